Context: an optimization exercise on an open-source flow, tuned for small area and a short achievable clock period. The choices shown serve that exercise and are no tape-out recipe.
Where RTL was checked, it was by simulation tests only, not by an equivalence proof against the original.
The runs stand in the order in which they began. Some may have run side by side, so a run need not build on the results above it, and the first need not be the original design.
Not every run is shown, and edits may drop behaviour that the tests do not exercise.
No functional check of the RTL was part of runs 10 to 20, 30, 32 to 34, 36 to 39, 41, 42, 51, 67 and 70.
The clock cells of runs 17 to 46 and 49 to 70 come from the design's own scripts or RTL, not from TritonCTS.
The clock port is modelled as an ideal driver, which makes a skipped or thinned clock tree look cheaper than it is; a real chip needs a root buffer or a tree.
Power figures rest on the tool's default switching activity, not on a simulated workload.

===== flow/run.sh =====
#!/bin/bash
# synth_recipe.tcl (not shown) runs the flow's synth.tcl, then flattens the netlist and writes it again
# the make line also repeats each setting of config.mk as NAME=value (left out here)
make -C /OpenROAD-flow-scripts/flow DESIGN_CONFIG=/design/flow/config.mk WORK_HOME=/design/flow/orfs CLKGATE_MAP_FILE= SYNTH_SCRIPT=/design/flow/synth_recipe.tcl finish

===== flow/config.mk =====
export PLATFORM = sky130hd
export DESIGN_NAME = Benes_8p
export DESIGN_NICKNAME = Benes_8p
export VERILOG_FILES = /design/flow/design.v
export SDC_FILE = /design/flow/constraint.sdc
export NUM_CORES = 4
export LEC_CHECK = 0
export CAP_MARGIN = 20
export CORE_MARGIN = 2
export CORE_UTILIZATION = 40
export SLEW_MARGIN = 20

===== flow/constraint.sdc =====
create_clock -name core_clock -period 2.5 [get_ports {clk}]
set_input_delay 0.5000 -clock core_clock [delete_from_list [all_inputs] [get_ports {clk}]]
set_output_delay 0.5000 -clock core_clock [all_outputs]
set_load 0.01 [all_outputs]

===== flow/design.v =====
module MN_Serials (
    input wire [2:0] mp0, mp1, mp2, mp3, mp4, mp5, mp6, mp7,
    output wire [2:0]  mn0, mn1, mn2, mn3, mn4, mn5, mn6, mn7
);
    wire [2:0] mp [0:7];
    reg [2:0] mn [0:7];
    assign mp[0] = mp0;
    assign mp[1] = mp1;
    assign mp[2] = mp2;
    assign mp[3] = mp3;
    assign mp[4] = mp4;
    assign mp[5] = mp5;
    assign mp[6] = mp6;
    assign mp[7] = mp7;
    assign mn0 = mn[0];
    assign mn1 = mn[1];
    assign mn2 = mn[2];
    assign mn3 = mn[3];
    assign mn4 = mn[4];
    assign mn5 = mn[5];
    assign mn6 = mn[6];
    assign mn7 = mn[7];
    integer i;
    always @(*) begin
        for (i=0; i<8; i=i+1) begin
            mn[i] = 3'd0;
        end
        for (i=0; i<8; i=i+1) begin
            mn[mp[i]] = i;
        end
    end
endmodule
module NB_Series (
    input wire [2:0] mp0, mp1, mp2, mp3, mp4, mp5, mp6, mp7,mn0, mn1, mn2, mn3, mn4, mn5, mn6, mn7,
    output wire [2:0]  nb0, nb1, nb2, nb3, nb4, nb5, nb6, nb7
);
    wire [2:0] mp [0:7];
    reg [2:0] nb [0:7];
    wire [2:0] mt [0:7];
    wire [2:0] mn [0:7];
    assign mp[0] = mp0;
    assign mp[1] = mp1;
    assign mp[2] = mp2;
    assign mp[3] = mp3;
    assign mp[4] = mp4;
    assign mp[5] = mp5;
    assign mp[6] = mp6;
    assign mp[7] = mp7;
    assign mn[0] = mn0;
    assign mn[1] = mn1;
    assign mn[2] = mn2;
    assign mn[3] = mn3;
    assign mn[4] = mn4;
    assign mn[5] = mn5;
    assign mn[6] = mn6;
    assign mn[7] = mn7;
    assign nb0 = nb[0];
    assign nb1 = nb[1];
    assign nb2 = nb[2];
    assign nb3 = nb[3];
    assign nb4 = nb[4];
    assign nb5 = nb[5];
    assign nb6 = nb[6];
    assign nb7 = nb[7];
    assign mt[0] = 3'd1;
    assign mt[1] = 3'd0;
    assign mt[2] = 3'd3;
    assign mt[3] = 3'd2;
    assign mt[4] = 3'd5;
    assign mt[5] = 3'd4;
    assign mt[6] = 3'd7;
    assign mt[7] = 3'd6;
    integer i;
    always @(*) begin
        for (i=0; i<8; i=i+1) begin
            nb[i] = mn[mt[mp[i]]];
        end
    end
endmodule
`timescale 1ns / 1ps
module Priority_4_Encoder(input wire [3:0] in1, output wire [1:0] value);
    wire [1:0] data_2;
    assign value[1] = &(in1[1:0]);
    assign value[0] = data_2[0];
    assign data_2 = value[1] ? in1[3:2] : in1[1:0];
endmodule
module decoder2to4 (
    input [1:0] in,      
    output reg [3:0] out  
);
always @(*) begin
    out = 4'b0000;  
    case (in)
        2'b00: out[0] = 1;
        2'b01: out[1] = 1;
        2'b10: out[2] = 1;
        2'b11: out[3] = 1;
        default: out = 4'b0000;  
    endcase
end
endmodule
module benes_4(
    input [1:0] in0,
    input [1:0] in1,
    input [1:0] in2,
    input [1:0] in3,
    output reg state_0_0,
    output reg state_0_1,
    output reg state_0_2,
    output reg state_1_0,
    output reg state_1_1,
    output reg state_1_2
);
always @(*) begin
    case({in0, in1, in2, in3})
        {2'd0, 2'd1, 2'd2, 2'd3}: begin
            state_0_0 = 1'b1;
            state_0_1 = 1'b1;
            state_0_2 = 1'b1;
            state_1_0 = 1'b1;
            state_1_1 = 1'b1;
            state_1_2 = 1'b1;
        end
        {2'd0, 2'd1, 2'd3, 2'd2}: begin
            state_0_0 = 1'b1;
            state_0_1 = 1'b1;
            state_0_2 = 1'b1;
            state_1_0 = 1'b1;
            state_1_1 = 1'b1;
            state_1_2 = 1'b0;
        end
        {2'd0, 2'd2, 2'd1, 2'd3}: begin
            state_0_0 = 1'b1;
            state_0_1 = 1'b1;
            state_0_2 = 1'b1;
            state_1_0 = 1'b0;
            state_1_1 = 1'b0;
            state_1_2 = 1'b0;
        end
        {2'd0, 2'd2, 2'd3, 2'd1}: begin
            state_0_0 = 1'b1;
            state_0_1 = 1'b1;
            state_0_2 = 1'b1;
            state_1_0 = 1'b1;
            state_1_1 = 1'b0;
            state_1_2 = 1'b0;
        end
        {2'd0, 2'd3, 2'd1, 2'd2}: begin
            state_0_0 = 1'b1;
            state_0_1 = 1'b1;
            state_0_2 = 1'b1;
            state_1_0 = 1'b0;
            state_1_1 = 1'b0;
            state_1_2 = 1'b1;
        end
        {2'd0, 2'd3, 2'd2, 2'd1}: begin
            state_0_0 = 1'b1;
            state_0_1 = 1'b1;
            state_0_2 = 1'b1;
            state_1_0 = 1'b1;
            state_1_1 = 1'b0;
            state_1_2 = 1'b1;
        end
        {2'd1, 2'd0, 2'd2, 2'd3}: begin
            state_0_0 = 1'b1;
            state_0_1 = 1'b1;
            state_0_2 = 1'b0;
            state_1_0 = 1'b1;
            state_1_1 = 1'b1;
            state_1_2 = 1'b1;
        end
        {2'd1, 2'd0, 2'd3, 2'd2}: begin
            state_0_0 = 1'b1;
            state_0_1 = 1'b1;
            state_0_2 = 1'b0;
            state_1_0 = 1'b1;
            state_1_1 = 1'b1;
            state_1_2 = 1'b0;
        end
        {2'd1, 2'd2, 2'd0, 2'd3}: begin
            state_0_0 = 1'b1;
            state_0_1 = 1'b1;
            state_0_2 = 1'b0;
            state_1_0 = 1'b0;
            state_1_1 = 1'b0;
            state_1_2 = 1'b0;
        end
        {2'd1, 2'd2, 2'd3, 2'd0}: begin
            state_0_0 = 1'b1;
            state_0_1 = 1'b1;
            state_0_2 = 1'b0;
            state_1_0 = 1'b1;
            state_1_1 = 1'b0;
            state_1_2 = 1'b0;
        end
        {2'd1, 2'd3, 2'd0, 2'd2}: begin
            state_0_0 = 1'b1;
            state_0_1 = 1'b1;
            state_0_2 = 1'b0;
            state_1_0 = 1'b0;
            state_1_1 = 1'b0;
            state_1_2 = 1'b1;
        end
        {2'd1, 2'd3, 2'd2, 2'd0}: begin
            state_0_0 = 1'b1;
            state_0_1 = 1'b1;
            state_0_2 = 1'b0;
            state_1_0 = 1'b1;
            state_1_1 = 1'b0;
            state_1_2 = 1'b1;
        end
        {2'd2, 2'd0, 2'd1, 2'd3}: begin
            state_0_0 = 1'b1;
            state_0_1 = 1'b0;
            state_0_2 = 1'b0;
            state_1_0 = 1'b1;
            state_1_1 = 1'b1;
            state_1_2 = 1'b1;
        end
        {2'd2, 2'd0, 2'd3, 2'd1}: begin
            state_0_0 = 1'b1;
            state_0_1 = 1'b0;
            state_0_2 = 1'b0;
            state_1_0 = 1'b0;
            state_1_1 = 1'b1;
            state_1_2 = 1'b1;
        end
        {2'd2, 2'd1, 2'd0, 2'd3}: begin
            state_0_0 = 1'b1;
            state_0_1 = 1'b0;
            state_0_2 = 1'b1;
            state_1_0 = 1'b1;
            state_1_1 = 1'b1;
            state_1_2 = 1'b1;
        end
        {2'd2, 2'd1, 2'd3, 2'd0}: begin
            state_0_0 = 1'b1;
            state_0_1 = 1'b0;
            state_0_2 = 1'b1;
            state_1_0 = 1'b0;
            state_1_1 = 1'b1;
            state_1_2 = 1'b1;
        end
        {2'd2, 2'd3, 2'd0, 2'd1}: begin
            state_0_0 = 1'b1;
            state_0_1 = 1'b0;
            state_0_2 = 1'b1;
            state_1_0 = 1'b1;
            state_1_1 = 1'b0;
            state_1_2 = 1'b1;
        end
        {2'd2, 2'd3, 2'd1, 2'd0}: begin
            state_0_0 = 1'b1;
            state_0_1 = 1'b0;
            state_0_2 = 1'b0;
            state_1_0 = 1'b1;
            state_1_1 = 1'b0;
            state_1_2 = 1'b1;
        end
        {2'd3, 2'd0, 2'd1, 2'd2}: begin
            state_0_0 = 1'b1;
            state_0_1 = 1'b0;
            state_0_2 = 1'b0;
            state_1_0 = 1'b1;
            state_1_1 = 1'b1;
            state_1_2 = 1'b0;
        end
        {2'd3, 2'd0, 2'd2, 2'd1}: begin
            state_0_0 = 1'b1;
            state_0_1 = 1'b0;
            state_0_2 = 1'b0;
            state_1_0 = 1'b0;
            state_1_1 = 1'b1;
            state_1_2 = 1'b0;
        end
        {2'd3, 2'd1, 2'd0, 2'd2}: begin
            state_0_0 = 1'b1;
            state_0_1 = 1'b0;
            state_0_2 = 1'b1;
            state_1_0 = 1'b1;
            state_1_1 = 1'b1;
            state_1_2 = 1'b0;
        end
        {2'd3, 2'd1, 2'd2, 2'd0}: begin
            state_0_0 = 1'b1;
            state_0_1 = 1'b0;
            state_0_2 = 1'b1;
            state_1_0 = 1'b0;
            state_1_1 = 1'b1;
            state_1_2 = 1'b0;
        end
        {2'd3, 2'd2, 2'd0, 2'd1}: begin
            state_0_0 = 1'b1;
            state_0_1 = 1'b0;
            state_0_2 = 1'b1;
            state_1_0 = 1'b1;
            state_1_1 = 1'b0;
            state_1_2 = 1'b0;
        end
        {2'd3, 2'd2, 2'd1, 2'd0}: begin
            state_0_0 = 1'b1;
            state_0_1 = 1'b0;
            state_0_2 = 1'b0;
            state_1_0 = 1'b1;
            state_1_1 = 1'b0;
            state_1_2 = 1'b0;
        end
        default: begin
            state_0_0 = 1'b0;
            state_0_1 = 1'b0;
            state_0_2 = 1'b0;
            state_1_0 = 1'b0;
            state_1_1 = 1'b0;
            state_1_2 = 1'b0;
        end
    endcase
end
endmodule
module Benes_8p (input wire [2:0] mp0, mp1, mp2, mp3, mp4, mp5, mp6, mp7,
    input clk,
    output reg [19:0] state
);
    wire [2:0] nb0, nb1, nb2, nb3, nb4, nb5, nb6, nb7;
    wire [2:0]  mn0, mn1, mn2, mn3, mn4, mn5, mn6, mn7;
    MN_Serials m1(.mp0(mp0),
    .mp1(mp1),
    .mp2(mp2),
    .mp3(mp3),
    .mp4(mp4),
    .mp5(mp5),
    .mp6(mp6),
    .mp7(mp7),
    .mn0(mn0),
    .mn1(mn1),
    .mn2(mn2),
    .mn3(mn3),
    .mn4(mn4),
    .mn5(mn5),
    .mn6(mn6),
    .mn7(mn7)
    );
    NB_Series m2(.mp0(MP_1[0]),
    .mp1(MP_1[1]),
    .mp2(MP_1[2]),
    .mp3(MP_1[3]),
    .mp4(MP_1[4]),
    .mp5(MP_1[5]),
    .mp6(MP_1[6]),
    .mp7(MP_1[7]),
    .mn0(MN_1[0]),
    .mn1(MN_1[1]),
    .mn2(MN_1[2]),
    .mn3(MN_1[3]),
    .mn4(MN_1[4]),
    .mn5(MN_1[5]),
    .mn6(MN_1[6]),
    .mn7(MN_1[7]),
    .nb0(nb0),
    .nb1(nb1),
    .nb2(nb2),
    .nb3(nb3),
    .nb4(nb4),
    .nb5(nb5),
    .nb6(nb6),
    .nb7(nb7)
    );
    wire [2:0] mp [0:7];
    integer i, j, m;
    reg [2:0] MP_1 [0:7];
    reg [2:0] MN_1 [0:7];
    reg [2:0] MP_2 [0:7];
    reg [2:0] NB_2 [0:7];
    reg [3:0] CI_2;
    reg [2:0] MP_3 [0:7];
    reg [2:0] NB_3 [0:7];
    reg [3:0] CI_3;
    wire [2:0] P_NEXT_3_W;
    reg [2:0] P_NEXT_3;
    reg [3:0] COVER_TBL_3;
    assign P_NEXT_3_W = (NB_2[1] == 3'b000) ? 3'b010 : NB_2[1];
    wire [3:0] MASK_3_2, MASK_3;
    wire [1:0] MIN_PORT_3_W; 
    assign MASK_3_2 = 4'b0001;
    decoder2to4 d3(.in(P_NEXT_3_W[2:1]),
    .out(MASK_3)
    );
    Priority_4_Encoder p3(.in1(COVER_TBL_3),
    .value(MIN_PORT_3_W)
    );
    reg [2:0] MP_4 [0:7];
    reg [2:0] NB_4 [0:7];
    reg [3:0] CI_4;
    wire [2:0] P_NEXT_4_W, P_NEXT_4_W1;
    reg [2:0] P_NEXT_4;
    reg [3:0] COVER_TBL_4;
    assign P_NEXT_4_W = NB_3[{P_NEXT_3[2:1], ~P_NEXT_3[0]}];
    assign P_NEXT_4_W1 = (COVER_TBL_3[P_NEXT_4_W[2:1]] == 0) ? P_NEXT_4_W: {MIN_PORT_3_W,1'b0} ;
    wire [3:0] MASK_4;
    wire [1:0] MIN_PORT_4_W;
    decoder2to4 d4(.in(P_NEXT_4_W1[2:1]),
    .out(MASK_4)
    );
    Priority_4_Encoder p4(.in1(COVER_TBL_4),
    .value(MIN_PORT_4_W)
    );
    reg [2:0] P_NEXT_5;
    reg [3:0] CI_5;
    reg [2:0] MP_5 [0:7];
    wire [2:0] P_NEXT_5_W, P_NEXT_5_W1;
    assign P_NEXT_5_W = NB_4[{P_NEXT_4[2:1], ~P_NEXT_4[0]}];
    assign P_NEXT_5_W1 = (COVER_TBL_4[P_NEXT_5_W[2:1]] == 0) ? P_NEXT_5_W: {MIN_PORT_4_W,1'b0} ;
    wire [3:0] MASK_5;
    decoder2to4 d5(.in(P_NEXT_5_W1[2:1]),
    .out(MASK_5)
    );
    reg [7:0] CO;
    reg [3:0] CI_6;
    reg [1:0] ump [0:3];
    reg [1:0] dmp [0:3];
    wire state_0_0, state_0_1, state_0_2, state_1_0, state_1_1, state_1_2;
    wire state_0_0d, state_0_1d, state_0_2d, state_1_0d, state_1_1d, state_1_2d;
    benes_4 B6_U(.in0(ump[0]),
        .in1(ump[1]),
        .in2(ump[2]),
        .in3(ump[3]),
        .state_0_0(state_0_0),
        .state_0_1(state_0_1),
        .state_0_2(state_0_2),
        .state_1_0(state_1_0),
        .state_1_1(state_1_1),
        .state_1_2(state_1_2)
    );
    benes_4 B6_D(.in0(dmp[0]),
        .in1(dmp[1]),
        .in2(dmp[2]),
        .in3(dmp[3]),
        .state_0_0(state_0_0d),
        .state_0_1(state_0_1d),
        .state_0_2(state_0_2d),
        .state_1_0(state_1_0d),
        .state_1_1(state_1_1d),
        .state_1_2(state_1_2d)
    );
    always@(posedge clk)begin
        MN_1[0] <= mn0;
        MN_1[1] <= mn1;
        MN_1[2] <= mn2;
        MN_1[3] <= mn3;
        MN_1[4] <= mn4;
        MN_1[5] <= mn5;
        MN_1[6] <= mn6;
        MN_1[7] <= mn7;
        MP_1[0] <= mp0;
        MP_1[1] <= mp1;
        MP_1[2] <= mp2;
        MP_1[3] <= mp3;
        MP_1[4] <= mp4;
        MP_1[5] <= mp5;
        MP_1[6] <= mp6;
        MP_1[7] <= mp7;
        NB_2[0] <= nb0;
        NB_2[1] <= nb1;
        NB_2[2] <= nb2;
        NB_2[3] <= nb3;
        NB_2[4] <= nb4;
        NB_2[5] <= nb5;
        NB_2[6] <= nb6;
        NB_2[7] <= nb7;
        MP_2[0] <= MP_1[0];
        MP_2[1] <= MP_1[1];
        MP_2[2] <= MP_1[2];
        MP_2[3] <= MP_1[3];
        MP_2[4] <= MP_1[4];
        MP_2[5] <= MP_1[5];
        MP_2[6] <= MP_1[6];
        MP_2[7] <= MP_1[7];
        CI_2[0] <= 1'b1;
        CI_2[1] <= 1'b0;
        CI_2[2] <= 1'b0;
        CI_2[3] <= 1'b0;
        P_NEXT_3 <= P_NEXT_3_W; 
        CI_3 <= CI_2 | (MASK_3 & {4{~P_NEXT_3_W[0]}});
        MP_3[0] <= MP_2[0];
        MP_3[1] <= MP_2[1];
        MP_3[2] <= MP_2[2];
        MP_3[3] <= MP_2[3];
        MP_3[4] <= MP_2[4];
        MP_3[5] <= MP_2[5];
        MP_3[6] <= MP_2[6];
        MP_3[7] <= MP_2[7];
        NB_3[0] <= NB_2[0];
        NB_3[1] <= NB_2[1];
        NB_3[2] <= NB_2[2];
        NB_3[3] <= NB_2[3];
        NB_3[4] <= NB_2[4];
        NB_3[5] <= NB_2[5];
        NB_3[6] <= NB_2[6];
        NB_3[7] <= NB_2[7];
        COVER_TBL_3 <= MASK_3 | MASK_3_2;
        P_NEXT_4 <= P_NEXT_4_W1; 
        CI_4 <= CI_3 | (MASK_4 & {4{~P_NEXT_4_W1[0]}});
        MP_4[0] <= MP_3[0];
        MP_4[1] <= MP_3[1];
        MP_4[2] <= MP_3[2];
        MP_4[3] <= MP_3[3];
        MP_4[4] <= MP_3[4];
        MP_4[5] <= MP_3[5];
        MP_4[6] <= MP_3[6];
        MP_4[7] <= MP_3[7];
        NB_4[0] <= NB_3[0];
        NB_4[1] <= NB_3[1];
        NB_4[2] <= NB_3[2];
        NB_4[3] <= NB_3[3];
        NB_4[4] <= NB_3[4];
        NB_4[5] <= NB_3[5];
        NB_4[6] <= NB_3[6];
        NB_4[7] <= NB_3[7];
        COVER_TBL_4 <= MASK_4 | COVER_TBL_3;
        MP_5[0] <= MP_4[0];
        MP_5[1] <= MP_4[1];
        MP_5[2] <= MP_4[2];
        MP_5[3] <= MP_4[3];
        MP_5[4] <= MP_4[4];
        MP_5[5] <= MP_4[5];
        MP_5[6] <= MP_4[6];
        MP_5[7] <= MP_4[7];
        P_NEXT_5 <= P_NEXT_5_W1; 
        CI_5 <= CI_4 | (MASK_5 & {4{~P_NEXT_5_W1[0]}});
        for (i=0; i<8; i=i+1) begin
            CO[MP_5[i]] <= CI_5[i[2:1]] ^ i[0] ;
        end
        for (j=0; j<4; j=j+1) begin
            ump[j] <= (CI_5[j]== 1'b1) ? MP_5[2*j][2:1] : MP_5[2*j+1][2:1];
            dmp[j] <= (CI_5[j]== 1'b1) ? MP_5[2*j+1][2:1] : MP_5[2*j][2:1];
        end
        CI_6 <= CI_5;
        for (m=0; m<4; m=m+1) begin
            state[5*m] <= CI_6[m];
            state[5*m+4] <= CO[2*m];
        end
        state[1] <= state_0_0;
        state[2] <= state_0_1;
        state[3] <= state_0_2;
        state[6] <= state_1_0;
        state[7] <= state_1_1;
        state[8] <= state_1_2;
        state[11] <= state_0_0d;
        state[12] <= state_0_1d;
        state[13] <= state_0_2d;
        state[16] <= state_1_0d;
        state[17] <= state_1_1d;
        state[18] <= state_1_2d;
    end
endmodule

==> summary.md, run 1 <==
| Metric | Value |
|---|---|
| Status | `complete, no violations` |
| Seq/Total Area, Yosys | `50.6%` |
| TritonCTS clock tree | `yes` |
| CP startpoint kind | `flip-flop` |
| Crit path kind | `flip-flop to flip-flop` |
| H-tree Lvls | `1` |
| Final nets | `1181` |
| Clock Sink Count | `279` |
| Worst slew pin tran | `0.662 ns` |
| Post-synth top area share | `50.6%` |
| Worst-path clk slew | `0.06 ns` |
| Leading cell types in the layout, fill and taps excluded | `dfxtp_1 (279), nand2_1 (80), nor2_1 (63), a21oi_1 (61), o21ai_0 (61)` |
| Skew final | `0.0143 ns` |
| Tot Pwr | `12.4 mW` |
| PortBufs | `43` |
| Fmax | `0.439 GHz` |
| Die Wd | `170 µm` |
| Pins Over Slew Limit | `0` |
| Ys flop type | `dfxtp_1` |
| Top routing layer in use | `met4` |
| Initial antenna violation count | `0` |
| Per-cell routed wire length | `16.9 µm` |
| Skew-Pair Late Insertion Delay | `0.54 ns` |
| Post-Syn Instances | `1127` |
| Remaining DRCs | `0` |
| Final Critical Period | `2.28 ns` |
| Fin crit share | `91.2%` |
| Synth cell types | `73` |
| Largest net degree at the start of global routing | `18` |
| CP max-delay cell | `dfxtp_1` |
| CTS max path bufs | `3` |
| # resized after CTS | `0` |
| I/O pin total | `45` |
| Critical Path Sink Type | `flip-flop` |
| FFs w/ async S/R, synth | `0%` |
| Detailed Place HPWL | `18300 µm` |
| Syn Area/Cell | `9.79 µm²` |
| Area Overhead vs Synth | `14.3%` |
| Ordered list of cells on the worst path | `inv_1 > ha_1 > nor4_1 > nand2_1 > and3_1 > a211o_1 > a221oi_1 > o221ai_1` |
| DR vias | `8334` |
| Global-route wire length before repair | `40900 µm` |
| First-pass iteration count of the detailed router | `5` |
| RePlAce Congestion | `0.876` |
| Vias in the first global route | `7802` |
| RSZ-0062 raised after global routing | `false` |
| Leading cell type in the layout, fill and taps excluded | `dfxtp_1` |
| Core footprint | `27000 µm²` |
| YS warnings | `29` |
| Fillcell total | `2550` |
| Synth Register Bits | `279` |
| Crit-path leading delay family | `simple AND/OR/NAND/NOR gates` |
| Post-Syn Area | `11000 µm²` |
| Pwr Density | `983 nW/µm²` |
| Hold buffers post-CTS | `0` |
| Post-DR vias/cell | `5.53` |
| CP required | `2.90 ns` |
| Routed Antenna Nets | `0` |
| Sequential cell area | `5590 µm²` |
| Top post-synthesis cells by area | `dfxtp_1 (51%), mux4_2 (4.7%), a21oi_1 (2.8%)` |
| Slew headroom | `55.8%` |
| First DRT Iteration DRCs | `668` |
| CTS Buf Count | `29` |
| Share of cells above drive strength 1 | `9.86%` |
| Final Hold Fails | `0` |
| Total track usage | `17.6%` |
| Met3 WL | `1330 µm` |
| Setup violators final | `0` |
| Routed wire length | `25400 µm` |
| CP bufs+invs | `1` |
| Post-synth top area cell | `dfxtp_1` |
| Setup Buffers After CTS | `0` |
| Met1 WL | `11400 µm` |
| Critical Path Fanout Max | `5` |
| Multi-input logic area | `5000 µm²` |
| WP data arrival | `2.68 ns` |
| Worst VDD drop | `0.512 mV` |
| EDFF count, synth | `0` |
| Die Span Y | `170 µm` |
| Antenna diode instance count | `0` |
| Met2 wire length | `12100 µm` |
| Setup TNS | `0 ns` |
| CP peak stage delay | `0.39 ns` |
| Initial Util | `40.8%` |
| Worst hold path type | `flip-flop to flip-flop` |
| FP Rows | `60` |
| Pleak | `4.93 nW` |
| Remaining global-route overflow | `0` |
| Max-cap violations | `0` |
| Root buffer cell | `clkbuf_16` |
| Die ar. | `28900 µm²` |
-- cell families (layout without fill, tap and decap cells) --
logic type                 after synthesis  count (layout)  synth area share [%]
and+or+nand+nor                        382             382                  18.8
other                                    1               1                0.0340
muxes                                   64              64                  8.65
adders and majority gates               11              11                  1.25
xor gates and xnor gates                11              11                 0.874
DFF                                    279             279                  50.6
buffers and inverters                  114             153                  4.05
AOI/OAI and AO/OA                      265             265                  15.7
-- through the flow --
step           hold slack (ns)  utilization, %  worst slack [ns]  cells  cell area [µm²]
5_1_grt                  0.328            46.6            0.0848   1507            12600
4_1_cts                  0.324            46.6             0.278   1507            12600
2_1_floorplan            0.310               -             0.511   1127            11000
6_report                 0.323            46.6             0.221   1507            12600
3_5_place_dp             0.312            43.2             0.297   1455            11700
3_3_place_gp             0.310            43.2             0.355   1455            11700
-- cell usage after synthesis (all sizes together) (15+ instances only) --
master  number
a31oi       17
clkbuf      58
o22ai       15
mux2        20
nor2        63
nor3        29
nand2b      37
nor2b       28
nor3b       23
nand3b      17
nand3       36
mux4        23
dfxtp      279
o21ai       62
inv         50
a21oi       61
nand2       81
mux2i       21
-- final timing paths --
check | start | end | slack [ns] | depth (start not counted)
max | MP_5[3][1]$_DFF_P_ | CO[0]$_DFF_P_ | 0.22 | 8
min | NB_2[6][1]$_DFF_P_ | NB_3[6][1]$_DFF_P_ | 0.32 | 0
max reg2reg | MP_5[3][1]$_DFF_P_ | CO[0]$_DFF_P_ | 0.22 | 8
min reg2reg | NB_2[6][1]$_DFF_P_ | NB_3[6][1]$_DFF_P_ | 0.32 | 0
-- layer usage --
layer	global-route usage, %	up-vias
met2	30.2	273
li1	-	4103
met4	5.43	0
met1	23.0	3917
met3	2.56	41
met5	0	-
-- worst register-to-register path, delay by kind of cell, from the launching register on --
family / cells / cell delay [ns]
adder cells (fa/ha/maj): 1 / 0.30
AO/OA/AOI/OAI: 3 / 0.68
AND/OR/NAND/NOR: 3 / 0.71
buffers and inverters: 1 / 0.07
flip-flops: 1 / 0.39
-- flip-flops by register name, indices dropped and copies added (netlist names), 19 cells and up --
name	flops
MP_3	24
NB_2	24
NB_4	24
state	19
MP_2	24
MN_1	24
MP_1	24
NB_3	24
MP_5	24
MP_4	24
-- layout make-up --
type                            instances  area share (%)
Sequential cell                       279            44.3
Multi-Input combinational cell        734            39.6
Clock buffer                           40            6.56
Timing Repair Buffer                   51            3.89
Tap cell                              341            3.39
Inverter                               50            1.49
Clock inverter                         12           0.695
-- power by group --
part           leakage (nW)  internal, mW  switching (mW)
registers              2.35          5.15           0.858
logic                  2.15          1.20            1.17
clock network         0.437          2.32            1.68
total                  4.93          8.67            3.72
==> inputs of run 2 (changes only) <==
==> flow/design.v (replaced) <==
module Col0_Route (
    input  [23:0] p,
    output [2:0]  s0       
);
    wire [1:0] d [0:7];
    genvar k;
    generate for (k = 0; k < 8; k = k + 1) begin : g_d
        assign d[k] = p[3*k+1 +: 2];
    end endgenerate
    wire bs01 = (d[0] == d[3]) | (d[1] == d[2]);
    wire bd01 = (d[0] == d[2]) | (d[1] == d[3]);
    wire bs02 = (d[0] == d[5]) | (d[1] == d[4]);
    wire bd02 = (d[0] == d[4]) | (d[1] == d[5]);
    wire bs03 = (d[0] == d[7]) | (d[1] == d[6]);
    wire bd03 = (d[0] == d[6]) | (d[1] == d[7]);
    wire bs12 = (d[2] == d[5]) | (d[3] == d[4]);
    wire bd12 = (d[2] == d[4]) | (d[3] == d[5]);
    wire bs13 = (d[2] == d[7]) | (d[3] == d[6]);
    wire bd13 = (d[2] == d[6]) | (d[3] == d[7]);
    wire bs23 = (d[4] == d[7]) | (d[5] == d[6]);
    wire bd23 = (d[4] == d[6]) | (d[5] == d[7]);
    wire a1 = bs01 | bd01, a2 = bs02 | bd02, a3 = bs03 | bd03;
    wire v1 = bs01, v2 = bs02, v3 = bs03;
    wire h1_2 = a2 & (bs12 | bd12);
    wire h1_3 = a3 & (bs13 | bd13);
    wire w1   = h1_2 ? (v2 ^ bd12) : h1_3 ? (v3 ^ bd13) : 1'b1;
    wire s1   = a1 ? v1 : w1;
    wire h2_1 = a1 & (bs12 | bd12);
    wire h2_3 = a3 & (bs23 | bd23);
    wire w2   = h2_1 ? (v1 ^ bd12) : h2_3 ? (v3 ^ bd23) :
                (bs12 | bd12) ? (s1 ^ bd12) : 1'b1;
    wire s2   = a2 ? v2 : w2;
    wire h3_1 = a1 & (bs13 | bd13);
    wire h3_2 = a2 & (bs23 | bd23);
    wire w3   = h3_1 ? (v1 ^ bd13) : h3_2 ? (v2 ^ bd23) :
                (bs13 | bd13) ? (s1 ^ bd13) : (bs23 | bd23) ? (s2 ^ bd23) : 1'b1;
    wire s3   = a3 ? v3 : w3;
    assign s0 = {s3, s2, s1};
endmodule
module Sub_Route (
    input [1:0] g0,
    input       g1h,
    input [1:0] g2,
    input       g3l,
    output [4:0] s     
);
    wire c11 = g2[1] ^ g0[1];
    wire a   = ~g0[0];
    wire b   = c11 ? ~g2[0] : ~g3l;
    assign s[0] = c11;
    assign s[1] = ~g0[1];
    assign s[2] = ~g1h;
    assign s[3] = g0[1] ? b : a;
    assign s[4] = g0[1] ? a : b;
endmodule
module Benes_8p (input wire [2:0] mp0, mp1, mp2, mp3, mp4, mp5, mp6, mp7,
    input clk,
    output wire [19:0] state
);
    reg [23:0] p1;
    always @(posedge clk) p1 <= {mp7, mp6, mp5, mp4, mp3, mp2, mp1, mp0};
    wire [2:0] s0_w;
    Col0_Route c0(.p(p1), .s0(s0_w));
    reg [2:0] s0_2;
    reg [7:0] su_2;      
    reg [3:0] lu_2;      
    reg [5:0] sl_2;      
    wire [3:0] s0x = {s0_w, 1'b1};
    integer r;
    always @(posedge clk) begin
        s0_2 <= s0_w;
        for (r = 0; r < 4; r = r + 1) begin
            su_2[2*r +: 2] <= s0x[r] ? p1[6*r+1 +: 2] : p1[6*r+4 +: 2];
            lu_2[r]        <= s0x[r] ? p1[6*r]        : p1[6*r+3];
        end
        sl_2[1:0] <= p1[5:4];                         
        sl_2[2]   <= s0x[1] ? p1[11]    : p1[8];      
        sl_2[4:3] <= s0x[2] ? p1[17:16] : p1[14:13];  
        sl_2[5]   <= s0x[3] ? p1[22]    : p1[19];     
    end
    wire [3:0] t_w;
    wire [4:0] bu_w, bl_w;
    assign t_w[0] = |{su_2[1:0] == 2'd0 & ~lu_2[0], su_2[3:2] == 2'd0 & ~lu_2[1],
                      su_2[5:4] == 2'd0 & ~lu_2[2], su_2[7:6] == 2'd0 & ~lu_2[3]};
    assign t_w[1] = |{su_2[1:0] == 2'd1 & ~lu_2[0], su_2[3:2] == 2'd1 & ~lu_2[1],
                      su_2[5:4] == 2'd1 & ~lu_2[2], su_2[7:6] == 2'd1 & ~lu_2[3]};
    assign t_w[2] = |{su_2[1:0] == 2'd2 & ~lu_2[0], su_2[3:2] == 2'd2 & ~lu_2[1],
                      su_2[5:4] == 2'd2 & ~lu_2[2], su_2[7:6] == 2'd2 & ~lu_2[3]};
    assign t_w[3] = |{su_2[1:0] == 2'd3 & ~lu_2[0], su_2[3:2] == 2'd3 & ~lu_2[1],
                      su_2[5:4] == 2'd3 & ~lu_2[2], su_2[7:6] == 2'd3 & ~lu_2[3]};
    Sub_Route bu(.g0(su_2[1:0]), .g1h(su_2[3]), .g2(su_2[5:4]), .g3l(su_2[6]), .s(bu_w));
    Sub_Route bl(.g0(sl_2[1:0]), .g1h(sl_2[2]), .g2(sl_2[4:3]), .g3l(sl_2[5]), .s(bl_w));
    reg [16:0] q3, q4, q5, q6, q7;
    always @(posedge clk) begin
        q3 <= {t_w, s0_2, bl_w, bu_w};
        q4 <= q3;
        q5 <= q4;
        q6 <= q5;
        q7 <= q6;
    end
    assign state[0]  = 1'b1;
    assign state[1]  = 1'b1;
    assign state[2]  = q7[1];
    assign state[3]  = q7[3];
    assign state[4]  = q7[13];
    assign state[5]  = q7[10];
    assign state[6]  = q7[0];
    assign state[7]  = q7[2];
    assign state[8]  = q7[4];
    assign state[9]  = q7[14];
    assign state[10] = q7[11];
    assign state[11] = 1'b1;
    assign state[12] = q7[6];
    assign state[13] = q7[8];
    assign state[14] = q7[15];
    assign state[15] = q7[12];
    assign state[16] = q7[5];
    assign state[17] = q7[7];
    assign state[18] = q7[9];
    assign state[19] = q7[16];
endmodule
==> run 2 against run 1 <==
Net effect:
- now fails the layout checks on negative setup slack
- power shrank 55%
- cell area fell by 57%
- cell count fell by 65%
- combinational power decreased by 66%
- worst setup slack got worse by 0.55 ns
- count of clock-buffer cells in the layout fell by 21
- utilization increased by 8.5 points
- via count is 72% lower
- synthesized area fell by 64%
- synthesized cell count shrank 73%
- clock power shrank 47%
- largest power group unchanged
==> summary.md, run 2 <==
| Metric | Value |
|---|---|
| Status | `failed layout checks` |
| SO Viols | `negative setup slack` |
| DP Area | `4720 µm² (-60%)` |
| Setup Buffers After CTS | `5 (+5)` |
| Post-DR vias/cell | `4.50 (-19%)` |
| Per-cell routed wire length | `12.7 µm (-25%)` |
| Area Overhead vs Synth | `34.5%` |
| Ys flop type | `dfxtp_1` |
| Final nets | `403 (-66%)` |
| Setup ws final | `-0.326 ns (-0.548 ns)` |
| Core footprint | `9730 µm² (-64%)` |
| Largest Register | `p1` |
| Detailed Place HPWL | `4510 µm (-75%)` |
| Switching share of total power | `24.9% (-5.1 points)` |
| Top routing layer in use | `met4` |
| CTS max path bufs | `2 (-1)` |
| Routed wire length | `6680 µm (-74%)` |
| Pins Over Slew Limit | `0 (unchanged)` |
| Setup violators final | `10 (+10)` |
| Final Util | `55.2% (+8.5 points)` |
| Setup crit start | `p1[5]$_DFF_P_` |
| TritonCTS clock tree | `yes` |
| Global-route wire length before repair | `11000 µm (-73%)` |
| Remaining global-route overflow | `0 (unchanged)` |
| Multi-input comb cells | `153 (-79%)` |
| CLK BUF | `19 (-53%)` |
| Multi-input logic area | `1380 µm² (-72%)` |
| FFs w/ async S/R, synth | `0% (unchanged)` |
| Worst-path clk slew | `0.06 ns (about the same)` |
| Inverters | `8 (-84%)` |
| Seq/Total Area, Yosys | `64.7% (+14 points)` |
| Combinational share of power | `14.8% (-4.4 points)` |
| YS warnings | `2 (-93%)` |
| Synth cell types | `44 (-40%)` |
| NetSw | `1.38 mW (-63%)` |
| Clock Power | `2.12 mW (-47%)` |
| Largest register FFs | `23` |
| Post-synth top area share | `64.7% (+14 points)` |
| Leading cell type in the layout, fill and taps excluded | `dfxtp_1` |
| RSZ-0062 raised after global routing | `true` |
| Hold buffers post-CTS | `0 (unchanged)` |
| Clock share of power | `38.3% (+6.0 points)` |
| Synth Register Bits | `129 (-54%)` |
| Root buffer cell | `clkbuf_8` |
| Pre-CTS setup slack | `-0.485 ns (-0.782 ns)` |
| Sequential cell area | `2640 µm² (-53%)` |
| PortBufs | `40 (-7.0%)` |
| Vias in the first global route | `2338 (-70%)` |
| Tap cell count | `133 (-61%)` |
==> run 2: cell count changes in the layout (fill, tap and decap cells not counted), sizes merged, moves of 22 or more <==
cell,previous run,this run
mux4,23,0
xor2,7,50
dfxtp,279,129
nor3b,23,1
a21oi,61,10
o21ai,62,2
nand2b,37,4
nor3,29,3
nand2,81,5
inv,53,14
nor2,63,10
nand3,36,0
nor2b,28,2
==> run 2: per-layer routing <==
layer  vias up  global-route usage [%]
met4         0                    8.30
met1      1100                    14.6
met3        19                    4.20
met2        62                    22.2
met5         -                       0
li1       1179                       -
==> run 2: kinds of logic (layout without fill, tap and decap cells) <==
| logic type | Yosys count | count (layout) | synth area share (%) |
|---|---|---|---|
| buffers and inverters | 28 | 109 | 4.23 |
| xor gates and xnor gates | 50 | 50 | 11.2 |
| other | 1 | 3 | 0.0940 |
| DFF | 129 | 129 | 64.7 |
| and+or+nand+nor | 32 | 32 | 4.42 |
| AOI/OAI and AO/OA | 51 | 51 | 10.3 |
| muxes | 17 | 17 | 5.05 |
==> run 2: worst max-delay path, stage by stage, from the launching register on <==
cell and delay (ns):
dfxtp_4 0.39, xor2_2 0.19, o22a_1 0.26, nand4_1 0.13, a21oi_1 0.07, o32a_1 0.32
or4_4 0.55, o311ai_4 0.24, a31o_4 0.25, mux2_4 0.31
==> run 2: path summary, 6_finish.rpt <==
path / endpoint / slack [ns] / depth (start not counted)
worst max-delay path: su_2[6]$_DFF_P_ / -0.33 / 9
worst min-delay path: q4[0]$_DFF_P_ / 0.31 / 0
worst max register to register: su_2[6]$_DFF_P_ / -0.33 / 9
worst min register to register: q4[0]$_DFF_P_ / 0.31 / 0
==> inputs of run 3 (changes only) <==
--- a/flow/design.v
+++ b/flow/design.v
@@ -58,6 +58,5 @@
     output wire [19:0] state
 );
-    reg [23:0] p1;
-    always @(posedge clk) p1 <= {mp7, mp6, mp5, mp4, mp3, mp2, mp1, mp0};
+    wire [23:0] p1 = {mp7, mp6, mp5, mp4, mp3, mp2, mp1, mp0};
     wire [2:0] s0_w;
     Col0_Route c0(.p(p1), .s0(s0_w));
@@ -91,7 +90,8 @@
     Sub_Route bu(.g0(su_2[1:0]), .g1h(su_2[3]), .g2(su_2[5:4]), .g3l(su_2[6]), .s(bu_w));
     Sub_Route bl(.g0(sl_2[1:0]), .g1h(sl_2[2]), .g2(sl_2[4:3]), .g3l(sl_2[5]), .s(bl_w));
-    reg [16:0] q3, q4, q5, q6, q7;
+    reg [16:0] q2, q3, q4, q5, q6, q7;
     always @(posedge clk) begin
-        q3 <= {t_w, s0_2, bl_w, bu_w};
+        q2 <= {t_w, s0_2, bl_w, bu_w};
+        q3 <= q2;
         q4 <= q3;
         q5 <= q4;
==> run 3 against run 2 <==
Net effect:
- still fails the layout checks on negative setup slack
- non-clock buffer count up 36
- clock power up 16%
- critical path depth up 2
- cell count up 4.8%
- worst hold slack worse by 0.12 ns
- clock skew down 0.0075 ns
- global-route usage up 2.1 points
- routed wire length up 12%
- sequential power down 3%
- via count up 4.5%
- worst setup slack better by 0.23 ns
- synthesized area down 3.0%
==> summary.md, run 3 <==
| Metric | Value |
|---|---|
| Worst hold path stage count | `1 (+1)` |
| R2R depth | `3 (-6)` |
| RePlAce Congestion | `0.805` |
| Die Wd | `102 µm` |
| Ordered list of cells on the worst path | `buf_2 > buf_12 > xor2_1 > o22a_1 > nand4_1 > a21oi_1 > o32a_1 > or4_4 > o311ai_4 > a31o_4 > mux2_4` |
| Synth cell types | `44 (unchanged)` |
| Post-DR vias/cell | `4.49 (-0.23%)` |
| Post-synth top area share | `63.6% (-1.1 points)` |
| CP max-delay cell | `or4_4` |
| Worst-path clk slew | `0.05 ns (about the same)` |
| Hold buffers post-CTS | `0 (unchanged)` |
| Met3 usage | `5.13% (+0.93 points)` |
| Ys flop type | `dfxtp_1` |
| Mux cell area share after synthesis | `5.21% (+0.16 points)` |
| Met1 usage | `16.0% (+1.5 points)` |
| CP peak stage delay | `0.54 ns (about the same)` |
| FFs w/ async S/R, synth | `0% (unchanged)` |
| SO Viols | `negative setup slack` |
| Clock Sink Count | `123` |
| GRT Max-Usage Layer | `met2` |
| Seq/Total Area, Yosys | `63.6% (-1.1 points)` |
| PortBufs | `40 (unchanged)` |
| Global-route wire length before repair | `11900 µm (+8.2%)` |
| RSZ-0062 raised after global routing | `true` |
| Area Overhead vs Synth | `51.2%` |
| XOR/XNOR share of the synthesized area | `11.5% (+0.35 points)` |
| Root buffer cell | `clkbuf_8` |
| Post-synth top area cell | `dfxtp_1` |
| Status | `failed layout checks` |
| Skew final | `0.00485 ns` |
| Per-cell routed wire length | `13.6 µm (+6.8%)` |
| TritonCTS clock tree | `yes` |
| Final nets | `433 (+7.4%)` |
| Setup ws final | `-0.0954 ns (+0.231 ns)` |
| Pre-CTS setup slack | `-1.10 ns (-0.613 ns)` |
| Crit-path leading delay family | `compound AO/OA/AOI/OAI gates` |
| Pins Over Slew Limit | `0 (unchanged)` |
| Setup violators final | `4 (-6)` |
| YS warnings | `2 (unchanged)` |
| Leading cell type in the layout, fill and taps excluded | `dfxtp_1` |
| Routed wire length | `7470 µm (+12%)` |
| Compound-gate portion of the synthesized area | `10.6% (+0.32 points)` |
| Final Util | `62.7% (+7.5 points)` |
| Routing usage on met2 | `27.4% (+5.2 points)` |
| Remaining global-route overflow | `0 (unchanged)` |
| CTS max path bufs | `2 (unchanged)` |
| R2R Path End | `q2[16]$_DFF_P_` |
| R2R Setup Slk | `1.38 ns (+1.71 ns)` |
| Synth Area in Simple Gates | `4.56% (+0.14 points)` |
run 3: cell count changes after synthesis:
cell	delta
dfxtp_1	-6
run 3: where the power goes:
| part | internal, mW | switching, mW |
|---|---|---|
| registers | 2.39 | 0.125 |
| logic | 0.581 | 0.444 |
| clock network | 1.62 | 0.831 |
run 3: stage by stage:
step	setup TNS [ns]	area, µm²	instances
4_1_cts	-0.390	5780	554
2_1_floorplan	-2.36	3970	304
3_3_place_gp	-12.70	4700	497
5_1_grt	-0.600	5850	549
3_5_place_dp	-12.31	4700	497
6_report	-0.373	5850	549
run 3: worst max path at each step:
stage | startpoint | to | cells past startpoint
2_1_floorplan | mp5[2] | lu_2[3]$_DFF_P_ | 10
3_3_place_gp | mp1[2] | su_2[7]$_DFF_P_ | 10
3_5_place_dp | mp1[2] | sl_2[5]$_DFF_P_ | 10
4_1_cts | mp2[2] | sl_2[5]$_DFF_P_ | 11
5_1_grt | mp5[2] | lu_2[3]$_DFF_P_ | 11
6_report | mp4[2] | su_2[7]$_DFF_P_ | 11
run 3: layout make-up:
class | instances | area [µm²]
fillers | 753 | 3480
flip-flops and latches | 123 | 2460
multi-input cells | 153 | 1640
repair buffers | 105 | 947
clock buffers | 18 | 418
clock inverters | 13 | 193
well taps | 129 | 161
inverters | 8 | 30.0
run 3: metal layers:
layer | up-vias | routed length [µm]
met5 | - | 0
met2 | 54 | 4080
met3 | 15 | 177
met1 | 1187 | 3030
li1 | 1211 | -
met4 | 0 | 180
run 3: timing repair:
item / CTS / global route
endpoints found under the hold margin: 0 / 0
pin swaps: 22 / 7
buffers inserted: 26 / 3
gates resized for setup: 114 / 28
setup endpoints to repair: 11 / 10
==> inputs of run 4 (changes only) <==
--- a/flow/design.v
+++ b/flow/design.v
@@ -20,20 +20,12 @@
     wire bs23 = (d[4] == d[7]) | (d[5] == d[6]);
     wire bd23 = (d[4] == d[6]) | (d[5] == d[7]);
-    wire a1 = bs01 | bd01, a2 = bs02 | bd02, a3 = bs03 | bd03;
-    wire v1 = bs01, v2 = bs02, v3 = bs03;
-    wire h1_2 = a2 & (bs12 | bd12);
-    wire h1_3 = a3 & (bs13 | bd13);
-    wire w1   = h1_2 ? (v2 ^ bd12) : h1_3 ? (v3 ^ bd13) : 1'b1;
-    wire s1   = a1 ? v1 : w1;
-    wire h2_1 = a1 & (bs12 | bd12);
-    wire h2_3 = a3 & (bs23 | bd23);
-    wire w2   = h2_1 ? (v1 ^ bd12) : h2_3 ? (v3 ^ bd23) :
-                (bs12 | bd12) ? (s1 ^ bd12) : 1'b1;
-    wire s2   = a2 ? v2 : w2;
-    wire h3_1 = a1 & (bs13 | bd13);
-    wire h3_2 = a2 & (bs23 | bd23);
-    wire w3   = h3_1 ? (v1 ^ bd13) : h3_2 ? (v2 ^ bd23) :
-                (bs13 | bd13) ? (s1 ^ bd13) : (bs23 | bd23) ? (s2 ^ bd23) : 1'b1;
-    wire s3   = a3 ? v3 : w3;
+    wire f0_1 = bd01 | (bs02 & bd12) | (bd02 & bs12) | (bs03 & bd13) | (bd03 & bs13);
+    wire f1_2 = bs02 | (bs01 & bs12) | (bd01 & bd12) | (bs03 & bs23) | (bd03 & bd23);
+    wire f0_2 = bd02 | (bs01 & bd12) | (bd01 & bs12) | (bs03 & bd23) | (bd03 & bs23);
+    wire f1_3 = bs03 | (bs01 & bs13) | (bd01 & bd13) | (bs02 & bs23) | (bd02 & bd23);
+    wire f0_3 = bd03 | (bs01 & bd13) | (bd01 & bs13) | (bs02 & bd23) | (bd02 & bs23);
+    wire s1 = ~f0_1;
+    wire s2 = f1_2 | ~(f0_2 | bd12);
+    wire s3 = f1_3 | ~(f0_3 | bd13 | (bd23 & ~bs13));
     assign s0 = {s3, s2, s1};
 endmodule
@@ -58,5 +50,6 @@
     output wire [19:0] state
 );
-    wire [23:0] p1 = {mp7, mp6, mp5, mp4, mp3, mp2, mp1, mp0};
+    reg [23:0] p1;
+    always @(posedge clk) p1 <= {mp7, mp6, mp5, mp4, mp3, mp2, mp1, mp0};
     wire [2:0] s0_w;
     Col0_Route c0(.p(p1), .s0(s0_w));
@@ -90,8 +83,7 @@
     Sub_Route bu(.g0(su_2[1:0]), .g1h(su_2[3]), .g2(su_2[5:4]), .g3l(su_2[6]), .s(bu_w));
     Sub_Route bl(.g0(sl_2[1:0]), .g1h(sl_2[2]), .g2(sl_2[4:3]), .g3l(sl_2[5]), .s(bl_w));
-    reg [16:0] q2, q3, q4, q5, q6, q7;
+    reg [16:0] q3, q4, q5, q6, q7;
     always @(posedge clk) begin
-        q2 <= {t_w, s0_2, bl_w, bu_w};
-        q3 <= q2;
+        q3 <= {t_w, s0_2, bl_w, bu_w};
         q4 <= q3;
         q5 <= q4;
==> run 4 against run 3 <==
Net effect:
- now clean on timing, DRC and antenna
- non-clock buffer count is 62 lower
- sequential share of layout area rose by 11 points
- die area decreased by 0.25%
- register-to-register slack got worse by 1.1 ns
- flip-flop and latch count grew 6
- clock power shrank 4%
- synthesized area down 0.26%
- count of clock-buffer cells in the layout is 2 higher
- sequential power barely moved
- routed wire length down 24%
- cell area is 17% lower
- global-route usage down 3.1 points
==> summary.md, run 4 <==
| Metric | Value |
|---|---|
| Routed wire length | `5680 µm (-24%)` |
| RePlAce Congestion | `0.896 (+11%)` |
| Global-route wire length before repair | `9150 µm (-23%)` |
| PortBufs | `40 (unchanged)` |
| Cell area after layout | `4870 µm² (-17%)` |
| Critical Path Fanout Max | `8` |
| Pwr Density | `1110 nW/µm²` |
| CP peak stage delay | `0.61 ns (+0.07 ns)` |
| Root buffer cell | `clkbuf_8` |
| Hold buffers post-CTS | `0 (unchanged)` |
| Stages on the worst setup path | `7 (-4)` |
| Setup crit start | `p1[14]$_DFF_P_` |
| Setup TNS | `0 ns (+0.373 ns)` |
| Pins Over Slew Limit | `0 (unchanged)` |
| CP endpoint | `su_2[6]$_DFF_P_` |
| CTS max path bufs | `2 (unchanged)` |
| R2R depth | `7 (+4)` |
| Pre-CTS setup slack | `0.281 ns (+1.38 ns)` |
| Remaining global-route overflow | `0 (unchanged)` |
| Die Wd | `102 µm (-0.13%)` |
| DP Area | `4290 µm² (-8.8%)` |
| # resized after CTS | `0 (-100%)` |
| TritonCTS clock tree | `yes` |
| Post-DR vias/cell | `4.23 (-5.9%)` |
| Setup violators final | `0 (-4)` |
| Fillcell total | `810 (+7.6%)` |
| Die Span Y | `102 µm` |
| YS warnings | `2 (unchanged)` |
| Ordered list of cells on the worst path | `xnor2_1 > a22oi_4 > nand2_1 > a2111oi_2 > a211oi_2 > buf_4 > mux2_2` |
| CP max-delay cell | `dfxtp_1` |
| Worst-path clk slew | `0.06 ns (about the same)` |
| RSZ-0062 raised after global routing | `false` |
| Leading cell type in the layout, fill and taps excluded | `dfxtp_1` |
| Synth cell types | `41 (-6.8%)` |
| R2R Path End | `su_2[6]$_DFF_P_` |
| Final nets | `356 (-18%)` |
| Area Overhead vs Synth | `26.2%` |
| Per-cell routed wire length | `12.0 µm (-12%)` |
| Ys flop type | `dfxtp_1` |
| Status | `complete, no violations` |
| Final Util | `52.4% (-10 points)` |
| Post-synth top area share | `66.9% (+3.3 points)` |
| Setup Buffers After CTS | `0 (-100%)` |
| R2R Setup Slk | `0.25 ns (-1.13 ns)` |
| Crit-path leading delay family | `compound AO/OA/AOI/OAI gates` |
| Seq/Total Area, Yosys | `66.9% (+3.3 points)` |
| Placed instance count | `441 (-11%)` |
| Min-delay src | `q6[14]$_DFF_P_` |
| FFs w/ async S/R, synth | `0% (unchanged)` |
## run 4: cell count changes in the layout (fill, tap and decap cells not counted), sizes merged, moves of 4 or more
cell           delta
a21oi             -4
a22oi             +5
o22a              -6
dfxtp             +6
clkdlybuf4s50    +16
xor2             -12
o22ai             -5
buf              -74
nand3             +4
xnor2            +12
## run 4: cell families (layout without fill, tap and decap cells)
logic type,Yosys count,count (layout),synth area share [%]
AOI/OAI and AO/OA,31,31,7.17
xor gates and xnor gates,50,50,11.5
buffers and inverters,27,82,4.93
DFF,129,129,66.9
muxes,17,17,4.83
other,1,3,0.0972
and+or+nand+nor,32,32,4.51
## run 4: layout make-up
type / count / area [µm²] / area share, %
Multi-Input combinational cell: 133 / 1090 / 22.5
Clock buffer: 20 / 435 / 8.94
Timing Repair Buffer: 43 / 423 / 8.69
Inverter: 7 / 26.3 / 0.540
Tap cell: 129 / 161 / 3.32
Clock inverter: 12 / 146 / 3.01
Sequential cell: 129 / 2580 / 53.0
## run 4: worst register-to-register path, delay by kind of cell, from the launching register on
family	cells	cell delay, ns
DFF	1	0.61
buffers and inverters	1	0.18
xor gates and xnor gates	1	0.19
AOI/OAI and AO/OA	3	0.79
and+or+nand+nor	1	0.09
muxes	1	0.27
## run 4: per-layer routing
layer	share of wire [%]	track usage, %
met5	0	0
met4	3.1	7.38
met2	45	19.4
met1	46	13.6
met3	5.5	5.47
## run 4: power by group
group,internal [mW],switching [mW],leakage (nW)
Combinational,0.297,0.207,0.637
Clock,1.47,0.895,0.282
Sequential,2.40,0.140,1.09
==> inputs of run 5 (changes only) <==
--- a/flow/design.v
+++ b/flow/design.v
@@ -50,6 +50,5 @@
     output wire [19:0] state
 );
-    reg [23:0] p1;
-    always @(posedge clk) p1 <= {mp7, mp6, mp5, mp4, mp3, mp2, mp1, mp0};
+    wire [23:0] p1 = {mp7, mp6, mp5, mp4, mp3, mp2, mp1, mp0};
     wire [2:0] s0_w;
     Col0_Route c0(.p(p1), .s0(s0_w));
@@ -83,7 +82,8 @@
     Sub_Route bu(.g0(su_2[1:0]), .g1h(su_2[3]), .g2(su_2[5:4]), .g3l(su_2[6]), .s(bu_w));
     Sub_Route bl(.g0(sl_2[1:0]), .g1h(sl_2[2]), .g2(sl_2[4:3]), .g3l(sl_2[5]), .s(bl_w));
-    reg [16:0] q3, q4, q5, q6, q7;
+    reg [16:0] q2, q3, q4, q5, q6, q7;
     always @(posedge clk) begin
-        q3 <= {t_w, s0_2, bl_w, bu_w};
+        q2 <= {t_w, s0_2, bl_w, bu_w};
+        q3 <= q2;
         q4 <= q3;
         q5 <= q4;
==> run 5 against run 4 <==
Net effect:
- utilization rose by 2.0 points
- worst setup slack worse by 0.12 ns
- still clean on timing, DRC and antenna
- largest cell class unchanged
- flip-flop and latch count down 6
- fmax is 5.0% lower
- critical endpoint is now sl_2[3]$_DFF_P_
==> summary.md, run 5 <==
| Metric | Value |
|---|---|
| Pins Over Slew Limit | `0 (unchanged)` |
| Seq/Total Area, Yosys | `65.9% (-1.1 points)` |
| Die Span Y | `101 µm (-1.5%)` |
| Synth cell types | `41 (unchanged)` |
| Mux cell area share after synthesis | `4.99% (+0.16 points)` |
| RSZ-0062 raised after global routing | `false` |
| Clock share of power | `42.2% (-1.5 points)` |
| # resized after CTS | `0 (unchanged)` |
| Pwr Density | `1070 nW/µm² (-3.9%)` |
| Leading cell type in the layout, fill and taps excluded | `dfxtp_1` |
| Setup violators final | `0 (unchanged)` |
| Setup Buffers After CTS | `0 (unchanged)` |
| Adder-Cell Fraction of Synth Area | `0% (unchanged)` |
| Fillcell total | `741 (-8.5%)` |
| Worst-path clk slew | `0.06 ns (about the same)` |
| NetSw | `1.27 mW (+2.3%)` |
| Global-route wire length before repair | `9830 µm (+7.5%)` |
| Root buffer cell | `clkbuf_8` |
| CTS max path bufs | `2 (unchanged)` |
| Pre-CTS setup slack | `-0.374 ns (-0.655 ns)` |
| Final Util | `54.4% (+2.0 points)` |
| Combinational share of power | `11.8% (+2.5 points)` |
| Sequential share of power | `46.0% (-1.0 points)` |
| Post-DR vias/cell | `4.29 (+1.3%)` |
| Int Power | `4.05 mW (-2.8%)` |
| Compound-gate portion of the synthesized area | `7.40% (+0.23 points)` |
| Clock Power | `2.25 mW (-5%)` |
| Routed wire length | `5900 µm (+3.8%)` |
| Area Overhead vs Synth | `33.3%` |
| Status | `complete, no violations` |
| Switching share of total power | `23.9% (+0.91 points)` |
| XOR/XNOR share of the synthesized area | `11.9% (+0.37 points)` |
| Remaining global-route overflow | `0 (unchanged)` |
| Final nets | `385 (+8.1%)` |
| Ys flop type | `dfxtp_1` |
| Synth Area in Simple Gates | `4.65% (+0.14 points)` |
| Per-cell routed wire length | `12.2 µm (+1.5%)` |
| YS warnings | `2 (unchanged)` |
| PortBufs | `40 (unchanged)` |
| Seq group | `2.45 mW (-4%)` |
| FFs w/ async S/R, synth | `0% (unchanged)` |
| Die Wd | `101 µm (-1.5%)` |
| Post-synth top area share | `65.9% (-1.1 points)` |
| Largest family of logic cells by synthesized area | `XOR/XNOR gates` |
| Cell area after layout | `4980 µm² (+2.4%)` |
| Comb power | `626 µW (+24%)` |
| Critical Path Fanout Max | `6 (-2)` |
| DP Area | `4410 µm² (+2.8%)` |
| Placed instance count | `452 (+2.5%)` |
## run 5: layout make-up
class	count	area [µm²]	share of cell area (%)
Sequential cell	123	2460	49.4
Tap cell	111	139	2.79
Timing Repair Buffer	78	686	13.8
Clock inverter	15	155	3.11
Inverter	7	26.3	0.527
Clock buffer	17	414	8.31
Multi-Input combinational cell	133	1100	22.1
## run 5: path summary, 6_finish.rpt
check,start,end,slack (ns)
setup / recovery,mp4[2],sl_2[3]$_DFF_P_,0.13
hold / removal,q2[2]$_DFF_P_,q3[2]$_DFF_P_,0.32
setup reg to reg,su_2[5]$_DFF_P_,q2[13]$_DFF_P_,1.43
hold reg to reg,q2[2]$_DFF_P_,q3[2]$_DFF_P_,0.32
## run 5: stage by stage
| stage | TNS (ns) | hold WS (ns) | power, mW |
|---|---|---|---|
| 2_1_floorplan | 0 | 0.310 | 2.83 |
| 3_3_place_gp | -5.57 | 0.310 | 3.10 |
| 3_5_place_dp | -4.64 | 0.312 | 3.12 |
| 4_1_cts | 0 | 0.320 | 5.39 |
| 5_1_grt | 0 | 0.323 | 5.58 |
| 6_report | 0 | 0.320 | 5.32 |
## run 5: critical path, stage by stage
cell and delay [ns]:
clkdlybuf4s50_1 0.65, buf_4 0.21, xnor2_1 0.10, a22oi_2 0.25
nor2b_1 0.13, a2111oi_4 0.35, nand3_2 0.23, mux2_2 0.33
## run 5: routing by layer
metal  routed length (µm)  vias to the layer above  track usage, %
li1                     -                     1080               -
met2                 2950                       45            21.4
met5                    0                        -               0
met4                  125                        0            7.48
met1                 2630                      939            14.6
met3                  190                       10            4.99
==> inputs of run 6 (changes only) <==
--- a/flow/design.v
+++ b/flow/design.v
@@ -50,5 +50,6 @@
     output wire [19:0] state
 );
-    wire [23:0] p1 = {mp7, mp6, mp5, mp4, mp3, mp2, mp1, mp0};
+    reg [23:0] p1;
+    always @(posedge clk) p1 <= {mp7, mp6, mp5, mp4, mp3, mp2, mp1, mp0};
     wire [2:0] s0_w;
     Col0_Route c0(.p(p1), .s0(s0_w));
@@ -82,8 +83,7 @@
     Sub_Route bu(.g0(su_2[1:0]), .g1h(su_2[3]), .g2(su_2[5:4]), .g3l(su_2[6]), .s(bu_w));
     Sub_Route bl(.g0(sl_2[1:0]), .g1h(sl_2[2]), .g2(sl_2[4:3]), .g3l(sl_2[5]), .s(bl_w));
-    reg [16:0] q2, q3, q4, q5, q6, q7;
+    reg [16:0] q3, q4, q5, q6, q7;
     always @(posedge clk) begin
-        q2 <= {t_w, s0_2, bl_w, bu_w};
-        q3 <= q2;
+        q3 <= {t_w, s0_2, bl_w, bu_w};
         q4 <= q3;
         q5 <= q4;
--- a/flow/config.mk
+++ b/flow/config.mk
@@ -9,3 +9,4 @@
 export CORE_MARGIN = 2
 export CORE_UTILIZATION = 40
+export SETUP_SLACK_MARGIN = 1.1
 export SLEW_MARGIN = 20
==> run 6 against run 5 <==
Net effect:
- still clean
- via count decreased by 1.7%
- worst setup slack improved by 0.42 ns
- register-to-register slack got worse by 0.88 ns
- power increased by 5.7%
- clock power increased by 12%
- synthesized area increased by 3.2%
- utilization increased by 1.2 points
- non-clock buffer count decreased by 24
- cell area increased by 3.7%
- fmax increased by 21%
- critical endpoint is now su_2[7]$_DFF_P_
==> summary.md, run 6 <==
| Metric | Value |
|---|---|
| Setup violators final | `0 (unchanged)` |
| Remaining global-route overflow | `0 (unchanged)` |
| Met2 wire length | `2890 µm (-2.0%)` |
| Global-route wire length before repair | `9600 µm (-2.3%)` |
| Post-DR vias/cell | `4.21 (-1.7%)` |
| PortBufs | `40 (unchanged)` |
| Top routing layer in use | `met4` |
| CP endpoint | `su_2[7]$_DFF_P_` |
| YS warnings | `2 (unchanged)` |
| Pwr Density | `1090 nW/µm² (+1.9%)` |
| Leading cell type in the layout, fill and taps excluded | `dfxtp_1` |
| Seq_cells | `129 (+4.9%)` |
| Post-synth top area share | `66.9% (+1.1 points)` |
| Stages on the worst setup path | `7 (-1)` |
| Met1 WL | `2560 µm (-2.8%)` |
| Biggest Area Class | `registers` |
| Synth cell types | `41 (unchanged)` |
| ClkCell Share | `12.0% (+0.58 points)` |
| Combinational share of power | `9.8% (-2.0 points)` |
| Status | `complete, no violations` |
| RSZ-0062 raised after global routing | `true` |
| Worst hold endpoint | `q5[10]$_DFF_P_` |
| Met3 WL | `310 µm (+63%)` |
| Area Overhead vs Synth | `34.0%` |
| Crit-path leading delay family | `compound AO/OA/AOI/OAI gates` |
| DP Area | `4290 µm² (-2.7%)` |
| Pins Over Slew Limit | `0 (unchanged)` |
| Setup crit start | `p1[22]$_DFF_P_` |
| Multi-input comb cells | `133 (unchanged)` |
| Comb power | `554 µW (-12%)` |
| Worst r2r src | `p1[22]$_DFF_P_` |
| Tap cell count | `129 (+16%)` |
| Non-clock buffer share | `8.40% (-5.4 points)` |
| NetSw | `1.28 mW (+0.71%)` |
| Inverters | `7 (unchanged)` |
| R2R Path End | `su_2[7]$_DFF_P_` |
| Die Wd | `102 µm (+1.5%)` |
| Die Span Y | `102 µm (+1.5%)` |
| Clock Power | `2.53 mW (+12%)` |
| Seq/Total Area, Yosys | `66.9% (+1.1 points)` |
| Seq/total area | `51.1% (+1.7 points)` |
| Setup TNS | `0 ns (unchanged)` |
| Cell area after layout | `5170 µm² (+3.7%)` |
| Root buffer cell | `clkbuf_8` |
| Sequential share of power | `45.2% (-0.8 points)` |
| CTS max path bufs | `2 (unchanged)` |
| Multi-input combinational area share | `24.8% (+2.7 points)` |
| Routed wire length | `5850 µm (-0.83%)` |
| FFs w/ async S/R, synth | `0% (unchanged)` |
==> run 6: cell types whose count changed after synthesis <==
cell     change
dfxtp_1      +6
==> run 6: worst reg2reg max path, cell delays in order (launching register included) <==
cell and delay, ns:
dfxtp_4 0.40, xor2_2 0.19, o22ai_2 0.23, nand2_2 0.11, a2111oi_4 0.34, a211oi_2 0.11
buf_4 0.17, mux2_4 0.29
==> run 6: kinds of logic after synthesis <==
family          after synthesis  synth area share, %
compound gates               31                 7.17
xor+xnor                     50                 11.5
buf+inv                      27                 4.93
flops                       129                 66.9
mux                          17                 4.83
other cells                   1               0.0972
simple gates                 32                 4.51
==> run 6: per-layer routing <==
metal	vias to the layer above	GRT usage, %
li1	1040	-
met1	937	14.5
met2	52	19.4
met3	9	6.91
met4	0	7.08
met5	-	0
==> run 6: timing repair <==
| item | 4_1_cts | 5_1_grt |
|---|---|---|
| pin swaps | 6 | 6 |
| setup endpoints to repair | 33 | 33 |
| resized for setup | 112 | 21 |
| hold buffers | 0 | 0 |
| buffers inserted | 8 | 4 |
==> run 6: stage by stage <==
step,utilization [%],hold slack (ns),worst slack (ns),cells,power [mW]
final,55.7,0.315,0.551,484,5.63
after global routing,55.7,0.325,0.452,484,5.89
after CTS,53.9,0.320,0.573,480,5.65
after detailed placement,46.2,0.312,0.290,440,3.09
after global placement,46.2,0.310,0.292,440,3.08
after floorplan,-,0.310,0.641,289,2.89
==> inputs of run 7 (changes only) <==
--- a/flow/design.v
+++ b/flow/design.v
@@ -50,6 +50,5 @@
     output wire [19:0] state
 );
-    reg [23:0] p1;
-    always @(posedge clk) p1 <= {mp7, mp6, mp5, mp4, mp3, mp2, mp1, mp0};
+    wire [23:0] p1 = {mp7, mp6, mp5, mp4, mp3, mp2, mp1, mp0};
     wire [2:0] s0_w;
     Col0_Route c0(.p(p1), .s0(s0_w));
@@ -83,7 +82,8 @@
     Sub_Route bu(.g0(su_2[1:0]), .g1h(su_2[3]), .g2(su_2[5:4]), .g3l(su_2[6]), .s(bu_w));
     Sub_Route bl(.g0(sl_2[1:0]), .g1h(sl_2[2]), .g2(sl_2[4:3]), .g3l(sl_2[5]), .s(bl_w));
-    reg [16:0] q3, q4, q5, q6, q7;
+    reg [16:0] q2, q3, q4, q5, q6, q7;
     always @(posedge clk) begin
-        q3 <= {t_w, s0_2, bl_w, bu_w};
+        q2 <= {t_w, s0_2, bl_w, bu_w};
+        q3 <= q2;
         q4 <= q3;
         q5 <= q4;
==> run 7 against run 6 <==
Net effect:
- register-to-register slack better by 0.92 ns
- sequential share of layout area down 7.5 points
- combinational power up 49%
- synthesized area down 3.1%
- clock power down 17%
- flip-flop and latch count down 6
- synthesized cell count down 2.1%
- first-iteration DRC count up 83%
- non-clock buffer count up 53
- critical path type is now input port to flip-flop
- highest routed layer unchanged
==> summary.md, run 7 <==
| Metric | Value |
|---|---|
| Status | `complete, no violations` |
| Core footprint | `9150 µm²` |
| FFs w/ async S/R, synth | `0% (unchanged)` |
| NetSw | `1.34 mW (+4.5%)` |
| Sequential share of power | `45.5% (+0.3 points)` |
| Tot Pwr | `5.37 mW (-4.5%)` |
| # resized after CTS | `187 (+67%)` |
| Placed instance count | `454 (+3.2%)` |
| Hold buffers post-CTS | `0 (unchanged)` |
| FP Rows | `35` |
| Seq group | `2.45 mW` |
| Setup violators final | `0 (unchanged)` |
| Global-route wire length before repair | `10500 µm (+9.1%)` |
| Seq/Total Area, Yosys | `65.9% (-1.1 points)` |
| Post-DR vias/cell | `4.39 (+4.2%)` |
| Crit-path most repeated cell | `buf_6` |
| DP Area | `4460 µm² (+4.1%)` |
| Comb power | `826 µW (+49%)` |
| Die Span Y | `101 µm (-1.5%)` |
| Leading cell type in the layout, fill and taps excluded | `dfxtp_1` |
| Pins Over Slew Limit | `0 (unchanged)` |
| Pre-CTS setup slack | `-0.371 ns (-0.661 ns)` |
| Critical Path Sink Type | `flip-flop` |
| Pwr top | `registers` |
| Pwr Density | `951 nW/µm² (-13%)` |
| Routed Antenna Nets | `0` |
| Root buffer cell | `clkbuf_8` |
| Remaining global-route overflow | `0 (unchanged)` |
| Post-synth top area share | `65.9% (-1.1 points)` |
| PortBufs | `40 (unchanged)` |
| Setup ws final | `0.665 ns (+0.114 ns)` |
| Clock Power | `2.10 mW (-17%)` |
| Post-synth top area cell | `dfxtp_1` |
| CTS Buf Count | `17` |
| Combinational share of power | `15.4% (+5.6 points)` |
| Die Wd | `101 µm (-1.5%)` |
| Crit-path leading delay family | `compound AO/OA/AOI/OAI gates` |
| Synth cell types | `41 (unchanged)` |
| YS warnings | `2 (unchanged)` |
| I/O pin total | `45` |
| CP peak stage delay | `0.39 ns` |
| CTS max path bufs | `2 (unchanged)` |
| Final Non-Filler Cells | `513 (+6.0%)` |
| Area Overhead vs Synth | `51.1%` |
| Cell area after layout | `5650 µm² (+9.2%)` |
| Routed wire length | `6810 µm (+16%)` |
| Post-synth top cells | `dfxtp_1 (123), xor2_1 (38), buf_4 (15)` |
| Setup Buffers After CTS | `17 (+9)` |
| RSZ-0062 raised after global routing | `true` |
==> run 7: cells by family after synthesis <==
logic type                synth area share, %
buffers and inverters                    5.09
xor gates and xnor gates                 11.9
AOI/OAI and AO/OA                        7.40
other                                   0.100
and+or+nand+nor                          4.65
DFF                                      65.9
muxes                                    4.99
==> run 7: worst paths after layout <==
check	from	to	slack [ns]	cells past startpoint
worst max-delay path	mp6[1]	su_2[4]$_DFF_P_	0.66	9
worst min-delay path	mp1[2]	sl_2[1]$_DFF_P_	0.24	2
worst max register to register	su_2[5]$_DFF_P_	q2[13]$_DFF_P_	1.47	3
worst min register to register	q2[14]$_DFF_P_	q3[14]$_DFF_P_	0.32	0
==> run 7: per-stage QoR <==
stage | hold slack (ns) | TNS, ns | utilization (%)
5_1_grt | 0.216 | 0 | 61.7
3_3_place_gp | 0.310 | -3.78 | 48.8
6_report | 0.240 | 0 | 61.7
3_5_place_dp | 0.312 | -3.92 | 48.8
4_1_cts | 0.196 | 0 | 57.6
2_1_floorplan | 0.310 | 0 | -
==> run 7: final cells by class <==
| cell class | instances | area share [%] |
|---|---|---|
| Sequential cell | 123 | 43.6 |
| Clock buffer | 17 | 7.33 |
| Clock inverter | 15 | 2.06 |
| Inverter | 7 | 0.465 |
| Timing Repair Buffer | 107 | 17.4 |
| Multi-Input combinational cell | 133 | 26.7 |
| Tap cell | 111 | 2.46 |
==> run 7: layer usage <==
layer	share of wire (%)	up-vias	global-route usage (%)
li1	-	1127	-
met1	41	1060	15.4
met2	52	52	22.8
met3	3.9	12	5.41
met4	3.4	0	8.11
met5	0	-	0
==> inputs of run 8 (changes only) <==
--- a/flow/design.v
+++ b/flow/design.v
@@ -50,5 +50,6 @@
     output wire [19:0] state
 );
-    wire [23:0] p1 = {mp7, mp6, mp5, mp4, mp3, mp2, mp1, mp0};
+    reg [23:0] p1;
+    always @(posedge clk) p1 <= {mp7, mp6, mp5, mp4, mp3, mp2, mp1, mp0};
     wire [2:0] s0_w;
     Col0_Route c0(.p(p1), .s0(s0_w));
@@ -82,8 +83,7 @@
     Sub_Route bu(.g0(su_2[1:0]), .g1h(su_2[3]), .g2(su_2[5:4]), .g3l(su_2[6]), .s(bu_w));
     Sub_Route bl(.g0(sl_2[1:0]), .g1h(sl_2[2]), .g2(sl_2[4:3]), .g3l(sl_2[5]), .s(bl_w));
-    reg [16:0] q2, q3, q4, q5, q6, q7;
+    reg [16:0] q3, q4, q5, q6, q7;
     always @(posedge clk) begin
-        q2 <= {t_w, s0_2, bl_w, bu_w};
-        q3 <= q2;
+        q3 <= {t_w, s0_2, bl_w, bu_w};
         q4 <= q3;
         q5 <= q4;
--- a/flow/config.mk
+++ b/flow/config.mk
@@ -9,4 +9,6 @@
 export CORE_MARGIN = 2
 export CORE_UTILIZATION = 40
+export CTS_CLUSTER_DIAMETER = 150
+export CTS_CLUSTER_SIZE = 50
 export SETUP_SLACK_MARGIN = 1.1
 export SLEW_MARGIN = 20
==> run 8 against run 7 <==
Net effect:
- count of clock-buffer cells in the layout increased by 1
- via count decreased by 9.5%
- first-iteration DRC count decreased by 45%
- worst hold slack improved by 0.075 ns
- critical endpoint is now su_2[7]$_DFF_P_
==> summary.md, run 8 <==
| Metric | Value |
|---|---|
| Worst r2r src | `p1[22]$_DFF_P_` |
| Setup crit start | `p1[22]$_DFF_P_` |
| Placed instance count | `440 (-3.1%)` |
| R2R Setup Slk | `0.55 ns (-0.92 ns)` |
| Die Wd | `102 µm (+1.5%)` |
| CTS Buf Count | `17 (unchanged)` |
| Synth cell types | `41 (unchanged)` |
| Synth Area in Simple Gates | `4.51% (-0.14 points)` |
| Seq/Total Area, Yosys | `66.9% (+1.1 points)` |
| Mux cell area share after synthesis | `4.83% (-0.16 points)` |
| R2R Path End | `su_2[7]$_DFF_P_` |
| Sequential share of power | `45.2% (-0.3 points)` |
| Root buffer cell | `clkbuf_8` |
| Largest family of logic cells by synthesized area | `XOR/XNOR gates` |
| Routed Antenna Nets | `0 (unchanged)` |
| Met1 usage | `14.5% (-0.89 points)` |
| Compound-gate portion of the synthesized area | `7.17% (-0.23 points)` |
| FP Rows | `35 (unchanged)` |
| Post-synth top area share | `66.9% (+1.1 points)` |
| R2R depth | `7 (+4)` |
| Core footprint | `9280 µm² (+1.4%)` |
| Area Overhead vs Synth | `34.0%` |
| Pins Over Slew Limit | `0 (unchanged)` |
| GRT Max-Usage Layer | `met2` |
| Final Non-Filler Cells | `484 (-5.7%)` |
| Met2 wire length | `2890 µm (-18%)` |
| FFs w/ async S/R, synth | `0% (unchanged)` |
| Routing usage on met2 | `19.4% (-3.3 points)` |
| Routed wire length | `5850 µm (-14%)` |
| CTS max path bufs | `2 (unchanged)` |
| RSZ-0062 raised after global routing | `true` |
| I/O pin total | `45 (unchanged)` |
| Global-route wire length before repair | `9600 µm (-8.4%)` |
| Setup TNS | `0 ns (unchanged)` |
| Met3 WL | `310 µm (+18%)` |
| YS warnings | `2 (unchanged)` |
| Met1 WL | `2560 µm (-7.5%)` |
| Post-DR vias/cell | `4.21 (-4.0%)` |
| Adder-Cell Fraction of Synth Area | `0% (unchanged)` |
| Leading cell type in the layout, fill and taps excluded | `dfxtp_1` |
| Pwr Density | `1090 nW/µm² (+14%)` |
| Min-delay src | `q4[10]$_DFF_P_` |
| Status | `complete, no violations` |
| Top routing layer in use | `met4` |
| Met3 usage | `6.91% (+1.5 points)` |
| NetSw | `1.28 mW (-4.3%)` |
| Critical Path Sink Type | `flip-flop` |
| PortBufs | `40 (unchanged)` |
| Remaining global-route overflow | `0 (unchanged)` |
run 8: layout make-up:
cell class,instances,area [µm²]
clock buffers,18,418
clock inverters,14,203
fillers,783,4110
well taps,129,161
flip-flops and latches,129,2640
multi-input cells,133,1280
repair buffers,54,434
inverters,7,26.3
run 8: stage by stage:
step           power, mW  area [µm²]  util [%]  hold slack (ns)
2_1_floorplan       2.89        3870         -            0.310
3_3_place_gp        3.08        4290      46.2            0.310
3_5_place_dp        3.09        4290      46.2            0.312
4_1_cts             5.65        5010      53.9            0.320
5_1_grt             5.89        5170      55.7            0.325
6_report            5.63        5170      55.7            0.315
run 8: power groups by stage:
stage	registers (mW)	clock network, mW	logic, mW
final	2.55	2.53	0.554
after floorplan	2.55	0	0.343
after global routing	2.59	2.70	0.603
after detailed placement	2.59	0	0.500
after CTS	2.54	2.60	0.506
after global placement	2.58	0	0.496
run 8: repair_timing:
| action | in CTS | in global routing |
|---|---|---|
| pin swaps | 6 | 6 |
| setup buffers | 8 | 4 |
| resized for setup | 112 | 21 |
| setup endpoints to repair | 33 | 33 |
| hold buffers | 0 | 0 |
run 8: worst max-delay path, cell delays in order (launching register included):
cell	delay, ns
dfxtp_4	0.40
xor2_2	0.19
o22ai_2	0.22
nand2_2	0.11
a2111oi_4	0.34
a211oi_2	0.11
buf_4	0.17
mux2_4	0.29
run 8: cells by family after synthesis:
family                    count (synthesis)
and+or+nand+nor                          32
xor gates and xnor gates                 50
DFF                                     129
muxes                                    17
AOI/OAI and AO/OA                        31
buffers and inverters                    27
other                                     1
==> inputs of run 9 (changes only) <==
--- a/flow/config.mk
+++ b/flow/config.mk
@@ -9,6 +9,6 @@
 export CORE_MARGIN = 2
 export CORE_UTILIZATION = 40
-export CTS_CLUSTER_DIAMETER = 150
-export CTS_CLUSTER_SIZE = 50
+export CTS_CLUSTER_DIAMETER = 100
+export CTS_CLUSTER_SIZE = 30
 export SETUP_SLACK_MARGIN = 1.1
 export SLEW_MARGIN = 20
==> run 9 against run 8 <==
Net effect:
- via count stayed put
- synthesized area unchanged
- sequential power is essentially flat
- critical path type unchanged
- cell count did not move
- critical endpoint unchanged
- worst setup slack unchanged
- largest cell class unchanged
==> summary.md, run 9 <==
| Metric | Value |
|---|---|
| Placed instance count | `440 (unchanged)` |
| Post-DR vias/cell | `4.21 (unchanged)` |
| I/O pin total | `45 (unchanged)` |
| Leading cell type in the layout, fill and taps excluded | `dfxtp_1` |
| PortBufs | `40 (unchanged)` |
| Synth Area in Simple Gates | `4.51% (unchanged)` |
| Root buffer cell | `clkbuf_8` |
| Tot Pwr | `5.63 mW (unchanged)` |
| RSZ-0062 raised after global routing | `true` |
| Sequential share of power | `45.2% (about the same)` |
| Routed Antenna Nets | `0 (unchanged)` |
| DP Area | `4290 µm² (unchanged)` |
| Final nets | `367` |
| Remaining global-route overflow | `0 (unchanged)` |
| Pins Over Slew Limit | `0 (unchanged)` |
| FFs w/ async S/R, synth | `0% (unchanged)` |
| Largest family of logic cells by synthesized area | `XOR/XNOR gates` |
| CTS max path bufs | `2 (unchanged)` |
| Area Overhead vs Synth | `34.0% (unchanged)` |
| Final Util | `55.7% (unchanged)` |
| CTS Buf Count | `17 (unchanged)` |
| Final Non-Filler Cells | `484 (unchanged)` |
| Post-synth top area cell | `dfxtp_1` |
| Setup TNS | `0 ns (unchanged)` |
| Hold buffers post-CTS | `0 (unchanged)` |
| Adder-Cell Fraction of Synth Area | `0% (unchanged)` |
| Synth cell types | `41 (unchanged)` |
| Switching share of total power | `22.7%` |
| Worst hold margin | `0.315 ns (unchanged)` |
| Compound-gate portion of the synthesized area | `7.17% (unchanged)` |
| Cell area after layout | `5170 µm² (unchanged)` |
| Post-synth top area share | `66.9% (unchanged)` |
| RePlAce Congestion | `0.916` |
| H-tree Lvls | `4` |
| Seq/Total Area, Yosys | `66.9% (unchanged)` |
| Mux cell area share after synthesis | `4.83% (unchanged)` |
| Pwr Density | `1090 nW/µm² (unchanged)` |
| Status | `complete, no violations` |
| Critical Path Sink Type | `flip-flop` |
| Routed wire length | `5850 µm (unchanged)` |
| Die Wd | `102 µm (unchanged)` |
| Global-route wire length before repair | `9600 µm (unchanged)` |
| FP Rows | `35 (unchanged)` |
| NetSw | `1.28 mW (unchanged)` |
| R2R Setup Slk | `0.55 ns (about the same)` |
| Core footprint | `9280 µm² (unchanged)` |
| YS warnings | `2 (unchanged)` |
| Largest Register | `p1` |
| Antenna diode instance count | `0` |
==> run 9: cell counts in the layout (fill, tap and decap cells not counted) <==
No cell type changed its count.
==> run 9: routing by layer <==
layer	vias up	routed length, µm	global-route usage, %
met3	9	310	6.91
met2	52	2890	19.4
li1	1040	-	-
met4	0	89	7.08
met1	937	2560	14.5
met5	-	0	0
==> run 9: worst paths after layout <==
kind | from | end | cells past startpoint
worst max-delay path | p1[22]$_DFF_P_ | su_2[7]$_DFF_P_ | 7
worst min-delay path | q4[10]$_DFF_P_ | q5[10]$_DFF_P_ | 0
worst max register to register | p1[22]$_DFF_P_ | su_2[7]$_DFF_P_ | 7
worst min register to register | q4[10]$_DFF_P_ | q5[10]$_DFF_P_ | 0
==> run 9: repair_timing <==
item | in CTS | in global routing
buffers inserted | 8 | 4
setup endpoints to repair | 33 | 33
resized for setup | 112 | 21
pin swaps | 6 | 6
==> run 9: area by class of cell <==
class	count	area (µm²)
Tap cell	129	161
Clock inverter	14	203
Multi-Input combinational cell	133	1280
Timing Repair Buffer	54	434
Fill cell	783	4110
Sequential cell	129	2640
Inverter	7	26.3
Clock buffer	18	418
==> run 9: worst max-delay path, cell delays in order (launching register included) <==
cell and delay (ns):
dfxtp_4 0.40, xor2_2 0.19, o22ai_2 0.22, nand2_2 0.11, a2111oi_4 0.34, a211oi_2 0.11, buf_4 0.17, mux2_4 0.29
==> run 9: power groups by stage <==
stage	Clock [mW]	Sequential, mW	Combinational [mW]
after floorplan	0	2.55	0.343
after global placement	0	2.58	0.496
after detailed placement	0	2.59	0.500
after CTS	2.60	2.54	0.506
after global routing	2.70	2.59	0.603
final	2.53	2.55	0.554
==> inputs of run 10 (changes only) <==
--- a/flow/design.v
+++ b/flow/design.v
@@ -46,4 +46,33 @@
     assign s[4] = g0[1] ? a : b;
 endmodule
+module Rest_Route (
+    input  [23:0] p,
+    input  [2:0]  s0,
+    output [16:0] q     
+);
+    wire [3:0] s0x = {s0, 1'b1};
+    wire [7:0] su;      
+    wire [3:0] lu;      
+    wire [5:0] sl;      
+    genvar r;
+    generate for (r = 0; r < 4; r = r + 1) begin : g_u
+        assign su[2*r +: 2] = s0x[r] ? p[6*r+1 +: 2] : p[6*r+4 +: 2];
+        assign lu[r]        = s0x[r] ? p[6*r]        : p[6*r+3];
+    end endgenerate
+    assign sl[1:0] = p[5:4];                         
+    assign sl[2]   = s0x[1] ? p[11]    : p[8];       
+    assign sl[4:3] = s0x[2] ? p[17:16] : p[14:13];   
+    assign sl[5]   = s0x[3] ? p[22]    : p[19];      
+    wire [3:0] t;
+    genvar j;
+    generate for (j = 0; j < 4; j = j + 1) begin : g_t
+        assign t[j] = (su[1:0] == j & ~lu[0]) | (su[3:2] == j & ~lu[1]) |
+                      (su[5:4] == j & ~lu[2]) | (su[7:6] == j & ~lu[3]);
+    end endgenerate
+    wire [4:0] bu, bl;
+    Sub_Route u(.g0(su[1:0]), .g1h(su[3]), .g2(su[5:4]), .g3l(su[6]), .s(bu));
+    Sub_Route l(.g0(sl[1:0]), .g1h(sl[2]), .g2(sl[4:3]), .g3l(sl[5]), .s(bl));
+    assign q = {t, s0, bl, bu};
+endmodule
 module Benes_8p (input wire [2:0] mp0, mp1, mp2, mp3, mp4, mp5, mp6, mp7,
     input clk,
@@ -54,36 +83,15 @@
     wire [2:0] s0_w;
     Col0_Route c0(.p(p1), .s0(s0_w));
-    reg [2:0] s0_2;
-    reg [7:0] su_2;      
-    reg [3:0] lu_2;      
-    reg [5:0] sl_2;      
-    wire [3:0] s0x = {s0_w, 1'b1};
-    integer r;
+    reg [23:0] p2;
+    reg [2:0]  s0_2;
     always @(posedge clk) begin
+        p2   <= p1;
         s0_2 <= s0_w;
-        for (r = 0; r < 4; r = r + 1) begin
-            su_2[2*r +: 2] <= s0x[r] ? p1[6*r+1 +: 2] : p1[6*r+4 +: 2];
-            lu_2[r]        <= s0x[r] ? p1[6*r]        : p1[6*r+3];
-        end
-        sl_2[1:0] <= p1[5:4];                         
-        sl_2[2]   <= s0x[1] ? p1[11]    : p1[8];      
-        sl_2[4:3] <= s0x[2] ? p1[17:16] : p1[14:13];  
-        sl_2[5]   <= s0x[3] ? p1[22]    : p1[19];     
     end
-    wire [3:0] t_w;
-    wire [4:0] bu_w, bl_w;
-    assign t_w[0] = |{su_2[1:0] == 2'd0 & ~lu_2[0], su_2[3:2] == 2'd0 & ~lu_2[1],
-                      su_2[5:4] == 2'd0 & ~lu_2[2], su_2[7:6] == 2'd0 & ~lu_2[3]};
-    assign t_w[1] = |{su_2[1:0] == 2'd1 & ~lu_2[0], su_2[3:2] == 2'd1 & ~lu_2[1],
-                      su_2[5:4] == 2'd1 & ~lu_2[2], su_2[7:6] == 2'd1 & ~lu_2[3]};
-    assign t_w[2] = |{su_2[1:0] == 2'd2 & ~lu_2[0], su_2[3:2] == 2'd2 & ~lu_2[1],
-                      su_2[5:4] == 2'd2 & ~lu_2[2], su_2[7:6] == 2'd2 & ~lu_2[3]};
-    assign t_w[3] = |{su_2[1:0] == 2'd3 & ~lu_2[0], su_2[3:2] == 2'd3 & ~lu_2[1],
-                      su_2[5:4] == 2'd3 & ~lu_2[2], su_2[7:6] == 2'd3 & ~lu_2[3]};
-    Sub_Route bu(.g0(su_2[1:0]), .g1h(su_2[3]), .g2(su_2[5:4]), .g3l(su_2[6]), .s(bu_w));
-    Sub_Route bl(.g0(sl_2[1:0]), .g1h(sl_2[2]), .g2(sl_2[4:3]), .g3l(sl_2[5]), .s(bl_w));
+    wire [16:0] q_w;
+    Rest_Route rr(.p(p2), .s0(s0_2), .q(q_w));
     reg [16:0] q3, q4, q5, q6, q7;
     always @(posedge clk) begin
-        q3 <= {t_w, s0_2, bl_w, bu_w};
+        q3 <= q_w;
         q4 <= q3;
         q5 <= q4;
--- a/flow/config.mk
+++ b/flow/config.mk
@@ -9,6 +9,4 @@
 export CORE_MARGIN = 2
 export CORE_UTILIZATION = 40
-export CTS_CLUSTER_DIAMETER = 100
-export CTS_CLUSTER_SIZE = 30
 export SETUP_SLACK_MARGIN = 1.1
 export SLEW_MARGIN = 20
==> run 10 against run 9 <==
Net effect:
- utilization grew 0.30 points
- worst setup slack improved by 0.48 ns
- sequential share of layout area increased by 1.6 points
- sequential power is 3% higher
- first-iteration DRC count decreased by 61%
- count of clock-buffer cells in the layout stayed put
- non-clock buffer count decreased by 10
- critical path type unchanged
- highest routed layer unchanged
==> summary.md, run 10 <==
| Metric | Value |
|---|---|
| NetSw | `1.32 mW (+3.1%)` |
| Root buffer cell | `clkbuf_8` |
| FFs w/ async S/R, synth | `0% (unchanged)` |
| Global-route wire length before repair | `9630 µm (+0.29%)` |
| Synth cell types | `36 (-12%)` |
| Seq group | `2.63 mW (+3%)` |
| CP max-delay cell | `dfxtp_4` |
| Met1 WL | `2710 µm (+5.8%)` |
| Comb power | `511 µW (-7.8%)` |
| Area Overhead vs Synth | `34.8%` |
| YS warnings | `2 (unchanged)` |
| Met3 usage | `5.95% (-0.96 points)` |
| R2R Setup Slk | `1.03 ns (+0.48 ns)` |
| Post-DR vias/cell | `4.33 (+2.7%)` |
| Switching share of total power | `22.9% (+0.16 points)` |
| Antenna diode instance count | `0 (unchanged)` |
| Ordered list of cells on the worst path | `xor2_1 > o22a_1 > o22ai_1 > a221oi_2 > o211ai_1` |
| CTS max path bufs | `2 (unchanged)` |
| PortBufs | `40 (unchanged)` |
| Setup TNS | `0 ns (unchanged)` |
| CP peak stage delay | `0.44 ns (+0.04 ns)` |
| Tot Pwr | `5.76 mW (+2.3%)` |
| Met1 usage | `15.0% (+0.50 points)` |
| RSZ-0062 raised after global routing | `true` |
| Routed wire length | `6030 µm (+3.0%)` |
| Met3 WL | `264 µm (-15%)` |
| Pwr top | `registers` |
| Post-synth top area share | `69.2% (+2.3 points)` |
| H-tree Lvls | `4 (unchanged)` |
| Final Util | `56.0% (+0.30 points)` |
| Leading cell type in the layout, fill and taps excluded | `dfxtp_1` |
| Fillcell total | `752 (-4.0%)` |
| Ys flop type | `dfxtp_1` |
| CTS Buf Count | `17 (unchanged)` |
| Final nets | `353 (-3.8%)` |
| Top routing layer in use | `met4` |
| Status | `complete, no violations` |
| Core footprint | `9330 µm² (+0.47%)` |
| Routed Antenna Nets | `0 (unchanged)` |
| Sequential share of power | `45.7% (+0.5 points)` |
| I/O pin total | `45 (unchanged)` |
| FP Rows | `35 (unchanged)` |
| Pwr Density | `1100 nW/µm² (+1.3%)` |
| RePlAce Congestion | `0.768 (-16%)` |
| Fin crit share | `58.8%` |
| Routing usage on met2 | `19.8% (+0.38 points)` |
| Die Wd | `102 µm (+0.21%)` |
| Post-synth top area cell | `dfxtp_1` |
| Pins Over Slew Limit | `0 (unchanged)` |
-- run 10: final timing paths --
kind	start	end	cells after the start
max reg2reg	p1[4]$_DFF_P_	s0_2[2]$_DFF_P_	5
min reg2reg	q6[2]$_DFF_P_	q7[2]$_DFF_P_	0
max	p1[4]$_DFF_P_	s0_2[2]$_DFF_P_	5
min	q6[2]$_DFF_P_	q7[2]$_DFF_P_	0
-- run 10: cell families (layout without fill, tap and decap cells) --
logic type,Yosys count,after routing,synth area share (%)
compound gates,40,40,8.72
other cells,1,3,0.0968
flops,134,134,69.2
buf+inv,27,81,4.62
mux,15,15,3.97
xor+xnor,50,50,11.3
simple gates,18,18,2.07
-- run 10: area by class of cell --
class	instances	area (µm²)	share of cell area [%]
Multi-Input combinational cell	126	1290	24.7
Clock buffer	18	428	8.19
Sequential cell	134	2750	52.7
Timing Repair Buffer	44	358	6.85
Clock inverter	14	211	4.05
Tap cell	129	161	3.09
Inverter	5	18.8	0.359
-- run 10: repair_timing --
action | in CTS | in global routing
gates resized for setup | 118 | 27
pin swaps | 7 | 7
hold buffers | 0 | 0
endpoints found under the setup margin | 26 | 25
setup buffers | 2 | 2
-- run 10: metrics by stage --
step / cell area [µm²] / hold WS, ns / instances
final: 5220 / 0.321 / 470
after global routing: 5220 / 0.330 / 470
after CTS: 5050 / 0.324 / 468
after detailed placement: 4320 / 0.312 / 434
after global placement: 4320 / 0.310 / 434
after floorplan: 3920 / 0.310 / 287
-- run 10: critical path, delay by kind of cell (launching register included) --
family | cells | cell delay [ns]
compound gates | 4 | 0.66
flops | 1 | 0.44
xor+xnor | 1 | 0.22
==> inputs of run 11 (changes only) <==
--- a/flow/design.v
+++ b/flow/design.v
@@ -79,19 +79,19 @@
     output wire [19:0] state
 );
+    wire [23:0] p0 = {mp7, mp6, mp5, mp4, mp3, mp2, mp1, mp0};
+    wire [2:0] s0_w;
+    Col0_Route c0(.p(p0), .s0(s0_w));
     reg [23:0] p1;
-    always @(posedge clk) p1 <= {mp7, mp6, mp5, mp4, mp3, mp2, mp1, mp0};
-    wire [2:0] s0_w;
-    Col0_Route c0(.p(p1), .s0(s0_w));
-    reg [23:0] p2;
-    reg [2:0]  s0_2;
+    reg [2:0]  s0_1;
     always @(posedge clk) begin
-        p2   <= p1;
-        s0_2 <= s0_w;
+        p1   <= p0;
+        s0_1 <= s0_w;
     end
     wire [16:0] q_w;
-    Rest_Route rr(.p(p2), .s0(s0_2), .q(q_w));
-    reg [16:0] q3, q4, q5, q6, q7;
+    Rest_Route rr(.p(p1), .s0(s0_1), .q(q_w));
+    reg [16:0] q2, q3, q4, q5, q6, q7;
     always @(posedge clk) begin
-        q3 <= q_w;
+        q2 <= q_w;
+        q3 <= q2;
         q4 <= q3;
         q5 <= q4;
==> run 11 against run 10 <==
Net effect:
- worst hold slack lost 0.073 ns
- critical path depth fell by 4
- worst setup slack better by 0.047 ns
- die area decreased by 3.0%
- non-clock buffer count is 18 higher
- routed wire length decreased by 1.7%
- synthesized cell count is 2.1% lower
- still clean on timing, DRC and antenna
- cell area shrank 3.4%
- global-route usage increased by 0.14 points
- synthesized area shrank 3.1%
- fmax grew 3.3%
- largest power group unchanged
- sequential power is 4% lower
- critical endpoint is now state[15]
- largest cell class unchanged
==> summary.md, run 11 <==
| Metric | Value |
|---|---|
| Post-synth top area cell | `dfxtp_1` |
| H-tree Lvls | `4 (unchanged)` |
| Setup TNS | `0 ns (unchanged)` |
| Crit-path leading delay family | `flip-flops` |
| Ys flop type | `dfxtp_1` |
| Post-DR vias/cell | `4.54 (+4.9%)` |
| Final Util | `55.1% (-0.86 points)` |
| Setup violators final | `0` |
| RSZ-0062 raised after global routing | `true` |
| Final nets | `365 (+3.4%)` |
| DP Area | `4330 µm² (+0.26%)` |
| Leading cell type in the layout, fill and taps excluded | `dfxtp_1` |
| CP peak stage delay | `0.31 ns (-0.13 ns)` |
| Die Span Y | `101 µm` |
| CTS max path bufs | `2 (unchanged)` |
| Hold buffers post-CTS | `0 (unchanged)` |
| Worst r2r src | `s0_1[0]$_DFF_P_` |
| Antenna diode instance count | `0 (unchanged)` |
| Pwr Density | `1060 nW/µm² (-4.1%)` |
| Cell area after layout | `5050 µm² (-3.4%)` |
| FFs w/ async S/R, synth | `0% (unchanged)` |
| Final Non-Filler Cells | `464 (-1.3%)` |
| Global-route wire length before repair | `9520 µm (-1.2%)` |
| Crit path kind | `flip-flop to output pin` |
| Worst hold endpoint | `p1[11]$_DFF_P_` |
| Status | `complete, no violations` |
| R2R Setup Slk | `1.16 ns (+0.13 ns)` |
| CTS Buf Count | `17 (unchanged)` |
| Setup crit start | `q7[12]$_DFF_P_` |
| R2R depth | `4 (-1)` |
| Min-delay src | `mp3[2]` |
| Worst hold margin | `0.248 ns (-0.0733 ns)` |
| R2R Path End | `q2[16]$_DFF_P_` |
| Stages on the worst setup path | `1 (-4)` |
| YS warnings | `2 (unchanged)` |
| CP bufs+invs | `1 (+1)` |
| RePlAce Congestion | `0.812 (+5.7%)` |
| Pins Over Slew Limit | `0 (unchanged)` |
| Fin crit share | `56.9% (-1.9 points)` |
| Post-synth top area share | `68.2% (-0.98 points)` |
| Routed wire length | `5920 µm (-1.7%)` |
| Worst hold path stage count | `1 (+1)` |
| CP endpoint | `state[15]` |
| Die Wd | `101 µm (-1.5%)` |
| PortBufs | `40 (unchanged)` |
| Placed instance count | `418 (-3.7%)` |
| Clock Sink Count | `128` |
| CP max-delay cell | `dfxtp_2` |
| Routed Antenna Nets | `0 (unchanged)` |
-- run 11: cell type report --
class	count	area [µm²]	share of cell area (%)
Clock buffer	18	428	8.48
Tap cell	111	139	2.75
Clock inverter	14	133	2.63
Multi-Input combinational cell	126	1270	25.1
Sequential cell	128	2570	51.0
Timing Repair Buffer	62	487	9.65
Inverter	5	18.8	0.372
-- run 11: power breakdown --
part | internal [mW] | switching (mW)
clock network | 1.35 | 0.868
registers | 2.42 | 0.107
logic | 0.305 | 0.283
total | 4.08 | 1.26
-- run 11: worst reg2reg max path, delay by kind of cell, from the launching register on --
kind	cells	cell delay [ns]
AND/OR/NAND/NOR	2	0.24
AO/OA/AOI/OAI	1	0.30
flip-flops	1	0.40
multiplexers	1	0.28
-- run 11: cell families (layout without fill, tap and decap cells) --
logic type	count (synthesis)	in the layout	share of synthesized area (%)
flip-flops	128	128	68.2
buffers and inverters	27	99	4.77
other	1	3	0.0999
AND/OR/NAND/NOR	18	18	2.13
multiplexers	15	15	4.10
AO/OA/AOI/OAI	40	40	9.00
XOR/XNOR	50	50	11.7
-- run 11: routing by layer --
layer	wire length (µm)	vias to the layer above	track usage [%]	part of all wire [%]
met5	0	-	0	0
met4	202	0	7.59	3.4
met3	326	18	5.62	5.5
met2	2990	78	21.4	51
met1	2400	956	13.1	41
li1	-	1054	-	-
-- run 11: repair_timing --
action / in CTS / in global routing
setup buffers: 9 / 5
resized for setup: 130 / 29
endpoints found under the setup margin: 26 / 24
pin swaps: 16 / 9
==> inputs of run 12 (changes only) <==
--- a/flow/config.mk
+++ b/flow/config.mk
@@ -9,4 +9,5 @@
 export CORE_MARGIN = 2
 export CORE_UTILIZATION = 40
-export SETUP_SLACK_MARGIN = 1.1
+export CTS_BUF_LIST = sky130_fd_sc_hd__clkbuf_16
+export SETUP_SLACK_MARGIN = 1.2
 export SLEW_MARGIN = 20
==> run 12 against run 11 <==
Net effect:
- still clean on timing, DRC and antenna
- clock skew up 0.0036 ns
- combinational power is 13% higher
- fmax rose by 1.6%
- via count decreased by 1.0%
- worst setup slack better by 0.023 ns
- routed wire length rose by 3.4%
- critical path depth up 6
- power is 2.3% higher
- register-to-register slack better by 0.04 ns
- sequential power barely moved
- cell area rose by 4.4%
- highest routed layer unchanged
==> summary.md, run 12 <==
| Metric | Value |
|---|---|
| Top routing layer in use | `met4` |
| Pins Over Slew Limit | `0 (unchanged)` |
| Final Non-Filler Cells | `466 (+0.43%)` |
| Fin crit share | `56.0% (-0.91 points)` |
| Max-cap violations | `0` |
| Post-synth top area cell | `dfxtp_1` |
| Routing usage on met2 | `22.3% (+0.82 points)` |
| Leading cell type in the layout, fill and taps excluded | `dfxtp_1` |
| CTS max path bufs | `2 (unchanged)` |
| Setup violators final | `0 (unchanged)` |
| Post-DR vias/cell | `4.47 (-1.4%)` |
| Worst hold endpoint | `p1[23]$_DFF_P_` |
| H-tree Lvls | `4 (unchanged)` |
| Crit path kind | `input port to flip-flop` |
| First-pass iteration count of the detailed router | `5` |
| Placed instance count | `419 (+0.24%)` |
| Detailed Place HPWL | `3930 µm` |
| GRT Max-Usage Layer | `met2` |
| RePlAce Congestion | `0.849 (+4.6%)` |
| YS warnings | `2 (unchanged)` |
| R2R Setup Slk | `1.20 ns (+0.04 ns)` |
| R2R Path End | `q2[3]$_DFF_P_` |
| Die Wd | `101 µm (unchanged)` |
| Routed Antenna Nets | `0 (unchanged)` |
| Antenna diode instance count | `0 (unchanged)` |
| Final nets | `367 (+0.55%)` |
| Met3 WL | `287 µm (-12%)` |
| Routed wire length | `6120 µm (+3.4%)` |
| Ys flop type | `dfxtp_1` |
| TritonCTS clock tree | `yes` |
| Global-route wire length before repair | `9560 µm (+0.43%)` |
| Met1 usage | `13.7% (+0.57 points)` |
| Met1 WL | `2500 µm (+4.3%)` |
| Met2 wire length | `3250 µm (+8.6%)` |
| FFs w/ async S/R, synth | `0% (unchanged)` |
| Clock Sink Count | `128 (unchanged)` |
| Setup crit start | `mp1[2]` |
| Die Span Y | `101 µm (unchanged)` |
| Setup TNS | `0 ns (unchanged)` |
| R2R depth | `5 (+1)` |
| Per-cell routed wire length | `13.1 µm` |
| Pwr Density | `1040 nW/µm² (-2.0%)` |
| Post-synth top area share | `68.2% (unchanged)` |
| Worst hold path stage count | `1 (unchanged)` |
| RSZ-0062 raised after global routing | `true` |
| Met3 usage | `5.62% (unchanged)` |
| Worst r2r src | `s0_1[1]$_DFF_P_` |
| Status | `complete, no violations` |
| Min-delay src | `mp7[2]` |
==> run 12: cell counts after synthesis <==
Identical to the previous run, type by type.
==> run 12: what timing repair did <==
| action | CTS | global route |
|---|---|---|
| pin swaps | 19 | 14 |
| buffers inserted | 10 | 5 |
| resized for setup | 172 | 38 |
| endpoints found under the hold margin | 0 | 0 |
| setup endpoints to repair | 26 | 27 |
==> run 12: stage by stage <==
stage	instance area [µm²]	hold slack, ns
3_3_place_gp	4360	0.309
5_1_grt	5270	0.200
3_5_place_dp	4360	0.312
2_1_floorplan	3950	0.310
4_1_cts	5040	0.206
6_report	5270	0.224
==> run 12: worst max-delay path: stages <==
cell	delay, ns
buf_6	0.10
buf_12	0.14
buf_8	0.13
xnor2_4	0.14
a22oi_4	0.22
o21ai_2	0.10
a2111o_1	0.35
==> run 12: cell type report <==
cell class	count	area [µm²]	area share [%]
Inverter	5	18.8	0.356
Sequential cell	128	2570	48.9
Multi-Input combinational cell	126	1370	25.9
Timing Repair Buffer	64	596	11.3
Clock inverter	15	146	2.78
Clock buffer	17	425	8.08
Tap cell	111	139	2.64
==> run 12: kinds of logic after synthesis <==
logic type / synth area share (%)
mux: 4.10
flops: 68.2
xor+xnor: 11.7
buf+inv: 4.77
compound gates: 9.00
simple gates: 2.13
other cells: 0.0999
==> run 12: power breakdown <==
group          leakage, nW  switching [mW]  internal, mW  total [mW]
combinational        0.883           0.309         0.355       0.664
sequential            1.08           0.110          2.42        2.53
clock                0.276           0.944          1.32        2.26
total                 2.24            1.36          4.10        5.46
==> inputs of run 13 (changes only) <==
--- a/flow/config.mk
+++ b/flow/config.mk
@@ -10,4 +10,4 @@
 export CORE_UTILIZATION = 40
 export CTS_BUF_LIST = sky130_fd_sc_hd__clkbuf_16
-export SETUP_SLACK_MARGIN = 1.2
+export SETUP_SLACK_MARGIN = 1.3
 export SLEW_MARGIN = 20
==> run 13 against run 12 <==
Net effect:
- still clean on timing, DRC and antenna
- sequential share of layout area rose by 0.64 points
- cell area is 1.2% lower
- synthesized area unchanged
- cell count fell by 0.86%
- fmax is 0.89% higher
- via count increased by 0.29%
- routed wire length down 3.7%
- synthesized cell count did not move
- die area did not move
- non-clock buffer count decreased by 4
- power is 3.6% higher
- largest cell class unchanged
- highest routed layer unchanged
==> summary.md, run 13 <==
| Metric | Value |
|---|---|
| Comb power | `629 µW (-5.3%)` |
| Clock Power | `2.48 mW (+9.7%)` |
| Ys flop type | `dfxtp_1` |
| Post-synth top area share | `68.2% (unchanged)` |
| Sequential share of power | `45.0% (-1.4 points)` |
| Ordered list of cells on the worst path | `buf_6 > buf_8 > buf_4 > xor2_1 > o22ai_2 > a2111oi_2 > a2111o_1` |
| Crit-path leading delay family | `compound AO/OA/AOI/OAI gates` |
| CP bufs+invs | `3 (unchanged)` |
| H-tree Lvls | `4 (unchanged)` |
| Post-synth top area cell | `dfxtp_1` |
| FFs w/ async S/R, synth | `0% (unchanged)` |
| Pwr Density | `1090 nW/µm² (+4.9%)` |
| Leading cell type in the layout, fill and taps excluded | `dfxtp_1` |
| Seq group | `2.55 mW (about the same)` |
| Setup crit start | `mp5[2]` |
| Status | `complete, no violations` |
| Post-DR vias/cell | `4.53 (+1.2%)` |
| Setup violators final | `0 (unchanged)` |
| CTS max path bufs | `2 (unchanged)` |
| Worst r2r src | `s0_1[0]$_DFF_P_` |
| Met3 usage | `4.99% (-0.62 points)` |
| Global-route wire length before repair | `9650 µm (+1.0%)` |
| Routed Antenna Nets | `0 (unchanged)` |
| NetSw | `1.23 mW (-9.6%)` |
| Final nets | `363 (-1.1%)` |
| Clock share of power | `43.9% (+2.4 points)` |
| GRT Max-Usage Layer | `met2` |
| Setup TNS | `0 ns (unchanged)` |
| RSZ-0062 raised after global routing | `true` |
| Routing usage on met2 | `20.5% (-1.8 points)` |
| Max-cap violations | `0 (unchanged)` |
| TritonCTS clock tree | `yes` |
| First-pass iteration count of the detailed router | `4 (-1)` |
| Fin crit share | `55.5% (-0.49 points)` |
| RePlAce Congestion | `0.864 (+1.8%)` |
| Worst hold path stage count | `0 (-1)` |
| Switching share of total power | `21.8% (-3.2 points)` |
| Worst hold endpoint | `q4[12]$_DFF_P_` |
| R2R Path End | `q2[16]$_DFF_P_` |
| Crit path kind | `input port to flip-flop` |
| Int Power | `4.43 mW (+8.0%)` |
| Clock Sink Count | `128 (unchanged)` |
| Detailed Place HPWL | `3850 µm (-2.1%)` |
| Stages on the worst setup path | `7 (unchanged)` |
| Pins Over Slew Limit | `0 (unchanged)` |
| Combinational share of power | `11.1% (-1.1 points)` |
| Antenna diode instance count | `0 (unchanged)` |
| Per-cell routed wire length | `12.8 µm (-2.9%)` |
| CP peak stage delay | `0.31 ns (-0.04 ns)` |
-- run 13: cell counts after synthesis --
Identical to the previous run, type by type.
-- run 13: cell families (layout without fill, tap and decap cells) --
logic type / count (synthesis) / count (layout) / synth area share, %
buffers and inverters: 27 / 97 / 4.77
DFF: 128 / 128 / 68.2
AOI/OAI and AO/OA: 40 / 40 / 9.00
xor gates and xnor gates: 50 / 50 / 11.7
muxes: 15 / 15 / 4.10
other: 1 / 3 / 0.0999
and+or+nand+nor: 18 / 18 / 2.13
-- run 13: area by class of cell --
class	instances	share of cell area (%)
Sequential cell	128	49.5
Timing Repair Buffer	60	10.2
Clock inverter	15	3.73
Inverter	5	0.361
Multi-Input combinational cell	126	25.4
Tap cell	111	2.67
Clock buffer	17	8.18
-- run 13: stage by stage --
stage	std cells	setup WS [ns]	hold WS (ns)	area (µm²)	utilization, %
after CTS	460	1.12	0.319	5020	54.9
after floorplan	281	0.938	0.310	3990	-
after global placement	421	0.121	0.310	4400	48.1
after global routing	462	1.06	0.327	5200	56.8
final	462	1.11	0.318	5200	56.8
after detailed placement	421	0.0613	0.312	4400	48.1
-- run 13: what timing repair did --
| item | in CTS | in global routing |
|---|---|---|
| setup buffers | 7 | 2 |
| resized for setup | 162 | 34 |
| endpoints found under the setup margin | 29 | 28 |
| pin swaps | 18 | 14 |
-- run 13: per-layer routing --
metal	vias to the layer above	part of all wire, %
met2	62	50
met4	0	1.8
met1	972	43
met3	10	4.7
li1	1047	-
met5	-	0
==> inputs of run 14 (changes only) <==
--- a/flow/config.mk
+++ b/flow/config.mk
@@ -6,4 +6,5 @@
 export NUM_CORES = 4
 export LEC_CHECK = 0
+export ABC_CLOCK_PERIOD_IN_PS = 1200
 export CAP_MARGIN = 20
 export CORE_MARGIN = 2
==> run 14 against run 13 <==
Net effect:
- still clean
- via count unchanged
- global-route usage unchanged
- combinational power is essentially flat
- count of clock-buffer cells in the layout unchanged
- worst hold slack is the same
- utilization stayed put
- cell area is the same
- cell count unchanged
- routed wire length stayed put
- clock power barely moved
- die area is the same
- critical path type unchanged
==> summary.md, run 14 <==
| Metric | Value |
|---|---|
| Routed Antenna Nets | `0 (unchanged)` |
| CP peak stage delay | `0.31 ns (about the same)` |
| Die ar. | `10200 µm²` |
| H-tree Lvls | `4 (unchanged)` |
| RePlAce Congestion | `0.864 (unchanged)` |
| Placed instance count | `421 (unchanged)` |
| Global-route wire length before repair | `9650 µm (unchanged)` |
| Worst hold path stage count | `0 (unchanged)` |
| Leading cell type in the layout, fill and taps excluded | `dfxtp_1` |
| Per-cell routed wire length | `12.8 µm (unchanged)` |
| Max-cap violations | `0 (unchanged)` |
| First-pass iteration count of the detailed router | `4 (unchanged)` |
| CTS max path bufs | `2 (unchanged)` |
| WP data arrival | `1.66 ns` |
| Post-synth top area share | `68.2% (unchanged)` |
| Worst hold endpoint | `q4[12]$_DFF_P_` |
| Setup crit start | `mp5[2]` |
| Stages on the worst setup path | `7 (unchanged)` |
| Crit path kind | `input port to flip-flop` |
| Met3 WL | `275 µm (unchanged)` |
| Remaining DRCs | `0` |
| R2R Setup Slk | `1.13 ns` |
| Ys flop type | `dfxtp_1` |
| TritonCTS clock tree | `yes` |
| RSZ-0062 raised after global routing | `true` |
| Post-Syn Instances | `279` |
| CP bufs+invs | `3 (unchanged)` |
| Post-DR vias/cell | `4.53 (unchanged)` |
| Vias in the first global route | `2031` |
| Worst r2r src | `s0_1[0]$_DFF_P_` |
| FFs w/ async S/R, synth | `0% (unchanged)` |
| Status | `complete, no violations` |
| Clock Sink Count | `128 (unchanged)` |
| Met2 wire length | `2960 µm (unchanged)` |
| Met1 WL | `2560 µm (unchanged)` |
| Crit-path leading delay family | `compound AO/OA/AOI/OAI gates` |
| Post-synth top area cell | `dfxtp_1` |
| Final Non-Filler Cells | `462 (unchanged)` |
| Pins Over Slew Limit | `0 (unchanged)` |
| Antenna diode instance count | `0 (unchanged)` |
| Final nets | `363 (unchanged)` |
| Ordered list of cells on the worst path | `buf_6 > buf_8 > buf_4 > xor2_1 > o22ai_2 > a2111oi_2 > a2111o_1` |
| Setup TNS | `0 ns (unchanged)` |
| Setup violators final | `0 (unchanged)` |
| Pwr Density | `1090 nW/µm² (unchanged)` |
| Fin crit share | `55.5% (unchanged)` |
| R2R Path End | `q2[16]$_DFF_P_` |
| Detailed Place HPWL | `3850 µm (unchanged)` |
| Top routing layer in use | `met4` |
## run 14: cell counts after synthesis
No cell type changed its count.
## run 14: per-stage QoR
stage          utilization (%)  instance area [µm²]  setup WS (ns)  hold slack [ns]
5_1_grt                   56.8                 5200           1.06            0.327
3_3_place_gp              48.1                 4400          0.121            0.310
6_report                  56.8                 5200           1.11            0.318
4_1_cts                   54.9                 5020           1.12            0.319
2_1_floorplan                -                 3990          0.938            0.310
3_5_place_dp              48.1                 4400         0.0613            0.312
## run 14: logic make-up after synthesis
| group | count (synthesis) | share of synthesized area (%) |
|---|---|---|
| buffers and inverters | 27 | 4.77 |
| XOR/XNOR | 50 | 11.7 |
| flip-flops | 128 | 68.2 |
| AND/OR/NAND/NOR | 18 | 2.13 |
| multiplexers | 15 | 4.10 |
| other | 1 | 0.0999 |
| AO/OA/AOI/OAI | 40 | 9.00 |
## run 14: per-layer routing
metal	track usage (%)	vias to the layer above
li1	-	1047
met1	14.4	972
met2	20.5	62
met3	4.99	10
met4	7.38	0
met5	0	-
## run 14: where the power goes
part	total, mW	switching, mW	internal, mW
clock	2.48	0.824	1.66
sequential	2.55	0.120	2.43
combinational	0.629	0.287	0.342
total	5.66	1.23	4.43
## run 14: what timing repair did
action	4_1_cts	5_1_grt
gates cloned	0	0
endpoints found under the setup margin	29	28
pin swaps	18	14
resized for setup	162	34
buffers inserted	7	2
## run 14: area by class of cell
type | instances | area, µm²
fillers | 707 | 3950
flip-flops and latches | 128 | 2580
multi-input cells | 126 | 1320
repair buffers | 60 | 529
clock buffers | 17 | 425
clock inverters | 15 | 194
well taps | 111 | 139
inverters | 5 | 18.8
==> inputs of run 15 (changes only) <==
--- a/flow/config.mk
+++ b/flow/config.mk
@@ -6,5 +6,5 @@
 export NUM_CORES = 4
 export LEC_CHECK = 0
-export ABC_CLOCK_PERIOD_IN_PS = 1200
+export ABC_CLOCK_PERIOD_IN_PS = 600
 export CAP_MARGIN = 20
 export CORE_MARGIN = 2
==> run 15 against run 14 <==
Net effect:
- register-to-register slack barely moved
- largest cell class unchanged
- routed wire length did not move
- sequential power barely moved
- cell area did not move
- global-route usage did not move
- synthesized area did not move
- worst setup slack did not move
- worst hold slack did not move
- utilization did not move
==> summary.md, run 15 <==
| Metric | Value |
|---|---|
| Met3 WL | `275 µm (unchanged)` |
| DP Area | `4400 µm² (unchanged)` |
| Compound-gate portion of the synthesized area | `9.00% (unchanged)` |
| Per-cell routed wire length | `12.8 µm (unchanged)` |
| Fillcell total | `707 (unchanged)` |
| R2R Path End | `q2[16]$_DFF_P_` |
| Setup TNS | `0 ns (unchanged)` |
| Routing usage on met2 | `20.5% (unchanged)` |
| Met1 WL | `2560 µm (unchanged)` |
| Mux cell area share after synthesis | `4.10% (unchanged)` |
| Routed Antenna Nets | `0 (unchanged)` |
| Setup violators final | `0 (unchanged)` |
| Final Non-Filler Cells | `462 (unchanged)` |
| Clock Power | `2.48 mW (about the same)` |
| Int Power | `4.43 mW (unchanged)` |
| Remaining DRCs | `0 (unchanged)` |
| Worst hold path stage count | `0 (unchanged)` |
| RePlAce Congestion | `0.864 (unchanged)` |
| Sequential share of power | `45.0% (about the same)` |
| Synth Area in Simple Gates | `2.13% (unchanged)` |
| TritonCTS clock tree | `yes` |
| Largest family of logic cells by synthesized area | `XOR/XNOR gates` |
| XOR/XNOR share of the synthesized area | `11.7% (unchanged)` |
| Global-route wire length before repair | `9650 µm (unchanged)` |
| Pwr Density | `1090 nW/µm² (unchanged)` |
| Comb power | `629 µW (about the same)` |
| Final nets | `363 (unchanged)` |
| NetSw | `1.23 mW (unchanged)` |
| Antenna diode instance count | `0 (unchanged)` |
| Combinational share of power | `11.1% (about the same)` |
| Switching share of total power | `21.8% (unchanged)` |
| Worst hold endpoint | `q4[12]$_DFF_P_` |
| Pre-CTS setup slack | `0.0613 ns (unchanged)` |
| Detailed Place HPWL | `3850 µm (unchanged)` |
| Die ar. | `10200 µm² (unchanged)` |
| First-pass iteration count of the detailed router | `4 (unchanged)` |
| Status | `complete, no violations` |
| Leading cell type in the layout, fill and taps excluded | `dfxtp_1` |
| Clock share of power | `43.9% (about the same)` |
| Fin crit share | `55.5% (unchanged)` |
| Max-cap violations | `0 (unchanged)` |
| CTS max path bufs | `2 (unchanged)` |
| Post-synth top area share | `68.2% (unchanged)` |
| WP data arrival | `1.66 ns (about the same)` |
| Ys flop type | `dfxtp_1` |
| Worst hold margin | `0.318 ns (unchanged)` |
| Clock Sink Count | `128 (unchanged)` |
| Met1 usage | `14.4% (unchanged)` |
| Met2 wire length | `2960 µm (unchanged)` |
-- run 15: cell counts in the layout (fill, tap and decap cells not counted) --
Identical to the previous run, type by type.
-- run 15: worst max-delay path, stage by stage --
cell and delay (ns):
buf_6 0.09, buf_8 0.14, buf_4 0.13, xor2_1 0.15
o22ai_2 0.23, a2111oi_2 0.10, a2111o_1 0.31
-- run 15: layout make-up --
type | instances | area [µm²] | share of cell area [%]
multi-input cells | 126 | 1320 | 25.4
inverters | 5 | 18.8 | 0.361
clock buffers | 17 | 425 | 8.18
repair buffers | 60 | 529 | 10.2
clock inverters | 15 | 194 | 3.73
flip-flops and latches | 128 | 2580 | 49.5
well taps | 111 | 139 | 2.67
-- run 15: timing repair --
action / CTS / global route
setup buffers: 7 / 2
setup endpoints to repair: 29 / 28
pin swaps: 18 / 14
resized for setup: 162 / 34
-- run 15: cell families after synthesis --
family	Yosys count
AOI/OAI and AO/OA	40
buffers and inverters	27
and+or+nand+nor	18
DFF	128
xor gates and xnor gates	50
muxes	15
other	1
-- run 15: worst max path at each step --
stage | startpoint | endpoint | slack [ns]
3_5_place_dp | mp5[1] | s0_1[1]$_DFF_P_ | 0.06
3_3_place_gp | mp5[1] | s0_1[1]$_DFF_P_ | 0.12
5_1_grt | mp7[2] | s0_1[2]$_DFF_P_ | 1.06
2_1_floorplan | mp1[1] | s0_1[1]$_DFF_P_ | 0.94
6_report | mp5[2] | s0_1[1]$_DFF_P_ | 1.11
4_1_cts | mp7[1] | s0_1[2]$_DFF_P_ | 1.12
==> inputs of run 16 (changes only) <==
--- a/flow/design.v
+++ b/flow/design.v
@@ -30,48 +30,55 @@
     assign s0 = {s3, s2, s1};
 endmodule
-module Sub_Route (
-    input [1:0] g0,
-    input       g1h,
-    input [1:0] g2,
-    input       g3l,
-    output [4:0] s     
+module Rest_Route (
+    input  [23:0] p,       
+    input  [2:0]  s,       
+    input  [2:0]  sn,      
+    output [16:0] q        
 );
-    wire c11 = g2[1] ^ g0[1];
-    wire a   = ~g0[0];
-    wire b   = c11 ? ~g2[0] : ~g3l;
-    assign s[0] = c11;
-    assign s[1] = ~g0[1];
-    assign s[2] = ~g1h;
-    assign s[3] = g0[1] ? b : a;
-    assign s[4] = g0[1] ? a : b;
-endmodule
-module Rest_Route (
-    input  [23:0] p,
-    input  [2:0]  s0,
-    output [16:0] q     
-);
-    wire [3:0] s0x = {s0, 1'b1};
-    wire [7:0] su;      
-    wire [3:0] lu;      
-    wire [5:0] sl;      
-    genvar r;
-    generate for (r = 0; r < 4; r = r + 1) begin : g_u
-        assign su[2*r +: 2] = s0x[r] ? p[6*r+1 +: 2] : p[6*r+4 +: 2];
-        assign lu[r]        = s0x[r] ? p[6*r]        : p[6*r+3];
+    wire [2:0] m [0:7];
+    genvar k;
+    generate for (k = 0; k < 8; k = k + 1) begin : g_m
+        assign m[k] = p[3*k +: 3];
     end endgenerate
-    assign sl[1:0] = p[5:4];                         
-    assign sl[2]   = s0x[1] ? p[11]    : p[8];       
-    assign sl[4:3] = s0x[2] ? p[17:16] : p[14:13];   
-    assign sl[5]   = s0x[3] ? p[22]    : p[19];      
     wire [3:0] t;
     genvar j;
     generate for (j = 0; j < 4; j = j + 1) begin : g_t
-        assign t[j] = (su[1:0] == j & ~lu[0]) | (su[3:2] == j & ~lu[1]) |
-                      (su[5:4] == j & ~lu[2]) | (su[7:6] == j & ~lu[3]);
+        assign t[j] = (m[0] == 2*j) |
+                      (s[0] & (m[2] == 2*j)) | (sn[0] & (m[3] == 2*j)) |
+                      (s[1] & (m[4] == 2*j)) | (sn[1] & (m[5] == 2*j)) |
+                      (s[2] & (m[6] == 2*j)) | (sn[2] & (m[7] == 2*j));
     end endgenerate
     wire [4:0] bu, bl;
-    Sub_Route u(.g0(su[1:0]), .g1h(su[3]), .g2(su[5:4]), .g3l(su[6]), .s(bu));
-    Sub_Route l(.g0(sl[1:0]), .g1h(sl[2]), .g2(sl[4:3]), .g3l(sl[5]), .s(bl));
-    assign q = {t, s0, bl, bu};
+    wire cu4 = m[4][2] ^ m[0][2], cu5 = m[5][2] ^ m[0][2];
+    wire bu46 = cu4 ? ~m[4][1] : ~m[6][1];
+    wire bu47 = cu4 ? ~m[4][1] : ~m[7][1];
+    wire bu56 = cu5 ? ~m[5][1] : ~m[6][1];
+    wire bu57 = cu5 ? ~m[5][1] : ~m[7][1];
+    wire au   = ~m[0][1];
+    wire [3:0] b3u = m[0][2] ? {bu57, bu56, bu47, bu46} : {4{au}};
+    wire [3:0] b4u = m[0][2] ? {4{au}} : {bu57, bu56, bu47, bu46};
+    assign bu[0] = (s[1] & cu4) | (sn[1] & cu5);
+    assign bu[1] = ~m[0][2];
+    assign bu[2] = ~((s[0] & m[2][2]) | (sn[0] & m[3][2]));
+    assign bu[3] = (s[1] & s[2] & b3u[0]) | (s[1] & sn[2] & b3u[1]) |
+                   (sn[1] & s[2] & b3u[2]) | (sn[1] & sn[2] & b3u[3]);
+    assign bu[4] = (s[1] & s[2] & b4u[0]) | (s[1] & sn[2] & b4u[1]) |
+                   (sn[1] & s[2] & b4u[2]) | (sn[1] & sn[2] & b4u[3]);
+    wire cl5 = m[5][2] ^ m[1][2], cl4 = m[4][2] ^ m[1][2];
+    wire bl57 = cl5 ? ~m[5][1] : ~m[7][1];
+    wire bl56 = cl5 ? ~m[5][1] : ~m[6][1];
+    wire bl47 = cl4 ? ~m[4][1] : ~m[7][1];
+    wire bl46 = cl4 ? ~m[4][1] : ~m[6][1];
+    wire al   = ~m[1][1];
+    wire [3:0] b3l = m[1][2] ? {bl46, bl47, bl56, bl57} : {4{al}};
+    wire [3:0] b4l = m[1][2] ? {4{al}} : {bl46, bl47, bl56, bl57};
+    assign bl[0] = (s[1] & cl5) | (sn[1] & cl4);
+    assign bl[1] = ~m[1][2];
+    assign bl[2] = ~((s[0] & m[3][2]) | (sn[0] & m[2][2]));
+    assign bl[3] = (s[1] & s[2] & b3l[0]) | (s[1] & sn[2] & b3l[1]) |
+                   (sn[1] & s[2] & b3l[2]) | (sn[1] & sn[2] & b3l[3]);
+    assign bl[4] = (s[1] & s[2] & b4l[0]) | (s[1] & sn[2] & b4l[1]) |
+                   (sn[1] & s[2] & b4l[2]) | (sn[1] & sn[2] & b4l[3]);
+    assign q = {t, s, bl, bu};
 endmodule
 module Benes_8p (input wire [2:0] mp0, mp1, mp2, mp3, mp4, mp5, mp6, mp7,
@@ -83,11 +90,12 @@
     Col0_Route c0(.p(p0), .s0(s0_w));
     reg [23:0] p1;
-    reg [2:0]  s0_1;
+    reg [2:0]  s0_1, s0n_1;    
     always @(posedge clk) begin
-        p1   <= p0;
-        s0_1 <= s0_w;
+        p1    <= p0;
+        s0_1  <= s0_w;
+        s0n_1 <= ~s0_w;
     end
     wire [16:0] q_w;
-    Rest_Route rr(.p(p1), .s0(s0_1), .q(q_w));
+    Rest_Route rr(.p(p1), .s(s0_1), .sn(s0n_1), .q(q_w));
     reg [16:0] q2, q3, q4, q5, q6, q7;
     always @(posedge clk) begin
--- a/flow/config.mk
+++ b/flow/config.mk
@@ -6,5 +6,4 @@
 export NUM_CORES = 4
 export LEC_CHECK = 0
-export ABC_CLOCK_PERIOD_IN_PS = 600
 export CAP_MARGIN = 20
 export CORE_MARGIN = 2
==> run 16 against run 15 <==
Net effect:
- first-iteration DRC count grew 75%
- routed wire length grew 29%
- sequential share of layout area shrank 3.3 points
- worst hold slack lost 0.0057 ns
- critical path depth is the same
- via count grew 24%
- fmax shrank 15%
- clock power is essentially flat
- synthesized cell count grew 19%
- worst setup slack lost 0.25 ns
- clock skew grew 0.0063 ns
- global-route usage grew 2.2 points
- largest cell class unchanged
- highest routed layer unchanged
==> summary.md, run 16 <==
| Metric | Value |
|---|---|
| Status | `complete, no violations` |
| WP data arrival | `1.92 ns (+0.26 ns)` |
| Met1 usage | `16.8% (+2.3 points)` |
| Setup TNS | `0 ns (unchanged)` |
| Combinational share of power | `12.7% (+1.6 points)` |
| Final nets | `444 (+22%)` |
| Crit path kind | `input port to flip-flop` |
| Clock Power | `2.46 mW (about the same)` |
| TritonCTS clock tree | `yes` |
| Met2 wire length | `3760 µm (+27%)` |
| Setup crit start | `mp7[1]` |
| Worst hold endpoint | `q6[16]$_DFF_P_` |
| Clock share of power | `42.1% (-1.8 points)` |
| CP startpoint kind | `input port` |
| Die ar. | `10800 µm² (+6.2%)` |
| Pwr Density | `1020 nW/µm² (-5.9%)` |
| CP endpoint | `s0_1[2]$_DFF_P_` |
| RSZ-0062 raised after global routing | `true` |
| Remaining DRCs | `0 (unchanged)` |
| Routing usage on met2 | `24.8% (+4.4 points)` |
| Met3 WL | `375 µm (+36%)` |
| DP Area | `4650 µm² (+5.7%)` |
| Global-route wire length before repair | `12500 µm (+30%)` |
| Max-cap violations | `0 (unchanged)` |
| Comb power | `744 µW (+18%)` |
| CP max-delay cell | `or4_4` |
| Worst hold margin | `0.312 ns (-0.00570 ns)` |
| Switching share of total power | `23.6% (+1.8 points)` |
| CP peak stage delay | `0.47 ns (+0.16 ns)` |
| Detailed Place HPWL | `4810 µm (+25%)` |
| Ordered list of cells on the worst path | `buf_6 > buf_6 > xor2_2 > o22a_1 > o211a_1 > and3_4 > or4_4` |
| First DRT Iteration DRCs | `135` |
| Pwr top | `registers` |
| R2R Path End | `q2[8]$_DFF_P_` |
| Fin crit share | `65.6% (+10 points)` |
| Antenna diode instance count | `0 (unchanged)` |
| Worst hold path stage count | `0 (unchanged)` |
| Int Power | `4.47 mW (+0.93%)` |
| Post-synth top cells | `dfxtp_1 (131), xor2_1 (43), nand2_1 (21)` |
| Per-cell routed wire length | `13.5 µm (+5.8%)` |
| First-pass iteration count of the detailed router | `4 (unchanged)` |
| Crit-path most repeated cell | `buf_6` |
| Met1 WL | `3330 µm (+30%)` |
| Leading cell type in the layout, fill and taps excluded | `dfxtp_1` |
| Setup violators final | `0 (unchanged)` |
| Routed Antenna Nets | `0 (unchanged)` |
| Sequential share of power | `45.2% (+0.2 points)` |
| Ys flop type | `dfxtp_1` |
| RePlAce Congestion | `0.831 (-3.8%)` |
[run 16: changes by cell type after synthesis, moves of 4 or more]
cell	before	now
nand2_1	6	21
a22oi_1	1	10
xnor2_1	22	9
buf_4	11	3
mux2i_1	12	0
xor2_1	28	43
a31oi_1	1	5
[run 16: stage by stage]
stage | power [mW] | util [%] | std cells | setup WS, ns
2_1_floorplan | 3.03 | - | 333 | 0.570
3_3_place_gp | 3.29 | 47.8 | 508 | 0.0265
3_5_place_dp | 3.32 | 47.8 | 508 | 0.0184
4_1_cts | 5.80 | 56.0 | 560 | 0.824
5_1_grt | 6.12 | 58.7 | 565 | 0.803
6_report | 5.85 | 58.7 | 565 | 0.859
[run 16: what timing repair did]
| item | 4_1_cts | 5_1_grt |
|---|---|---|
| setup buffers | 20 | 5 |
| gates resized for setup | 162 | 58 |
| gates cloned | 0 | 0 |
| pin swaps | 17 | 17 |
| setup endpoints to repair | 30 | 30 |
[run 16: logic make-up after synthesis]
family                    Yosys count  synth area share [%]
AOI/OAI and AO/OA                  57                  10.1
and+or+nand+nor                    58                  7.51
xor gates and xnor gates           52                  11.4
buffers and inverters              32                  5.23
other                               1                0.0938
DFF                               131                  65.6
[run 16: final cells by class]
type	instances	area, µm²
Clock buffer	17	425
Clock inverter	15	181
Fill cell	811	4020
Inverter	8	30.0
Multi-Input combinational cell	170	1530
Sequential cell	131	2640
Tap cell	133	166
Timing Repair Buffer	91	742
[run 16: critical path, delay by kind of cell]
kind | cells | cell delay (ns)
xor+xnor | 1 | 0.15
buf+inv | 2 | 0.22
compound gates | 2 | 0.43
simple gates | 2 | 0.62
==> inputs of run 17 (changes only) <==
==> flow/design.v: back to that of run 11 <==
==> flow/flow/run.sh (new file) <==
#!/bin/bash
# The standard layout, with the clock tree built by flow/clock_tree.tcl (a
# two-stage tree with up to FLOW_CTS_LEAF registers per leaf buffer) in
# place of TritonCTS's.
set -euo pipefail
here=$(pwd)
export FLOW_CTS_LEAF=${FLOW_CTS_LEAF:-32}
export FLOW_CLOCK_PORT=clk
bash standard.sh "PRE_CTS_TCL=$here/flow/clock_tree.tcl" finish > "$here/make_finish.log" 2>&1
test -f out/final.def
==> flow/flow/clock_tree.tcl (new file) <==
# Clock tree for a small design, run as ORFS's PRE_CTS_TCL hook: the clock
# port drives one root buffer, which drives one leaf buffer per group of at
# most FLOW_CTS_LEAF registers. The groups come from splitting the
# registers at the median of their longer spread, recursively, and each
# leaf buffer sits at its group's centre and the root at the centre of the
# leaves. Every register sees the same two buffer stages. TritonCTS is then
# skipped; the rest of cts.tcl (legalisation, timing repair) runs as usual.
set ::ct_leaf [expr {[info exists ::env(FLOW_CTS_LEAF)] ? $::env(FLOW_CTS_LEAF) : 32}]
set ::ct_cell sky130_fd_sc_hd__clkbuf_16
set ::ct_block [ord::get_db_block]
set ::ct_master [[ord::get_db] findMaster $::ct_cell]

proc ct_center {iterms} {
  set sx 0.0; set sy 0.0
  foreach it $iterms {
    set b [[$it getInst] getBBox]
    set sx [expr {$sx + ([$b xMin] + [$b xMax]) / 2.0}]
    set sy [expr {$sy + ([$b yMin] + [$b yMax]) / 2.0}]
  }
  set n [llength $iterms]
  return [list [expr {$sx / $n}] [expr {$sy / $n}]]
}

proc ct_split {iterms leaf} {
  if {[llength $iterms] <= $leaf} { return [list $iterms] }
  set pts {}
  set xs {}; set ys {}
  foreach it $iterms {
    set b [[$it getInst] getBBox]
    set x [expr {([$b xMin] + [$b xMax]) / 2}]
    set y [expr {([$b yMin] + [$b yMax]) / 2}]
    lappend pts [list $it $x $y]
    lappend xs $x; lappend ys $y
  }
  set xs [lsort -integer $xs]; set ys [lsort -integer $ys]
  set k [expr {([lindex $xs end] - [lindex $xs 0]) >= ([lindex $ys end] - [lindex $ys 0]) ? 1 : 2}]
  set pts [lsort -integer -index $k $pts]
  set h [expr {[llength $pts] / 2}]
  set a {}; set b {}
  foreach p [lrange $pts 0 [expr {$h - 1}]] { lappend a [lindex $p 0] }
  foreach p [lrange $pts $h end] { lappend b [lindex $p 0] }
  return [concat [ct_split $a $leaf] [ct_split $b $leaf]]
}

proc ct_buffer {name x y in_net out_net} {
  set ct_block $::ct_block; set ct_master $::ct_master
  set inst [odb::dbInst_create $ct_block $ct_master $name]
  $inst setLocation [expr {int($x)}] [expr {int($y)}]
  $inst setPlacementStatus PLACED
  [$inst findITerm A] connect $in_net
  [$inst findITerm X] connect $out_net
  return $inst
}

proc ct_build {} {
  set ct_port [$::ct_block findBTerm $::env(FLOW_CLOCK_PORT)]
  set ct_clk [$ct_port getNet]
  set ct_sinks [$ct_clk getITerms]
  set ct_groups [ct_split $ct_sinks $::ct_leaf]
  puts "clock_tree: [llength $ct_sinks] sinks in [llength $ct_groups] groups of at most $::ct_leaf"

  set ct_root_net [odb::dbNet_create $::ct_block clknet_root]
  $ct_root_net setSigType CLOCK
  set ct_i 0
  set ct_leaves {}
  foreach g $ct_groups {
    set net [odb::dbNet_create $::ct_block clknet_leaf_$ct_i]
    $net setSigType CLOCK
    foreach it $g {
      $it disconnect
      $it connect $net
    }
    lassign [ct_center $g] x y
    set inst [ct_buffer clkbuf_leaf_$ct_i $x $y $ct_root_net $net]
    lappend ct_leaves [$inst findITerm A]
    incr ct_i
  }
  lassign [ct_center $ct_leaves] x y
  ct_buffer clkbuf_root $x $y $ct_clk $ct_root_net
  $ct_clk setSigType CLOCK
}
ct_build

set_propagated_clock [all_clocks]
proc clock_tree_synthesis {args} {
  puts "clock_tree: TritonCTS skipped, the tree is built"
}
==> flow/standard.sh (new file) <==
#!/bin/bash
# synth_recipe.tcl (not shown) runs the flow's synth.tcl, then flattens the netlist and writes it again
# the make line also repeats each setting of config.mk as NAME=value (left out here)
make -C /OpenROAD-flow-scripts/flow DESIGN_CONFIG=/design/flow/config.mk WORK_HOME=/design/flow/orfs CLKGATE_MAP_FILE= SYNTH_SCRIPT=/design/flow/synth_recipe.tcl "${@:-finish}"
--- a/flow/config.mk
+++ b/flow/config.mk
@@ -9,5 +9,4 @@
 export CORE_MARGIN = 2
 export CORE_UTILIZATION = 40
-export CTS_BUF_LIST = sky130_fd_sc_hd__clkbuf_16
 export SETUP_SLACK_MARGIN = 1.3
 export SLEW_MARGIN = 20
removed: flow/run.sh
==> run 17 against run 16 <==
Net effect:
- first-iteration DRC count shrank 65%
- worst setup slack improved by 0.19 ns
- fmax grew 13%
- critical path depth did not move
==> summary.md, run 17 <==
| Metric | Value |
|---|---|
| Final nets | `351 (-21%)` |
| Fillcell total | `769 (-5.2%)` |
| Detailed Place HPWL | `3850 µm (-20%)` |
| DP Area | `4400 µm² (-5.4%)` |
| Int Power | `3.11 mW (-30%)` |
| Ordered list of cells on the worst path | `buf_2 > buf_8 > xnor2_1 > a22oi_2 > o22ai_1 > a221oi_1 > o211ai_1` |
| Remaining DRCs | `0 (unchanged)` |
| First-pass iteration count of the detailed router | `4 (unchanged)` |
| Post-synth top cells | `dfxtp_1 (128), xor2_1 (28), xnor2_1 (22)` |
| First DRT Iteration DRCs | `47 (-65%)` |
| WP data arrival | `1.65 ns (-0.27 ns)` |
| Combinational share of power | `15.1% (+2.4 points)` |
| R2R Path End | `q2[16]$_DFF_P_` |
| Largest net degree at the start of global routing | `33` |
| Switching share of total power | `22.7% (-0.89 points)` |
| CP bufs+invs | `2 (unchanged)` |
| CP peak stage delay | `0.26 ns (-0.21 ns)` |
| Die ar. | `10200 µm² (-5.8%)` |
| Pre-CTS setup slack | `0.0613 ns (+0.0429 ns)` |
| Pwr Density | `861 nW/µm² (-16%)` |
| Global-route wire length before repair | `8830 µm (-30%)` |
| Routed Antenna Nets | `0 (unchanged)` |
| Setup TNS | `0 ns (unchanged)` |
| Met3 WL | `242 µm (-35%)` |
| Crit path kind | `input port to flip-flop` |
| RSZ-0062 raised after global routing | `true` |
| CP startpoint kind | `input port` |
| Final Util | `51.1% (-7.6 points)` |
| CP endpoint | `s0_1[2]$_DFF_P_` |
| Max-cap violations | `0 (unchanged)` |
| Fin crit share | `58.1% (-7.5 points)` |
| CP max-delay cell | `a22oi_2` |
| Tot Pwr | `4.03 mW (-31%)` |
| Syn Area/Cell | `13.5 µm²` |
| Worst hold margin | `0.332 ns (+0.0199 ns)` |
| Sequential share of power | `62.9% (+18 points)` |
| Antenna diode instance count | `0 (unchanged)` |
| Routing usage on met2 | `19.0% (-5.8 points)` |
| Stages on the worst setup path | `7 (unchanged)` |
| Setup violators final | `0 (unchanged)` |
| RePlAce Congestion | `0.864 (+4.0%)` |
| Clock share of power | `22.0% (-20 points)` |
| Per-cell routed wire length | `12.8 µm (-5.4%)` |
| YS warnings | `2` |
| Placed instance count | `421 (-17%)` |
| Ys flop type | `dfxtp_1` |
| Setup crit start | `mp4[1]` |
| Status | `complete, no violations` |
| Crit-path leading delay family | `compound AO/OA/AOI/OAI gates` |
run 17: what timing repair did:
action | CTS | global route
resized for setup | 159 | 33
pin swaps | 18 | 12
setup endpoints to repair | 32 | 28
hold buffers | 0 | 0
buffers inserted | 4 | 5
run 17: power by group through the flow:
| stage | registers (mW) | clock network [mW] | logic, mW |
|---|---|---|---|
| after floorplan | 2.56 | 0 | 0.396 |
| after global placement | 2.56 | 0 | 0.568 |
| after detailed placement | 2.58 | 0 | 0.574 |
| after CTS | 2.54 | 0.926 | 0.545 |
| after global routing | 2.57 | 0.992 | 0.656 |
| final | 2.53 | 0.887 | 0.608 |
run 17: kinds of logic after synthesis:
group / count (synthesis) / share of synthesized area, %
AOI/OAI and AO/OA: 40 / 9.00
muxes: 15 / 4.10
xor gates and xnor gates: 50 / 11.7
buffers and inverters: 27 / 4.77
other: 1 / 0.0999
and+or+nand+nor: 18 / 2.13
DFF: 128 / 68.2
run 17: worst min-delay path by stage:
stage	slack (ns)	to	cells past startpoint
6_report	0.33	q7[16]$_DFF_P_	0
5_1_grt	0.34	q5[5]$_DFF_P_	0
4_1_cts	0.33	q7[11]$_DFF_P_	0
3_5_place_dp	0.31	q4[0]$_DFF_P_	0
3_3_place_gp	0.31	q4[7]$_DFF_P_	0
2_1_floorplan	0.31	q3[0]$_DFF_P_	0
run 17: cell type report:
cell class	count	area, µm²	share of cell area (%)
buffer	5	125	2.68
inverter	5	18.8	0.401
multi-input combinational	126	1290	27.5
sequential	128	2580	55.1
tap	111	139	2.97
timing repair buffer	60	531	11.3
==> inputs of run 18 (changes only) <==
--- a/flow/flow/run.sh
+++ b/flow/flow/run.sh
@@ -7,4 +7,4 @@
 export FLOW_CTS_LEAF=${FLOW_CTS_LEAF:-32}
 export FLOW_CLOCK_PORT=clk
-bash standard.sh "PRE_CTS_TCL=$here/flow/clock_tree.tcl" finish > "$here/make_finish.log" 2>&1
+bash standard.sh "PRE_CTS_TCL=$here/flow/clock_tree.tcl" "BUFFER_PORTS_ARGS=-buffer_cell sky130_fd_sc_hd__buf_4" finish > "$here/make_finish.log" 2>&1
 test -f out/final.def
==> run 18 against run 17 <==
Net effect:
- global-route usage grew 0.30 points
- power is 1.8% higher
- synthesized cell count stayed put
- sequential power barely moved
- cell area increased by 1.2%
- critical endpoint is now s0_1[1]$_DFF_P_
- fmax is 5.9% higher
- clock power down 1%
- worst hold slack worse by 0.063 ns
- worst setup slack improved by 0.081 ns
- critical path depth unchanged
- register-to-register slack improved by 0.05 ns
==> summary.md, run 18 <==
| Metric | Value |
|---|---|
| Global-route wire length before repair | `9000 µm (+2.0%)` |
| Setup TNS | `0 ns (unchanged)` |
| Status | `complete, no violations` |
| Placed instance count | `410 (-2.6%)` |
| Fmax | `0.729 GHz` |
| Hold buffers post-CTS | `0 (unchanged)` |
| DP Area | `4200 µm² (-4.4%)` |
| Fin crit share | `54.9% (-3.2 points)` |
| RePlAce Congestion | `0.849 (-1.7%)` |
| Switching share of total power | `22.7% (about the same)` |
| Tot Pwr | `4.10 mW (+1.8%)` |
| Sequential share of power | `62.2% (-0.7 points)` |
| RSZ-0062 raised after global routing | `true` |
| CP startpoint kind | `input port` |
| Initial antenna violation count | `0` |
| Total track usage | `10.8%` |
| Pre-CTS setup slack | `0.683 ns (+0.621 ns)` |
| Routed Antenna Nets | `0 (unchanged)` |
| Remaining global-route overflow | `0` |
| Post-synth top cells | `dfxtp_1 (128), xor2_1 (28), xnor2_1 (22)` |
| Int Power | `3.17 mW (+1.8%)` |
| I/O pin total | `45` |
| YS warnings | `2 (unchanged)` |
| Die ar. | `10200 µm² (unchanged)` |
| Ys flop type | `dfxtp_1` |
| Combinational share of power | `16.4% (+1.3 points)` |
| Setup Buffers After CTS | `8 (+4)` |
| Worst hold margin | `0.269 ns (-0.0630 ns)` |
| Post-synth top area cell | `dfxtp_1` |
| Max-cap violations | `0 (unchanged)` |
| Antenna diode instance count | `0 (unchanged)` |
| Detailed Place HPWL | `3820 µm (-0.80%)` |
| # resized after CTS | `52 (-67%)` |
| Pwr Density | `867 nW/µm² (+0.67%)` |
| Largest net degree at the start of global routing | `33 (unchanged)` |
| PortBufs | `40` |
| Seq/Total Area, Yosys | `68.2%` |
| First DRT Iteration DRCs | `65 (+38%)` |
| Setup violators final | `0 (unchanged)` |
| First-pass iteration count of the detailed router | `4 (unchanged)` |
| Met3 WL | `176 µm (-27%)` |
| Per-cell routed wire length | `13.4 µm (+4.6%)` |
| WP data arrival | `1.59 ns (-0.06 ns)` |
| Syn Area/Cell | `13.5 µm² (unchanged)` |
| Final nets | `340 (-3.1%)` |
| Remaining DRCs | `0 (unchanged)` |
| Crit path kind | `input port to flip-flop` |
| Final Util | `51.7% (+0.59 points)` |
| Clock share of power | `21.4% (-0.6 points)` |
-- run 18: final timing paths --
kind | slack, ns | cells after the start | end | from
worst max-delay path | 1.13 | 7 | s0_1[1]$_DFF_P_ | mp7[1]
worst max register to register | 1.20 | 5 | q2[4]$_DFF_P_ | s0_1[1]$_DFF_P_
worst min-delay path | 0.27 | 1 | p1[21]$_DFF_P_ | mp7[0]
worst min register to register | 0.33 | 0 | q7[8]$_DFF_P_ | q6[8]$_DFF_P_
-- run 18: logic make-up after synthesis --
family                    share of synthesized area (%)
AOI/OAI and AO/OA                                  9.00
xor gates and xnor gates                           11.7
buffers and inverters                              4.77
DFF                                                68.2
muxes                                              4.10
other                                            0.0999
and+or+nand+nor                                    2.13
-- run 18: worst max-delay path, stage by stage --
cell       delay, ns
buf_12          0.12
buf_12          0.13
xnor2_2         0.16
a22oi_4         0.09
o22ai_2         0.16
a2111oi_2       0.06
a2111o_1        0.37
-- run 18: layer usage --
layer / vias up / GRT usage (%)
met5: - / 0
met4: 0 / 2.21
met3: 9 / 0.902
met2: 43 / 20.4
met1: 923 / 13.5
li1: 984 / -
-- run 18: cell type report --
type	count	area, µm²
plain buffers	5	125
fillers	788	4420
inverters	5	18.8
multi-input cells	126	1330
flip-flops and latches	128	2590
well taps	111	139
repair buffers	49	528
-- run 18: power groups by stage --
stage / registers [mW] / logic, mW / clock network, mW
floorplan: 2.56 / 0.396 / 0
global placement: 2.56 / 0.522 / 0
detailed placement: 2.58 / 0.529 / 0
CTS: 2.55 / 0.639 / 0.920
global route: 2.59 / 0.726 / 0.984
finish: 2.55 / 0.674 / 0.876
==> inputs of run 19 (changes only) <==
==> flow/flow/run.sh (replaced) <==
#!/bin/bash
# The standard layout, with the clock tree built by flow/clock_tree.tcl (a
# two-stage tree with up to FLOW_CTS_LEAF registers per leaf buffer) in
# place of TritonCTS's.
set -euo pipefail
here=$(pwd)
export FLOW_CTS_LEAF=${FLOW_CTS_LEAF:-26}
export FLOW_CLOCK_PORT=clk
bash standard.sh "PRE_CTS_TCL=$here/flow/clock_tree.tcl" finish > "$here/make_finish.log" 2>&1
test -f out/final.def
==> run 19 against run 18 <==
Net effect:
- still clean
- worst setup slack worse by 0.073 ns
- combinational power decreased by 8.3%
- sequential power is essentially flat
- worst hold slack gained 0.057 ns
- die area is the same
- routed wire length fell by 1.7%
- register-to-register slack hardly changed
- clock skew is 0.0012 ns higher
- critical endpoint unchanged
==> summary.md, run 19 <==
| Metric | Value |
|---|---|
| Switching share of total power | `22.2% (-0.48 points)` |
| Setup TNS | `0 ns (unchanged)` |
| CP bufs+invs | `3 (+1)` |
| Crit path kind | `input port to flip-flop` |
| Worst hold path stage count | `0 (-1)` |
| Detailed Place HPWL | `3850 µm (+0.81%)` |
| RSZ-0062 raised after global routing | `true` |
| Post-synth top area cell | `dfxtp_1` |
| Pre-CTS setup slack | `0.0613 ns (-0.621 ns)` |
| Tot Pwr | `4.36 mW (+6.4%)` |
| First DRT Iteration DRCs | `30 (-54%)` |
| Initial antenna violation count | `0 (unchanged)` |
| Post-synth top cells | `dfxtp_1 (128), xor2_1 (28), xnor2_1 (22)` |
| Worst hold endpoint | `q4[9]$_DFF_P_` |
| PortBufs | `40 (unchanged)` |
| Fmax | `0.692 GHz (-5.1%)` |
| R2R depth | `5 (unchanged)` |
| Setup crit start | `mp5[2]` |
| Crit-path leading delay family | `compound AO/OA/AOI/OAI gates` |
| I/O pin total | `45 (unchanged)` |
| DP Area | `4400 µm² (+4.6%)` |
| Hold buffers post-CTS | `0 (unchanged)` |
| Largest net degree at the start of global routing | `17 (-48%)` |
| R2R Path End | `q2[4]$_DFF_P_` |
| CP peak stage delay | `0.30 ns (-0.07 ns)` |
| Remaining DRCs | `0 (unchanged)` |
| Ordered list of cells on the worst path | `buf_6 > buf_8 > buf_4 > xor2_1 > o22ai_2 > a2111oi_2 > a2111o_1` |
| Status | `complete, no violations` |
| Int Power | `3.39 mW (+7.1%)` |
| Clock Power | `1.21 mW (+38%)` |
| Min-delay src | `q3[9]$_DFF_P_` |
| Total track usage | `10.7% (-0.14 points)` |
| CP startpoint kind | `input port` |
| Antenna diode instance count | `0 (unchanged)` |
| Final nets | `354 (+4.1%)` |
| Seq group | `2.54 mW (about the same)` |
| Pwr top | `registers` |
| Global-route wire length before repair | `8960 µm (-0.46%)` |
| Worst hold margin | `0.326 ns (+0.0565 ns)` |
| Ys flop type | `dfxtp_1` |
| Placed instance count | `421 (+2.7%)` |
| Remaining global-route overflow | `0 (unchanged)` |
| Combinational share of power | `14.2% (-2.2 points)` |
| Per-cell routed wire length | `12.7 µm (-4.9%)` |
| Final Util | `52.4% (+0.72 points)` |
| CP max-delay cell | `a2111o_1` |
| Worst r2r src | `s0_1[1]$_DFF_P_` |
| Pwr Density | `909 nW/µm² (+4.9%)` |
| Clock share of power | `27.6% (+6.2 points)` |
-- run 19: timing repair --
| item | in CTS | in global routing |
|---|---|---|
| pin swaps | 18 | 15 |
| resized for setup | 163 | 32 |
| endpoints found under the setup margin | 31 | 28 |
| buffers inserted | 5 | 3 |
-- run 19: routing by layer --
layer / GRT usage (%) / vias up / share of wire [%]
met1: 13.9 / 902 / 45
li1: - / 1010 / -
met3: 1.25 / 9 / 4.0
met4: 2.21 / 0 / 1.9
met2: 19.2 / 44 / 49
met5: 0 / - / 0
-- run 19: logic make-up after synthesis --
kind of cell / Yosys count / share of synthesized area, %
compound gates: 40 / 9.00
xor+xnor: 50 / 11.7
buf+inv: 27 / 4.77
flops: 128 / 68.2
mux: 15 / 4.10
other cells: 1 / 0.0999
simple gates: 18 / 2.13
-- run 19: worst max path at each step --
stage,end,slack (ns),depth (start not counted)
after CTS,s0_1[2]$_DFF_P_,1.07,7
after global routing,s0_1[2]$_DFF_P_,1.01,7
final,s0_1[1]$_DFF_P_,1.05,7
after detailed placement,s0_1[1]$_DFF_P_,0.06,5
after global placement,s0_1[1]$_DFF_P_,0.12,5
after floorplan,s0_1[1]$_DFF_P_,0.94,5
-- run 19: layout make-up --
cell class	instances	area, µm²
Buffer	9	225
Fill cell	760	4360
Inverter	5	18.8
Multi-Input combinational cell	126	1320
Sequential cell	128	2580
Tap cell	111	139
Timing Repair Buffer	59	519
-- run 19: worst reg2reg max path, stage by stage, from the launching register on --
cell and delay, ns:
dfxtp_4 0.39, mux2i_4 0.29, xnor2_2 0.16, nor2_1 0.06, a31oi_1 0.19, mux2i_1 0.11
==> inputs of run 20 (changes only) <==
==> flow/design.v (replaced) <==
module Col0_Links (
    input  [23:0] p,
    output [11:0] l     
);
    wire [1:0] d [0:7];
    genvar k;
    generate for (k = 0; k < 8; k = k + 1) begin : g_d
        assign d[k] = p[3*k+1 +: 2];
    end endgenerate
    assign l[0]  = (d[0] == d[3]) | (d[1] == d[2]);
    assign l[1]  = (d[0] == d[2]) | (d[1] == d[3]);
    assign l[2]  = (d[0] == d[5]) | (d[1] == d[4]);
    assign l[3]  = (d[0] == d[4]) | (d[1] == d[5]);
    assign l[4]  = (d[0] == d[7]) | (d[1] == d[6]);
    assign l[5]  = (d[0] == d[6]) | (d[1] == d[7]);
    assign l[6]  = (d[2] == d[5]) | (d[3] == d[4]);
    assign l[7]  = (d[2] == d[4]) | (d[3] == d[5]);
    assign l[8]  = (d[2] == d[7]) | (d[3] == d[6]);
    assign l[9]  = (d[2] == d[6]) | (d[3] == d[7]);
    assign l[10] = (d[4] == d[7]) | (d[5] == d[6]);
    assign l[11] = (d[4] == d[6]) | (d[5] == d[7]);
endmodule
module Col0_Settings (
    input  [11:0] l,
    output [2:0]  s0       
);
    wire bs01 = l[0],  bd01 = l[1],  bs02 = l[2],  bd02 = l[3];
    wire bs03 = l[4],  bd03 = l[5],  bs12 = l[6],  bd12 = l[7];
    wire bs13 = l[8],  bd13 = l[9],  bs23 = l[10], bd23 = l[11];
    wire f0_1 = bd01 | (bs02 & bd12) | (bd02 & bs12) | (bs03 & bd13) | (bd03 & bs13);
    wire f1_2 = bs02 | (bs01 & bs12) | (bd01 & bd12) | (bs03 & bs23) | (bd03 & bd23);
    wire f0_2 = bd02 | (bs01 & bd12) | (bd01 & bs12) | (bs03 & bd23) | (bd03 & bs23);
    wire f1_3 = bs03 | (bs01 & bs13) | (bd01 & bd13) | (bs02 & bs23) | (bd02 & bd23);
    wire f0_3 = bd03 | (bs01 & bd13) | (bd01 & bs13) | (bs02 & bd23) | (bd02 & bs23);
    wire s1 = ~f0_1;
    wire s2 = f1_2 | ~(f0_2 | bd12);
    wire s3 = f1_3 | ~(f0_3 | bd13 | (bd23 & ~bs13));
    assign s0 = {s3, s2, s1};
endmodule
module Sub_Route (
    input [1:0] g0,
    input       g1h,
    input [1:0] g2,
    input       g3l,
    output [4:0] s     
);
    wire c11 = g2[1] ^ g0[1];
    wire a   = ~g0[0];
    wire b   = c11 ? ~g2[0] : ~g3l;
    assign s[0] = c11;
    assign s[1] = ~g0[1];
    assign s[2] = ~g1h;
    assign s[3] = g0[1] ? b : a;
    assign s[4] = g0[1] ? a : b;
endmodule
module Benes_8p (input wire [2:0] mp0, mp1, mp2, mp3, mp4, mp5, mp6, mp7,
    input clk,
    output wire [19:0] state
);
    wire [23:0] p0 = {mp7, mp6, mp5, mp4, mp3, mp2, mp1, mp0};
    wire [11:0] l_w;
    Col0_Links c0l(.p(p0), .l(l_w));
    reg [23:0] p1;
    reg [11:0] l1;
    always @(posedge clk) begin
        p1 <= p0;
        l1 <= l_w;
    end
    wire [2:0] s0_w;
    Col0_Settings c0s(.l(l1), .s0(s0_w));
    reg [2:0] s0_2;
    reg [7:0] su_2;      
    reg [3:0] lu_2;      
    reg [5:0] sl_2;      
    wire [3:0] s0x = {s0_w, 1'b1};
    integer r;
    always @(posedge clk) begin
        s0_2 <= s0_w;
        for (r = 0; r < 4; r = r + 1) begin
            su_2[2*r +: 2] <= s0x[r] ? p1[6*r+1 +: 2] : p1[6*r+4 +: 2];
            lu_2[r]        <= s0x[r] ? p1[6*r]        : p1[6*r+3];
        end
        sl_2[1:0] <= p1[5:4];                         
        sl_2[2]   <= s0x[1] ? p1[11]    : p1[8];      
        sl_2[4:3] <= s0x[2] ? p1[17:16] : p1[14:13];  
        sl_2[5]   <= s0x[3] ? p1[22]    : p1[19];     
    end
    wire [3:0] t_w;
    wire [4:0] bu_w, bl_w;
    genvar j;
    generate for (j = 0; j < 4; j = j + 1) begin : g_t
        assign t_w[j] = (su_2[1:0] == j & ~lu_2[0]) | (su_2[3:2] == j & ~lu_2[1]) |
                        (su_2[5:4] == j & ~lu_2[2]) | (su_2[7:6] == j & ~lu_2[3]);
    end endgenerate
    Sub_Route bu(.g0(su_2[1:0]), .g1h(su_2[3]), .g2(su_2[5:4]), .g3l(su_2[6]), .s(bu_w));
    Sub_Route bl(.g0(sl_2[1:0]), .g1h(sl_2[2]), .g2(sl_2[4:3]), .g3l(sl_2[5]), .s(bl_w));
    reg [16:0] q3, q4, q5, q6, q7;
    always @(posedge clk) begin
        q3 <= {t_w, s0_2, bl_w, bu_w};
        q4 <= q3;
        q5 <= q4;
        q6 <= q5;
        q7 <= q6;
    end
    assign state[0]  = 1'b1;
    assign state[1]  = 1'b1;
    assign state[2]  = q7[1];
    assign state[3]  = q7[3];
    assign state[4]  = q7[13];
    assign state[5]  = q7[10];
    assign state[6]  = q7[0];
    assign state[7]  = q7[2];
    assign state[8]  = q7[4];
    assign state[9]  = q7[14];
    assign state[10] = q7[11];
    assign state[11] = 1'b1;
    assign state[12] = q7[6];
    assign state[13] = q7[8];
    assign state[14] = q7[15];
    assign state[15] = q7[12];
    assign state[16] = q7[5];
    assign state[17] = q7[7];
    assign state[18] = q7[9];
    assign state[19] = q7[16];
endmodule
--- a/flow/flow/run.sh
+++ b/flow/flow/run.sh
@@ -5,5 +5,5 @@
 set -euo pipefail
 here=$(pwd)
-export FLOW_CTS_LEAF=${FLOW_CTS_LEAF:-26}
+export FLOW_CTS_LEAF=${FLOW_CTS_LEAF:-32}
 export FLOW_CLOCK_PORT=clk
 bash standard.sh "PRE_CTS_TCL=$here/flow/clock_tree.tcl" finish > "$here/make_finish.log" 2>&1
==> run 20 against run 19 <==
Net effect:
- still clean on timing, DRC and antenna
- combinational power decreased by 22%
- cell area fell by 3.4%
- clock skew down 0.0035 ns
- via count increased by 3.6%
==> summary.md, run 20 <==
| Metric | Value |
|---|---|
| Per-cell routed wire length | `12.1 µm (-4.6%)` |
| Met3 WL | `302 µm (+34%)` |
| CP bufs+invs | `1 (-2)` |
| Crit-path leading delay family | `compound AO/OA/AOI/OAI gates` |
| Clock share of power | `28.1% (+0.5 points)` |
| Routed Antenna Nets | `0` |
| Antenna diode instance count | `0 (unchanged)` |
| WP data arrival | `1.76 ns` |
| Met2 wire length | `2760 µm (+0.80%)` |
| Synth Area in Simple Gates | `3.38% (+1.2 points)` |
| Largest Register | `p1` |
| Compound-gate portion of the synthesized area | `5.77% (-3.2 points)` |
| I/O pin total | `45 (unchanged)` |
| Final nets | `358 (+1.1%)` |
| Adder-Cell Fraction of Synth Area | `0% (unchanged)` |
| Multi-input logic area | `1020 µm² (-23%)` |
| Pwr Density | `972 nW/µm² (+6.9%)` |
| Seq group | `2.76 mW (+8.7%)` |
| Fmax | `0.651 GHz (-5.8%)` |
| XOR/XNOR share of the synthesized area | `11.2% (-0.51 points)` |
| Int Power | `3.52 mW (+3.8%)` |
| First DRT Iteration DRCs | `55 (+83%)` |
| CP startpoint kind | `flip-flop` |
| Status | `complete, no violations` |
| Met1 WL | `2500 µm (about the same)` |
| GRT Max-Usage Layer | `met2` |
| CP peak stage delay | `0.34 ns (+0.04 ns)` |
| Largest family of logic cells by synthesized area | `XOR/XNOR gates` |
| Mux cell area share after synthesis | `4.75% (+0.65 points)` |
| Met3 usage | `1.15% (-0.096 points)` |
| Remaining global-route overflow | `0 (unchanged)` |
| Initial antenna violation count | `0 (unchanged)` |
| Combinational share of power | `10.6% (-3.6 points)` |
| Detailed Place HPWL | `3700 µm (-4.0%)` |
| RSZ-0062 raised after global routing | `true` |
| CP max-delay cell | `a222oi_1` |
| Sequential cell area | `2830 µm² (+9.8%)` |
| Remaining DRCs | `0 (unchanged)` |
| Switching share of total power | `21.7% (-0.46 points)` |
| Ordered list of cells on the worst path | `a222oi_1 > nand2_1 > a31oi_4 > buf_12 > mux2_4` |
| Total track usage | `10.4% (-0.31 points)` |
| Routing usage on met2 | `19.4% (+0.25 points)` |
| Fin crit share | `61.4%` |
| Met1 usage | `13.3% (-0.63 points)` |
| Pwr top | `registers` |
| Post-synth top cells | `dfxtp_1 (141), xor2_1 (50), clkbuf_1 (14)` |
| Tot Pwr | `4.50 mW (+3.2%)` |
| Fillcell total | `918 (+21%)` |
| Largest net degree at the start of global routing | `19 (+2)` |
==> run 20: cell count changes in the layout (fill, tap and decap cells not counted), sizes merged, moves of 8 or more <==
cell / previous run / this run
buf: 50 / 23
dfxtp: 128 / 141
dlygate4sd2: 0 / 16
mux2: 3 / 13
mux2i: 12 / 4
xnor2: 22 / 0
xor2: 28 / 50
==> run 20: worst paths after layout <==
kind                     endpoint           from  cells past startpoint  slack (ns)
hold reg to reg     q6[1]$_DFF_P_  q5[1]$_DFF_P_                      0        0.33
setup / recovery  sl_2[5]$_DFF_P_  l1[0]$_DFF_P_                      5        0.96
setup reg to reg  sl_2[5]$_DFF_P_  l1[0]$_DFF_P_                      5        0.96
hold / removal      q6[1]$_DFF_P_  q5[1]$_DFF_P_                      0        0.33
==> run 20: through the flow <==
step                      instance area, µm²  utilization [%]  setup WS (ns)  std cells  hold WS (ns)
final                                   4630             48.1          0.965        464         0.326
after CTS                               4590             47.6          0.946        462         0.328
after global placement                  4410             45.8          0.813        449         0.310
after floorplan                         3930                -           1.12        297         0.310
after global routing                    4630             48.1          0.914        464         0.332
after detailed placement                4410             45.8          0.813        449         0.312
==> run 20: repair_timing <==
action / in CTS / in global routing
hold buffers: 0 / 0
setup endpoints to repair: 43 / 34
pin swaps: 3 / 4
gates resized for setup: 89 / 13
setup buffers: 4 / 2
==> run 20: area by class of cell <==
type / instances / share of cell area, %
sequential: 141 / 61.1
multi-input combinational: 128 / 21.9
timing repair buffer: 46 / 7.99
buffer: 9 / 4.86
tap: 133 / 3.59
inverter: 7 / 0.567
==> inputs of run 21 (changes only) <==
--- a/flow/design.v
+++ b/flow/design.v
@@ -54,4 +54,35 @@
     assign s[4] = g0[1] ? a : b;
 endmodule
+module Rest_Route (
+    input  [23:0] p,
+    input  [2:0]  s,
+    input  [2:0]  sn,
+    output [16:0] q     
+);
+    wire [3:0] sx  = {s, 1'b1};
+    wire [3:0] sxn = {sn, 1'b0};
+    wire [7:0] su;      
+    wire [3:0] lu;      
+    wire [5:0] sl;      
+    genvar r;
+    generate for (r = 0; r < 4; r = r + 1) begin : g_u
+        assign su[2*r +: 2] = ({2{sx[r]}} & p[6*r+1 +: 2]) | ({2{sxn[r]}} & p[6*r+4 +: 2]);
+        assign lu[r]        = (sx[r] & p[6*r])             | (sxn[r] & p[6*r+3]);
+    end endgenerate
+    assign sl[1:0] = p[5:4];                                           
+    assign sl[2]   = (sx[1] & p[11])            | (sxn[1] & p[8]);           
+    assign sl[4:3] = ({2{sx[2]}} & p[17:16])    | ({2{sxn[2]}} & p[14:13]);  
+    assign sl[5]   = (sx[3] & p[22])            | (sxn[3] & p[19]);          
+    wire [3:0] t;
+    genvar j;
+    generate for (j = 0; j < 4; j = j + 1) begin : g_t
+        assign t[j] = (su[1:0] == j & ~lu[0]) | (su[3:2] == j & ~lu[1]) |
+                      (su[5:4] == j & ~lu[2]) | (su[7:6] == j & ~lu[3]);
+    end endgenerate
+    wire [4:0] bu, bl;
+    Sub_Route u(.g0(su[1:0]), .g1h(su[3]), .g2(su[5:4]), .g3l(su[6]), .s(bu));
+    Sub_Route l(.g0(sl[1:0]), .g1h(sl[2]), .g2(sl[4:3]), .g3l(sl[5]), .s(bl));
+    assign q = {t, s, bl, bu};
+endmodule
 module Benes_8p (input wire [2:0] mp0, mp1, mp2, mp3, mp4, mp5, mp6, mp7,
     input clk,
@@ -69,33 +100,16 @@
     wire [2:0] s0_w;
     Col0_Settings c0s(.l(l1), .s0(s0_w));
-    reg [2:0] s0_2;
-    reg [7:0] su_2;      
-    reg [3:0] lu_2;      
-    reg [5:0] sl_2;      
-    wire [3:0] s0x = {s0_w, 1'b1};
-    integer r;
+    reg [23:0] p2;
+    reg [2:0]  s0_2, s0n_2;
     always @(posedge clk) begin
-        s0_2 <= s0_w;
-        for (r = 0; r < 4; r = r + 1) begin
-            su_2[2*r +: 2] <= s0x[r] ? p1[6*r+1 +: 2] : p1[6*r+4 +: 2];
-            lu_2[r]        <= s0x[r] ? p1[6*r]        : p1[6*r+3];
-        end
-        sl_2[1:0] <= p1[5:4];                         
-        sl_2[2]   <= s0x[1] ? p1[11]    : p1[8];      
-        sl_2[4:3] <= s0x[2] ? p1[17:16] : p1[14:13];  
-        sl_2[5]   <= s0x[3] ? p1[22]    : p1[19];     
+        p2     <= p1;
+        s0_2   <= s0_w;
+        s0n_2  <= ~s0_w;
     end
-    wire [3:0] t_w;
-    wire [4:0] bu_w, bl_w;
-    genvar j;
-    generate for (j = 0; j < 4; j = j + 1) begin : g_t
-        assign t_w[j] = (su_2[1:0] == j & ~lu_2[0]) | (su_2[3:2] == j & ~lu_2[1]) |
-                        (su_2[5:4] == j & ~lu_2[2]) | (su_2[7:6] == j & ~lu_2[3]);
-    end endgenerate
-    Sub_Route bu(.g0(su_2[1:0]), .g1h(su_2[3]), .g2(su_2[5:4]), .g3l(su_2[6]), .s(bu_w));
-    Sub_Route bl(.g0(sl_2[1:0]), .g1h(sl_2[2]), .g2(sl_2[4:3]), .g3l(sl_2[5]), .s(bl_w));
+    wire [16:0] q_w;
+    Rest_Route rr(.p(p2), .s(s0_2), .sn(s0n_2), .q(q_w));
     reg [16:0] q3, q4, q5, q6, q7;
     always @(posedge clk) begin
-        q3 <= {t_w, s0_2, bl_w, bu_w};
+        q3 <= q_w;
         q4 <= q3;
         q5 <= q4;
--- a/flow/flow/run.sh
+++ b/flow/flow/run.sh
@@ -7,4 +7,4 @@
 export FLOW_CTS_LEAF=${FLOW_CTS_LEAF:-32}
 export FLOW_CLOCK_PORT=clk
-bash standard.sh "PRE_CTS_TCL=$here/flow/clock_tree.tcl" finish > "$here/make_finish.log" 2>&1
+bash standard.sh "PRE_CTS_TCL=$here/flow/clock_tree.tcl" "BUFFER_PORTS_ARGS=-buffer_cell sky130_fd_sc_hd__buf_4" finish > "$here/make_finish.log" 2>&1
 test -f out/final.def
==> run 21 against run 20 <==
Net effect:
- flip-flop and latch count increased by 8
- register-to-register slack improved by 0.32 ns
- clock skew increased by 0.0061 ns
- sequential power increased by 8.0%
- highest routed layer unchanged
- clock power about the same
- global-route usage decreased by 0.28 points
- critical path type is now flip-flop to output pin
==> summary.md, run 21 <==
| Metric | Value |
|---|---|
| Status | `complete, no violations` |
| Antenna diode instance count | `0 (unchanged)` |
| Per-cell routed wire length | `12.1 µm (+0.22%)` |
| DP Area | `4480 µm² (+1.5%)` |
| Met1 WL | `2620 µm (+5.0%)` |
| Setup ws final | `1.23 ns (+0.265 ns)` |
| Hold buffers post-CTS | `0 (unchanged)` |
| Clock share of power | `26.8% (-1.3 points)` |
| CP peak stage delay | `0.32 ns (-0.02 ns)` |
| Met2 wire length | `2850 µm (+3.6%)` |
| FFs w/ async S/R, synth | `0%` |
| Remaining global-route overflow | `0 (unchanged)` |
| I/O pin total | `45 (unchanged)` |
| CP max-delay cell | `dfxtp_2` |
| Initial antenna violation count | `0 (unchanged)` |
| Routed Antenna Nets | `0 (unchanged)` |
| Largest net degree at the start of global routing | `20 (+1)` |
| Cell area after layout | `4860 µm² (+5.0%)` |
| Crit-path leading delay family | `flip-flops` |
| Global-route wire length before repair | `9380 µm` |
| Ordered list of cells on the worst path | `buf_6` |
| Final Non-Filler Cells | `482 (+3.9%)` |
| Detailed Place HPWL | `3970 µm (+7.6%)` |
| Pleak | `2.05 nW` |
| First DRT Iteration DRCs | `62 (+13%)` |
| CP startpoint kind | `flip-flop` |
| Worst hold margin | `0.251 ns (-0.0759 ns)` |
| Final Util | `49.3% (+1.2 points)` |
| Post-synth top cells | `dfxtp_1 (149), xor2_1 (48), nand2_1 (16)` |
| Final nets | `376 (+5.0%)` |
| Post-DR vias/cell | `4.53` |
| Remaining DRCs | `0 (unchanged)` |
| First-pass iteration count of the detailed router | `4` |
| Fmax | `0.787 GHz (+21%)` |
| Met3 WL | `215 µm (-29%)` |
| Pwr top | `registers` |
| Fin crit share | `50.8% (-11 points)` |
| Combinational share of power | `11.6% (+1.0 points)` |
| Total track usage | `10.1% (-0.28 points)` |
| Fillcell total | `816 (-11%)` |
| Pwr Density | `994 nW/µm² (+2.3%)` |
| Pre-CTS setup slack | `1.19 ns (+0.381 ns)` |
| Pins Over Slew Limit | `0` |
| WP data arrival | `0.77 ns (-0.99 ns)` |
| Seq group | `2.98 mW (+8.0%)` |
| CP bufs+invs | `1 (unchanged)` |
| Die ar. | `11000 µm²` |
| Int Power | `3.77 mW (+7.1%)` |
| Switching share of total power | `22.0% (+0.23 points)` |
[run 21: cell families after synthesis]
| group | synth area share, % |
|---|---|
| flip-flops | 73.0 |
| XOR/XNOR | 10.9 |
| AO/OA/AOI/OAI | 8.55 |
| AND/OR/NAND/NOR | 3.77 |
| buffers and inverters | 2.66 |
| multiplexers | 1.01 |
| other | 0.0918 |
[run 21: timing repair]
item / CTS / global route
setup buffers: 2 / 3
pin swaps: 1 / 6
resized for setup: 26 / 22
setup endpoints to repair: 21 / 23
hold endpoints to repair: 0 / 0
[run 21: path summary, 6_finish.rpt]
kind	startpoint	endpoint	slack, ns	cells past startpoint
setup / recovery	q7[11]$_DFF_P_	state[10]	1.23	1
hold / removal	mp5[0]	p1[15]$_DFF_P_	0.25	1
setup reg to reg	s0_2[2]$_DFF_P_	q3[14]$_DFF_P_	1.28	3
hold reg to reg	p1[19]$_DFF_P_	p2[19]$_DFF_P_	0.32	0
[run 21: layout make-up]
| cell class | count | area, µm² | area share (%) |
|---|---|---|---|
| buffer | 9 | 225 | 4.63 |
| inverter | 7 | 26.3 | 0.540 |
| multi-input combinational | 139 | 1030 | 21.2 |
| sequential | 149 | 3020 | 62.0 |
| tap | 133 | 166 | 3.42 |
| timing repair buffer | 45 | 402 | 8.26 |
[run 21: metal layers]
metal | track usage [%] | vias to the layer above
met4 | 3.14 | 0
met3 | 1.31 | 14
met5 | 0 | -
met1 | 12.7 | 1020
met2 | 18.0 | 55
li1 | - | 1094
==> inputs of run 22 (changes only) <==
==> flow/flow/run.sh (replaced) <==
#!/bin/bash
# The standard layout, with the clock tree built by flow/clock_tree.tcl (a
# two-stage tree with up to FLOW_CTS_LEAF registers per leaf buffer) in
# place of TritonCTS's.
set -euo pipefail
here=$(pwd)
export FLOW_CTS_LEAF=${FLOW_CTS_LEAF:-32}
export FLOW_CLOCK_PORT=clk
bash standard.sh "PRE_CTS_TCL=$here/flow/clock_tree.tcl" finish > "$here/make_finish.log" 2>&1
test -f out/final.def
==> run 22 against run 21 <==
Net effect:
- synthesized area unchanged
- clock power about the same
- utilization fell by 0.57 points
- combinational power down 9.8%
- register-to-register slack gained 0.02 ns
- synthesized cell count stayed put
- still clean on timing, DRC and antenna
- via count down 0.37%
==> summary.md, run 22 <==
| Metric | Value |
|---|---|
| Clock share of power | `27.2% (+0.4 points)` |
| CP peak stage delay | `0.32 ns (about the same)` |
| Die Wd | `105 µm` |
| EDFF count, synth | `0` |
| Pre-CTS setup slack | `0.806 ns (-0.387 ns)` |
| Worst VDD drop | `0.410 mV` |
| Fmax | `0.787 GHz (about the same)` |
| First-pass iteration count of the detailed router | `5 (+1)` |
| Remaining global-route overflow | `0 (unchanged)` |
| WP data arrival | `0.77 ns (about the same)` |
| Post-DR vias/cell | `4.51 (-0.37%)` |
| Status | `complete, no violations` |
| Fillcell total | `879 (+7.7%)` |
| Hold buffers post-CTS | `0 (unchanged)` |
| Routed Antenna Nets | `0 (unchanged)` |
| Die ar. | `11000 µm² (unchanged)` |
| Crit-path leading delay family | `flip-flops` |
| Mux cell area share after synthesis | `1.01% (unchanged)` |
| Largest family of logic cells by synthesized area | `XOR/XNOR gates` |
| CP max-delay cell | `dfxtp_2` |
| Detailed Place HPWL | `3900 µm (-1.8%)` |
| CP bufs+invs | `1 (unchanged)` |
| Final nets | `376 (unchanged)` |
| Pleak | `2.02 nW (-1.2%)` |
| Switching share of total power | `22.0% (+0.077 points)` |
| Synth Area in Simple Gates | `3.77% (unchanged)` |
| Total track usage | `10.2% (+0.093 points)` |
| Compound-gate portion of the synthesized area | `8.55% (unchanged)` |
| Pins Over Slew Limit | `0 (unchanged)` |
| Ordered list of cells on the worst path | `buf_6` |
| Per-cell routed wire length | `12.1 µm (-0.72%)` |
| Largest net degree at the start of global routing | `20 (unchanged)` |
| Post-synth top cells | `dfxtp_1 (149), xor2_1 (48), nand2_1 (16)` |
| Worst r2r src | `s0n_2[1]$_DFF_P_` |
| Seq group | `2.96 mW (about the same)` |
| FFs w/ async S/R, synth | `0% (unchanged)` |
| Antenna diode instance count | `0 (unchanged)` |
| CP startpoint kind | `flip-flop` |
| Pwr Density | `991 nW/µm² (-0.32%)` |
| Setup ws final | `1.23 ns (+0.0000300 ns)` |
| Final Util | `48.7% (-0.57 points)` |
| First DRT Iteration DRCs | `77 (+24%)` |
| Final Non-Filler Cells | `482 (unchanged)` |
| XOR/XNOR share of the synthesized area | `10.9% (unchanged)` |
| Int Power | `3.72 mW (-1.6%)` |
| Initial antenna violation count | `0 (unchanged)` |
| Seq/Total Area, Yosys | `73.0%` |
| Adder-Cell Fraction of Synth Area | `0% (unchanged)` |
| Pwr top | `registers` |
run 22: cell counts after synthesis:
Identical to the previous run, type by type.
run 22: worst paths after layout:
kind | end | slack (ns) | cells after the start
worst min register to register | p2[1]$_DFF_P_ | 0.32 | 0
worst min-delay path | p2[1]$_DFF_P_ | 0.32 | 0
worst max register to register | q3[9]$_DFF_P_ | 1.30 | 4
worst max-delay path | state[10] | 1.23 | 1
run 22: cell type report:
type	instances	area, µm²	area share (%)
buffer	9	225	4.68
sequential	149	3000	62.4
multi-input combinational	139	1020	21.3
inverter	7	26.3	0.546
tap	133	166	3.46
timing repair buffer	45	364	7.57
run 22: repair_timing:
action                     in CTS  in global routing
resized for setup              94                 16
buffers inserted                3                  2
setup endpoints to repair      34                 22
pin swaps                       3                  6
run 22: logic make-up after synthesis:
group                  after synthesis
buffers and inverters               26
flip-flops                         149
AND/OR/NAND/NOR                     33
XOR/XNOR                            50
other                                1
AO/OA/AOI/OAI                       49
multiplexers                         4
run 22: per-layer routing:
| metal | global-route usage (%) | vias to the layer above | wire length (µm) |
|---|---|---|---|
| li1 | - | 1100 | - |
| met1 | 12.1 | 999 | 2510 |
| met2 | 19.3 | 62 | 2870 |
| met3 | 1.19 | 14 | 289 |
| met4 | 2.67 | 0 | 136 |
| met5 | 0 | - | 0 |
run 22: stage by stage:
stage	total power, mW	hold slack [ns]	area (µm²)
6_report	4.77	0.324	4810
5_1_grt	4.99	0.325	4810
4_1_cts	4.77	0.328	4740
3_5_place_dp	3.52	0.312	4580
3_3_place_gp	3.50	0.310	4580
2_1_floorplan	3.27	0.310	4090
==> inputs of run 23 (changes only) <==
==> flow/flow/run.sh (replaced) <==
#!/bin/bash
# The standard layout, with the clock tree built by flow/clock_tree.tcl (a
# tree with up to FLOW_CTS_LEAF registers per leaf buffer) in
# place of TritonCTS's.
set -euo pipefail
here=$(pwd)
export FLOW_CTS_LEAF=${FLOW_CTS_LEAF:-38}
export FLOW_CLOCK_PORT=clk
bash standard.sh "PRE_CTS_TCL=$here/flow/clock_tree.tcl" finish > "$here/make_finish.log" 2>&1
test -f out/final.def
==> flow/flow/clock_tree.tcl (replaced) <==
set ::ct_leaf [expr {[info exists ::env(FLOW_CTS_LEAF)] ? $::env(FLOW_CTS_LEAF) : 32}]
set ::ct_cell sky130_fd_sc_hd__clkbuf_16
set ::ct_port_max 4
set ::ct_block [ord::get_db_block]
set ::ct_master [[ord::get_db] findMaster $::ct_cell]

proc ct_center {iterms} {
  set sx 0.0; set sy 0.0
  foreach it $iterms {
    set b [[$it getInst] getBBox]
    set sx [expr {$sx + ([$b xMin] + [$b xMax]) / 2.0}]
    set sy [expr {$sy + ([$b yMin] + [$b yMax]) / 2.0}]
  }
  set n [llength $iterms]
  return [list [expr {$sx / $n}] [expr {$sy / $n}]]
}

proc ct_split {iterms k} {
  if {$k <= 1} { return [list $iterms] }
  set pts {}
  set xs {}; set ys {}
  foreach it $iterms {
    set b [[$it getInst] getBBox]
    set x [expr {([$b xMin] + [$b xMax]) / 2}]
    set y [expr {([$b yMin] + [$b yMax]) / 2}]
    lappend pts [list $it $x $y]
    lappend xs $x; lappend ys $y
  }
  set xs [lsort -integer $xs]; set ys [lsort -integer $ys]
  set axis [expr {([lindex $xs end] - [lindex $xs 0]) >= ([lindex $ys end] - [lindex $ys 0]) ? 1 : 2}]
  set pts [lsort -integer -index $axis $pts]
  set k1 [expr {$k / 2}]
  set h [expr {([llength $pts] * $k1 + $k / 2) / $k}]
  set a {}; set b {}
  foreach p [lrange $pts 0 [expr {$h - 1}]] { lappend a [lindex $p 0] }
  foreach p [lrange $pts $h end] { lappend b [lindex $p 0] }
  return [concat [ct_split $a $k1] [ct_split $b [expr {$k - $k1}]]]
}

proc ct_buffer {name x y in_net out_net} {
  set ct_block $::ct_block; set ct_master $::ct_master
  set inst [odb::dbInst_create $ct_block $ct_master $name]
  $inst setLocation [expr {int($x)}] [expr {int($y)}]
  $inst setPlacementStatus PLACED
  [$inst findITerm A] connect $in_net
  [$inst findITerm X] connect $out_net
  return $inst
}

proc ct_build {} {
  set port [$::ct_block findBTerm $::env(FLOW_CLOCK_PORT)]
  set clk [$port getNet]
  set sinks [$clk getITerms]
  set k [expr {([llength $sinks] + $::ct_leaf - 1) / $::ct_leaf}]
  set groups [ct_split $sinks $k]
  # the clock port drives the leaf buffers itself when there are at most
  # ct_port_max of them, else through one root buffer
  if {$k <= $::ct_port_max} {
    set feed $clk
  } else {
    set feed [odb::dbNet_create $::ct_block clknet_root]
    $feed setSigType CLOCK
  }
  puts "clock_tree: [llength $sinks] sinks in $k groups, root buffer: [expr {$k > $::ct_port_max}]"
  set i 0
  set leaves {}
  foreach g $groups {
    set net [odb::dbNet_create $::ct_block clknet_leaf_$i]
    $net setSigType CLOCK
    foreach it $g {
      $it disconnect
      $it connect $net
    }
    lassign [ct_center $g] x y
    set inst [ct_buffer clkbuf_leaf_$i $x $y $feed $net]
    lappend leaves [$inst findITerm A]
    incr i
  }
  if {$k > $::ct_port_max} {
    lassign [ct_center $leaves] x y
    ct_buffer clkbuf_root $x $y $clk $feed
  }
  $clk setSigType CLOCK
}
ct_build

set_propagated_clock [all_clocks]
proc clock_tree_synthesis {args} {
  puts "clock_tree: TritonCTS skipped, the tree is built"
}
==> run 23 against run 22 <==
Net effect:
- still clean
- worst setup slack gained 0.055 ns
- utilization shrank 2.0 points
- die area is the same
- register-to-register slack lost 0.02 ns
- via count shrank 1.7%
- routed wire length shrank 2.3%
- critical path type is now flip-flop to flip-flop
==> summary.md, run 23 <==
| Metric | Value |
|---|---|
| R2R Setup Slk | `1.28 ns (-0.02 ns)` |
| Fmax | `0.823 GHz (+4.5%)` |
| WP data arrival | `1.29 ns (+0.52 ns)` |
| Max-cap violations | `0` |
| First DRT Iteration DRCs | `134 (+74%)` |
| Total track usage | `9.85% (-0.36 points)` |
| Met2 wire length | `2750 µm (-4.3%)` |
| Seq/Total Area, Yosys | `73.0% (unchanged)` |
| Die Wd | `105 µm (unchanged)` |
| Largest net degree at the start of global routing | `39 (+95%)` |
| Final nets | `370 (-1.6%)` |
| Setup Buffers After CTS | `1 (-2)` |
| DP Area | `4580 µm² (unchanged)` |
| Pre-CTS setup slack | `0.806 ns (unchanged)` |
| Remaining global-route overflow | `0 (unchanged)` |
| Skew final | `0.0111 ns` |
| Top routing layer in use | `met4` |
| Share of cells above drive strength 1 | `15.2%` |
| Met1 WL | `2590 µm (+2.8%)` |
| Detailed Place HPWL | `3900 µm (unchanged)` |
| Hold buffers post-CTS | `0 (unchanged)` |
| R2R depth | `4 (unchanged)` |
| Pwr Density | `923 nW/µm² (-6.9%)` |
| CP startpoint kind | `flip-flop` |
| First-pass iteration count of the detailed router | `5 (unchanged)` |
| Per-cell routed wire length | `11.9 µm (-1.1%)` |
| R2R Path End | `q3[4]$_DFF_P_` |
| Final Non-Filler Cells | `476 (-1.2%)` |
| Antenna diode instance count | `0 (unchanged)` |
| Final Hold Fails | `0` |
| Pins Over Slew Limit | `0 (unchanged)` |
| Routing usage on met2 | `18.6% (-0.65 points)` |
| Fillcell total | `885 (+0.68%)` |
| Die ar. | `11000 µm² (unchanged)` |
| Worst hold path stage count | `0 (unchanged)` |
| Crit path kind | `flip-flop to flip-flop` |
| GRT Max-Usage Layer | `met2` |
| Worst VDD drop | `0.553 mV (+35%)` |
| CP endpoint | `q3[4]$_DFF_P_` |
| Worst hold endpoint | `q6[2]$_DFF_P_` |
| Initial antenna violation count | `0 (unchanged)` |
| # resized after CTS | `91 (-3.2%)` |
| Post-DR vias/cell | `4.49 (-0.42%)` |
| Routed Antenna Nets | `0 (unchanged)` |
| Cell area after layout | `4610 µm² (-4.1%)` |
| Status | `complete, no violations` |
| Worst r2r src | `s0_2[1]$_DFF_P_` |
| Post-synth top cells | `dfxtp_1 (149), xor2_1 (48), nand2_1 (16)` |
| Tot Pwr | `4.26 mW (-11%)` |
==> run 23: changes by cell type in the layout (fill, tap and decap cells not counted), sizes merged <==
cell	previous run	this run
buf	22	20
dlygate4sd2	16	5
clkbuf	9	14
clkdlybuf4s15	0	2
==> run 23: final cells by class <==
cell class                 instances  area (µm²)  share of cell area [%]
buffer                             4         100                    2.17
inverter                           7        26.3                   0.570
multi-input combinational        139        1020                    22.2
sequential                       149        3000                    65.0
tap                              133         166                    3.61
timing repair buffer              44         295                    6.40
==> run 23: metrics by stage <==
step                util (%)  hold slack (ns)
detailed placement      46.4            0.312
global route            46.8            0.339
finish                  46.8            0.336
global placement        46.4            0.310
CTS                     46.7            0.336
floorplan                  -            0.310
==> run 23: logic make-up (layout without fill, tap and decap cells) <==
logic type / Yosys count / in the layout / synth area share (%)
xor gates and xnor gates: 50 / 50 / 10.9
other: 1 / 3 / 0.0918
buffers and inverters: 26 / 55 / 2.66
muxes: 4 / 4 / 1.01
and+or+nand+nor: 33 / 33 / 3.77
AOI/OAI and AO/OA: 49 / 49 / 8.55
DFF: 149 / 149 / 73.0
==> run 23: where the power goes <==
part | leakage, nW | total, mW | switching, mW | internal [mW]
clock | 0.0493 | 0.829 | 0.529 | 0.300
combinational | 0.628 | 0.476 | 0.240 | 0.236
sequential | 1.26 | 2.95 | 0.148 | 2.80
==> run 23: critical path: stages, from the launching register on <==
cell     delay, ns
dfxtp_4       0.39
a22oi_2       0.27
mux2_4        0.33
nand2_2       0.06
o21ai_1       0.05
==> inputs of run 24 (changes only) <==
--- a/flow/config.mk
+++ b/flow/config.mk
@@ -9,4 +9,4 @@
 export CORE_MARGIN = 2
 export CORE_UTILIZATION = 40
-export SETUP_SLACK_MARGIN = 1.3
+export SETUP_SLACK_MARGIN = 1.4
 export SLEW_MARGIN = 20
==> run 24 against run 23 <==
Net effect:
- clock skew increased by 0.00052 ns
- first-iteration DRC count is 37% lower
- die area is the same
- fmax fell by 1.8%
- synthesized cell count did not move
- cell count grew 2.3%
- worst hold slack worse by 0.0017 ns
- utilization up 2.6 points
- highest routed layer unchanged
- flip-flop and latch count stayed put
==> summary.md, run 24 <==
| Metric | Value |
|---|---|
| Final nets | `381 (+3.0%)` |
| Adder-Cell Fraction of Synth Area | `0% (unchanged)` |
| CP startpoint kind | `flip-flop` |
| Per-cell routed wire length | `12.2 µm (+2.0%)` |
| Top post-synthesis cells by area | `dfxtp_1 (73%), xor2_1 (10%), o22ai_1 (2.1%)` |
| Worst VDD drop | `0.390 mV (-30%)` |
| Compound-gate portion of the synthesized area | `8.55% (unchanged)` |
| Int Power | `3.44 mW (+2.9%)` |
| Crit path kind | `flip-flop to flip-flop` |
| Post-DR vias/cell | `4.43 (-1.5%)` |
| Post-synth top cells | `dfxtp_1 (149), xor2_1 (48), nand2_1 (16)` |
| Detailed Place HPWL | `4020 µm (+3.0%)` |
| Die Wd | `105 µm (unchanged)` |
| Clock share of power | `18.8% (-0.7 points)` |
| Leading cell types in the layout, fill and taps excluded | `dfxtp_1 (131), xor2_1 (48), clkdlybuf4s15_2 (16), nand2_1 (15)` |
| Antenna diode instance count | `0 (unchanged)` |
| RePlAce Congestion | `0.832` |
| DP Area | `4590 µm² (+0.27%)` |
| Largest net degree at the start of global routing | `39 (unchanged)` |
| Final Non-Filler Cells | `487 (+2.3%)` |
| R2R depth | `4 (unchanged)` |
| Cell area after layout | `4870 µm² (+5.6%)` |
| Largest family of logic cells by synthesized area | `XOR/XNOR gates` |
| Share of cells above drive strength 1 | `24.0% (+8.9 points)` |
| Worst hold path stage count | `0 (unchanged)` |
| Initial antenna violation count | `0 (unchanged)` |
| Pre-CTS setup slack | `0.803 ns (-0.00297 ns)` |
| Final Hold Fails | `0 (unchanged)` |
| Worst hold path type | `flip-flop to flip-flop` |
| Die ar. | `11000 µm² (unchanged)` |
| Max-cap violations | `0 (unchanged)` |
| Pwr Density | `899 nW/µm² (-2.5%)` |
| Seq/Total Area, Yosys | `73.0% (unchanged)` |
| Status | `complete, no violations` |
| Worst hold margin | `0.334 ns (-0.00172 ns)` |
| Mux cell area share after synthesis | `1.01% (unchanged)` |
| WP data arrival | `1.31 ns (+0.02 ns)` |
| XOR/XNOR share of the synthesized area | `10.9% (unchanged)` |
| Combinational share of power | `13.7% (+2.5 points)` |
| Fmax | `0.808 GHz (-1.8%)` |
| NetSw | `945 µW (+3.1%)` |
| Remaining global-route overflow | `0 (unchanged)` |
| Sequential share of power | `67.5% (-1.9 points)` |
| Skew final | `0.0116 ns (+0.000523 ns)` |
| Switching share of total power | `21.6% (+0.032 points)` |
| Total track usage | `10.6% (+0.71 points)` |
| First DRT Iteration DRCs | `84 (-37%)` |
| Synth Area in Simple Gates | `3.77% (unchanged)` |
| Final Util | `49.4% (+2.6 points)` |
==> run 24: final timing paths <==
kind	start	endpoint	slack [ns]
max	p2[14]$_DFF_P_	q3[9]$_DFF_P_	1.26
max reg2reg	p2[14]$_DFF_P_	q3[9]$_DFF_P_	1.26
min reg2reg	q6[15]$_DFF_P_	q7[15]$_DFF_P_	0.33
min	q6[15]$_DFF_P_	q7[15]$_DFF_P_	0.33
==> run 24: power groups by stage <==
stage | Clock [mW] | Sequential [mW] | Combinational, mW
floorplan | 0 | 3.00 | 0.285
global placement | 0 | 2.99 | 0.518
detailed placement | 0 | 3.01 | 0.530
CTS | 0.861 | 2.95 | 0.545
global route | 0.959 | 3.01 | 0.656
finish | 0.824 | 2.96 | 0.602
==> run 24: area by class of cell <==
type                       count  area [µm²]
timing repair buffer          55         514
sequential                   149        3020
fill                         868        4990
tap                          133         166
buffer                         4         100
multi-input combinational    139        1050
inverter                       7        26.3
==> run 24: what timing repair did <==
item                       CTS  global route
buffers inserted            12             3
cloned                       0             0
setup endpoints to repair   55            28
resized for setup          128            31
pin swaps                    9            11
hold buffers                 0             0
==> run 24: worst max-delay path, stage by stage, from the launching register on <==
cell and delay, ns:
dfxtp_4 0.37, a22oi_2 0.24, xnor2_2 0.15, mux2i_1 0.26, mux2i_1 0.10
==> run 24: per-layer routing <==
metal / global-route usage, % / up-vias / part of all wire (%)
met2: 19.2 / 47 / 49
met4: 3.05 / 0 / 3.2
met1: 13.3 / 984 / 44
li1: - / 1112 / -
met3: 0.811 / 13 / 3.7
met5: 0 / - / 0
==> inputs of run 25 (changes only) <==
--- a/flow/config.mk
+++ b/flow/config.mk
@@ -8,5 +8,5 @@
 export CAP_MARGIN = 20
 export CORE_MARGIN = 2
-export CORE_UTILIZATION = 40
-export SETUP_SLACK_MARGIN = 1.4
+export CORE_UTILIZATION = 60
+export SETUP_SLACK_MARGIN = 1.3
 export SLEW_MARGIN = 20
==> run 25 against run 24 <==
Net effect:
- still clean on timing, DRC and antenna
- first-iteration DRC count grew 31%
- cell count shrank 12%
- synthesized area did not move
- synthesized cell count is the same
- worst hold slack better by 0.00074 ns
- fmax rose by 2.5%
- worst setup slack gained 0.030 ns
- critical path depth unchanged
- global-route usage rose by 4.6 points
- sequential power about the same
- cell area fell by 5.6%
==> summary.md, run 25 <==
| Metric | Value |
|---|---|
| Clock share of power | `19.2% (+0.4 points)` |
| Switching share of total power | `21.7% (+0.091 points)` |
| # resized after CTS | `97 (-24%)` |
| Met3 WL | `244 µm (+10%)` |
| Share of cells above drive strength 1 | `16.7% (-7.3 points)` |
| Die ar. | `7480 µm² (-32%)` |
| Max-cap violations | `0 (unchanged)` |
| Fmax | `0.829 GHz (+2.5%)` |
| Setup Buffers After CTS | `6 (-6)` |
| NetSw | `930 µW (-1.6%)` |
| Worst r2r src | `s0n_2[1]$_DFF_P_` |
| Cell area after layout | `4600 µm² (-5.6%)` |
| Detailed Place HPWL | `3890 µm (-3.3%)` |
| Fillcell total | `512 (-41%)` |
| Hold buffers post-CTS | `0 (unchanged)` |
| Seq group | `2.96 mW (about the same)` |
| CP max-delay cell | `dfxtp_4` |
| Worst VDD drop | `0.534 mV (+37%)` |
| Status | `complete, no violations` |
| R2R Setup Slk | `1.29 ns (+0.03 ns)` |
| Post-synth top cells | `dfxtp_1 (149), xor2_1 (48), nand2_1 (16)` |
| CP peak stage delay | `0.39 ns (+0.02 ns)` |
| Per-cell routed wire length | `13.6 µm (+12%)` |
| Final nets | `375 (-1.6%)` |
| Largest net degree at the start of global routing | `39 (unchanged)` |
| Final Util | `68.9% (+19 points)` |
| Final Hold Fails | `0 (unchanged)` |
| Worst hold path type | `flip-flop to flip-flop` |
| Final Non-Filler Cells | `428 (-12%)` |
| R2R Path End | `q3[8]$_DFF_P_` |
| Worst hold margin | `0.335 ns (+0.000736 ns)` |
| Pwr top | `registers` |
| Leading cell types in the layout, fill and taps excluded | `dfxtp_1 (136), xor2_1 (48), nand2_1 (16), buf_2 (16), o22ai_1 (14)` |
| Sequential share of power | `68.9% (+1.4 points)` |
| Ordered list of cells on the worst path | `a22oi_2 > xnor2_2 > mux2i_1 > mux2i_1` |
| Int Power | `3.36 mW (-2.2%)` |
| Routing usage on met2 | `28.3% (+9.1 points)` |
| CP endpoint | `q3[8]$_DFF_P_` |
| Met1 usage | `19.8% (+6.5 points)` |
| Met2 wire length | `2830 µm (-2.0%)` |
| Remaining global-route overflow | `0 (unchanged)` |
| Die Wd | `86.5 µm (-18%)` |
| Combinational share of power | `11.9% (-1.8 points)` |
| GRT Max-Usage Layer | `met2` |
| Top post-synthesis cells by area | `dfxtp_1 (73%), xor2_1 (10%), o22ai_1 (2.1%)` |
| WP data arrival | `1.29 ns (-0.02 ns)` |
| Seq/Total Area, Yosys | `73.0% (unchanged)` |
| Comb power | `510 µW (-15%)` |
| First DRT Iteration DRCs | `110 (+31%)` |
run 25: cells by family (layout without fill, tap and decap cells):
| family | count (synthesis) | after routing | share of synthesized area, % |
|---|---|---|---|
| xor+xnor | 50 | 50 | 10.9 |
| flops | 149 | 149 | 73.0 |
| compound gates | 49 | 49 | 8.55 |
| buf+inv | 26 | 60 | 2.66 |
| simple gates | 33 | 33 | 3.77 |
| mux | 4 | 4 | 1.01 |
| other cells | 1 | 3 | 0.0918 |
run 25: area by class of cell:
| type | count | area, µm² | share of cell area [%] |
|---|---|---|---|
| buffer | 4 | 100 | 2.18 |
| inverter | 7 | 26.3 | 0.571 |
| tap | 80 | 100 | 2.18 |
| sequential | 149 | 3010 | 65.4 |
| multi-input combinational | 139 | 1020 | 22.2 |
| timing repair buffer | 49 | 343 | 7.45 |
run 25: worst min-delay path by stage:
stage,startpoint,end,slack [ns],cells after the start
2_1_floorplan,p1[0]$_DFF_P_,p2[0]$_DFF_P_,0.31,0
3_5_place_dp,p1[9]$_DFF_P_,p2[9]$_DFF_P_,0.31,0
6_report,q6[9]$_DFF_P_,q7[9]$_DFF_P_,0.33,0
4_1_cts,q6[9]$_DFF_P_,q7[9]$_DFF_P_,0.33,0
5_1_grt,p1[14]$_DFF_P_,p2[14]$_DFF_P_,0.34,0
3_3_place_gp,q3[8]$_DFF_P_,q4[8]$_DFF_P_,0.31,0
run 25: critical path: cells and delay by family (launching register included):
family | cells | cell delay, ns
compound gates | 1 | 0.21
mux | 2 | 0.35
xor+xnor | 1 | 0.15
flops | 1 | 0.39
==> inputs of run 26 (changes only) <==
--- a/flow/config.mk
+++ b/flow/config.mk
@@ -8,5 +8,5 @@
 export CAP_MARGIN = 20
 export CORE_MARGIN = 2
-export CORE_UTILIZATION = 60
+export CORE_UTILIZATION = 75
 export SETUP_SLACK_MARGIN = 1.3
 export SLEW_MARGIN = 20
==> run 26 against run 25 <==
Net effect:
- still clean
- via count up 19%
- worst hold slack gained 0.0038 ns
- routed wire length increased by 64%
- critical path type unchanged
- cell count decreased by 1.2%
- cell area up 1.9%
==> summary.md, run 26 <==
| Metric | Value |
|---|---|
| Per-cell routed wire length | `22.6 µm (+66%)` |
| Final Hold Fails | `0 (unchanged)` |
| Worst hold path stage count | `0 (unchanged)` |
| Switching share of total power | `25.0% (+3.3 points)` |
| Remaining global-route overflow | `0 (unchanged)` |
| Worst hold path type | `flip-flop to flip-flop` |
| NetSw | `1.14 mW (+22%)` |
| # resized after CTS | `106 (+9.3%)` |
| Combinational share of power | `14.8% (+2.9 points)` |
| Mux cell area share after synthesis | `1.01% (unchanged)` |
| Largest net degree at the start of global routing | `39 (unchanged)` |
| Seq/Total Area, Yosys | `73.0% (unchanged)` |
| Hold buffers post-CTS | `0 (unchanged)` |
| Synth Area in Simple Gates | `3.77% (unchanged)` |
| Largest family of logic cells by synthesized area | `XOR/XNOR gates` |
| Leading cell type in the layout, fill and taps excluded | `dfxtp_1` |
| Setup Buffers After CTS | `10 (+4)` |
| First-pass iteration count of the detailed router | `7` |
| Clock share of power | `19.0% (-0.2 points)` |
| Die Wd | `77.8 µm (-10%)` |
| Top post-synthesis cells by area | `dfxtp_1 (73%), xor2_1 (10%), o22ai_1 (2.1%)` |
| Compound-gate portion of the synthesized area | `8.55% (unchanged)` |
| Worst r2r src | `s0_2[1]$_DFF_P_` |
| R2R Path End | `q3[14]$_DFF_P_` |
| Global-route wire length before repair | `12800 µm` |
| XOR/XNOR share of the synthesized area | `10.9% (unchanged)` |
| Sequential cell area | `3010 µm² (unchanged)` |
| Max-cap violations | `0 (unchanged)` |
| Int Power | `3.42 mW (+1.6%)` |
| Fmax | `0.650 GHz (-22%)` |
| Final nets | `380 (+1.3%)` |
| FFs w/ async S/R, synth | `0%` |
| First DRT Iteration DRCs | `187 (+70%)` |
| Adder-Cell Fraction of Synth Area | `0% (unchanged)` |
| Multi-input logic area | `1080 µm² (+6.0%)` |
| Leading cell types in the layout, fill and taps excluded | `dfxtp_1 (136), xor2_1 (48), buf_2 (16), nand2_1 (15)` |
| Sequential share of power | `66.2% (-2.7 points)` |
| R2R Setup Slk | `0.96 ns (-0.33 ns)` |
| WP data arrival | `1.61 ns (+0.32 ns)` |
| Worst hold endpoint | `p2[14]$_DFF_P_` |
| Worst VDD drop | `0.723 mV (+35%)` |
| CP endpoint | `q3[14]$_DFF_P_` |
| Fillcell total | `184 (-64%)` |
| Share of cells above drive strength 1 | `22.4% (+5.7 points)` |
| Die ar. | `6050 µm² (-19%)` |
| Detailed Place HPWL | `4500 µm (+16%)` |
| Status | `complete, no violations` |
| Min-delay src | `p1[14]$_DFF_P_` |
| Post-synth top cells | `dfxtp_1 (149), xor2_1 (48), nand2_1 (16)` |
## run 26: cell counts after synthesis
No cell type changed its count.
## run 26: worst max-delay path, cell delays in order, from the launching register on
cell     delay [ns]
dfxtp_4        0.41
buf_4          0.13
buf_6          0.11
o21ai_0        0.20
nand2_1        0.21
nor2_1         0.07
a311o_1        0.31
## run 26: cell families after synthesis
| family | Yosys count |
|---|---|
| flops | 149 |
| other cells | 1 |
| xor+xnor | 50 |
| compound gates | 49 |
| mux | 4 |
| buf+inv | 26 |
| simple gates | 33 |
## run 26: layout make-up
type | count | share of cell area, %
tap | 70 | 1.87
timing repair buffer | 54 | 8.16
sequential | 149 | 64.2
inverter | 7 | 0.560
buffer | 4 | 2.13
multi-input combinational | 139 | 23.1
## run 26: metal layers
layer / global-route usage, % / share of wire, % / vias to the layer above
met5: 0 / 0 / -
met4: 11.8 / 5.3 / 0
met3: 3.37 / 6.9 / 52
met2: 51.5 / 51 / 169
met1: 31.3 / 37 / 1228
li1: - / - / 1107
## run 26: stage by stage
stage                     cell area [µm²]  utilization [%]  std cells  hold slack (ns)
after floorplan                      4090                -        314            0.310
after global placement               4500             87.0        405            0.310
after detailed placement             4500             87.0        405            0.312
after CTS                            4630             89.6        419            0.337
after global routing                 4690             90.7        423            0.339
final                                4690             90.7        423            0.338
## run 26: power groups by stage
stage,clock network [mW],registers (mW),logic (mW)
global placement,0,2.98,0.500
floorplan,0,3.00,0.275
finish,0.866,3.01,0.675
global route,0.917,3.04,0.708
CTS,0.846,2.98,0.563
detailed placement,0,3.02,0.526
==> inputs of run 27 (changes only) <==
--- a/flow/config.mk
+++ b/flow/config.mk
@@ -8,5 +8,5 @@
 export CAP_MARGIN = 20
 export CORE_MARGIN = 2
-export CORE_UTILIZATION = 75
-export SETUP_SLACK_MARGIN = 1.3
+export CORE_UTILIZATION = 60
+export SETUP_SLACK_MARGIN = 1.2
 export SLEW_MARGIN = 20
==> run 27 against run 26 <==
Net effect:
- power fell by 6.2%
- critical path depth fell by 5
- register-to-register slack improved by 0.29 ns
- sequential share of layout area rose by 0.47 points
- synthesized cell count did not move
- utilization fell by 22 points
- die area rose by 24%
- synthesized area did not move
- largest power group unchanged
==> summary.md, run 27 <==
| Metric | Value |
|---|---|
| Status | `complete, no violations` |
| Share of cells above drive strength 1 | `5.26% (-17 points)` |
| Per-cell routed wire length | `13.3 µm (-41%)` |
| Detailed Place HPWL | `3890 µm (-14%)` |
| WP data arrival | `0.76 ns (-0.85 ns)` |
| Die ar. | `7480 µm² (+24%)` |
| Worst hold path type | `flip-flop to flip-flop` |
| R2R depth | `4` |
| Initial Util | `61.1%` |
| Setup violators final | `0` |
| Post-synth top cells | `dfxtp_1 (149), xor2_1 (48), nand2_1 (16)` |
| R2R Path End | `q3[4]$_DFF_P_` |
| Seq/Total Area, Yosys | `73.0% (unchanged)` |
| Max-cap violations | `0 (unchanged)` |
| Die Wd | `86.5 µm (+11%)` |
| R2R Setup Slk | `1.25 ns (+0.29 ns)` |
| Ordered list of cells on the worst path | `dlygate4sd2_1` |
| Worst-path clk slew | `0.12 ns` |
| Worst r2r src | `s0_2[1]$_DFF_P_` |
| DP Area | `4510 µm² (+0.28%)` |
| Worst hold margin | `0.338 ns (+0.000115 ns)` |
| Final Hold Fails | `0 (unchanged)` |
| CP bufs+invs | `1 (-1)` |
| Skew-Pair Late Insertion Delay | `0.18 ns` |
| Leading cell type in the layout, fill and taps excluded | `dfxtp_1` |
| Stages on the worst setup path | `1 (-5)` |
| Leading cell types in the layout, fill and taps excluded | `dfxtp_1 (146), xor2_1 (48), dlygate4sd2_1 (27), nand2_1 (16), o22ai_1 (14)` |
| Final Util | `69.2% (-22 points)` |
| Largest net degree at the start of global routing | `39 (unchanged)` |
| Critical Path Sink Type | `output pin` |
| CP peak stage delay | `0.32 ns (-0.09 ns)` |
| Fmax | `0.792 GHz (+22%)` |
| Tot Pwr | `4.27 mW` |
| Crit-path leading delay family | `flip-flops` |
| First DRT Iteration DRCs | `83 (-56%)` |
| CP endpoint | `state[4]` |
| CP max-delay cell | `dfxtp_1` |
| Cell area after layout | `4620 µm² (-1.5%)` |
| Worst VDD drop | `0.534 mV (-26%)` |
| Remaining global-route overflow | `0 (unchanged)` |
| Final nets | `369 (-2.9%)` |
| Top post-synthesis cells by area | `dfxtp_1 (73%), xor2_1 (10%), o22ai_1 (2.1%)` |
| First-pass iteration count of the detailed router | `4 (-3)` |
| Min-delay src | `p1[22]$_DFF_P_` |
| Worst hold path stage count | `0 (unchanged)` |
| FFs w/ async S/R, synth | `0% (unchanged)` |
| Leading registers by flop count | `p1 x23, p2 x23` |
| Global-route wire length before repair | `9160 µm (-29%)` |
| Worst hold endpoint | `p2[22]$_DFF_P_` |
-- run 27: cell counts after synthesis --
No cell type changed its count.
-- run 27: power breakdown --
| group | leakage (nW) | switching [mW] | total [mW] | internal (mW) |
|---|---|---|---|---|
| sequential | 1.25 | 0.153 | 2.95 | 2.80 |
| clock | 0.0493 | 0.528 | 0.828 | 0.300 |
| combinational | 0.647 | 0.240 | 0.492 | 0.251 |
-- run 27: layer usage --
| layer | vias up | GRT usage [%] | wire length (µm) |
|---|---|---|---|
| met1 | 975 | 19.0 | 2560 |
| met3 | 4 | 1.43 | 202 |
| met2 | 44 | 28.3 | 2800 |
| met5 | - | 0 | 0 |
| li1 | 1081 | - | - |
| met4 | 0 | 1.56 | 68 |
-- run 27: cells by family after synthesis --
kind of cell | Yosys count | share of synthesized area, %
compound gates | 49 | 8.55
xor+xnor | 50 | 10.9
buf+inv | 26 | 2.66
flops | 149 | 73.0
mux | 4 | 1.01
other cells | 1 | 0.0918
simple gates | 33 | 3.77
-- run 27: area by class of cell --
cell class | count | area, µm²
Multi-Input combinational cell | 139 | 1020
Tap cell | 80 | 100
Sequential cell | 149 | 2990
Buffer | 4 | 100
Fill cell | 516 | 2060
Inverter | 7 | 26.3
Timing Repair Buffer | 43 | 389
-- run 27: repair_timing --
item	in CTS	in global routing
pin swaps	1	2
hold buffers	0	0
resized for setup	36	9
endpoints found under the setup margin	31	11
setup buffers	2	1
-- run 27: per-stage QoR --
step,setup slack [ns],instances
5_1_grt,1.19,422
6_report,1.24,422
4_1_cts,1.20,421
3_3_place_gp,0.835,415
2_1_floorplan,1.32,314
3_5_place_dp,0.805,415
==> inputs of run 28 (changes only) <==
--- a/flow/config.mk
+++ b/flow/config.mk
@@ -9,4 +9,4 @@
 export CORE_MARGIN = 2
 export CORE_UTILIZATION = 60
-export SETUP_SLACK_MARGIN = 1.2
+export SETUP_SLACK_MARGIN = 1.35
 export SLEW_MARGIN = 20
==> run 28 against run 27 <==
Net effect:
- still clean on timing, DRC and antenna
- clock skew is 0.0026 ns lower
- clock power is 1% lower
- worst setup slack better by 0.043 ns
- global-route usage hardly changed
- critical path depth is 3 higher
- flip-flop and latch count stayed put
- combinational power is 3% higher
- register-to-register slack better by 0.03 ns
- worst hold slack worse by 0.0046 ns
- via count is 2.9% higher
- cell count is 0.95% higher
- largest cell class unchanged
- largest power group unchanged
- highest routed layer unchanged
==> summary.md, run 28 <==
| Metric | Value |
|---|---|
| Status | `complete, no violations` |
| Leading registers by flop count | `p1 x23, p2 x23` |
| CP peak stage delay | `0.40 ns (+0.08 ns)` |
| Adder-Cell Fraction of Synth Area | `0% (unchanged)` |
| XOR/XNOR share of the synthesized area | `10.9% (unchanged)` |
| Post-synth top cells | `dfxtp_1 (149), xor2_1 (48), nand2_1 (16)` |
| R2R Path End | `q3[4]$_DFF_P_` |
| Fmax | `0.820 GHz (+3.5%)` |
| Seq group | `2.96 mW (about the same)` |
| Critical Path Sink Type | `flip-flop` |
| Setup violators final | `0 (unchanged)` |
| Compound-gate portion of the synthesized area | `8.55% (unchanged)` |
| Mux cell area share after synthesis | `1.01% (unchanged)` |
| Initial Util | `61.1% (unchanged)` |
| CP bufs+invs | `0 (-1)` |
| Met2 wire length | `2910 µm (+4.1%)` |
| Final Hold Fails | `0 (unchanged)` |
| CP max-delay cell | `dfxtp_4` |
| Met3 WL | `285 µm (+41%)` |
| Fillcell total | `515 (-0.19%)` |
| Worst hold path type | `flip-flop to flip-flop` |
| Detailed Place HPWL | `3980 µm (+2.4%)` |
| Largest family of logic cells by synthesized area | `XOR/XNOR gates` |
| R2R Setup Slk | `1.28 ns (+0.03 ns)` |
| Clock share of power | `19.1% (-0.3 points)` |
| Synth Area in Simple Gates | `3.77% (unchanged)` |
| Leading cell types in the layout, fill and taps excluded | `dfxtp_1 (139), xor2_1 (48), nand2_1 (16), buf_2 (16), o22ai_1 (14)` |
| Met1 WL | `2490 µm (-2.6%)` |
| Per-cell routed wire length | `13.6 µm (+2.0%)` |
| NetSw | `925 µW (+0.38%)` |
| Worst VDD drop | `0.525 mV (-1.7%)` |
| Leading cell type in the layout, fill and taps excluded | `dfxtp_1` |
| Seq/Total Area, Yosys | `73.0% (unchanged)` |
| Met3 usage | `1.43% (unchanged)` |
| Max-cap violations | `0 (unchanged)` |
| Worst hold endpoint | `q6[13]$_DFF_P_` |
| Met1 usage | `18.8% (-0.28 points)` |
| Comb power | `508 µW (+3%)` |
| Min-delay src | `q5[13]$_DFF_P_` |
| First-pass iteration count of the detailed router | `4 (unchanged)` |
| Pwr top | `registers` |
| Largest net degree at the start of global routing | `39 (unchanged)` |
| FFs w/ async S/R, synth | `0% (unchanged)` |
| Combinational share of power | `11.8% (+0.3 points)` |
| First DRT Iteration DRCs | `78 (-6.0%)` |
| Global-route wire length before repair | `9090 µm (-0.83%)` |
| Routing usage on met2 | `28.3% (unchanged)` |
| Worst r2r src | `s0_2[1]$_DFF_P_` |
| Ordered list of cells on the worst path | `a22oi_2 > mux2_4 > nand2_1 > o21ai_1` |
[run 28: cell count changes in the layout (fill, tap and decap cells not counted), moves of 3 or more]
cell             delta
dlygate4sd2_1      -27
buf_2              +16
clkdlybuf4s15_2    +10
dfxtp_1             -7
clkbuf_2            +6
clkdlybuf4s15_1     -6
buf_4               +4
dfxtp_4             +4
dfxtp_2             +3
[run 28: logic make-up (layout without fill, tap and decap cells)]
group / after synthesis / after routing
buf+inv: 26 / 58
simple gates: 33 / 33
flops: 149 / 149
mux: 4 / 4
other cells: 1 / 3
compound gates: 49 / 49
xor+xnor: 50 / 50
[run 28: layout make-up]
cell class / instances / area, µm² / share of cell area [%]
sequential: 149 / 3010 / 65.1
multi-input combinational: 139 / 1030 / 22.3
timing repair buffer: 47 / 357 / 7.73
buffer: 4 / 100 / 2.17
tap: 80 / 100 / 2.17
inverter: 7 / 26.3 / 0.569
[run 28: stage by stage]
| stage | instance area (µm²) | setup WS [ns] | hold slack [ns] | util, % | instances |
|---|---|---|---|---|---|
| after floorplan | 4100 | 1.35 | 0.310 | - | 314 |
| after global placement | 4520 | 0.845 | 0.309 | 67.6 | 415 |
| after detailed placement | 4520 | 0.828 | 0.312 | 67.6 | 415 |
| after CTS | 4600 | 1.28 | 0.333 | 68.8 | 424 |
| after global routing | 4620 | 1.24 | 0.343 | 69.1 | 426 |
| final | 4620 | 1.28 | 0.334 | 69.1 | 426 |
[run 28: what timing repair did]
item / CTS / global route
resized for setup: 112 / 21
pin swaps: 6 / 7
setup buffers: 5 / 2
hold buffers: 0 / 0
setup endpoints to repair: 48 / 26
==> inputs of run 29 (changes only) <==
--- a/flow/config.mk
+++ b/flow/config.mk
@@ -9,4 +9,4 @@
 export CORE_MARGIN = 2
 export CORE_UTILIZATION = 60
-export SETUP_SLACK_MARGIN = 1.35
+export SETUP_SLACK_MARGIN = 1.25
 export SLEW_MARGIN = 20
==> run 29 against run 28 <==
Net effect:
- die area unchanged
- synthesized area stayed put
- critical path depth shrank 3
- combinational power shrank 1%
- routed wire length down 1.0%
- critical path type is now flip-flop to output pin
- sequential share of layout area did not move
- first-iteration DRC count increased by 15%
- cell count decreased by 0.23%
- via count decreased by 2.0%
- worst hold slack improved by 0.0037 ns
- global-route usage rose by 0.089 points
- worst setup slack worse by 0.018 ns
==> summary.md, run 29 <==
| Metric | Value |
|---|---|
| Worst r2r src | `s0n_2[1]$_DFF_P_` |
| Routed wire length | `5730 µm` |
| GRT Max-Usage Layer | `met2` |
| Placed instance count | `415 (unchanged)` |
| Remaining global-route overflow | `0` |
| Met1 usage | `19.4% (+0.64 points)` |
| Worst hold path type | `flip-flop to flip-flop` |
| Critical Path Sink Type | `output pin` |
| Switching share of total power | `21.6%` |
| NetSw | `927 µW (+0.19%)` |
| Routing usage on met2 | `28.2% (-0.14 points)` |
| Seq/Total Area, Yosys | `73.0% (unchanged)` |
| Met1 WL | `2630 µm (+5.7%)` |
| Post-synth top cells | `dfxtp_1 (149), xor2_1 (48), nand2_1 (16)` |
| First DRT Iteration DRCs | `90 (+15%)` |
| Setup crit start | `q7[11]$_DFF_P_` |
| Met2 wire length | `2810 µm (-3.3%)` |
| Detailed Place HPWL | `3890 µm (-2.3%)` |
| Met3 usage | `1.43% (unchanged)` |
| Clock share of power | `19.3% (+0.2 points)` |
| CP peak stage delay | `0.33 ns (-0.07 ns)` |
| Final Critical Period | `1.24 ns` |
| Setup violators final | `0 (unchanged)` |
| Share of cells above drive strength 1 | `13.3%` |
| Worst VDD drop | `0.535 mV (+2.0%)` |
| CP max-delay cell | `dfxtp_1` |
| Worst hold margin | `0.338 ns (+0.00371 ns)` |
| Leading registers by flop count | `p1 x23, p2 x23` |
| Per-cell routed wire length | `13.5 µm (-0.77%)` |
| Ordered list of cells on the worst path | `clkdlybuf4s15_1` |
| Seq group | `2.96 mW (about the same)` |
| Final Non-Filler Cells | `425 (-0.23%)` |
| Pwr top | `registers` |
| FFs w/ async S/R, synth | `0% (unchanged)` |
| CP bufs+invs | `1 (+1)` |
| Met3 WL | `216 µm (-24%)` |
| Leading cell type in the layout, fill and taps excluded | `dfxtp_1` |
| Skew final | `0.0130 ns` |
| Initial Util | `61.1% (unchanged)` |
| Fmax | `0.808 GHz (-1.4%)` |
| Routed Antenna Nets | `0` |
| Leading cell types in the layout, fill and taps excluded | `dfxtp_1 (137), xor2_1 (48), nand2_1 (16), o22ai_1 (14)` |
| Global-route wire length before repair | `9220 µm (+1.4%)` |
| Min-delay src | `p1[22]$_DFF_P_` |
| Comb power | `502 µW (-1%)` |
| First-pass iteration count of the detailed router | `4 (unchanged)` |
| Combinational share of power | `11.7% (about the same)` |
| Max-cap violations | `0 (unchanged)` |
| Status | `complete, no violations` |
[run 29: per-stage QoR]
step	instance area, µm²	total power [mW]	worst slack (ns)
2_1_floorplan	4090	3.27	1.32
5_1_grt	4620	4.49	1.20
4_1_cts	4630	4.31	1.22
3_5_place_dp	4510	3.53	0.805
3_3_place_gp	4510	3.49	0.835
6_report	4620	4.29	1.26
[run 29: path summary, 6_finish.rpt]
| kind | endpoint | slack (ns) | depth (start not counted) |
|---|---|---|---|
| worst max register to register | q3[8]$_DFF_P_ | 1.30 | 4 |
| worst min-delay path | p2[22]$_DFF_P_ | 0.34 | 0 |
| worst max-delay path | state[10] | 1.26 | 1 |
| worst min register to register | p2[22]$_DFF_P_ | 0.34 | 0 |
[run 29: final cells by class]
cell class / instances / area, µm²
well taps: 80 / 100
flip-flops and latches: 149 / 3010
multi-input cells: 139 / 1020
fillers: 514 / 2070
plain buffers: 4 / 100
inverters: 7 / 26.3
repair buffers: 46 / 362
[run 29: logic make-up after synthesis]
kind of cell,share of synthesized area [%]
flip-flops,73.0
XOR/XNOR,10.9
AO/OA/AOI/OAI,8.55
AND/OR/NAND/NOR,3.77
buffers and inverters,2.66
multiplexers,1.01
other,0.0918
[run 29: what timing repair did]
action	4_1_cts	5_1_grt
setup endpoints to repair	34	22
hold buffers	0	0
pin swaps	2	6
resized for setup	58	32
setup buffers	3	3
hold endpoints to repair	0	0
[run 29: worst register-to-register path, cell delays in order (launching register included)]
cell and delay (ns):
dfxtp_4 0.39, a22oi_2 0.21, xnor2_2 0.15, mux2i_1 0.25, mux2i_1 0.10
==> inputs of run 30 (changes only) <==
--- a/flow/design.v
+++ b/flow/design.v
@@ -55,33 +55,26 @@
 endmodule
 module Rest_Route (
-    input  [23:0] p,
-    input  [2:0]  s,
-    input  [2:0]  sn,
-    output [16:0] q     
+    input  [2:0]  m0,
+    input  [2:1]  m1,
+    input  [2:0]  u1,
+    input         l1h,
+    input  [5:0]  m45,     
+    input  [5:0]  m67,     
+    input  [1:0]  s,       
+    input  [1:0]  sn,
+    output [3:0]  t,
+    output [4:0]  bu,
+    output [4:0]  bl
 );
-    wire [3:0] sx  = {s, 1'b1};
-    wire [3:0] sxn = {sn, 1'b0};
-    wire [7:0] su;      
-    wire [3:0] lu;      
-    wire [5:0] sl;      
-    genvar r;
-    generate for (r = 0; r < 4; r = r + 1) begin : g_u
-        assign su[2*r +: 2] = ({2{sx[r]}} & p[6*r+1 +: 2]) | ({2{sxn[r]}} & p[6*r+4 +: 2]);
-        assign lu[r]        = (sx[r] & p[6*r])             | (sxn[r] & p[6*r+3]);
-    end endgenerate
-    assign sl[1:0] = p[5:4];                                           
-    assign sl[2]   = (sx[1] & p[11])            | (sxn[1] & p[8]);           
-    assign sl[4:3] = ({2{sx[2]}} & p[17:16])    | ({2{sxn[2]}} & p[14:13]);  
-    assign sl[5]   = (sx[3] & p[22])            | (sxn[3] & p[19]);          
-    wire [3:0] t;
+    wire [2:0] u2 = ({3{s[0]}} & m45[2:0]) | ({3{sn[0]}} & m45[5:3]);
+    wire [2:0] u3 = ({3{s[1]}} & m67[2:0]) | ({3{sn[1]}} & m67[5:3]);
+    wire [1:0] l2 = ({2{s[0]}} & m45[5:4]) | ({2{sn[0]}} & m45[2:1]);
+    wire       l3 = (s[1] & m67[4])        | (sn[1] & m67[1]);
     genvar j;
     generate for (j = 0; j < 4; j = j + 1) begin : g_t
-        assign t[j] = (su[1:0] == j & ~lu[0]) | (su[3:2] == j & ~lu[1]) |
-                      (su[5:4] == j & ~lu[2]) | (su[7:6] == j & ~lu[3]);
+        assign t[j] = (m0 == 2*j) | (u1 == 2*j) | (u2 == 2*j) | (u3 == 2*j);
     end endgenerate
-    wire [4:0] bu, bl;
-    Sub_Route u(.g0(su[1:0]), .g1h(su[3]), .g2(su[5:4]), .g3l(su[6]), .s(bu));
-    Sub_Route l(.g0(sl[1:0]), .g1h(sl[2]), .g2(sl[4:3]), .g3l(sl[5]), .s(bl));
-    assign q = {t, s, bl, bu};
+    Sub_Route u(.g0(m0[2:1]), .g1h(u1[2]), .g2(u2[2:1]), .g3l(u3[1]), .s(bu));
+    Sub_Route l(.g0(m1[2:1]), .g1h(l1h),   .g2(l2),      .g3l(l3),    .s(bl));
 endmodule
 module Benes_8p (input wire [2:0] mp0, mp1, mp2, mp3, mp4, mp5, mp6, mp7,
@@ -100,13 +93,26 @@
     wire [2:0] s0_w;
     Col0_Settings c0s(.l(l1), .s0(s0_w));
-    reg [23:0] p2;
-    reg [2:0]  s0_2, s0n_2;
+    reg [2:0]  s0_2;
+    reg [1:0]  s0n_2;
+    reg [2:0]  m0_2;
+    reg [2:1]  m1_2;
+    reg [2:0]  u1_2;
+    reg        l1h_2;
+    reg [11:0] m47_2;
     always @(posedge clk) begin
-        p2     <= p1;
-        s0_2   <= s0_w;
-        s0n_2  <= ~s0_w;
+        s0_2  <= s0_w;
+        s0n_2 <= ~s0_w[2:1];
+        m0_2  <= p1[2:0];
+        m1_2  <= p1[5:4];
+        u1_2  <= s0_w[0] ? p1[8:6] : p1[11:9];
+        l1h_2 <= s0_w[0] ? p1[11]  : p1[8];
+        m47_2 <= p1[23:12];
     end
-    wire [16:0] q_w;
-    Rest_Route rr(.p(p2), .s(s0_2), .sn(s0n_2), .q(q_w));
+    wire [3:0] t_w;
+    wire [4:0] bu_w, bl_w;
+    Rest_Route rr(.m0(m0_2), .m1(m1_2), .u1(u1_2), .l1h(l1h_2),
+                  .m45(m47_2[5:0]), .m67(m47_2[11:6]),
+                  .s(s0_2[2:1]), .sn(s0n_2), .t(t_w), .bu(bu_w), .bl(bl_w));
+    wire [16:0] q_w = {t_w, s0_2, bl_w, bu_w};
     reg [16:0] q3, q4, q5, q6, q7;
     always @(posedge clk) begin
--- a/flow/config.mk
+++ b/flow/config.mk
@@ -9,4 +9,4 @@
 export CORE_MARGIN = 2
 export CORE_UTILIZATION = 60
-export SETUP_SLACK_MARGIN = 1.25
+export SETUP_SLACK_MARGIN = 1.3
 export SLEW_MARGIN = 20
==> run 30 against run 29 <==
Net effect:
- still clean
- die area shrank 1.2%
- clock skew shrank 0.0029 ns
- worst hold slack lost 0.0013 ns
- power shrank 2.6%
- first-iteration DRC count grew 2.2%
- critical path type is now flip-flop to flip-flop
==> summary.md, run 30 <==
| Metric | Value |
|---|---|
| Status | `complete, no violations` |
| Switching share of total power | `21.7% (+0.073 points)` |
| Post-synth top cells | `dfxtp_1 (146), xor2_1 (48), clkbuf_1 (14)` |
| Worst hold path type | `flip-flop to flip-flop` |
| Critical Path Sink Type | `flip-flop` |
| DP Area | `4450 µm² (-1.3%)` |
| R2R Setup Slk | `1.20 ns (-0.10 ns)` |
| Pre-CTS setup slack | `0.837 ns (+0.0325 ns)` |
| First-pass iteration count of the detailed router | `4 (unchanged)` |
| Multi-input comb cells | `134 (-3.6%)` |
| Seq/Total Area, Yosys | `72.5% (-0.56 points)` |
| CP bufs+invs | `0 (-1)` |
| Combinational share of power | `11.3% (-0.4 points)` |
| Inverters | `11 (+4)` |
| Min-delay src | `p1[17]$_DFF_P_` |
| Setup violators final | `0 (unchanged)` |
| Ordered list of cells on the worst path | `a222oi_1 > nand2_2 > mux2_2` |
| Stages on the worst setup path | `3 (+2)` |
| CP max-delay cell | `a222oi_1` |
| Max-cap violations | `0 (unchanged)` |
| Seq/total area | `65.5% (+0.42 points)` |
| Seq_cells | `146 (-2.0%)` |
| Remaining global-route overflow | `0 (unchanged)` |
| Multi-input combinational area share | `22.8% (+0.67 points)` |
| Final Critical Period | `1.30 ns (+0.0588 ns)` |
| Initial Util | `62.8% (+1.7 points)` |
| Comb power | `472 µW (-6.0%)` |
| Seq group | `2.89 mW (-2%)` |
| Worst hold margin | `0.336 ns (-0.00129 ns)` |
| R2R depth | `3 (-1)` |
| Worst hold path stage count | `0 (unchanged)` |
| Pwr top | `registers` |
| Clock share of power | `19.4% (about the same)` |
| FFs w/ async S/R, synth | `0% (unchanged)` |
| Share of cells above drive strength 1 | `15.1% (+1.8 points)` |
| Multi-input logic area | `1020 µm² (unchanged)` |
| Hold buffers post-CTS | `0 (unchanged)` |
| Cell area after layout | `4480 µm² (-3.0%)` |
| Biggest Area Class | `registers` |
| Fillcell total | `480 (-6.6%)` |
| Sequential cell area | `2940 µm² (-2.3%)` |
| NetSw | `905 µW (-2.3%)` |
| Global-route wire length before repair | `8670 µm (-5.9%)` |
| First DRT Iteration DRCs | `92 (+2.2%)` |
| Worst hold endpoint | `m47_2[5]$_DFF_P_` |
| Per-cell routed wire length | `13.4 µm (-0.74%)` |
| Detailed Place HPWL | `3790 µm (-2.4%)` |
| Leading cell types in the layout, fill and taps excluded | `dfxtp_1 (140), xor2_1 (48), buf_2 (16), o22ai_1 (12)` |
| Skew final | `0.0101 ns (-0.00288 ns)` |
[run 30: how the worst max path moves through the flow]
stage                     startpoint               to  slack (ns)
floorplan            s0_2[1]$_DFF_P_    q3[8]$_DFF_P_        1.31
global placement              mp1[2]    l1[2]$_DFF_P_        0.84
detailed placement            mp5[2]    l1[7]$_DFF_P_        0.84
CTS                    l1[2]$_DFF_P_  u1_2[1]$_DFF_P_        1.18
global route        s0n_2[0]$_DFF_P_    q3[8]$_DFF_P_        1.16
finish                 l1[2]$_DFF_P_  u1_2[1]$_DFF_P_        1.20
[run 30: timing repair]
| item | 4_1_cts | 5_1_grt |
|---|---|---|
| endpoints found under the setup margin | 38 | 20 |
| buffers inserted | 1 | 2 |
| pin swaps | 3 | 2 |
| gates resized for setup | 87 | 27 |
[run 30: stage by stage]
stage	std cells	power, mW
floorplan	312	3.20
global placement	408	3.42
detailed placement	408	3.45
CTS	413	4.17
global route	415	4.36
finish	415	4.17
[run 30: cells by family (layout without fill, tap and decap cells)]
| kind of cell | Yosys count | count (layout) | share of synthesized area (%) |
|---|---|---|---|
| mux | 8 | 8 | 2.11 |
| compound gates | 50 | 50 | 8.50 |
| xor+xnor | 50 | 50 | 11.0 |
| buf+inv | 32 | 58 | 3.29 |
| flops | 146 | 146 | 72.5 |
| simple gates | 23 | 23 | 2.51 |
| other cells | 1 | 3 | 0.0930 |
[run 30: metal layers]
metal	share of wire, %	routed length (µm)	GRT usage (%)	up-vias
li1	-	-	-	1062
met1	44	2420	18.1	980
met2	51	2830	27.3	41
met3	4.3	240	1.35	6
met4	1.1	63	1.44	0
met5	0	0	0	-
==> inputs of run 31 (changes only) <==
==> flow/design.v: back to that of run 21 <==
--- a/flow/flow/run.sh
+++ b/flow/flow/run.sh
@@ -7,4 +7,4 @@
 export FLOW_CTS_LEAF=${FLOW_CTS_LEAF:-38}
 export FLOW_CLOCK_PORT=clk
-bash standard.sh "PRE_CTS_TCL=$here/flow/clock_tree.tcl" finish > "$here/make_finish.log" 2>&1
+bash standard.sh "PRE_CTS_TCL=$here/flow/clock_tree.tcl" "BUFFER_PORTS_ARGS=-buffer_cell sky130_fd_sc_hd__buf_4" finish > "$here/make_finish.log" 2>&1
 test -f out/final.def
==> run 31 against run 30 <==
Net effect:
- still clean
- fmax rose by 6.3%
- critical endpoint is now q3[14]$_DFF_P_
- global-route usage is 0.56 points higher
- sequential power increased by 2%
- cell count is 2.9% higher
- register-to-register slack improved by 0.08 ns
==> summary.md, run 31 <==
| Metric | Value |
|---|---|
| CP max-delay cell | `dfxtp_4` |
| FP Rows | `30` |
| Worst hold endpoint | `p2[14]$_DFF_P_` |
| Stages on the worst setup path | `3 (unchanged)` |
| Ordered list of cells on the worst path | `a22oi_2 > nor2_1 > a311o_1` |
| Post-synth top cells | `dfxtp_1 (149), xor2_1 (48), nand2_1 (16)` |
| Routing usage on met2 | `26.7% (-0.56 points)` |
| Leading cell types in the layout, fill and taps excluded | `dfxtp_1 (140), xor2_1 (48), buf_4 (48), nand2_1 (16), o22ai_1 (14)` |
| Combinational share of power | `12.5% (+1.2 points)` |
| Skew final | `0.0131 ns (+0.00299 ns)` |
| Final Critical Period | `1.22 ns (-0.0770 ns)` |
| Worst hold margin | `0.337 ns (+0.00100 ns)` |
| Clock share of power | `19.0% (-0.4 points)` |
| Min-delay src | `p1[14]$_DFF_P_` |
| Initial Util | `61.1% (-1.7 points)` |
| Fillcell total | `488 (+1.7%)` |
| Remaining global-route overflow | `0 (unchanged)` |
| Pre-CTS setup slack | `1.20 ns (+0.362 ns)` |
| Share of cells above drive strength 1 | `20.2% (+5.1 points)` |
| Met1 usage | `20.3% (+2.2 points)` |
| Synth Area in Simple Gates | `3.77% (+1.3 points)` |
| DP Area | `4410 µm² (-0.93%)` |
| Hold buffers post-CTS | `0 (unchanged)` |
| Seq/Total Area, Yosys | `73.0% (+0.56 points)` |
| Status | `complete, no violations` |
| Setup violators final | `0 (unchanged)` |
| Critical Path Sink Type | `flip-flop` |
| Detailed Place HPWL | `3710 µm (-2.3%)` |
| Largest family of logic cells by synthesized area | `XOR/XNOR gates` |
| Top routing layer in use | `met4` |
| First DRT Iteration DRCs | `116 (+26%)` |
| Compound-gate portion of the synthesized area | `8.55% (+0.046 points)` |
| Max-cap violations | `0 (unchanged)` |
| Per-cell routed wire length | `13.0 µm (-3.1%)` |
| Cell area after layout | `4620 µm² (+3.0%)` |
| CP endpoint | `q3[14]$_DFF_P_` |
| R2R depth | `3 (unchanged)` |
| Global-route wire length before repair | `9050 µm (+4.3%)` |
| XOR/XNOR share of the synthesized area | `10.9% (-0.14 points)` |
| Met2 wire length | `2710 µm (-4.2%)` |
| Worst hold path type | `flip-flop to flip-flop` |
| Met1 WL | `2540 µm (+4.9%)` |
| Worst hold path stage count | `0 (unchanged)` |
| First-pass iteration count of the detailed router | `5 (+1)` |
| NetSw | `924 µW (+2.1%)` |
| Mux cell area share after synthesis | `1.01% (-1.1 points)` |
| R2R Setup Slk | `1.28 ns (+0.08 ns)` |
| GRT Max-Usage Layer | `met2` |
| FFs w/ async S/R, synth | `0% (unchanged)` |
[run 31: changes by cell type in the layout (fill, tap and decap cells not counted), sizes merged, moves of 3 or more]
cell / before / now
clkdlybuf4s50: 7 / 0
o221ai: 3 / 0
dlygate4sd2: 7 / 0
clkbuf: 14 / 4
dfxtp: 146 / 149
nand3: 1 / 6
mux2: 4 / 1
buf: 19 / 48
inv: 11 / 7
nand2: 12 / 16
a21oi: 7 / 4
[run 31: cell families after synthesis]
family / count (synthesis)
DFF: 149
xor gates and xnor gates: 50
AOI/OAI and AO/OA: 49
and+or+nand+nor: 33
buffers and inverters: 26
muxes: 4
other: 1
[run 31: power by group through the flow]
stage / clock (mW) / combinational [mW] / sequential [mW]
CTS: 0.845 / 0.516 / 2.96
global placement: 0 / 0.472 / 2.99
finish: 0.822 / 0.540 / 2.96
floorplan: 0 / 0.275 / 3.00
global route: 0.930 / 0.591 / 3.01
detailed placement: 0 / 0.480 / 3.01
[run 31: cell type report]
type | instances | area (µm²) | area share, %
flip-flops and latches | 149 | 3000 | 65.0
multi-input cells | 139 | 1030 | 22.3
repair buffers | 48 | 360 | 7.81
plain buffers | 4 | 100 | 2.17
well taps | 80 | 100 | 2.17
inverters | 7 | 26.3 | 0.569
[run 31: repair_timing]
action | 4_1_cts | 5_1_grt
buffers inserted | 5 | 3
pin swaps | 5 | 7
setup endpoints to repair | 5 | 8
gates resized for setup | 9 | 10
[run 31: through the flow]
step	util, %	power, mW	std cells
final	69.1	4.32	427
after global placement	66.0	3.46	415
after floorplan	-	3.27	314
after global routing	69.1	4.53	427
after detailed placement	66.0	3.49	415
after CTS	68.4	4.32	424
==> inputs of run 32 (changes only) <==
==> flow/design.v (replaced) <==
module Col0_Links (
    input  [23:0] p,
    output [10:0] l     
);
    wire [1:0] d [0:7];
    genvar k;
    generate for (k = 0; k < 8; k = k + 1) begin : g_d
        assign d[k] = p[3*k+1 +: 2];
    end endgenerate
    wire bs02 = (d[0] == d[5]) | (d[1] == d[4]);
    wire bd02 = (d[0] == d[4]) | (d[1] == d[5]);
    wire bs03 = (d[0] == d[7]) | (d[1] == d[6]);
    wire bd03 = (d[0] == d[6]) | (d[1] == d[7]);
    wire bs12 = (d[2] == d[5]) | (d[3] == d[4]);
    wire bd12 = (d[2] == d[4]) | (d[3] == d[5]);
    wire bs13 = (d[2] == d[7]) | (d[3] == d[6]);
    wire bd13 = (d[2] == d[6]) | (d[3] == d[7]);
    wire bs23 = (d[4] == d[7]) | (d[5] == d[6]);
    wire bd23 = (d[4] == d[6]) | (d[5] == d[7]);
    assign l[0]  = (d[0] == d[2]) | (d[1] == d[3]);      
    assign l[1]  = ~((bs02 & bd12) | (bd02 & bs12));     
    assign l[2]  = ~((bs03 & bd13) | (bd03 & bs13));     
    assign l[3]  = bd02;
    assign l[4]  = bs12;
    assign l[5]  = bd12;
    assign l[6]  = bs13;
    assign l[7]  = bd13;
    assign l[8]  = bs23;
    assign l[9]  = bd23;
    assign l[10] = bd03;
endmodule
module Col0_Settings (
    input  [10:0] l,
    output [2:0]  s0       
);
    wire bd01 = l[0], h2 = l[1], h3 = l[2], bd02 = l[3];
    wire bs12 = l[4], bd12 = l[5], bs13 = l[6], bd13 = l[7];
    wire bs23 = l[8], bd23 = l[9], bd03 = l[10];
    wire s1 = ~bd01 & h2 & h3;
    wire s2 = (bs12 | bd12) ? (s1 ^ bd12) : ~bd02;
    wire s3 = (bs13 | bd13) ? (s1 ^ bd13) : (bs23 | bd23) ? (s2 ^ bd23) : ~bd03;
    assign s0 = {s3, s2, s1};
endmodule
module Sub_Route (
    input [1:0] g0,
    input       g1h,
    input [1:0] g2,
    input       g3l,
    output [4:0] s     
);
    wire c11 = g2[1] ^ g0[1];
    wire a   = ~g0[0];
    wire b   = c11 ? ~g2[0] : ~g3l;
    assign s[0] = c11;
    assign s[1] = ~g0[1];
    assign s[2] = ~g1h;
    assign s[3] = g0[1] ? b : a;
    assign s[4] = g0[1] ? a : b;
endmodule
module Benes_8p (input wire [2:0] mp0, mp1, mp2, mp3, mp4, mp5, mp6, mp7,
    input clk,
    output wire [19:0] state
);
    wire [23:0] p0 = {mp7, mp6, mp5, mp4, mp3, mp2, mp1, mp0};
    wire [10:0] l_w;
    Col0_Links c0l(.p(p0), .l(l_w));
    reg [23:0] p1;
    reg [10:0] l1;
    always @(posedge clk) begin
        p1 <= p0;
        l1 <= l_w;
    end
    wire [2:0] s0_w;
    Col0_Settings c0s(.l(l1), .s0(s0_w));
    reg [2:0] s0_2;
    reg [7:0] su_2;      
    reg [3:0] lu_2;      
    reg [5:0] sl_2;      
    wire [3:0] s0x = {s0_w, 1'b1};
    integer r;
    always @(posedge clk) begin
        s0_2 <= s0_w;
        for (r = 0; r < 4; r = r + 1) begin
            su_2[2*r +: 2] <= s0x[r] ? p1[6*r+1 +: 2] : p1[6*r+4 +: 2];
            lu_2[r]        <= s0x[r] ? p1[6*r]        : p1[6*r+3];
        end
        sl_2[1:0] <= p1[5:4];                         
        sl_2[2]   <= s0x[1] ? p1[11]    : p1[8];      
        sl_2[4:3] <= s0x[2] ? p1[17:16] : p1[14:13];  
        sl_2[5]   <= s0x[3] ? p1[22]    : p1[19];     
    end
    wire [3:0] t_w;
    wire [4:0] bu_w, bl_w;
    genvar j;
    generate for (j = 0; j < 4; j = j + 1) begin : g_t
        assign t_w[j] = (su_2[1:0] == j & ~lu_2[0]) | (su_2[3:2] == j & ~lu_2[1]) |
                        (su_2[5:4] == j & ~lu_2[2]) | (su_2[7:6] == j & ~lu_2[3]);
    end endgenerate
    Sub_Route bu(.g0(su_2[1:0]), .g1h(su_2[3]), .g2(su_2[5:4]), .g3l(su_2[6]), .s(bu_w));
    Sub_Route bl(.g0(sl_2[1:0]), .g1h(sl_2[2]), .g2(sl_2[4:3]), .g3l(sl_2[5]), .s(bl_w));
    reg [16:0] q3, q4, q5, q6, q7;
    always @(posedge clk) begin
        q3 <= {t_w, s0_2, bl_w, bu_w};
        q4 <= q3;
        q5 <= q4;
        q6 <= q5;
        q7 <= q6;
    end
    assign state[0]  = 1'b1;
    assign state[1]  = 1'b1;
    assign state[2]  = q7[1];
    assign state[3]  = q7[3];
    assign state[4]  = q7[13];
    assign state[5]  = q7[10];
    assign state[6]  = q7[0];
    assign state[7]  = q7[2];
    assign state[8]  = q7[4];
    assign state[9]  = q7[14];
    assign state[10] = q7[11];
    assign state[11] = 1'b1;
    assign state[12] = q7[6];
    assign state[13] = q7[8];
    assign state[14] = q7[15];
    assign state[15] = q7[12];
    assign state[16] = q7[5];
    assign state[17] = q7[7];
    assign state[18] = q7[9];
    assign state[19] = q7[16];
endmodule
==> flow/flow/run.sh (replaced) <==
#!/bin/bash
# The standard layout, with the clock tree built by flow/clock_tree.tcl (a
# tree with up to FLOW_CTS_LEAF registers per leaf buffer) in
# place of TritonCTS's.
set -euo pipefail
here=$(pwd)
export FLOW_CTS_LEAF=${FLOW_CTS_LEAF:-38}
export FLOW_CLOCK_PORT=clk
bash standard.sh "PRE_CTS_TCL=$here/flow/clock_tree.tcl" "BUFFER_PORTS_ARGS=-buffer_cell sky130_fd_sc_hd__buf_2" finish > "$here/make_finish.log" 2>&1
test -f out/final.def
==> run 32 against run 31 <==
Net effect:
- clock skew shrank 0.0062 ns
- worst setup slack got worse by 0.18 ns
- sequential share of layout area down 2.5 points
- flip-flop and latch count decreased by 9
- critical path type unchanged
- cell area down 2.8%
- global-route usage is 0.079 points lower
- still clean
- first-iteration DRC count down 43%
- routed wire length shrank 0.90%
- cell count rose by 1.6%
- largest power group unchanged
- utilization increased by 0.80 points
- combinational power is 22% higher
==> summary.md, run 32 <==
| Metric | Value |
|---|---|
| Routing usage on met2 | `28.3% (+1.6 points)` |
| Multi-input logic area | `1160 µm² (+13%)` |
| Post-synth top cells | `dfxtp_1 (140), xor2_1 (46), nand2_1 (19)` |
| Biggest Area Class | `registers` |
| FP Rows | `29 (-3.3%)` |
| Setup violators final | `0 (unchanged)` |
| Worst hold margin | `0.337 ns (-0.0000110 ns)` |
| Pre-CTS setup slack | `1.05 ns (-0.145 ns)` |
| Core footprint | `6420 µm²` |
| Sequential cell area | `2810 µm² (-6.5%)` |
| Pins Over Slew Limit | `0` |
| EDFF count, synth | `0` |
| First-pass iteration count of the detailed router | `5 (unchanged)` |
| CP startpoint kind | `flip-flop` |
| Met1 WL | `2390 µm (-6.0%)` |
| Tap cell count | `77 (-3.8%)` |
| Critical Path Sink Type | `flip-flop` |
| Fin crit share | `55.8%` |
| Initial Util | `62.9% (+1.8 points)` |
| Final Non-Filler Cells | `434 (+1.6%)` |
| Per-cell routed wire length | `12.6 µm (-2.5%)` |
| Worst hold path type | `flip-flop to flip-flop` |
| Share of cells above drive strength 1 | `19.6% (-0.57 points)` |
| Seq_cells | `140 (-6.0%)` |
| Hold buffers post-CTS | `0 (unchanged)` |
| DP Area | `4240 µm² (-3.8%)` |
| FFs w/ async S/R, synth | `0% (unchanged)` |
| Met1 usage | `18.5% (-1.8 points)` |
| Skew final | `0.00686 ns (-0.00624 ns)` |
| Status | `complete, no violations` |
| Remaining global-route overflow | `0 (unchanged)` |
| Multi-input combinational area share | `25.9% (+3.6 points)` |
| Worst-path clk slew | `0.11 ns` |
| First DRT Iteration DRCs | `66 (-43%)` |
| Global-route wire length before repair | `9230 µm (+2.1%)` |
| Tot Pwr | `4.32 mW (+0.12%)` |
| Final Util | `69.9% (+0.80 points)` |
| Met2 wire length | `2820 µm (+3.7%)` |
| Cell area after layout | `4490 µm² (-2.8%)` |
| Post-DR vias/cell | `5.09` |
| Fillcell total | `464 (-4.9%)` |
| Inverters | `10 (+3)` |
| Cell with the most instances after synthesis | `dfxtp_1` |
| Detailed Place HPWL | `3760 µm (+1.4%)` |
| Fmax | `0.717 GHz` |
| GRT Max-Usage Layer | `met2` |
| Multi-input comb cells | `155 (+12%)` |
| Top routing layer in use | `met4` |
| Leading cell types in the layout, fill and taps excluded | `dfxtp_1 (137), xor2_1 (46), buf_2 (38), nand2_1 (19), o22ai_1 (11)` |
run 32: cell count changes in the layout (fill, tap and decap cells not counted), sizes merged, moves of 3 or more:
| cell | delta |
|---|---|
| nor2 | +8 |
| mux2 | +4 |
| o2111ai | +4 |
| o21ai | -7 |
| a21oi | +5 |
| a211oi | -4 |
| o211ai | +6 |
| a22oi | -5 |
| a222oi | -3 |
| dfxtp | -9 |
| nand2 | +3 |
run 32: critical path: stages (launching register included):
cell      delay [ns]
dfxtp_2         0.34
nand4b_1        0.30
buf_4           0.23
o211ai_4        0.12
o21a_4          0.20
o211ai_1        0.09
run 32: logic make-up after synthesis:
group	after synthesis	synth area share (%)
buf+inv	33	3.74
simple gates	50	6.13
mux	8	2.14
compound gates	48	8.60
flops	140	69.3
other cells	1	0.0928
xor+xnor	46	9.97
run 32: power breakdown:
group          internal (mW)  total, mW  switching (mW)  leakage [nW]
sequential              2.72       2.89           0.165          1.18
combinational          0.329      0.657           0.328         0.714
clock                  0.298      0.781           0.483        0.0493
total                   3.35       4.32           0.975          1.94
run 32: path summary, 6_finish.rpt:
kind	start	end	slack [ns]	cells after the start
worst min-delay path	q4[2]$_DFF_P_	q5[2]$_DFF_P_	0.34	0
worst max-delay path	l1[0]$_DFF_P_	lu_2[3]$_DFF_P_	1.10	5
worst min register to register	q4[2]$_DFF_P_	q5[2]$_DFF_P_	0.34	0
worst max register to register	l1[0]$_DFF_P_	lu_2[3]$_DFF_P_	1.10	5
run 32: what timing repair did:
action                                  in CTS  in global routing
buffers inserted                             5                  2
pin swaps                                    0                 10
gates resized for setup                      4                 15
endpoints found under the setup margin      13                 13
==> inputs of run 33 (changes only) <==
--- a/flow/design.v
+++ b/flow/design.v
@@ -1,5 +1,5 @@
 module Col0_Links (
     input  [23:0] p,
-    output [10:0] l     
+    output [8:0] l     
 );
     wire [1:0] d [0:7];
@@ -18,24 +18,22 @@
     wire bs23 = (d[4] == d[7]) | (d[5] == d[6]);
     wire bd23 = (d[4] == d[6]) | (d[5] == d[7]);
-    assign l[0]  = (d[0] == d[2]) | (d[1] == d[3]);      
-    assign l[1]  = ~((bs02 & bd12) | (bd02 & bs12));     
-    assign l[2]  = ~((bs03 & bd13) | (bd03 & bs13));     
-    assign l[3]  = bd02;
-    assign l[4]  = bs12;
-    assign l[5]  = bd12;
-    assign l[6]  = bs13;
-    assign l[7]  = bd13;
-    assign l[8]  = bs23;
-    assign l[9]  = bd23;
-    assign l[10] = bd03;
+    wire bd01 = (d[0] == d[2]) | (d[1] == d[3]);
+    assign l[0] = ~(bd01 | (bs02 & bd12) | (bd02 & bs12) | (bs03 & bd13) | (bd03 & bs13));
+    assign l[1] = bd02;
+    assign l[2] = bs12;
+    assign l[3] = bd12;
+    assign l[4] = bs13;
+    assign l[5] = bd13;
+    assign l[6] = bs23;
+    assign l[7] = bd23;
+    assign l[8] = bd03;
 endmodule
 module Col0_Settings (
-    input  [10:0] l,
+    input  [8:0]  l,
     output [2:0]  s0       
 );
-    wire bd01 = l[0], h2 = l[1], h3 = l[2], bd02 = l[3];
-    wire bs12 = l[4], bd12 = l[5], bs13 = l[6], bd13 = l[7];
-    wire bs23 = l[8], bd23 = l[9], bd03 = l[10];
-    wire s1 = ~bd01 & h2 & h3;
+    wire s1   = l[0], bd02 = l[1];
+    wire bs12 = l[2], bd12 = l[3], bs13 = l[4], bd13 = l[5];
+    wire bs23 = l[6], bd23 = l[7], bd03 = l[8];
     wire s2 = (bs12 | bd12) ? (s1 ^ bd12) : ~bd02;
     wire s3 = (bs13 | bd13) ? (s1 ^ bd13) : (bs23 | bd23) ? (s2 ^ bd23) : ~bd03;
@@ -63,8 +61,8 @@
 );
     wire [23:0] p0 = {mp7, mp6, mp5, mp4, mp3, mp2, mp1, mp0};
-    wire [10:0] l_w;
+    wire [8:0] l_w;
     Col0_Links c0l(.p(p0), .l(l_w));
     reg [23:0] p1;
-    reg [10:0] l1;
+    reg [8:0] l1;
     always @(posedge clk) begin
         p1 <= p0;
==> run 33 against run 32 <==
Net effect:
- still clean
- sequential share of layout area is 1.0 points higher
- global-route usage shrank 1.3 points
- synthesized cell count shrank 12%
- sequential power shrank 3%
- flip-flop and latch count down 2
- synthesized area down 4.8%
- first-iteration DRC count up 32%
- cell count is 9.4% lower
- worst setup slack worse by 0.048 ns
- routed wire length down 10%
- register-to-register slack worse by 0.05 ns
- critical endpoint is now sl_2[5]$_DFF_P_
==> summary.md, run 33 <==
| Metric | Value |
|---|---|
| Inverters | `9 (-1)` |
| GRT Max-Usage Layer | `met2` |
| First-pass iteration count of the detailed router | `4 (-1)` |
| Worst-path clk slew | `0.12 ns (about the same)` |
| Met1 WL | `2130 µm (-11%)` |
| Core footprint | `6280 µm² (-2.3%)` |
| Pins Over Slew Limit | `0 (unchanged)` |
| XOR/XNOR share of the synthesized area | `10.5% (+0.50 points)` |
| Fillcell total | `478 (+3.0%)` |
| Sequential cell area | `2780 µm² (-1.1%)` |
| Routing usage on met2 | `26.2% (-2.1 points)` |
| Remaining global-route overflow | `0 (unchanged)` |
| Critical Path Sink Type | `flip-flop` |
| Met1 usage | `16.2% (-2.3 points)` |
| FFs w/ async S/R, synth | `0% (unchanged)` |
| Skew final | `0.00912 ns (+0.00226 ns)` |
| Final Non-Filler Cells | `393 (-9.4%)` |
| CP required | `2.58 ns` |
| Seq_cells | `138 (-1.4%)` |
| Crit-path leading delay family | `flip-flops` |
| Multi-input logic area | `1000 µm² (-14%)` |
| Top routing layer in use | `met4` |
| CP max-delay cell | `dfxtp_4` |
| Cell with the most instances after synthesis | `dfxtp_1` |
| First DRT Iteration DRCs | `87 (+32%)` |
| Initial Util | `61.3% (-1.6 points)` |
| Setup violators final | `0 (unchanged)` |
| Per-cell routed wire length | `12.5 µm (-0.94%)` |
| Multi-input combinational area share | `23.0% (-2.9 points)` |
| Tot Pwr | `4.12 mW (-4.8%)` |
| Met2 wire length | `2560 µm (-9.2%)` |
| Ordered list of cells on the worst path | `nor2_1 > nor4b_2 > a221oi_2 > nand2_4 > mux2_4` |
| Detailed Place HPWL | `3460 µm (-7.8%)` |
| Fin crit share | `57.7% (+1.9 points)` |
| CP startpoint kind | `flip-flop` |
| Post-DR vias/cell | `4.82 (-5.3%)` |
| EDFF count, synth | `0 (unchanged)` |
| Mux cell area share after synthesis | `4.78% (+2.6 points)` |
| FP Rows | `29 (unchanged)` |
| Final Util | `69.6% (-0.30 points)` |
| Adder-Cell Fraction of Synth Area | `0% (unchanged)` |
| CP peak stage delay | `0.39 ns (+0.05 ns)` |
| Cell area after layout | `4370 µm² (-2.7%)` |
| Biggest Area Class | `registers` |
| Tap cell count | `77 (unchanged)` |
| Multi-input comb cells | `122 (-21%)` |
| Post-synth top cells | `dfxtp_1 (138), xor2_1 (42), buf_2 (15)` |
| DP Area | `4060 µm² (-4.4%)` |
| Status | `complete, no violations` |
==> run 33: cell count changes after synthesis, sizes merged, moves of 4 or more <==
cell,delta
o211ai,-6
o2111ai,-4
xor2,-4
mux2,+8
nand2,-16
clkbuf,-4
nor3,+5
nand3,-8
xnor2,+4
==> run 33: timing repair <==
| item | CTS | global route |
|---|---|---|
| gates resized for setup | 46 | 10 |
| endpoints found under the setup margin | 12 | 12 |
| buffers inserted | 3 | 0 |
| pin swaps | 19 | 5 |
==> run 33: path summary, 6_finish.rpt <==
| check | cells after the start | to | slack, ns | start |
|---|---|---|---|---|
| worst max-delay path | 5 | sl_2[5]$_DFF_P_ | 1.06 | l1[5]$_DFF_P_ |
| worst max register to register | 5 | sl_2[5]$_DFF_P_ | 1.06 | l1[5]$_DFF_P_ |
| worst min-delay path | 0 | q6[12]$_DFF_P_ | 0.34 | q5[12]$_DFF_P_ |
| worst min register to register | 0 | q6[12]$_DFF_P_ | 0.34 | q5[12]$_DFF_P_ |
==> run 33: power by group <==
part	leakage, nW	switching (mW)	internal, mW
Combinational	0.669	0.234	0.287
Clock	0.0493	0.491	0.298
Sequential	1.16	0.155	2.65
==> run 33: worst reg2reg max path, cell delays in order, from the launching register on <==
cell and delay, ns:
dfxtp_4 0.39, nor2_1 0.05, nor4b_2 0.16, a221oi_2 0.32, nand2_4 0.13, mux2_4 0.30
==> run 33: stage by stage <==
step | setup WS, ns | hold WS [ns]
6_report | 1.06 | 0.337
5_1_grt | 1.03 | 0.342
4_1_cts | 1.04 | 0.338
3_5_place_dp | 0.791 | 0.312
3_3_place_gp | 0.818 | 0.310
2_1_floorplan | 1.10 | 0.310
==> inputs of run 34 (changes only) <==
==> flow/design.v (replaced) <==
module Col0_Links (
    input  [23:0] p,
    output [9:0]  c
);
    wire [1:0] d [0:7];
    genvar k;
    generate for (k = 0; k < 8; k = k + 1) begin : g_d
        assign d[k] = p[3*k+1 +: 2];
    end endgenerate
    wire bd01 = (d[0] == d[2]) | (d[1] == d[3]);
    wire bs02 = (d[0] == d[5]) | (d[1] == d[4]);
    wire bd02 = (d[0] == d[4]) | (d[1] == d[5]);
    wire bs03 = (d[0] == d[7]) | (d[1] == d[6]);
    wire bd03 = (d[0] == d[6]) | (d[1] == d[7]);
    wire bs12 = (d[2] == d[5]) | (d[3] == d[4]);
    wire bd12 = (d[2] == d[4]) | (d[3] == d[5]);
    wire bs13 = (d[2] == d[7]) | (d[3] == d[6]);
    wire bd13 = (d[2] == d[6]) | (d[3] == d[7]);
    wire bs23 = (d[4] == d[7]) | (d[5] == d[6]);
    wire bd23 = (d[4] == d[6]) | (d[5] == d[7]);
    wire n13  = ~(bs13 | bd13);
    assign c[0] = bd01;
    assign c[1] = ~((bs02 & bd12) | (bd02 & bs12));
    assign c[2] = ~((bs03 & bd13) | (bd03 & bs13));
    assign c[3] = bs12 | (~bd12 & ~bd02);
    assign c[4] = bd12 | (~bs12 & ~bd02);
    assign c[5] = bs13;
    assign c[6] = bd13;
    assign c[7] = n13 & bs23;
    assign c[8] = n13 & bd23;
    assign c[9] = n13 & ~(bs23 | bd23 | bd03);
endmodule
module Col0_Settings (
    input  [9:0] c,
    output [2:0] s0
);
    wire s1 = ~c[0] & c[1] & c[2];
    wire x1 = c[5] | (c[7] & c[3]) | (c[8] & ~c[3]) | c[9];
    wire x0 = c[6] | (c[7] & c[4]) | (c[8] & ~c[4]) | c[9];
    assign s0[0] = s1;
    assign s0[1] = s1 ? c[3] : c[4];
    assign s0[2] = s1 ? x1 : x0;
endmodule
module Sub_Route (
    input [1:0] g0,
    input       g1h,
    input [1:0] g2,
    input       g3l,
    output [4:0] s     
);
    wire c11 = g2[1] ^ g0[1];
    wire a   = ~g0[0];
    wire b   = c11 ? ~g2[0] : ~g3l;
    assign s[0] = c11;
    assign s[1] = ~g0[1];
    assign s[2] = ~g1h;
    assign s[3] = g0[1] ? b : a;
    assign s[4] = g0[1] ? a : b;
endmodule
module Rest_Route (
    input  [2:0] m0,
    input  [2:1] m1,
    input  [2:0] u1,
    input        l1h,
    input  [2:0] u2,
    input  [2:1] l2,
    input  [2:0] m6,
    input  [2:0] m7,
    input        s3,
    input        s3n,
    output [3:0] t,
    output [4:0] bu,
    output [4:0] bl
);
    wire [2:0] u3 = ({3{s3}} & m6) | ({3{s3n}} & m7);
    wire       l3 = (s3 & m7[1]) | (s3n & m6[1]);
    genvar j;
    generate for (j = 0; j < 4; j = j + 1) begin : g_t
        assign t[j] = (m0 == 2*j) | (u1 == 2*j) | (u2 == 2*j) | (u3 == 2*j);
    end endgenerate
    Sub_Route u(.g0(m0[2:1]), .g1h(u1[2]), .g2(u2[2:1]), .g3l(u3[1]), .s(bu));
    Sub_Route l(.g0(m1[2:1]), .g1h(l1h),   .g2(l2),      .g3l(l3),    .s(bl));
endmodule
module Benes_8p (input wire [2:0] mp0, mp1, mp2, mp3, mp4, mp5, mp6, mp7,
    input clk,
    output wire [19:0] state
);
    wire [23:0] p0 = {mp7, mp6, mp5, mp4, mp3, mp2, mp1, mp0};
    wire [9:0] c_w;
    Col0_Links c0l(.p(p0), .c(c_w));
    reg [23:0] p1;
    reg [9:0]  c1;
    always @(posedge clk) begin
        p1 <= p0;
        c1 <= c_w;
    end
    wire [2:0] s0_w;
    Col0_Settings c0s(.c(c1), .s0(s0_w));
    reg [2:0] s0_2;
    reg       s3n_2;
    reg [2:0] m0_2, u1_2, u2_2, m6_2, m7_2;
    reg [2:1] m1_2, l2_2;
    reg       l1h_2;
    always @(posedge clk) begin
        s0_2  <= s0_w;
        s3n_2 <= ~s0_w[2];
        m0_2  <= p1[2:0];
        m1_2  <= p1[5:4];
        u1_2  <= s0_w[0] ? p1[8:6]   : p1[11:9];
        l1h_2 <= s0_w[0] ? p1[11]    : p1[8];
        u2_2  <= s0_w[1] ? p1[14:12] : p1[17:15];
        l2_2  <= s0_w[1] ? p1[17:16] : p1[14:13];
        m6_2  <= p1[20:18];
        m7_2  <= p1[23:21];
    end
    wire [3:0] t_w;
    wire [4:0] bu_w, bl_w;
    Rest_Route rr(.m0(m0_2), .m1(m1_2), .u1(u1_2), .l1h(l1h_2), .u2(u2_2), .l2(l2_2),
                  .m6(m6_2), .m7(m7_2), .s3(s0_2[2]), .s3n(s3n_2),
                  .t(t_w), .bu(bu_w), .bl(bl_w));
    reg [16:0] q3, q4, q5, q6, q7;
    always @(posedge clk) begin
        q3 <= {t_w, s0_2, bl_w, bu_w};
        q4 <= q3;
        q5 <= q4;
        q6 <= q5;
        q7 <= q6;
    end
    assign state[0]  = 1'b1;
    assign state[1]  = 1'b1;
    assign state[2]  = q7[1];
    assign state[3]  = q7[3];
    assign state[4]  = q7[13];
    assign state[5]  = q7[10];
    assign state[6]  = q7[0];
    assign state[7]  = q7[2];
    assign state[8]  = q7[4];
    assign state[9]  = q7[14];
    assign state[10] = q7[11];
    assign state[11] = 1'b1;
    assign state[12] = q7[6];
    assign state[13] = q7[8];
    assign state[14] = q7[15];
    assign state[15] = q7[12];
    assign state[16] = q7[5];
    assign state[17] = q7[7];
    assign state[18] = q7[9];
    assign state[19] = q7[16];
endmodule
==> run 34 against run 33 <==
Net effect:
- worst hold slack hardly changed
- routed wire length is 1.0% lower
- synthesized area is 2.6% higher
- combinational power is 8.1% higher
- sequential share of layout area is 0.57 points higher
- still clean
- critical endpoint is now s3n_2$_DFF_P_
- critical path type unchanged
- die area is 2.4% higher
- first-iteration DRC count is 34% higher
- largest cell class unchanged
- critical path depth stayed put
- register-to-register slack better by 0.15 ns
- clock power hardly changed
==> summary.md, run 34 <==
| Metric | Value |
|---|---|
| Cell area after layout | `4430 µm² (+1.5%)` |
| Switching share of total power | `21.4% (+0.095 points)` |
| Remaining DRCs | `0` |
| Fmax | `0.771 GHz` |
| First-pass iteration count of the detailed router | `4 (unchanged)` |
| R2R Setup Slk | `1.20 ns (+0.15 ns)` |
| Setup ws final | `1.20 ns (+0.147 ns)` |
| Worst hold endpoint | `q6[15]$_DFF_P_` |
| Comb power | `562 µW (+8.1%)` |
| DP Area | `4130 µm² (+1.9%)` |
| CP startpoint kind | `flip-flop` |
| FP Rows | `29 (unchanged)` |
| CP max-delay cell | `dfxtp_1` |
| Combinational share of power | `13.3% (+0.7 points)` |
| Final Util | `69.8% (+0.25 points)` |
| CP peak stage delay | `0.33 ns (-0.06 ns)` |
| Per-cell routed wire length | `11.9 µm (-4.6%)` |
| Worst r2r src | `c1[0]$_DFF_P_` |
| Critical Path Sink Type | `flip-flop` |
| Tot Pwr | `4.23 mW (+2.7%)` |
| Post-DR vias/cell | `4.79 (-0.58%)` |
| Post-synth top area share | `72.0%` |
| Worst hold path stage count | `0 (unchanged)` |
| Worst-path clk slew | `0.12 ns (about the same)` |
| Int Power | `3.32 mW (+2.6%)` |
| Worst VDD drop | `1.07 mV` |
| Core footprint | `6350 µm² (+1.2%)` |
| Cell with the most instances after synthesis | `dfxtp_1` |
| Skew final | `0.00793 ns (-0.00119 ns)` |
| FFs w/ async S/R, synth | `0% (unchanged)` |
| Initial Util | `62.2% (+0.86 points)` |
| R2R depth | `5 (unchanged)` |
| Detailed Place HPWL | `3400 µm (-2.0%)` |
| Pwr top | `registers` |
| R2R Path End | `s3n_2$_DFF_P_` |
| Ordered list of cells on the worst path | `nand3b_4 > mux2i_4 > buf_12 > mux2i_2 > and3b_1` |
| Clock Power | `790 µW (about the same)` |
| Final Non-Filler Cells | `408 (+3.8%)` |
| Pins Over Slew Limit | `0 (unchanged)` |
| Fin crit share | `51.9% (-5.9 points)` |
| NetSw | `907 µW (+3.2%)` |
| Sequential share of power | `68.0% (-0.2 points)` |
| Status | `complete, no violations` |
| Crit-path leading delay family | `multiplexers` |
| CP required | `2.63 ns (+0.05 ns)` |
| Min-delay src | `q5[15]$_DFF_P_` |
| Pre-CTS setup slack | `1.01 ns (+0.214 ns)` |
| EDFF count, synth | `0 (unchanged)` |
| First DRT Iteration DRCs | `117 (+34%)` |
[run 34: worst max-delay path by stage]
stage                        startpoint            end  slack [ns]  cells past startpoint
after floorplan                  mp6[1]  c1[7]$_DFF_P_        1.22                      5
after global placement           mp6[2]  c1[7]$_DFF_P_        1.03                      5
after detailed placement         mp7[2]  c1[9]$_DFF_P_        1.01                      5
after CTS                 c1[0]$_DFF_P_  s3n_2$_DFF_P_        1.20                      5
after global routing      c1[0]$_DFF_P_  s3n_2$_DFF_P_        1.14                      5
final                     c1[0]$_DFF_P_  s3n_2$_DFF_P_        1.20                      5
[run 34: per-layer routing]
metal / global-route usage, % / share of wire [%]
met2: 24.9 / 49
met4: 3.32 / 2.9
met5: 0 / 0
met3: 1.56 / 4.1
met1: 16.2 / 43
[run 34: layout make-up]
| type | count | area (µm²) | share of cell area [%] |
|---|---|---|---|
| Timing Repair Buffer | 45 | 303 | 6.83 |
| Sequential cell | 142 | 2840 | 64.1 |
| Tap cell | 77 | 96.3 | 2.17 |
| Buffer | 4 | 100 | 2.26 |
| Multi-Input combinational cell | 134 | 1070 | 24.1 |
| Inverter | 6 | 22.5 | 0.508 |
[run 34: what timing repair did]
action,CTS,global route
buffers inserted,3,2
cloned,0,0
pin swaps,5,9
gates resized for setup,17,18
setup endpoints to repair,10,14
[run 34: kinds of logic after synthesis]
| group | Yosys count | share of synthesized area, % |
|---|---|---|
| DFF | 142 | 72.0 |
| buffers and inverters | 26 | 3.77 |
| muxes | 11 | 3.26 |
| xor gates and xnor gates | 46 | 10.2 |
| AOI/OAI and AO/OA | 33 | 5.39 |
| other | 1 | 0.0950 |
| and+or+nand+nor | 41 | 5.26 |
==> inputs of run 35 (changes only) <==
==> flow/design.v: back to that of run 21 <==
==> run 35 against run 34 <==
Net effect:
- still clean
- power grew 0.92%
- register-to-register slack better by 0.09 ns
- fmax increased by 7.7%
- cell area up 1.6%
==> summary.md, run 35 <==
| Metric | Value |
|---|---|
| Worst-path clk slew | `0.12 ns (about the same)` |
| EDFF count, synth | `0 (unchanged)` |
| CP startpoint kind | `flip-flop` |
| R2R Path End | `q3[14]$_DFF_P_` |
| Synth Area in Simple Gates | `3.77% (-1.5 points)` |
| Mux cell area share after synthesis | `1.01% (-2.3 points)` |
| Detailed Place HPWL | `3800 µm (+12%)` |
| Post-synth top area share | `73.0% (+1.0 points)` |
| First-pass iteration count of the detailed router | `5 (+1)` |
| Fmax | `0.831 GHz (+7.7%)` |
| Initial Util | `61.1% (-1.0 points)` |
| Clock Power | `826 µW (+4.6%)` |
| Adder-Cell Fraction of Synth Area | `0% (unchanged)` |
| Per-cell routed wire length | `13.1 µm (+9.5%)` |
| Setup crit start | `s0_2[1]$_DFF_P_` |
| XOR/XNOR share of the synthesized area | `10.9% (+0.70 points)` |
| Worst r2r src | `s0_2[1]$_DFF_P_` |
| Final Util | `67.4% (-2.4 points)` |
| Pre-CTS setup slack | `1.17 ns (+0.167 ns)` |
| Largest family of logic cells by synthesized area | `XOR/XNOR gates` |
| Setup ws final | `1.30 ns (+0.0929 ns)` |
| Final Non-Filler Cells | `425 (+4.2%)` |
| Ordered list of cells on the worst path | `a22oi_2 > nor2_1 > a311o_1` |
| Remaining DRCs | `0 (unchanged)` |
| Worst VDD drop | `0.463 mV (-57%)` |
| Status | `complete, no violations` |
| Critical Path Sink Type | `flip-flop` |
| Met1 usage | `19.2% (+3.0 points)` |
| Sequential share of power | `69.3% (+1.3 points)` |
| Top routing layer in use | `met4` |
| # resized after CTS | `9 (-8)` |
| Crit-path leading delay family | `compound AO/OA/AOI/OAI gates` |
| CP endpoint | `q3[14]$_DFF_P_` |
| Routing usage on met2 | `27.7% (+2.8 points)` |
| Stages on the worst setup path | `3 (-2)` |
| Skew final | `0.00982 ns (+0.00190 ns)` |
| R2R Setup Slk | `1.30 ns (+0.09 ns)` |
| FP Rows | `30 (+3.4%)` |
| Post-DR vias/cell | `5.00 (+4.2%)` |
| Met2 wire length | `2780 µm (+15%)` |
| Setup Buffers After CTS | `3 (unchanged)` |
| GRT Max-Usage Layer | `met2` |
| Pins Over Slew Limit | `0 (unchanged)` |
| Int Power | `3.34 mW (+0.65%)` |
| NetSw | `924 µW (+1.9%)` |
| Cell with the most instances after synthesis | `dfxtp_1` |
| R2R depth | `3 (-2)` |
| Fin crit share | `48.1% (-3.7 points)` |
| Comb power | `484 µW (-14%)` |
run 35: changes by cell type after synthesis, moves of 4 or more:
cell      previous run  this run
buf_1                0         7
xor2_1              38        48
clkbuf_1             5         9
nand3_1              0         6
dfxtp_1            142       149
buf_2                5         0
nor3_1               5         0
o22ai_1              9        14
mux2_2               5         1
nor2_1               8         3
xnor2_1              8         1
buf_4                8         3
run 35: worst register-to-register path, cell delays in order, from the launching register on:
cell and delay (ns):
dfxtp_4 0.39, a22oi_2 0.32, nor2_1 0.09, a311o_1 0.29
run 35: layout make-up:
cell class / count / area (µm²) / area share [%]
sequential: 149 / 3000 / 66.7
multi-input combinational: 139 / 1030 / 22.9
timing repair buffer: 46 / 245 / 5.44
buffer: 4 / 100 / 2.22
tap: 80 / 100 / 2.22
inverter: 7 / 26.3 / 0.583
run 35: through the flow:
step / area [µm²] / hold WS, ns
6_report: 4510 / 0.339
2_1_floorplan: 4090 / 0.310
5_1_grt: 4510 / 0.343
3_3_place_gp: 4310 / 0.310
3_5_place_dp: 4310 / 0.312
4_1_cts: 4460 / 0.340
run 35: worst min path at each step:
stage                     slack [ns]  depth (start not counted)              to           start
after floorplan                 0.31                          0   p2[0]$_DFF_P_   p1[0]$_DFF_P_
after global placement          0.31                          0   q7[2]$_DFF_P_   q6[2]$_DFF_P_
after detailed placement        0.31                          0  p2[10]$_DFF_P_  p1[10]$_DFF_P_
after CTS                       0.34                          0  q7[12]$_DFF_P_  q6[12]$_DFF_P_
after global routing            0.34                          0   q6[6]$_DFF_P_   q5[6]$_DFF_P_
final                           0.34                          0  q7[16]$_DFF_P_  q6[16]$_DFF_P_
==> inputs of run 36 (changes only) <==
==> flow/design.v (replaced) <==
module Col0_Links (
    input  [23:0] p,
    output [9:0]  c
);
    wire [1:0] d [0:7];
    genvar k;
    generate for (k = 0; k < 8; k = k + 1) begin : g_d
        assign d[k] = p[3*k+1 +: 2];
    end endgenerate
    wire bd01 = (d[0] == d[2]) | (d[1] == d[3]);
    wire bs02 = (d[0] == d[5]) | (d[1] == d[4]);
    wire bd02 = (d[0] == d[4]) | (d[1] == d[5]);
    wire bs03 = (d[0] == d[7]) | (d[1] == d[6]);
    wire bd03 = (d[0] == d[6]) | (d[1] == d[7]);
    wire bs12 = (d[2] == d[5]) | (d[3] == d[4]);
    wire bd12 = (d[2] == d[4]) | (d[3] == d[5]);
    wire bs13 = (d[2] == d[7]) | (d[3] == d[6]);
    wire bd13 = (d[2] == d[6]) | (d[3] == d[7]);
    wire bs23 = (d[4] == d[7]) | (d[5] == d[6]);
    wire bd23 = (d[4] == d[6]) | (d[5] == d[7]);
    wire n13  = ~(bs13 | bd13);
    assign c[0] = bd01;
    assign c[1] = ~((bs02 & bd12) | (bd02 & bs12));
    assign c[2] = ~((bs03 & bd13) | (bd03 & bs13));
    assign c[3] = bs12 | (~bd12 & ~bd02);
    assign c[4] = bd12 | (~bs12 & ~bd02);
    assign c[5] = bs13;
    assign c[6] = bd13;
    assign c[7] = n13 & bs23;
    assign c[8] = n13 & bd23;
    assign c[9] = n13 & ~(bs23 | bd23 | bd03);
endmodule
module Col0_Settings (
    input  [9:0] c,
    output [2:0] s0
);
    wire s1 = ~c[0] & c[1] & c[2];
    wire x1 = c[5] | (c[7] & c[3]) | (c[8] & ~c[3]) | c[9];
    wire x0 = c[6] | (c[7] & c[4]) | (c[8] & ~c[4]) | c[9];
    assign s0[0] = s1;
    assign s0[1] = s1 ? c[3] : c[4];
    assign s0[2] = s1 ? x1 : x0;
endmodule
module Sub_Route (
    input [1:0] g0,
    input       g1h,
    input [1:0] g2,
    input       g3l,
    output [4:0] s     
);
    wire c11 = g2[1] ^ g0[1];
    wire a   = ~g0[0];
    wire b   = c11 ? ~g2[0] : ~g3l;
    assign s[0] = c11;
    assign s[1] = ~g0[1];
    assign s[2] = ~g1h;
    assign s[3] = g0[1] ? b : a;
    assign s[4] = g0[1] ? a : b;
endmodule
module Rest_Route (
    input  [2:0]  m0,
    input  [2:1]  m1,
    input  [2:0]  u1,
    input         l1h,
    input  [5:0]  m45,     
    input  [5:0]  m67,     
    input  [1:0]  s,       
    input  [1:0]  sn,
    output [3:0]  t,
    output [4:0]  bu,
    output [4:0]  bl
);
    wire [2:0] u2 = ({3{s[0]}} & m45[2:0]) | ({3{sn[0]}} & m45[5:3]);
    wire [2:0] u3 = ({3{s[1]}} & m67[2:0]) | ({3{sn[1]}} & m67[5:3]);
    wire [1:0] l2 = ({2{s[0]}} & m45[5:4]) | ({2{sn[0]}} & m45[2:1]);
    wire       l3 = (s[1] & m67[4])        | (sn[1] & m67[1]);
    genvar j;
    generate for (j = 0; j < 4; j = j + 1) begin : g_t
        assign t[j] = (m0 == 2*j) | (u1 == 2*j) | (u2 == 2*j) | (u3 == 2*j);
    end endgenerate
    Sub_Route u(.g0(m0[2:1]), .g1h(u1[2]), .g2(u2[2:1]), .g3l(u3[1]), .s(bu));
    Sub_Route l(.g0(m1[2:1]), .g1h(l1h),   .g2(l2),      .g3l(l3),    .s(bl));
endmodule
module Benes_8p (input wire [2:0] mp0, mp1, mp2, mp3, mp4, mp5, mp6, mp7,
    input clk,
    output wire [19:0] state
);
    wire [23:0] p0 = {mp7, mp6, mp5, mp4, mp3, mp2, mp1, mp0};
    wire [9:0] c_w;
    Col0_Links c0l(.p(p0), .c(c_w));
    reg [23:0] p1;
    reg [9:0]  c1;
    always @(posedge clk) begin
        p1 <= p0;
        c1 <= c_w;
    end
    wire [2:0] s0_w;
    Col0_Settings c0s(.c(c1), .s0(s0_w));
    reg [2:0]  s0_2;
    reg [1:0]  s0n_2;
    reg [2:0]  m0_2;
    reg [2:1]  m1_2;
    reg [2:0]  u1_2;
    reg        l1h_2;
    reg [11:0] m47_2;
    always @(posedge clk) begin
        s0_2  <= s0_w;
        s0n_2 <= ~s0_w[2:1];
        m0_2  <= p1[2:0];
        m1_2  <= p1[5:4];
        u1_2  <= s0_w[0] ? p1[8:6] : p1[11:9];
        l1h_2 <= s0_w[0] ? p1[11]  : p1[8];
        m47_2 <= p1[23:12];
    end
    wire [3:0] t_w;
    wire [4:0] bu_w, bl_w;
    Rest_Route rr(.m0(m0_2), .m1(m1_2), .u1(u1_2), .l1h(l1h_2),
                  .m45(m47_2[5:0]), .m67(m47_2[11:6]),
                  .s(s0_2[2:1]), .sn(s0n_2), .t(t_w), .bu(bu_w), .bl(bl_w));
    reg [16:0] q3, q4, q5, q6, q7;
    always @(posedge clk) begin
        q3 <= {t_w, s0_2, bl_w, bu_w};
        q4 <= q3;
        q5 <= q4;
        q6 <= q5;
        q7 <= q6;
    end
    assign state[0]  = 1'b1;
    assign state[1]  = 1'b1;
    assign state[2]  = q7[1];
    assign state[3]  = q7[3];
    assign state[4]  = q7[13];
    assign state[5]  = q7[10];
    assign state[6]  = q7[0];
    assign state[7]  = q7[2];
    assign state[8]  = q7[4];
    assign state[9]  = q7[14];
    assign state[10] = q7[11];
    assign state[11] = 1'b1;
    assign state[12] = q7[6];
    assign state[13] = q7[8];
    assign state[14] = q7[15];
    assign state[15] = q7[12];
    assign state[16] = q7[5];
    assign state[17] = q7[7];
    assign state[18] = q7[9];
    assign state[19] = q7[16];
endmodule
==> run 36 against run 35 <==
Net effect:
- power up 1.5%
- largest cell class unchanged
- sequential share of layout area down 1.4 points
- highest routed layer unchanged
- worst setup slack worse by 0.0091 ns
- clock skew down 0.0025 ns
- fmax down 0.75%
- combinational power up 19%
==> summary.md, run 36 <==
| Metric | Value |
|---|---|
| Status | `complete, no violations` |
| Sequential cell area | `2890 µm² (-3.7%)` |
| Setup TNS | `0 ns` |
| Top routing layer in use | `met4` |
| Pins Over Slew Limit | `0 (unchanged)` |
| Fmax | `0.825 GHz (-0.75%)` |
| Worst VDD drop | `1.01 mV (+120%)` |
| Met3 usage | `1.15%` |
| Min-delay src | `q6[13]$_DFF_P_` |
| Setup ws final | `1.29 ns (-0.00908 ns)` |
| Multi-input comb cells | `128 (-7.9%)` |
| Final Util | `69.4% (+2.0 points)` |
| Worst r2r src | `s0n_2[0]$_DFF_P_` |
| DR vias | `1938` |
| Met2 wire length | `2700 µm (-2.9%)` |
| CP required | `2.56 ns` |
| Worst-path clk slew | `0.12 ns (about the same)` |
| Critical Path Sink Type | `flip-flop` |
| First-pass iteration count of the detailed router | `4 (-1)` |
| Post-DR vias/cell | `4.80 (-4.0%)` |
| Worst hold path stage count | `0 (unchanged)` |
| CP startpoint kind | `flip-flop` |
| Ordered list of cells on the worst path | `a22oi_2 > xnor2_2 > mux2i_1 > mux2i_1` |
| Skew final | `0.00732 ns (-0.00250 ns)` |
| Tap cell count | `77 (-3.8%)` |
| Inverters | `6 (-1)` |
| FP Rows | `29 (-3.3%)` |
| EDFF count, synth | `0 (unchanged)` |
| Cell area after layout | `4430 µm² (-1.6%)` |
| # resized after CTS | `11 (+2)` |
| R2R Setup Slk | `1.29 ns (about the same)` |
| FFs w/ async S/R, synth | `0%` |
| Per-cell routed wire length | `13.0 µm (-0.86%)` |
| Detailed Place HPWL | `3580 µm (-5.7%)` |
| Remaining DRCs | `0 (unchanged)` |
| Cell with the most instances after synthesis | `dfxtp_1` |
| Multi-input logic area | `1040 µm² (+1.5%)` |
| R2R Path End | `q3[8]$_DFF_P_` |
| Worst hold endpoint | `q7[13]$_DFF_P_` |
| Worst hold margin | `0.334 ns (-0.00436 ns)` |
| Post-synth top area share | `72.2% (-0.81 points)` |
| DP Area | `4180 µm² (-3.1%)` |
| Crit-path leading delay family | `flip-flops` |
| R2R depth | `4 (+1)` |
| Fin crit share | `48.5% (+0.36 points)` |
| Met1 usage | `16.1% (-3.1 points)` |
| Seq/total area | `65.3% (-1.4 points)` |
| Seq_cells | `144 (-3.4%)` |
| Biggest Area Class | `registers` |
## run 36: cells by family (layout without fill, tap and decap cells)
logic type | Yosys count | after routing | share of synthesized area [%]
other | 1 | 3 | 0.0939
xor gates and xnor gates | 46 | 46 | 10.7
and+or+nand+nor | 33 | 33 | 4.20
AOI/OAI and AO/OA | 40 | 40 | 7.40
muxes | 6 | 6 | 1.82
buffers and inverters | 25 | 55 | 3.63
DFF | 144 | 144 | 72.2
## run 36: worst max path at each step
stage / to / slack, ns / cells after the start / start
floorplan: c1[7]$_DFF_P_ / 1.22 / 5 / mp3[2]
global placement: c1[9]$_DFF_P_ / 1.05 / 5 / mp6[2]
detailed placement: c1[9]$_DFF_P_ / 1.03 / 5 / mp6[2]
CTS: q3[8]$_DFF_P_ / 1.30 / 4 / s0_2[1]$_DFF_P_
global route: q3[4]$_DFF_P_ / 1.20 / 5 / s0_2[1]$_DFF_P_
finish: q3[8]$_DFF_P_ / 1.29 / 4 / s0n_2[0]$_DFF_P_
## run 36: worst register-to-register path: cells and delay by family (launching register included)
| kind | cells | cell delay (ns) |
|---|---|---|
| compound gates | 1 | 0.20 |
| mux | 2 | 0.37 |
| xor+xnor | 1 | 0.15 |
| flops | 1 | 0.39 |
## run 36: power by group
| group | total (mW) | internal, mW | leakage (nW) | switching, mW |
|---|---|---|---|---|
| Sequential | 2.95 | 2.80 | 1.21 | 0.150 |
| Clock | 0.806 | 0.299 | 0.0493 | 0.507 |
| Combinational | 0.576 | 0.280 | 0.646 | 0.296 |
| Total | 4.33 | 3.38 | 1.91 | 0.953 |
==> inputs of run 37 (changes only) <==
--- a/flow/config.mk
+++ b/flow/config.mk
@@ -6,4 +6,5 @@
 export NUM_CORES = 4
 export LEC_CHECK = 0
+export ABC_AREA = 1
 export CAP_MARGIN = 20
 export CORE_MARGIN = 2
==> run 37 against run 36 <==
Net effect:
- first-iteration DRC count grew 64%
- cell count increased by 34%
- critical path depth is 5 higher
- flip-flop and latch count stayed put
- cell area is 2.4% higher
- routed wire length up 15%
- register-to-register slack better by 0.11 ns
- sequential power is 2% lower
- global-route usage grew 1.5 points
- synthesized cell count rose by 42%
- synthesized area rose by 6.9%
- fmax is 3.1% higher
- largest cell class unchanged
==> summary.md, run 37 <==
| Metric | Value |
|---|---|
| Detailed Place HPWL | `4320 µm (+21%)` |
| Final Util | `66.4% (-3.0 points)` |
| Clock share of power | `19.2% (+0.6 points)` |
| Seq/Total Area, Yosys | `67.6%` |
| Final Hold Fails | `0` |
| R2R depth | `7 (+3)` |
| First-pass iteration count of the detailed router | `4 (unchanged)` |
| FFs w/ async S/R, synth | `0% (unchanged)` |
| Met1 usage | `17.6% (+1.5 points)` |
| Sequential share of power | `67.8% (-0.3 points)` |
| Critical Path Sink Type | `flip-flop` |
| Pins Over Slew Limit | `0 (unchanged)` |
| Status | `complete, no violations` |
| Setup TNS | `0 ns (unchanged)` |
| Crit-path leading delay family | `simple AND/OR/NAND/NOR gates` |
| Post-DR vias/cell | `4.53 (-5.6%)` |
| Worst-path clk slew | `0.12 ns (about the same)` |
| EDFF count, synth | `0 (unchanged)` |
| CP peak stage delay | `0.20 ns` |
| DR vias | `2459 (+27%)` |
| Stages on the worst setup path | `9 (+5)` |
| Fin crit share | `47.1% (-1.4 points)` |
| Skew final | `0.00733 ns (+0.00000391 ns)` |
| Core footprint | `6830 µm²` |
| Seq group | `2.88 mW (-2%)` |
| Met3 WL | `179 µm` |
| Int Power | `3.27 mW (-3.3%)` |
| Combinational share of power | `13.0% (-0.3 points)` |
| CP startpoint kind | `input port` |
| Pwr top | `registers` |
| CP required | `2.63 ns (+0.07 ns)` |
| Met3 usage | `0.933% (-0.22 points)` |
| Skew-Pair Late Insertion Delay | `0.18 ns` |
| NetSw | `980 µW (+2.8%)` |
| Comb power | `552 µW (-4.2%)` |
| Worst VDD drop | `0.431 mV (-57%)` |
| CP max-delay cell | `buf_2` |
| Top routing layer in use | `met4` |
| Worst hold path stage count | `0 (unchanged)` |
| Setup ws final | `1.32 ns (+0.0359 ns)` |
| Cell with the most instances after synthesis | `dfxtp_1` |
| Initial Util | `62.5%` |
| Clock Power | `815 µW (+1%)` |
| Final Non-Filler Cells | `543` |
| Remaining DRCs | `0 (unchanged)` |
| Per-cell routed wire length | `11.1 µm (-15%)` |
| Switching share of total power | `23.1% (+1.1 points)` |
| Post-synth top area share | `67.6% (-4.6 points)` |
| Met2 wire length | `3170 µm (+17%)` |
run 37: changes by cell type after synthesis, moves of 5 or more:
cell,before,now
buf_2,5,0
inv_2,0,8
buf_6,2,8
xnor2_1,9,23
o22ai_1,8,1
nand2_1,18,132
nand3_1,0,13
inv_1,6,36
xor2_1,34,4
mux2i_1,5,0
a22oi_1,11,0
nand4_1,0,6
run 37: repair_timing:
item                                    CTS  global route
resized for setup                         0             8
buffers inserted                          0             0
endpoints found under the setup margin    0             8
run 37: stage by stage:
stage,total power [mW],hold slack [ns],area (µm²)
6_report,4.25,0.338,4540
4_1_cts,4.27,0.340,4520
5_1_grt,4.47,0.344,4540
3_3_place_gp,3.45,0.310,4420
3_5_place_dp,3.48,0.312,4420
2_1_floorplan,3.31,0.310,4270
run 37: final cells by class:
class                           count  area [µm²]
Fill cell                         578        2290
Inverter                           45         171
Sequential cell                   144        2890
Tap cell                           96         120
Multi-Input combinational cell    214        1050
Buffer                              4         100
Timing Repair Buffer               40         213
run 37: final timing paths:
check                                      from        endpoint  slack (ns)
worst max-delay path                     mp6[1]   c1[9]$_DFF_P_        1.32
worst min-delay path             q5[16]$_DFF_P_  q6[16]$_DFF_P_        0.34
worst max register to register  s0_2[1]$_DFF_P_   q3[4]$_DFF_P_        1.40
worst min register to register   q5[16]$_DFF_P_  q6[16]$_DFF_P_        0.34
run 37: cells by family after synthesis:
kind of cell    count (synthesis)  synth area share [%]
simple gates                  169                  16.5
flops                         144                  67.6
buf+inv                        64                  8.06
xor+xnor                       27                  5.54
compound gates                 15                  2.29
other cells                     1                0.0879
==> inputs of run 38 (changes only) <==
--- a/flow/config.mk
+++ b/flow/config.mk
@@ -10,4 +10,4 @@
 export CORE_MARGIN = 2
 export CORE_UTILIZATION = 60
-export SETUP_SLACK_MARGIN = 1.3
+export SETUP_SLACK_MARGIN = 1.4
 export SLEW_MARGIN = 20
==> run 38 against run 37 <==
Net effect:
- synthesized cell count did not move
- synthesized area is the same
- sequential share of layout area shrank 4.0 points
- largest power group unchanged
- clock skew grew 0.0017 ns
- die area stayed put
- worst setup slack improved by 0.057 ns
- still clean
- cell area is 7.3% higher
- critical path depth fell by 8
- combinational power rose by 21%
- cell count rose by 0.55%
- first-iteration DRC count decreased by 17%
- flip-flop and latch count did not move
- critical endpoint is now state[14]
==> summary.md, run 38 <==
| Metric | Value |
|---|---|
| Status | `complete, no violations` |
| WP data arrival | `0.62 ns` |
| Seq/Total Area, Yosys | `67.6% (unchanged)` |
| CP required | `2.00 ns (-0.63 ns)` |
| Worst hold margin | `0.334 ns (-0.00345 ns)` |
| Global-route wire length before repair | `9920 µm` |
| First-pass iteration count of the detailed router | `4 (unchanged)` |
| Remaining DRCs | `0 (unchanged)` |
| Tot Pwr | `4.37 mW (+2.9%)` |
| Setup violators final | `0` |
| Setup ws final | `1.38 ns (+0.0566 ns)` |
| Skew-Pair Late Insertion Delay | `0.18 ns (about the same)` |
| DR vias | `2505 (+1.9%)` |
| Crit path kind | `flip-flop to output pin` |
| CP peak stage delay | `0.34 ns (+0.14 ns)` |
| Max-cap violations | `0` |
| Setup TNS | `0 ns (unchanged)` |
| FFs w/ async S/R, synth | `0% (unchanged)` |
| Final Non-Filler Cells | `546 (+0.55%)` |
| Post-synth top area share | `67.6% (unchanged)` |
| Initial Util | `62.5% (unchanged)` |
| CP max-delay cell | `dfxtp_2` |
| Per-cell routed wire length | `11.4 µm (+2.6%)` |
| Skew final | `0.00907 ns (+0.00174 ns)` |
| Worst VDD drop | `0.477 mV (+11%)` |
| EDFF count, synth | `0 (unchanged)` |
| Pins Over Slew Limit | `0 (unchanged)` |
| Critical Path Sink Type | `output pin` |
| Crit-path leading delay family | `flip-flops` |
| Fin crit share | `44.8% (-2.3 points)` |
| Cell with the most instances after synthesis | `dfxtp_1` |
| Routed Antenna Nets | `0` |
| Worst-path clk slew | `0.11 ns (about the same)` |
| DP Area | `4500 µm² (+1.8%)` |
| Core footprint | `6830 µm² (unchanged)` |
| Detailed Place HPWL | `4470 µm (+3.5%)` |
| CP startpoint kind | `flip-flop` |
| PortBufs | `40` |
| Post-DR vias/cell | `4.59 (+1.3%)` |
| Critical Path Fanout Max | `1` |
| Antenna diode instance count | `0` |
| Routed wire length | `6210 µm` |
| Cell area after layout | `4870 µm² (+7.3%)` |
| Largest net degree at the start of global routing | `37` |
| RePlAce Congestion | `0.857` |
| Placed instance count | `539` |
| Final Util | `71.2% (+4.8 points)` |
| Final Hold Fails | `0 (unchanged)` |
| Ordered list of cells on the worst path | `buf_6` |
run 38: cell counts after synthesis:
Identical to the previous run, type by type.
run 38: path summary, 6_finish.rpt:
kind	start	to	slack [ns]	depth (start not counted)
worst max register to register	m47_2[5]$_DFF_P_	q3[4]$_DFF_P_	1.48	7
worst min-delay path	q6[2]$_DFF_P_	q7[2]$_DFF_P_	0.33	0
worst min register to register	q6[2]$_DFF_P_	q7[2]$_DFF_P_	0.33	0
worst max-delay path	q7[15]$_DFF_P_	state[14]	1.38	1
run 38: cell families (layout without fill, tap and decap cells):
logic type,count (synthesis),in the layout,synth area share (%)
compound gates,15,15,2.29
xor+xnor,27,27,5.54
buf+inv,64,92,8.06
flops,144,144,67.6
other cells,1,3,0.0879
simple gates,169,169,16.5
run 38: cell type report:
type	count	area (µm²)
multi-input cells	214	1190
flip-flops and latches	144	2900
well taps	96	120
inverters	45	179
repair buffers	43	383
fillers	509	1960
plain buffers	4	100
run 38: where the power goes:
part           internal (mW)  total, mW  switching (mW)
registers               2.76       2.89           0.130
logic                  0.302      0.667           0.364
clock network          0.299      0.810           0.511
total                   3.37       4.37            1.01
run 38: what timing repair did:
item	in CTS	in global routing
pin swaps	0	6
hold endpoints to repair	0	0
setup endpoints to repair	27	31
gates resized for setup	15	59
buffers inserted	0	3
run 38: per-layer routing:
layer | global-route usage, % | vias to the layer above | share of wire [%]
met5 | 0 | - | 0
met1 | 18.2 | 1127 | 41
met3 | 1.59 | 10 | 3.7
met4 | 3.72 | 0 | 2.7
li1 | - | 1315 | -
met2 | 31.2 | 53 | 52
==> inputs of run 39 (changes only) <==
==> flow/design.v (replaced) <==
module Col0_Links (
    input  [23:0] p,
    output [11:0] l     
);
    wire [1:0] d [0:7];
    genvar k;
    generate for (k = 0; k < 8; k = k + 1) begin : g_d
        assign d[k] = p[3*k+1 +: 2];
    end endgenerate
    assign l[0]  = (d[0] == d[3]) | (d[1] == d[2]);
    assign l[1]  = (d[0] == d[2]) | (d[1] == d[3]);
    assign l[2]  = (d[0] == d[5]) | (d[1] == d[4]);
    assign l[3]  = (d[0] == d[4]) | (d[1] == d[5]);
    assign l[4]  = (d[0] == d[7]) | (d[1] == d[6]);
    assign l[5]  = (d[0] == d[6]) | (d[1] == d[7]);
    assign l[6]  = (d[2] == d[5]) | (d[3] == d[4]);
    assign l[7]  = (d[2] == d[4]) | (d[3] == d[5]);
    assign l[8]  = (d[2] == d[7]) | (d[3] == d[6]);
    assign l[9]  = (d[2] == d[6]) | (d[3] == d[7]);
    assign l[10] = (d[4] == d[7]) | (d[5] == d[6]);
    assign l[11] = (d[4] == d[6]) | (d[5] == d[7]);
endmodule
module Col0_Settings (
    input  [11:0] l,
    output [2:0]  s0       
);
    wire bs01 = l[0],  bd01 = l[1],  bs02 = l[2],  bd02 = l[3];
    wire bs03 = l[4],  bd03 = l[5],  bs12 = l[6],  bd12 = l[7];
    wire bs13 = l[8],  bd13 = l[9],  bs23 = l[10], bd23 = l[11];
    wire f0_1 = bd01 | (bs02 & bd12) | (bd02 & bs12) | (bs03 & bd13) | (bd03 & bs13);
    wire f1_2 = bs02 | (bs01 & bs12) | (bd01 & bd12) | (bs03 & bs23) | (bd03 & bd23);
    wire f0_2 = bd02 | (bs01 & bd12) | (bd01 & bs12) | (bs03 & bd23) | (bd03 & bs23);
    wire f1_3 = bs03 | (bs01 & bs13) | (bd01 & bd13) | (bs02 & bs23) | (bd02 & bd23);
    wire f0_3 = bd03 | (bs01 & bd13) | (bd01 & bs13) | (bs02 & bd23) | (bd02 & bs23);
    wire s1 = ~f0_1;
    wire s2 = f1_2 | ~(f0_2 | bd12);
    wire s3 = f1_3 | ~(f0_3 | bd13 | (bd23 & ~bs13));
    assign s0 = {s3, s2, s1};
endmodule
module Sub_Route (
    input [1:0] g0,
    input       g1h,
    input [1:0] g2,
    input       g3l,
    output [4:0] s     
);
    wire c11 = g2[1] ^ g0[1];
    wire a   = ~g0[0];
    wire b   = c11 ? ~g2[0] : ~g3l;
    assign s[0] = c11;
    assign s[1] = ~g0[1];
    assign s[2] = ~g1h;
    assign s[3] = g0[1] ? b : a;
    assign s[4] = g0[1] ? a : b;
endmodule
module Rest_Route (
    input  [23:0] p,
    input  [2:0]  s,
    input  [2:0]  sn,
    output [16:0] q     
);
    wire [3:0] sx  = {s, 1'b1};
    wire [3:0] sxn = {sn, 1'b0};
    wire [7:0] su;      
    wire [3:0] lu;      
    wire [5:0] sl;      
    genvar r;
    generate for (r = 0; r < 4; r = r + 1) begin : g_u
        assign su[2*r +: 2] = ({2{sx[r]}} & p[6*r+1 +: 2]) | ({2{sxn[r]}} & p[6*r+4 +: 2]);
        assign lu[r]        = (sx[r] & p[6*r])             | (sxn[r] & p[6*r+3]);
    end endgenerate
    assign sl[1:0] = p[5:4];                                           
    assign sl[2]   = (sx[1] & p[11])            | (sxn[1] & p[8]);           
    assign sl[4:3] = ({2{sx[2]}} & p[17:16])    | ({2{sxn[2]}} & p[14:13]);  
    assign sl[5]   = (sx[3] & p[22])            | (sxn[3] & p[19]);          
    wire [3:0] t;
    genvar j;
    generate for (j = 0; j < 4; j = j + 1) begin : g_t
        assign t[j] = (su[1:0] == j & ~lu[0]) | (su[3:2] == j & ~lu[1]) |
                      (su[5:4] == j & ~lu[2]) | (su[7:6] == j & ~lu[3]);
    end endgenerate
    wire [4:0] bu, bl;
    Sub_Route u(.g0(su[1:0]), .g1h(su[3]), .g2(su[5:4]), .g3l(su[6]), .s(bu));
    Sub_Route l(.g0(sl[1:0]), .g1h(sl[2]), .g2(sl[4:3]), .g3l(sl[5]), .s(bl));
    assign q = {t, s, bl, bu};
endmodule
module Benes_8p (input wire [2:0] mp0, mp1, mp2, mp3, mp4, mp5, mp6, mp7,
    input clk,
    output wire [19:0] state
);
    wire [23:0] p0 = {mp7, mp6, mp5, mp4, mp3, mp2, mp1, mp0};
    wire [11:0] l_w;
    Col0_Links c0l(.p(p0), .l(l_w));
    reg [23:0] p1;
    reg [11:0] l1;
    always @(posedge clk) begin
        p1 <= p0;
        l1 <= l_w;
    end
    wire [2:0] s0_w;
    Col0_Settings c0s(.l(l1), .s0(s0_w));
    reg [23:0] p2;
    reg [2:0]  s0_2;
    always @(posedge clk) begin
        p2     <= p1;
        s0_2   <= s0_w;
    end
    wire [16:0] q_w;
    Rest_Route rr(.p(p2), .s(s0_2), .sn(~s0_2), .q(q_w));
    reg [16:0] q3, q4, q5, q6, q7;
    always @(posedge clk) begin
        q3 <= q_w;
        q4 <= q3;
        q5 <= q4;
        q6 <= q5;
        q7 <= q6;
    end
    assign state[0]  = 1'b1;
    assign state[1]  = 1'b1;
    assign state[2]  = q7[1];
    assign state[3]  = q7[3];
    assign state[4]  = q7[13];
    assign state[5]  = q7[10];
    assign state[6]  = q7[0];
    assign state[7]  = q7[2];
    assign state[8]  = q7[4];
    assign state[9]  = q7[14];
    assign state[10] = q7[11];
    assign state[11] = 1'b1;
    assign state[12] = q7[6];
    assign state[13] = q7[8];
    assign state[14] = q7[15];
    assign state[15] = q7[12];
    assign state[16] = q7[5];
    assign state[17] = q7[7];
    assign state[18] = q7[9];
    assign state[19] = q7[16];
endmodule
--- a/flow/config.mk
+++ b/flow/config.mk
@@ -10,4 +10,4 @@
 export CORE_MARGIN = 2
 export CORE_UTILIZATION = 60
-export SETUP_SLACK_MARGIN = 1.4
+export SETUP_SLACK_MARGIN = 1.3
 export SLEW_MARGIN = 20
==> run 39 against run 38 <==
Net effect:
- routed wire length down 8.7%
- worst setup slack worse by 0.0050 ns
- worst hold slack worse by 0.0047 ns
- critical path depth unchanged
- die area down 0.64%
- fmax down 0.44%
- global-route usage down 0.74 points
- combinational power down 29%
- critical endpoint is now state[15]
- highest routed layer unchanged
==> summary.md, run 39 <==
| Metric | Value |
|---|---|
| Max-cap violations | `0 (unchanged)` |
| Post-DR vias/cell | `4.59 (about the same)` |
| Skew-Pair Late Insertion Delay | `0.18 ns (about the same)` |
| Clock Power | `819 µW (+1%)` |
| Per-cell routed wire length | `11.5 µm (+1.1%)` |
| CP peak stage delay | `0.33 ns (about the same)` |
| Skew final | `0.0148 ns (+0.00576 ns)` |
| EDFF count, synth | `0 (unchanged)` |
| Cell area after layout | `4540 µm² (-6.7%)` |
| Tot Pwr | `4.15 mW (-5.0%)` |
| Comb power | `476 µW (-29%)` |
| Crit path kind | `flip-flop to output pin` |
| Crit-path leading delay family | `flip-flops` |
| Seq group | `2.86 mW (about the same)` |
| Cell with the most instances after synthesis | `dfxtp_1` |
| DP Area | `4430 µm² (-1.6%)` |
| Combinational share of power | `11.5% (-3.8 points)` |
| PortBufs | `40 (unchanged)` |
| Worst-path clk slew | `0.12 ns (about the same)` |
| Largest net degree at the start of global routing | `38 (+2.7%)` |
| Initial Util | `62.0% (-0.42 points)` |
| Global-route wire length before repair | `9490 µm (-4.2%)` |
| FFs w/ async S/R, synth | `0% (unchanged)` |
| Min-delay src | `p1[17]$_DFF_P_` |
| Pins Over Slew Limit | `0 (unchanged)` |
| Worst r2r src | `s0_2[1]$_DFF_P_` |
| Fillcell total | `545 (+7.1%)` |
| Routed wire length | `5660 µm (-8.7%)` |
| Critical Path Fanout Max | `1 (unchanged)` |
| Final Non-Filler Cells | `493 (-9.7%)` |
| DR vias | `2264 (-9.6%)` |
| CP max-delay cell | `dfxtp_1` |
| Setup ws final | `1.37 ns (-0.00497 ns)` |
| WP data arrival | `0.63 ns (about the same)` |
| CP required | `2.00 ns (about the same)` |
| NetSw | `939 µW (-6.5%)` |
| Final Util | `66.4% (-4.8 points)` |
| Seq/Total Area, Yosys | `69.0% (+1.4 points)` |
| Status | `complete, no violations` |
| Ordered list of cells on the worst path | `buf_2` |
| Worst hold margin | `0.330 ns (-0.00474 ns)` |
| Placed instance count | `489 (-9.3%)` |
| Worst VDD drop | `0.460 mV (-3.6%)` |
| Adder-Cell Fraction of Synth Area | `0% (unchanged)` |
| Largest family of logic cells by synthesized area | `simple AND/OR/NAND/NOR gates` |
| Setup TNS | `0 ns (unchanged)` |
| Final Hold Fails | `0 (unchanged)` |
| Fin crit share | `45.0% (+0.20 points)` |
| Pwr top | `registers` |
==> run 39: cell types whose count changed after synthesis, sizes merged, moves of 4 or more <==
cell | previous run | this run
o22ai | 1 | 12
xnor2 | 23 | 0
xor2 | 4 | 48
nand3 | 14 | 35
nor2 | 10 | 5
a21oi | 3 | 8
o21ai | 7 | 13
nand2 | 136 | 52
nand4 | 6 | 2
inv | 45 | 29
==> run 39: metal layers <==
layer	global-route usage, %	share of wire, %	vias up
met4	2.75	2.1	0
met5	0	0	-
met1	18.9	44	1006
met3	1.51	4.3	8
li1	-	-	1203
met2	28.4	49	47
==> run 39: final timing paths <==
check	to	slack, ns	cells past startpoint
max reg2reg	q3[13]$_DFF_P_	1.41	8
min reg2reg	p2[17]$_DFF_P_	0.33	0
max	state[15]	1.37	1
min	p2[17]$_DFF_P_	0.33	0
==> run 39: what timing repair did <==
| item | 4_1_cts | 5_1_grt |
|---|---|---|
| resized for setup | 4 | 2 |
| endpoints found under the setup margin | 9 | 6 |
| hold buffers | 0 | 0 |
| endpoints found under the hold margin | 0 | 0 |
==> run 39: kinds of logic (layout without fill, tap and decap cells) <==
logic type                after synthesis  after routing
buffers and inverters                  51             73
and+or+nand+nor                        94             94
AOI/OAI and AO/OA                      33             33
DFF                                   146            146
xor gates and xnor gates               48             48
other                                   1              3
==> run 39: layout make-up <==
type | count | area (µm²) | area share, %
sequential | 146 | 2930 | 64.5
multi-input combinational | 178 | 1080 | 23.8
timing repair buffer | 40 | 200 | 4.41
tap | 96 | 120 | 2.65
inverter | 29 | 109 | 2.40
buffer | 4 | 100 | 2.21
==> inputs of run 40 (changes only) <==
--- a/flow/design.v
+++ b/flow/design.v
@@ -101,11 +101,12 @@
     Col0_Settings c0s(.l(l1), .s0(s0_w));
     reg [23:0] p2;
-    reg [2:0]  s0_2;
+    reg [2:0]  s0_2, s0n_2;
     always @(posedge clk) begin
         p2     <= p1;
         s0_2   <= s0_w;
+        s0n_2  <= ~s0_w;
     end
     wire [16:0] q_w;
-    Rest_Route rr(.p(p2), .s(s0_2), .sn(~s0_2), .q(q_w));
+    Rest_Route rr(.p(p2), .s(s0_2), .sn(s0n_2), .q(q_w));
     reg [16:0] q3, q4, q5, q6, q7;
     always @(posedge clk) begin
--- a/flow/config.mk
+++ b/flow/config.mk
@@ -9,5 +9,5 @@
 export CAP_MARGIN = 20
 export CORE_MARGIN = 2
-export CORE_UTILIZATION = 60
+export CORE_UTILIZATION = 70
 export SETUP_SLACK_MARGIN = 1.3
 export SLEW_MARGIN = 20
==> run 40 against run 39 <==
Net effect:
- synthesized cell count decreased by 2.1%
- sequential power up 2%
- routed wire length is 0.81% lower
- cell area shrank 1.2%
- largest cell class unchanged
- largest power group unchanged
==> summary.md, run 40 <==
| Metric | Value |
|---|---|
| Status | `complete, no violations` |
| Met1 WL | `2360 µm (-6.0%)` |
| Largest net degree at the start of global routing | `39 (+2.6%)` |
| PortBufs | `40 (unchanged)` |
| NetSw | `933 µW (-0.67%)` |
| Fillcell total | `368 (-32%)` |
| Combinational share of power | `10.9% (-0.6 points)` |
| Critical Path Fanout Max | `1 (unchanged)` |
| CP endpoint | `state[9]` |
| Met1 usage | `19.5% (+0.58 points)` |
| DR vias | `2285 (+0.93%)` |
| Setup TNS | `0 ns (unchanged)` |
| Initial Util | `71.5% (+9.5 points)` |
| Worst hold endpoint | `p2[16]$_DFF_P_` |
| Skew final | `0.0130 ns (-0.00186 ns)` |
| Worst r2r src | `s0_2[1]$_DFF_P_` |
| Global-route wire length before repair | `8760 µm (-7.8%)` |
| CP required | `2.00 ns (about the same)` |
| Crit-path leading delay family | `flip-flops` |
| Crit path kind | `flip-flop to output pin` |
| Post-synth top area share | `71.3%` |
| FFs w/ async S/R, synth | `0% (unchanged)` |
| WP data arrival | `0.63 ns (about the same)` |
| Seq/Total Area, Yosys | `71.3% (+2.3 points)` |
| Fin crit share | `45.3% (+0.32 points)` |
| Cell with the most instances after synthesis | `dfxtp_1` |
| Worst-path clk slew | `0.12 ns (about the same)` |
| Min-delay src | `p1[16]$_DFF_P_` |
| R2R Path End | `q3[8]$_DFF_P_` |
| Cell area after layout | `4480 µm² (-1.2%)` |
| Post-synth top cells | `dfxtp_1 (149), nand2_1 (71), xor2_1 (48)` |
| Per-cell routed wire length | `12.0 µm (+4.7%)` |
| CP max-delay cell | `dfxtp_1` |
| Skew-Pair Late Insertion Delay | `0.18 ns (about the same)` |
| DP Area | `4380 µm² (-1.0%)` |
| Met3 WL | `201 µm (-18%)` |
| Met2 wire length | `2950 µm (+5.8%)` |
| Hold buffers post-CTS | `0 (unchanged)` |
| R2R depth | `6 (-2)` |
| Max-cap violations | `0 (unchanged)` |
| R2R Setup Slk | `1.47 ns (+0.06 ns)` |
| Top routing layer in use | `met4` |
| Routing usage on met2 | `33.9% (+5.4 points)` |
| Routed wire length | `5620 µm (-0.81%)` |
| # resized after CTS | `0 (-4)` |
| Post-DR vias/cell | `4.89 (+6.5%)` |
| Final Hold Fails | `0 (unchanged)` |
| CP peak stage delay | `0.34 ns (about the same)` |
| Synth cell types | `19` |
## run 40: changes by cell type in the layout (fill, tap and decap cells not counted), moves of 4 or more
| cell | change |
|---|---|
| nand3_1 | -14 |
| nand2_1 | +26 |
| o21ai_2 | -5 |
| inv_2 | -4 |
| inv_1 | -7 |
| dfxtp_1 | +6 |
## run 40: final cells by class
class                   instances  area (µm²)  area share, %
flip-flops and latches        149        2980           66.5
repair buffers                 40         200           4.47
well taps                      75        93.8           2.09
inverters                      18        67.6           1.51
plain buffers                   4         100           2.23
multi-input cells             181        1040           23.2
## run 40: logic make-up after synthesis
family / Yosys count / synth area share [%]
flip-flops: 149 / 71.3
AND/OR/NAND/NOR: 110 / 11.6
XOR/XNOR: 48 / 10.0
buffers and inverters: 37 / 4.07
AO/OA/AOI/OAI: 20 / 2.90
other: 1 / 0.0896
## run 40: through the flow
step / utilization, % / hold WS [ns] / setup WS [ns] / power, mW / instances
after floorplan: - / 0.310 / 1.48 / 3.27 / 367
after global placement: 74.9 / 0.310 / 1.40 / 3.40 / 463
after detailed placement: 74.9 / 0.312 / 1.37 / 3.44 / 463
after CTS: 76.6 / 0.339 / 1.36 / 4.23 / 467
after global routing: 76.6 / 0.343 / 1.31 / 4.40 / 467
final: 76.6 / 0.336 / 1.37 / 4.20 / 467
## run 40: power groups by stage
stage | clock [mW] | combinational [mW] | sequential (mW)
after floorplan | 0 | 0.300 | 2.97
after global placement | 0 | 0.445 | 2.95
after detailed placement | 0 | 0.461 | 2.98
after CTS | 0.839 | 0.464 | 2.92
after global routing | 0.916 | 0.526 | 2.96
final | 0.821 | 0.459 | 2.92
==> inputs of run 41 (changes only) <==
--- a/flow/design.v
+++ b/flow/design.v
@@ -101,12 +101,11 @@
     Col0_Settings c0s(.l(l1), .s0(s0_w));
     reg [23:0] p2;
-    reg [2:0]  s0_2, s0n_2;
+    reg [2:0]  s0_2;
     always @(posedge clk) begin
         p2     <= p1;
         s0_2   <= s0_w;
-        s0n_2  <= ~s0_w;
     end
     wire [16:0] q_w;
-    Rest_Route rr(.p(p2), .s(s0_2), .sn(s0n_2), .q(q_w));
+    Rest_Route rr(.p(p2), .s(s0_2), .sn(~s0_2), .q(q_w));
     reg [16:0] q3, q4, q5, q6, q7;
     always @(posedge clk) begin
==> run 41 against run 40 <==
Net effect:
- still clean on timing, DRC and antenna
- sequential share of layout area down 2.0 points
- utilization grew 0.50 points
- cell count up 1.7%
- first-iteration DRC count grew 49%
- die area increased by 1.2%
- synthesized area is 1.3% higher
- synthesized cell count up 2.2%
- combinational power up about 10%
- cell area grew 1.3%
- register-to-register slack worse by 0.08 ns
- critical endpoint is now state[3]
- highest routed layer unchanged
==> summary.md, run 41 <==
| Metric | Value |
|---|---|
| Status | `complete, no violations` |
| PortBufs | `40 (unchanged)` |
| Met3 WL | `181 µm (-10%)` |
| Fillcell total | `413 (+12%)` |
| CP max-delay cell | `dfxtp_1` |
| Leading cell types in the layout, fill and taps excluded | `dfxtp_1 (143), xor2_1 (48), nand2_1 (45), buf_2 (40), nand3_1 (33)` |
| Global-route wire length before repair | `9300 µm (+6.2%)` |
| Cell area after layout | `4540 µm² (+1.3%)` |
| Synth cell types | `22 (+3)` |
| Crit path kind | `flip-flop to output pin` |
| Final Hold Fails | `0 (unchanged)` |
| Met2 wire length | `3000 µm (+1.5%)` |
| Pre-CTS setup slack | `1.11 ns (-0.263 ns)` |
| Initial Util | `72.0% (+0.49 points)` |
| R2R depth | `7 (+1)` |
| Final Util | `77.1% (+0.50 points)` |
| Skew-Pair Late Insertion Delay | `0.18 ns (about the same)` |
| CP peak stage delay | `0.33 ns (about the same)` |
| DP Area | `4400 µm² (+0.46%)` |
| Post-synth top cells | `dfxtp_1 (146), xor2_1 (48), nand2_1 (45)` |
| Worst hold endpoint | `q7[9]$_DFF_P_` |
| Post-synth top area share | `69.0% (-2.3 points)` |
| FFs w/ async S/R, synth | `0% (unchanged)` |
| Setup TNS | `0 ns (unchanged)` |
| CP endpoint | `state[3]` |
| Worst-path clk slew | `0.11 ns (about the same)` |
| Fin crit share | `45.2% (-0.15 points)` |
| Combinational share of power | `12.1% (+1.2 points)` |
| Post-DR vias/cell | `4.83 (-1.3%)` |
| Min-delay src | `q6[9]$_DFF_P_` |
| Final Non-Filler Cells | `475 (+1.7%)` |
| NetSw | `956 µW (+2.5%)` |
| Setup ws final | `1.37 ns (+0.00373 ns)` |
| Met1 WL | `2430 µm (+3.2%)` |
| WP data arrival | `0.63 ns (about the same)` |
| CP required | `2.00 ns (about the same)` |
| Skew final | `0.00947 ns (-0.00349 ns)` |
| Critical Path Fanout Max | `1 (unchanged)` |
| Cell with the most instances after synthesis | `dfxtp_1` |
| Max-cap violations | `0 (unchanged)` |
| Met1 usage | `19.8% (+0.36 points)` |
| Routing usage on met2 | `35.1% (+1.3 points)` |
| Switching share of total power | `22.9%` |
| Tot Pwr | `4.18 mW (-0.36%)` |
| Seq/Total Area, Yosys | `69.0% (-2.3 points)` |
| Top routing layer in use | `met4` |
| Crit-path leading delay family | `flip-flops` |
| R2R Path End | `q3[3]$_DFF_P_` |
| Largest net degree at the start of global routing | `38 (-2.6%)` |
==> run 41: changes by cell type in the layout (fill, tap and decap cells not counted), moves of 3 or more <==
cell	before	now
inv_1	17	24
a21oi_1	5	8
nand2_1	71	45
inv_2	1	4
o21ai_2	0	5
buf_4	0	3
dfxtp_1	149	143
nand3_1	19	33
o21ai_1	0	4
==> run 41: cell type report <==
| class | count | area (µm²) | area share, % |
|---|---|---|---|
| Buffer | 4 | 100 | 2.21 |
| Inverter | 29 | 113 | 2.48 |
| Multi-Input combinational cell | 178 | 1080 | 23.8 |
| Sequential cell | 146 | 2930 | 64.5 |
| Tap cell | 75 | 93.8 | 2.07 |
| Timing Repair Buffer | 43 | 223 | 4.91 |
==> run 41: cells by family after synthesis <==
| logic type | Yosys count | share of synthesized area [%] |
|---|---|---|
| buffers and inverters | 51 | 5.79 |
| other | 1 | 0.0885 |
| AND/OR/NAND/NOR | 94 | 10.4 |
| flip-flops | 146 | 69.0 |
| AO/OA/AOI/OAI | 33 | 4.87 |
| XOR/XNOR | 48 | 9.92 |
==> run 41: power groups by stage <==
| stage | combinational, mW | clock [mW] | sequential [mW] |
|---|---|---|---|
| 2_1_floorplan | 0.366 | 0 | 2.88 |
| 3_3_place_gp | 0.460 | 0 | 2.89 |
| 3_5_place_dp | 0.478 | 0 | 2.91 |
| 4_1_cts | 0.481 | 0.830 | 2.87 |
| 5_1_grt | 0.575 | 0.910 | 2.90 |
| 6_report | 0.505 | 0.823 | 2.86 |
==> run 41: what timing repair did <==
item                       CTS  global route
setup endpoints to repair    9             7
gates cloned                 0             0
buffers inserted             0             3
hold buffers                 0             0
resized for setup            3             4
==> inputs of run 42 (changes only) <==
--- a/flow/design.v
+++ b/flow/design.v
@@ -55,33 +55,26 @@
 endmodule
 module Rest_Route (
-    input  [23:0] p,
-    input  [2:0]  s,
-    input  [2:0]  sn,
-    output [16:0] q     
+    input  [2:0]  m0,
+    input  [2:1]  m1,
+    input  [2:0]  u1,
+    input         l1h,
+    input  [5:0]  m45,     
+    input  [5:0]  m67,     
+    input  [1:0]  s,       
+    input  [1:0]  sn,
+    output [3:0]  t,
+    output [4:0]  bu,
+    output [4:0]  bl
 );
-    wire [3:0] sx  = {s, 1'b1};
-    wire [3:0] sxn = {sn, 1'b0};
-    wire [7:0] su;      
-    wire [3:0] lu;      
-    wire [5:0] sl;      
-    genvar r;
-    generate for (r = 0; r < 4; r = r + 1) begin : g_u
-        assign su[2*r +: 2] = ({2{sx[r]}} & p[6*r+1 +: 2]) | ({2{sxn[r]}} & p[6*r+4 +: 2]);
-        assign lu[r]        = (sx[r] & p[6*r])             | (sxn[r] & p[6*r+3]);
-    end endgenerate
-    assign sl[1:0] = p[5:4];                                           
-    assign sl[2]   = (sx[1] & p[11])            | (sxn[1] & p[8]);           
-    assign sl[4:3] = ({2{sx[2]}} & p[17:16])    | ({2{sxn[2]}} & p[14:13]);  
-    assign sl[5]   = (sx[3] & p[22])            | (sxn[3] & p[19]);          
-    wire [3:0] t;
+    wire [2:0] u2 = ({3{s[0]}} & m45[2:0]) | ({3{sn[0]}} & m45[5:3]);
+    wire [2:0] u3 = ({3{s[1]}} & m67[2:0]) | ({3{sn[1]}} & m67[5:3]);
+    wire [1:0] l2 = ({2{s[0]}} & m45[5:4]) | ({2{sn[0]}} & m45[2:1]);
+    wire       l3 = (s[1] & m67[4])        | (sn[1] & m67[1]);
     genvar j;
     generate for (j = 0; j < 4; j = j + 1) begin : g_t
-        assign t[j] = (su[1:0] == j & ~lu[0]) | (su[3:2] == j & ~lu[1]) |
-                      (su[5:4] == j & ~lu[2]) | (su[7:6] == j & ~lu[3]);
+        assign t[j] = (m0 == 2*j) | (u1 == 2*j) | (u2 == 2*j) | (u3 == 2*j);
     end endgenerate
-    wire [4:0] bu, bl;
-    Sub_Route u(.g0(su[1:0]), .g1h(su[3]), .g2(su[5:4]), .g3l(su[6]), .s(bu));
-    Sub_Route l(.g0(sl[1:0]), .g1h(sl[2]), .g2(sl[4:3]), .g3l(sl[5]), .s(bl));
-    assign q = {t, s, bl, bu};
+    Sub_Route u(.g0(m0[2:1]), .g1h(u1[2]), .g2(u2[2:1]), .g3l(u3[1]), .s(bu));
+    Sub_Route l(.g0(m1[2:1]), .g1h(l1h),   .g2(l2),      .g3l(l3),    .s(bl));
 endmodule
 module Benes_8p (input wire [2:0] mp0, mp1, mp2, mp3, mp4, mp5, mp6, mp7,
@@ -100,12 +93,24 @@
     wire [2:0] s0_w;
     Col0_Settings c0s(.l(l1), .s0(s0_w));
-    reg [23:0] p2;
     reg [2:0]  s0_2;
+    reg [2:0]  m0_2;
+    reg [2:1]  m1_2;
+    reg [2:0]  u1_2;
+    reg        l1h_2;
+    reg [11:0] m47_2;
     always @(posedge clk) begin
-        p2     <= p1;
-        s0_2   <= s0_w;
+        s0_2  <= s0_w;
+        m0_2  <= p1[2:0];
+        m1_2  <= p1[5:4];
+        u1_2  <= s0_w[0] ? p1[8:6] : p1[11:9];
+        l1h_2 <= s0_w[0] ? p1[11]  : p1[8];
+        m47_2 <= p1[23:12];
     end
-    wire [16:0] q_w;
-    Rest_Route rr(.p(p2), .s(s0_2), .sn(~s0_2), .q(q_w));
+    wire [3:0] t_w;
+    wire [4:0] bu_w, bl_w;
+    Rest_Route rr(.m0(m0_2), .m1(m1_2), .u1(u1_2), .l1h(l1h_2),
+                  .m45(m47_2[5:0]), .m67(m47_2[11:6]),
+                  .s(s0_2[2:1]), .sn(~s0_2[2:1]), .t(t_w), .bu(bu_w), .bl(bl_w));
+    wire [16:0] q_w = {t_w, s0_2, bl_w, bu_w};
     reg [16:0] q3, q4, q5, q6, q7;
     always @(posedge clk) begin
==> run 42 against run 41 <==
Net effect:
- still clean
- global-route usage up 2.5 points
- die area down 2.9%
- power down 0.97%
- critical path depth up 4
- flip-flop and latch count down 2
- fmax down 0.62%
- worst setup slack worse by 0.0070 ns
- via count up 1.6%
- critical path type is now flip-flop to flip-flop
- largest power group unchanged
- highest routed layer unchanged
==> summary.md, run 42 <==
| Metric | Value |
|---|---|
| Leading cell type in the layout, fill and taps excluded | `dfxtp_1` |
| Skew final | `0.00867 ns (-0.000805 ns)` |
| Seq/total area | `65.6% (+1.0 points)` |
| Biggest Area Class | `registers` |
| R2R Path End | `q3[16]$_DFF_P_` |
| PortBufs | `40 (unchanged)` |
| Seq/Total Area, Yosys | `70.2% (+1.2 points)` |
| Worst-path clk slew | `0.12 ns (about the same)` |
| WP data arrival | `1.20 ns (+0.57 ns)` |
| Setup TNS | `0 ns (unchanged)` |
| Critical Path Fanout Max | `9 (+8)` |
| Leading cell types in the layout, fill and taps excluded | `dfxtp_1 (142), nand2_1 (50), xor2_1 (48), buf_2 (40), nand3_1 (35)` |
| Crit-path leading delay family | `flip-flops` |
| Final Hold Fails | `0 (unchanged)` |
| Max-cap violations | `0 (unchanged)` |
| Worst hold endpoint | `q5[4]$_DFF_P_` |
| Inverters | `24 (-17%)` |
| Fin crit share | `45.5% (+0.28 points)` |
| Met1 WL | `2550 µm (+4.8%)` |
| Crit path kind | `flip-flop to flip-flop` |
| Multi-input combinational area share | `23.5% (-0.35 points)` |
| Initial Util | `73.7% (+1.7 points)` |
| Worst VDD drop | `0.786 mV` |
| CP peak stage delay | `0.44 ns (+0.11 ns)` |
| Fillcell total | `322 (-22%)` |
| Setup Buffers After CTS | `0 (unchanged)` |
| Multi-input comb cells | `174 (-2.2%)` |
| Synth cell types | `22 (unchanged)` |
| CP max-delay cell | `dfxtp_2` |
| Met2 wire length | `3370 µm (+12%)` |
| Post-synth top area share | `70.2% (+1.2 points)` |
| Routing usage on met2 | `39.9% (+4.8 points)` |
| Min-delay src | `q4[4]$_DFF_P_` |
| Multi-input logic area | `1030 µm² (-4.4%)` |
| Post-DR vias/cell | `5.09 (+5.4%)` |
| Final Non-Filler Cells | `458 (-3.6%)` |
| Top routing layer in use | `met4` |
| CP required | `2.56 ns (+0.56 ns)` |
| Tap cell count | `72 (-4.0%)` |
| Met3 WL | `256 µm (+41%)` |
| Global-route wire length before repair | `10300 µm (+10%)` |
| Post-synth top cells | `dfxtp_1 (144), nand2_1 (51), xor2_1 (48)` |
| R2R depth | `5 (-2)` |
| Largest net degree at the start of global routing | `37 (-2.6%)` |
| Seq_cells | `144 (-1.4%)` |
| Core footprint | `5570 µm²` |
| Met1 usage | `22.7% (+2.9 points)` |
| Status | `complete, no violations` |
| RSZ-0062 raised after global routing | `false` |
-- run 42: cell types whose count changed in the layout (fill, tap and decap cells not counted), sizes merged --
| cell | previous run | this run |
|---|---|---|
| buf | 43 | 40 |
| and2 | 0 | 1 |
| nand3 | 35 | 38 |
| a21oi | 8 | 7 |
| dfxtp | 146 | 144 |
| nor2 | 5 | 1 |
| nand2 | 52 | 53 |
| inv | 28 | 24 |
| o21ai | 13 | 6 |
| clkinvlp | 1 | 0 |
| nand4 | 2 | 5 |
-- run 42: kinds of logic (layout without fill, tap and decap cells) --
| group | Yosys count | after routing | share of synthesized area (%) |
|---|---|---|---|
| AND/OR/NAND/NOR | 98 | 98 | 11.0 |
| buffers and inverters | 44 | 68 | 5.02 |
| AO/OA/AOI/OAI | 25 | 25 | 3.50 |
| other | 1 | 3 | 0.0913 |
| XOR/XNOR | 48 | 48 | 10.2 |
| flip-flops | 144 | 144 | 70.2 |
-- run 42: through the flow --
stage	util [%]	power [mW]	area, µm²	setup WS, ns
final	79.0	4.14	4400	1.36
after global placement	77.0	3.30	4290	1.34
after detailed placement	77.0	3.36	4290	1.26
after CTS	78.8	4.14	4390	1.33
after global routing	79.0	4.34	4400	1.32
after floorplan	-	3.19	4120	1.48
-- run 42: power breakdown --
part,internal (mW),switching [mW],leakage (nW)
clock,0.300,0.518,0.0493
combinational,0.187,0.298,0.773
sequential,2.70,0.143,1.21
total,3.18,0.959,2.03
-- run 42: what timing repair did --
action | CTS | global route
endpoints found under the hold margin | 0 | 0
setup endpoints to repair | 8 | 8
hold buffers | 0 | 0
gates resized for setup | 1 | 4
==> inputs of run 43 (changes only) <==
==> flow/design.v: back to that of run 21 <==
==> flow/flow/run.sh (replaced) <==
#!/bin/bash
# The standard layout, with the clock tree built by flow/clock_tree.tcl (a
# tree with up to FLOW_CTS_LEAF registers per leaf buffer) in
# place of TritonCTS's.
set -euo pipefail
here=$(pwd)
export FLOW_CTS_LEAF=${FLOW_CTS_LEAF:-38}
export FLOW_CLOCK_PORT=clk
bash standard.sh "PRE_CTS_TCL=$here/flow/clock_tree.tcl" "BUFFER_PORTS_ARGS=-buffer_cell sky130_fd_sc_hd__buf_2" RECOVER_POWER=100 finish > "$here/make_finish.log" 2>&1
test -f out/final.def
--- a/flow/config.mk
+++ b/flow/config.mk
@@ -10,4 +10,4 @@
 export CORE_MARGIN = 2
 export CORE_UTILIZATION = 70
-export SETUP_SLACK_MARGIN = 1.3
+export SETUP_SLACK_MARGIN = 1.37
 export SLEW_MARGIN = 20
==> run 43 against run 42 <==
Net effect:
- still clean on timing, DRC and antenna
- global-route usage shrank 3.2 points
- combinational power shrank 3%
- worst hold slack better by 0.0017 ns
==> summary.md, run 43 <==
| Metric | Value |
|---|---|
| Status | `complete, no violations` |
| Crit-path leading delay family | `flip-flops` |
| Int Power | `3.28 mW (+3.0%)` |
| CP required | `2.00 ns (-0.56 ns)` |
| Critical Path Fanout Max | `1 (-8)` |
| Final Non-Filler Cells | `467 (+2.0%)` |
| Final Hold Fails | `0 (unchanged)` |
| Fillcell total | `389 (+21%)` |
| Sequential share of power | `69.4% (+0.9 points)` |
| Post-synth top cells | `dfxtp_1 (149), nand2_1 (71), xor2_1 (48)` |
| PortBufs | `40 (unchanged)` |
| Cell area after layout | `4480 µm² (+1.7%)` |
| R2R depth | `6 (+1)` |
| Crit path kind | `flip-flop to output pin` |
| Initial Util | `71.5% (-2.2 points)` |
| Tot Pwr | `4.23 mW (+2.0%)` |
| Skew final | `0.0102 ns (+0.00152 ns)` |
| Leading cell types in the layout, fill and taps excluded | `dfxtp_1 (149), nand2_1 (73), xor2_1 (48), clkbuf_1 (26), nand3_1 (21)` |
| Multi-input combinational area share | `22.8% (-0.62 points)` |
| NetSw | `947 µW (-1.3%)` |
| CP peak stage delay | `0.33 ns (-0.11 ns)` |
| Max-cap violations | `0 (unchanged)` |
| Seq/total area | `66.6% (+1.0 points)` |
| Combinational share of power | `11.2% (-0.5 points)` |
| Worst-path clk slew | `0.11 ns (about the same)` |
| WP data arrival | `0.66 ns (-0.54 ns)` |
| Routed Antenna Nets | `0` |
| Setup Buffers After CTS | `0 (unchanged)` |
| Worst VDD drop | `0.911 mV (+16%)` |
| Global-route wire length before repair | `8780 µm (-15%)` |
| Seq_cells | `149 (+3.5%)` |
| Post-Syn Area | `4180 µm²` |
| Synth cell types | `19 (-14%)` |
| Leading cell type in the layout, fill and taps excluded | `dfxtp_1` |
| Top routing layer in use | `met4` |
| Met1 usage | `19.5% (-3.3 points)` |
| Met2 wire length | `3200 µm (-5.1%)` |
| Switching share of total power | `22.4% (-0.75 points)` |
| Hold buffers post-CTS | `0 (unchanged)` |
| RSZ-0062 raised after global routing | `true` |
| Met3 WL | `180 µm (-30%)` |
| Post-DR vias/cell | `4.90 (-3.8%)` |
| Tap cell count | `75 (+4.2%)` |
| Biggest Area Class | `registers` |
| Inverters | `18 (-25%)` |
| Post-synth top area share | `71.3% (+1.1 points)` |
| CP max-delay cell | `dfxtp_1` |
| Routing usage on met2 | `34.0% (-5.9 points)` |
| Setup TNS | `0 ns (unchanged)` |
## run 43: cell types whose count changed after synthesis, moves of 2 or more
cell	change
nand2_1	+20
nand3_1	-16
nor2_1	+6
dfxtp_1	+5
inv_1	-5
o21ai_1	-3
a21oi_1	-2
nand2_2	+2
## run 43: path summary, 6_finish.rpt
kind / from / slack [ns] / to
hold / removal: q5[13]$_DFF_P_ / 0.34 / q6[13]$_DFF_P_
setup / recovery: q7[15]$_DFF_P_ / 1.34 / state[14]
hold reg to reg: q5[13]$_DFF_P_ / 0.34 / q6[13]$_DFF_P_
setup reg to reg: s0_2[1]$_DFF_P_ / 1.39 / q3[3]$_DFF_P_
## run 43: per-stage QoR
| step | utilization, % | setup slack (ns) |
|---|---|---|
| after floorplan | - | 1.48 |
| after global placement | 74.9 | 1.40 |
| after detailed placement | 74.9 | 1.37 |
| after CTS | 76.8 | 1.37 |
| after global routing | 76.6 | 1.23 |
| final | 76.6 | 1.34 |
## run 43: power by group through the flow
stage	combinational (mW)	sequential (mW)	clock, mW
final	0.472	2.93	0.823
after global routing	0.537	2.98	0.923
after CTS	0.471	2.93	0.839
after detailed placement	0.461	2.98	0
after global placement	0.445	2.95	0
after floorplan	0.300	2.97	0
## run 43: what timing repair did
item	CTS	global route
endpoints found under the setup margin	2	22
gates resized for setup	2	13
pin swaps	0	0
## run 43: logic make-up after synthesis
family	Yosys count	synth area share (%)
other cells	1	0.0896
compound gates	20	2.90
buf+inv	37	4.07
xor+xnor	48	10.0
simple gates	110	11.6
flops	149	71.3
==> inputs of run 44 (changes only) <==
--- a/flow/config.mk
+++ b/flow/config.mk
@@ -10,4 +10,4 @@
 export CORE_MARGIN = 2
 export CORE_UTILIZATION = 70
-export SETUP_SLACK_MARGIN = 1.37
+export SETUP_SLACK_MARGIN = 1.3
 export SLEW_MARGIN = 20
==> run 44 against run 43 <==
Net effect:
- power decreased by 1.2%
- sequential share of layout area rose by 0.71 points
- largest cell class unchanged
- via count is 0.87% lower
- register-to-register slack gained 0.04 ns
- cell area decreased by 1.1%
- largest power group unchanged
- still clean
==> summary.md, run 44 <==
| Metric | Value |
|---|---|
| Status | `complete, no violations` |
| Seq group | `2.92 mW (about the same)` |
| Hold buffers post-CTS | `0 (unchanged)` |
| Seq/total area | `67.3% (+0.71 points)` |
| Clock Power | `822 µW (about the same)` |
| Int Power | `3.24 mW (-1.1%)` |
| First-pass iteration count of the detailed router | `4` |
| Max-cap violations | `0 (unchanged)` |
| Worst VDD drop | `0.912 mV (about the same)` |
| WP data arrival | `0.66 ns (about the same)` |
| Initial Util | `71.5% (unchanged)` |
| Pwr top | `registers` |
| Fillcell total | `391 (+0.51%)` |
| RSZ-0062 raised after global routing | `false` |
| Synth cell types | `19 (unchanged)` |
| NetSw | `933 µW (-1.5%)` |
| Crit-path leading delay family | `flip-flops` |
| YS warnings | `2` |
| Tap cell count | `75 (unchanged)` |
| R2R Setup Slk | `1.43 ns (+0.04 ns)` |
| Setup TNS | `0 ns (unchanged)` |
| Final Util | `75.7% (-0.81 points)` |
| CP peak stage delay | `0.34 ns (about the same)` |
| Tot Pwr | `4.18 mW (-1.2%)` |
| Combinational share of power | `10.4% (-0.8 points)` |
| Routed Antenna Nets | `0 (unchanged)` |
| Post-Syn Area | `4180 µm² (unchanged)` |
| Worst-path clk slew | `0.11 ns (about the same)` |
| Leading cell types in the layout, fill and taps excluded | `dfxtp_1 (149), nand2_1 (71), xor2_1 (48), clkbuf_1 (33), nand3_1 (21)` |
| Crit path kind | `flip-flop to output pin` |
| Sequential share of power | `69.9% (+0.5 points)` |
| Final Hold Fails | `0 (unchanged)` |
| Multi-input combinational area share | `23.2% (+0.36 points)` |
| CP max-delay cell | `dfxtp_1` |
| Setup Buffers After CTS | `0 (unchanged)` |
| Comb power | `434 µW (-8.1%)` |
| PortBufs | `40 (unchanged)` |
| Post-synth top area share | `71.3% (unchanged)` |
| Inverters | `18 (unchanged)` |
| Min-delay src | `q6[6]$_DFF_P_` |
| Post-synth top cells | `dfxtp_1 (149), nand2_1 (71), xor2_1 (48)` |
| Post-DR vias/cell | `4.85 (-0.87%)` |
| R2R Path End | `q3[3]$_DFF_P_` |
| Critical Path Fanout Max | `1 (unchanged)` |
| CP required | `2.00 ns (about the same)` |
| R2R depth | `5 (-1)` |
| CP bufs+invs | `1` |
| Worst hold path stage count | `0` |
| Global-route wire length before repair | `8760 µm (-0.23%)` |
-- run 44: cell counts after synthesis --
No cell type changed its count.
-- run 44: cell families after synthesis --
family / Yosys count / share of synthesized area (%)
other: 1 / 0.0896
AO/OA/AOI/OAI: 20 / 2.90
flip-flops: 149 / 71.3
XOR/XNOR: 48 / 10.0
buffers and inverters: 37 / 4.07
AND/OR/NAND/NOR: 110 / 11.6
-- run 44: worst max-delay path by stage --
stage / cells after the start / from / to
3_5_place_dp: 3 / mp0[2] / l1[0]$_DFF_P_
5_1_grt: 6 / s0_2[1]$_DFF_P_ / q3[8]$_DFF_P_
6_report: 1 / q7[14]$_DFF_P_ / state[9]
3_3_place_gp: 3 / mp0[2] / l1[2]$_DFF_P_
4_1_cts: 1 / q7[14]$_DFF_P_ / state[9]
2_1_floorplan: 3 / mp3[2] / l1[0]$_DFF_P_
-- run 44: per-stage QoR --
| stage | instances | setup WS, ns | instance area, µm² | hold slack (ns) |
|---|---|---|---|---|
| global placement | 463 | 1.40 | 4380 | 0.310 |
| detailed placement | 463 | 1.37 | 4380 | 0.312 |
| CTS | 467 | 1.36 | 4480 | 0.339 |
| finish | 467 | 1.34 | 4430 | 0.339 |
| global route | 467 | 1.28 | 4430 | 0.343 |
| floorplan | 367 | 1.48 | 4190 | 0.310 |
-- run 44: per-layer routing --
| layer | global-route usage, % | vias up | routed length (µm) |
|---|---|---|---|
| met5 | 0 | - | 0 |
| met4 | 3.05 | 0 | 104 |
| met1 | 19.5 | 1035 | 2380 |
| met3 | 1.00 | 8 | 222 |
| li1 | - | 1176 | - |
| met2 | 33.9 | 48 | 2950 |
==> inputs of run 45 (changes only) <==
==> flow/flow/run.sh (replaced) <==
#!/bin/bash
# The standard layout, with the clock tree built by flow/clock_tree.tcl (a
# tree with up to FLOW_CTS_LEAF registers per leaf buffer) in
# place of TritonCTS's.
set -euo pipefail
here=$(pwd)
export FLOW_CTS_LEAF=${FLOW_CTS_LEAF:-38}
export FLOW_CLOCK_PORT=clk
bash standard.sh "PRE_CTS_TCL=$here/flow/clock_tree.tcl" "BUFFER_PORTS_ARGS=-buffer_cell sky130_fd_sc_hd__buf_2" finish > "$here/make_finish.log" 2>&1
test -f out/final.def
--- a/flow/config.mk
+++ b/flow/config.mk
@@ -10,4 +10,5 @@
 export CORE_MARGIN = 2
 export CORE_UTILIZATION = 70
+export PLACE_DENSITY = 0.75
 export SETUP_SLACK_MARGIN = 1.3
 export SLEW_MARGIN = 20
==> run 45 against run 44 <==
Net effect:
- still clean
- clock power hardly changed
- first-iteration DRC count shrank 16%
- global-route usage unchanged
- fmax is 2.1% higher
- largest cell class unchanged
- largest power group unchanged
==> summary.md, run 45 <==
| Metric | Value |
|---|---|
| Max-cap violations | `0 (unchanged)` |
| Setup ws final | `1.37 ns (+0.0242 ns)` |
| CP peak stage delay | `0.34 ns (about the same)` |
| Post-DR vias/cell | `4.89 (+0.79%)` |
| Leading cell types in the layout, fill and taps excluded | `dfxtp_1 (149), nand2_1 (71), xor2_1 (48), buf_2 (40), nand3_1 (19)` |
| Initial Util | `71.5% (unchanged)` |
| Final Util | `76.6% (+0.88 points)` |
| Core footprint | `5850 µm²` |
| Global-route wire length before repair | `8760 µm (unchanged)` |
| YS warnings | `2 (unchanged)` |
| PortBufs | `40 (unchanged)` |
| Compound-gate portion of the synthesized area | `2.90% (unchanged)` |
| Routed Antenna Nets | `0 (unchanged)` |
| Multi-input combinational area share | `23.2% (-0.042 points)` |
| Fillcell total | `368 (-5.9%)` |
| Post-synth top area share | `71.3% (unchanged)` |
| Setup Buffers After CTS | `0 (unchanged)` |
| XOR/XNOR share of the synthesized area | `10.0% (unchanged)` |
| CP max-delay cell | `dfxtp_1` |
| Largest family of logic cells by synthesized area | `simple AND/OR/NAND/NOR gates` |
| Crit path kind | `flip-flop to output pin` |
| Pins Over Slew Limit | `0` |
| CP bufs+invs | `1 (unchanged)` |
| Seq/total area | `66.5% (-0.77 points)` |
| Pre-CTS setup slack | `1.37 ns (unchanged)` |
| First-pass iteration count of the detailed router | `4 (unchanged)` |
| Adder-Cell Fraction of Synth Area | `0% (unchanged)` |
| Status | `complete, no violations` |
| Post-synth top cells | `dfxtp_1 (149), nand2_1 (71), xor2_1 (48)` |
| Tap cell count | `75 (unchanged)` |
| Post-Syn Instances | `365` |
| Share of cells above drive strength 1 | `13.5%` |
| Final Non-Filler Cells | `467 (unchanged)` |
| Synth cell types | `19 (unchanged)` |
| Critical Path Fanout Max | `1 (unchanged)` |
| RSZ-0062 raised after global routing | `false` |
| Worst VDD drop | `0.916 mV (+0.41%)` |
| Setup TNS | `0 ns (unchanged)` |
| Synth Area in Simple Gates | `11.6% (unchanged)` |
| Final Hold Fails | `0 (unchanged)` |
| # resized after CTS | `0` |
| Tot Pwr | `4.20 mW (+0.55%)` |
| Mux cell area share after synthesis | `0% (unchanged)` |
| WP data arrival | `0.63 ns (-0.03 ns)` |
| CP required | `2.00 ns (about the same)` |
| Die Span Y | `81.3 µm` |
| Crit-path leading delay family | `flip-flops` |
| Inverters | `18 (unchanged)` |
| Worst-path clk slew | `0.12 ns (about the same)` |
[run 45: cell types whose count changed in the layout (fill, tap and decap cells not counted)]
cell and change:
inv_1 -1, nand3_2 +2, clkbuf_1 -33, nand3_1 -2
buf_2 +33, inv_2 +1
[run 45: path summary, 6_finish.rpt]
| kind | to | from | cells after the start | slack, ns |
|---|---|---|---|---|
| worst min-delay path | p2[16]$_DFF_P_ | p1[16]$_DFF_P_ | 0 | 0.34 |
| worst max-delay path | state[9] | q7[14]$_DFF_P_ | 1 | 1.37 |
| worst max register to register | q3[8]$_DFF_P_ | s0_2[1]$_DFF_P_ | 6 | 1.47 |
| worst min register to register | p2[16]$_DFF_P_ | p1[16]$_DFF_P_ | 0 | 0.34 |
[run 45: routing by layer]
metal  vias to the layer above  share of wire [%]  GRT usage, %
met5                         -                  0             0
met4                         0                1.9          3.05
met3                         8                3.6          1.00
met2                        56                 53          33.9
met1                      1045                 42          19.5
li1                       1176                  -             -
[run 45: cells by family (layout without fill, tap and decap cells)]
group                     after synthesis  in the layout
buffers and inverters                  37             62
AOI/OAI and AO/OA                      20             20
and+or+nand+nor                       110            110
DFF                                   149            149
other                                   1              3
xor gates and xnor gates               48             48
[run 45: where the power goes]
group          leakage, nW  internal (mW)  switching (mW)
sequential            1.25           2.78           0.139
combinational        0.777          0.186           0.274
clock               0.0493          0.300           0.521
[run 45: metrics by stage]
step	hold slack [ns]	instance area (µm²)
final	0.336	4480
after global routing	0.343	4480
after CTS	0.339	4480
after detailed placement	0.312	4380
after global placement	0.310	4380
after floorplan	0.310	4190
==> inputs of run 46 (changes only) <==
--- a/flow/config.mk
+++ b/flow/config.mk
@@ -10,5 +10,5 @@
 export CORE_MARGIN = 2
 export CORE_UTILIZATION = 70
-export PLACE_DENSITY = 0.75
+export PLACE_DENSITY = 0.9
 export SETUP_SLACK_MARGIN = 1.3
 export SLEW_MARGIN = 20
==> run 46 against run 45 <==
Net effect:
- still clean on timing, DRC and antenna
- cell area is the same
- synthesized cell count is the same
- worst setup slack lost 0.00075 ns
- routed wire length grew 16%
- sequential share of layout area is the same
- cell count is the same
- utilization is the same
- largest cell class unchanged
- synthesized area is the same
- largest power group unchanged
==> summary.md, run 46 <==
| Metric | Value |
|---|---|
| Status | `complete, no violations` |
| Largest family of logic cells by synthesized area | `simple AND/OR/NAND/NOR gates` |
| # resized after CTS | `0 (unchanged)` |
| Critical Path Fanout Max | `1 (unchanged)` |
| First-pass iteration count of the detailed router | `4 (unchanged)` |
| GRT Max-Usage Layer | `met2` |
| WP data arrival | `0.63 ns (about the same)` |
| Min-delay src | `q6[1]$_DFF_P_` |
| Combinational share of power | `11.2% (+0.3 points)` |
| Crit path kind | `flip-flop to output pin` |
| Leading cell types in the layout, fill and taps excluded | `dfxtp_1 (149), nand2_1 (71), xor2_1 (48), buf_2 (40), nand3_1 (19)` |
| Mux cell area share after synthesis | `0% (unchanged)` |
| Cell area after layout | `4480 µm² (unchanged)` |
| Setup Buffers After CTS | `0 (unchanged)` |
| PortBufs | `40 (unchanged)` |
| NetSw | `969 µW (+3.9%)` |
| Final Util | `76.6% (unchanged)` |
| Die Span Y | `81.3 µm (unchanged)` |
| Worst hold margin | `0.331 ns (-0.00474 ns)` |
| Sequential share of power | `69.3% (-0.2 points)` |
| Core footprint | `5850 µm² (unchanged)` |
| Crit-path leading delay family | `flip-flops` |
| Clock share of power | `19.5% (about the same)` |
| YS warnings | `2 (unchanged)` |
| Share of cells above drive strength 1 | `13.5% (unchanged)` |
| RSZ-0062 raised after global routing | `false` |
| Fillcell total | `367 (-0.27%)` |
| Pins Over Slew Limit | `0 (unchanged)` |
| Switching share of total power | `22.9% (+0.65 points)` |
| Synth cell types | `19 (unchanged)` |
| Worst hold path type | `flip-flop to flip-flop` |
| XOR/XNOR share of the synthesized area | `10.0% (unchanged)` |
| Worst r2r src | `s0_2[1]$_DFF_P_` |
| Post-synth top cells | `dfxtp_1 (149), nand2_1 (71), xor2_1 (48)` |
| Met1 usage | `20.5% (+1.1 points)` |
| Setup crit start | `q7[3]$_DFF_P_` |
| Setup TNS | `0 ns (unchanged)` |
| Synth Area in Simple Gates | `11.6% (unchanged)` |
| DP Area | `4380 µm² (unchanged)` |
| CP required | `2.00 ns (about the same)` |
| Post-synth top area share | `71.3% (unchanged)` |
| Int Power | `3.27 mW (about the same)` |
| Setup ws final | `1.37 ns (-0.000750 ns)` |
| Met3 usage | `1.11% (+0.11 points)` |
| Pre-CTS setup slack | `1.36 ns (-0.0140 ns)` |
| Adder-Cell Fraction of Synth Area | `0% (unchanged)` |
| Routed Antenna Nets | `0 (unchanged)` |
| Global-route wire length before repair | `10200 µm (+16%)` |
| CP bufs+invs | `1 (unchanged)` |
==> run 46: power by group through the flow <==
stage	registers, mW	clock network, mW	logic, mW
final	2.93	0.827	0.475
after global routing	2.98	0.911	0.531
after CTS	2.94	0.843	0.474
after detailed placement	2.99	0	0.470
after global placement	2.95	0	0.439
after floorplan	2.97	0	0.300
==> run 46: area by class of cell <==
cell class / instances / area share (%)
Timing Repair Buffer: 40 / 4.47
Sequential cell: 149 / 66.5
Tap cell: 75 / 2.09
Buffer: 4 / 2.23
Inverter: 18 / 1.51
Multi-Input combinational cell: 181 / 23.2
==> run 46: logic make-up (layout without fill, tap and decap cells) <==
| logic type | Yosys count | after routing |
|---|---|---|
| flip-flops | 149 | 149 |
| XOR/XNOR | 48 | 48 |
| buffers and inverters | 37 | 62 |
| AND/OR/NAND/NOR | 110 | 110 |
| AO/OA/AOI/OAI | 20 | 20 |
| other | 1 | 3 |
==> run 46: metal layers <==
| metal | wire, µm | vias to the layer above |
|---|---|---|
| li1 | - | 1176 |
| met5 | 0 | - |
| met3 | 220 | 15 |
| met4 | 161 | 0 |
| met2 | 3630 | 68 |
| met1 | 2480 | 1138 |
==> run 46: final timing paths <==
kind                          to  slack, ns  depth (start not counted)
setup / recovery        state[3]       1.37                          1
hold / removal     q7[1]$_DFF_P_       0.33                          0
setup reg to reg  q3[15]$_DFF_P_       1.40                          5
hold reg to reg    q7[1]$_DFF_P_       0.33                          0
==> run 46: worst register-to-register path: stages (launching register included) <==
cell,delay [ns]
dfxtp_1,0.45
nand2_1,0.09
nand2_1,0.17
inv_1,0.09
nand3_1,0.10
nand4_1,0.09
==> inputs of run 47 (changes only) <==
==> flow/flow/run.sh (replaced) <==
#!/bin/bash
# The standard layout, with the clock tree built by flow/clock_tree.tcl (a
# tree with up to FLOW_CTS_LEAF registers per leaf buffer) in
# place of TritonCTS's.
set -euo pipefail
here=$(pwd)
export FLOW_CTS_LEAF=${FLOW_CTS_LEAF:-38}
export FLOW_CLOCK_PORT=clk
bash standard.sh "PRE_CTS_TCL=$here/flow/clock_tree.tcl" "POST_CTS_TCL=$here/flow/output_stage.tcl" "BUFFER_PORTS_ARGS=-buffer_cell sky130_fd_sc_hd__buf_2" finish > "$here/make_finish.log" 2>&1
test -f out/final.def
==> flow/flow/output_stage.tcl (new file) <==
# Run as ORFS's POST_CTS_TCL hook: size up the registers that drive the
# outputs and the buffers between them and the output ports, the paths that
# set the period once the rest is fast enough.
foreach inst [get_cells q7*] {
  replace_cell $inst sky130_fd_sc_hd__dfxtp_2
}
foreach port [get_ports state*] {
  set drv [get_pins -quiet -of_objects [get_nets -of_objects $port] -filter "direction==output"]
  if {[llength $drv] != 1} { continue }
  set inst [get_cells -of_objects $drv]
  if {[string match "sky130_fd_sc_hd__buf_*" [get_property $inst ref_name]]} {
    replace_cell $inst sky130_fd_sc_hd__buf_4
  }
}
detailed_placement
--- a/flow/config.mk
+++ b/flow/config.mk
@@ -10,5 +10,4 @@
 export CORE_MARGIN = 2
 export CORE_UTILIZATION = 70
-export PLACE_DENSITY = 0.9
 export SETUP_SLACK_MARGIN = 1.3
 export SLEW_MARGIN = 20
==> run 47 against run 46 <==
Net effect:
- the flow now stops in clock tree synthesis
- synthesized cell count did not move
- synthesized area unchanged
==> summary.md, run 47 <==
| Metric | Value |
|---|---|
| Detailed Place HPWL | `4090 µm` |
| Synth cell types | `19 (unchanged)` |
| Post-synth top cells | `dfxtp_1 (149), nand2_1 (71), xor2_1 (48)` |
| FP Rows | `28` |
| Ys flop type | `dfxtp_1` |
| Die Span Y | `81.3 µm (unchanged)` |
| PortBufs | `40 (unchanged)` |
| RePlAce Congestion | `0.882` |
| Initial Util | `71.5%` |
| Post-synth top area share | `71.3% (unchanged)` |
| Status | `stopped before the end` |
| YS warnings | `2 (unchanged)` |
| FFs w/ async S/R, synth | `0%` |
| Syn Area/Cell | `11.5 µm²` |
| Post-Syn Instances | `365` |
| Post-Syn Area | `4180 µm²` |
| Top post-synthesis cells by area | `dfxtp_1 (71%), xor2_1 (10%), nand2_1 (6.4%)` |
| Synth Register Bits | `149` |
| Failed at | `clock tree synthesis` |
| Post-synth top area cell | `dfxtp_1` |
| Seq/Total Area, Yosys | `71.3%` |
| I/O pin total | `45` |
| EDFF count, synth | `0` |
| Die Wd | `81.3 µm` |
| Cell with the most instances after synthesis | `dfxtp_1` |
| Error | `[ERROR STA-0100] unsupported object type Port.` |
run 47: power groups by stage:
stage | clock network, mW | logic [mW] | registers, mW
after floorplan | 0 | 0.300 | 2.97
after global placement | 0 | 0.445 | 2.95
after detailed placement | 0 | 0.461 | 2.98
run 47: kinds of logic after synthesis:
group / after synthesis / synth area share (%)
flip-flops: 149 / 71.3
other: 1 / 0.0896
buffers and inverters: 37 / 4.07
XOR/XNOR: 48 / 10.0
AND/OR/NAND/NOR: 110 / 11.6
AO/OA/AOI/OAI: 20 / 2.90
run 47: how the worst max path moves through the flow:
stage / endpoint / cells past startpoint
after floorplan: l1[0]$_DFF_P_ / 3
after global placement: l1[2]$_DFF_P_ / 3
after detailed placement: l1[0]$_DFF_P_ / 3
run 47: through the flow:
step	instances	total power, mW	cell area, µm²	setup slack (ns)
after detailed placement	463	3.44	4380	1.37
after global placement	463	3.40	4380	1.40
after floorplan	367	3.27	4190	1.48
==> inputs of run 48 (changes only) <==
--- a/flow/flow/output_stage.tcl
+++ b/flow/flow/output_stage.tcl
@@ -3,5 +3,5 @@
 # set the period once the rest is fast enough.
 foreach inst [get_cells q7*] {
-  replace_cell $inst sky130_fd_sc_hd__dfxtp_2
+  replace_cell $inst sky130_fd_sc_hd__dfxtp_4
 }
 foreach port [get_ports state*] {
@@ -10,5 +10,5 @@
   set inst [get_cells -of_objects $drv]
   if {[string match "sky130_fd_sc_hd__buf_*" [get_property $inst ref_name]]} {
-    replace_cell $inst sky130_fd_sc_hd__buf_4
+    replace_cell $inst sky130_fd_sc_hd__buf_6
   }
 }
==> run 48 against run 47 <==
Net effect:
- the flow again stops in clock tree synthesis
- synthesized area did not move
- synthesized cell count did not move
==> summary.md, run 48 <==
| Metric | Value |
|---|---|
| PortBufs | `40 (unchanged)` |
| Failed at | `clock tree synthesis` |
| Cell with the most instances after synthesis | `dfxtp_1` |
| Post-synth top cells | `dfxtp_1 (149), nand2_1 (71), xor2_1 (48)` |
| EDFF count, synth | `0 (unchanged)` |
| YS warnings | `2 (unchanged)` |
| Seq/Total Area, Yosys | `71.3% (unchanged)` |
| Post-Syn Area | `4180 µm² (unchanged)` |
| Die Wd | `81.3 µm (unchanged)` |
| Status | `stopped before the end` |
| Synth cell types | `19 (unchanged)` |
| Top post-synthesis cells by area | `dfxtp_1 (71%), xor2_1 (10%), nand2_1 (6.4%)` |
| RePlAce Congestion | `0.882 (unchanged)` |
| Die Span Y | `81.3 µm (unchanged)` |
| Error | `[ERROR STA-0100] unsupported object type Port.` |
| FP Rows | `28 (unchanged)` |
| I/O pin total | `45 (unchanged)` |
| Initial Util | `71.5% (unchanged)` |
| Post-Syn Instances | `365 (unchanged)` |
| Post-synth top area cell | `dfxtp_1` |
| Ys flop type | `dfxtp_1` |
| Post-synth top area share | `71.3% (unchanged)` |
| FFs w/ async S/R, synth | `0% (unchanged)` |
| DP Area | `4380 µm² (unchanged)` |
| Detailed Place HPWL | `4090 µm (unchanged)` |
| Syn Area/Cell | `11.5 µm² (unchanged)` |
| Synth Register Bits | `149 (unchanged)` |
[run 48: cell counts after synthesis]
Identical to the previous run, type by type.
[run 48: worst max path at each step]
| stage | start | endpoint | slack (ns) | depth (start not counted) |
|---|---|---|---|---|
| global placement | mp0[2] | l1[2]$_DFF_P_ | 1.40 | 3 |
| floorplan | mp3[2] | l1[0]$_DFF_P_ | 1.48 | 3 |
| detailed placement | mp0[2] | l1[0]$_DFF_P_ | 1.37 | 3 |
[run 48: stage by stage]
step | utilization, % | std cells | setup WS [ns] | total power [mW]
detailed placement | 74.9 | 463 | 1.37 | 3.44
global placement | 74.9 | 463 | 1.40 | 3.40
floorplan | - | 367 | 1.48 | 3.27
[run 48: cell families after synthesis]
logic type | share of synthesized area [%]
flops | 71.3
simple gates | 11.6
xor+xnor | 10.0
buf+inv | 4.07
compound gates | 2.90
other cells | 0.0896
[run 48: power groups by stage]
stage	Clock, mW	Sequential (mW)	Combinational, mW
after global placement	0	2.95	0.445
after floorplan	0	2.97	0.300
after detailed placement	0	2.98	0.461
==> inputs of run 49 (changes only) <==
==> flow/flow/output_stage.tcl (replaced) <==
# Run as ORFS's POST_CTS_TCL hook: size up the registers that drive the
# outputs and the buffers between them and the output ports, the paths that
# set the period once the rest is fast enough.
foreach inst [get_cells q7*] {
  replace_cell $inst sky130_fd_sc_hd__dfxtp_2
}
foreach bterm [[ord::get_db_block] getBTerms] {
  if {![string match "state*" [$bterm getName]] || [$bterm getNet] == "NULL"} { continue }
  foreach it [[$bterm getNet] getITerms] {
    if {![$it isOutputSignal]} { continue }
    set inst [$it getInst]
    if {[string match "sky130_fd_sc_hd__buf_*" [[$inst getMaster] getName]]} {
      replace_cell [$inst getName] sky130_fd_sc_hd__buf_4
    }
  }
}
detailed_placement
==> run 49 against run 48 <==
Net effect:
- synthesized cell count did not move
- now clean on timing, DRC and antenna
- synthesized area did not move
==> summary.md, run 49 <==
| Metric | Value |
|---|---|
| Post-synth top area share | `71.3% (unchanged)` |
| Synth cell types | `19 (unchanged)` |
| Max-cap violations | `0` |
| Final Hold Fails | `0` |
| Die Span Y | `81.3 µm (unchanged)` |
| Die Wd | `81.3 µm (unchanged)` |
| FP Rows | `28 (unchanged)` |
| Fmax | `0.879 GHz` |
| Detailed Place HPWL | `4090 µm (unchanged)` |
| CP peak stage delay | `0.33 ns` |
| I/O pin total | `45 (unchanged)` |
| Multi-input logic area | `1040 µm²` |
| Worst-path clk slew | `0.11 ns` |
| Worst hold endpoint | `q7[12]$_DFF_P_` |
| Met3 usage | `1.00%` |
| Seq/Total Area, Yosys | `71.3% (unchanged)` |
| Share of cells above drive strength 1 | `17.9%` |
| Post-Syn Instances | `365 (unchanged)` |
| Largest net degree at the start of global routing | `39` |
| Synth Register Bits | `149 (unchanged)` |
| Leading cell type in the layout, fill and taps excluded | `dfxtp_1` |
| First-pass iteration count of the detailed router | `4` |
| FFs w/ async S/R, synth | `0% (unchanged)` |
| Worst r2r src | `p2[2]$_DFF_P_` |
| Post-Syn Area | `4180 µm² (unchanged)` |
| Min-delay src | `q6[12]$_DFF_P_` |
| Remaining DRCs | `0` |
| Ordered list of cells on the worst path | `buf_4` |
| Syn Area/Cell | `11.5 µm² (unchanged)` |
| Vias in the first global route | `2125` |
| Worst hold path stage count | `0` |
| Tot Pwr | `4.28 mW` |
| DR vias | `2310` |
| Per-cell routed wire length | `13.5 µm` |
| GRT Max-Usage Layer | `met2` |
| Setup crit start | `q7[9]$_DFF_P_` |
| Top post-synthesis cells by area | `dfxtp_1 (71%), xor2_1 (10%), nand2_1 (6.4%)` |
| Sequential cell area | `3000 µm²` |
| Leading registers by flop count | `p1 x23, p2 x23` |
| Ys flop type | `dfxtp_1` |
| Placed instance count | `463 (unchanged)` |
| First DRT Iteration DRCs | `88` |
| Pwr Density | `942 nW/µm²` |
| CP startpoint kind | `flip-flop` |
| Worst VDD drop | `0.882 mV` |
| Status | `complete, no violations` |
| PortBufs | `40 (unchanged)` |
| Final Util | `77.7%` |
| Total track usage | `19.1%` |
| Critical Path Sink Type | `output pin` |
| EDFF count, synth | `0 (unchanged)` |
| RePlAce Congestion | `0.882 (unchanged)` |
| DP Area | `4380 µm² (unchanged)` |
| Final nets | `419` |
| YS warnings | `2 (unchanged)` |
| Cell with the most instances after synthesis | `dfxtp_1` |
| Post-synth top cells | `dfxtp_1 (149), nand2_1 (71), xor2_1 (48)` |
| Initial Util | `71.5% (unchanged)` |
| Leading cell types in the layout, fill and taps excluded | `dfxtp_1 (132), nand2_1 (71), xor2_1 (48), buf_2 (23), nand3_1 (19)` |
| R2R Setup Slk | `1.46 ns` |
| Critical Path Fanout Max | `1` |
| Pins Over Slew Limit | `0` |
| Worst hold margin | `0.335 ns` |
| WP data arrival | `0.64 ns` |
| Pre-CTS setup slack | `1.37 ns (unchanged)` |
| Post-synth top area cell | `dfxtp_1` |
| Setup violators final | `0` |
| Setup ws final | `1.36 ns` |
| Worst hold path type | `flip-flop to flip-flop` |
| Skew final | `0.00987 ns` |
| Routing usage on met2 | `38.9%` |
## run 49: cell counts after synthesis
No cell type changed its count.
## run 49: cell families (layout without fill, tap and decap cells)
family	Yosys count	in the layout	share of synthesized area [%]
flip-flops	149	149	71.3
AND/OR/NAND/NOR	110	110	11.6
AO/OA/AOI/OAI	20	20	2.90
XOR/XNOR	48	48	10.0
buffers and inverters	37	62	4.07
other	1	3	0.0896
## run 49: worst register-to-register path: stages (launching register included)
cell and delay [ns]:
dfxtp_1 0.48, inv_2 0.12, nand3_1 0.13, nand3_2 0.09, nand3_1 0.09, nand2_1 0.06
## run 49: cell type report
cell class	count	area share [%]
Buffer	4	2.20
Inverter	18	1.49
Multi-Input combinational cell	181	22.8
Sequential cell	149	66.1
Tap cell	75	2.06
Timing Repair Buffer	40	5.34
## run 49: how the worst max path moves through the flow
stage,cells past startpoint,to
6_report,1,state[18]
3_3_place_gp,3,l1[2]$_DFF_P_
2_1_floorplan,3,l1[0]$_DFF_P_
5_1_grt,6,q3[8]$_DFF_P_
3_5_place_dp,3,l1[0]$_DFF_P_
## run 49: per-layer routing
layer	part of all wire, %	vias to the layer above
met5	0	-
met4	1.4	0
met3	2.9	6
met2	55	49
met1	41	1078
li1	-	1177
## run 49: where the power goes
part / leakage [nW] / switching (mW) / total (mW) / internal (mW)
clock network: 0.0493 / 0.530 / 0.830 / 0.300
registers: 1.25 / 0.160 / 2.95 / 2.79
logic: 0.791 / 0.279 / 0.497 / 0.217
total: 2.10 / 0.969 / 4.28 / 3.31
==> inputs of run 50 (changes only) <==
--- a/flow/flow/output_stage.tcl
+++ b/flow/flow/output_stage.tcl
@@ -3,5 +3,5 @@
 # set the period once the rest is fast enough.
 foreach inst [get_cells q7*] {
-  replace_cell $inst sky130_fd_sc_hd__dfxtp_2
+  replace_cell $inst sky130_fd_sc_hd__dfxtp_4
 }
 foreach bterm [[ord::get_db_block] getBTerms] {
@@ -11,5 +11,5 @@
     set inst [$it getInst]
     if {[string match "sky130_fd_sc_hd__buf_*" [[$inst getMaster] getName]]} {
-      replace_cell [$inst getName] sky130_fd_sc_hd__buf_4
+      replace_cell [$inst getName] sky130_fd_sc_hd__buf_6
     }
   }
==> run 50 against run 49 <==
Net effect:
- critical path type unchanged
- clock power is 0.5% lower
- via count increased by 1.2%
- flip-flop and latch count unchanged
- largest power group unchanged
- still clean on timing, DRC and antenna
- utilization is 1.8 points higher
- sequential power about the same
- worst setup slack got worse by 0.012 ns
- cell count stayed put
- largest cell class unchanged
- combinational power up 8.0%
- routed wire length about the same
- synthesized cell count stayed put
- clock skew is 0.0020 ns lower
==> summary.md, run 50 <==
| Metric | Value |
|---|---|
| Status | `complete, no violations` |
| PortBufs | `40 (unchanged)` |
| Die Span Y | `81.3 µm (unchanged)` |
| Final Hold Fails | `0 (unchanged)` |
| Worst r2r src | `s0n_2[1]$_DFF_P_` |
| Seq/Total Area, Yosys | `71.3% (unchanged)` |
| Setup crit start | `q7[13]$_DFF_P_` |
| Die Wd | `81.3 µm (unchanged)` |
| Critical Path Fanout Max | `1 (unchanged)` |
| Critical Path Sink Type | `output pin` |
| Syn Area/Cell | `11.5 µm² (unchanged)` |
| Per-cell routed wire length | `13.5 µm (about the same)` |
| Leading registers by flop count | `p1 x23, p2 x23` |
| Cell with the most instances after synthesis | `dfxtp_1` |
| Largest family of logic cells by synthesized area | `simple AND/OR/NAND/NOR gates` |
| Post-synth top cells | `dfxtp_1 (149), nand2_1 (71), xor2_1 (48)` |
| Worst VDD drop | `0.851 mV (-3.6%)` |
| Fmax | `0.870 GHz (-1.0%)` |
| Pins Over Slew Limit | `0 (unchanged)` |
| FFs w/ async S/R, synth | `0% (unchanged)` |
| Pre-CTS setup slack | `1.37 ns (unchanged)` |
| Setup ws final | `1.35 ns (-0.0120 ns)` |
| First DRT Iteration DRCs | `90 (+2.3%)` |
| DP Area | `4380 µm² (unchanged)` |
| CP peak stage delay | `0.36 ns (+0.03 ns)` |
| Leading cell type in the layout, fill and taps excluded | `dfxtp_1` |
| Vias in the first global route | `2123 (-0.094%)` |
| Compound-gate portion of the synthesized area | `2.90% (unchanged)` |
| Pwr Density | `933 nW/µm² (-0.96%)` |
| Adder-Cell Fraction of Synth Area | `0% (unchanged)` |
| Synth Register Bits | `149 (unchanged)` |
| First-pass iteration count of the detailed router | `4 (unchanged)` |
| Post-Syn Instances | `365 (unchanged)` |
| DR vias | `2338 (+1.2%)` |
| Total track usage | `18.8% (-0.22 points)` |
| I/O pin total | `45 (unchanged)` |
| Detailed Place HPWL | `4090 µm (unchanged)` |
| Post-Syn Area | `4180 µm² (unchanged)` |
| RePlAce Congestion | `0.882 (unchanged)` |
| R2R Setup Slk | `1.47 ns (about the same)` |
| Setup violators final | `0 (unchanged)` |
| Final Util | `79.6% (+1.8 points)` |
| Leading cell types in the layout, fill and taps excluded | `dfxtp_1 (131), nand2_1 (71), xor2_1 (48), buf_2 (23), nand3_1 (19)` |
| Largest net degree at the start of global routing | `39 (unchanged)` |
| WP data arrival | `0.65 ns (about the same)` |
| XOR/XNOR share of the synthesized area | `10.0% (unchanged)` |
| EDFF count, synth | `0 (unchanged)` |
| Worst hold path stage count | `0 (unchanged)` |
| Max-cap violations | `0 (unchanged)` |
-- run 50: logic make-up after synthesis --
| family | Yosys count |
|---|---|
| compound gates | 20 |
| simple gates | 110 |
| other cells | 1 |
| flops | 149 |
| xor+xnor | 48 |
| buf+inv | 37 |
-- run 50: layout make-up --
cell class	count	area, µm²	share of cell area (%)
sequential	149	3050	65.5
multi-input combinational	181	1040	22.3
timing repair buffer	40	307	6.59
buffer	4	100	2.15
tap	75	93.8	2.02
inverter	18	67.6	1.45
-- run 50: layer usage --
metal / share of wire (%) / vias to the layer above / global-route usage (%)
met1: 42 / 1088 / 22.1
li1: - / 1183 / -
met3: 3.3 / 8 / 1.00
met5: 0 / - / 0
met4: 1.4 / 0 / 2.37
met2: 53 / 59 / 38.2
-- run 50: where the power goes --
part	switching [mW]	internal (mW)
Sequential	0.167	2.81
Combinational	0.283	0.254
Clock	0.526	0.300
-- run 50: stage by stage --
step	cells	power, mW
floorplan	367	3.27
detailed placement	463	3.44
finish	467	4.34
global route	467	4.54
global placement	463	3.40
-- run 50: how the worst min path moves through the flow --
stage	startpoint	to	slack, ns
floorplan	p1[0]$_DFF_P_	p2[0]$_DFF_P_	0.31
global placement	q6[11]$_DFF_P_	q7[11]$_DFF_P_	0.31
detailed placement	p1[11]$_DFF_P_	p2[11]$_DFF_P_	0.31
global route	q6[9]$_DFF_P_	q7[9]$_DFF_P_	0.34
finish	q6[14]$_DFF_P_	q7[14]$_DFF_P_	0.33
==> inputs of run 51 (changes only) <==
--- a/flow/design.v
+++ b/flow/design.v
@@ -1,5 +1,5 @@
 module Col0_Links (
     input  [23:0] p,
-    output [11:0] l     
+    output [10:0] l     
 );
     wire [1:0] d [0:7];
@@ -8,33 +8,30 @@
         assign d[k] = p[3*k+1 +: 2];
     end endgenerate
-    assign l[0]  = (d[0] == d[3]) | (d[1] == d[2]);
-    assign l[1]  = (d[0] == d[2]) | (d[1] == d[3]);
-    assign l[2]  = (d[0] == d[5]) | (d[1] == d[4]);
-    assign l[3]  = (d[0] == d[4]) | (d[1] == d[5]);
-    assign l[4]  = (d[0] == d[7]) | (d[1] == d[6]);
-    assign l[5]  = (d[0] == d[6]) | (d[1] == d[7]);
-    assign l[6]  = (d[2] == d[5]) | (d[3] == d[4]);
-    assign l[7]  = (d[2] == d[4]) | (d[3] == d[5]);
-    assign l[8]  = (d[2] == d[7]) | (d[3] == d[6]);
-    assign l[9]  = (d[2] == d[6]) | (d[3] == d[7]);
-    assign l[10] = (d[4] == d[7]) | (d[5] == d[6]);
-    assign l[11] = (d[4] == d[6]) | (d[5] == d[7]);
+    assign l[0]  = (d[0] == d[2]) | (d[1] == d[3]);
+    assign l[1]  = (d[0] == d[5]) | (d[1] == d[4]);
+    assign l[2]  = (d[0] == d[4]) | (d[1] == d[5]);
+    assign l[3]  = (d[0] == d[7]) | (d[1] == d[6]);
+    assign l[4]  = (d[0] == d[6]) | (d[1] == d[7]);
+    assign l[5]  = (d[2] == d[5]) | (d[3] == d[4]);
+    assign l[6]  = (d[2] == d[4]) | (d[3] == d[5]);
+    assign l[7]  = (d[2] == d[7]) | (d[3] == d[6]);
+    assign l[8]  = (d[2] == d[6]) | (d[3] == d[7]);
+    assign l[9]  = (d[4] == d[7]) | (d[5] == d[6]);
+    assign l[10] = (d[4] == d[6]) | (d[5] == d[7]);
 endmodule
 module Col0_Settings (
-    input  [11:0] l,
+    input  [10:0] l,
     output [2:0]  s0       
 );
-    wire bs01 = l[0],  bd01 = l[1],  bs02 = l[2],  bd02 = l[3];
-    wire bs03 = l[4],  bd03 = l[5],  bs12 = l[6],  bd12 = l[7];
-    wire bs13 = l[8],  bd13 = l[9],  bs23 = l[10], bd23 = l[11];
-    wire f0_1 = bd01 | (bs02 & bd12) | (bd02 & bs12) | (bs03 & bd13) | (bd03 & bs13);
-    wire f1_2 = bs02 | (bs01 & bs12) | (bd01 & bd12) | (bs03 & bs23) | (bd03 & bd23);
-    wire f0_2 = bd02 | (bs01 & bd12) | (bd01 & bs12) | (bs03 & bd23) | (bd03 & bs23);
-    wire f1_3 = bs03 | (bs01 & bs13) | (bd01 & bd13) | (bs02 & bs23) | (bd02 & bd23);
-    wire f0_3 = bd03 | (bs01 & bd13) | (bd01 & bs13) | (bs02 & bd23) | (bd02 & bs23);
-    wire s1 = ~f0_1;
-    wire s2 = f1_2 | ~(f0_2 | bd12);
-    wire s3 = f1_3 | ~(f0_3 | bd13 | (bd23 & ~bs13));
-    assign s0 = {s3, s2, s1};
+    wire bd01 = l[0], bs02 = l[1], bd02 = l[2], bs03 = l[3], bd03 = l[4];
+    wire bs12 = l[5], bd12 = l[6], bs13 = l[7], bd13 = l[8];
+    wire bs23 = l[9], bd23 = l[10];
+    wire n13 = ~(bs13 | bd13), n23 = ~(bs23 | bd23);
+    wire s1 = ~(bd01 | (bs02 & bd12) | (bd02 & bs12) | (bs03 & bd13) | (bd03 & bs13));
+    wire y1 = bs12 | (~bd12 & ~bd02);
+    wire y0 = bd12 | (~bs12 & ~bd02);
+    wire x1 = bs13 | (n13 & ((bs23 & y1) | (bd23 & ~y1) | (n23 & ~bd03)));
+    wire x0 = bd13 | (n13 & ((bs23 & y0) | (bd23 & ~y0) | (n23 & ~bd03)));
+    assign s0 = {s1 ? x1 : x0, s1 ? y1 : y0, s1};
 endmodule
 module Sub_Route (
@@ -90,8 +87,8 @@
 );
     wire [23:0] p0 = {mp7, mp6, mp5, mp4, mp3, mp2, mp1, mp0};
-    wire [11:0] l_w;
+    wire [10:0] l_w;
     Col0_Links c0l(.p(p0), .l(l_w));
     reg [23:0] p1;
-    reg [11:0] l1;
+    reg [10:0] l1;
     always @(posedge clk) begin
         p1 <= p0;
@@ -101,12 +98,11 @@
     Col0_Settings c0s(.l(l1), .s0(s0_w));
     reg [23:0] p2;
-    reg [2:0]  s0_2, s0n_2;
+    reg [2:0]  s0_2;
     always @(posedge clk) begin
         p2     <= p1;
         s0_2   <= s0_w;
-        s0n_2  <= ~s0_w;
     end
     wire [16:0] q_w;
-    Rest_Route rr(.p(p2), .s(s0_2), .sn(s0n_2), .q(q_w));
+    Rest_Route rr(.p(p2), .s(s0_2), .sn(~s0_2), .q(q_w));
     reg [16:0] q3, q4, q5, q6, q7;
     always @(posedge clk) begin
==> flow/flow/run.sh (replaced) <==
#!/bin/bash
# The standard layout, with the clock tree built by flow/clock_tree.tcl (a
# tree with up to FLOW_CTS_LEAF registers per leaf buffer) in
# place of TritonCTS's.
set -euo pipefail
here=$(pwd)
export FLOW_CTS_LEAF=${FLOW_CTS_LEAF:-38}
export FLOW_CLOCK_PORT=clk
bash standard.sh "PRE_CTS_TCL=$here/flow/clock_tree.tcl" "BUFFER_PORTS_ARGS=-buffer_cell sky130_fd_sc_hd__buf_2" finish > "$here/make_finish.log" 2>&1
test -f out/final.def
removed: flow/flow/output_stage.tcl
==> run 51 against run 50 <==
Net effect:
- still clean
- synthesized area down 3.1%
- fmax down 5.4%
- sequential power down 2%
- clock power down 1%
- worst hold slack better by 0.00061 ns
- first-iteration DRC count up 18%
- routed wire length down 2.6%
- via count down 3.7%
- worst setup slack worse by 0.065 ns
- power down 0.93%
- sequential share of layout area up 0.93 points
- die area down 3.0%
- critical path type is now flip-flop to flip-flop
- largest cell class unchanged
- highest routed layer unchanged
==> summary.md, run 51 <==
| Metric | Value |
|---|---|
| Status | `complete, no violations` |
| EDFF count, synth | `0 (unchanged)` |
| First DRT Iteration DRCs | `106 (+18%)` |
| I/O pin total | `45 (unchanged)` |
| Vias in the first global route | `2154 (+1.5%)` |
| Switching share of total power | `23.6% (+1.1 points)` |
| Critical Path Sink Type | `flip-flop` |
| Combinational share of power | `13.2% (+0.8 points)` |
| Setup violators final | `0 (unchanged)` |
| Leading cell types in the layout, fill and taps excluded | `dfxtp_1 (140), xor2_1 (44), nand2_1 (43), buf_2 (40)` |
| DR vias | `2251 (-3.7%)` |
| Pins Over Slew Limit | `0 (unchanged)` |
| Per-cell routed wire length | `13.6 µm (+1.3%)` |
| Post-synth top cells | `dfxtp_1 (145), nand2_1 (44), xor2_1 (44)` |
| Die Wd | `80.1 µm (-1.5%)` |
| Final Non-Filler Cells | `449 (-3.9%)` |
| Placed instance count | `444 (-4.1%)` |
| Comb power | `568 µW (+5.8%)` |
| Worst r2r src | `s0_2[1]$_DFF_P_` |
| Worst hold path stage count | `0 (unchanged)` |
| Int Power | `3.29 mW (-2.3%)` |
| Fmax | `0.823 GHz (-5.4%)` |
| First-pass iteration count of the detailed router | `4 (unchanged)` |
| Pwr Density | `980 nW/µm² (+5.1%)` |
| Leading registers by flop count | `p1 x23, p2 x23` |
| Post-Syn Instances | `350 (-4.1%)` |
| Largest net degree at the start of global routing | `38 (-2.6%)` |
| Share of cells above drive strength 1 | `17.0%` |
| Seq/Total Area, Yosys | `71.6% (+0.34 points)` |
| Worst VDD drop | `0.882 mV (+3.7%)` |
| DP Area | `4240 µm² (-3.2%)` |
| Tot Pwr | `4.30 mW (-0.93%)` |
| CP peak stage delay | `0.44 ns (+0.08 ns)` |
| FFs w/ async S/R, synth | `0% (unchanged)` |
| Clock share of power | `19.0% (about the same)` |
| Final Hold Fails | `0 (unchanged)` |
| Syn Area/Cell | `11.6 µm² (+1.0%)` |
| Setup ws final | `1.29 ns (-0.0653 ns)` |
| Cell with the most instances after synthesis | `dfxtp_1` |
| Final Util | `79.2% (-0.35 points)` |
| Seq group | `2.92 mW (-2%)` |
| Worst hold endpoint | `q4[5]$_DFF_P_` |
| WP data arrival | `1.30 ns (+0.65 ns)` |
| Post-Syn Area | `4050 µm² (-3.1%)` |
| Detailed Place HPWL | `4020 µm (-1.7%)` |
| Pre-CTS setup slack | `1.06 ns (-0.310 ns)` |
| R2R Setup Slk | `1.29 ns (-0.18 ns)` |
| NetSw | `1.01 mW (+3.9%)` |
| Pwr top | `registers` |
==> run 51: cell count changes after synthesis, sizes merged, moves of 2 or more <==
cell and delta:
nand3 +4, dfxtp -4, nand2 -28, clkbuf +3, o21ai +14, buf -2
a21oi -4, xor2 -4, nor2 -2, inv +9
==> run 51: kinds of logic after synthesis <==
| logic type | count (synthesis) | share of synthesized area, % |
|---|---|---|
| AND/OR/NAND/NOR | 85 | 9.39 |
| XOR/XNOR | 44 | 9.51 |
| other | 1 | 0.0925 |
| flip-flops | 145 | 71.6 |
| AO/OA/AOI/OAI | 28 | 4.20 |
| buffers and inverters | 47 | 5.19 |
==> run 51: repair_timing <==
item,in CTS,in global routing
resized for setup,6,12
setup endpoints to repair,9,8
pin swaps,0,1
gates cloned,0,0
setup buffers,1,0
==> run 51: metal layers <==
| layer | wire length (µm) | GRT usage, % | part of all wire, % | up-vias |
|---|---|---|---|---|
| met1 | 2470 | 22.1 | 40 | 1039 |
| met3 | 241 | 1.46 | 3.9 | 10 |
| met4 | 133 | 2.20 | 2.2 | 0 |
| met5 | 0 | 0 | 0 | - |
| met2 | 3280 | 38.3 | 54 | 62 |
| li1 | - | - | - | 1140 |
==> run 51: critical path: cells and delay by family (launching register included) <==
kind / cells / cell delay [ns]
and+or+nand+nor: 6 / 0.56
AOI/OAI and AO/OA: 1 / 0.12
DFF: 1 / 0.44
==> run 51: cell type report <==
class / instances / area [µm²] / share of cell area [%]
multi-input combinational: 160 / 971 / 22.1
buffer: 4 / 100 / 2.28
tap: 72 / 90.1 / 2.05
timing repair buffer: 41 / 211 / 4.82
sequential: 145 / 2910 / 66.4
inverter: 27 / 101 / 2.31
==> inputs of run 52 (changes only) <==
--- a/flow/design.v
+++ b/flow/design.v
@@ -98,11 +98,12 @@
     Col0_Settings c0s(.l(l1), .s0(s0_w));
     reg [23:0] p2;
-    reg [2:0]  s0_2;
+    reg [2:0]  s0_2, s0n_2;
     always @(posedge clk) begin
         p2     <= p1;
         s0_2   <= s0_w;
+        s0n_2  <= ~s0_w;
     end
     wire [16:0] q_w;
-    Rest_Route rr(.p(p2), .s(s0_2), .sn(~s0_2), .q(q_w));
+    Rest_Route rr(.p(p2), .s(s0_2), .sn(s0n_2), .q(q_w));
     reg [16:0] q3, q4, q5, q6, q7;
     always @(posedge clk) begin
==> run 52 against run 51 <==
Net effect:
- cell count up 1.6%
- synthesized cell count up 2.0%
- synthesized area up 1.5%
- combinational power up 1%
- power up 2.4%
- global-route usage down 0.73 points
- register-to-register slack better by 0.09 ns
- critical path type is now flip-flop to output pin
- largest cell class unchanged
- largest power group unchanged
- highest routed layer unchanged
==> summary.md, run 52 <==
| Metric | Value |
|---|---|
| Status | `complete, no violations` |
| Fmax | `0.888 GHz (+7.9%)` |
| Setup ws final | `1.37 ns (+0.0885 ns)` |
| Worst hold endpoint | `q5[10]$_DFF_P_` |
| Compound-gate portion of the synthesized area | `3.89% (-0.30 points)` |
| Share of cells above drive strength 1 | `16.9% (-0.049 points)` |
| Per-cell routed wire length | `12.9 µm (-5.2%)` |
| Largest family of logic cells by synthesized area | `XOR/XNOR gates` |
| FFs w/ async S/R, synth | `0% (unchanged)` |
| Leading registers by flop count | `p1 x23, p2 x23` |
| Placed instance count | `452 (+1.8%)` |
| CP peak stage delay | `0.33 ns (-0.11 ns)` |
| Final Non-Filler Cells | `456 (+1.6%)` |
| I/O pin total | `45 (unchanged)` |
| Max-cap violations | `0` |
| Post-DR vias/cell | `4.85` |
| Vias in the first global route | `1999 (-7.2%)` |
| Pwr Density | `995 nW/µm² (+1.6%)` |
| Final Util | `79.4% (+0.17 points)` |
| Worst VDD drop | `0.749 mV (-15%)` |
| Post-synth top cells | `dfxtp_1 (148), nand2_1 (45), xor2_1 (44)` |
| Post-Syn Area | `4110 µm² (+1.5%)` |
| Worst r2r src | `s0n_2[0]$_DFF_P_` |
| Mux cell area share after synthesis | `0% (unchanged)` |
| Leading cell types in the layout, fill and taps excluded | `dfxtp_1 (147), nand2_1 (45), xor2_1 (44), buf_2 (40), inv_1 (26)` |
| DR vias | `2210 (-1.8%)` |
| Adder-Cell Fraction of Synth Area | `0% (unchanged)` |
| Setup Buffers After CTS | `0 (-1)` |
| WP data arrival | `0.63 ns (-0.67 ns)` |
| XOR/XNOR share of the synthesized area | `9.37% (-0.14 points)` |
| Critical Path Sink Type | `output pin` |
| Synth Area in Simple Gates | `9.01% (-0.38 points)` |
| Hold buffers post-CTS | `0` |
| Detailed Place HPWL | `3990 µm (-0.77%)` |
| Die Wd | `80.7 µm (+0.70%)` |
| Pre-CTS setup slack | `1.36 ns (+0.300 ns)` |
| Final Hold Fails | `0 (unchanged)` |
| Setup violators final | `0 (unchanged)` |
| # resized after CTS | `0 (-6)` |
| CP bufs+invs | `1 (+1)` |
| First-pass iteration count of the detailed router | `4 (unchanged)` |
| Largest net degree at the start of global routing | `38 (unchanged)` |
| Crit-path leading delay family | `flip-flops` |
| Syn Area/Cell | `11.5 µm² (-0.51%)` |
| R2R Setup Slk | `1.37 ns (+0.09 ns)` |
| Post-Syn Instances | `357 (+2.0%)` |
| Cell with the most instances after synthesis | `dfxtp_1` |
| Worst hold path type | `flip-flop to flip-flop` |
| Crit path kind | `flip-flop to output pin` |
## run 52: changes by cell type after synthesis, moves of 3 or more
cell	change
inv_2	+7
o21ai_0	-6
o21ai_1	+6
nand3_1	-5
buf_2	+4
clkbuf_1	-3
dfxtp_1	+3
nand2_2	+3
## run 52: per-layer routing
layer,global-route usage (%),routed length [µm]
met3,1.57,253
met5,0,0
met2,34.6,2920
met1,22.6,2660
met4,3.22,58
## run 52: how the worst max path moves through the flow
stage	start	depth (start not counted)	to
6_report	q7[12]$_DFF_P_	1	state[15]
5_1_grt	s0n_2[2]$_DFF_P_	5	q3[16]$_DFF_P_
4_1_cts	s0_2[0]$_DFF_P_	5	q3[13]$_DFF_P_
3_5_place_dp	mp6[2]	3	l1[8]$_DFF_P_
3_3_place_gp	s0n_2[0]$_DFF_P_	5	q3[13]$_DFF_P_
2_1_floorplan	mp4[2]	3	l1[10]$_DFF_P_
## run 52: per-stage QoR
| stage | area (µm²) | power [mW] |
|---|---|---|
| floorplan | 4120 | 3.40 |
| CTS | 4410 | 4.41 |
| global placement | 4310 | 3.55 |
| finish | 4420 | 4.40 |
| global route | 4420 | 4.60 |
| detailed placement | 4310 | 3.60 |
## run 52: power by group
group / total, mW / switching, mW / internal, mW
Sequential: 2.99 / 0.147 / 2.85
Clock: 0.834 / 0.534 / 0.300
Combinational: 0.576 / 0.358 / 0.218
## run 52: cell type report
class                      count  area (µm²)  share of cell area, %
buffer                         4         100                   2.26
tap                           72        90.1                   2.04
multi-input combinational    158         942                   21.3
sequential                   148        2960                   67.0
timing repair buffer          40         200                   4.52
inverter                      34         128                   2.88
==> inputs of run 53 (changes only) <==
--- a/flow/design.v
+++ b/flow/design.v
@@ -52,33 +52,26 @@
 endmodule
 module Rest_Route (
-    input  [23:0] p,
-    input  [2:0]  s,
-    input  [2:0]  sn,
-    output [16:0] q     
+    input  [2:0]  m0,
+    input  [2:1]  m1,
+    input  [2:0]  u1,
+    input         l1h,
+    input  [5:0]  m45,     
+    input  [5:0]  m67,     
+    input  [1:0]  s,       
+    input  [1:0]  sn,
+    output [3:0]  t,
+    output [4:0]  bu,
+    output [4:0]  bl
 );
-    wire [3:0] sx  = {s, 1'b1};
-    wire [3:0] sxn = {sn, 1'b0};
-    wire [7:0] su;      
-    wire [3:0] lu;      
-    wire [5:0] sl;      
-    genvar r;
-    generate for (r = 0; r < 4; r = r + 1) begin : g_u
-        assign su[2*r +: 2] = ({2{sx[r]}} & p[6*r+1 +: 2]) | ({2{sxn[r]}} & p[6*r+4 +: 2]);
-        assign lu[r]        = (sx[r] & p[6*r])             | (sxn[r] & p[6*r+3]);
-    end endgenerate
-    assign sl[1:0] = p[5:4];                                           
-    assign sl[2]   = (sx[1] & p[11])            | (sxn[1] & p[8]);           
-    assign sl[4:3] = ({2{sx[2]}} & p[17:16])    | ({2{sxn[2]}} & p[14:13]);  
-    assign sl[5]   = (sx[3] & p[22])            | (sxn[3] & p[19]);          
-    wire [3:0] t;
+    wire [2:0] u2 = ({3{s[0]}} & m45[2:0]) | ({3{sn[0]}} & m45[5:3]);
+    wire [2:0] u3 = ({3{s[1]}} & m67[2:0]) | ({3{sn[1]}} & m67[5:3]);
+    wire [1:0] l2 = ({2{s[0]}} & m45[5:4]) | ({2{sn[0]}} & m45[2:1]);
+    wire       l3 = (s[1] & m67[4])        | (sn[1] & m67[1]);
     genvar j;
     generate for (j = 0; j < 4; j = j + 1) begin : g_t
-        assign t[j] = (su[1:0] == j & ~lu[0]) | (su[3:2] == j & ~lu[1]) |
-                      (su[5:4] == j & ~lu[2]) | (su[7:6] == j & ~lu[3]);
+        assign t[j] = (m0 == 2*j) | (u1 == 2*j) | (u2 == 2*j) | (u3 == 2*j);
     end endgenerate
-    wire [4:0] bu, bl;
-    Sub_Route u(.g0(su[1:0]), .g1h(su[3]), .g2(su[5:4]), .g3l(su[6]), .s(bu));
-    Sub_Route l(.g0(sl[1:0]), .g1h(sl[2]), .g2(sl[4:3]), .g3l(sl[5]), .s(bl));
-    assign q = {t, s, bl, bu};
+    Sub_Route u(.g0(m0[2:1]), .g1h(u1[2]), .g2(u2[2:1]), .g3l(u3[1]), .s(bu));
+    Sub_Route l(.g0(m1[2:1]), .g1h(l1h),   .g2(l2),      .g3l(l3),    .s(bl));
 endmodule
 module Benes_8p (input wire [2:0] mp0, mp1, mp2, mp3, mp4, mp5, mp6, mp7,
@@ -97,13 +90,26 @@
     wire [2:0] s0_w;
     Col0_Settings c0s(.l(l1), .s0(s0_w));
-    reg [23:0] p2;
-    reg [2:0]  s0_2, s0n_2;
+    reg [2:0]  s0_2;
+    reg [1:0]  s0n_2;
+    reg [2:0]  m0_2;
+    reg [2:1]  m1_2;
+    reg [2:0]  u1_2;
+    reg        l1h_2;
+    reg [11:0] m47_2;
     always @(posedge clk) begin
-        p2     <= p1;
-        s0_2   <= s0_w;
-        s0n_2  <= ~s0_w;
+        s0_2  <= s0_w;
+        s0n_2 <= ~s0_w[2:1];
+        m0_2  <= p1[2:0];
+        m1_2  <= p1[5:4];
+        u1_2  <= s0_w[0] ? p1[8:6] : p1[11:9];
+        l1h_2 <= s0_w[0] ? p1[11]  : p1[8];
+        m47_2 <= p1[23:12];
     end
-    wire [16:0] q_w;
-    Rest_Route rr(.p(p2), .s(s0_2), .sn(s0n_2), .q(q_w));
+    wire [3:0] t_w;
+    wire [4:0] bu_w, bl_w;
+    Rest_Route rr(.m0(m0_2), .m1(m1_2), .u1(u1_2), .l1h(l1h_2),
+                  .m45(m47_2[5:0]), .m67(m47_2[11:6]),
+                  .s(s0_2[2:1]), .sn(s0n_2), .t(t_w), .bu(bu_w), .bl(bl_w));
+    wire [16:0] q_w = {t_w, s0_2, bl_w, bu_w};
     reg [16:0] q3, q4, q5, q6, q7;
     always @(posedge clk) begin
==> run 53 against run 52 <==
Net effect:
- sequential share of layout area shrank 0.87 points
- utilization shrank 0.45 points
- clock power shrank 0.7%
- synthesized cell count shrank 1.7%
- die area shrank 0.84%
- cell count shrank 1.3%
- flip-flop and latch count shrank 3
- largest power group unchanged
- critical path type is now flip-flop to flip-flop
- combinational power grew 4.5%
- register-to-register slack is essentially flat
- global-route usage grew 1.4 points
==> summary.md, run 53 <==
| Metric | Value |
|---|---|
| Status | `complete, no violations` |
| NetSw | `1.07 mW (+3.3%)` |
| Worst VDD drop | `0.899 mV (+20%)` |
| Cell with the most instances after synthesis | `dfxtp_1` |
| Leading cell types in the layout, fill and taps excluded | `dfxtp_1 (142), nand2_1 (45), xor2_1 (44), buf_2 (40), inv_1 (26)` |
| Die Wd | `80.3 µm (-0.42%)` |
| Setup violators final | `0 (unchanged)` |
| Detailed Place HPWL | `4200 µm (+5.1%)` |
| Fmax | `0.877 GHz (-1.2%)` |
| Final Hold Fails | `0 (unchanged)` |
| Synth Area in Simple Gates | `9.15% (+0.14 points)` |
| Setup crit start | `s0_2[2]$_DFF_P_` |
| Final Util | `78.9% (-0.45 points)` |
| Cell area after layout | `4400 µm² (-0.57%)` |
| Mux cell area share after synthesis | `0% (unchanged)` |
| WP data arrival | `1.21 ns (+0.58 ns)` |
| Area Overhead vs Synth | `7.92%` |
| Pwr top | `registers` |
| Clock share of power | `18.7% (-0.2 points)` |
| Die ar. | `6450 µm²` |
| Tot Pwr | `4.42 mW (+0.28%)` |
| Clock Power | `828 µW (-0.7%)` |
| Worst r2r src | `s0_2[2]$_DFF_P_` |
| Setup ws final | `1.36 ns (-0.0136 ns)` |
| XOR/XNOR share of the synthesized area | `9.45% (+0.083 points)` |
| Switching share of total power | `24.3% (+0.70 points)` |
| DP Area | `4270 µm² (-0.84%)` |
| Pwr Density | `1000 nW/µm² (+0.85%)` |
| Compound-gate portion of the synthesized area | `4.54% (+0.65 points)` |
| DR vias | `2160 (-2.3%)` |
| Setup Buffers After CTS | `0 (unchanged)` |
| Max-cap violations | `0 (unchanged)` |
| Crit path kind | `flip-flop to flip-flop` |
| Largest net degree at the start of global routing | `38 (unchanged)` |
| Final Non-Filler Cells | `450 (-1.3%)` |
| Post-Syn Area | `4080 µm² (-0.88%)` |
| Post-DR vias/cell | `4.80 (-0.96%)` |
| Post-synth top cells | `dfxtp_1 (145), nand2_1 (47), xor2_1 (44)` |
| Worst hold path type | `flip-flop to flip-flop` |
| First-pass iteration count of the detailed router | `4 (unchanged)` |
| Syn Area/Cell | `11.6 µm² (+0.81%)` |
| Adder-Cell Fraction of Synth Area | `0% (unchanged)` |
| Post-Syn Instances | `351 (-1.7%)` |
| Combinational share of power | `13.6% (+0.5 points)` |
| Seq group | `2.99 mW (about the same)` |
| Share of cells above drive strength 1 | `18.0% (+1.1 points)` |
| Comb power | `602 µW (+4.5%)` |
| CP peak stage delay | `0.38 ns (+0.05 ns)` |
| Critical Path Sink Type | `flip-flop` |
-- run 53: area by class of cell --
class / count / area, µm²
plain buffers: 4 / 100
inverters: 33 / 124
repair buffers: 40 / 200
flip-flops and latches: 145 / 2910
multi-input cells: 156 / 976
well taps: 72 / 90.1
fillers: 332 / 1170
-- run 53: timing repair --
| item | in CTS | in global routing |
|---|---|---|
| pin swaps | 0 | 0 |
| resized for setup | 1 | 8 |
| endpoints found under the setup margin | 1 | 7 |
| hold buffers | 0 | 0 |
-- run 53: routing by layer --
metal / track usage, % / share of wire, % / vias to the layer above
met5: 0 / 0 / -
li1: - / - / 1127
met4: 3.39 / 1.6 / 0
met2: 39.8 / 53 / 55
met1: 22.2 / 41 / 969
met3: 1.69 / 3.6 / 9
-- run 53: cells by family (layout without fill, tap and decap cells) --
| logic type | count (synthesis) | count (layout) |
|---|---|---|
| flops | 145 | 145 |
| buf+inv | 52 | 77 |
| xor+xnor | 44 | 44 |
| other cells | 1 | 3 |
| compound gates | 29 | 29 |
| simple gates | 80 | 80 |
-- run 53: critical path, delay by kind of cell (launching register included) --
| family | cells | cell delay (ns) |
|---|---|---|
| AND/OR/NAND/NOR | 2 | 0.23 |
| AO/OA/AOI/OAI | 2 | 0.35 |
| buffers and inverters | 1 | 0.07 |
| flip-flops | 1 | 0.38 |
-- run 53: worst paths after layout --
check             slack, ns       endpoint  cells past startpoint
setup / recovery       1.36  q3[9]$_DFF_P_                      5
hold reg to reg        0.34  q4[2]$_DFF_P_                      0
hold / removal         0.34  q4[2]$_DFF_P_                      0
setup reg to reg       1.36  q3[9]$_DFF_P_                      5
==> inputs of run 54 (changes only) <==
==> flow/design.v: back to that of run 52 <==
--- a/flow/config.mk
+++ b/flow/config.mk
@@ -9,5 +9,5 @@
 export CAP_MARGIN = 20
 export CORE_MARGIN = 2
-export CORE_UTILIZATION = 70
+export CORE_UTILIZATION = 65
 export SETUP_SLACK_MARGIN = 1.3
 export SLEW_MARGIN = 20
==> run 54 against run 53 <==
Net effect:
- routed wire length shrank 17%
- highest routed layer unchanged
- worst hold slack gained 0.0018 ns
- utilization shrank 5.4 points
- synthesized cell count grew 1.7%
- clock power is essentially flat
- register-to-register slack gained 0.02 ns
- sequential share of layout area grew 0.81 points
- sequential power is essentially flat
- worst setup slack gained 0.017 ns
- synthesized area grew 0.89%
- cell area grew 0.65%
- critical path type is now flip-flop to output pin
- largest power group unchanged
- cell count grew 2.0%
==> summary.md, run 54 <==
| Metric | Value |
|---|---|
| Worst VDD drop | `1.00 mV (+11%)` |
| Post-Syn Area | `4110 µm² (+0.89%)` |
| Compound-gate portion of the synthesized area | `3.89% (-0.65 points)` |
| Multi-input logic area | `942 µm² (-3.5%)` |
| Fillcell total | `437 (+32%)` |
| Critical Path Sink Type | `output pin` |
| Seq_cells | `148 (+2.1%)` |
| R2R Setup Slk | `1.38 ns (+0.02 ns)` |
| Tap cell count | `75 (+4.2%)` |
| Setup ws final | `1.38 ns (+0.0168 ns)` |
| Met3 WL | `213 µm (-3.6%)` |
| Hold buffers post-CTS | `0 (unchanged)` |
| Synth Area in Simple Gates | `9.01% (-0.14 points)` |
| GRT Max-Usage Layer | `met2` |
| Routing usage on met2 | `26.8% (-13 points)` |
| Syn Area/Cell | `11.5 µm² (-0.81%)` |
| Multi-input combinational area share | `21.3% (-0.91 points)` |
| Detailed Place HPWL | `3750 µm (-11%)` |
| Worst hold path type | `flip-flop to flip-flop` |
| First-pass iteration count of the detailed router | `4 (unchanged)` |
| Setup violators final | `0 (unchanged)` |
| Worst hold endpoint | `q7[16]$_DFF_P_` |
| R2R Path End | `q3[14]$_DFF_P_` |
| Final Hold Fails | `0 (unchanged)` |
| Fmax | `0.891 GHz (+1.5%)` |
| R2R depth | `5 (unchanged)` |
| Die Wd | `83.5 µm (+4.0%)` |
| Cell with the most instances after synthesis | `dfxtp_1` |
| Core footprint | `6030 µm²` |
| Largest net degree at the start of global routing | `38 (unchanged)` |
| WP data arrival | `0.62 ns (-0.59 ns)` |
| Pwr Density | `984 nW/µm² (-2.0%)` |
| Status | `complete, no violations` |
| Leading cell types in the layout, fill and taps excluded | `dfxtp_1 (147), nand2_1 (45), xor2_1 (44), buf_2 (40), inv_1 (26)` |
| Post-Syn Instances | `357 (+1.7%)` |
| Worst r2r src | `s0n_2[0]$_DFF_P_` |
| DR vias | `2156 (-0.19%)` |
| Routed wire length | `5130 µm` |
| CP bufs+invs | `1 (unchanged)` |
| Met1 WL | `2360 µm (-7.3%)` |
| Top routing layer in use | `met4` |
| XOR/XNOR share of the synthesized area | `9.37% (-0.083 points)` |
| Sequential cell area | `2960 µm² (+1.9%)` |
| Setup Buffers After CTS | `0 (unchanged)` |
| Biggest Area Class | `registers` |
| Mux cell area share after synthesis | `0% (unchanged)` |
| Met1 usage | `18.8% (-3.4 points)` |
| Post-synth top cells | `dfxtp_1 (148), nand2_1 (45), xor2_1 (44)` |
| Post-DR vias/cell | `4.70 (-2.1%)` |
## run 54: changes by cell type after synthesis, moves of 2 or more
cell / delta
dfxtp_1: +3
a22o_1: -2
nand4_1: +2
a21oi_1: +2
o31ai_1: -4
nand3_1: +2
o21ai_1: +3
nand2_1: -2
## run 54: worst max path at each step
stage	end	slack [ns]	start	cells past startpoint
floorplan	l1[10]$_DFF_P_	1.48	mp4[2]	3
global placement	q3[13]$_DFF_P_	1.39	s0_2[0]$_DFF_P_	5
detailed placement	l1[10]$_DFF_P_	1.38	mp6[2]	3
CTS	q3[13]$_DFF_P_	1.36	s0_2[0]$_DFF_P_	5
global route	q3[13]$_DFF_P_	1.29	s0n_2[0]$_DFF_P_	5
finish	state[10]	1.38	q7[11]$_DFF_P_	1
## run 54: stage by stage
| step | cells | total power [mW] | utilization, % | instance area, µm² |
|---|---|---|---|---|
| global placement | 455 | 3.55 | 71.6 | 4310 |
| finish | 459 | 4.36 | 73.5 | 4430 |
| global route | 459 | 4.57 | 73.5 | 4430 |
| detailed placement | 455 | 3.59 | 71.6 | 4310 |
| CTS | 459 | 4.38 | 73.2 | 4410 |
| floorplan | 359 | 3.40 | - | 4120 |
## run 54: worst register-to-register path, stage by stage (launching register included)
cell,delay [ns]
dfxtp_1,0.39
inv_2,0.07
o21ai_1,0.21
nor2_1,0.09
a21oi_1,0.17
nand3_1,0.09
## run 54: where the power goes
group / switching (mW) / total, mW / leakage [nW] / internal, mW
Clock: 0.527 / 0.827 / 0.0493 / 0.300
Combinational: 0.329 / 0.547 / 0.760 / 0.218
Sequential: 0.137 / 2.98 / 1.25 / 2.85
==> inputs of run 55 (changes only) <==
--- a/flow/flow/clock_tree.tcl
+++ b/flow/flow/clock_tree.tcl
@@ -16,4 +16,27 @@
 }
 
+# Estimated load (fF) of a leaf net over points {x y} in database units:
+# the pins plus a Steiner length guess for their bounding box.
+proc ct_load {pts} {
+  set n [llength $pts]
+  if {$n == 0} { return 0.0 }
+  set x0 1e12; set y0 1e12; set x1 -1e12; set y1 -1e12
+  foreach p $pts {
+    lassign $p it x y
+    if {$x < $x0} { set x0 $x }
+    if {$x > $x1} { set x1 $x }
+    if {$y < $y0} { set y0 $y }
+    if {$y > $y1} { set y1 $y }
+  }
+  set dbu [[$::ct_block getTech] getDbUnitsPerMicron]
+  set w [expr {($x1 - $x0) / double($dbu)}]
+  set h [expr {($y1 - $y0) / double($dbu)}]
+  set len [expr {0.8 * sqrt($n * $w * $h) + ($w + $h) / 2.0}]
+  return [expr {$n * 1.8 + $len * 0.17}]
+}
+
+# Split the registers into k groups: cut along the longer spread, near the
+# point that gives each side registers in proportion to its groups, where
+# the larger estimated load per group is smallest.
 proc ct_split {iterms k} {
   if {$k <= 1} { return [list $iterms] }
@@ -30,10 +53,22 @@
   set axis [expr {([lindex $xs end] - [lindex $xs 0]) >= ([lindex $ys end] - [lindex $ys 0]) ? 1 : 2}]
   set pts [lsort -integer -index $axis $pts]
+  set n [llength $pts]
   set k1 [expr {$k / 2}]
-  set h [expr {([llength $pts] * $k1 + $k / 2) / $k}]
+  set k2 [expr {$k - $k1}]
+  set h0 [expr {($n * $k1 + $k / 2) / $k}]
+  set d [expr {$n / 10}]
+  set best_h $h0
+  set best 1e12
+  for {set h [expr {$h0 - $d}]} {$h <= $h0 + $d} {incr h} {
+    if {$h < 1 || $h > $n - 1} { continue }
+    set ca [expr {[ct_load [lrange $pts 0 [expr {$h - 1}]]] / $k1}]
+    set cb [expr {[ct_load [lrange $pts $h end]] / $k2}]
+    set c [expr {max($ca, $cb)}]
+    if {$c < $best} { set best $c; set best_h $h }
+  }
   set a {}; set b {}
-  foreach p [lrange $pts 0 [expr {$h - 1}]] { lappend a [lindex $p 0] }
-  foreach p [lrange $pts $h end] { lappend b [lindex $p 0] }
-  return [concat [ct_split $a $k1] [ct_split $b [expr {$k - $k1}]]]
+  foreach p [lrange $pts 0 [expr {$best_h - 1}]] { lappend a [lindex $p 0] }
+  foreach p [lrange $pts $best_h end] { lappend b [lindex $p 0] }
+  return [concat [ct_split $a $k1] [ct_split $b $k2]]
 }
 
==> run 55 against run 54 <==
Net effect:
- combinational power hardly changed
- synthesized area stayed put
- flip-flop and latch count stayed put
- worst hold slack worse by 0.0026 ns
- die area stayed put
- cell count stayed put
- global-route usage is 0.063 points higher
- critical path depth stayed put
- register-to-register slack better by 0.02 ns
==> summary.md, run 55 <==
| Metric | Value |
|---|---|
| DR vias | `2154 (-0.093%)` |
| Pins Over Slew Limit | `0` |
| FP Rows | `28` |
| YS warnings | `2` |
| Cell area after layout | `4430 µm² (about the same)` |
| Largest net degree at the start of global routing | `40 (+5.3%)` |
| WP data arrival | `0.63 ns (about the same)` |
| Worst hold path type | `flip-flop to flip-flop` |
| Syn Area/Cell | `11.5 µm² (unchanged)` |
| Multi-input logic area | `942 µm² (unchanged)` |
| Final Hold Fails | `0 (unchanged)` |
| Routing usage on met2 | `26.5% (-0.29 points)` |
| Status | `complete, no violations` |
| DP Area | `4310 µm² (unchanged)` |
| Pwr Density | `984 nW/µm² (about the same)` |
| Cell with the most instances after synthesis | `dfxtp_1` |
| CP bufs+invs | `1 (unchanged)` |
| Critical Path Sink Type | `output pin` |
| Skew final | `0.00847 ns` |
| Worst VDD drop | `1.03 mV (+2.4%)` |
| Core footprint | `6030 µm² (unchanged)` |
| Setup Buffers After CTS | `0 (unchanged)` |
| Seq/Total Area, Yosys | `72.0%` |
| Routed wire length | `5140 µm (+0.23%)` |
| Sequential cell area | `2960 µm² (about the same)` |
| First-pass iteration count of the detailed router | `4 (unchanged)` |
| Post-synth top area cell | `dfxtp_1` |
| Fillcell total | `436 (-0.23%)` |
| Placed instance count | `455 (unchanged)` |
| Post-DR vias/cell | `4.69 (about the same)` |
| Die Wd | `83.5 µm (unchanged)` |
| Remaining global-route overflow | `0` |
| Detailed Place HPWL | `3750 µm (unchanged)` |
| Final Util | `73.5% (about the same)` |
| PortBufs | `40` |
| Post-synth top cells | `dfxtp_1 (148), nand2_1 (45), xor2_1 (44)` |
| Met1 usage | `19.3% (+0.46 points)` |
| GRT Max-Usage Layer | `met2` |
| Final Non-Filler Cells | `459 (unchanged)` |
| Leading cell types in the layout, fill and taps excluded | `dfxtp_1 (148), nand2_1 (45), xor2_1 (44), buf_2 (40), inv_1 (26)` |
| Critical Path Fanout Max | `1` |
| First DRT Iteration DRCs | `69` |
| Tot Pwr | `4.36 mW (about the same)` |
| Post-Syn Area | `4110 µm² (unchanged)` |
| Fmax | `0.886 GHz (-0.52%)` |
| Setup ws final | `1.37 ns (-0.00590 ns)` |
| Setup violators final | `0 (unchanged)` |
| Post-Syn Instances | `357 (unchanged)` |
| Hold buffers post-CTS | `0 (unchanged)` |
==> run 55: cell counts after synthesis <==
Identical to the previous run, type by type.
==> run 55: logic make-up (layout without fill, tap and decap cells) <==
| logic type | after synthesis | count (layout) | synth area share [%] |
|---|---|---|---|
| AOI/OAI and AO/OA | 27 | 27 | 3.89 |
| xor gates and xnor gates | 44 | 44 | 9.37 |
| buffers and inverters | 53 | 78 | 5.60 |
| DFF | 148 | 148 | 72.0 |
| other | 1 | 3 | 0.0912 |
| and+or+nand+nor | 84 | 84 | 9.01 |
==> run 55: power by group <==
part	switching [mW]	internal, mW	leakage [nW]
sequential	0.137	2.84	1.25
clock	0.529	0.300	0.0493
combinational	0.329	0.218	0.760
total	0.995	3.36	2.06
==> run 55: metal layers <==
metal	share of wire, %	vias to the layer above
li1	-	1143
met1	47	963
met2	48	43
met3	3.8	5
met4	1.1	0
met5	0	-
==> run 55: worst paths after layout <==
kind	start	endpoint	slack, ns	cells after the start
hold / removal	q5[10]$_DFF_P_	q6[10]$_DFF_P_	0.34	0
hold reg to reg	q5[10]$_DFF_P_	q6[10]$_DFF_P_	0.34	0
setup / recovery	q7[2]$_DFF_P_	state[7]	1.37	1
setup reg to reg	s0n_2[0]$_DFF_P_	q3[13]$_DFF_P_	1.40	5
==> run 55: area by class of cell <==
cell class                 instances  share of cell area (%)
buffer                             4                    2.26
inverter                          34                    2.88
multi-input combinational        158                    21.3
sequential                       148                    66.9
tap                               75                    2.12
timing repair buffer              40                    4.52
==> inputs of run 56 (changes only) <==
--- a/flow/config.mk
+++ b/flow/config.mk
@@ -9,5 +9,5 @@
 export CAP_MARGIN = 20
 export CORE_MARGIN = 2
-export CORE_UTILIZATION = 65
+export CORE_UTILIZATION = 70
 export SETUP_SLACK_MARGIN = 1.3
 export SLEW_MARGIN = 20
==> run 56 against run 55 <==
Net effect:
- cell area about the same
- combinational power increased by 5.1%
- worst setup slack better by 0.0011 ns
- still clean
- sequential share of layout area increased by 0.066 points
- sequential power hardly changed
- global-route usage up 3.7 points
- clock skew increased by 0.0032 ns
- critical path depth stayed put
- flip-flop and latch count did not move
- power is 0.99% higher
- fmax hardly changed
- synthesized cell count is the same
==> summary.md, run 56 <==
| Metric | Value |
|---|---|
| Setup Buffers After CTS | `0 (unchanged)` |
| R2R Setup Slk | `1.38 ns (-0.02 ns)` |
| Routed wire length | `5890 µm (+14%)` |
| Remaining global-route overflow | `0 (unchanged)` |
| Critical Path Fanout Max | `1 (unchanged)` |
| Seq/total area | `67.0% (about the same)` |
| WP data arrival | `0.63 ns (about the same)` |
| Skew final | `0.0116 ns (+0.00318 ns)` |
| Worst hold path type | `flip-flop to flip-flop` |
| Pwr Density | `995 nW/µm² (+1.0%)` |
| Seq/Total Area, Yosys | `72.0% (unchanged)` |
| Pins Over Slew Limit | `0 (unchanged)` |
| NetSw | `1.04 mW (+4.1%)` |
| Multi-input comb cells | `158 (unchanged)` |
| Syn Area/Cell | `11.5 µm² (unchanged)` |
| Int Power | `3.37 mW (about the same)` |
| DR vias | `2199 (+2.1%)` |
| FP Rows | `27 (-3.6%)` |
| Leading cell types in the layout, fill and taps excluded | `dfxtp_1 (147), nand2_1 (45), xor2_1 (44), buf_2 (40), inv_1 (26)` |
| Sequential cell area | `2960 µm² (about the same)` |
| Cell area after layout | `4420 µm² (about the same)` |
| PortBufs | `40 (unchanged)` |
| First-pass iteration count of the detailed router | `4 (unchanged)` |
| Detailed Place HPWL | `3990 µm (+6.4%)` |
| Sequential share of power | `68.0% (-0.4 points)` |
| Die Wd | `80.7 µm (-3.5%)` |
| Post-synth top area cell | `dfxtp_1` |
| Status | `complete, no violations` |
| Inverters | `34 (unchanged)` |
| Tap cell count | `72 (-4.0%)` |
| Pwr top | `registers` |
| Multi-input combinational area share | `21.3% (about the same)` |
| Clock Power | `831 µW (about the same)` |
| Fillcell total | `326 (-25%)` |
| R2R depth | `7 (+2)` |
| Combinational share of power | `13.1% (+0.5 points)` |
| Post-DR vias/cell | `4.82 (+2.8%)` |
| Fmax | `0.887 GHz (about the same)` |
| First DRT Iteration DRCs | `74 (+7.2%)` |
| Largest net degree at the start of global routing | `39 (-2.5%)` |
| Biggest Area Class | `registers` |
| Clock share of power | `18.9% (about the same)` |
| Cell with the most instances after synthesis | `dfxtp_1` |
| Worst VDD drop | `0.738 mV (-28%)` |
| Tot Pwr | `4.40 mW (+0.99%)` |
| Final Hold Fails | `0 (unchanged)` |
| CP endpoint | `state[19]` |
| Hold buffers post-CTS | `0 (unchanged)` |
| YS warnings | `2 (unchanged)` |
-- run 56: cell types whose count changed in the layout (fill, tap and decap cells not counted) --
cell / previous run / this run
dfxtp_2: 0 / 1
dfxtp_1: 148 / 147
-- run 56: how the worst min path moves through the flow --
| stage | from | end | cells after the start |
|---|---|---|---|
| after global routing | q6[7]$_DFF_P_ | q7[7]$_DFF_P_ | 0 |
| after detailed placement | p1[18]$_DFF_P_ | p2[18]$_DFF_P_ | 0 |
| after global placement | q5[4]$_DFF_P_ | q6[4]$_DFF_P_ | 0 |
| after floorplan | p1[0]$_DFF_P_ | p2[0]$_DFF_P_ | 0 |
| final | q6[7]$_DFF_P_ | q7[7]$_DFF_P_ | 0 |
| after CTS | q6[7]$_DFF_P_ | q7[7]$_DFF_P_ | 0 |
-- run 56: metrics by stage --
step / utilization (%) / setup slack (ns) / hold slack (ns) / cells
floorplan: - / 1.48 / 0.310 / 359
global placement: 77.3 / 1.39 / 0.310 / 452
detailed placement: 77.3 / 1.36 / 0.312 / 452
CTS: 79.1 / 1.32 / 0.338 / 456
global route: 79.4 / 1.30 / 0.335 / 456
finish: 79.4 / 1.37 / 0.333 / 456
-- run 56: cells by family after synthesis --
kind of cell	share of synthesized area (%)
compound gates	3.89
other cells	0.0912
xor+xnor	9.37
flops	72.0
simple gates	9.01
buf+inv	5.60
-- run 56: per-layer routing --
metal  GRT usage, %  part of all wire, %  routed length (µm)
met2           34.4                   50                2930
met1           22.2                   45                2640
met3           1.46                  4.2                 249
met5              0                    0                   0
met4           3.73                  1.2                  69
==> inputs of run 57 (changes only) <==
--- a/flow/config.mk
+++ b/flow/config.mk
@@ -9,5 +9,5 @@
 export CAP_MARGIN = 20
 export CORE_MARGIN = 2
-export CORE_UTILIZATION = 70
+export CORE_UTILIZATION = 65
 export SETUP_SLACK_MARGIN = 1.3
 export SLEW_MARGIN = 20
==> run 57 against run 56 <==
Net effect:
- still clean
- via count is 2.0% lower
- register-to-register slack better by 0.02 ns
- worst hold slack better by 0.0021 ns
- synthesized cell count stayed put
- cell count is 0.66% higher
- sequential share of layout area is 0.066 points lower
- fmax hardly changed
- synthesized area stayed put
==> summary.md, run 57 <==
| Metric | Value |
|---|---|
| Routing usage on met2 | `26.5% (-7.9 points)` |
| Worst hold path type | `flip-flop to flip-flop` |
| Met1 WL | `2410 µm (-8.6%)` |
| Initial antenna violation count | `0` |
| Setup ws final | `1.37 ns (-0.00107 ns)` |
| Met3 usage | `0.989% (-0.47 points)` |
| Skew final | `0.00847 ns (-0.00318 ns)` |
| R2R depth | `5 (-2)` |
| WP data arrival | `0.63 ns (about the same)` |
| Vias in the first global route | `1912` |
| Setup Buffers After CTS | `0 (unchanged)` |
| GRT Max-Usage Layer | `met2` |
| Leading cell types in the layout, fill and taps excluded | `dfxtp_1 (148), nand2_1 (45), xor2_1 (44), buf_2 (40), inv_1 (26)` |
| R2R Setup Slk | `1.40 ns (+0.02 ns)` |
| Worst hold endpoint | `q6[10]$_DFF_P_` |
| Worst hold margin | `0.336 ns (+0.00211 ns)` |
| Seq/Total Area, Yosys | `72.0% (unchanged)` |
| Final Hold Fails | `0 (unchanged)` |
| Detailed Place HPWL | `3750 µm (-6.0%)` |
| Largest net degree at the start of global routing | `40 (+2.6%)` |
| Cell with the most instances after synthesis | `dfxtp_1` |
| Post-synth top area cell | `dfxtp_1` |
| Final Non-Filler Cells | `459 (+0.66%)` |
| Worst hold path stage count | `0 (unchanged)` |
| Status | `complete, no violations` |
| Met2 wire length | `2480 µm (-15%)` |
| Ys flop type | `dfxtp_1` |
| Min-delay src | `q5[10]$_DFF_P_` |
| Pins Over Slew Limit | `0 (unchanged)` |
| Met3 WL | `196 µm (-21%)` |
| Tot Pwr | `4.36 mW (-0.98%)` |
| Critical Path Fanout Max | `1 (unchanged)` |
| Routed wire length | `5140 µm (-13%)` |
| Met1 usage | `19.3% (-3.0 points)` |
| PortBufs | `40 (unchanged)` |
| Top routing layer in use | `met4` |
| Post-DR vias/cell | `4.69 (-2.7%)` |
| Placed instance count | `455 (+0.66%)` |
| Die Wd | `83.5 µm (+3.6%)` |
| Pre-CTS setup slack | `1.38 ns (+0.0221 ns)` |
| Worst VDD drop | `1.03 mV (+39%)` |
| YS warnings | `2 (unchanged)` |
| Hold buffers post-CTS | `0 (unchanged)` |
| First-pass iteration count of the detailed router | `4 (unchanged)` |
| DR vias | `2154 (-2.0%)` |
| FP Rows | `28 (+3.7%)` |
| Pwr Density | `984 nW/µm² (-1.0%)` |
| Fmax | `0.886 GHz (about the same)` |
| First DRT Iteration DRCs | `69 (-6.8%)` |
## run 57: changes by cell type in the layout (fill, tap and decap cells not counted)
| cell | before | now |
|---|---|---|
| dfxtp_2 | 1 | 0 |
| dfxtp_1 | 147 | 148 |
## run 57: stage by stage
stage                     utilization, %  instance area (µm²)
after global routing                73.5                 4430
after floorplan                        -                 4120
after global placement              71.6                 4310
final                               73.5                 4430
after CTS                           73.2                 4410
after detailed placement            71.6                 4310
## run 57: report_power, final
group          switching [mW]  total, mW  internal, mW
clock                   0.529      0.829         0.300
combinational           0.329      0.547         0.218
sequential              0.137       2.98          2.84
total                   0.995       4.36          3.36
## run 57: cell type report
type	instances	area [µm²]
flip-flops and latches	148	2960
fillers	436	1600
multi-input cells	158	942
repair buffers	40	200
inverters	34	128
plain buffers	4	100
well taps	75	93.8
## run 57: worst max path at each step
stage | from | end
after floorplan | mp4[2] | l1[10]$_DFF_P_
after global placement | s0_2[0]$_DFF_P_ | q3[13]$_DFF_P_
after detailed placement | mp6[2] | l1[10]$_DFF_P_
after CTS | s0_2[0]$_DFF_P_ | q3[13]$_DFF_P_
after global routing | s0n_2[0]$_DFF_P_ | q3[13]$_DFF_P_
final | q7[2]$_DFF_P_ | state[7]
## run 57: cells by family (layout without fill, tap and decap cells)
family	Yosys count	in the layout	share of synthesized area, %
AO/OA/AOI/OAI	27	27	3.89
flip-flops	148	148	72.0
AND/OR/NAND/NOR	84	84	9.01
XOR/XNOR	44	44	9.37
buffers and inverters	53	78	5.60
other	1	3	0.0912
==> inputs of run 58 (changes only) <==
==> flow/design.v: back to that of run 53 <==
==> run 58 against run 57 <==
Net effect:
- critical path depth did not move
- first-iteration DRC count fell by 10%
- sequential power about the same
- critical endpoint is now state[15]
- largest cell class unchanged
==> summary.md, run 58 <==
| Metric | Value |
|---|---|
| Cell area after layout | `4380 µm² (-1.0%)` |
| Multi-input logic area | `958 µm² (+1.7%)` |
| Placed instance count | `449 (-1.3%)` |
| CP peak stage delay | `0.33 ns` |
| YS warnings | `2 (unchanged)` |
| WP data arrival | `0.63 ns (about the same)` |
| Status | `complete, no violations` |
| Die Wd | `83.2 µm (-0.42%)` |
| Compound-gate portion of the synthesized area | `4.54% (+0.65 points)` |
| First DRT Iteration DRCs | `62 (-10%)` |
| Crit-path leading delay family | `flip-flops` |
| Routed wire length | `5260 µm (+2.2%)` |
| DP Area | `4280 µm² (-0.84%)` |
| Seq/Total Area, Yosys | `71.2% (-0.83 points)` |
| Die Span Y | `83.2 µm` |
| Ys flop type | `dfxtp_1` |
| Pwr Density | `989 nW/µm² (+0.52%)` |
| CP endpoint | `state[15]` |
| Final Non-Filler Cells | `453 (-1.3%)` |
| Largest net degree at the start of global routing | `39 (-2.5%)` |
| Mux cell area share after synthesis | `0% (unchanged)` |
| Worst hold path type | `flip-flop to flip-flop` |
| Final Util | `73.1% (-0.32 points)` |
| First-pass iteration count of the detailed router | `5 (+1)` |
| Skew final | `0.0110 ns (+0.00255 ns)` |
| Worst hold margin | `0.336 ns (+0.000305 ns)` |
| Hold buffers post-CTS | `0 (unchanged)` |
| Pins Over Slew Limit | `0 (unchanged)` |
| Critical Path Fanout Max | `1 (unchanged)` |
| Sequential cell area | `2910 µm² (-1.9%)` |
| Synth Area in Simple Gates | `9.15% (+0.14 points)` |
| Vias in the first global route | `1968 (+2.9%)` |
| XOR/XNOR share of the synthesized area | `9.45% (+0.083 points)` |
| Fmax | `0.885 GHz (about the same)` |
| DR vias | `2124 (-1.4%)` |
| Fillcell total | `428 (-1.8%)` |
| Setup crit start | `q7[12]$_DFF_P_` |
| Initial antenna violation count | `0 (unchanged)` |
| Adder-Cell Fraction of Synth Area | `0% (unchanged)` |
| Post-synth top area cell | `dfxtp_1` |
| PortBufs | `40 (unchanged)` |
| R2R Setup Slk | `1.42 ns (+0.02 ns)` |
| Leading cell types in the layout, fill and taps excluded | `dfxtp_1 (143), nand2_1 (47), xor2_1 (44), buf_2 (40), inv_1 (26)` |
| Final Hold Fails | `0 (unchanged)` |
| Worst VDD drop | `0.927 mV (-9.6%)` |
| FP Rows | `28 (unchanged)` |
| Setup Buffers After CTS | `0 (unchanged)` |
| Post-DR vias/cell | `4.69 (about the same)` |
| R2R depth | `5 (unchanged)` |
==> run 58: worst min path at each step <==
stage / from / end / slack (ns) / depth (start not counted)
detailed placement: p1[12]$_DFF_P_ / m47_2[0]$_DFF_P_ / 0.31 / 0
global placement: q3[8]$_DFF_P_ / q4[8]$_DFF_P_ / 0.31 / 0
global route: q6[16]$_DFF_P_ / q7[16]$_DFF_P_ / 0.34 / 0
CTS: p1[20]$_DFF_P_ / m47_2[8]$_DFF_P_ / 0.34 / 0
finish: q4[2]$_DFF_P_ / q5[2]$_DFF_P_ / 0.34 / 0
floorplan: p1[0]$_DFF_P_ / m0_2[0]$_DFF_P_ / 0.31 / 0
==> run 58: power breakdown <==
part / internal (mW) / switching [mW]
clock: 0.300 / 0.519
sequential: 2.81 / 0.147
combinational: 0.228 / 0.337
==> run 58: final cells by class <==
class	count	share of cell area, %
buffer	4	2.28
inverter	33	2.83
multi-input combinational	156	21.9
sequential	145	66.3
tap	75	2.14
timing repair buffer	40	4.57
==> run 58: through the flow <==
step | setup WS [ns] | power [mW]
after floorplan | 1.48 | 3.38
final | 1.37 | 4.34
after detailed placement | 1.36 | 3.57
after CTS | 1.36 | 4.35
after global placement | 1.39 | 3.53
after global routing | 1.32 | 4.55
==> run 58: worst register-to-register path, cell delays in order, from the launching register on <==
cell and delay [ns]:
dfxtp_1 0.39, inv_1 0.07, o21ai_0 0.23, nand3_1 0.13, nand3_1 0.10, o21ai_0 0.07
==> run 58: per-layer routing <==
metal	GRT usage (%)	wire length [µm]
met1	19.4	2450
met2	27.3	2580
met3	1.09	171
met4	2.09	59
met5	0	0
==> inputs of run 59 (changes only) <==
==> flow/flow/run.sh (replaced) <==
#!/bin/bash
# The standard layout, with the clock tree built by flow/clock_tree.tcl (a
# tree with up to FLOW_CTS_LEAF registers per leaf buffer) in
# place of TritonCTS's.
set -euo pipefail
here=$(pwd)
export FLOW_CTS_LEAF=${FLOW_CTS_LEAF:-38}
export FLOW_CLOCK_PORT=clk
bash standard.sh "PRE_CTS_TCL=$here/flow/clock_tree.tcl" "POST_CTS_TCL=$here/flow/input_buffers.tcl" "BUFFER_PORTS_ARGS=-buffer_cell sky130_fd_sc_hd__buf_2" finish > "$here/make_finish.log" 2>&1
test -f out/final.def
==> flow/flow/input_buffers.tcl (new file) <==
# Run as ORFS's POST_CTS_TCL hook: the buffers on the permutation inputs
# drive paths with time to spare, so they are made the smallest buffer; timing
# repair after global routing may size them up again.
foreach bterm [[ord::get_db_block] getBTerms] {
  if {![string match "mp*" [$bterm getName]] || [$bterm getNet] == "NULL"} { continue }
  foreach it [[$bterm getNet] getITerms] {
    if {![$it isInputSignal]} { continue }
    set inst [$it getInst]
    if {[string match "sky130_fd_sc_hd__buf_*" [[$inst getMaster] getName]]} {
      replace_cell [$inst getName] sky130_fd_sc_hd__buf_1
    }
  }
}
detailed_placement
--- a/flow/config.mk
+++ b/flow/config.mk
@@ -9,5 +9,5 @@
 export CAP_MARGIN = 20
 export CORE_MARGIN = 2
-export CORE_UTILIZATION = 65
+export CORE_UTILIZATION = 58
 export SETUP_SLACK_MARGIN = 1.3
 export SLEW_MARGIN = 20
==> run 59 against run 58 <==
Net effect:
- critical path type is now input port to flip-flop
- power shrank 0.41%
- first-iteration DRC count is 8.1% lower
- critical endpoint is now l1[8]$_DFF_P_
- worst setup slack got worse by 0.0075 ns
==> summary.md, run 59 <==
| Metric | Value |
|---|---|
| Vias in the first global route | `1829 (-7.1%)` |
| Met1 WL | `2420 µm (-1.1%)` |
| Adder-Cell Fraction of Synth Area | `0% (unchanged)` |
| Ys flop type | `dfxtp_1` |
| Top routing layer in use | `met4` |
| GRT Max-Usage Layer | `met2` |
| Largest net degree at the start of global routing | `39 (unchanged)` |
| YS warnings | `2 (unchanged)` |
| R2R depth | `6 (+1)` |
| Critical Path Fanout Max | `7 (+6)` |
| Pwr Density | `985 nW/µm² (-0.49%)` |
| Final Util | `64.5% (-8.6 points)` |
| FP Rows | `30 (+7.1%)` |
| Synth Area in Simple Gates | `9.15% (unchanged)` |
| Fillcell total | `557 (+30%)` |
| DR vias | `2077 (-2.2%)` |
| Post-synth top area cell | `dfxtp_1` |
| Worst hold path type | `flip-flop to flip-flop` |
| WP data arrival | `1.21 ns (+0.58 ns)` |
| Min-delay src | `q3[11]$_DFF_P_` |
| Final Hold Fails | `0 (unchanged)` |
| CP peak stage delay | `0.39 ns (+0.06 ns)` |
| PortBufs | `40 (unchanged)` |
| Leading cell types in the layout, fill and taps excluded | `dfxtp_1 (143), nand2_1 (47), xor2_1 (44), inv_1 (26), buf_1 (21)` |
| Fmax | `0.879 GHz (-0.66%)` |
| Core footprint | `6790 µm²` |
| FFs w/ async S/R, synth | `0%` |
| Met1 usage | `17.7% (-1.7 points)` |
| Seq/Total Area, Yosys | `71.2% (unchanged)` |
| Status | `complete, no violations` |
| Routing usage on met2 | `26.2% (-1.1 points)` |
| Worst VDD drop | `0.435 mV (-53%)` |
| Met2 wire length | `2590 µm (+0.50%)` |
| Routed wire length | `5250 µm (about the same)` |
| Pins Over Slew Limit | `0 (unchanged)` |
| Met3 usage | `1.32% (+0.23 points)` |
| Worst hold path stage count | `0 (unchanged)` |
| Sequential cell area | `2910 µm² (unchanged)` |
| DP Area | `4300 µm² (+0.61%)` |
| Met3 WL | `185 µm (+8.2%)` |
| Initial antenna violation count | `0 (unchanged)` |
| Worst hold endpoint | `q4[11]$_DFF_P_` |
| Mux cell area share after synthesis | `0% (unchanged)` |
| First-pass iteration count of the detailed router | `4 (-1)` |
| Skew final | `0.00752 ns (-0.00350 ns)` |
| First DRT Iteration DRCs | `57 (-8.1%)` |
| Compound-gate portion of the synthesized area | `4.54% (unchanged)` |
| Die Span Y | `87.8 µm (+5.6%)` |
| Setup crit start | `mp6[2]` |
-- run 59: cell counts after synthesis --
No cell type changed its count.
-- run 59: final cells by class --
cell class                      count  area share, %
Multi-Input combinational cell    156           21.9
Inverter                           33           2.82
Timing Repair Buffer               40           3.97
Buffer                              4           2.28
Tap cell                           96           2.74
Sequential cell                   145           66.2
-- run 59: worst max path at each step --
stage	end	slack, ns	depth (start not counted)
floorplan	l1[10]$_DFF_P_	1.48	3
global placement	l1[8]$_DFF_P_	1.37	3
detailed placement	l1[8]$_DFF_P_	1.36	3
global route	l1[8]$_DFF_P_	1.32	3
finish	l1[8]$_DFF_P_	1.36	3
-- run 59: through the flow --
step / worst slack [ns] / hold slack, ns / total power, mW / instances
after floorplan: 1.48 / 0.310 / 3.38 / 353
after detailed placement: 1.36 / 0.312 / 3.56 / 470
final: 1.36 / 0.335 / 4.32 / 474
after global routing: 1.32 / 0.341 / 4.56 / 474
after global placement: 1.37 / 0.310 / 3.53 / 470
-- run 59: power by group --
part	internal [mW]	leakage [nW]	switching [mW]
logic	0.224	0.708	0.339
registers	2.80	1.22	0.133
clock network	0.300	0.0493	0.519
-- run 59: logic make-up after synthesis --
group                     Yosys count
AOI/OAI and AO/OA                  29
xor gates and xnor gates           44
buffers and inverters              52
DFF                               145
other                               1
and+or+nand+nor                    80
-- run 59: worst max-delay path, delay by kind of cell --
kind,cells,cell delay [ns]
compound gates,1,0.12
xor+xnor,1,0.20
buf+inv,1,0.39
==> inputs of run 60 (changes only) <==
--- a/flow/config.mk
+++ b/flow/config.mk
@@ -9,5 +9,5 @@
 export CAP_MARGIN = 20
 export CORE_MARGIN = 2
-export CORE_UTILIZATION = 58
+export CORE_UTILIZATION = 62
 export SETUP_SLACK_MARGIN = 1.3
 export SLEW_MARGIN = 20
==> run 60 against run 59 <==
Net effect:
- power fell by 0.42%
- first-iteration DRC count increased by 23%
- die area decreased by 6.2%
- global-route usage up 0.28 points
- worst setup slack better by 0.0064 ns
- clock skew fell by 0.0020 ns
- worst hold slack hardly changed
- fmax rose by 0.57%
- critical path type unchanged
- highest routed layer unchanged
==> summary.md, run 60 <==
| Metric | Value |
|---|---|
| Status | `complete, no violations` |
| Die Span Y | `85.1 µm (-3.1%)` |
| Fmax | `0.884 GHz (+0.57%)` |
| Adder-Cell Fraction of Synth Area | `0% (unchanged)` |
| First DRT Iteration DRCs | `70 (+23%)` |
| Final nets | `405` |
| PortBufs | `40 (unchanged)` |
| First-pass iteration count of the detailed router | `4 (unchanged)` |
| Synth Area in Simple Gates | `9.15% (unchanged)` |
| Compound-gate portion of the synthesized area | `4.54% (unchanged)` |
| Met1 WL | `2270 µm (-6.4%)` |
| Routing usage on met2 | `27.5% (+1.3 points)` |
| Seq/Total Area, Yosys | `71.2% (unchanged)` |
| Core footprint | `6350 µm² (-6.5%)` |
| RePlAce Congestion | `0.801` |
| Routed wire length | `5170 µm (-1.7%)` |
| Final Util | `68.5% (+4.0 points)` |
| Initial antenna violation count | `0 (unchanged)` |
| Pleak | `1.97 nW` |
| GRT Max-Usage Layer | `met2` |
| Met1 usage | `17.0% (-0.72 points)` |
| FP Rows | `29 (-3.3%)` |
| Pre-CTS setup slack | `1.36 ns (+0.00308 ns)` |
| Per-cell routed wire length | `11.4 µm` |
| DR vias | `2150 (+3.5%)` |
| WP data arrival | `1.20 ns (about the same)` |
| Mux cell area share after synthesis | `0% (unchanged)` |
| Top post-synthesis cells by area | `dfxtp_1 (71%), xor2_1 (9.5%), nand2_1 (4.3%)` |
| Synth cell types | `21` |
| Largest net degree at the start of global routing | `39 (unchanged)` |
| Critical Path Fanout Max | `7 (unchanged)` |
| Worst hold path type | `flip-flop to flip-flop` |
| Pwr Density | `988 nW/µm² (+0.39%)` |
| Met3 WL | `198 µm (+7.0%)` |
| Setup ws final | `1.37 ns (+0.00639 ns)` |
| Worst VDD drop | `1.19 mV (+170%)` |
| Ys flop type | `dfxtp_1` |
| Final Hold Fails | `0 (unchanged)` |
| Post-Syn Area | `4080 µm²` |
| Met2 wire length | `2620 µm (+1.0%)` |
| Skew final | `0.00553 ns (-0.00199 ns)` |
| Vias in the first global route | `1954 (+6.8%)` |
| YS warnings | `2 (unchanged)` |
| Synth Register Bits | `145` |
| Leading cell types in the layout, fill and taps excluded | `dfxtp_1 (144), nand2_1 (47), xor2_1 (44), inv_1 (26), buf_1 (23)` |
| Top routing layer in use | `met4` |
| Met3 usage | `1.36% (+0.042 points)` |
| Pins Over Slew Limit | `0 (unchanged)` |
| FFs w/ async S/R, synth | `0% (unchanged)` |
## run 60: power by group
group          switching [mW]  internal (mW)
Sequential              0.135           2.80
Combinational           0.335          0.220
Clock                   0.507          0.299
Total                   0.977           3.32
## run 60: path summary, 6_finish.rpt
path                          from              to  slack [ns]  depth (start not counted)
hold / removal      q3[11]$_DFF_P_  q4[11]$_DFF_P_        0.33                          0
setup reg to reg  s0n_2[0]$_DFF_P_  q3[16]$_DFF_P_        1.41                          6
hold reg to reg     q3[11]$_DFF_P_  q4[11]$_DFF_P_        0.33                          0
setup / recovery            mp7[2]   l1[7]$_DFF_P_        1.37                          3
## run 60: final cells by class
| cell class | count | area [µm²] |
|---|---|---|
| repair buffers | 40 | 171 |
| flip-flops and latches | 145 | 2900 |
| inverters | 33 | 124 |
| well taps | 77 | 96.3 |
| plain buffers | 4 | 100 |
| multi-input cells | 156 | 955 |
| fillers | 481 | 2000 |
## run 60: worst max-delay path, stage by stage
cell and delay, ns:
buf_1 0.41, xor2_1 0.19, o22ai_1 0.10
## run 60: logic make-up (layout without fill, tap and decap cells)
| kind of cell | count (synthesis) | count (layout) |
|---|---|---|
| and+or+nand+nor | 80 | 80 |
| buffers and inverters | 52 | 77 |
| AOI/OAI and AO/OA | 29 | 29 |
| DFF | 145 | 145 |
| other | 1 | 3 |
| xor gates and xnor gates | 44 | 44 |
## run 60: per-stage QoR
step	cell area (µm²)	power (mW)	hold WS, ns	cells
floorplan	4080	3.38	0.310	353
global placement	4280	3.53	0.309	451
detailed placement	4280	3.57	0.312	451
global route	4350	4.53	0.340	455
finish	4350	4.30	0.335	455
==> inputs of run 61 (changes only) <==
--- a/flow/config.mk
+++ b/flow/config.mk
@@ -9,5 +9,5 @@
 export CAP_MARGIN = 20
 export CORE_MARGIN = 2
-export CORE_UTILIZATION = 62
+export CORE_UTILIZATION = 68
 export SETUP_SLACK_MARGIN = 1.3
 export SLEW_MARGIN = 20
==> run 61 against run 60 <==
Net effect:
- first-iteration DRC count increased by 14%
- routed wire length increased by 2.1%
- clock power about the same
- register-to-register slack about the same
- sequential power about the same
- power increased by 0.50%
- fmax increased by 0.55%
- critical path depth decreased by 2
- cell area about the same
- highest routed layer unchanged
==> summary.md, run 61 <==
| Metric | Value |
|---|---|
| FFs w/ async S/R, synth | `0% (unchanged)` |
| RSZ-0062 raised after global routing | `true` |
| Final Non-Filler Cells | `453 (-0.44%)` |
| Die Span Y | `81.4 µm (-4.3%)` |
| First DRT Iteration DRCs | `80 (+14%)` |
| PortBufs | `40 (unchanged)` |
| CP bufs+invs | `1 (unchanged)` |
| Setup crit start | `q7[12]$_DFF_P_` |
| CP endpoint | `state[15]` |
| Leading cell types in the layout, fill and taps excluded | `dfxtp_1 (143), nand2_1 (47), xor2_1 (44), inv_1 (26), buf_1 (23)` |
| Top routing layer in use | `met4` |
| Stages on the worst setup path | `1 (-2)` |
| FP Rows | `28 (-3.4%)` |
| WP data arrival | `0.62 ns (-0.58 ns)` |
| RePlAce Congestion | `0.897 (+12%)` |
| Multi-input logic area | `958 µm² (+0.39%)` |
| Initial antenna violation count | `0 (unchanged)` |
| Met2 wire length | `2810 µm (+7.5%)` |
| Pleak | `1.97 nW (about the same)` |
| Status | `complete, no violations` |
| Top post-synthesis cells by area | `dfxtp_1 (71%), xor2_1 (9.5%), nand2_1 (4.3%)` |
| R2R depth | `6 (unchanged)` |
| Worst VDD drop | `0.891 mV (-25%)` |
| Ordered list of cells on the worst path | `buf_2` |
| R2R Path End | `s0n_2[0]$_DFF_P_` |
| Final Hold Fails | `0 (unchanged)` |
| Pre-CTS setup slack | `1.37 ns (+0.00901 ns)` |
| Skew final | `0.00594 ns (+0.000409 ns)` |
| Met1 WL | `2180 µm (-3.7%)` |
| Core footprint | `5850 µm² (-7.9%)` |
| Per-cell routed wire length | `11.6 µm (+2.5%)` |
| Worst r2r src | `l1[6]$_DFF_P_` |
| Worst hold path stage count | `0 (unchanged)` |
| Setup ws final | `1.38 ns (+0.00616 ns)` |
| Routed wire length | `5270 µm (+2.1%)` |
| Synth cell types | `21 (unchanged)` |
| Pins Over Slew Limit | `0 (unchanged)` |
| Fillcell total | `423 (-12%)` |
| Placed instance count | `449 (-0.44%)` |
| Ys flop type | `dfxtp_1` |
| Critical Path Fanout Max | `1 (-6)` |
| Met3 WL | `217 µm (+9.6%)` |
| Sequential cell area | `2910 µm² (about the same)` |
| First-pass iteration count of the detailed router | `4 (unchanged)` |
| DR vias | `2166 (+0.74%)` |
| Crit-path leading delay family | `flip-flops` |
| CP max-delay cell | `dfxtp_1` |
| Seq/Total Area, Yosys | `71.2% (unchanged)` |
| Post-Syn Area | `4080 µm² (unchanged)` |
==> run 61: cell types whose count changed in the layout (fill, tap and decap cells not counted) <==
cell and change:
o21ai_2 +1, dfxtp_1 -1, o21ai_0 -1, dfxtp_2 +1
==> run 61: logic make-up (layout without fill, tap and decap cells) <==
family	Yosys count	after routing	synth area share (%)
XOR/XNOR	44	44	9.45
flip-flops	145	145	71.2
other	1	3	0.0920
AO/OA/AOI/OAI	29	29	4.54
buffers and inverters	52	77	5.56
AND/OR/NAND/NOR	80	80	9.15
==> run 61: worst register-to-register path, stage by stage (launching register included) <==
cell and delay (ns):
dfxtp_1 0.34, nand2_1 0.11, nand3b_4 0.12, nor2_8 0.15
inv_2 0.10, o21ai_2 0.14, inv_2 0.03
==> run 61: stage by stage <==
stage	area (µm²)	util [%]	total power, mW
3_5_place_dp	4280	73.1	3.58
6_report	4350	74.4	4.32
2_1_floorplan	4080	-	3.38
3_3_place_gp	4280	73.1	3.53
5_1_grt	4350	74.4	4.55
==> run 61: power breakdown <==
part,switching (mW),leakage (nW),internal [mW]
logic,0.342,0.702,0.222
registers,0.146,1.22,2.81
clock network,0.506,0.0493,0.299
==> run 61: final cells by class <==
cell class | count | share of cell area, %
Multi-Input combinational cell | 156 | 22.0
Sequential cell | 145 | 66.7
Tap cell | 75 | 2.16
Buffer | 4 | 2.30
Inverter | 33 | 2.85
Timing Repair Buffer | 40 | 3.94
==> run 61: routing by layer <==
metal,global-route usage (%),vias to the layer above
li1,-,1124
met1,19.6,994
met2,32.7,42
met3,1.65,6
met4,2.71,0
met5,0,-
==> inputs of run 62 (changes only) <==
--- a/flow/config.mk
+++ b/flow/config.mk
@@ -9,5 +9,5 @@
 export CAP_MARGIN = 20
 export CORE_MARGIN = 2
-export CORE_UTILIZATION = 68
+export CORE_UTILIZATION = 65
 export SETUP_SLACK_MARGIN = 1.3
 export SLEW_MARGIN = 20
==> run 62 against run 61 <==
Net effect:
- register-to-register slack about the same
- sequential share of layout area about the same
- synthesized area unchanged
- cell area about the same
- fmax decreased by 0.44%
- clock skew increased by 0.0051 ns
- utilization decreased by 1.7 points
- first-iteration DRC count decreased by 24%
- critical path type unchanged
- still clean on timing, DRC and antenna
- critical path depth unchanged
- global-route usage decreased by 1.8 points
- die area increased by 4.4%
==> summary.md, run 62 <==
| Metric | Value |
|---|---|
| Status | `complete, no violations` |
| RePlAce Congestion | `0.773 (-14%)` |
| Setup ws final | `1.37 ns (-0.00502 ns)` |
| CP max-delay cell | `dfxtp_1` |
| Cell area after layout | `4350 µm² (about the same)` |
| Critical Path Sink Type | `output pin` |
| Seq/Total Area, Yosys | `71.2% (unchanged)` |
| Fillcell total | `435 (+2.8%)` |
| Crit-path leading delay family | `flip-flops` |
| Routed wire length | `5260 µm (-0.27%)` |
| RSZ-0062 raised after global routing | `false` |
| CP bufs+invs | `1 (unchanged)` |
| WP data arrival | `0.63 ns (about the same)` |
| Ordered list of cells on the worst path | `buf_2` |
| Core footprint | `5990 µm² (+2.4%)` |
| Leading cell type in the layout, fill and taps excluded | `dfxtp_1` |
| DR vias | `2123 (-2.0%)` |
| Final Hold Fails | `0 (unchanged)` |
| PortBufs | `40 (unchanged)` |
| Per-cell routed wire length | `11.6 µm (-0.27%)` |
| Leading cell types in the layout, fill and taps excluded | `dfxtp_1 (143), nand2_1 (47), xor2_1 (44), inv_1 (26), buf_1 (22)` |
| Initial antenna violation count | `0 (unchanged)` |
| Worst VDD drop | `0.927 mV (+4.1%)` |
| Ys flop type | `dfxtp_1` |
| Pins Over Slew Limit | `0 (unchanged)` |
| Post-synth top area share | `71.2%` |
| Sequential cell area | `2910 µm² (unchanged)` |
| Skew final | `0.0110 ns (+0.00509 ns)` |
| Area Overhead vs Synth | `6.81%` |
| CP required | `2.00 ns` |
| Pwr Density | `994 nW/µm²` |
| Placed instance count | `449 (unchanged)` |
| Tot Pwr | `4.33 mW (+0.20%)` |
| Top post-synthesis cells by area | `dfxtp_1 (71%), xor2_1 (9.5%), nand2_1 (4.3%)` |
| Final Non-Filler Cells | `453 (unchanged)` |
| First DRT Iteration DRCs | `61 (-24%)` |
| FFs w/ async S/R, synth | `0% (unchanged)` |
| Crit path kind | `flip-flop to output pin` |
| FP Rows | `28 (unchanged)` |
| Slew headroom | `64.2%` |
| Die Span Y | `83.2 µm (+2.2%)` |
| Post-Syn Area | `4080 µm² (unchanged)` |
| Pre-CTS setup slack | `1.36 ns (-0.0170 ns)` |
| Multi-input logic area | `958 µm² (unchanged)` |
| DP Area | `4280 µm² (unchanged)` |
| Setup violators final | `0` |
| Final Util | `72.7% (-1.7 points)` |
| Critical Path Fanout Max | `1 (unchanged)` |
| Synth cell types | `21 (unchanged)` |
run 62: cell types whose count changed in the layout (fill, tap and decap cells not counted), sizes merged:
cell / change
buf: -1
clkbuf: +1
run 62: path summary, 6_finish.rpt:
path / startpoint / end / slack (ns) / cells after the start
max reg2reg: s0_2[2]$_DFF_P_ / q3[9]$_DFF_P_ / 1.42 / 5
max: q7[12]$_DFF_P_ / state[15] / 1.37 / 1
min: q4[2]$_DFF_P_ / q5[2]$_DFF_P_ / 0.34 / 0
min reg2reg: q4[2]$_DFF_P_ / q5[2]$_DFF_P_ / 0.34 / 0
run 62: logic make-up after synthesis:
group                     Yosys count  share of synthesized area (%)
AOI/OAI and AO/OA                  29                           4.54
DFF                               145                           71.2
other                               1                         0.0920
xor gates and xnor gates           44                           9.45
and+or+nand+nor                    80                           9.15
buffers and inverters              52                           5.56
run 62: layout make-up:
class                   count  area share (%)
flip-flops and latches    145            66.7
repair buffers             40            3.97
multi-input cells         156            22.0
well taps                  75            2.16
plain buffers               4            2.30
inverters                  33            2.84
run 62: layer usage:
layer,wire [µm],vias to the layer above,track usage [%]
met1,2450,951,19.4
met3,172,8,1.09
li1,-,1128,-
met5,0,-,0
met4,59,0,2.09
met2,2580,36,27.3
run 62: where the power goes:
group | leakage [nW] | switching (mW) | total [mW] | internal (mW)
combinational | 0.705 | 0.337 | 0.559 | 0.222
sequential | 1.22 | 0.147 | 2.95 | 2.81
clock | 0.0493 | 0.519 | 0.818 | 0.300
total | 1.98 | 1.00 | 4.33 | 3.33
==> inputs of run 63 (changes only) <==
--- a/flow/config.mk
+++ b/flow/config.mk
@@ -10,4 +10,4 @@
 export CORE_MARGIN = 2
 export CORE_UTILIZATION = 65
-export SETUP_SLACK_MARGIN = 1.3
+export SETUP_SLACK_MARGIN = 1.0
 export SLEW_MARGIN = 20
==> run 63 against run 62 <==
Net effect:
- still clean
- synthesized cell count unchanged
- flip-flop and latch count did not move
- routed wire length decreased by 0.91%
- clock skew shrank 0.0019 ns
- utilization decreased by 0.13 points
- die area unchanged
- synthesized area stayed put
- critical path depth unchanged
- sequential share of layout area increased by 0.058 points
- sequential power is essentially flat
- fmax is essentially flat
- critical endpoint unchanged
- largest cell class unchanged
- largest power group unchanged
- highest routed layer unchanged
==> summary.md, run 63 <==
| Metric | Value |
|---|---|
| Status | `complete, no violations` |
| Placed instance count | `449 (unchanged)` |
| Seq/Total Area, Yosys | `71.2% (unchanged)` |
| Top post-synthesis cells by area | `dfxtp_1 (71%), xor2_1 (9.5%), nand2_1 (4.3%)` |
| CP max-delay cell | `dfxtp_1` |
| Initial antenna violation count | `0 (unchanged)` |
| Critical Path Fanout Max | `1 (unchanged)` |
| RePlAce Congestion | `0.773 (unchanged)` |
| Per-cell routed wire length | `11.5 µm (-0.91%)` |
| Ordered list of cells on the worst path | `buf_2` |
| Worst hold endpoint | `q5[2]$_DFF_P_` |
| Leading cell types in the layout, fill and taps excluded | `dfxtp_1 (145), nand2_1 (47), xor2_1 (44), inv_1 (26), buf_1 (23)` |
| Die Span Y | `83.2 µm (unchanged)` |
| FP Rows | `28 (unchanged)` |
| Core footprint | `5990 µm² (unchanged)` |
| Slew headroom | `64.2% (about the same)` |
| R2R Setup Slk | `1.40 ns (-0.02 ns)` |
| Setup violators final | `0 (unchanged)` |
| Post-Syn Area | `4080 µm² (unchanged)` |
| Setup ws final | `1.37 ns (+0.000620 ns)` |
| Crit-path leading delay family | `flip-flops` |
| Final Non-Filler Cells | `453 (unchanged)` |
| Top routing layer in use | `met4` |
| Final Util | `72.6% (-0.13 points)` |
| Synth cell types | `21 (unchanged)` |
| Worst VDD drop | `0.928 mV (about the same)` |
| Met1 WL | `2380 µm (-2.7%)` |
| Min-delay src | `q4[2]$_DFF_P_` |
| RSZ-0062 raised after global routing | `false` |
| First DRT Iteration DRCs | `57 (-6.6%)` |
| DP Area | `4280 µm² (unchanged)` |
| Pins Over Slew Limit | `0 (unchanged)` |
| Worst hold path stage count | `0 (unchanged)` |
| Cell area after layout | `4350 µm² (-0.17%)` |
| Crit path kind | `flip-flop to output pin` |
| DR vias | `2117 (-0.28%)` |
| Worst-path clk slew | `0.12 ns` |
| Post-synth top area share | `71.2% (unchanged)` |
| Ys flop type | `dfxtp_1` |
| Leading cell type in the layout, fill and taps excluded | `dfxtp_1` |
| Routed wire length | `5210 µm (-0.91%)` |
| Met3 WL | `170 µm (-1.2%)` |
| Final Hold Fails | `0 (unchanged)` |
| WP data arrival | `0.63 ns (about the same)` |
| Critical Path Sink Type | `output pin` |
| PortBufs | `40 (unchanged)` |
| Met2 wire length | `2600 µm (+0.70%)` |
| CP required | `2.00 ns (about the same)` |
| R2R Path End | `q3[3]$_DFF_P_` |
-- run 63: changes by cell type in the layout (fill, tap and decap cells not counted) --
cell,delta
dfxtp_1,+2
clkbuf_2,-1
o21ai_1,+1
dfxtp_2,-2
o21ai_2,-1
buf_1,+1
-- run 63: kinds of logic after synthesis --
group,count (synthesis),share of synthesized area (%)
buf+inv,52,5.56
compound gates,29,4.54
simple gates,80,9.15
flops,145,71.2
other cells,1,0.0920
xor+xnor,44,9.45
-- run 63: where the power goes --
part	internal, mW	switching [mW]	total (mW)
Sequential	2.80	0.146	2.95
Combinational	0.220	0.334	0.554
Clock	0.300	0.515	0.815
-- run 63: worst max path at each step --
stage / start / to / slack (ns) / cells after the start
6_report: q7[12]$_DFF_P_ / state[15] / 1.37 / 1
3_3_place_gp: mp7[1] / l1[7]$_DFF_P_ / 1.39 / 3
2_1_floorplan: mp4[2] / l1[10]$_DFF_P_ / 1.48 / 3
5_1_grt: s0_2[1]$_DFF_P_ / q3[3]$_DFF_P_ / 1.25 / 7
3_5_place_dp: mp7[2] / l1[9]$_DFF_P_ / 1.36 / 3
-- run 63: layout make-up --
type / instances / area (µm²)
plain buffers: 4 / 100
fillers: 438 / 1640
inverters: 33 / 124
multi-input cells: 156 / 955
flip-flops and latches: 145 / 2900
well taps: 75 / 93.8
repair buffers: 40 / 171
-- run 63: routing by layer --
| layer | track usage [%] | up-vias |
|---|---|---|
| met5 | 0 | - |
| met4 | 2.09 | 0 |
| met3 | 1.09 | 7 |
| met2 | 27.3 | 34 |
| met1 | 19.4 | 950 |
| li1 | - | 1126 |
==> inputs of run 64 (changes only) <==
--- a/flow/config.mk
+++ b/flow/config.mk
@@ -10,4 +10,4 @@
 export CORE_MARGIN = 2
 export CORE_UTILIZATION = 65
-export SETUP_SLACK_MARGIN = 1.0
+export SETUP_SLACK_MARGIN = 1.2
 export SLEW_MARGIN = 20
==> run 64 against run 63 <==
Net effect:
- utilization stayed put
- routed wire length stayed put
- synthesized cell count is the same
- critical path type unchanged
- largest cell class unchanged
- largest power group unchanged
- global-route usage did not move
- critical path depth unchanged
- cell count is the same
- die area unchanged
- flip-flop and latch count did not move
- highest routed layer unchanged
- worst setup slack unchanged
- sequential share of layout area stayed put
- clock skew did not move
==> summary.md, run 64 <==
| Metric | Value |
|---|---|
| Seq/Total Area, Yosys | `71.2% (unchanged)` |
| Synth cell types | `21 (unchanged)` |
| Worst-path clk slew | `0.12 ns (about the same)` |
| Met3 usage | `1.09% (unchanged)` |
| Share of cells above drive strength 1 | `10.1%` |
| Top post-synthesis cells by area | `dfxtp_1 (71%), xor2_1 (9.5%), nand2_1 (4.3%)` |
| Routing usage on met2 | `27.3% (unchanged)` |
| Core footprint | `5990 µm² (unchanged)` |
| Leading cell types in the layout, fill and taps excluded | `dfxtp_1 (145), nand2_1 (47), xor2_1 (44), inv_1 (26), buf_1 (23)` |
| DR vias | `2117 (unchanged)` |
| Crit path kind | `flip-flop to output pin` |
| Pins Over Slew Limit | `0 (unchanged)` |
| Post-synth top area share | `71.2% (unchanged)` |
| Critical Path Fanout Max | `1 (unchanged)` |
| Met3 WL | `170 µm (unchanged)` |
| Pleak | `1.97 nW` |
| Top routing layer in use | `met4` |
| Per-cell routed wire length | `11.5 µm (unchanged)` |
| PortBufs | `40 (unchanged)` |
| CP required | `2.00 ns (about the same)` |
| Pwr Density | `993 nW/µm²` |
| WP data arrival | `0.63 ns (about the same)` |
| Met2 wire length | `2600 µm (unchanged)` |
| Skew final | `0.00907 ns` |
| GRT Max-Usage Layer | `met2` |
| Met1 usage | `19.4% (unchanged)` |
| FP Rows | `28 (unchanged)` |
| Final Hold Fails | `0 (unchanged)` |
| Crit-path leading delay family | `flip-flops` |
| Status | `complete, no violations` |
| Slew headroom | `64.2% (unchanged)` |
| Critical Path Sink Type | `output pin` |
| Setup violators final | `0 (unchanged)` |
| Initial antenna violation count | `0 (unchanged)` |
| Worst VDD drop | `0.928 mV (unchanged)` |
| First-pass iteration count of the detailed router | `4` |
| RSZ-0062 raised after global routing | `false` |
| Leading cell type in the layout, fill and taps excluded | `dfxtp_1` |
| Die Span Y | `83.2 µm (unchanged)` |
| CP peak stage delay | `0.33 ns` |
| Routed wire length | `5210 µm (unchanged)` |
| Setup ws final | `1.37 ns (unchanged)` |
| First DRT Iteration DRCs | `57 (unchanged)` |
| Met1 WL | `2380 µm (unchanged)` |
| Ys flop type | `dfxtp_1` |
| Post-Syn Area | `4080 µm² (unchanged)` |
| Fillcell total | `438 (unchanged)` |
| RePlAce Congestion | `0.773 (unchanged)` |
| Cell with the most instances after synthesis | `dfxtp_1` |
==> run 64: layout make-up <==
| type | instances | area (µm²) | share of cell area (%) |
|---|---|---|---|
| Tap cell | 75 | 93.8 | 2.16 |
| Multi-Input combinational cell | 156 | 955 | 22.0 |
| Sequential cell | 145 | 2900 | 66.8 |
| Buffer | 4 | 100 | 2.30 |
| Inverter | 33 | 124 | 2.85 |
| Timing Repair Buffer | 40 | 171 | 3.94 |
==> run 64: worst paths after layout <==
| check | start | to | slack [ns] | depth (start not counted) |
|---|---|---|---|---|
| max | q7[12]$_DFF_P_ | state[15] | 1.37 | 1 |
| min | q4[2]$_DFF_P_ | q5[2]$_DFF_P_ | 0.34 | 0 |
| max reg2reg | s0_2[1]$_DFF_P_ | q3[3]$_DFF_P_ | 1.40 | 7 |
| min reg2reg | q4[2]$_DFF_P_ | q5[2]$_DFF_P_ | 0.34 | 0 |
==> run 64: through the flow <==
| step | hold WS [ns] | cell area (µm²) | util [%] | power (mW) | cells |
|---|---|---|---|---|---|
| floorplan | 0.310 | 4080 | - | 3.38 | 353 |
| global placement | 0.310 | 4280 | 71.4 | 3.53 | 449 |
| detailed placement | 0.312 | 4280 | 71.4 | 3.57 | 449 |
| global route | 0.343 | 4350 | 72.6 | 4.53 | 453 |
| finish | 0.335 | 4350 | 72.6 | 4.32 | 453 |
==> run 64: where the power goes <==
group          internal (mW)  switching [mW]
combinational          0.220           0.334
sequential              2.80           0.146
clock                  0.300           0.515
total                   3.32           0.995
==> run 64: cell families after synthesis <==
group           synth area share [%]
xor+xnor                        9.45
flops                           71.2
compound gates                  4.54
buf+inv                         5.56
simple gates                    9.15
other cells                   0.0920
==> inputs of run 65 (changes only) <==
--- a/flow/config.mk
+++ b/flow/config.mk
@@ -6,8 +6,7 @@
 export NUM_CORES = 4
 export LEC_CHECK = 0
-export ABC_AREA = 1
 export CAP_MARGIN = 20
 export CORE_MARGIN = 2
 export CORE_UTILIZATION = 65
-export SETUP_SLACK_MARGIN = 1.2
+export SETUP_SLACK_MARGIN = 1.3
 export SLEW_MARGIN = 20
==> run 65 against run 64 <==
Net effect:
- power down 1.5%
- worst setup slack worse by 0.079 ns
- synthesized area down 1.8%
- global-route usage rose by 1.1 points
- fmax down 6.6%
- critical path type is now flip-flop to flip-flop
- critical path depth increased by 2
- cell area up 0.20%
- still clean on timing, DRC and antenna
- sequential power about the same
- flip-flop and latch count is the same
- clock power is essentially flat
- register-to-register slack worse by 0.11 ns
- clock skew is 0.0023 ns higher
==> summary.md, run 65 <==
| Metric | Value |
|---|---|
| Status | `complete, no violations` |
| RePlAce Congestion | `0.790 (+2.2%)` |
| Final Non-Filler Cells | `406 (-10%)` |
| Placed instance count | `400 (-11%)` |
| Crit-path leading delay family | `compound AO/OA/AOI/OAI gates` |
| CP peak stage delay | `0.36 ns (+0.03 ns)` |
| Worst hold path stage count | `0 (unchanged)` |
| First DRT Iteration DRCs | `108 (+89%)` |
| Slew headroom | `66.6% (+2.4 points)` |
| Synth cell types | `39 (+86%)` |
| Worst-path clk slew | `0.12 ns (about the same)` |
| Initial antenna violation count | `0 (unchanged)` |
| Routed wire length | `5370 µm (+3.1%)` |
| PortBufs | `40 (unchanged)` |
| Detailed Place HPWL | `3760 µm` |
| DR vias | `2034 (-3.9%)` |
| Post-Syn Area | `4000 µm² (-1.8%)` |
| Critical Path Sink Type | `flip-flop` |
| Core footprint | `5920 µm² (-1.2%)` |
| Post-synth top area share | `72.5% (+1.3 points)` |
| RSZ-0062 raised after global routing | `true` |
| Min-delay src | `q3[16]$_DFF_P_` |
| Crit path kind | `flip-flop to flip-flop` |
| Stages on the worst setup path | `3 (+2)` |
| Leading cell type in the layout, fill and taps excluded | `dfxtp_1` |
| Worst hold endpoint | `q4[16]$_DFF_P_` |
| Skew final | `0.0114 ns (+0.00230 ns)` |
| Setup crit start | `l1[7]$_DFF_P_` |
| Fillcell total | `432 (-1.4%)` |
| Pwr Density | `977 nW/µm² (-1.7%)` |
| R2R Setup Slk | `1.29 ns (-0.11 ns)` |
| CP required | `2.57 ns (+0.57 ns)` |
| First-pass iteration count of the detailed router | `4 (unchanged)` |
| Cell with the most instances after synthesis | `dfxtp_1` |
| FP Rows | `28 (unchanged)` |
| Pleak | `1.82 nW (-7.7%)` |
| Worst VDD drop | `0.932 mV (+0.39%)` |
| CP endpoint | `s0_2[2]$_DFF_P_` |
| R2R depth | `3 (-4)` |
| Die Wd | `82.5 µm` |
| Leading cell types in the layout, fill and taps excluded | `dfxtp_1 (136), xor2_1 (44), buf_1 (23), buf_2 (17), o22ai_1 (12)` |
| Per-cell routed wire length | `13.2 µm (+15%)` |
| WP data arrival | `1.28 ns (+0.65 ns)` |
| Pins Over Slew Limit | `0 (unchanged)` |
| Top post-synthesis cells by area | `dfxtp_1 (73%), xor2_1 (9.6%), o22ai_1 (1.9%)` |
| Die Span Y | `82.5 µm (-0.87%)` |
| Setup violators final | `0 (unchanged)` |
| R2R Path End | `s0_2[2]$_DFF_P_` |
| Critical Path Fanout Max | `8 (+7)` |
run 65: stage by stage:
step	cell area, µm²	power (mW)	hold WS, ns	worst slack (ns)	util [%]
floorplan	4020	3.29	0.310	1.31	-
global placement	4220	3.43	0.309	1.19	71.2
detailed placement	4220	3.47	0.312	1.15	71.2
global route	4360	4.47	0.340	1.23	73.6
finish	4360	4.25	0.326	1.29	73.6
run 65: per-layer routing:
layer / up-vias / track usage (%) / wire, µm
li1: 1048 / - / -
met1: 928 / 19.7 / 2380
met2: 51 / 30.5 / 2670
met3: 7 / 1.52 / 251
met4: 0 / 1.83 / 65
met5: - / 0 / 0
run 65: cells by family (layout without fill, tap and decap cells):
logic type	count (synthesis)	count (layout)	synth area share, %
DFF	145	145	72.5
AOI/OAI and AO/OA	50	50	8.69
xor gates and xnor gates	46	46	10.3
buffers and inverters	29	54	3.03
and+or+nand+nor	25	25	3.28
muxes	8	8	2.13
other	1	3	0.0937
run 65: layout make-up:
cell class / instances / area (µm²) / area share [%]
plain buffers: 4 / 100 / 2.30
inverters: 8 / 30.0 / 0.689
multi-input cells: 132 / 1020 / 23.4
flip-flops and latches: 145 / 2920 / 67.1
well taps: 75 / 93.8 / 2.15
repair buffers: 42 / 186 / 4.28
run 65: report_power, final:
| part | switching, mW | internal, mW |
|---|---|---|
| logic | 0.265 | 0.237 |
| clock network | 0.512 | 0.299 |
| registers | 0.161 | 2.78 |
run 65: worst reg2reg max path: stages (launching register included):
cell and delay (ns):
dfxtp_2 0.36, a22oi_2 0.25, nand3_4 0.17, o32a_1 0.32
==> inputs of run 66 (changes only) <==
==> flow/flow/run.sh (replaced) <==
#!/bin/bash
# The standard layout (standard.sh: ORFS with the standard synthesis),
# with three changes passed to ORFS as make variables:
#  - flow/clock_tree.tcl (PRE_CTS_TCL) builds the clock tree in place of
#    TritonCTS: the clock port drives one leaf buffer per group of at most
#    FLOW_CTS_LEAF registers (4 groups here), so every register is two cells
#    from the port;
#  - the ports are buffered with buf_2 rather than the default cell;
#  - flow/input_buffers.tcl (POST_CTS_TCL) makes the input-port buffers buf_1,
#    since the input paths have time to spare.
# All of make's output goes to make_finish.log, and ORFS's own per-step logs
# to orfs/logs/.
set -euo pipefail
here=$(pwd)
export FLOW_CTS_LEAF=${FLOW_CTS_LEAF:-38}
export FLOW_CLOCK_PORT=clk
bash standard.sh "PRE_CTS_TCL=$here/flow/clock_tree.tcl" "POST_CTS_TCL=$here/flow/input_buffers.tcl" \
    "BUFFER_PORTS_ARGS=-buffer_cell sky130_fd_sc_hd__buf_2" finish > "$here/make_finish.log" 2>&1
test -f out/final.def
--- a/flow/config.mk
+++ b/flow/config.mk
@@ -6,4 +6,5 @@
 export NUM_CORES = 4
 export LEC_CHECK = 0
+export ABC_AREA = 1
 export CAP_MARGIN = 20
 export CORE_MARGIN = 2
==> run 66 against run 65 <==
Net effect:
- still clean on timing, DRC and antenna
- sequential power about the same
- fmax increased by 7.0%
- combinational power increased by 12%
- die area increased by 1.8%
- first-iteration DRC count decreased by 44%
- via count increased by 4.4%
- clock skew about the same
- critical endpoint is now state[15]
- largest power group unchanged
==> summary.md, run 66 <==
| Metric | Value |
|---|---|
| Crit-path leading delay family | `flip-flops` |
| Core footprint | `5990 µm² (+1.2%)` |
| Tot Pwr | `4.33 mW (+1.8%)` |
| Post-synth top area share | `71.2% (-1.3 points)` |
| Worst-path clk slew | `0.12 ns (about the same)` |
| First DRT Iteration DRCs | `61 (-44%)` |
| FP Rows | `28 (unchanged)` |
| Top post-synthesis cells by area | `dfxtp_1 (71%), xor2_1 (9.5%), nand2_1 (4.3%)` |
| Combinational share of power | `12.9% (+1.1 points)` |
| Worst VDD drop | `0.927 mV (-0.47%)` |
| Slew headroom | `64.2% (-2.4 points)` |
| Worst hold margin | `0.336 ns (+0.00951 ns)` |
| DR vias | `2123 (+4.4%)` |
| Status | `complete, no violations` |
| Clock share of power | `18.9% (-0.2 points)` |
| RSZ-0062 raised after global routing | `false` |
| RePlAce Congestion | `0.773 (-2.2%)` |
| Placed instance count | `449 (+12%)` |
| Int Power | `3.33 mW (+0.37%)` |
| Setup violators final | `0 (unchanged)` |
| DP Area | `4280 µm² (+1.4%)` |
| Setup ws final | `1.37 ns (+0.0786 ns)` |
| Per-cell routed wire length | `11.6 µm (-12%)` |
| Crit path kind | `flip-flop to output pin` |
| Fillcell total | `435 (+0.69%)` |
| Initial antenna violation count | `0 (unchanged)` |
| Switching share of total power | `23.2% (+1.1 points)` |
| Final Non-Filler Cells | `453 (+12%)` |
| Multi-input logic area | `958 µm² (-6.1%)` |
| Leading cell types in the layout, fill and taps excluded | `dfxtp_1 (143), nand2_1 (47), xor2_1 (44), inv_1 (26), buf_1 (22)` |
| Synth cell types | `21 (-46%)` |
| Pwr Density | `994 nW/µm² (+1.8%)` |
| Share of cells above drive strength 1 | `11.1%` |
| Pleak | `1.98 nW (+8.6%)` |
| Critical Path Sink Type | `output pin` |
| PortBufs | `40 (unchanged)` |
| Die Wd | `83.2 µm (+0.87%)` |
| Pre-CTS setup slack | `1.36 ns (+0.206 ns)` |
| Detailed Place HPWL | `3760 µm (about the same)` |
| Skew final | `0.0110 ns (-0.000350 ns)` |
| R2R Setup Slk | `1.42 ns (+0.13 ns)` |
| CP max-delay cell | `dfxtp_1` |
| Post-Syn Area | `4080 µm² (+1.8%)` |
| Routed wire length | `5260 µm (-2.1%)` |
| CP required | `2.00 ns (-0.57 ns)` |
| WP data arrival | `0.63 ns (-0.65 ns)` |
| Die Span Y | `83.2 µm (+0.87%)` |
| First-pass iteration count of the detailed router | `5 (+1)` |
| Leading cell type in the layout, fill and taps excluded | `dfxtp_1` |
[run 66: kinds of logic after synthesis]
kind of cell	count (synthesis)	share of synthesized area, %
flip-flops	145	71.2
AND/OR/NAND/NOR	80	9.15
buffers and inverters	52	5.56
XOR/XNOR	44	9.45
AO/OA/AOI/OAI	29	4.54
other	1	0.0920
[run 66: final timing paths]
kind,start,end,cells after the start
worst max-delay path,q7[12]$_DFF_P_,state[15],1
worst min-delay path,q4[2]$_DFF_P_,q5[2]$_DFF_P_,0
worst max register to register,s0_2[2]$_DFF_P_,q3[9]$_DFF_P_,5
worst min register to register,q4[2]$_DFF_P_,q5[2]$_DFF_P_,0
[run 66: final cells by class]
| type | instances | area share (%) |
|---|---|---|
| flip-flops and latches | 145 | 66.7 |
| multi-input cells | 156 | 22.0 |
| repair buffers | 40 | 3.97 |
| inverters | 33 | 2.84 |
| plain buffers | 4 | 2.30 |
| well taps | 75 | 2.16 |
[run 66: power by group through the flow]
stage                     Combinational [mW]  Clock (mW)  Sequential (mW)
after global routing                   0.631       0.912             3.00
final                                  0.559       0.818             2.95
after detailed placement               0.565           0             3.01
after global placement                 0.552           0             2.98
after floorplan                        0.374           0             3.01
[run 66: routing by layer]
| layer | routed length, µm | track usage, % | vias to the layer above | share of wire, % |
|---|---|---|---|---|
| met3 | 172 | 1.09 | 8 | 3.3 |
| li1 | - | - | 1128 | - |
| met1 | 2450 | 19.4 | 951 | 47 |
| met5 | 0 | 0 | - | 0 |
| met4 | 59 | 2.09 | 0 | 1.1 |
| met2 | 2580 | 27.3 | 36 | 49 |
==> inputs of run 67 (changes only) <==
--- a/flow/design.v
+++ b/flow/design.v
@@ -1,5 +1,5 @@
 module Col0_Links (
     input  [23:0] p,
-    output [10:0] l     
+    output [8:0] l     
 );
     wire [1:0] d [0:7];
@@ -17,14 +17,15 @@
     assign l[7]  = (d[2] == d[7]) | (d[3] == d[6]);
     assign l[8]  = (d[2] == d[6]) | (d[3] == d[7]);
-    assign l[9]  = (d[4] == d[7]) | (d[5] == d[6]);
-    assign l[10] = (d[4] == d[6]) | (d[5] == d[7]);
 endmodule
 module Col0_Settings (
-    input  [10:0] l,
+    input  [8:0]  l,
+    input  [11:0] p47,     
     output [2:0]  s0       
 );
     wire bd01 = l[0], bs02 = l[1], bd02 = l[2], bs03 = l[3], bd03 = l[4];
     wire bs12 = l[5], bd12 = l[6], bs13 = l[7], bd13 = l[8];
-    wire bs23 = l[9], bd23 = l[10];
+    wire [1:0] d4 = p47[2:1], d5 = p47[5:4], d6 = p47[8:7], d7 = p47[11:10];
+    wire bs23 = (d4 == d7) | (d5 == d6);
+    wire bd23 = (d4 == d6) | (d5 == d7);
     wire n13 = ~(bs13 | bd13), n23 = ~(bs23 | bd23);
     wire s1 = ~(bd01 | (bs02 & bd12) | (bd02 & bs12) | (bs03 & bd13) | (bd03 & bs13));
@@ -80,8 +81,8 @@
 );
     wire [23:0] p0 = {mp7, mp6, mp5, mp4, mp3, mp2, mp1, mp0};
-    wire [10:0] l_w;
+    wire [8:0] l_w;
     Col0_Links c0l(.p(p0), .l(l_w));
     reg [23:0] p1;
-    reg [10:0] l1;
+    reg [8:0] l1;
     always @(posedge clk) begin
         p1 <= p0;
@@ -89,5 +90,5 @@
     end
     wire [2:0] s0_w;
-    Col0_Settings c0s(.l(l1), .s0(s0_w));
+    Col0_Settings c0s(.l(l1), .p47(p1[23:12]), .s0(s0_w));
     reg [2:0]  s0_2;
     reg [1:0]  s0n_2;
==> run 67 against run 66 <==
Net effect:
- power up 0.66%
- combinational power up about 20%
- via count up 7.3%
- still clean
- largest cell class unchanged
- die area down 1.1%
- flip-flop and latch count down 2
- worst setup slack worse by 0.13 ns
- synthesized area down 1.2%
- global-route usage up 1.6 points
==> summary.md, run 67 <==
| Metric | Value |
|---|---|
| WP data arrival | `1.33 ns (+0.70 ns)` |
| Combinational share of power | `15.4% (+2.5 points)` |
| CP endpoint | `s0n_2[1]$_DFF_P_` |
| Tot Pwr | `4.36 mW (+0.66%)` |
| DR vias | `2279 (+7.3%)` |
| Seq_cells | `143 (-1.4%)` |
| Share of cells above drive strength 1 | `21.1% (+10 points)` |
| Critical Path Sink Type | `flip-flop` |
| Setup violators final | `0 (unchanged)` |
| XOR/XNOR share of the synthesized area | `8.70% (-0.76 points)` |
| RSZ-0062 raised after global routing | `true` |
| Worst-path clk slew | `0.12 ns (about the same)` |
| Crit-path leading delay family | `simple AND/OR/NAND/NOR gates` |
| Clock share of power | `18.2% (-0.7 points)` |
| Skew final | `0.0103 ns (-0.000730 ns)` |
| R2R Setup Slk | `1.24 ns (-0.18 ns)` |
| Worst VDD drop | `1.01 mV (+8.5%)` |
| First DRT Iteration DRCs | `74 (+21%)` |
| Biggest Area Class | `registers` |
| Worst hold endpoint | `q4[3]$_DFF_P_` |
| DP Area | `4280 µm² (about the same)` |
| CP max-delay cell | `dfxtp_4` |
| Multi-input combinational area share | `23.7% (+1.7 points)` |
| Compound-gate portion of the synthesized area | `4.26% (-0.29 points)` |
| Detailed Place HPWL | `4040 µm (+7.3%)` |
| Die Span Y | `82.7 µm (-0.57%)` |
| Stages on the worst setup path | `11 (+10)` |
| R2R Path End | `s0n_2[1]$_DFF_P_` |
| R2R depth | `11 (+6)` |
| Multi-input comb cells | `165 (+5.8%)` |
| RePlAce Congestion | `0.853 (+10%)` |
| Seq/total area | `63.4% (-3.3 points)` |
| Min-delay src | `q3[3]$_DFF_P_` |
| Fillcell total | `417 (-4.1%)` |
| Int Power | `3.34 mW (+0.38%)` |
| Switching share of total power | `23.4% (+0.21 points)` |
| Mux cell area share after synthesis | `0% (unchanged)` |
| Status | `complete, no violations` |
| Leading cell types in the layout, fill and taps excluded | `dfxtp_1 (130), nand2_1 (50), xor2_1 (38), inv_1 (32), buf_1 (23)` |
| Top post-synthesis cells by area | `dfxtp_1 (71%), xor2_1 (8.3%), nand2_1 (6.1%)` |
| Routed wire length | `5630 µm (+7.0%)` |
| Initial antenna violation count | `0 (unchanged)` |
| Worst r2r src | `p1[14]$_DFF_P_` |
| Inverters | `45 (+36%)` |
| CP required | `2.56 ns (+0.56 ns)` |
| Die Wd | `82.7 µm (-0.57%)` |
| Setup crit start | `p1[14]$_DFF_P_` |
| Adder-Cell Fraction of Synth Area | `0% (unchanged)` |
| Per-cell routed wire length | `11.8 µm (+1.4%)` |
[run 67: cell types whose count changed after synthesis, moves of 5 or more]
| cell | delta |
|---|---|
| nand2_1 | +18 |
| inv_1 | +15 |
| o21ai_1 | -5 |
| buf_2 | -16 |
| xor2_1 | -6 |
| nand3_1 | -5 |
[run 67: through the flow]
stage	cells	hold WS (ns)	worst slack, ns
floorplan	364	0.310	1.37
global placement	468	0.310	1.25
detailed placement	468	0.312	1.22
global route	478	0.337	1.18
finish	478	0.329	1.24
[run 67: power by group through the flow]
stage          Clock, mW  Combinational (mW)  Sequential, mW
3_5_place_dp           0               0.562            2.95
2_1_floorplan          0               0.350            2.95
5_1_grt            0.882               0.754            2.95
3_3_place_gp           0               0.546            2.92
6_report           0.792               0.671            2.90
[run 67: cells by family (layout without fill, tap and decap cells)]
group	count (synthesis)	after routing
buffers and inverters	56	95
flip-flops	143	143
other	1	3
AND/OR/NAND/NOR	97	97
XOR/XNOR	40	40
AO/OA/AOI/OAI	25	25
[run 67: metal layers]
metal / vias up / GRT usage [%] / part of all wire [%]
met3: 8 / 1.41 / 4.4
met2: 50 / 33.1 / 53
met4: 0 / 2.13 / 1.4
met1: 1033 / 18.9 / 41
li1: 1188 / - / -
met5: - / 0 / 0
[run 67: worst reg2reg max path: cells and delay by family, from the launching register on]
| kind | cells | cell delay, ns |
|---|---|---|
| buf+inv | 1 | 0.05 |
| flops | 1 | 0.40 |
| simple gates | 10 | 0.70 |
==> inputs of run 68 (changes only) <==
--- a/flow/design.v
+++ b/flow/design.v
@@ -1,5 +1,5 @@
 module Col0_Links (
     input  [23:0] p,
-    output [8:0] l     
+    output [10:0] l     
 );
     wire [1:0] d [0:7];
@@ -17,15 +17,14 @@
     assign l[7]  = (d[2] == d[7]) | (d[3] == d[6]);
     assign l[8]  = (d[2] == d[6]) | (d[3] == d[7]);
+    assign l[9]  = (d[4] == d[7]) | (d[5] == d[6]);
+    assign l[10] = (d[4] == d[6]) | (d[5] == d[7]);
 endmodule
 module Col0_Settings (
-    input  [8:0]  l,
-    input  [11:0] p47,     
+    input  [10:0] l,
     output [2:0]  s0       
 );
     wire bd01 = l[0], bs02 = l[1], bd02 = l[2], bs03 = l[3], bd03 = l[4];
     wire bs12 = l[5], bd12 = l[6], bs13 = l[7], bd13 = l[8];
-    wire [1:0] d4 = p47[2:1], d5 = p47[5:4], d6 = p47[8:7], d7 = p47[11:10];
-    wire bs23 = (d4 == d7) | (d5 == d6);
-    wire bd23 = (d4 == d6) | (d5 == d7);
+    wire bs23 = l[9], bd23 = l[10];
     wire n13 = ~(bs13 | bd13), n23 = ~(bs23 | bd23);
     wire s1 = ~(bd01 | (bs02 & bd12) | (bd02 & bs12) | (bs03 & bd13) | (bd03 & bs13));
@@ -81,8 +80,8 @@
 );
     wire [23:0] p0 = {mp7, mp6, mp5, mp4, mp3, mp2, mp1, mp0};
-    wire [8:0] l_w;
+    wire [10:0] l_w;
     Col0_Links c0l(.p(p0), .l(l_w));
     reg [23:0] p1;
-    reg [8:0] l1;
+    reg [10:0] l1;
     always @(posedge clk) begin
         p1 <= p0;
@@ -90,5 +89,5 @@
     end
     wire [2:0] s0_w;
-    Col0_Settings c0s(.l(l1), .p47(p1[23:12]), .s0(s0_w));
+    Col0_Settings c0s(.l(l1), .s0(s0_w));
     reg [2:0]  s0_2;
     reg [1:0]  s0n_2;
--- a/flow/flow/run.sh
+++ b/flow/flow/run.sh
@@ -15,5 +15,5 @@
 export FLOW_CTS_LEAF=${FLOW_CTS_LEAF:-38}
 export FLOW_CLOCK_PORT=clk
-bash standard.sh "PRE_CTS_TCL=$here/flow/clock_tree.tcl" "POST_CTS_TCL=$here/flow/input_buffers.tcl" \
+bash standard.sh "PRE_GLOBAL_PLACE_TCL=$here/flow/clock_tree.tcl" "PRE_CTS_TCL=$here/flow/clock_tree.tcl" "POST_CTS_TCL=$here/flow/input_buffers.tcl" \
     "BUFFER_PORTS_ARGS=-buffer_cell sky130_fd_sc_hd__buf_2" finish > "$here/make_finish.log" 2>&1
 test -f out/final.def
--- a/flow/flow/clock_tree.tcl
+++ b/flow/flow/clock_tree.tcl
@@ -86,4 +86,8 @@
   set port [$::ct_block findBTerm $::env(FLOW_CLOCK_PORT)]
   set clk [$port getNet]
+  if {[$::ct_block findInst clkbuf_leaf_0] != "NULL"} {
+    puts "clock_tree: already built"
+    return
+  }
   set sinks [$clk getITerms]
   set k [expr {([llength $sinks] + $::ct_leaf - 1) / $::ct_leaf}]
==> run 68 against run 67 <==
Net effect:
- still clean on timing, DRC and antenna
- power fell by 0.90%
- clock skew fell by 0.0026 ns
- utilization fell by 3.9 points
- combinational power fell by 17%
- register-to-register slack improved by 0.18 ns
- via count fell by 6.8%
- worst hold slack improved by 0.0059 ns
- synthesized cell count fell by 3.0%
- critical path type is now input port to flip-flop
==> summary.md, run 68 <==
| Metric | Value |
|---|---|
| Setup ws final | `1.35 ns (+0.116 ns)` |
| Setup violators final | `0 (unchanged)` |
| Worst-path clk slew | `0.12 ns (about the same)` |
| Mux cell area share after synthesis | `0% (unchanged)` |
| Per-cell routed wire length | `11.5 µm (-2.0%)` |
| Setup crit start | `mp7[2]` |
| Routing usage on met2 | `28.0% (-5.1 points)` |
| R2R Path End | `q3[9]$_DFF_P_` |
| Stages on the worst setup path | `3 (-8)` |
| Initial antenna violation count | `0 (unchanged)` |
| Top post-synthesis cells by area | `dfxtp_1 (71%), xor2_1 (9.5%), nand2_1 (4.3%)` |
| R2R depth | `5 (-6)` |
| CP endpoint | `l1[9]$_DFF_P_` |
| Crit-path leading delay family | `buffers and inverters` |
| Skew final | `0.00774 ns (-0.00256 ns)` |
| Fillcell total | `433 (+3.8%)` |
| Critical Path Sink Type | `flip-flop` |
| CP max-delay cell | `buf_1` |
| R2R Setup Slk | `1.42 ns (+0.18 ns)` |
| First-pass iteration count of the detailed router | `4` |
| Die Span Y | `83.2 µm (+0.57%)` |
| Clock share of power | `18.8% (+0.6 points)` |
| Met2 wire length | `2640 µm (-12%)` |
| XOR/XNOR share of the synthesized area | `9.45% (+0.76 points)` |
| Die Wd | `83.2 µm (+0.57%)` |
| Pre-CTS setup slack | `1.36 ns (+0.134 ns)` |
| Worst VDD drop | `0.916 mV (-9.0%)` |
| Post-DR vias/cell | `4.69` |
| Compound-gate portion of the synthesized area | `4.54% (+0.29 points)` |
| Detailed Place HPWL | `3730 µm (-7.6%)` |
| Met3 usage | `1.29% (-0.12 points)` |
| Routed wire length | `5220 µm (-7.2%)` |
| Status | `complete, no violations` |
| Share of cells above drive strength 1 | `10.8% (-10 points)` |
| Met1 usage | `19.0% (+0.10 points)` |
| WP data arrival | `1.22 ns (-0.11 ns)` |
| CP required | `2.58 ns (+0.02 ns)` |
| Leading cell types in the layout, fill and taps excluded | `dfxtp_1 (143), nand2_1 (47), xor2_1 (44), inv_1 (26), buf_1 (22)` |
| Final Non-Filler Cells | `453 (-5.2%)` |
| Combinational share of power | `12.9% (-2.5 points)` |
| Worst r2r src | `s0_2[2]$_DFF_P_` |
| GRT Max-Usage Layer | `met2` |
| Top routing layer in use | `met4` |
| Placed instance count | `449 (-4.1%)` |
| Met1 WL | `2330 µm (+1.1%)` |
| DR vias | `2125 (-6.8%)` |
| Switching share of total power | `23.0% (-0.36 points)` |
| RSZ-0062 raised after global routing | `false` |
| RePlAce Congestion | `0.773 (-9.4%)` |
## run 68: cell types whose count changed after synthesis, sizes merged
cell    change
nand2      -16
xnor2       -2
buf        +12
o31ai       +4
clkbuf      -4
o21ai       +5
nand4       -4
o22ai       -4
dfxtp       +2
nand3       +5
inv        -12
a21o        -1
nor2        -2
xor2        +6
## run 68: layout make-up
type,instances,area [µm²],share of cell area (%)
flip-flops and latches,145,2910,66.8
well taps,75,93.8,2.16
repair buffers,40,173,3.97
plain buffers,4,100,2.30
multi-input cells,156,955,21.9
inverters,33,124,2.85
## run 68: power by group through the flow
stage	Clock, mW	Sequential, mW	Combinational [mW]
after floorplan	0	3.01	0.374
after global placement	0	2.96	0.552
after detailed placement	0	3.01	0.568
final	0.811	2.95	0.558
after global routing	0.917	3.00	0.626
## run 68: how the worst min path moves through the flow
stage | start | endpoint | slack (ns) | cells past startpoint
floorplan | p1[0]$_DFF_P_ | m0_2[0]$_DFF_P_ | 0.31 | 0
global placement | q6[7]$_DFF_P_ | q7[7]$_DFF_P_ | 0.31 | 0
detailed placement | p1[12]$_DFF_P_ | m47_2[0]$_DFF_P_ | 0.31 | 0
finish | q4[2]$_DFF_P_ | q5[2]$_DFF_P_ | 0.34 | 0
global route | q6[16]$_DFF_P_ | q7[16]$_DFF_P_ | 0.34 | 0
## run 68: metrics by stage
stage	total power [mW]	hold slack, ns	instance area, µm²	util [%]
global route	4.55	0.343	4350	72.6
global placement	3.51	0.311	4280	71.4
floorplan	3.38	0.310	4080	-
detailed placement	3.57	0.312	4280	71.4
finish	4.32	0.335	4350	72.6
==> inputs of run 69 (changes only) <==
--- a/flow/flow/clock_tree.tcl
+++ b/flow/flow/clock_tree.tcl
@@ -88,4 +88,7 @@
   if {[$::ct_block findInst clkbuf_leaf_0] != "NULL"} {
     puts "clock_tree: already built"
+    foreach inst [$::ct_block getInsts] {
+      if {[string match "clkbuf_leaf_*" [$inst getName]]} { unset_dont_touch [$inst getName] }
+    }
     return
   }
@@ -113,4 +116,6 @@
     lassign [ct_center $g] x y
     set inst [ct_buffer clkbuf_leaf_$i $x $y $feed $net]
+    # kept through global placement's buffer removal; released at CTS
+    set_dont_touch [$inst getName]
     lappend leaves [$inst findITerm A]
     incr i
==> run 69 against run 68 <==
Net effect:
- cell area did not move
- combinational power barely moved
- power fell by 0.10%
- critical endpoint is now l1[7]$_DFF_P_
==> summary.md, run 69 <==
| Metric | Value |
|---|---|
| Critical Path Sink Type | `flip-flop` |
| Top post-synthesis cells by area | `dfxtp_1 (71%), xor2_1 (9.5%), nand2_1 (4.3%)` |
| Post-synth top area share | `71.2%` |
| Crit path kind | `input port to flip-flop` |
| Post-DR vias/cell | `4.73 (+0.75%)` |
| R2R Path End | `s0n_2[0]$_DFF_P_` |
| Worst slew pin tran | `0.526 ns` |
| Worst hold endpoint | `q3[10]$_DFF_P_` |
| Remaining global-route overflow | `0` |
| Area Overhead vs Synth | `6.72%` |
| Crit-path leading delay family | `buffers and inverters` |
| WP data arrival | `1.19 ns (-0.03 ns)` |
| Critical Path Fanout Max | `7` |
| Switching share of total power | `22.9% (-0.060 points)` |
| FP Rows | `28` |
| Combinational share of power | `13.0% (about the same)` |
| Status | `complete, no violations` |
| CP startpoint kind | `input port` |
| Setup ws final | `1.37 ns (+0.0169 ns)` |
| RePlAce Congestion | `0.776 (+0.36%)` |
| Setup violators final | `0 (unchanged)` |
| Pwr Density | `992 nW/µm²` |
| Min-delay src | `s0_2[0]$_DFF_P_` |
| Slew headroom | `64.9%` |
| Skew-Pair Late Insertion Delay | `0.18 ns` |
| Worst VDD drop | `1.16 mV (+27%)` |
| DR vias | `2141 (+0.75%)` |
| Setup crit start | `mp7[1]` |
| Routed wire length | `5140 µm (-1.6%)` |
| R2R depth | `6 (+1)` |
| RSZ-0062 raised after global routing | `false` |
| Syn Area/Cell | `11.6 µm²` |
| YS warnings | `2` |
| Skew final | `0.00756 ns (-0.000181 ns)` |
| Detailed Place HPWL | `4080 µm (+9.6%)` |
| Clock share of power | `18.8% (about the same)` |
| Share of cells above drive strength 1 | `10.8% (unchanged)` |
| Setup TNS | `0 ns` |
| Post-Syn Area | `4080 µm²` |
| Global-route wire length before repair | `8900 µm` |
| Antenna diode instance count | `0` |
| Worst hold path stage count | `0 (unchanged)` |
| Die Wd | `83.2 µm (unchanged)` |
| NetSw | `990 µW` |
| DP Area | `4380 µm² (+2.3%)` |
| Largest net degree at the start of global routing | `39` |
| Fin crit share | `45.2%` |
| CP max-delay cell | `buf_1` |
| R2R Setup Slk | `1.41 ns (about the same)` |
| First-pass iteration count of the detailed router | `4 (unchanged)` |
| Worst hold margin | `0.337 ns (+0.00208 ns)` |
| CP bufs+invs | `1` |
| Worst-path clk slew | `0.11 ns (about the same)` |
| Worst r2r src | `l1[6]$_DFF_P_` |
| Leading cell type in the layout, fill and taps excluded | `dfxtp_1` |
| Stages on the worst setup path | `3 (unchanged)` |
| CP required | `2.56 ns (-0.02 ns)` |
| Cell area after layout | `4350 µm² (unchanged)` |
| FFs w/ async S/R, synth | `0%` |
| Die Span Y | `83.2 µm (unchanged)` |
| Tot Pwr | `4.31 mW (-0.10%)` |
| Initial antenna violation count | `0 (unchanged)` |
| EDFF count, synth | `0` |
| Largest Register | `p1` |
| Pins Over Slew Limit | `0` |
| Leading cell types in the layout, fill and taps excluded | `dfxtp_1 (142), nand2_1 (47), xor2_1 (44), inv_1 (26), buf_1 (23)` |
| Per-cell routed wire length | `11.3 µm (-1.6%)` |
| Total track usage | `15.0%` |
| Pre-CTS setup slack | `1.36 ns (+0.000550 ns)` |
| Post-Syn Instances | `351` |
| Int Power | `3.32 mW` |
## run 69: how the worst max path moves through the flow
stage	end	slack, ns
floorplan	l1[10]$_DFF_P_	1.48
global placement	state[18]	1.38
detailed placement	l1[2]$_DFF_P_	1.36
global route	q3[9]$_DFF_P_	1.30
finish	l1[7]$_DFF_P_	1.37
## run 69: metrics by stage
stage	std cells	utilization, %
6_report	453	72.6
5_1_grt	453	72.6
3_5_place_dp	453	73.0
3_3_place_gp	453	73.0
2_1_floorplan	353	-
## run 69: logic make-up after synthesis
group,count (synthesis),synth area share (%)
xor+xnor,44,9.45
buf+inv,52,5.56
compound gates,29,4.54
simple gates,80,9.15
other cells,1,0.0920
flops,145,71.2
## run 69: layout make-up
cell class              count  area (µm²)
repair buffers             40         171
well taps                  75        93.8
flip-flops and latches    145        2910
plain buffers               4         100
fillers                   448        1640
inverters                  33         124
multi-input cells         156         955
## run 69: routing by layer
metal  up-vias  track usage [%]  wire length [µm]
li1       1128                -                 -
met1       966             18.5              2330
met5         -                0                 0
met2        43             29.8              2610
met3         4            0.696               153
met4         0             1.19                47
## run 69: power by group through the flow
stage | logic (mW) | clock network (mW) | registers [mW]
floorplan | 0.374 | 0 | 3.01
global placement | 0.552 | 0.819 | 2.92
detailed placement | 0.570 | 0.645 | 3.00
global route | 0.627 | 0.904 | 3.00
finish | 0.561 | 0.812 | 2.94
==> inputs of run 70 (changes only) <==
==> flow/design.v: back to that of run 34 <==
--- a/flow/flow/run.sh
+++ b/flow/flow/run.sh
@@ -15,5 +15,5 @@
 export FLOW_CTS_LEAF=${FLOW_CTS_LEAF:-38}
 export FLOW_CLOCK_PORT=clk
-bash standard.sh "PRE_GLOBAL_PLACE_TCL=$here/flow/clock_tree.tcl" "PRE_CTS_TCL=$here/flow/clock_tree.tcl" "POST_CTS_TCL=$here/flow/input_buffers.tcl" \
+bash standard.sh "PRE_CTS_TCL=$here/flow/clock_tree.tcl" "POST_CTS_TCL=$here/flow/input_buffers.tcl" \
     "BUFFER_PORTS_ARGS=-buffer_cell sky130_fd_sc_hd__buf_2" finish > "$here/make_finish.log" 2>&1
 test -f out/final.def
--- a/flow/flow/clock_tree.tcl
+++ b/flow/flow/clock_tree.tcl
@@ -86,11 +86,4 @@
   set port [$::ct_block findBTerm $::env(FLOW_CLOCK_PORT)]
   set clk [$port getNet]
-  if {[$::ct_block findInst clkbuf_leaf_0] != "NULL"} {
-    puts "clock_tree: already built"
-    foreach inst [$::ct_block getInsts] {
-      if {[string match "clkbuf_leaf_*" [$inst getName]]} { unset_dont_touch [$inst getName] }
-    }
-    return
-  }
   set sinks [$clk getITerms]
   set k [expr {([llength $sinks] + $::ct_leaf - 1) / $::ct_leaf}]
@@ -116,6 +109,4 @@
     lassign [ct_center $g] x y
     set inst [ct_buffer clkbuf_leaf_$i $x $y $feed $net]
-    # kept through global placement's buffer removal; released at CTS
-    set_dont_touch [$inst getName]
     lappend leaves [$inst findITerm A]
     incr i
==> run 70 against run 69 <==
Net effect:
- still clean on timing, DRC and antenna
- critical endpoint is now c1[9]$_DFF_P_
- synthesized cell count increased by 15%
- power decreased by 1.5%
- critical path depth increased by 6
- routed wire length increased by 15%
- sequential share of layout area decreased by 2.8 points
- synthesized area increased by 2.0%
- sequential power decreased by 2%
- combinational power about the same
- largest cell class unchanged
- worst setup slack got worse by 0.031 ns
==> summary.md, run 70 <==
| Metric | Value |
|---|---|
| Largest Register | `p1` |
| Post-Syn Area | `4160 µm² (+2.0%)` |
| Leading cell type in the layout, fill and taps excluded | `dfxtp_1` |
| Worst hold endpoint | `m0_2[2]$_DFF_P_` |
| YS warnings | `2 (unchanged)` |
| Pins Over Slew Limit | `0 (unchanged)` |
| Remaining global-route overflow | `0 (unchanged)` |
| Top post-synthesis cells by area | `dfxtp_1 (68%), nand2_1 (9.8%), xnor2_1 (4.8%)` |
| Crit-path leading delay family | `simple AND/OR/NAND/NOR gates` |
| Int Power | `3.27 mW (-1.6%)` |
| Setup crit start | `mp7[1]` |
| CP startpoint kind | `input port` |
| Skew-Pair Late Insertion Delay | `0.17 ns (about the same)` |
| RePlAce Congestion | `0.839 (+8.2%)` |
| Share of cells above drive strength 1 | `12.6% (+1.7 points)` |
| FFs w/ async S/R, synth | `0% (unchanged)` |
| Area Overhead vs Synth | `6.89%` |
| Critical Path Sink Type | `flip-flop` |
| Clock share of power | `18.8% (about the same)` |
| Worst hold path stage count | `0 (unchanged)` |
| Pre-CTS setup slack | `1.14 ns (-0.224 ns)` |
| CP max-delay cell | `buf_2` |
| Post-DR vias/cell | `4.63 (-2.1%)` |
| Critical Path Fanout Max | `8 (+1)` |
| NetSw | `978 µW (-1.3%)` |
| Setup TNS | `0 ns (unchanged)` |
| Combinational share of power | `13.2% (+0.2 points)` |
| CP bufs+invs | `2 (+1)` |
| FP Rows | `29 (+3.6%)` |
| Fin crit share | `46.4% (+1.2 points)` |
| DR vias | `2346 (+9.6%)` |
| EDFF count, synth | `0 (unchanged)` |
| Stages on the worst setup path | `9 (+6)` |
| R2R Setup Slk | `1.39 ns (-0.02 ns)` |
| R2R depth | `5 (-1)` |
| WP data arrival | `1.27 ns (+0.08 ns)` |
| Worst VDD drop | `1.11 mV (-4.2%)` |
| Die Wd | `84.0 µm (+0.93%)` |
| Antenna diode instance count | `0 (unchanged)` |
| Detailed Place HPWL | `4210 µm (+3.2%)` |
| Status | `complete, no violations` |
| CP endpoint | `c1[9]$_DFF_P_` |
| Tot Pwr | `4.25 mW (-1.5%)` |
| DP Area | `4310 µm² (-1.5%)` |
| Total track usage | `16.7% (+1.7 points)` |
| Die Span Y | `84.0 µm (+0.93%)` |
| Setup violators final | `0 (unchanged)` |
| Worst-path clk slew | `0.12 ns (about the same)` |
| R2R Path End | `u2_2[0]$_DFF_P_` |
==> run 70: cell types whose count changed after synthesis, sizes merged, moves of 3 or more <==
cell,before,now
nand2,52,113
xor2,44,6
xnor2,0,23
inv,33,46
nand3,19,6
o22ai,12,4
nor2,7,14
nor3,1,8
a21oi,0,4
nand4,0,4
dfxtp,145,142
o21ai,11,8
==> run 70: logic make-up after synthesis <==
logic type / count (synthesis) / share of synthesized area, %
DFF: 142 / 68.4
other: 1 / 0.0902
xor gates and xnor gates: 29 / 6.11
buffers and inverters: 66 / 7.80
AOI/OAI and AO/OA: 21 / 3.16
and+or+nand+nor: 145 / 14.4
==> run 70: power groups by stage <==
| stage | registers, mW | clock network (mW) | logic, mW |
|---|---|---|---|
| floorplan | 2.95 | 0 | 0.367 |
| global placement | 2.92 | 0 | 0.530 |
| detailed placement | 2.95 | 0 | 0.545 |
| global route | 2.94 | 0.886 | 0.633 |
| finish | 2.89 | 0.799 | 0.561 |
==> run 70: metrics by stage <==
stage               cells  utilization [%]  hold slack, ns
floorplan             406                -           0.310
detailed placement    503             68.6           0.312
global placement      503             68.6           0.310
global route          507             70.8           0.339
finish                507             70.8           0.333
==> run 70: area by class of cell <==
class | instances | area [µm²]
well taps | 77 | 96.3
multi-input cells | 198 | 1010
flip-flops and latches | 142 | 2840
plain buffers | 4 | 100
repair buffers | 40 | 216
fillers | 470 | 1830
inverters | 46 | 173
==> run 70: per-layer routing <==
metal  vias to the layer above  track usage (%)  part of all wire, %
met5                         -                0                    0
met4                         0             2.79                  1.5
met3                         8             1.29                  3.9
met2                        54             32.2                   50
met1                      1032             20.5                   44
li1                       1252                -                    -

separate check: timing with driven ports:
Ports are ideal in the flow. The routed layouts listed here were re-timed in OpenROAD. Step 1: set_driving_cell puts a clkbuf_16 on clk and a buf_2 on each other input, an assumption about the parent block. Step 2 adds t to the input delays and takes it off the output delays; t is the mean of the earliest and latest rising clock arrival at the registers after step 1. Input paths then give back, and output paths get back, about the clock's delay inside the block. Slacks: no drivers / after step 1 / after step 2; pairs: no drivers / after step 1.
run	t, ns	setup WS [ns]	worst setup path at the end	cell pins on the clock port's net
run 1	0.579	0.221 / 0.221 / 0.221	register to register	1
run 2	0.522	-0.326 / -0.326 / -0.326	register to register	1
run 3	0.523	-0.095 / -0.092 / -0.615	input to register	1
run 4	0.532	0.253 / 0.253 / 0.253	register to register	1
run 5	0.518	0.135 / 0.142 / -0.376	input to register	1
run 6	0.534	0.551 / 0.551 / 0.551	register to register	1
run 7	0.525	0.665 / 0.661 / 0.136	input to register	1
run 8	0.534	0.551 / 0.551 / 0.551	register to register	1
run 9	0.534	0.551 / 0.551 / 0.551	register to register	1
run 10	0.527	1.030 / 1.030 / 1.030	register to register	1
run 11	0.526	1.077 / 1.048 / 0.612	input to register	1
run 12	0.430	1.100 / 1.104 / 0.674	input to register	1
run 13	0.426	1.112 / 1.115 / 0.689	input to register	1
run 14	0.426	1.112 / 1.115 / 0.689	input to register	1
run 15	0.426	1.112 / 1.115 / 0.689	input to register	1
run 16	0.431	0.859 / 0.862 / 0.431	input to register	1
run 17	0.349	1.047 / 1.051 / 0.702	input to register	1
run 18	0.348	1.127 / 1.112 / 0.764	input to register	1
run 19	0.357	1.054 / 1.054 / 0.697	input to register	1
run 20	0.363	0.965 / 0.965 / 0.965	register to register	1
run 21	0.376	1.230 / 1.198 / 1.283	register to register	1
run 22	0.379	1.230 / 1.195 / 1.088	input to register	1
run 23	0.253	1.285 / 1.285 / 1.155	input to register	4
run 24	0.251	1.263 / 1.263 / 1.244	input to register	4
run 25	0.250	1.293 / 1.292 / 1.131	input to register	4
run 26	0.257	0.962 / 0.962 / 0.962	register to register	4
run 27	0.250	1.237 / 1.163 / 1.096	input to register	4
run 28	0.245	1.280 / 1.280 / 1.243	input to register	4
run 29	0.251	1.263 / 1.188 / 1.093	input to register	4
run 30	0.252	1.204 / 1.204 / 1.147	input to register	4
run 31	0.248	1.281 / 1.281 / 1.281	register to register	4
run 32	0.244	1.105 / 1.105 / 1.105	register to register	4
run 33	0.240	1.056 / 1.057 / 1.032	input to register	4
run 34	0.240	1.203 / 1.203 / 1.071	input to register	4
run 35	0.251	1.296 / 1.296 / 1.296	register to register	4
run 36	0.249	1.287 / 1.287 / 1.104	input to register	4
run 37	0.247	1.323 / 1.292 / 1.130	input to register	4
run 38	0.248	1.380 / 1.303 / 1.248	input to register	4
run 39	0.252	1.375 / 1.299 / 1.376	input to register	4
run 40	0.248	1.367 / 1.294 / 1.384	input to register	4
run 41	0.251	1.371 / 1.296 / 1.380	input to register	4
run 42	0.251	1.363 / 1.296 / 1.347	input to register	4
run 43	0.249	1.342 / 1.269 / 1.170	input to register	4
run 44	0.248	1.343 / 1.270 / 1.170	input to register	4
run 45	0.248	1.367 / 1.294 / 1.384	input to register	4
run 46	0.245	1.366 / 1.294 / 1.362	input to register	4
run 49	0.250	1.363 / 1.289 / 1.389	input to register	4
run 50	0.246	1.351 / 1.278 / 1.387	input to register	4
run 51	0.249	1.285 / 1.281 / 1.285	register to register	4
run 52	0.246	1.374 / 1.303 / 1.353	input to register	4
run 53	0.247	1.360 / 1.290 / 1.360	register to register	4
run 54	0.247	1.377 / 1.306 / 1.383	register to register	4
run 55	0.246	1.371 / 1.300 / 1.388	input to register	4
run 56	0.247	1.372 / 1.302 / 1.350	input to register	4
run 57	0.246	1.371 / 1.300 / 1.388	input to register	4
run 58	0.242	1.370 / 1.300 / 1.369	input to register	4
run 59	0.247	1.363 / 1.309 / 1.162	input to register	4
run 60	0.247	1.369 / 1.296 / 1.168	input to register	4
run 61	0.244	1.375 / 1.304 / 1.180	input to register	4
run 62	0.242	1.370 / 1.300 / 1.184	input to register	4
run 63	0.244	1.371 / 1.300 / 1.176	input to register	4
run 64	0.244	1.371 / 1.300 / 1.176	input to register	4
run 65	0.241	1.292 / 1.292 / 1.177	input to register	4
run 66	0.242	1.370 / 1.300 / 1.184	input to register	4
run 67	0.241	1.238 / 1.238 / 1.210	input to register	4
run 68	0.241	1.354 / 1.304 / 1.161	input to register	4
run 69	0.238	1.371 / 1.308 / 1.178	input to register	4
run 70	0.242	1.340 / 1.270 / 1.148	input to register	4
With both steps, setup timing fails in run 5, where it was met with ideal ports. For run 7, which loses most, drivers alone change the setup slack by -0.004 ns; drivers and shift together by -0.529 ns.
